Background: an optimization exercise with open tools, aiming at small area and a short achievable clock period. Do not read the settings as production practice. Where RTL was checked, it was by simulation tests only, not by an equivalence proof against the original. The runs stand in the order in which they began. Some may have run side by side, so a run need not build on the results above it, and the first need not be the original design. The series may have gaps, and a smaller design here may also do less where the tests do not look. The RTL of runs 5 to 14, 17 and 32 was laid out without a check of its function. Power and IR drop assume default switching activity.

==> flow/design.v <==
`timescale 1ns / 1ps
module alu (
    input clk,
    input [2:0] s,
    input [7:0] A,
    input [7:0] B,
    input cin,
    output reg [15:0] C
);
    wire [15:0] dadda_result;
    wire [7:0] sum_out;
    wire sum_cout;
    dadda_8 dadda_multiplier (.A(A), .B(B), .y(dadda_result));
    kb kb_adder (
        .a(A),
        .b(B),
        .cin(cin),
        .sum(sum_out),
        .cout(sum_cout)
    );
    always @(posedge clk) begin
        case (s)
            3'b000: C <= {8'b0, sum_cout, sum_out};
            3'b001: C <= dadda_result;
            3'b010: C <= {8'b0, A & B};
            3'b011: C <= {8'b0, A | B};
            3'b100: C <= {8'b0, ~A};
            3'b101: C <= {8'b0, ~B};
            default: C <= C;
        endcase
    end
endmodule
module re (
    input clk,
    input [1:0] cui,
    input [7:0] in1,
    input [7:0] filter,
    input [2:0] o,
    output reg [15:0] pe
);
    reg [7:0] alu_A, alu_B;
    wire [15:0] alu_result;
    always @(posedge clk) begin
        if (cui == 2'b00) begin
            alu_A <= in1;
            alu_B <= filter;
        end else if (cui == 2'b01) begin
            pe <= alu_result;
        end
    end
    alu alu_1 (
        .clk(clk),
        .s(o),
        .A(alu_A),
        .B(alu_B),
        .cin(1'b0),
        .C(alu_result)
    );
endmodule
module pe (
    input clk,
    input [2:0] a,
    input [1:0] r,
    input [7:0] in1,
    input [7:0] filter,
    output [15:0] pe_out
);
    wire [15:0] pe;
    re re_1 (
        .clk(clk),
        .cui(r),
        .in1(in1),
        .filter(filter),
        .o(a),
        .pe(pe)
    );
    assign pe_out = pe;
endmodule
module NoC (
    input clk,
    input [31:0] data_in,
    input [7:0] control,
    input [11:0] control2,
    input [31:0] filter,
    output [63:0] data_out
);
    genvar i;
    generate
        for (i = 0; i < 4; i = i + 1) begin : PE_INST
            pe pe_inst (
                .clk(clk),
                .a(control2[3*i +: 3]),
                .r(control[2*i +: 2]),
                .in1(data_in[8*i +: 8]),
                .filter(filter[8*i +: 8]),
                .pe_out(data_out[16*i +: 16])
            );
        end
    endgenerate
endmodule
module TopModule (
    input clk,
    input [31:0] global_data,
    input [7:0] global_control,
    input [11:0] global_control2,
    input [31:0] global_filter,
    output [63:0] global_output
);
    NoC noc_inst (
        .clk(clk),
        .data_in(global_data),
        .control(global_control),
        .control2(global_control2),
        .filter(global_filter),
        .data_out(global_output)
    );
endmodule
module dadda_8(A,B,y);
    input [7:0] A;
    input [7:0] B;
    output wire [15:0] y;
    wire  gen_pp [0:7][7:0];
    wire [0:5]s1,c1;
    wire [0:13]s2,c2;  
    wire [0:9]s3,c3;
    wire [0:11]s4,c4;
    wire [0:13]s5,c5;
genvar i;
genvar j;
for(i = 0; i<8; i=i+1)begin
   for(j = 0; j<8;j = j+1)begin
      assign gen_pp[i][j] = A[j]*B[i];
end
end
    HA h1(.a(gen_pp[6][0]),.b(gen_pp[5][1]),.Sum(s1[0]),.Cout(c1[0]));
    HA h2(.a(gen_pp[4][3]),.b(gen_pp[3][4]),.Sum(s1[2]),.Cout(c1[2]));
    HA h3(.a(gen_pp[4][4]),.b(gen_pp[3][5]),.Sum(s1[4]),.Cout(c1[4]));
    csa_dadda c11(.A(gen_pp[7][0]),.B(gen_pp[6][1]),.Cin(gen_pp[5][2]),.Y(s1[1]),.Cout(c1[1]));
    csa_dadda c12(.A(gen_pp[7][1]),.B(gen_pp[6][2]),.Cin(gen_pp[5][3]),.Y(s1[3]),.Cout(c1[3]));    
    csa_dadda c13(.A(gen_pp[7][2]),.B(gen_pp[6][3]),.Cin(gen_pp[5][4]),.Y(s1[5]),.Cout(c1[5]));
    HA h4(.a(gen_pp[4][0]),.b(gen_pp[3][1]),.Sum(s2[0]),.Cout(c2[0]));
    HA h5(.a(gen_pp[2][3]),.b(gen_pp[1][4]),.Sum(s2[2]),.Cout(c2[2]));
    csa_dadda c21(.A(gen_pp[5][0]),.B(gen_pp[4][1]),.Cin(gen_pp[3][2]),.Y(s2[1]),.Cout(c2[1]));
    csa_dadda c22(.A(s1[0]),.B(gen_pp[4][2]),.Cin(gen_pp[3][3]),.Y(s2[3]),.Cout(c2[3]));
    csa_dadda c23(.A(gen_pp[2][4]),.B(gen_pp[1][5]),.Cin(gen_pp[0][6]),.Y(s2[4]),.Cout(c2[4]));
    csa_dadda c24(.A(s1[1]),.B(s1[2]),.Cin(c1[0]),.Y(s2[5]),.Cout(c2[5]));
    csa_dadda c25(.A(gen_pp[2][5]),.B(gen_pp[1][6]),.Cin(gen_pp[0][7]),.Y(s2[6]),.Cout(c2[6]));
    csa_dadda c26(.A(s1[3]),.B(s1[4]),.Cin(c1[1]),.Y(s2[7]),.Cout(c2[7]));
    csa_dadda c27(.A(c1[2]),.B(gen_pp[2][6]),.Cin(gen_pp[1][7]),.Y(s2[8]),.Cout(c2[8]));
    csa_dadda c28(.A(s1[5]),.B(c1[3]),.Cin(c1[4]),.Y(s2[9]),.Cout(c2[9]));
    csa_dadda c29(.A(gen_pp[4][5]),.B(gen_pp[3][6]),.Cin(gen_pp[2][7]),.Y(s2[10]),.Cout(c2[10]));
    csa_dadda c210(.A(gen_pp[7][3]),.B(c1[5]),.Cin(gen_pp[6][4]),.Y(s2[11]),.Cout(c2[11]));
    csa_dadda c211(.A(gen_pp[5][5]),.B(gen_pp[4][6]),.Cin(gen_pp[3][7]),.Y(s2[12]),.Cout(c2[12]));
    csa_dadda c212(.A(gen_pp[7][4]),.B(gen_pp[6][5]),.Cin(gen_pp[5][6]),.Y(s2[13]),.Cout(c2[13]));
    HA h6(.a(gen_pp[3][0]),.b(gen_pp[2][1]),.Sum(s3[0]),.Cout(c3[0]));
    csa_dadda c31(.A(s2[0]),.B(gen_pp[2][2]),.Cin(gen_pp[1][3]),.Y(s3[1]),.Cout(c3[1]));
    csa_dadda c32(.A(s2[1]),.B(s2[2]),.Cin(c2[0]),.Y(s3[2]),.Cout(c3[2]));
    csa_dadda c33(.A(c2[1]),.B(c2[2]),.Cin(s2[3]),.Y(s3[3]),.Cout(c3[3]));
    csa_dadda c34(.A(c2[3]),.B(c2[4]),.Cin(s2[5]),.Y(s3[4]),.Cout(c3[4]));
    csa_dadda c35(.A(c2[5]),.B(c2[6]),.Cin(s2[7]),.Y(s3[5]),.Cout(c3[5]));
    csa_dadda c36(.A(c2[7]),.B(c2[8]),.Cin(s2[9]),.Y(s3[6]),.Cout(c3[6]));
    csa_dadda c37(.A(c2[9]),.B(c2[10]),.Cin(s2[11]),.Y(s3[7]),.Cout(c3[7]));
    csa_dadda c38(.A(c2[11]),.B(c2[12]),.Cin(s2[13]),.Y(s3[8]),.Cout(c3[8]));
    csa_dadda c39(.A(gen_pp[7][5]),.B(gen_pp[6][6]),.Cin(gen_pp[5][7]),.Y(s3[9]),.Cout(c3[9]));
    HA h7(.a(gen_pp[2][0]),.b(gen_pp[1][1]),.Sum(s4[0]),.Cout(c4[0]));
    csa_dadda c41(.A(s3[0]),.B(gen_pp[1][2]),.Cin(gen_pp[0][3]),.Y(s4[1]),.Cout(c4[1]));
    csa_dadda c42(.A(c3[0]),.B(s3[1]),.Cin(gen_pp[0][4]),.Y(s4[2]),.Cout(c4[2]));
    csa_dadda c43(.A(c3[1]),.B(s3[2]),.Cin(gen_pp[0][5]),.Y(s4[3]),.Cout(c4[3]));
    csa_dadda c44(.A(c3[2]),.B(s3[3]),.Cin(s2[4]),.Y(s4[4]),.Cout(c4[4]));
    csa_dadda c45(.A(c3[3]),.B(s3[4]),.Cin(s2[6]),.Y(s4[5]),.Cout(c4[5]));
    csa_dadda c46(.A(c3[4]),.B(s3[5]),.Cin(s2[8]),.Y(s4[6]),.Cout(c4[6]));
    csa_dadda c47(.A(c3[5]),.B(s3[6]),.Cin(s2[10]),.Y(s4[7]),.Cout(c4[7]));
    csa_dadda c48(.A(c3[6]),.B(s3[7]),.Cin(s2[12]),.Y(s4[8]),.Cout(c4[8]));
    csa_dadda c49(.A(c3[7]),.B(s3[8]),.Cin(gen_pp[4][7]),.Y(s4[9]),.Cout(c4[9]));
    csa_dadda c410(.A(c3[8]),.B(s3[9]),.Cin(c2[13]),.Y(s4[10]),.Cout(c4[10]));
    csa_dadda c411(.A(c3[9]),.B(gen_pp[7][6]),.Cin(gen_pp[6][7]),.Y(s4[11]),.Cout(c4[11]));
    HA h8(.a(gen_pp[1][0]),.b(gen_pp[0][1]),.Sum(y[1]),.Cout(c5[0]));
    csa_dadda c51(.A(s4[0]),.B(gen_pp[0][2]),.Cin(c5[0]),.Y(y[2]),.Cout(c5[1]));
    csa_dadda c52(.A(c4[0]),.B(s4[1]),.Cin(c5[1]),.Y(y[3]),.Cout(c5[2]));
    csa_dadda c54(.A(c4[1]),.B(s4[2]),.Cin(c5[2]),.Y(y[4]),.Cout(c5[3]));
    csa_dadda c55(.A(c4[2]),.B(s4[3]),.Cin(c5[3]),.Y(y[5]),.Cout(c5[4]));
    csa_dadda c56(.A(c4[3]),.B(s4[4]),.Cin(c5[4]),.Y(y[6]),.Cout(c5[5]));
    csa_dadda c57(.A(c4[4]),.B(s4[5]),.Cin(c5[5]),.Y(y[7]),.Cout(c5[6]));
    csa_dadda c58(.A(c4[5]),.B(s4[6]),.Cin(c5[6]),.Y(y[8]),.Cout(c5[7]));
    csa_dadda c59(.A(c4[6]),.B(s4[7]),.Cin(c5[7]),.Y(y[9]),.Cout(c5[8]));
    csa_dadda c510(.A(c4[7]),.B(s4[8]),.Cin(c5[8]),.Y(y[10]),.Cout(c5[9]));
    csa_dadda c511(.A(c4[8]),.B(s4[9]),.Cin(c5[9]),.Y(y[11]),.Cout(c5[10]));
    csa_dadda c512(.A(c4[9]),.B(s4[10]),.Cin(c5[10]),.Y(y[12]),.Cout(c5[11]));
    csa_dadda c513(.A(c4[10]),.B(s4[11]),.Cin(c5[11]),.Y(y[13]),.Cout(c5[12]));
    csa_dadda c514(.A(c4[11]),.B(gen_pp[7][7]),.Cin(c5[12]),.Y(y[14]),.Cout(c5[13]));
    assign y[0] =  gen_pp[0][0];
    assign y[15] = c5[13];
endmodule
module csa_dadda(A,B,Cin,Y,Cout);
input A,B,Cin;
output Y,Cout;
assign Y = A^B^Cin;
assign Cout = (A&B)|(A&Cin)|(B&Cin);
endmodule
module HA(a, b, Sum, Cout);
input a, b;  
output Sum, Cout;  
assign Sum = a ^ b;
assign Cout = a & b;
endmodule
module kb(
    input [7:0] a,
    input [7:0] b,
    input cin,
    output [7:0] sum,
    output cout
);
    wire [7:0] p, g, c;
    assign p = a ^ b;
    assign g = a & b;
    assign c[0] = cin;
    assign c[1] = g[0] | (p[0] & c[0]);
    assign c[2] = g[1] | (p[1] & c[1]);
    assign c[3] = g[2] | (p[2] & c[2]);
    assign c[4] = g[3] | (p[3] & c[3]);
    assign c[5] = g[4] | (p[4] & c[4]);
    assign c[6] = g[5] | (p[5] & c[5]);
    assign c[7] = g[6] | (p[6] & c[6]);
    assign cout = g[7] | (p[7] & c[7]);  
    assign sum = p ^ c;
endmodule
==> flow/run.sh <==
#!/bin/bash
# synth_recipe.tcl (not shown) runs the flow's synth.tcl, then flattens the netlist and writes it again
# the make line also repeats each setting of config.mk as NAME=value (left out here)
make -C /OpenROAD-flow-scripts/flow DESIGN_CONFIG=/design/flow/config.mk WORK_HOME=/design/flow/orfs CLKGATE_MAP_FILE= SYNTH_SCRIPT=/design/flow/synth_recipe.tcl finish
==> flow/config.mk <==
export PLATFORM = sky130hd
export DESIGN_NAME = TopModule
export DESIGN_NICKNAME = TopModule
export VERILOG_FILES = /design/flow/design.v
export SDC_FILE = /design/flow/constraint.sdc
export NUM_CORES = 4
export LEC_CHECK = 0
export CAP_MARGIN = 20
export CORE_MARGIN = 2
export CORE_UTILIZATION = 40
export SLEW_MARGIN = 20
==> flow/constraint.sdc <==
create_clock -name core_clock -period 7.0 [get_ports {clk}]
set_input_delay 1.4000 -clock core_clock [delete_from_list [all_inputs] [get_ports {clk}]]
set_output_delay 1.4000 -clock core_clock [all_outputs]
set_load 0.01 [all_outputs]
==> impl_metrics.json, run 1 <==
{
  "die-area_um2": 40520,
  "r2r_slack_ns": 0.31,
  "ys_top_cells_by_count": "inv_1 (273), nor2_1 (222), fa_1 (220)",
  "avgSynthCellArea_um2": 11.39,
  "drt_first_pass_iters": 5,
  "drive_gt1_share_pct": 4.622,
  "critPathCaptureType": "flip-flop",
  "worstSetupEndpoint": "noc_inst.PE_INST[0].pe_inst.re_1.alu_1.C[14]$_DFFE_PP_",
  "slew_headroom_pct": 40.37,
  "grt_max_degree": 38,
  "p_sw_mw": 1.409,
  "rsz0062_at_grt": "false",
  "clkTransAtPathRegs_ns": 0.07,
  "gr-total-overflow": 0,
  "synth_xor_area_share_pct": 0.05625,
  "drc": 0,
  "layout-area-overhead-vs-synth_pct": 17.27,
  "die_w_um": 201.3,
  "drtAntennaViolNets": 0,
  "post-route-min-period_ns": 6.691,
  "grtUsageTotal_pct": 18.09,
  "critPathKind": "flip-flop to flip-flop",
  "min_period_over_period_pct": 95.59,
  "synth_top_cell_by_area": "edfxtp_1",
  "path_max_fanout": 7,
  "skew_ns": 0.01613,
  "gp_congestion": 0.8900,
  "grt_pass1_wl_um": 57060,
  "cp.arrival_ns": 7.01,
  "hpwl_um": 27640,
  "fin_util_pct": 47.36,
  "synth_cells": 1367,
  "tightest_slew_ns": 0.8916,
  "grt_pass1_vias": 10680,
  "pre_cts_slack_ns": 0.3672,
  "synth_compound_gate_area_share_pct": 5.143,
  "cts_hold_buf": 0,
  "start_util_pct": 40.38,
  "holdCritPathClass": "flip-flop to flip-flop",
  "layout.nets": 1927,
  "portBuffers": 148,
  "postSynthNetCount": 1768,
  "numClockSinks": 192,
  "power_density_nw_per_um2": 227.2,
  "finalPower_mw": 4.148,
  "cts_buffers": 17,
  "row_count": 72,
  "routedWlPerCell_um": 16.75,
  "synth_top_family_by_area": "adder cells",
  "wl_um": 34400,
  "clk_path_buf_depth": 2,
  "syn-cell-area_um2": 15570,
  "antennaDiodeCount": 0,
  "num_vias": 9889,
  "viasPerCell": 4.815,
  "worstReg2RegStart": "noc_inst.PE_INST[0].pe_inst.re_1.alu_B[3]$_DFFE_PN_",
  "synth_seq_cells": 192,
  "synth_top_area_share_pct": 37.03,
  "r2r_cells": 18,
  "cts_resized": 0,
  "r2r-end": "noc_inst.PE_INST[0].pe_inst.re_1.alu_1.C[14]$_DFFE_PP_",
  "maxCapViolCount": 0,
  "run_status": "timing/DRC/antenna clean",
  "maxSlewViolCount": 0,
  "h-tree-depth": 4,
  "synth-simple-area-share_pct": 9.916,
  "clkPwrFrac_pct": 23.8,
  "synth-main-ff-cell": "edfxtp_1",
  "postSynth.asyncResetShare_pct": 0,
  "ys_top_cells_by_area": "edfxtp_1 (37%), fa_1 (28%), ha_1 (7.7%)",
  "cts_tree": "built",
  "fin_tns_setup_ns": 0,
  "p_seq_share_pct": 36.3,
  "setup_viol": 0,
  "first_iter_violations": 555,
  "irDropWorstVdd_mv": 0.1340,
  "cp_data_required_time_ns": 7.32,
  "swShare_pct": 33.96,
  "synth_adder_area_share_pct": 36.00,
  "synth_mux_area_share_pct": 3.592,
  "synth_cell_types": 53,
  "postCtsSetupRepairBufs": 0,
  "clk_latency_ns": 0.47,
  "num_io_pins": 149,
  "clockRootBuffer": "clkbuf_16",
  "synth_most_common_cell": "inv_1",
  "cellInternalPower_mw": 2.739,
  "yosysSeqAreaShare_pct": 37.03,
  "fmax_mhz": 149.4,
  "ys_warn_count": 3,
  "die_y_um": 201.3,
  "combPwrFrac_pct": 40.0,
  "synth_enable_flop_cells": 192,
  "setup_ws_ns": 0.3086,
  "p_leak_nw": 7.841,
  "cp-start-kind": "flip-flop",
  "startpoint": "noc_inst.PE_INST[0].pe_inst.re_1.alu_B[3]$_DFFE_PN_",
  "antenna_found_initial": 0,
  "timing.final.hold_violations": 0,
  "core-area_um2": 38560
}
layout by cell type, fill, tap and decap left out, types with 17 or more instances in the layout:
cell and instances:
ha_1 96, a21oi_1 31, o21ai_0 27, fa_1 220, clkinv_1 18, edfxtp_1 192
mux2i_1 27, buf_4 22, nor2_1 222, clkbuf_16 17, inv_1 273, clkdlybuf4s50_1 148
nand2_1 84
metal layers:
layer	up-vias	wire length, µm	GRT usage [%]
li1	4657	-	-
met1	4970	15060	23.66
met2	228	17490	31.17
met3	34	1399	3.142
met4	0	454	4.911
met5	-	0	0
area by class of cell:
cell class | count | area [µm²]
Fill cell | 3616 | 20300
Tap cell | 518 | 648.1
Sequential cell | 192 | 5766
Clock inverter | 11 | 140.1
Inverter | 292 | 1096
Multi-Input combinational cell | 852 | 8518
Clock buffer | 18 | 429.2
Timing Repair Buffer | 171 | 1662
kinds of logic after synthesis:
group,count (synthesis)
flip-flops,192
AND/OR/NAND/NOR,371
multiplexers,42
XOR/XNOR,1
buffers and inverters,323
AO/OA/AOI/OAI,122
adder cells (fa/ha/maj),316
state kept, by name, summed over array words and instances, names as in the netlist:
signal	count
noc_inst.PE_INST.pe_inst.re_1.pe	64
noc_inst.PE_INST.pe_inst.re_1.alu_A	32
noc_inst.PE_INST.pe_inst.re_1.alu_B	32
noc_inst.PE_INST.pe_inst.re_1.alu_1.C	64
worst min path at each step:
stage                                                                start  cells past startpoint                                           endpoint
floorplan            noc_inst.PE_INST[0].pe_inst.re_1.alu_1.C[0]$_DFFE_PP_                      0   noc_inst.PE_INST[0].pe_inst.re_1.pe[0]$_DFFE_PP_
global placement     noc_inst.PE_INST[3].pe_inst.re_1.alu_1.C[8]$_DFFE_PP_                      0   noc_inst.PE_INST[3].pe_inst.re_1.pe[8]$_DFFE_PP_
detailed placement  noc_inst.PE_INST[0].pe_inst.re_1.alu_1.C[10]$_DFFE_PP_                      0  noc_inst.PE_INST[0].pe_inst.re_1.pe[10]$_DFFE_PP_
CTS                  noc_inst.PE_INST[0].pe_inst.re_1.alu_1.C[9]$_DFFE_PP_                      0   noc_inst.PE_INST[0].pe_inst.re_1.pe[9]$_DFFE_PP_
global route        noc_inst.PE_INST[0].pe_inst.re_1.alu_1.C[13]$_DFFE_PP_                      0  noc_inst.PE_INST[0].pe_inst.re_1.pe[13]$_DFFE_PP_
finish               noc_inst.PE_INST[0].pe_inst.re_1.alu_1.C[6]$_DFFE_PP_                      0   noc_inst.PE_INST[0].pe_inst.re_1.pe[6]$_DFFE_PP_
per-stage QoR:
step | cell area, µm² | instances | hold slack (ns)
after floorplan | 15570 | 1367 | 0.4003
after global placement | 17670 | 2024 | 0.4003
after detailed placement | 17670 | 2024 | 0.4045
after CTS | 18240 | 2053 | 0.4202
after global routing | 18260 | 2054 | 0.4250
final | 18260 | 2054 | 0.4163
critical path, stage by stage (launching register included):
cell and delay, ns:
edfxtp_1 0.47, inv_1 0.23, nor2_1 0.07, ha_1 0.31
fa_1 0.57, fa_1 0.45, fa_1 0.43, fa_1 0.40
fa_1 0.39, fa_1 0.44, fa_1 0.43, fa_1 0.43
fa_1 0.40, fa_1 0.40, fa_1 0.38, inv_1 0.08
fa_1 0.18, fa_1 0.40, nor2_1 0.10
power groups by stage:
stage	logic (mW)	clock network, mW	registers (mW)
after floorplan	1.10	0	1.52
final	1.66	0.986	1.50
after detailed placement	1.67	0	1.53
after CTS	1.68	1.02	1.51
after global routing	1.95	1.05	1.52
after global placement	1.63	0	1.53
==> inputs of run 2 (changes only) <==
==> flow/design.v (replaced) <==
`timescale 1ns / 1ps
module mul_csa (
    input  [7:0] A,
    input  [7:0] B,
    output [15:0] s,
    output [14:0] t
);
    wire pp [0:7][0:7];
    genvar i, j;
    for (i = 0; i < 8; i = i + 1) begin : g_i
        for (j = 0; j < 8; j = j + 1) begin : g_j
            assign pp[i][j] = A[j] & B[i];
        end
    end
    wire hs0 = pp[0][2] ^ pp[1][1];
    wire hc0 = pp[0][2] & pp[1][1];
    wire fs0 = pp[0][3] ^ pp[1][2] ^ pp[2][1];
    wire fc0 = (pp[0][3] & pp[1][2]) | (pp[0][3] & pp[2][1]) | (pp[1][2] & pp[2][1]);
    wire hs1 = pp[3][0] ^ hc0;
    wire hc1 = pp[3][0] & hc0;
    wire fs1 = pp[0][4] ^ pp[1][3] ^ pp[2][2];
    wire fc1 = (pp[0][4] & pp[1][3]) | (pp[0][4] & pp[2][2]) | (pp[1][3] & pp[2][2]);
    wire fs2 = pp[3][1] ^ pp[4][0] ^ fc0;
    wire fc2 = (pp[3][1] & pp[4][0]) | (pp[3][1] & fc0) | (pp[4][0] & fc0);
    wire hs2 = hc1 ^ fs1;
    wire hc2 = hc1 & fs1;
    wire fs3 = pp[0][5] ^ pp[1][4] ^ pp[2][3];
    wire fc3 = (pp[0][5] & pp[1][4]) | (pp[0][5] & pp[2][3]) | (pp[1][4] & pp[2][3]);
    wire fs4 = pp[3][2] ^ pp[4][1] ^ pp[5][0];
    wire fc4 = (pp[3][2] & pp[4][1]) | (pp[3][2] & pp[5][0]) | (pp[4][1] & pp[5][0]);
    wire fs5 = fc1 ^ fs3 ^ fs4;
    wire fc5 = (fc1 & fs3) | (fc1 & fs4) | (fs3 & fs4);
    wire hs3 = hc2 ^ fc2;
    wire hc3 = hc2 & fc2;
    wire fs6 = pp[0][6] ^ pp[1][5] ^ pp[2][4];
    wire fc6 = (pp[0][6] & pp[1][5]) | (pp[0][6] & pp[2][4]) | (pp[1][5] & pp[2][4]);
    wire fs7 = pp[3][3] ^ pp[4][2] ^ pp[5][1];
    wire fc7 = (pp[3][3] & pp[4][2]) | (pp[3][3] & pp[5][1]) | (pp[4][2] & pp[5][1]);
    wire fs8 = pp[6][0] ^ fc3 ^ fc4;
    wire fc8 = (pp[6][0] & fc3) | (pp[6][0] & fc4) | (fc3 & fc4);
    wire fs9 = fs6 ^ fs7 ^ fc5;
    wire fc9 = (fs6 & fs7) | (fs6 & fc5) | (fs7 & fc5);
    wire hs4 = fs8 ^ hc3;
    wire hc4 = fs8 & hc3;
    wire fs10 = pp[0][7] ^ pp[1][6] ^ pp[2][5];
    wire fc10 = (pp[0][7] & pp[1][6]) | (pp[0][7] & pp[2][5]) | (pp[1][6] & pp[2][5]);
    wire fs11 = pp[3][4] ^ pp[4][3] ^ pp[5][2];
    wire fc11 = (pp[3][4] & pp[4][3]) | (pp[3][4] & pp[5][2]) | (pp[4][3] & pp[5][2]);
    wire fs12 = pp[6][1] ^ pp[7][0] ^ fc6;
    wire fc12 = (pp[6][1] & pp[7][0]) | (pp[6][1] & fc6) | (pp[7][0] & fc6);
    wire fs13 = fc7 ^ fs10 ^ fs11;
    wire fc13 = (fc7 & fs10) | (fc7 & fs11) | (fs10 & fs11);
    wire fs14 = fc8 ^ fs12 ^ fs13;
    wire fc14 = (fc8 & fs12) | (fc8 & fs13) | (fs12 & fs13);
    wire hs5 = hc4 ^ fc9;
    wire hc5 = hc4 & fc9;
    wire fs15 = pp[1][7] ^ pp[2][6] ^ pp[3][5];
    wire fc15 = (pp[1][7] & pp[2][6]) | (pp[1][7] & pp[3][5]) | (pp[2][6] & pp[3][5]);
    wire fs16 = pp[4][4] ^ pp[5][3] ^ pp[6][2];
    wire fc16 = (pp[4][4] & pp[5][3]) | (pp[4][4] & pp[6][2]) | (pp[5][3] & pp[6][2]);
    wire fs17 = pp[7][1] ^ fc10 ^ fc11;
    wire fc17 = (pp[7][1] & fc10) | (pp[7][1] & fc11) | (fc10 & fc11);
    wire fs18 = fs15 ^ fs16 ^ fc12;
    wire fc18 = (fs15 & fs16) | (fs15 & fc12) | (fs16 & fc12);
    wire fs19 = fc13 ^ fs17 ^ fs18;
    wire fc19 = (fc13 & fs17) | (fc13 & fs18) | (fs17 & fs18);
    wire hs6 = fc14 ^ hc5;
    wire hc6 = fc14 & hc5;
    wire fs20 = pp[2][7] ^ pp[3][6] ^ pp[4][5];
    wire fc20 = (pp[2][7] & pp[3][6]) | (pp[2][7] & pp[4][5]) | (pp[3][6] & pp[4][5]);
    wire fs21 = pp[5][4] ^ pp[6][3] ^ pp[7][2];
    wire fc21 = (pp[5][4] & pp[6][3]) | (pp[5][4] & pp[7][2]) | (pp[6][3] & pp[7][2]);
    wire fs22 = fc15 ^ fc16 ^ fs20;
    wire fc22 = (fc15 & fc16) | (fc15 & fs20) | (fc16 & fs20);
    wire fs23 = fs21 ^ fc17 ^ fs22;
    wire fc23 = (fs21 & fc17) | (fs21 & fs22) | (fc17 & fs22);
    wire fs24 = fc18 ^ fs23 ^ hc6;
    wire fc24 = (fc18 & fs23) | (fc18 & hc6) | (fs23 & hc6);
    wire fs25 = pp[3][7] ^ pp[4][6] ^ pp[5][5];
    wire fc25 = (pp[3][7] & pp[4][6]) | (pp[3][7] & pp[5][5]) | (pp[4][6] & pp[5][5]);
    wire fs26 = pp[6][4] ^ pp[7][3] ^ fc20;
    wire fc26 = (pp[6][4] & pp[7][3]) | (pp[6][4] & fc20) | (pp[7][3] & fc20);
    wire fs27 = fc21 ^ fs25 ^ fc22;
    wire fc27 = (fc21 & fs25) | (fc21 & fc22) | (fs25 & fc22);
    wire fs28 = fs26 ^ fc23 ^ fs27;
    wire fc28 = (fs26 & fc23) | (fs26 & fs27) | (fc23 & fs27);
    wire fs29 = pp[4][7] ^ pp[5][6] ^ pp[6][5];
    wire fc29 = (pp[4][7] & pp[5][6]) | (pp[4][7] & pp[6][5]) | (pp[5][6] & pp[6][5]);
    wire fs30 = pp[7][4] ^ fc25 ^ fs29;
    wire fc30 = (pp[7][4] & fc25) | (pp[7][4] & fs29) | (fc25 & fs29);
    wire fs31 = fc26 ^ fs30 ^ fc27;
    wire fc31 = (fc26 & fs30) | (fc26 & fc27) | (fs30 & fc27);
    wire fs32 = pp[5][7] ^ pp[6][6] ^ pp[7][5];
    wire fc32 = (pp[5][7] & pp[6][6]) | (pp[5][7] & pp[7][5]) | (pp[6][6] & pp[7][5]);
    wire fs33 = fc29 ^ fs32 ^ fc30;
    wire fc33 = (fc29 & fs32) | (fc29 & fc30) | (fs32 & fc30);
    wire fs34 = pp[6][7] ^ pp[7][6] ^ fc32;
    wire fc34 = (pp[6][7] & pp[7][6]) | (pp[6][7] & fc32) | (pp[7][6] & fc32);
    assign s[0] = pp[0][0];
    assign s[1] = pp[0][1];
    assign s[2] = pp[2][0];
    assign s[3] = fs0;
    assign s[4] = hs2;
    assign s[5] = fs5;
    assign s[6] = hs4;
    assign s[7] = fs14;
    assign s[8] = fs19;
    assign s[9] = fc19;
    assign s[10] = fs28;
    assign s[11] = fc28;
    assign s[12] = fs33;
    assign s[13] = fs34;
    assign s[14] = pp[7][7];
    assign s[15] = 1'b0;
    assign t[0] = 1'b0;
    assign t[1] = pp[1][0];
    assign t[2] = hs0;
    assign t[3] = hs1;
    assign t[4] = fs2;
    assign t[5] = hs3;
    assign t[6] = fs9;
    assign t[7] = hs5;
    assign t[8] = hs6;
    assign t[9] = fs24;
    assign t[10] = fc24;
    assign t[11] = fs31;
    assign t[12] = fc31;
    assign t[13] = fc33;
    assign t[14] = fc34;
endmodule
module pe (
    input clk,
    input [2:0] a,
    input [1:0] r,
    input [7:0] in1,
    input [7:0] filter,
    output reg [15:0] pe_out
);
    reg [7:0] A, B;
    reg [15:0] cs;
    reg [14:0] ct;
    wire [15:0] ms;
    wire [14:0] mt;
    mul_csa mul (.A(A), .B(B), .s(ms), .t(mt));
    always @(posedge clk) begin
        if (r == 2'b00) begin
            A <= in1;
            B <= filter;
        end
        if (r == 2'b01)
            pe_out <= cs + ct;
        case (a)
            3'b000: begin cs <= {8'b0, A};  ct <= {{(15-8){1'b0}}, B}; end
            3'b001: begin cs <= ms;         ct <= mt; end
            3'b010: begin cs <= {8'b0, A & B}; ct <= 0; end
            3'b011: begin cs <= {8'b0, A | B}; ct <= 0; end
            3'b100: begin cs <= {8'b0, ~A}; ct <= 0; end
            3'b101: begin cs <= {8'b0, ~B}; ct <= 0; end
            default: ;
        endcase
    end
endmodule
module TopModule (
    input clk,
    input [31:0] global_data,
    input [7:0] global_control,
    input [11:0] global_control2,
    input [31:0] global_filter,
    output [63:0] global_output
);
    genvar i;
    generate
        for (i = 0; i < 4; i = i + 1) begin : PE_INST
            pe pe_inst (
                .clk(clk),
                .a(global_control2[3*i +: 3]),
                .r(global_control[2*i +: 2]),
                .in1(global_data[8*i +: 8]),
                .filter(global_filter[8*i +: 8]),
                .pe_out(global_output[16*i +: 16])
            );
        end
    endgenerate
endmodule
==> run 2 against run 1 <==
Effect of this change:
- still clean
- die area grew 13%
- first-iteration DRC count is 51% higher
- final cell count grew 14%
- clock-buffer cell count up 16
- register-to-register slack better by 3.2 ns
- synthesized cell count up 20%
- via count increased by 21%
- sequential share of layout area increased by 4.8 points
- combinational power shrank 27%
- power up 11%
- non-clock buffer count is 17 lower
- hold slack improved by 0.12 ns
==> impl_metrics.json, run 2 <==
{
  "run_status": "timing/DRC/antenna clean",
  "synth_top_cell_by_area": "edfxtp_1",
  "power_density_nw_per_um2": 225.6,
  "synth_top_area_share_pct": 42.28,
  "layout_common_cells": "edfxtp_1 (248), inv_1 (169), nand2_1 (157), and2_1 (148), clkdlybuf4s50_1 (148)",
  "die_w_um": 213.8,
  "cts_buffers": 30,
  "clkPwrFrac_pct": 31.2,
  "clk_latency_ns": 0.56,
  "grtUsageMet1_pct": 22.35,
  "cellInternalPower_mw": 3.226,
  "antenna_found_initial": 0,
  "synth_cell_types": 56,
  "numClockSinks": 248,
  "clk_path_buf_depth": 3,
  "swShare_pct": 30.08,
  "regArea_um2": 7447,
  "skew_ns": 0.02008,
  "fmax_mhz": 287.8,
  "irDropWorstVdd_mv": 0.1931,
  "largest_reg_flops": 64,
  "cts_tree": "built",
  "drtAntennaViolNets": 0,
  "timing.final.hold_violations": 0,
  "maxSlewViolCount": 0,
  "fin_tns_setup_ns": 0,
  "p_seq_share_pct": 42.4,
  "layout-area-overhead-vs-synth_pct": 16.15,
  "start_util_pct": 40.71,
  "portBuffers": 148,
  "nFillCells": 4020,
  "num_vias": 12000,
  "antennaDiodeCount": 0,
  "rsz0062_at_grt": "false",
  "row_count": 76,
  "grt_pass1_vias": 12170,
  "p_sw_mw": 1.388,
  "viasPerCell": 5.111,
  "drc": 0,
  "syn-cell-area_um2": 17610,
  "ys_warn_count": 2,
  "gr-usage-met3_pct": 2.871,
  "first_iter_violations": 838,
  "multi_input_area_um2": 9181,
  "clkTransAtPathRegs_ns": 0.06,
  "postPlaceCellArea_um2": 19520,
  "cts_hold_buf": 0,
  "h-tree-depth": 1,
  "num_io_pins": 149,
  "postSynth.asyncResetShare_pct": 0,
  "synth_seq_cells": 248,
  "yosysSeqAreaShare_pct": 42.28,
  "clockRootBuffer": "clkbuf_16",
  "ys_top_cells_by_area": "edfxtp_1 (42%), fa_1 (16%), ha_1 (6.3%)",
  "synth_cells": 1646,
  "grt_pass1_wl_um": 62710,
  "hpwl_um": 28280,
  "slew_headroom_pct": 31.41,
  "p_leak_nw": 8.331,
  "setup_viol": 0,
  "wl_um": 38110,
  "gp_congestion": 0.8612,
  "synth_most_common_cell": "edfxtp_1",
  "postSynthNetCount": 1963,
  "ys_top_cells_by_count": "edfxtp_1 (248), inv_1 (169), nand2_1 (157)",
  "critPathCaptureType": "flip-flop",
  "gr-total-overflow": 0,
  "layout.nets": 2056,
  "postCtsSetupRepairBufs": 0,
  "core-area_um2": 43270,
  "synth_enable_flop_cells": 248,
  "die-area_um2": 45730,
  "cp.arrival_ns": 3.78,
  "tightest_slew_ns": 1.026,
  "holdCritPathClass": "flip-flop to flip-flop",
  "met2_usage_pct": 29.58,
  "grtUsageTotal_pct": 17.05,
  "grt_max_degree": 29,
  "drive_gt1_share_pct": 3.916,
  "die_y_um": 213.8,
  "design_area_um2": 20460,
  "drt_first_pass_iters": 5,
  "path_max_fanout": 10,
  "avgSynthCellArea_um2": 10.70,
  "synth-main-ff-cell": "edfxtp_1",
  "cp_data_required_time_ns": 7.30,
  "cp-start-kind": "flip-flop",
  "layout_commonest_cell": "edfxtp_1",
  "cts_resized": 0,
  "min_period_over_period_pct": 49.64,
  "combPwrFrac_pct": 26.4,
  "routedWlPerCell_um": 16.24,
  "top_register": "PE_INST.pe_inst.pe_out",
  "maxCapViolCount": 0,
  "reg.largest.list": "PE_INST.pe_inst.pe_out: 64 flops, PE_INST.pe_inst.cs: 60 flops, PE_INST.pe_inst.ct: 60 flops",
  "post-route-min-period_ns": 3.475,
  "grt.busiest_layer": "met2",
  "critPathKind": "flip-flop to flip-flop"
}
## run 2: cell types whose count changed after synthesis, sizes merged, moves of 29 or more
cell / delta
inv: -108
fa: -76
nor2: -93
edfxtp: +56
o21ai: +29
and2: +142
clkbuf: +81
xnor2: +33
nand2: +73
a21oi: +45
## run 2: critical path, cell delays in order (launching register included)
cell and delay (ns):
edfxtp_1 0.58, and2_1 0.27, fa_1 0.53, inv_1 0.05, fa_1 0.49, fa_1 0.43, inv_1 0.06, ha_1 0.14
inv_1 0.06, fa_1 0.54, nor2_1 0.05
## run 2: through the flow
stage / hold slack (ns) / cells / total power [mW] / setup WS, ns / utilization, %
floorplan: 0.5128 / 1646 / 2.795 / 3.721 / -
global placement: 0.5232 / 2292 / 3.186 / 3.184 / 45.12
detailed placement: 0.5298 / 2292 / 3.204 / 3.077 / 45.12
CTS: 0.5429 / 2347 / 4.673 / 3.519 / 47.28
global route: 0.5686 / 2347 / 4.915 / 3.380 / 47.28
finish: 0.5359 / 2347 / 4.614 / 3.525 / 47.28
## run 2: area by class of cell
cell class | instances | area share [%]
multi-input cells | 1135 | 44.88
clock buffers | 34 | 3.743
well taps | 585 | 3.578
repair buffers | 154 | 7.462
flip-flops and latches | 248 | 36.40
inverters | 170 | 3.119
clock inverters | 21 | 0.8135
## run 2: routing by layer
metal  vias up  wire length (µm)
li1       5818                 -
met1      5832             16790
met2       294             18700
met3        52              1896
met4         0               714
met5         -                 0
## run 2: final timing paths
path / start / endpoint / slack [ns] / depth (start not counted)
worst max register to register: PE_INST[0].pe_inst.B[2]$_DFFE_PN_ / PE_INST[0].pe_inst.ct[9]$_DFFE_PP_ / 3.53 / 10
worst min-delay path: PE_INST[0].pe_inst.cs[0]$_DFFE_PP_ / PE_INST[0].pe_inst.pe_out[0]$_DFFE_PN_ / 0.54 / 1
worst max-delay path: PE_INST[0].pe_inst.B[2]$_DFFE_PN_ / PE_INST[0].pe_inst.ct[9]$_DFFE_PP_ / 3.53 / 10
worst min register to register: PE_INST[0].pe_inst.cs[0]$_DFFE_PP_ / PE_INST[0].pe_inst.pe_out[0]$_DFFE_PN_ / 0.54 / 1
## run 2: kinds of logic (layout without fill, tap and decap cells)
logic type | count (synthesis) | count (layout) | synth area share, %
buffers and inverters | 263 | 379 | 5.619
AOI/OAI and AO/OA | 304 | 304 | 11.30
adders and majority gates | 232 | 232 | 22.62
muxes | 16 | 16 | 0.9591
and+or+nand+nor | 533 | 533 | 14.74
xor gates and xnor gates | 50 | 50 | 2.486
DFF | 248 | 248 | 42.28
## run 2: power groups by stage
| stage | Clock [mW] | Sequential, mW | Combinational, mW |
|---|---|---|---|
| global placement | 0 | 1.99 | 1.20 |
| finish | 1.44 | 1.96 | 1.22 |
| global route | 1.55 | 1.98 | 1.39 |
| detailed placement | 0 | 1.99 | 1.21 |
| floorplan | 0 | 1.92 | 0.873 |
| CTS | 1.49 | 1.96 | 1.22 |
==> inputs of run 3 (changes only) <==
--- a/flow/config.mk
+++ b/flow/config.mk
@@ -5,7 +5,9 @@
 export SDC_FILE = /design/flow/constraint.sdc
 export NUM_CORES = 4
 export LEC_CHECK = 0
+export ABC_CLOCK_PERIOD_IN_PS = 2500
 export CAP_MARGIN = 20
 export CORE_MARGIN = 2
 export CORE_UTILIZATION = 40
+export SETUP_SLACK_MARGIN = 4.5
 export SLEW_MARGIN = 20
==> run 3 against run 2 <==
Effect of this change:
- hold slack worse by 0.0066 ns
- sequential share of layout area shrank 3.5 points
- largest power group unchanged
- cell area rose by 11%
- power is 6.2% higher
- final cell count increased by 8.2%
- register-to-register slack better by 0.36 ns
- largest cell class unchanged
==> impl_metrics.json, run 3 <==
{
  "reg.largest.list": "PE_INST.pe_inst.pe_out: 64 flops, PE_INST.pe_inst.cs: 60 flops, PE_INST.pe_inst.ct: 60 flops",
  "ys_warn_count": 2,
  "p_sw_mw": 1.461,
  "critPathSlowestCell": "edfxtp_1",
  "grt_max_degree": 29,
  "cp-start-kind": "flip-flop",
  "min_period_over_period_pct": 44.50,
  "yosysSeqAreaShare_pct": 42.28,
  "synth_top_cell_by_area": "edfxtp_1",
  "fin_tns_setup_ns": 0,
  "synth_seq_cells": 248,
  "worstHoldStart": "PE_INST[2].pe_inst.cs[0]$_DFFE_PP_",
  "slew_headroom_pct": 47.51,
  "timing.final.hold_violations": 0,
  "die_w_um": 213.8,
  "setup_viol": 0,
  "run_status": "timing/DRC/antenna clean",
  "cts_tree": "built",
  "min_to": "PE_INST[2].pe_inst.pe_out[0]$_DFFE_PN_",
  "syn-cell-area_um2": 17610,
  "first_iter_violations": 729,
  "cp_top_family": "adder cells",
  "irDropWorstVdd_mv": 0.1755,
  "wl_um": 40420,
  "worstReg2RegStart": "PE_INST[2].pe_inst.B[2]$_DFFE_PN_",
  "r2r-end": "PE_INST[2].pe_inst.ct[9]$_DFFE_PP_",
  "cp.arrival_ns": 3.41,
  "finalPower_mw": 4.902,
  "start_util_pct": 40.71,
  "holdPathStages": 1,
  "r2r_cells": 10,
  "combPwrFrac_pct": 29.8,
  "drt_first_pass_iters": 6,
  "ys_top_cells_by_count": "edfxtp_1 (248), inv_1 (169), nand2_1 (157)",
  "crit_path_cell_trace": "and2_4 > fa_1 > inv_2 > fa_1 > fa_2 > inv_2 > ha_4 > inv_2 > fa_1 > nor2_1",
  "tightest_slew_ns": 0.7837,
  "cp_data_required_time_ns": 7.30,
  "routedWlPerCell_um": 15.92,
  "drtAntennaViolNets": 0,
  "cts_buffers": 30,
  "antennaDiodeCount": 0,
  "postSynth.asyncResetShare_pct": 0,
  "num_io_pins": 149,
  "swShare_pct": 29.80,
  "maxSlewViolCount": 0,
  "core-area_um2": 43270,
  "drc": 0,
  "layout.nets": 2248,
  "slowest_delay_ns": 0.52,
  "avgSynthCellArea_um2": 10.70,
  "gp_congestion": 0.8615,
  "layout_commonest_cell": "edfxtp_1",
  "clkTransAtPathRegs_ns": 0.06,
  "grtUsageTotal_pct": 17.74,
  "layout-area-overhead-vs-synth_pct": 28.58,
  "fmax_mhz": 321.0,
  "maxCapViolCount": 0,
  "numClockSinks": 248,
  "postPlaceCellArea_um2": 19840,
  "num_vias": 12820,
  "synth_enable_flop_cells": 248,
  "clk_path_buf_depth": 3,
  "clk_latency_ns": 0.56,
  "path_max_fanout": 6,
  "synth_most_common_cell": "edfxtp_1",
  "holdCritPathClass": "flip-flop to flip-flop",
  "synth-main-ff-cell": "edfxtp_1",
  "grt_pass1_wl_um": 65020,
  "ys_top_cells_by_area": "edfxtp_1 (42%), fa_1 (16%), ha_1 (6.3%)",
  "design_area_um2": 22650,
  "die-area_um2": 45730,
  "top_register": "PE_INST.pe_inst.pe_out",
  "p_seq_share_pct": 39.0,
  "cp_num_buf_inv": 3,
  "grt_pass1_vias": 13140,
  "clkPwrFrac_pct": 31.2,
  "power_density_nw_per_um2": 216.5,
  "skew_ns": 0.01493,
  "viasPerCell": 5.047,
  "antenna_found_initial": 0,
  "drive_gt1_share_pct": 30.14,
  "h-tree-depth": 1,
  "hpwl_um": 27980,
  "clockRootBuffer": "clkbuf_16",
  "layout_common_cells": "edfxtp_1 (248), buf_4 (149), nand2_1 (127), inv_1 (122), nor2_1 (121)",
  "postSynthNetCount": 1963,
  "critPathKind": "flip-flop to flip-flop",
  "portBuffers": 148,
  "p_leak_nw": 9.443,
  "r2r_slack_ns": 3.89,
  "rsz0062_at_grt": "true",
  "synth_cell_types": 56,
  "largest_reg_flops": 64,
  "die_y_um": 213.8,
  "row_count": 76,
  "synth_top_area_share_pct": 42.28,
  "gr-total-overflow": 0,
  "synth_cells": 1646,
  "post-route-min-period_ns": 3.115,
  "cellInternalPower_mw": 3.442,
  "critPathCaptureType": "flip-flop"
}
==> run 3: cell counts after synthesis <==
No cell type changed its count.
==> run 3: stage by stage <==
stage / hold WS [ns] / instances / setup WS, ns / utilization (%)
2_1_floorplan: 0.5128 / 1646 / 4.003 / -
6_report: 0.5293 / 2539 / 3.885 / 52.34
3_5_place_dp: 0.5261 / 2289 / 3.220 / 45.86
4_1_cts: 0.5333 / 2503 / 3.932 / 50.87
5_1_grt: 0.5561 / 2539 / 3.798 / 52.34
3_3_place_gp: 0.5338 / 2288 / 3.275 / 45.84
==> run 3: kinds of logic after synthesis <==
family,share of synthesized area (%)
buffers and inverters,5.619
adder cells (fa/ha/maj),22.62
flip-flops,42.28
XOR/XNOR,2.486
AND/OR/NAND/NOR,14.74
AO/OA/AOI/OAI,11.30
multiplexers,0.9591
==> run 3: worst register-to-register path, cell delays in order (launching register included) <==
cell,delay (ns)
edfxtp_1,0.52
and2_4,0.22
fa_1,0.49
inv_2,0.04
fa_1,0.47
fa_2,0.36
inv_2,0.08
ha_4,0.13
inv_2,0.03
fa_1,0.47
nor2_1,0.04
==> run 3: per-layer routing <==
metal | GRT usage (%) | share of wire, %
met1 | 22.19 | 43
met2 | 31.53 | 50
met3 | 2.973 | 4.3
met4 | 5.196 | 2.4
met5 | 0 | 0
==> run 3: worst max-delay path by stage <==
stage                                            startpoint                                 end  slack [ns]  depth (start not counted)
after floorplan           PE_INST[0].pe_inst.A[6]$_DFFE_PN_  PE_INST[0].pe_inst.ct[9]$_DFFE_PP_        4.00                         11
after global placement                   global_control2[9]  PE_INST[3].pe_inst.cs[5]$_DFFE_PP_        3.28                          6
after detailed placement                 global_control2[9]  PE_INST[3].pe_inst.cs[5]$_DFFE_PP_        3.22                          6
after CTS                 PE_INST[2].pe_inst.B[2]$_DFFE_PN_  PE_INST[2].pe_inst.ct[9]$_DFFE_PP_        3.93                         10
after global routing      PE_INST[3].pe_inst.A[3]$_DFFE_PN_  PE_INST[3].pe_inst.ct[9]$_DFFE_PP_        3.80                          9
final                     PE_INST[2].pe_inst.B[2]$_DFFE_PN_  PE_INST[2].pe_inst.ct[9]$_DFFE_PP_        3.89                         10
==> run 3: cell type report <==
cell class                 count  area (µm²)
clock buffer                  32       779.5
clock inverter                23       206.4
fill                        3837       20620
inverter                     170       654.4
multi-input combinational   1135        9967
sequential                   248        7447
tap                          585       732.0
timing repair buffer         346        2860
==> run 3: power by group through the flow <==
stage	clock [mW]	sequential, mW	combinational [mW]
after floorplan	0	1.92	0.942
after global placement	0	1.99	1.22
after detailed placement	0	1.99	1.25
after CTS	1.57	1.92	1.38
after global routing	1.63	1.93	1.65
final	1.53	1.91	1.46
==> run 3: repair_timing <==
item,in CTS,in global routing
pin swaps,60,60
buffers inserted,159,36
endpoints found under the setup margin,316,185
hold buffers,0,0
gates resized for setup,392,126
==> inputs of run 4 (changes only) <==
--- a/flow/config.mk
+++ b/flow/config.mk
@@ -5,7 +5,6 @@
 export SDC_FILE = /design/flow/constraint.sdc
 export NUM_CORES = 4
 export LEC_CHECK = 0
-export ABC_CLOCK_PERIOD_IN_PS = 2500
 export CAP_MARGIN = 20
 export CORE_MARGIN = 2
 export CORE_UTILIZATION = 40
==> run 4 against run 3 <==
Effect of this change:
- clock power hardly changed
- still clean
- largest power group unchanged
- final cell count is the same
- utilization is the same
- maximum frequency stayed put
- via count stayed put
==> impl_metrics.json, run 4 <==
{
  "run_status": "timing/DRC/antenna clean",
  "grt_pass1_wl_um": 65020,
  "power_density_nw_per_um2": 216.5,
  "combPwrFrac_pct": 29.8,
  "final_cells": 2539,
  "post-route-min-period_ns": 3.115,
  "ys_top_cells_by_area": "edfxtp_1 (42%), fa_1 (16%), ha_1 (6.3%)",
  "largest_reg_flops": 64,
  "skew_ns": 0.01493,
  "cp_data_required_time_ns": 7.30,
  "maxCapViolCount": 0,
  "viasPerCell": 5.047,
  "placed_cells": 2289,
  "tightest_slew_ns": 0.7837,
  "synth_cells": 1646,
  "numClockSinks": 248,
  "synth_mux_area_share_pct": 0.9590,
  "path_max_fanout": 6,
  "synth_top_family_by_area": "adder cells",
  "core-area_um2": 43270,
  "layout_commonest_cell": "edfxtp_1",
  "p_sw_mw": 1.461,
  "ys_top_cells_by_count": "edfxtp_1 (248), inv_1 (169), nand2_1 (157)",
  "setup_viol": 0,
  "start_util_pct": 40.71,
  "gp_congestion": 0.8615,
  "maxSlewViolCount": 0,
  "clk_latency_ns": 0.56,
  "layout.nets": 2248,
  "critPathKind": "flip-flop to flip-flop",
  "num_io_pins": 149,
  "die-area_um2": 45730,
  "min_period_over_period_pct": 44.50,
  "postPlaceCellArea_um2": 19840,
  "design_area_um2": 22650,
  "synth-simple-area-share_pct": 14.74,
  "cp.arrival_ns": 3.41,
  "holdCritPathClass": "flip-flop to flip-flop",
  "drive_gt1_share_pct": 30.14,
  "drtAntennaViolNets": 0,
  "cellInternalPower_mw": 3.442,
  "num_vias": 12820,
  "grtUsageTotal_pct": 17.74,
  "gr-total-overflow": 0,
  "clockRootBuffer": "clkbuf_16",
  "synth_enable_flop_cells": 248,
  "synth_xor_area_share_pct": 2.486,
  "fin_tns_setup_ns": 0,
  "swShare_pct": 29.80,
  "die_y_um": 213.8,
  "h-tree-depth": 1,
  "postSynth.asyncResetShare_pct": 0,
  "grt_pass1_vias": 13140,
  "synth_compound_gate_area_share_pct": 11.30,
  "routedWlPerCell_um": 15.92,
  "row_count": 76,
  "drc": 0,
  "die_w_um": 213.8,
  "nFillCells": 3837,
  "hpwl_um": 27980,
  "clkTransAtPathRegs_ns": 0.06,
  "slew_headroom_pct": 47.51,
  "postSynthNetCount": 1963,
  "finalPower_mw": 4.902,
  "synth_most_common_cell": "edfxtp_1",
  "synth_adder_area_share_pct": 22.62,
  "rsz0062_at_grt": "true",
  "synth_seq_cells": 248,
  "finalHoldWorstSlack_ns": 0.5293,
  "critPathCaptureType": "flip-flop",
  "irDropWorstVdd_mv": 0.1755,
  "synth-main-ff-cell": "edfxtp_1",
  "layout_common_cells": "edfxtp_1 (248), buf_4 (149), nand2_1 (127), inv_1 (122), nor2_1 (121)",
  "fmax_mhz": 321.0,
  "top_register": "PE_INST.pe_inst.pe_out",
  "reg.largest.list": "PE_INST.pe_inst.pe_out: 64 flops, PE_INST.pe_inst.cs: 60 flops, PE_INST.pe_inst.ct: 60 flops",
  "wl_um": 40420,
  "p_leak_nw": 9.443,
  "antenna_found_initial": 0,
  "portBuffers": 148,
  "yosysSeqAreaShare_pct": 42.28,
  "ys_warn_count": 2,
  "clk_path_buf_depth": 3,
  "synth_top_area_share_pct": 42.28,
  "drt_first_pass_iters": 6,
  "cp-start-kind": "flip-flop",
  "clkPwrFrac_pct": 31.2,
  "timing.final.hold_violations": 0,
  "layout-area-overhead-vs-synth_pct": 28.58,
  "synth_top_cell_by_area": "edfxtp_1",
  "avgSynthCellArea_um2": 10.70,
  "first_iter_violations": 729,
  "syn-cell-area_um2": 17610,
  "grt_max_degree": 29,
  "cts_tree": "built",
  "p_seq_share_pct": 39.0,
  "antennaDiodeCount": 0,
  "synth_cell_types": 56,
  "cts_buffers": 30
}
==> run 4: kinds of logic (layout without fill, tap and decap cells) <==
group           count (synthesis)  after routing
simple gates                  533            533
compound gates                304            304
buf+inv                       263            571
flops                         248            248
fa+ha+maj                     232            232
xor+xnor                       50             50
mux                            16             16
==> run 4: per-layer routing <==
metal / wire [µm] / up-vias / GRT usage (%)
met5: 0 / - / 0
met4: 953 / 0 / 5.196
met3: 1755 / 67 / 2.973
met2: 20320 / 299 / 31.53
met1: 17390 / 6239 / 22.19
li1: - / 6210 / -
==> run 4: worst max-delay path, cell delays in order (launching register included) <==
cell and delay (ns):
edfxtp_1 0.52, and2_4 0.22, fa_1 0.49, inv_2 0.04, fa_1 0.47, fa_2 0.36, inv_2 0.08, ha_4 0.13
inv_2 0.03, fa_1 0.47, nor2_1 0.04
==> run 4: worst paths after layout <==
| path | startpoint | slack [ns] | depth (start not counted) | endpoint |
|---|---|---|---|---|
| worst max-delay path | PE_INST[2].pe_inst.B[2]$_DFFE_PN_ | 3.89 | 10 | PE_INST[2].pe_inst.ct[9]$_DFFE_PP_ |
| worst min-delay path | PE_INST[2].pe_inst.cs[0]$_DFFE_PP_ | 0.53 | 1 | PE_INST[2].pe_inst.pe_out[0]$_DFFE_PN_ |
| worst max register to register | PE_INST[2].pe_inst.B[2]$_DFFE_PN_ | 3.89 | 10 | PE_INST[2].pe_inst.ct[9]$_DFFE_PP_ |
| worst min register to register | PE_INST[2].pe_inst.cs[0]$_DFFE_PP_ | 0.53 | 1 | PE_INST[2].pe_inst.pe_out[0]$_DFFE_PN_ |
==> run 4: timing repair <==
action | in CTS | in global routing
hold buffers | 0 | 0
resized for setup | 392 | 126
buffers inserted | 159 | 36
pin swaps | 60 | 60
setup endpoints to repair | 316 | 185
==> run 4: power groups by stage <==
stage / Sequential, mW / Clock [mW] / Combinational, mW
2_1_floorplan: 1.92 / 0 / 0.942
3_3_place_gp: 1.99 / 0 / 1.22
3_5_place_dp: 1.99 / 0 / 1.25
4_1_cts: 1.92 / 1.57 / 1.38
5_1_grt: 1.93 / 1.63 / 1.65
6_report: 1.91 / 1.53 / 1.46
==> run 4: layout make-up <==
type / count / area [µm²] / share of cell area (%)
Sequential cell: 248 / 7447 / 32.88
Clock buffer: 32 / 779.5 / 3.442
Inverter: 170 / 654.4 / 2.890
Multi-Input combinational cell: 1135 / 9967 / 44.01
Timing Repair Buffer: 346 / 2860 / 12.63
Clock inverter: 23 / 206.4 / 0.9116
Tap cell: 585 / 732.0 / 3.232
==> run 4: metrics by stage <==
step | util, % | setup slack (ns)
after floorplan | - | 4.003
after global placement | 45.84 | 3.275
after detailed placement | 45.86 | 3.220
after CTS | 50.87 | 3.932
after global routing | 52.34 | 3.798
final | 52.34 | 3.885
==> inputs of run 5 (changes only) <==
==> flow/design.v (replaced) <==
`timescale 1ns / 1ps
module mul_csa (
    input  [7:0] A,
    input  [3:0] b1,
    input  [3:0] b2,
    input  [3:0] bn,
    output [15:0] s,
    output [15:0] t
);
    wire [9:0] r0, r1, r2, r3;
    wire [7:0] r4;
    wire [9:0] ax = {1'b0, A, 1'b0};
    genvar k0;
    for (k0 = 0; k0 < 10; k0 = k0 + 1) begin : g_r0
        wire lo = (k0 < 9) ? ax[k0 + 1] : 1'b0;
        assign r0[k0] = bn[0] ^ ((b1[0] & lo) | (b2[0] & ax[k0]));
    end
    genvar k1;
    for (k1 = 0; k1 < 10; k1 = k1 + 1) begin : g_r1
        wire lo = (k1 < 9) ? ax[k1 + 1] : 1'b0;
        assign r1[k1] = bn[1] ^ ((b1[1] & lo) | (b2[1] & ax[k1]));
    end
    genvar k2;
    for (k2 = 0; k2 < 10; k2 = k2 + 1) begin : g_r2
        wire lo = (k2 < 9) ? ax[k2 + 1] : 1'b0;
        assign r2[k2] = bn[2] ^ ((b1[2] & lo) | (b2[2] & ax[k2]));
    end
    genvar k3;
    for (k3 = 0; k3 < 10; k3 = k3 + 1) begin : g_r3
        wire lo = (k3 < 9) ? ax[k3 + 1] : 1'b0;
        assign r3[k3] = bn[3] ^ ((b1[3] & lo) | (b2[3] & ax[k3]));
    end
    assign r4 = A & {8{bn[3]}};
    wire hs0 = bn[1] ^ r0[2];
    wire hc0 = bn[1] & r0[2];
    wire hs1 = r0[3] ^ r1[1];
    wire hc1 = r0[3] & r1[1];
    wire fs0 = bn[2] ^ r0[4] ^ r1[2];
    wire fc0 = (bn[2] & r0[4]) | (bn[2] & r1[2]) | (r0[4] & r1[2]);
    wire hs2 = r2[0] ^ hc1;
    wire hc2 = r2[0] & hc1;
    wire fs1 = r0[5] ^ r1[3] ^ r2[1];
    wire fc1 = (r0[5] & r1[3]) | (r0[5] & r2[1]) | (r1[3] & r2[1]);
    wire hs3 = hc2 ^ fc0;
    wire hc3 = hc2 & fc0;
    wire fs2 = bn[3] ^ r0[6] ^ r1[4];
    wire fc2 = (bn[3] & r0[6]) | (bn[3] & r1[4]) | (r0[6] & r1[4]);
    wire fs3 = r2[2] ^ r3[0] ^ fc1;
    wire fc3 = (r2[2] & r3[0]) | (r2[2] & fc1) | (r3[0] & fc1);
    wire hs4 = fs2 ^ hc3;
    wire hc4 = fs2 & hc3;
    wire fs4 = r0[7] ^ r1[5] ^ r2[3];
    wire fc4 = (r0[7] & r1[5]) | (r0[7] & r2[3]) | (r1[5] & r2[3]);
    wire fs5 = r3[1] ^ fc2 ^ fs4;
    wire fc5 = (r3[1] & fc2) | (r3[1] & fs4) | (fc2 & fs4);
    wire hs5 = hc4 ^ fc3;
    wire hc5 = hc4 & fc3;
    wire fs6 = r4[0] ^ r0[8] ^ r1[6];
    wire fc6 = (r4[0] & r0[8]) | (r4[0] & r1[6]) | (r0[8] & r1[6]);
    wire fs7 = r2[4] ^ r3[2] ^ fc4;
    wire fc7 = (r2[4] & r3[2]) | (r2[4] & fc4) | (r3[2] & fc4);
    wire fs8 = fs6 ^ fc5 ^ fs7;
    wire fc8 = (fs6 & fc5) | (fs6 & fs7) | (fc5 & fs7);
    wire fs9 = 1'b1 ^ r4[1] ^ r1[7];
    wire fc9 = (1'b1 & r4[1]) | (1'b1 & r1[7]) | (r4[1] & r1[7]);
    wire fs10 = r2[5] ^ r3[3] ^ ~r0[9];
    wire fc10 = (r2[5] & r3[3]) | (r2[5] & ~r0[9]) | (r3[3] & ~r0[9]);
    wire fs11 = fc6 ^ fs10 ^ fs9;
    wire fc11 = (fc6 & fs10) | (fc6 & fs9) | (fs10 & fs9);
    wire hs6 = fc7 ^ fs11;
    wire hc6 = fc7 & fs11;
    wire fs12 = 1'b1 ^ r4[2] ^ r1[8];
    wire fc12 = (1'b1 & r4[2]) | (1'b1 & r1[8]) | (r4[2] & r1[8]);
    wire fs13 = r2[6] ^ r3[4] ^ fc10;
    wire fc13 = (r2[6] & r3[4]) | (r2[6] & fc10) | (r3[4] & fc10);
    wire fs14 = fc9 ^ fs12 ^ fc11;
    wire fc14 = (fc9 & fs12) | (fc9 & fc11) | (fs12 & fc11);
    wire hs7 = fs13 ^ hc6;
    wire hc7 = fs13 & hc6;
    wire fs15 = r4[3] ^ r2[7] ^ r3[5];
    wire fc15 = (r4[3] & r2[7]) | (r4[3] & r3[5]) | (r2[7] & r3[5]);
    wire fs16 = ~r1[9] ^ fc12 ^ fs15;
    wire fc16 = (~r1[9] & fc12) | (~r1[9] & fs15) | (fc12 & fs15);
    wire fs17 = fc13 ^ fs16 ^ fc14;
    wire fc17 = (fc13 & fs16) | (fc13 & fc14) | (fs16 & fc14);
    wire fs18 = 1'b1 ^ r4[4] ^ r2[8];
    wire fc18 = (1'b1 & r4[4]) | (1'b1 & r2[8]) | (r4[4] & r2[8]);
    wire fs19 = r3[6] ^ fc15 ^ fs18;
    wire fc19 = (r3[6] & fc15) | (r3[6] & fs18) | (fc15 & fs18);
    wire hs8 = fc16 ^ fs19;
    wire hc8 = fc16 & fs19;
    wire fs20 = r4[5] ^ r3[7] ^ ~r2[9];
    wire fc20 = (r4[5] & r3[7]) | (r4[5] & ~r2[9]) | (r3[7] & ~r2[9]);
    wire fs21 = fc18 ^ fs20 ^ fc19;
    wire fc21 = (fc18 & fs20) | (fc18 & fc19) | (fs20 & fc19);
    wire fs22 = 1'b1 ^ r4[6] ^ r3[8];
    wire fc22 = (1'b1 & r4[6]) | (1'b1 & r3[8]) | (r4[6] & r3[8]);
    wire hs9 = fc20 ^ fs22;
    wire hc9 = fc20 & fs22;
    wire fs23 = r4[7] ^ ~r3[9] ^ fc22;
    wire fc23 = (r4[7] & ~r3[9]) | (r4[7] & fc22) | (~r3[9] & fc22);
    assign s[0] = bn[0];
    assign s[1] = r0[1];
    assign s[2] = r1[0];
    assign s[3] = hc0;
    assign s[4] = hs2;
    assign s[5] = fs1;
    assign s[6] = hs4;
    assign s[7] = fs5;
    assign s[8] = hc5;
    assign s[9] = hs6;
    assign s[10] = fs14;
    assign s[11] = hc7;
    assign s[12] = hs8;
    assign s[13] = hc8;
    assign s[14] = hs9;
    assign s[15] = hc9;
    assign t[0] = r0[0];
    assign t[1] = 1'b0;
    assign t[2] = hs0;
    assign t[3] = hs1;
    assign t[4] = fs0;
    assign t[5] = hs3;
    assign t[6] = fs3;
    assign t[7] = hs5;
    assign t[8] = fs8;
    assign t[9] = fc8;
    assign t[10] = hs7;
    assign t[11] = fs17;
    assign t[12] = fc17;
    assign t[13] = fs21;
    assign t[14] = fc21;
    assign t[15] = fs23;
endmodule
module pe (
    input clk,
    input [2:0] a,
    input [1:0] r,
    input [7:0] in1,
    input [7:0] filter,
    output reg [15:0] pe_out
);
    reg [7:0] A;
    reg [3:0] b1, b2, bn;
    reg [15:0] cs, ct;
    wire [15:0] ms, mt;
    wire [8:0] fx = {filter, 1'b0};
    wire [3:0] f1, f2, fn;
    genvar i;
    for (i = 0; i < 4; i = i + 1) begin : g_enc
        assign fn[i] = fx[2*i+2];
        assign f1[i] = fx[2*i+1] ^ fx[2*i];
        assign f2[i] = (fx[2*i+2] & ~fx[2*i+1] & ~fx[2*i]) |
                       (~fx[2*i+2] & fx[2*i+1] & fx[2*i]);
    end
    wire [7:0] B = {bn[3], b1[3] ^ bn[2], bn[2], b1[2] ^ bn[1],
                    bn[1], b1[1] ^ bn[0], bn[0], b1[0]};
    mul_csa mul (.A(A), .b1(b1), .b2(b2), .bn(bn), .s(ms), .t(mt));
    always @(posedge clk) begin
        if (r == 2'b00) begin
            A <= in1;
            b1 <= f1;
            b2 <= f2;
            bn <= fn;
        end
        if (r == 2'b01)
            pe_out <= cs + ct;
        case (a)
            3'b000: begin cs <= {8'b0, A};  ct <= {8'b0, B}; end
            3'b001: begin cs <= ms;         ct <= mt; end
            3'b010: begin cs <= {8'b0, A & B}; ct <= 16'b0; end
            3'b011: begin cs <= {8'b0, A | B}; ct <= 16'b0; end
            3'b100: begin cs <= {8'b0, ~A}; ct <= 16'b0; end
            3'b101: begin cs <= {8'b0, ~B}; ct <= 16'b0; end
            default: ;
        endcase
    end
endmodule
module TopModule (
    input clk,
    input [31:0] global_data,
    input [7:0] global_control,
    input [11:0] global_control2,
    input [31:0] global_filter,
    output [63:0] global_output
);
    genvar i;
    generate
        for (i = 0; i < 4; i = i + 1) begin : PE_INST
            pe pe_inst (
                .clk(clk),
                .a(global_control2[3*i +: 3]),
                .r(global_control[2*i +: 2]),
                .in1(global_data[8*i +: 8]),
                .filter(global_filter[8*i +: 8]),
                .pe_out(global_output[16*i +: 16])
            );
        end
    endgenerate
endmodule
==> run 5 against run 4 <==
Effect of this change:
- hold slack gained 0.013 ns
- sequential share of layout area grew 0.23 points
- sequential power grew 12%
- flip-flop and latch count grew 24
- wire length grew 12%
- worst setup slack gained 0.17 ns
- critical endpoint is now PE_INST[1].pe_inst.ct[11]$_DFFE_PP_
- largest power group unchanged
==> impl_metrics.json, run 5 <==
{
  "synth_top_cell_by_area": "edfxtp_1",
  "reg.largest.list": "PE_INST.pe_inst.cs: 64 flops, PE_INST.pe_inst.ct: 64 flops, PE_INST.pe_inst.pe_out: 64 flops",
  "maxSlewViolCount": 0,
  "synth_adder_area_share_pct": 15.46,
  "skew_ns": 0.01077,
  "pre_cts_slack_ns": 3.280,
  "grt_pass1_vias": 14000,
  "critPathCaptureType": "flip-flop",
  "die-area_um2": 50160,
  "gp_congestion": 0.8572,
  "maxCapViolCount": 0,
  "row_count": 80,
  "drive_gt1_share_pct": 28.56,
  "cp-start-kind": "flip-flop",
  "grt_max_degree": 35,
  "r2r_cells": 8,
  "cts_hold_buf": 0,
  "antenna_found_initial": 0,
  "hpwl_um": 29480,
  "die_w_um": 224.0,
  "grt_pass1_wl_um": 71970,
  "drt_first_pass_iters": 5,
  "clk_latency_ns": 0.53,
  "tightest_slew_ns": 0.9421,
  "ys_top_cells_by_count": "edfxtp_1 (272), xnor2_1 (171), nor2_1 (121)",
  "nFillCells": 4166,
  "die_y_um": 224.0,
  "rsz0062_at_grt": "true",
  "ys_warn_count": 1,
  "post-route-min-period_ns": 2.941,
  "run_status": "timing/DRC/antenna clean",
  "synth_mux_area_share_pct": 0.6465,
  "drtAntennaViolNets": 0,
  "antennaDiodeCount": 0,
  "irDropWorstVdd_mv": 0.1946,
  "clkTransAtPathRegs_ns": 0.06,
  "holdCritPathClass": "flip-flop to flip-flop",
  "start_util_pct": 40.54,
  "setup_viol": 0,
  "timing.final.hold_violations": 0,
  "critPathKind": "flip-flop to flip-flop",
  "cts_buffers": 34,
  "path_max_fanout": 4,
  "synth_compound_gate_area_share_pct": 16.15,
  "layout-area-overhead-vs-synth_pct": 27.45,
  "min_period_over_period_pct": 42.01,
  "synth_cells": 1839,
  "fmax_mhz": 340.0,
  "synth_top_area_share_pct": 42.20,
  "viasPerCell": 5.313,
  "gr-total-overflow": 0,
  "slew_headroom_pct": 37.13,
  "ys_top_cells_by_area": "edfxtp_1 (42%), fa_1 (7.9%), xnor2_1 (7.7%)",
  "synth_most_common_cell": "edfxtp_1",
  "num_vias": 14360,
  "first_iter_violations": 989,
  "cts_tree": "built",
  "layout.nets": 2339,
  "synth-main-ff-cell": "edfxtp_1",
  "num_io_pins": 149,
  "synth_cell_types": 68,
  "wl_um": 45170,
  "postPlaceCellArea_um2": 21430,
  "postSynth.asyncResetShare_pct": 0,
  "setup_ws_ns": 4.059,
  "clk_path_buf_depth": 3,
  "fin_tns_setup_ns": 0,
  "synth_xor_area_share_pct": 10.09,
  "layout_commonest_cell": "edfxtp_1",
  "drc": 0,
  "numClockSinks": 272,
  "routedWlPerCell_um": 16.72,
  "synth-simple-area-share_pct": 10.93,
  "postSynthNetCount": 2116,
  "layout_common_cells": "edfxtp_1 (272), xnor2_1 (148), buf_4 (118), nand2_1 (110), a21oi_1 (108)",
  "cp_data_required_time_ns": 7.28,
  "yosysSeqAreaShare_pct": 42.20,
  "r2r-end": "PE_INST[1].pe_inst.ct[11]$_DFFE_PP_",
  "synth_top_family_by_area": "compound AO/OA/AOI/OAI gates",
  "r2r_slack_ns": 4.06,
  "portBuffers": 148,
  "p_leak_nw": 9.680,
  "power_density_nw_per_um2": 247.5,
  "synth_enable_flop_cells": 272,
  "worstReg2RegStart": "PE_INST[1].pe_inst.A[5]$_DFFE_PN_",
  "syn-cell-area_um2": 19350,
  "design_area_um2": 24670,
  "startpoint": "PE_INST[1].pe_inst.A[5]$_DFFE_PN_",
  "cp.arrival_ns": 3.22,
  "worstSetupEndpoint": "PE_INST[1].pe_inst.ct[11]$_DFFE_PP_",
  "synth_seq_cells": 272,
  "grtUsageTotal_pct": 17.56,
  "h-tree-depth": 2,
  "core-area_um2": 47750,
  "clockRootBuffer": "clkbuf_16",
  "avgSynthCellArea_um2": 10.52
}
==> run 5: cell count changes after synthesis, moves of 39 or more <==
cell	delta
nand2_1	-39
a21oi_1	+40
and2_1	-95
inv_1	-77
a22oi_1	+98
xnor2_1	+137
fa_1	-68
==> run 5: cell type report <==
cell class,count,area (µm²),area share (%)
Tap cell,615,769.5,3.119
Clock buffer,38,929.6,3.769
Clock inverter,23,254.0,1.030
Sequential cell,272,8168,33.11
Inverter,102,402.9,1.633
Multi-Input combinational cell,1336,11480,46.56
Timing Repair Buffer,316,2659,10.78
==> run 5: kinds of logic (layout without fill, tap and decap cells) <==
group / after synthesis / after routing
compound gates: 470 / 470
simple gates: 437 / 437
flops: 272 / 272
buf+inv: 231 / 479
xor+xnor: 223 / 223
fa+ha+maj: 194 / 194
mux: 12 / 12
==> run 5: what timing repair did <==
item                       4_1_cts  5_1_grt
buffers inserted               134       32
setup endpoints to repair      314      178
resized for setup              422      151
pin swaps                       73      104
cloned                           0        1
==> run 5: where the power goes <==
part           internal (mW)  leakage, nW  switching, mW
clock network           1.15        0.586          0.685
registers               2.04         2.73          0.102
logic                   1.02         6.36           1.11
==> run 5: worst min path at each step <==
stage | startpoint | slack (ns) | depth (start not counted) | to
6_report | PE_INST[1].pe_inst.cs[0]$_DFFE_PP_ | 0.54 | 1 | PE_INST[1].pe_inst.pe_out[0]$_DFFE_PN_
3_3_place_gp | PE_INST[3].pe_inst.cs[0]$_DFFE_PP_ | 0.53 | 1 | PE_INST[3].pe_inst.pe_out[0]$_DFFE_PN_
2_1_floorplan | PE_INST[0].pe_inst.cs[0]$_DFFE_PP_ | 0.51 | 1 | PE_INST[0].pe_inst.pe_out[0]$_DFFE_PN_
4_1_cts | PE_INST[1].pe_inst.cs[0]$_DFFE_PP_ | 0.54 | 1 | PE_INST[1].pe_inst.pe_out[0]$_DFFE_PN_
3_5_place_dp | PE_INST[1].pe_inst.cs[0]$_DFFE_PP_ | 0.53 | 1 | PE_INST[1].pe_inst.pe_out[0]$_DFFE_PN_
5_1_grt | PE_INST[0].pe_inst.cs[0]$_DFFE_PP_ | 0.56 | 1 | PE_INST[0].pe_inst.pe_out[0]$_DFFE_PN_
==> run 5: worst max-delay path: stages, from the launching register on <==
cell	delay [ns]
edfxtp_1	0.50
a22oi_2	0.27
xnor2_2	0.10
fa_1	0.51
fa_2	0.37
fa_2	0.35
inv_2	0.07
fa_2	0.40
and2_1	0.14
==> run 5: per-stage QoR <==
stage	total power, mW	utilization [%]	std cells	hold WS, ns
CTS	5.985	49.83	2669	0.5431
floorplan	3.507	-	1839	0.5128
finish	6.104	51.66	2702	0.5426
global placement	3.981	44.88	2474	0.5265
global route	6.489	51.66	2702	0.5638
detailed placement	4.004	44.88	2474	0.5294
==> run 5: metal layers <==
metal	vias up	GRT usage, %	routed length [µm]
li1	7000	-	-
met1	6781	21.77	18710
met2	459	29.91	22370
met3	117	3.174	2375
met4	0	7.763	1717
met5	-	0	0
==> inputs of run 6 (changes only) <==
--- a/flow/config.mk
+++ b/flow/config.mk
@@ -8,5 +8,4 @@
 export CAP_MARGIN = 20
 export CORE_MARGIN = 2
 export CORE_UTILIZATION = 40
-export SETUP_SLACK_MARGIN = 4.5
 export SLEW_MARGIN = 20
==> run 6 against run 5 <==
Effect of this change:
- still clean on timing, DRC and antenna
- critical path depth is the same
- global-route usage shrank 1.0 points
- power shrank 7.7%
- largest power group unchanged
- highest routed layer unchanged
==> impl_metrics.json, run 6 <==
{
  "syn-cell-area_um2": 19350,
  "postSynthNetCount": 2116,
  "fin_tns_setup_ns": 0,
  "layout_commonest_cell": "edfxtp_1",
  "synth_cells": 1839,
  "synth_enable_flop_cells": 272,
  "ys_top_cells_by_area": "edfxtp_1 (42%), fa_1 (7.9%), xnor2_1 (7.7%)",
  "postSynth.asyncResetShare_pct": 0,
  "slew_headroom_pct": 31.40,
  "yosysSeqAreaShare_pct": 42.20,
  "h-tree-depth": 2,
  "ys_top_cells_by_count": "edfxtp_1 (272), xnor2_1 (171), nor2_1 (121)",
  "maxCapViolCount": 0,
  "avgSynthCellArea_um2": 10.52,
  "cts_hold_buf": 0,
  "tightest_slew_ns": 1.026,
  "cts_buffers": 34,
  "antenna_found_initial": 0,
  "cp_data_required_time_ns": 7.30,
  "row_count": 80,
  "skew_ns": 0.01109,
  "p_leak_nw": 8.592,
  "cts_tree": "built",
  "grtUsageTotal_pct": 16.53,
  "hpwl_um": 30170,
  "num_io_pins": 149,
  "synth_most_common_cell": "edfxtp_1",
  "clkTransAtPathRegs_ns": 0.06,
  "clockRootBuffer": "clkbuf_16",
  "run_status": "timing/DRC/antenna clean",
  "post-route-min-period_ns": 3.543,
  "critPathCaptureType": "flip-flop",
  "clk_latency_ns": 0.54,
  "timing.final.hold_violations": 0,
  "m1WireLength_um": 18520,
  "core-area_um2": 47750,
  "grt_pass1_wl_um": 68270,
  "setup_viol": 0,
  "ys_warn_count": 1,
  "gp_congestion": 0.8543,
  "drc": 0,
  "dr_wl_met3_um": 1950,
  "nFillCells": 4377,
  "setup_ws_ns": 3.457,
  "synth_top_area_share_pct": 42.20,
  "routedWlPerCell_um": 16.32,
  "fin_util_pct": 46.70,
  "min_period_over_period_pct": 50.62,
  "fmax_mhz": 282.2,
  "path_max_fanout": 12,
  "num_vias": 13610,
  "irDropWorstVdd_mv": 0.1925,
  "layout_common_cells": "edfxtp_1 (272), xnor2_1 (171), clkdlybuf4s50_1 (147), nand2_1 (118), nor2_1 (118)",
  "power_density_nw_per_um2": 252.6,
  "pre_cts_slack_ns": 3.010,
  "antennaDiodeCount": 0,
  "postPlaceCellArea_um2": 21170,
  "wl_um": 41470,
  "synth_top_cell_by_area": "edfxtp_1",
  "design_area_um2": 22300,
  "first_iter_violations": 833,
  "reg.largest.list": "PE_INST.pe_inst.cs: 64 flops, PE_INST.pe_inst.ct: 64 flops, PE_INST.pe_inst.pe_out: 64 flops",
  "start_util_pct": 40.54,
  "drt_first_pass_iters": 5,
  "maxSlewViolCount": 0,
  "drtAntennaViolNets": 0,
  "viasPerCell": 5.355,
  "synth_seq_cells": 272,
  "rsz0062_at_grt": "false",
  "synth-main-ff-cell": "edfxtp_1",
  "gr-total-overflow": 0,
  "die_w_um": 224.0,
  "drive_gt1_share_pct": 5.088,
  "grt_pass1_vias": 13430,
  "critPathKind": "flip-flop to flip-flop",
  "numClockSinks": 272,
  "wl_met2_um": 20170,
  "top_layer_used": "met4",
  "layout.nets": 2177,
  "cp.arrival_ns": 3.84,
  "clk_path_buf_depth": 3,
  "cts_resized": 0,
  "holdCritPathClass": "flip-flop to flip-flop",
  "die-area_um2": 50160,
  "die_y_um": 224.0,
  "postCtsSetupRepairBufs": 0,
  "cp-start-kind": "flip-flop",
  "layout-area-overhead-vs-synth_pct": 15.20,
  "portBuffers": 148,
  "synth_cell_types": 68,
  "grt_max_degree": 35
}
[run 6: cell counts after synthesis]
No cell type changed its count.
[run 6: critical path: stages, from the launching register on]
cell and delay, ns:
edfxtp_1 0.76, clkinv_1 0.43, xnor2_1 0.25, fa_1 0.44
fa_1 0.40, fa_1 0.42, inv_1 0.09, fa_1 0.37
and2_1 0.14
[run 6: path summary, 6_finish.rpt]
check	end	start	slack, ns	cells after the start
min reg2reg	PE_INST[0].pe_inst.pe_out[0]$_DFFE_PN_	PE_INST[0].pe_inst.cs[0]$_DFFE_PP_	0.54	1
max reg2reg	PE_INST[0].pe_inst.ct[11]$_DFFE_PP_	PE_INST[0].pe_inst.bn[1]$_DFFE_PN_	3.46	8
max	PE_INST[0].pe_inst.ct[11]$_DFFE_PP_	PE_INST[0].pe_inst.bn[1]$_DFFE_PN_	3.46	8
min	PE_INST[0].pe_inst.pe_out[0]$_DFFE_PN_	PE_INST[0].pe_inst.cs[0]$_DFFE_PP_	0.54	1
[run 6: logic make-up after synthesis]
kind of cell | share of synthesized area, %
buf+inv | 4.519
simple gates | 10.93
xor+xnor | 10.09
compound gates | 16.16
fa+ha+maj | 15.46
flops | 42.20
mux | 0.6465
[run 6: layout make-up]
type                            count  area (µm²)  share of cell area [%]
Timing Repair Buffer              154        1521                   6.823
Tap cell                          615       769.5                   3.451
Clock buffer                       42       944.7                   4.237
Multi-Input combinational cell   1336       10330                   46.35
Inverter                          102       382.9                   1.717
Sequential cell                   272        8168                   36.63
Clock inverter                     20       176.4                  0.7912
[run 6: per-layer routing]
metal	vias to the layer above	track usage [%]
met5	-	0
met4	0	5.204
met3	59	2.623
met2	346	28.49
met1	6531	21.29
li1	6672	-
[run 6: power by group]
group	leakage, nW	switching (mW)	internal, mW	total, mW
Clock	0.539	0.683	1.07	1.75
Combinational	5.32	0.875	0.796	1.67
Sequential	2.73	0.169	2.04	2.21
[run 6: through the flow]
stage	total power [mW]	hold slack [ns]	std cells
final	5.632	0.5438	2541
after detailed placement	3.907	0.5339	2479
after global routing	6.005	0.5585	2541
after global placement	3.872	0.5360	2479
after CTS	5.688	0.5478	2541
after floorplan	3.404	0.5128	1839
==> inputs of run 7 (changes only) <==
==> flow/design.v (replaced) <==
`timescale 1ns / 1ps
module mul_csa (
    input  [7:0] A,
    input  [7:0] B,
    output [15:0] s,
    output [14:0] t
);
    wire pp [0:7][0:7];
    genvar i, j;
    for (i = 0; i < 8; i = i + 1) begin : g_i
        for (j = 0; j < 8; j = j + 1) begin : g_j
            assign pp[i][j] = A[j] & B[i];
        end
    end
    wire hs0 = pp[0][2] ^ pp[1][1];
    wire hc0 = pp[0][2] & pp[1][1];
    wire fs0 = pp[0][3] ^ pp[1][2] ^ pp[2][1];
    wire fc0 = (pp[0][3] & pp[1][2]) | (pp[0][3] & pp[2][1]) | (pp[1][2] & pp[2][1]);
    wire hs1 = pp[3][0] ^ hc0;
    wire hc1 = pp[3][0] & hc0;
    wire fs1 = pp[0][4] ^ pp[1][3] ^ pp[2][2];
    wire fc1 = (pp[0][4] & pp[1][3]) | (pp[0][4] & pp[2][2]) | (pp[1][3] & pp[2][2]);
    wire fs2 = pp[3][1] ^ pp[4][0] ^ fc0;
    wire fc2 = (pp[3][1] & pp[4][0]) | (pp[3][1] & fc0) | (pp[4][0] & fc0);
    wire hs2 = hc1 ^ fs1;
    wire hc2 = hc1 & fs1;
    wire fs3 = pp[0][5] ^ pp[1][4] ^ pp[2][3];
    wire fc3 = (pp[0][5] & pp[1][4]) | (pp[0][5] & pp[2][3]) | (pp[1][4] & pp[2][3]);
    wire fs4 = pp[3][2] ^ pp[4][1] ^ pp[5][0];
    wire fc4 = (pp[3][2] & pp[4][1]) | (pp[3][2] & pp[5][0]) | (pp[4][1] & pp[5][0]);
    wire fs5 = fc1 ^ fs3 ^ fs4;
    wire fc5 = (fc1 & fs3) | (fc1 & fs4) | (fs3 & fs4);
    wire hs3 = hc2 ^ fc2;
    wire hc3 = hc2 & fc2;
    wire fs6 = pp[0][6] ^ pp[1][5] ^ pp[2][4];
    wire fc6 = (pp[0][6] & pp[1][5]) | (pp[0][6] & pp[2][4]) | (pp[1][5] & pp[2][4]);
    wire fs7 = pp[3][3] ^ pp[4][2] ^ pp[5][1];
    wire fc7 = (pp[3][3] & pp[4][2]) | (pp[3][3] & pp[5][1]) | (pp[4][2] & pp[5][1]);
    wire fs8 = pp[6][0] ^ fc3 ^ fc4;
    wire fc8 = (pp[6][0] & fc3) | (pp[6][0] & fc4) | (fc3 & fc4);
    wire fs9 = fs6 ^ fs7 ^ fc5;
    wire fc9 = (fs6 & fs7) | (fs6 & fc5) | (fs7 & fc5);
    wire hs4 = fs8 ^ hc3;
    wire hc4 = fs8 & hc3;
    wire fs10 = pp[0][7] ^ pp[1][6] ^ pp[2][5];
    wire fc10 = (pp[0][7] & pp[1][6]) | (pp[0][7] & pp[2][5]) | (pp[1][6] & pp[2][5]);
    wire fs11 = pp[3][4] ^ pp[4][3] ^ pp[5][2];
    wire fc11 = (pp[3][4] & pp[4][3]) | (pp[3][4] & pp[5][2]) | (pp[4][3] & pp[5][2]);
    wire fs12 = pp[6][1] ^ pp[7][0] ^ fc6;
    wire fc12 = (pp[6][1] & pp[7][0]) | (pp[6][1] & fc6) | (pp[7][0] & fc6);
    wire fs13 = fc7 ^ fs10 ^ fs11;
    wire fc13 = (fc7 & fs10) | (fc7 & fs11) | (fs10 & fs11);
    wire fs14 = fc8 ^ fs12 ^ fs13;
    wire fc14 = (fc8 & fs12) | (fc8 & fs13) | (fs12 & fs13);
    wire hs5 = hc4 ^ fc9;
    wire hc5 = hc4 & fc9;
    wire fs15 = pp[1][7] ^ pp[2][6] ^ pp[3][5];
    wire fc15 = (pp[1][7] & pp[2][6]) | (pp[1][7] & pp[3][5]) | (pp[2][6] & pp[3][5]);
    wire fs16 = pp[4][4] ^ pp[5][3] ^ pp[6][2];
    wire fc16 = (pp[4][4] & pp[5][3]) | (pp[4][4] & pp[6][2]) | (pp[5][3] & pp[6][2]);
    wire fs17 = pp[7][1] ^ fc10 ^ fc11;
    wire fc17 = (pp[7][1] & fc10) | (pp[7][1] & fc11) | (fc10 & fc11);
    wire fs18 = fs15 ^ fs16 ^ fc12;
    wire fc18 = (fs15 & fs16) | (fs15 & fc12) | (fs16 & fc12);
    wire fs19 = fc13 ^ fs17 ^ fs18;
    wire fc19 = (fc13 & fs17) | (fc13 & fs18) | (fs17 & fs18);
    wire hs6 = fc14 ^ hc5;
    wire hc6 = fc14 & hc5;
    wire fs20 = pp[2][7] ^ pp[3][6] ^ pp[4][5];
    wire fc20 = (pp[2][7] & pp[3][6]) | (pp[2][7] & pp[4][5]) | (pp[3][6] & pp[4][5]);
    wire fs21 = pp[5][4] ^ pp[6][3] ^ pp[7][2];
    wire fc21 = (pp[5][4] & pp[6][3]) | (pp[5][4] & pp[7][2]) | (pp[6][3] & pp[7][2]);
    wire fs22 = fc15 ^ fc16 ^ fs20;
    wire fc22 = (fc15 & fc16) | (fc15 & fs20) | (fc16 & fs20);
    wire fs23 = fs21 ^ fc17 ^ fs22;
    wire fc23 = (fs21 & fc17) | (fs21 & fs22) | (fc17 & fs22);
    wire fs24 = fc18 ^ fs23 ^ hc6;
    wire fc24 = (fc18 & fs23) | (fc18 & hc6) | (fs23 & hc6);
    wire fs25 = pp[3][7] ^ pp[4][6] ^ pp[5][5];
    wire fc25 = (pp[3][7] & pp[4][6]) | (pp[3][7] & pp[5][5]) | (pp[4][6] & pp[5][5]);
    wire fs26 = pp[6][4] ^ pp[7][3] ^ fc20;
    wire fc26 = (pp[6][4] & pp[7][3]) | (pp[6][4] & fc20) | (pp[7][3] & fc20);
    wire fs27 = fc21 ^ fs25 ^ fc22;
    wire fc27 = (fc21 & fs25) | (fc21 & fc22) | (fs25 & fc22);
    wire fs28 = fs26 ^ fc23 ^ fs27;
    wire fc28 = (fs26 & fc23) | (fs26 & fs27) | (fc23 & fs27);
    wire fs29 = pp[4][7] ^ pp[5][6] ^ pp[6][5];
    wire fc29 = (pp[4][7] & pp[5][6]) | (pp[4][7] & pp[6][5]) | (pp[5][6] & pp[6][5]);
    wire fs30 = pp[7][4] ^ fc25 ^ fs29;
    wire fc30 = (pp[7][4] & fc25) | (pp[7][4] & fs29) | (fc25 & fs29);
    wire fs31 = fc26 ^ fs30 ^ fc27;
    wire fc31 = (fc26 & fs30) | (fc26 & fc27) | (fs30 & fc27);
    wire fs32 = pp[5][7] ^ pp[6][6] ^ pp[7][5];
    wire fc32 = (pp[5][7] & pp[6][6]) | (pp[5][7] & pp[7][5]) | (pp[6][6] & pp[7][5]);
    wire fs33 = fc29 ^ fs32 ^ fc30;
    wire fc33 = (fc29 & fs32) | (fc29 & fc30) | (fs32 & fc30);
    wire fs34 = pp[6][7] ^ pp[7][6] ^ fc32;
    wire fc34 = (pp[6][7] & pp[7][6]) | (pp[6][7] & fc32) | (pp[7][6] & fc32);
    assign s[0] = pp[0][0];
    assign s[1] = pp[0][1];
    assign s[2] = pp[2][0];
    assign s[3] = fs0;
    assign s[4] = hs2;
    assign s[5] = fs5;
    assign s[6] = hs4;
    assign s[7] = fs14;
    assign s[8] = fs19;
    assign s[9] = fc19;
    assign s[10] = fs28;
    assign s[11] = fc28;
    assign s[12] = fs33;
    assign s[13] = fs34;
    assign s[14] = pp[7][7];
    assign s[15] = 1'b0;
    assign t[0] = 1'b0;
    assign t[1] = pp[1][0];
    assign t[2] = hs0;
    assign t[3] = hs1;
    assign t[4] = fs2;
    assign t[5] = hs3;
    assign t[6] = fs9;
    assign t[7] = hs5;
    assign t[8] = hs6;
    assign t[9] = fs24;
    assign t[10] = fc24;
    assign t[11] = fs31;
    assign t[12] = fc31;
    assign t[13] = fc33;
    assign t[14] = fc34;
endmodule
module pe (
    input clk,
    input [2:0] a,
    input [1:0] r,
    input [7:0] in1,
    input [7:0] filter,
    output reg [15:0] pe_out
);
    reg [7:0] A, B;
    reg [15:0] cs;
    reg [14:0] ct;
    wire [15:0] ms;
    wire [14:0] mt;
    mul_csa mul (.A(A), .B(B), .s(ms), .t(mt));
    wire ld = (r == 2'b00);      
    wire up = (r == 2'b01);      
    wire en = ~(a[2] & a[1]);    
    reg [15:0] cs_n;
    reg [14:0] ct_n;
    always @(*) begin
        case (a)
            3'b000: begin cs_n = {8'b0, A};  ct_n = {{(15-8){1'b0}}, B}; end
            3'b001: begin cs_n = ms;         ct_n = mt; end
            3'b010: begin cs_n = {8'b0, A & B}; ct_n = 0; end
            3'b011: begin cs_n = {8'b0, A | B}; ct_n = 0; end
            3'b100: begin cs_n = {8'b0, ~A}; ct_n = 0; end
            3'b101: begin cs_n = {8'b0, ~B}; ct_n = 0; end
            default: begin cs_n = 16'b0; ct_n = 0; end
        endcase
    end
    always @(posedge clk) begin
        A <= (in1 & {8{ld}}) | (A & {8{~ld}});
        B <= (filter & {8{ld}}) | (B & {8{~ld}});
        pe_out <= ((cs + ct) & {16{up}}) | (pe_out & {16{~up}});
        cs <= (cs_n & {16{en}}) | (cs & {16{~en}});
        ct <= (ct_n & {15{en}}) | (ct & {15{~en}});
    end
endmodule
module TopModule (
    input clk,
    input [31:0] global_data,
    input [7:0] global_control,
    input [11:0] global_control2,
    input [31:0] global_filter,
    output [63:0] global_output
);
    genvar i;
    generate
        for (i = 0; i < 4; i = i + 1) begin : PE_INST
            pe pe_inst (
                .clk(clk),
                .a(global_control2[3*i +: 3]),
                .r(global_control[2*i +: 2]),
                .in1(global_data[8*i +: 8]),
                .filter(global_filter[8*i +: 8]),
                .pe_out(global_output[16*i +: 16])
            );
        end
    endgenerate
endmodule
--- a/flow/config.mk
+++ b/flow/config.mk
@@ -8,4 +8,5 @@
 export CAP_MARGIN = 20
 export CORE_MARGIN = 2
 export CORE_UTILIZATION = 40
+export SETUP_SLACK_MARGIN = 4.5
 export SLEW_MARGIN = 20
==> run 7 against run 6 <==
Effect of this change:
- power is 15% lower
- clock-buffer cell count fell by 4
- critical path depth up 3
- flip-flop and latch count down 20
==> impl_metrics.json, run 7 <==
{
  "run_status": "timing/DRC/antenna clean",
  "portBuffers": 148,
  "synth_compound_gate_area_share_pct": 10.44,
  "final_cells": 2508,
  "ys_top_cells_by_count": "edfxtp_1 (248), nand2_1 (163), inv_1 (158)",
  "setup_ws_ns": 3.953,
  "fmax_mhz": 328.2,
  "grt_pass1_wl_um": 62180,
  "cts_hold_buf": 0,
  "cts_buffers": 29,
  "grt_max_degree": 37,
  "die_w_um": 214.3,
  "drt_first_pass_iters": 6,
  "die_y_um": 214.3,
  "tightest_slew_ns": 0.8477,
  "syn-cell-area_um2": 17690,
  "critPathCaptureType": "flip-flop",
  "synth-main-ff-cell": "edfxtp_1",
  "timing.final.hold_violations": 0,
  "power_density_nw_per_um2": 214.0,
  "pre_cts_slack_ns": 3.552,
  "drive_gt1_share_pct": 29.28,
  "cp_data_required_time_ns": 7.30,
  "antenna_found_initial": 1,
  "drc": 0,
  "layout.nets": 2210,
  "slew_headroom_pct": 43.23,
  "synth_mux_area_share_pct": 2.602,
  "synth_most_common_cell": "edfxtp_1",
  "num_io_pins": 149,
  "layout-area-overhead-vs-synth_pct": 26.55,
  "synth_adder_area_share_pct": 22.69,
  "gp_congestion": 0.8407,
  "grtUsageTotal_pct": 16.28,
  "r2r_slack_ns": 3.95,
  "routedWlPerCell_um": 14.87,
  "clkTransAtPathRegs_ns": 0.06,
  "r2r_cells": 11,
  "maxSlewViolCount": 0,
  "min_period_over_period_pct": 43.53,
  "synth_xor_area_share_pct": 2.228,
  "h-tree-depth": 1,
  "ys_top_cells_by_area": "edfxtp_1 (42%), fa_1 (16%), ha_1 (6.2%)",
  "core-area_um2": 43930,
  "setup_viol": 0,
  "holdCritPathClass": "flip-flop to flip-flop",
  "path_max_fanout": 6,
  "maxCapViolCount": 0,
  "layout_commonest_cell": "edfxtp_1",
  "cp-start-kind": "flip-flop",
  "cp.arrival_ns": 3.35,
  "synth-simple-area-share_pct": 13.61,
  "p_leak_nw": 9.265,
  "postSynth.asyncResetShare_pct": 0,
  "antennaDiodeCount": 0,
  "hpwl_um": 26100,
  "post-route-min-period_ns": 3.047,
  "start_util_pct": 40.27,
  "gr-total-overflow": 0,
  "layout_common_cells": "edfxtp_1 (248), nor2_1 (135), buf_4 (133), nand2_1 (125), inv_1 (116)",
  "finalPower_mw": 4.792,
  "synth_top_family_by_area": "adder cells",
  "ys_warn_count": 2,
  "fin_tns_setup_ns": 0,
  "postSynthNetCount": 1965,
  "synth_cell_types": 68,
  "row_count": 77,
  "placed_cells": 2282,
  "avgSynthCellArea_um2": 10.74,
  "numClockSinks": 252,
  "critPathKind": "flip-flop to flip-flop",
  "cts_tree": "built",
  "num_vias": 12310,
  "synth_cells": 1648,
  "die-area_um2": 45930,
  "viasPerCell": 4.906,
  "drtAntennaViolNets": 0,
  "clockRootBuffer": "clkbuf_16",
  "synth_enable_flop_cells": 248,
  "wl_um": 37290,
  "clk_latency_ns": 0.56,
  "fin_util_pct": 50.97,
  "rsz0062_at_grt": "true",
  "grt_pass1_vias": 12530,
  "synth_seq_cells": 252,
  "synth_top_area_share_pct": 42.09,
  "synth_top_cell_by_area": "edfxtp_1",
  "clk_path_buf_depth": 3,
  "first_iter_violations": 855,
  "yosysSeqAreaShare_pct": 42.54,
  "irDropWorstVdd_mv": 0.1907,
  "skew_ns": 0.01742
}
## run 7: cell count changes in the layout (fill, tap and decap cells not counted), sizes merged, moves of 31 or more
cell / before / now
a22oi: 108 / 4
xor2: 52 / 16
fa: 76 / 144
nand2b: 39 / 8
a21oi: 117 / 84
buf: 7 / 243
clkdlybuf4s50: 147 / 77
xnor2: 171 / 29
nand2: 118 / 164
inv: 100 / 159
and2: 53 / 114
## run 7: timing repair
action / in CTS / in global routing
resized for setup: 406 / 96
buffers inserted: 153 / 19
endpoints found under the setup margin: 261 / 151
pin swaps: 111 / 48
## run 7: metal layers
layer / wire [µm] / GRT usage [%] / vias to the layer above
met1: 16310 / 20.66 / 5912
li1: - / - / 6092
met5: 0 / 0 / -
met3: 1531 / 2.681 / 57
met4: 840 / 3.889 / 0
met2: 18620 / 29.06 / 244
## run 7: layout make-up
class                           count  area (µm²)
Inverter                          158       593.1
Fill cell                        3908       21540
Clock buffer                       38       779.5
Clock inverter                     16       185.2
Sequential cell                   252        7527
Multi-Input combinational cell   1125        9862
Tap cell                          592       740.7
Timing Repair Buffer              327        2704
## run 7: power breakdown
| group | switching [mW] | internal [mW] | leakage, nW |
|---|---|---|---|
| combinational | 0.721 | 0.655 | 6.25 |
| clock | 0.582 | 0.926 | 0.461 |
| sequential | 0.0729 | 1.83 | 2.56 |
| total | 1.38 | 3.42 | 9.27 |
## run 7: how the worst min path moves through the flow
stage	from	to	slack [ns]	cells past startpoint
6_report	PE_INST[3].pe_inst.cs[15]$_DFF_P_	PE_INST[3].pe_inst.cs[15]$_DFF_P_	0.52	1
5_1_grt	flip-flop	flip-flop	0.53	1
4_1_cts	PE_INST[3].pe_inst.cs[15]$_DFF_P_	PE_INST[3].pe_inst.cs[15]$_DFF_P_	0.52	1
3_5_place_dp	PE_INST[3].pe_inst.cs[15]$_DFF_P_	PE_INST[3].pe_inst.cs[15]$_DFF_P_	0.50	1
3_3_place_gp	PE_INST[3].pe_inst.cs[15]$_DFF_P_	PE_INST[3].pe_inst.cs[15]$_DFF_P_	0.51	1
2_1_floorplan	PE_INST[1].pe_inst.cs[15]$_DFF_P_	PE_INST[1].pe_inst.cs[15]$_DFF_P_	0.48	1
## run 7: worst max-delay path, stage by stage (launching register included)
cell	delay, ns
edfxtp_1	0.51
and2_4	0.20
fa_1	0.39
inv_1	0.10
fa_1	0.43
inv_1	0.07
ha_2	0.18
ha_4	0.14
ha_4	0.13
inv_2	0.04
fa_2	0.54
nor2_1	0.04
## run 7: logic make-up (layout without fill, tap and decap cells)
family	after synthesis	in the layout
compound gates	294	294
xor+xnor	45	45
fa+ha+maj	235	235
buf+inv	271	539
flops	252	252
mux	44	44
simple gates	507	507
## run 7: through the flow
step / area (µm²) / hold slack [ns]
floorplan: 18360 / 0.4845
global placement: 19800 / 0.5070
detailed placement: 19810 / 0.5039
CTS: 21960 / 0.5170
global route: 22390 / 0.5340
finish: 22390 / 0.5160
==> inputs of run 8 (changes only) <==
--- a/flow/config.mk
+++ b/flow/config.mk
@@ -8,5 +8,4 @@
 export CAP_MARGIN = 20
 export CORE_MARGIN = 2
 export CORE_UTILIZATION = 40
-export SETUP_SLACK_MARGIN = 4.5
 export SLEW_MARGIN = 20
==> run 8 against run 7 <==
Effect of this change:
- maximum frequency decreased by 9.6%
- non-clock buffer count is 167 lower
- critical path depth shrank 2
- register-to-register slack worse by 0.32 ns
- hold slack improved by 0.011 ns
- sequential share of layout area is 2.8 points higher
- area after synthesis stayed put
- die area is the same
- clock skew down 0.0089 ns
- clock-buffer cell count shrank 1
- utilization is 3.9 points lower
- via count is 5.1% lower
- critical path type unchanged
- highest routed layer unchanged
==> impl_metrics.json, run 8 <==
{
  "run_status": "timing/DRC/antenna clean",
  "synth_most_common_cell": "edfxtp_1",
  "portBuffers": 148,
  "num_io_pins": 149,
  "routedWlPerCell_um": 15.14,
  "die-area_um2": 45930,
  "layout.nets": 2045,
  "design_area_um2": 20680,
  "holdCritPathClass": "flip-flop to flip-flop",
  "viasPerCell": 4.981,
  "setup_viol": 0,
  "ys_warn_count": 2,
  "tightest_slew_ns": 0.8375,
  "pre_cts_slack_ns": 3.143,
  "drc": 0,
  "setup_ws_ns": 3.631,
  "final_cells": 2345,
  "fin_tns_setup_ns": 0,
  "postPlaceCellArea_um2": 19560,
  "start_util_pct": 40.27,
  "cts_buffers": 31,
  "power_density_nw_per_um2": 230.5,
  "irDropWorstVdd_mv": 0.2105,
  "finalHoldWorstSlack_ns": 0.5272,
  "h-tree-depth": 1,
  "post-route-min-period_ns": 3.369,
  "grt_max_degree": 37,
  "cts_resized": 0,
  "cp_data_required_time_ns": 7.41,
  "clockRootBuffer": "clkbuf_16",
  "fmax_mhz": 296.8,
  "clkTransAtPathRegs_ns": 0.06,
  "postCtsSetupRepairBufs": 0,
  "synth_top_area_share_pct": 42.09,
  "slew_headroom_pct": 43.99,
  "synth-main-ff-cell": "edfxtp_1",
  "synth_cells": 1648,
  "numClockSinks": 252,
  "grtUsageTotal_pct": 15.54,
  "antennaDiodeCount": 0,
  "synth_top_cell_by_area": "edfxtp_1",
  "cp.arrival_ns": 3.77,
  "die_y_um": 214.3,
  "hpwl_um": 26380,
  "yosysSeqAreaShare_pct": 42.54,
  "core-area_um2": 43930,
  "layout_common_cells": "edfxtp_1 (248), nand2_1 (159), inv_1 (158), clkdlybuf4s50_1 (148), nor2_1 (146)",
  "finalPower_mw": 4.766,
  "drt_first_pass_iters": 5,
  "row_count": 77,
  "cts_hold_buf": 0,
  "drtAntennaViolNets": 0,
  "min_period_over_period_pct": 48.13,
  "num_vias": 11680,
  "antenna_found_initial": 0,
  "cts_tree": "built",
  "skew_ns": 0.008540,
  "layout-area-overhead-vs-synth_pct": 16.88,
  "syn-cell-area_um2": 17690,
  "fin_util_pct": 47.07,
  "placed_cells": 2287,
  "first_iter_violations": 732,
  "postSynthNetCount": 1965,
  "critPathCaptureType": "flip-flop",
  "synth_enable_flop_cells": 248,
  "synth_cell_types": 68,
  "nFillCells": 4066,
  "critPathKind": "flip-flop to flip-flop",
  "wl_um": 35510,
  "maxCapViolCount": 0,
  "ys_top_cells_by_count": "edfxtp_1 (248), nand2_1 (163), inv_1 (158)",
  "multi_input_area_um2": 9138,
  "die_w_um": 214.3,
  "p_leak_nw": 8.469,
  "rsz0062_at_grt": "false",
  "drive_gt1_share_pct": 5.705,
  "r2r_slack_ns": 3.63,
  "layout_commonest_cell": "edfxtp_1",
  "timing.final.hold_violations": 0,
  "avgSynthCellArea_um2": 10.74,
  "gp_congestion": 0.8594,
  "synth_seq_cells": 252,
  "postSynth.asyncResetShare_pct": 0,
  "grt_pass1_vias": 11890,
  "grt_pass1_wl_um": 59610,
  "clk_path_buf_depth": 3,
  "cp-start-kind": "flip-flop",
  "clk_latency_ns": 0.56,
  "ys_top_cells_by_area": "edfxtp_1 (42%), fa_1 (16%), ha_1 (6.2%)",
  "regArea_um2": 7527,
  "gr-total-overflow": 0,
  "maxSlewViolCount": 0,
  "path_max_fanout": 11
}
run 8: cell counts after synthesis:
No cell type changed its count.
run 8: final timing paths:
path	start	to	depth (start not counted)
setup / recovery	flip-flop	flip-flop	9
hold / removal	PE_INST[3].pe_inst.cs[15]$_DFF_P_	PE_INST[3].pe_inst.cs[15]$_DFF_P_	1
setup reg to reg	flip-flop	flip-flop	9
hold reg to reg	PE_INST[3].pe_inst.cs[15]$_DFF_P_	PE_INST[3].pe_inst.cs[15]$_DFF_P_	1
run 8: metal layers:
metal | vias to the layer above | wire, µm | global-route usage [%]
met5 | - | 0 | 0
met4 | 0 | 827 | 4.028
met3 | 57 | 1194 | 2.241
met2 | 205 | 17260 | 26.81
met1 | 5659 | 16220 | 20.58
li1 | 5759 | - | -
run 8: power breakdown:
| group | leakage, nW | switching (mW) | internal, mW | total, mW |
|---|---|---|---|---|
| sequential | 2.56 | 0.109 | 1.84 | 1.94 |
| clock | 0.544 | 0.611 | 1.07 | 1.68 |
| combinational | 5.37 | 0.612 | 0.531 | 1.14 |
| total | 8.47 | 1.33 | 3.43 | 4.77 |
run 8: logic make-up after synthesis:
group,count (synthesis),share of synthesized area [%]
buf+inv,271,5.884
compound gates,294,10.44
xor+xnor,45,2.228
fa+ha+maj,235,22.69
flops,252,42.54
mux,44,2.602
simple gates,507,13.61
run 8: layout make-up:
type,count,area share (%)
tap,592,3.582
inverter,158,2.868
clock buffer,37,4.005
sequential,252,36.40
multi-input combinational,1125,44.19
clock inverter,21,1.361
timing repair buffer,160,7.599
run 8: worst max-delay path: stages, from the launching register on:
cell,delay (ns)
edfxtp_1,0.56
and2_1,0.24
fa_1,0.50
fa_1,0.49
fa_1,0.44
ha_1,0.21
ha_1,0.19
inv_1,0.08
fa_1,0.39
nor2_1,0.11
==> inputs of run 9 (changes only) <==
==> flow/design.v (replaced) <==
`timescale 1ns / 1ps
module mul_csa (
    input  [7:0] A,
    input  [7:0] B,
    output [14:0] s,
    output [14:0] t
);
    wire pp [0:7][0:7];
    genvar i, j;
    for (i = 0; i < 8; i = i + 1) begin : g_i
        for (j = 0; j < 8; j = j + 1) begin : g_j
            assign pp[i][j] = A[j] & B[i];
        end
    end
    wire hs0 = pp[0][6] ^ pp[1][5];
    wire hc0 = pp[0][6] & pp[1][5];
    wire fs0 = pp[0][7] ^ pp[1][6] ^ pp[2][5];
    wire fc0 = (pp[0][7] & pp[1][6]) | (pp[0][7] & pp[2][5]) | (pp[1][6] & pp[2][5]);
    wire hs1 = pp[3][4] ^ pp[4][3];
    wire hc1 = pp[3][4] & pp[4][3];
    wire fs1 = pp[1][7] ^ pp[2][6] ^ pp[3][5];
    wire fc1 = (pp[1][7] & pp[2][6]) | (pp[1][7] & pp[3][5]) | (pp[2][6] & pp[3][5]);
    wire hs2 = pp[4][4] ^ pp[5][3];
    wire hc2 = pp[4][4] & pp[5][3];
    wire fs2 = pp[2][7] ^ pp[3][6] ^ pp[4][5];
    wire fc2 = (pp[2][7] & pp[3][6]) | (pp[2][7] & pp[4][5]) | (pp[3][6] & pp[4][5]);
    wire hs3 = pp[0][4] ^ pp[1][3];
    wire hc3 = pp[0][4] & pp[1][3];
    wire fs3 = pp[0][5] ^ pp[1][4] ^ pp[2][3];
    wire fc3 = (pp[0][5] & pp[1][4]) | (pp[0][5] & pp[2][3]) | (pp[1][4] & pp[2][3]);
    wire hs4 = pp[3][2] ^ pp[4][1];
    wire hc4 = pp[3][2] & pp[4][1];
    wire fs4 = pp[2][4] ^ pp[3][3] ^ pp[4][2];
    wire fc4 = (pp[2][4] & pp[3][3]) | (pp[2][4] & pp[4][2]) | (pp[3][3] & pp[4][2]);
    wire fs5 = pp[5][1] ^ pp[6][0] ^ hs0;
    wire fc5 = (pp[5][1] & pp[6][0]) | (pp[5][1] & hs0) | (pp[6][0] & hs0);
    wire fs6 = pp[5][2] ^ pp[6][1] ^ pp[7][0];
    wire fc6 = (pp[5][2] & pp[6][1]) | (pp[5][2] & pp[7][0]) | (pp[6][1] & pp[7][0]);
    wire fs7 = hc0 ^ hs1 ^ fs0;
    wire fc7 = (hc0 & hs1) | (hc0 & fs0) | (hs1 & fs0);
    wire fs8 = pp[6][2] ^ pp[7][1] ^ hc1;
    wire fc8 = (pp[6][2] & pp[7][1]) | (pp[6][2] & hc1) | (pp[7][1] & hc1);
    wire fs9 = hs2 ^ fc0 ^ fs1;
    wire fc9 = (hs2 & fc0) | (hs2 & fs1) | (fc0 & fs1);
    wire fs10 = pp[5][4] ^ pp[6][3] ^ pp[7][2];
    wire fc10 = (pp[5][4] & pp[6][3]) | (pp[5][4] & pp[7][2]) | (pp[6][3] & pp[7][2]);
    wire fs11 = hc2 ^ fc1 ^ fs2;
    wire fc11 = (hc2 & fc1) | (hc2 & fs2) | (fc1 & fs2);
    wire fs12 = pp[3][7] ^ pp[4][6] ^ pp[5][5];
    wire fc12 = (pp[3][7] & pp[4][6]) | (pp[3][7] & pp[5][5]) | (pp[4][6] & pp[5][5]);
    wire fs13 = pp[6][4] ^ pp[7][3] ^ fc2;
    wire fc13 = (pp[6][4] & pp[7][3]) | (pp[6][4] & fc2) | (pp[7][3] & fc2);
    wire fs14 = pp[4][7] ^ pp[5][6] ^ pp[6][5];
    wire fc14 = (pp[4][7] & pp[5][6]) | (pp[4][7] & pp[6][5]) | (pp[5][6] & pp[6][5]);
    wire hs5 = pp[0][3] ^ pp[1][2];
    wire hc5 = pp[0][3] & pp[1][2];
    wire fs15 = pp[2][2] ^ pp[3][1] ^ pp[4][0];
    wire fc15 = (pp[2][2] & pp[3][1]) | (pp[2][2] & pp[4][0]) | (pp[3][1] & pp[4][0]);
    wire fs16 = pp[5][0] ^ hc3 ^ hs4;
    wire fc16 = (pp[5][0] & hc3) | (pp[5][0] & hs4) | (hc3 & hs4);
    wire fs17 = hc4 ^ fc3 ^ fs4;
    wire fc17 = (hc4 & fc3) | (hc4 & fs4) | (fc3 & fs4);
    wire fs18 = fc4 ^ fs6 ^ fc5;
    wire fc18 = (fc4 & fs6) | (fc4 & fc5) | (fs6 & fc5);
    wire fs19 = fc6 ^ fs8 ^ fc7;
    wire fc19 = (fc6 & fs8) | (fc6 & fc7) | (fs8 & fc7);
    wire fs20 = fs10 ^ fc8 ^ fc9;
    wire fc20 = (fs10 & fc8) | (fs10 & fc9) | (fc8 & fc9);
    wire fs21 = fc10 ^ fs12 ^ fc11;
    wire fc21 = (fc10 & fs12) | (fc10 & fc11) | (fs12 & fc11);
    wire fs22 = pp[7][4] ^ fc12 ^ fs14;
    wire fc22 = (pp[7][4] & fc12) | (pp[7][4] & fs14) | (fc12 & fs14);
    wire fs23 = pp[5][7] ^ pp[6][6] ^ pp[7][5];
    wire fc23 = (pp[5][7] & pp[6][6]) | (pp[5][7] & pp[7][5]) | (pp[6][6] & pp[7][5]);
    wire hs6 = pp[0][2] ^ pp[1][1];
    wire hc6 = pp[0][2] & pp[1][1];
    wire fs24 = pp[2][1] ^ pp[3][0] ^ hs5;
    wire fc24 = (pp[2][1] & pp[3][0]) | (pp[2][1] & hs5) | (pp[3][0] & hs5);
    wire fs25 = hc5 ^ hs3 ^ fs15;
    wire fc25 = (hc5 & hs3) | (hc5 & fs15) | (hs3 & fs15);
    wire fs26 = fc15 ^ fs3 ^ fs16;
    wire fc26 = (fc15 & fs3) | (fc15 & fs16) | (fs3 & fs16);
    wire fs27 = fc16 ^ fs5 ^ fs17;
    wire fc27 = (fc16 & fs5) | (fc16 & fs17) | (fs5 & fs17);
    wire fs28 = fc17 ^ fs7 ^ fs18;
    wire fc28 = (fc17 & fs7) | (fc17 & fs18) | (fs7 & fs18);
    wire fs29 = fs9 ^ fc18 ^ fs19;
    wire fc29 = (fs9 & fc18) | (fs9 & fs19) | (fc18 & fs19);
    wire fs30 = fs11 ^ fc19 ^ fs20;
    wire fc30 = (fs11 & fc19) | (fs11 & fs20) | (fc19 & fs20);
    wire fs31 = fs13 ^ fc20 ^ fs21;
    wire fc31 = (fs13 & fc20) | (fs13 & fs21) | (fc20 & fs21);
    wire fs32 = fc13 ^ fs22 ^ fc21;
    wire fc32 = (fc13 & fs22) | (fc13 & fc21) | (fs22 & fc21);
    wire fs33 = fc14 ^ fs23 ^ fc22;
    wire fc33 = (fc14 & fs23) | (fc14 & fc22) | (fs23 & fc22);
    wire fs34 = pp[6][7] ^ pp[7][6] ^ fc23;
    wire fc34 = (pp[6][7] & pp[7][6]) | (pp[6][7] & fc23) | (pp[7][6] & fc23);
    assign s[0] = pp[0][0];
    assign s[1] = pp[0][1];
    assign s[2] = pp[2][0];
    assign s[3] = hc6;
    assign s[4] = fc24;
    assign s[5] = fc25;
    assign s[6] = fc26;
    assign s[7] = fc27;
    assign s[8] = fc28;
    assign s[9] = fc29;
    assign s[10] = fc30;
    assign s[11] = fs32;
    assign s[12] = fs33;
    assign s[13] = fs34;
    assign s[14] = pp[7][7];
    assign t[0] = 1'b0;
    assign t[1] = pp[1][0];
    assign t[2] = hs6;
    assign t[3] = fs24;
    assign t[4] = fs25;
    assign t[5] = fs26;
    assign t[6] = fs27;
    assign t[7] = fs28;
    assign t[8] = fs29;
    assign t[9] = fs30;
    assign t[10] = fs31;
    assign t[11] = fc31;
    assign t[12] = fc32;
    assign t[13] = fc33;
    assign t[14] = fc34;
endmodule
module pe (
    input clk,
    input [2:0] a,
    input [1:0] r,
    input [7:0] in1,
    input [7:0] filter,
    output reg [15:0] pe_out
);
    reg [7:0] A, B;
    reg [14:0] cs;
    reg [14:0] ct;
    wire [14:0] ms;
    wire [14:0] mt;
    mul_csa mul (.A(A), .B(B), .s(ms), .t(mt));
    always @(posedge clk) begin
        if (r == 2'b00) begin
            A <= in1;
            B <= filter;
        end
        if (r == 2'b01)
            pe_out <= {{(16-15){1'b0}}, cs} + {{(16-15){1'b0}}, ct};
        case (a)
            3'b000: begin cs <= {{(15-8){1'b0}}, A};  ct <= {{(15-8){1'b0}}, B}; end
            3'b001: begin cs <= ms;         ct <= mt; end
            3'b010: begin cs <= {{(15-8){1'b0}}, A & B}; ct <= 0; end
            3'b011: begin cs <= {{(15-8){1'b0}}, A | B}; ct <= 0; end
            3'b100: begin cs <= {{(15-8){1'b0}}, ~A}; ct <= 0; end
            3'b101: begin cs <= {{(15-8){1'b0}}, ~B}; ct <= 0; end
            default: ;
        endcase
    end
endmodule
module TopModule (
    input clk,
    input [31:0] global_data,
    input [7:0] global_control,
    input [11:0] global_control2,
    input [31:0] global_filter,
    output [63:0] global_output
);
    genvar i;
    generate
        for (i = 0; i < 4; i = i + 1) begin : PE_INST
            pe pe_inst (
                .clk(clk),
                .a(global_control2[3*i +: 3]),
                .r(global_control[2*i +: 2]),
                .in1(global_data[8*i +: 8]),
                .filter(global_filter[8*i +: 8]),
                .pe_out(global_output[16*i +: 16])
            );
        end
    endgenerate
endmodule
--- a/flow/config.mk
+++ b/flow/config.mk
@@ -8,4 +8,5 @@
 export CAP_MARGIN = 20
 export CORE_MARGIN = 2
 export CORE_UTILIZATION = 40
+export SETUP_SLACK_MARGIN = 4.2
 export SLEW_MARGIN = 20
==> run 9 against run 8 <==
Effect of this change:
- sequential power about the same
- wire length up 10%
- highest routed layer unchanged
- global-route usage rose by 1.3 points
==> impl_metrics.json, run 9 <==
{
  "design_area_um2": 21780,
  "reg.largest.list": "PE_INST.pe_inst.pe_out: 64 flops, PE_INST.pe_inst.cs: 60 flops, PE_INST.pe_inst.ct: 60 flops",
  "fmax_mhz": 341.6,
  "synth_seq_cells": 248,
  "clkTransAtPathRegs_ns": 0.06,
  "layout.nets": 2190,
  "num_vias": 12440,
  "worstHoldStart": "PE_INST[0].pe_inst.cs[0]$_DFFE_PP_",
  "critPathSlowestCell": "edfxtp_1",
  "grtUsageTotal_pct": 16.86,
  "setup_viol": 0,
  "nFillCells": 4018,
  "combPwrFrac_pct": 27.1,
  "portBuffers": 148,
  "power_density_nw_per_um2": 227.5,
  "p_sw_mw": 1.430,
  "fin_util_pct": 49.48,
  "slowest_delay_ns": 0.53,
  "drc": 0,
  "top_register": "PE_INST.pe_inst.pe_out",
  "num_io_pins": 149,
  "finalHoldWorstSlack_ns": 0.5486,
  "holdPathStages": 1,
  "slew_headroom_pct": 46.59,
  "synth_enable_flop_cells": 248,
  "ys_warn_count": 2,
  "ys_top_cells_by_count": "edfxtp_1 (248), inv_1 (169), and2_1 (155)",
  "maxCapViolCount": 0,
  "clockRootBuffer": "clkbuf_16",
  "antenna_found_initial": 1,
  "synth_cell_types": 58,
  "layout_commonest_cell": "edfxtp_1",
  "wl_um": 39160,
  "largest_reg_flops": 64,
  "worstReg2RegStart": "PE_INST[0].pe_inst.B[3]$_DFFE_PN_",
  "maxSlewViolCount": 0,
  "clkPwrFrac_pct": 34.2,
  "die_w_um": 214.7,
  "swShare_pct": 28.85,
  "synth_top_area_share_pct": 41.96,
  "drive_gt1_share_pct": 14.65,
  "numClockSinks": 248,
  "fin_tns_setup_ns": 0,
  "skew_ns": 0.007414,
  "synth_most_common_cell": "edfxtp_1",
  "syn-cell-area_um2": 17750,
  "crit_path_cell_trace": "and2_4 > fa_1 > fa_2 > fa_1 > inv_1 > fa_1 > nor2_1",
  "p_seq_share_pct": 38.8,
  "drtAntennaViolNets": 0,
  "grt_pass1_wl_um": 64120,
  "startpoint": "PE_INST[0].pe_inst.B[3]$_DFFE_PN_",
  "post-route-min-period_ns": 2.927,
  "critPathKind": "flip-flop to flip-flop",
  "p_leak_nw": 9.082,
  "cts_tree": "built",
  "critPathCaptureType": "flip-flop",
  "cp-start-kind": "flip-flop",
  "cp_data_required_time_ns": 7.30,
  "layout-area-overhead-vs-synth_pct": 22.73,
  "timing.final.hold_violations": 0,
  "synth-main-ff-cell": "edfxtp_1",
  "postPlaceCellArea_um2": 19700,
  "cts_hold_buf": 0,
  "cp.arrival_ns": 3.23,
  "synth_top_cell_by_area": "edfxtp_1",
  "routedWlPerCell_um": 15.72,
  "cellInternalPower_mw": 3.526,
  "core-area_um2": 44030,
  "yosysSeqAreaShare_pct": 41.96,
  "gr-total-overflow": 0,
  "cts_buffers": 30,
  "postSynth.asyncResetShare_pct": 0,
  "row_count": 77,
  "drt_first_pass_iters": 8,
  "path_max_fanout": 8,
  "die-area_um2": 46070,
  "gp_congestion": 0.8426,
  "ys_top_cells_by_area": "edfxtp_1 (42%), fa_1 (16%), ha_1 (6.2%)",
  "path_common_cell": "fa_1",
  "irDropWorstVdd_mv": 0.1860,
  "hpwl_um": 27850,
  "r2r_cells": 7,
  "holdCritPathClass": "flip-flop to flip-flop",
  "die_y_um": 214.7,
  "final_cells": 2490,
  "first_iter_violations": 737,
  "rsz0062_at_grt": "true",
  "placed_cells": 2308,
  "h-tree-depth": 1,
  "tightest_slew_ns": 0.8012,
  "min_period_over_period_pct": 41.82,
  "layout_common_cells": "edfxtp_1 (248), inv_1 (154), nand2_1 (141), and2_1 (136), buf_4 (126)",
  "grt_max_degree": 29,
  "postSynthNetCount": 1973,
  "clk_path_buf_depth": 3,
  "grt_pass1_vias": 12720,
  "avgSynthCellArea_um2": 10.72,
  "run_status": "timing/DRC/antenna clean",
  "start_util_pct": 40.31,
  "viasPerCell": 4.996,
  "synth_cells": 1656,
  "clk_latency_ns": 0.56
}
==> run 9: cell count changes after synthesis, moves of 13 or more <==
cell / change
nand2_1: -17
o21ai_1: +22
a22o_1: +13
nor2_1: -37
mux2i_1: -24
nor2b_1: +17
and2_1: +41
mux2_2: -13
o21ai_0: -45
==> run 9: through the flow <==
| step | setup WS (ns) | total power [mW] |
|---|---|---|
| CTS | 4.092 | 4.984 |
| detailed placement | 3.065 | 3.236 |
| floorplan | 4.176 | 2.844 |
| finish | 4.073 | 4.956 |
| global placement | 3.202 | 3.216 |
| global route | 4.011 | 5.261 |
==> run 9: repair_timing <==
action,CTS,global route
pin swaps,34,37
setup buffers,89,36
gates resized for setup,102,46
endpoints found under the setup margin,213,89
==> run 9: cell families after synthesis <==
group           synth area share, %
mux                          0.9869
flops                         41.96
xor+xnor                      2.418
compound gates                11.86
simple gates                  14.46
fa+ha+maj                     22.44
buf+inv                       5.879
==> run 9: cell type report <==
cell class	instances	area, µm²	area share (%)
Clock buffer	34	787.0	3.613
Sequential cell	248	7447	34.19
Inverter	180	675.6	3.102
Clock inverter	22	297.8	1.367
Tap cell	592	740.7	3.400
Antenna cell	1	2.502	0.01149
Multi-Input combinational cell	1132	9437	43.32
Timing Repair Buffer	281	2396	11.00
==> run 9: worst max-delay path, delay by kind of cell, from the launching register on <==
kind          cells  cell delay [ns]
fa+ha+maj         4             1.82
flops             1             0.53
simple gates      2             0.26
buf+inv           1             0.05
==> run 9: power groups by stage <==
| stage | logic [mW] | clock network [mW] | registers (mW) |
|---|---|---|---|
| floorplan | 0.913 | 0 | 1.93 |
| global placement | 1.22 | 0 | 1.99 |
| detailed placement | 1.25 | 0 | 1.99 |
| CTS | 1.31 | 1.74 | 1.93 |
| global route | 1.52 | 1.80 | 1.94 |
| finish | 1.34 | 1.69 | 1.92 |
==> run 9: path summary, 6_finish.rpt <==
check,endpoint,slack (ns)
max,PE_INST[0].pe_inst.ct[9]$_DFFE_PP_,4.07
max reg2reg,PE_INST[0].pe_inst.ct[9]$_DFFE_PP_,4.07
min,PE_INST[0].pe_inst.pe_out[0]$_DFFE_PN_,0.55
min reg2reg,PE_INST[0].pe_inst.pe_out[0]$_DFFE_PN_,0.55
==> run 9: routing by layer <==
layer,vias to the layer above,global-route usage [%],part of all wire [%]
met5,-,0,0
met4,0,5.231,2.9
met3,73,2.837,4.2
met2,252,29.63,49
met1,6027,21.25,44
li1,6087,-,-
==> inputs of run 10 (changes only) <==
--- a/flow/config.mk
+++ b/flow/config.mk
@@ -8,5 +8,5 @@
 export CAP_MARGIN = 20
 export CORE_MARGIN = 2
 export CORE_UTILIZATION = 40
-export SETUP_SLACK_MARGIN = 4.2
+export SETUP_SLACK_MARGIN = 4.5
 export SLEW_MARGIN = 20
==> run 10 against run 9 <==
Effect of this change:
- clock power about the same
- combinational power increased by 9%
- register-to-register slack about the same
- clock skew increased by 0.0059 ns
- worst setup slack improved by 0.0050 ns
- power increased by 1.7%
- highest routed layer unchanged
==> impl_metrics.json, run 10 <==
{
  "synth_cell_types": 58,
  "timing.final.hold_violations": 0,
  "layout-area-overhead-vs-synth_pct": 26.31,
  "nFillCells": 3917,
  "grtUsageTotal_pct": 18.10,
  "maxSlewViolCount": 0,
  "antenna_found_initial": 0,
  "postSynthNetCount": 1973,
  "grt_pass1_vias": 13030,
  "path_max_fanout": 5,
  "top_register": "PE_INST.pe_inst.pe_out",
  "synth_seq_cells": 248,
  "cp-start-kind": "flip-flop",
  "slew_headroom_pct": 41.95,
  "critPathCaptureType": "flip-flop",
  "viasPerCell": 5.025,
  "drc": 0,
  "p_leak_nw": 9.269,
  "maxCapViolCount": 0,
  "num_io_pins": 149,
  "cp_num_buf_inv": 1,
  "holdCritPathClass": "flip-flop to flip-flop",
  "critPathSlowestCell": "fa_2",
  "irDropWorstVdd_mv": 0.1941,
  "design_area_um2": 22420,
  "portBuffers": 148,
  "clk_latency_ns": 0.57,
  "fmax_mhz": 342.2,
  "reg.largest.list": "PE_INST.pe_inst.pe_out: 64 flops, PE_INST.pe_inst.cs: 60 flops, PE_INST.pe_inst.ct: 60 flops",
  "synth_most_common_cell": "edfxtp_1",
  "multi_input_area_um2": 9910,
  "synth_enable_flop_cells": 248,
  "layout_common_cells": "edfxtp_1 (248), inv_1 (131), buf_4 (130), nand2_1 (120), and2_1 (109)",
  "drive_gt1_share_pct": 27.46,
  "pre_cts_slack_ns": 3.359,
  "fin_tns_setup_ns": 0,
  "post-route-min-period_ns": 2.922,
  "layout_commonest_cell": "edfxtp_1",
  "ys_warn_count": 2,
  "grt_pass1_wl_um": 68270,
  "die-area_um2": 46070,
  "critPathKind": "flip-flop to flip-flop",
  "grt_max_degree": 29,
  "regArea_um2": 7447,
  "cts_buffers": 30,
  "slowest_delay_ns": 0.53,
  "drt_first_pass_iters": 8,
  "min_period_over_period_pct": 41.74,
  "tightest_slew_ns": 0.8668,
  "drtAntennaViolNets": 0,
  "postPlaceCellArea_um2": 19860,
  "synth_cells": 1656,
  "postSynth.asyncResetShare_pct": 0,
  "run_status": "timing/DRC/antenna clean",
  "row_count": 77,
  "wl_um": 41830,
  "synth_top_cell_by_area": "edfxtp_1",
  "clkTransAtPathRegs_ns": 0.07,
  "yosysSeqAreaShare_pct": 41.96,
  "core-area_um2": 44030,
  "routedWlPerCell_um": 16.56,
  "setup_viol": 0,
  "avgSynthCellArea_um2": 10.72,
  "clk_path_buf_depth": 3,
  "layout.nets": 2227,
  "antennaDiodeCount": 0,
  "hpwl_um": 28520,
  "num_vias": 12690,
  "syn-cell-area_um2": 17750,
  "die_y_um": 214.7,
  "cp_data_required_time_ns": 7.30,
  "synth_top_area_share_pct": 41.96,
  "crit_path_cell_trace": "and2_4 > fa_1 > fa_2 > fa_1 > inv_1 > fa_2 > nor2_1",
  "synth-main-ff-cell": "edfxtp_1",
  "ys_top_cells_by_count": "edfxtp_1 (248), inv_1 (169), and2_1 (155)",
  "first_iter_violations": 793,
  "cp_top_family": "adder cells",
  "cts_tree": "built",
  "gr-total-overflow": 0,
  "h-tree-depth": 1,
  "start_util_pct": 40.31,
  "cp.arrival_ns": 3.22,
  "rsz0062_at_grt": "true",
  "clockRootBuffer": "clkbuf_16",
  "placed_cells": 2303,
  "largest_reg_flops": 64,
  "ys_top_cells_by_area": "edfxtp_1 (42%), fa_1 (16%), ha_1 (6.2%)",
  "power_density_nw_per_um2": 224.9,
  "skew_ns": 0.01327,
  "gp_congestion": 0.8466,
  "die_w_um": 214.7,
  "final_cells": 2526,
  "numClockSinks": 248,
  "setup_ws_ns": 4.078
}
## run 10: cell counts after synthesis
Identical to the previous run, type by type.
## run 10: final cells by class
cell class	count	area share (%)
Tap cell	592	3.304
Sequential cell	248	33.22
Timing Repair Buffer	318	11.52
Inverter	180	3.014
Multi-Input combinational cell	1132	44.20
Clock inverter	21	1.211
Clock buffer	35	3.527
## run 10: per-layer routing
layer	up-vias	share of wire [%]	GRT usage, %
met4	0	2.8	5.833
li1	6164	-	-
met5	-	0	0
met2	323	49	31.15
met3	85	4.8	2.936
met1	6121	43	23.34
## run 10: final timing paths
| check | start | endpoint | slack [ns] | depth (start not counted) |
|---|---|---|---|---|
| setup / recovery | PE_INST[2].pe_inst.B[3]$_DFFE_PN_ | PE_INST[2].pe_inst.ct[9]$_DFFE_PP_ | 4.08 | 7 |
| setup reg to reg | PE_INST[2].pe_inst.B[3]$_DFFE_PN_ | PE_INST[2].pe_inst.ct[9]$_DFFE_PP_ | 4.08 | 7 |
| hold / removal | PE_INST[1].pe_inst.cs[0]$_DFFE_PP_ | PE_INST[1].pe_inst.pe_out[0]$_DFFE_PN_ | 0.54 | 1 |
| hold reg to reg | PE_INST[1].pe_inst.cs[0]$_DFFE_PP_ | PE_INST[1].pe_inst.pe_out[0]$_DFFE_PN_ | 0.54 | 1 |
## run 10: cells by family after synthesis
group | after synthesis | synth area share [%]
DFF | 248 | 41.96
buffers and inverters | 276 | 5.879
AOI/OAI and AO/OA | 321 | 11.86
adders and majority gates | 232 | 22.44
xor gates and xnor gates | 49 | 2.418
muxes | 16 | 0.9869
and+or+nand+nor | 514 | 14.46
## run 10: report_power, final
part / internal [mW] / leakage, nW / switching [mW] / total (mW)
Sequential: 1.84 / 2.51 / 0.0869 / 1.92
Combinational: 0.688 / 6.24 / 0.768 / 1.46
Clock: 1.03 / 0.519 / 0.633 / 1.66
## run 10: stage by stage
stage	power [mW]	hold slack [ns]	utilization, %
finish	5.042	0.5396	50.92
global route	5.363	0.5553	50.92
CTS	5.027	0.5519	49.59
detailed placement	3.278	0.5334	45.10
global placement	3.254	0.5272	45.10
floorplan	2.879	0.5128	-
## run 10: repair_timing
| action | 4_1_cts | 5_1_grt |
|---|---|---|
| buffers inserted | 123 | 44 |
| hold buffers | 0 | 0 |
| pin swaps | 67 | 73 |
| endpoints found under the setup margin | 321 | 241 |
| gates resized for setup | 379 | 94 |
==> inputs of run 11 (changes only) <==
==> flow/design.v (replaced) <==
`timescale 1ns / 1ps
module mul_csa (
    input  [7:0] A,
    input  [9:0] A3,
    input  [7:0] B,
    output [15:0] s,
    output [14:0] t
);
    wire [9:0] a1 = {2'b0, A};
    wire [9:0] a2 = {1'b0, A, 1'b0};
    wire [9:0] p0, p1, p2, p3;
    wire [1:0] d0 = B[1:0];
    assign p0 = ({10{d0 == 2'd1}} & a1) | ({10{d0 == 2'd2}} & a2) |
                ({10{d0 == 2'd3}} & A3);
    wire [1:0] d1 = B[3:2];
    assign p1 = ({10{d1 == 2'd1}} & a1) | ({10{d1 == 2'd2}} & a2) |
                ({10{d1 == 2'd3}} & A3);
    wire [1:0] d2 = B[5:4];
    assign p2 = ({10{d2 == 2'd1}} & a1) | ({10{d2 == 2'd2}} & a2) |
                ({10{d2 == 2'd3}} & A3);
    wire [1:0] d3 = B[7:6];
    assign p3 = ({10{d3 == 2'd1}} & a1) | ({10{d3 == 2'd2}} & a2) |
                ({10{d3 == 2'd3}} & A3);
    wire hs0 = p0[6] ^ p1[4];
    wire hc0 = p0[6] & p1[4];
    wire fs0 = p0[7] ^ p1[5] ^ p2[3];
    wire fc0 = (p0[7] & p1[5]) | (p0[7] & p2[3]) | (p1[5] & p2[3]);
    wire fs1 = p0[8] ^ p1[6] ^ p2[4];
    wire fc1 = (p0[8] & p1[6]) | (p0[8] & p2[4]) | (p1[6] & p2[4]);
    wire fs2 = p0[9] ^ p1[7] ^ p2[5];
    wire fc2 = (p0[9] & p1[7]) | (p0[9] & p2[5]) | (p1[7] & p2[5]);
    wire hs1 = p1[8] ^ p2[6];
    wire hc1 = p1[8] & p2[6];
    wire hs2 = p1[9] ^ p2[7];
    wire hc2 = p1[9] & p2[7];
    wire hs3 = p0[4] ^ p1[2];
    wire hc3 = p0[4] & p1[2];
    wire fs3 = p0[5] ^ p1[3] ^ p2[1];
    wire fc3 = (p0[5] & p1[3]) | (p0[5] & p2[1]) | (p1[3] & p2[1]);
    wire fs4 = p2[2] ^ p3[0] ^ hs0;
    wire fc4 = (p2[2] & p3[0]) | (p2[2] & hs0) | (p3[0] & hs0);
    wire fs5 = p3[1] ^ hc0 ^ fs0;
    wire fc5 = (p3[1] & hc0) | (p3[1] & fs0) | (hc0 & fs0);
    wire fs6 = p3[2] ^ fc0 ^ fs1;
    wire fc6 = (p3[2] & fc0) | (p3[2] & fs1) | (fc0 & fs1);
    wire fs7 = p3[3] ^ fc1 ^ fs2;
    wire fc7 = (p3[3] & fc1) | (p3[3] & fs2) | (fc1 & fs2);
    wire fs8 = p3[4] ^ hs1 ^ fc2;
    wire fc8 = (p3[4] & hs1) | (p3[4] & fc2) | (hs1 & fc2);
    wire fs9 = p3[5] ^ hc1 ^ hs2;
    wire fc9 = (p3[5] & hc1) | (p3[5] & hs2) | (hc1 & hs2);
    wire fs10 = p2[8] ^ p3[6] ^ hc2;
    wire fc10 = (p2[8] & p3[6]) | (p2[8] & hc2) | (p3[6] & hc2);
    wire hs4 = p2[9] ^ p3[7];
    wire hc4 = p2[9] & p3[7];
    assign s[0] = p0[0];
    assign s[1] = p0[1];
    assign s[2] = p0[2];
    assign s[3] = p0[3];
    assign s[4] = p2[0];
    assign s[5] = hc3;
    assign s[6] = fc3;
    assign s[7] = fc4;
    assign s[8] = fc5;
    assign s[9] = fc6;
    assign s[10] = fc7;
    assign s[11] = fs9;
    assign s[12] = fs10;
    assign s[13] = hs4;
    assign s[14] = p3[8];
    assign s[15] = p3[9];
    assign t[0] = 1'b0;
    assign t[1] = 1'b0;
    assign t[2] = p1[0];
    assign t[3] = p1[1];
    assign t[4] = hs3;
    assign t[5] = fs3;
    assign t[6] = fs4;
    assign t[7] = fs5;
    assign t[8] = fs6;
    assign t[9] = fs7;
    assign t[10] = fs8;
    assign t[11] = fc8;
    assign t[12] = fc9;
    assign t[13] = fc10;
    assign t[14] = hc4;
endmodule
module pe (
    input clk,
    input [2:0] a,
    input [1:0] r,
    input [7:0] in1,
    input [7:0] filter,
    output reg [15:0] pe_out
);
    reg [7:0] A, B;
    reg [9:0] A3;
    reg [15:0] cs;
    reg [14:0] ct;
    wire [15:0] ms;
    wire [14:0] mt;
    mul_csa mul (.A(A), .A3(A3), .B(B), .s(ms), .t(mt));
    always @(posedge clk) begin
        if (r == 2'b00) begin
            A <= in1;
            A3 <= {2'b0, in1} + {1'b0, in1, 1'b0};
            B <= filter;
        end
        if (r == 2'b01)
            pe_out <= {{(16-16){1'b0}}, cs} + {{(16-15){1'b0}}, ct};
        case (a)
            3'b000: begin cs <= {{(16-8){1'b0}}, A};  ct <= {{(15-8){1'b0}}, B}; end
            3'b001: begin cs <= ms;         ct <= mt; end
            3'b010: begin cs <= {{(16-8){1'b0}}, A & B}; ct <= 0; end
            3'b011: begin cs <= {{(16-8){1'b0}}, A | B}; ct <= 0; end
            3'b100: begin cs <= {{(16-8){1'b0}}, ~A}; ct <= 0; end
            3'b101: begin cs <= {{(16-8){1'b0}}, ~B}; ct <= 0; end
            default: ;
        endcase
    end
endmodule
module TopModule (
    input clk,
    input [31:0] global_data,
    input [7:0] global_control,
    input [11:0] global_control2,
    input [31:0] global_filter,
    output [63:0] global_output
);
    genvar i;
    generate
        for (i = 0; i < 4; i = i + 1) begin : PE_INST
            pe pe_inst (
                .clk(clk),
                .a(global_control2[3*i +: 3]),
                .r(global_control[2*i +: 2]),
                .in1(global_data[8*i +: 8]),
                .filter(global_filter[8*i +: 8]),
                .pe_out(global_output[16*i +: 16])
            );
        end
    endgenerate
endmodule
==> run 11 against run 10 <==
Effect of this change:
- register-to-register slack better by 0.36 ns
- wire length grew 13%
- die area is 8.8% higher
- sequential share of layout area is 3.5 points higher
- hold slack improved by 0.0057 ns
- area after synthesis is 9.0% higher
- clock power grew 5%
- cell area increased by 5.2%
- utilization is 1.5 points lower
- sequential power rose by 16%
- largest cell class unchanged
- largest power group unchanged
==> impl_metrics.json, run 11 <==
{
  "num_io_pins": 149,
  "holdPathStages": 1,
  "layout.nets": 2264,
  "fmax_mhz": 384.5,
  "postSynth.asyncResetShare_pct": 0,
  "layout_commonest_cell": "edfxtp_1",
  "die-area_um2": 50140,
  "avgSynthCellArea_um2": 10.68,
  "drt_first_pass_iters": 6,
  "maxCapViolCount": 0,
  "p_sw_mw": 1.526,
  "multi_input_area_um2": 10480,
  "cp_num_cells": 1,
  "clkTransAtPathRegs_ns": 0.06,
  "min_period_over_period_pct": 37.15,
  "synth_top_area_share_pct": 44.70,
  "synth_cell_types": 67,
  "reg.largest.list": "PE_INST.pe_inst.cs: 64 flops, PE_INST.pe_inst.pe_out: 64 flops, PE_INST.pe_inst.ct: 60 flops",
  "yosysSeqAreaShare_pct": 44.70,
  "run_status": "timing/DRC/antenna clean",
  "wl_um": 47240,
  "critPathCaptureType": "output port",
  "gp_congestion": 0.8675,
  "fin_util_pct": 49.38,
  "slew_headroom_pct": 46.26,
  "synth_most_common_cell": "edfxtp_1",
  "cp_data_required_time_ns": 5.60,
  "post-route-min-period_ns": 2.601,
  "rsz0062_at_grt": "true",
  "drive_gt1_share_pct": 23.61,
  "numClockSinks": 288,
  "skew_ns": 0.01192,
  "irDropWorstVdd_mv": 0.1516,
  "layout_common_cells": "edfxtp_1 (288), nor2_1 (147), buf_4 (118), nand2_1 (111), a21oi_1 (107)",
  "cellInternalPower_mw": 3.762,
  "grt_max_degree": 30,
  "fin_tns_setup_ns": 0,
  "h-tree-depth": 2,
  "synth_cells": 1812,
  "postSynthNetCount": 2065,
  "cp.arrival_ns": 1.20,
  "portBuffers": 148,
  "viasPerCell": 5.518,
  "holdCritPathClass": "flip-flop to flip-flop",
  "power_density_nw_per_um2": 224.3,
  "start_util_pct": 40.52,
  "row_count": 80,
  "r2r_cells": 7,
  "timing.final.hold_violations": 0,
  "critPathKind": "flip-flop to output port",
  "p_seq_share_pct": 42.3,
  "num_vias": 14640,
  "slowest_delay_ns": 0.49,
  "cts_hold_buf": 0,
  "grt_pass1_wl_um": 75500,
  "layout-area-overhead-vs-synth_pct": 21.86,
  "syn-cell-area_um2": 19350,
  "synth-main-ff-cell": "edfxtp_1",
  "synth_seq_cells": 288,
  "core-area_um2": 47750,
  "hpwl_um": 32430,
  "ys_top_cells_by_area": "edfxtp_1 (45%), ha_1 (7.5%), fa_1 (5.4%)",
  "cp_top_family": "flip-flops",
  "p_leak_nw": 9.596,
  "crit_path_cell_trace": "buf_6",
  "tightest_slew_ns": 0.8025,
  "regArea_um2": 8648,
  "drtAntennaViolNets": 0,
  "maxSlewViolCount": 0,
  "clkPwrFrac_pct": 33.1,
  "ys_top_cells_by_count": "edfxtp_1 (288), nor2_1 (161), ha_1 (116), nand2_1 (116), a21oi_1 (114)",
  "clk_path_buf_depth": 3,
  "synth_enable_flop_cells": 288,
  "cp_num_buf_inv": 1,
  "ys_warn_count": 1,
  "synth_top_cell_by_area": "edfxtp_1",
  "nFillCells": 4303,
  "clk_latency_ns": 0.54,
  "gr-total-overflow": 0,
  "cp-start-kind": "flip-flop",
  "combPwrFrac_pct": 24.7,
  "grt_pass1_vias": 14400,
  "grtUsageTotal_pct": 18.56,
  "first_iter_violations": 1117,
  "drc": 0,
  "swShare_pct": 28.85,
  "path_max_fanout": 1,
  "cts_tree": "built",
  "critPathSlowestCell": "edfxtp_1",
  "cts_buffers": 36,
  "setup_viol": 0,
  "clockRootBuffer": "clkbuf_16",
  "antenna_found_initial": 4,
  "die_y_um": 223.9,
  "routedWlPerCell_um": 17.80,
  "die_w_um": 223.9
}
## run 11: logic make-up (layout without fill, tap and decap cells)
group	Yosys count	after routing	share of synthesized area [%]
mux	143	143	7.994
xor+xnor	66	66	2.988
compound gates	496	496	16.93
other cells	0	1	0
buf+inv	224	449	4.378
fa+ha+maj	168	168	12.88
flops	288	288	44.70
simple gates	427	427	10.13
## run 11: path summary, 6_finish.rpt
check,from,end,slack (ns)
hold reg to reg,PE_INST[0].pe_inst.cs[0]$_DFFE_PP_,PE_INST[0].pe_inst.pe_out[0]$_DFFE_PN_,0.55
setup / recovery,PE_INST[2].pe_inst.pe_out[10]$_DFFE_PN_,global_output[42],4.40
setup reg to reg,PE_INST[0].pe_inst.B[5]$_DFFE_PN_,PE_INST[0].pe_inst.ct[7]$_DFFE_PP_,4.44
hold / removal,PE_INST[0].pe_inst.cs[0]$_DFFE_PP_,PE_INST[0].pe_inst.pe_out[0]$_DFFE_PN_,0.55
## run 11: power groups by stage
stage                     sequential (mW)  clock, mW  combinational [mW]
after floorplan                      2.22          0               0.878
after global placement               2.32          0                1.15
after detailed placement             2.32          0                1.17
after CTS                            2.24       1.81                1.25
after global routing                 2.25       1.86                1.45
final                                2.23       1.75                1.31
## run 11: timing repair
action                                  4_1_cts  5_1_grt
pin swaps                                    10       59
setup buffers                                87       36
gates cloned                                  0        0
endpoints found under the setup margin      373      130
gates resized for setup                     407      118
## run 11: layout make-up
type | count | share of cell area [%]
multi-input cells | 1300 | 44.45
clock inverters | 22 | 0.6899
flip-flops and latches | 288 | 36.68
well taps | 615 | 3.264
inverters | 112 | 1.921
repair buffers | 273 | 8.969
clock buffers | 42 | 4.007
diodes | 1 | 0.01061
## run 11: routing by layer
metal	GRT usage [%]	share of wire, %	wire length [µm]
met2	31.27	48	22780
met3	3.292	5.1	2411
met5	0	0.036	17
met1	23.56	44	20630
met4	7.699	2.9	1391
## run 11: through the flow
stage	setup slack, ns	cells	hold WS, ns	instance area (µm²)	total power, mW
after global placement	3.234	2465	0.5265	21450	3.467
after CTS	4.365	2616	0.5348	23120	5.292
final	4.399	2653	0.5453	23580	5.288
after detailed placement	3.165	2465	0.5251	21460	3.481
after floorplan	4.259	1812	0.5128	19710	3.101
after global routing	4.357	2652	0.5663	23570	5.570
==> inputs of run 12 (changes only) <==
--- a/flow/config.mk
+++ b/flow/config.mk
@@ -8,5 +8,5 @@
 export CAP_MARGIN = 20
 export CORE_MARGIN = 2
 export CORE_UTILIZATION = 40
-export SETUP_SLACK_MARGIN = 4.5
+export SETUP_SLACK_MARGIN = 4.2
 export SLEW_MARGIN = 20
==> run 12 against run 11 <==
Effect of this change:
- still clean
- clock-buffer cell count stayed put
- clock power hardly changed
- cell area is 2.5% lower
- register-to-register slack worse by 0.13 ns
- final cell count is 1.6% lower
- sequential share of layout area is 0.96 points higher
- first-iteration DRC count is 5.2% lower
- global-route usage is 1.2 points lower
- maximum frequency is 5.5% lower
- synthesized cell count stayed put
- wire length is 6.8% lower
- sequential power hardly changed
- highest routed layer is now met4
==> impl_metrics.json, run 12 <==
{
  "run_status": "timing/DRC/antenna clean",
  "fin_tns_setup_ns": 0,
  "grt_max_degree": 30,
  "p_seq_share_pct": 43.0,
  "crit_path_cell_trace": "dlygate4sd2_1 > ha_2 > buf_4 > a21o_1 > a21oi_2 > o21ai_1 > nor4_1 > nor3_1 > xor2_1",
  "design_area_um2": 22970,
  "gp_congestion": 0.8906,
  "viasPerCell": 5.454,
  "gr-total-overflow": 0,
  "holdCritPathClass": "flip-flop to flip-flop",
  "clkPwrFrac_pct": 33.9,
  "r2r_cells": 7,
  "combPwrFrac_pct": 23.0,
  "timing.final.hold_violations": 0,
  "clockRootBuffer": "clkbuf_16",
  "path_max_fanout": 4,
  "final_cells": 2611,
  "swShare_pct": 28.20,
  "die_y_um": 223.9,
  "slew_headroom_pct": 53.81,
  "maxSlewViolCount": 0,
  "synth_cell_types": 67,
  "row_count": 80,
  "drt_first_pass_iters": 5,
  "min_to": "PE_INST[3].pe_inst.pe_out[0]$_DFFE_PN_",
  "wl_um": 44030,
  "clk_latency_ns": 0.54,
  "min_period_over_period_pct": 39.32,
  "maxCapViolCount": 0,
  "antenna_found_initial": 1,
  "postSynth.asyncResetShare_pct": 0,
  "irDropWorstVdd_mv": 0.1376,
  "synth_enable_flop_cells": 288,
  "critPathSlowestCell": "dlygate4sd2_1",
  "die_w_um": 223.9,
  "postPlaceCellArea_um2": 21280,
  "num_vias": 14240,
  "drc": 0,
  "cp_data_required_time_ns": 7.27,
  "tightest_slew_ns": 0.6912,
  "cp.arrival_ns": 3.03,
  "nFillCells": 4323,
  "ys_top_cells_by_count": "edfxtp_1 (288), nor2_1 (161), ha_1 (116), nand2_1 (116), a21oi_1 (114)",
  "synth-main-ff-cell": "edfxtp_1",
  "synth_most_common_cell": "edfxtp_1",
  "ys_warn_count": 1,
  "power_density_nw_per_um2": 227.6,
  "r2r_slack_ns": 4.31,
  "setup_viol": 0,
  "worstReg2RegStart": "PE_INST[0].pe_inst.B[3]$_DFFE_PN_",
  "ys_top_cells_by_area": "edfxtp_1 (45%), ha_1 (7.5%), fa_1 (5.4%)",
  "start_util_pct": 40.52,
  "synth_top_area_share_pct": 44.70,
  "clk_path_buf_depth": 3,
  "portBuffers": 148,
  "slowest_delay_ns": 0.27,
  "num_io_pins": 149,
  "rsz0062_at_grt": "false",
  "finalPower_mw": 5.228,
  "synth_seq_cells": 288,
  "grtUsageTotal_pct": 17.39,
  "first_iter_violations": 1059,
  "routedWlPerCell_um": 16.86,
  "synth_cells": 1812,
  "setup_ws_ns": 4.247,
  "die-area_um2": 50140,
  "grt_pass1_wl_um": 71740,
  "layout.nets": 2223,
  "numClockSinks": 288,
  "cts_buffers": 35,
  "drive_gt1_share_pct": 14.54,
  "skew_ns": 0.01104,
  "pre_cts_slack_ns": 2.802,
  "reg.largest.list": "PE_INST.pe_inst.cs: 64 flops, PE_INST.pe_inst.pe_out: 64 flops, PE_INST.pe_inst.ct: 60 flops",
  "cts_hold_buf": 0,
  "layout_commonest_cell": "edfxtp_1",
  "cellInternalPower_mw": 3.754,
  "avgSynthCellArea_um2": 10.68,
  "synth_top_cell_by_area": "edfxtp_1",
  "post-route-min-period_ns": 2.753,
  "syn-cell-area_um2": 19350,
  "clkTransAtPathRegs_ns": 0.06,
  "cts_tree": "built",
  "worstHoldStart": "PE_INST[3].pe_inst.cs[0]$_DFFE_PP_",
  "p_leak_nw": 9.342,
  "layout-area-overhead-vs-synth_pct": 18.76,
  "drtAntennaViolNets": 0,
  "core-area_um2": 47750,
  "postSynthNetCount": 2065,
  "cp-start-kind": "input port",
  "critPathKind": "input port to flip-flop",
  "r2r-end": "PE_INST[0].pe_inst.ct[7]$_DFFE_PP_",
  "grt_pass1_vias": 13800,
  "holdPathStages": 1,
  "fmax_mhz": 363.3,
  "yosysSeqAreaShare_pct": 44.70,
  "hpwl_um": 31170,
  "h-tree-depth": 2,
  "placed_cells": 2470,
  "layout_common_cells": "edfxtp_1 (288), nor2_1 (154), nand2_1 (113), a21oi_1 (110), ha_1 (109)",
  "critPathCaptureType": "flip-flop",
  "p_sw_mw": 1.474
}
==> run 12: repair_timing <==
| action | 4_1_cts | 5_1_grt |
|---|---|---|
| gates cloned | 0 | 0 |
| setup endpoints to repair | 307 | 120 |
| setup buffers | 22 | 56 |
| hold endpoints to repair | 0 | 0 |
| pin swaps | 6 | 4 |
| gates resized for setup | 114 | 31 |
==> run 12: layout make-up <==
type,instances,area (µm²),area share [%]
clock inverters,20,180.2,0.7842
inverters,112,439.2,1.912
clock buffers,42,944.7,4.112
diodes,1,2.502,0.01089
repair buffers,233,2009,8.746
flip-flops and latches,288,8648,37.64
well taps,615,769.5,3.349
multi-input cells,1300,9981,43.44
==> run 12: layer usage <==
layer  routed length [µm]  part of all wire (%)  vias to the layer above  global-route usage, %
li1                     -                     -                     7001                      -
met1                19310                    44                     6758                  22.26
met2                21390                    49                      407                  29.92
met3                 2218                   5.0                       75                  2.623
met4                 1116                   2.5                        0                  6.237
met5                    0                     0                        -                      0
==> run 12: critical path: cells and delay by family <==
family	cells	cell delay, ns
simple gates	2	0.39
fa+ha+maj	1	0.21
xor+xnor	1	0.16
compound gates	3	0.46
buf+inv	2	0.40
==> run 12: how the worst max path moves through the flow <==
| stage | endpoint | slack (ns) | cells after the start | start |
|---|---|---|---|---|
| after floorplan | PE_INST[0].pe_inst.A3[9]$_DFFE_PN_ | 4.20 | 9 | global_data[0] |
| after global placement | PE_INST[1].pe_inst.ct[7]$_DFFE_PP_ | 2.91 | 5 | global_control2[3] |
| after detailed placement | PE_INST[1].pe_inst.ct[7]$_DFFE_PP_ | 2.80 | 5 | global_control2[3] |
| after CTS | PE_INST[1].pe_inst.ct[7]$_DFFE_PP_ | 4.15 | 6 | PE_INST[1].pe_inst.B[1]$_DFFE_PN_ |
| after global routing | PE_INST[1].pe_inst.A3[7]$_DFFE_PN_ | 4.20 | 10 | global_data[9] |
| final | PE_INST[1].pe_inst.A3[8]$_DFFE_PN_ | 4.25 | 9 | global_data[9] |
==> run 12: kinds of logic after synthesis <==
family | count (synthesis) | share of synthesized area (%)
xor+xnor | 66 | 2.988
simple gates | 427 | 10.13
flops | 288 | 44.70
fa+ha+maj | 168 | 12.88
compound gates | 496 | 16.93
mux | 143 | 7.994
buf+inv | 224 | 4.378
==> run 12: through the flow <==
stage / hold slack (ns) / utilization, %
finish: 0.5380 / 48.12
global route: 0.5589 / 48.12
CTS: 0.5429 / 47.20
detailed placement: 0.5294 / 44.58
global placement: 0.5315 / 44.57
floorplan: 0.5128 / -
==> run 12: power groups by stage <==
| stage | Clock [mW] | Sequential [mW] | Combinational (mW) |
|---|---|---|---|
| global route | 1.90 | 2.27 | 1.35 |
| finish | 1.77 | 2.25 | 1.20 |
| global placement | 0 | 2.31 | 1.13 |
| detailed placement | 0 | 2.31 | 1.15 |
| CTS | 1.83 | 2.26 | 1.16 |
| floorplan | 0 | 2.22 | 0.862 |
==> inputs of run 13 (changes only) <==
--- a/flow/config.mk
+++ b/flow/config.mk
@@ -8,5 +8,7 @@
 export CAP_MARGIN = 20
 export CORE_MARGIN = 2
 export CORE_UTILIZATION = 40
-export SETUP_SLACK_MARGIN = 4.2
+export CTS_BUF_LIST = sky130_fd_sc_hd__clkbuf_8
+export CTS_CLUSTER_SIZE = 30
+export SETUP_SLACK_MARGIN = 4.5
 export SLEW_MARGIN = 20
==> run 13 against run 12 <==
Effect of this change:
- still clean on timing, DRC and antenna
- wire length up 7.5%
- die area unchanged
- synthesized cell count unchanged
- non-clock buffer count up 38
- clock power is 14% lower
- critical path depth decreased by 8
- sequential share of layout area down 0.60 points
- cell area increased by 1.6%
- critical endpoint is now global_output[42]
- largest power group unchanged
==> impl_metrics.json, run 13 <==
{
  "maxCapViolCount": 0,
  "design_area_um2": 23350,
  "clk_path_buf_depth": 3,
  "crit_path_cell_trace": "buf_6",
  "die_y_um": 223.9,
  "synth_cell_types": 67,
  "drt_first_pass_iters": 6,
  "first_iter_violations": 1058,
  "syn-cell-area_um2": 19350,
  "drive_gt1_share_pct": 23.90,
  "holdCritPathClass": "flip-flop to flip-flop",
  "synth_compound_gate_area_share_pct": 16.93,
  "clk_latency_ns": 0.62,
  "wl_um": 47350,
  "met2_usage_pct": 31.21,
  "row_count": 80,
  "synth_enable_flop_cells": 288,
  "layout_common_cells": "edfxtp_1 (288), nor2_1 (150), buf_4 (115), nand2_1 (111), a21oi_1 (105)",
  "layout_commonest_cell": "edfxtp_1",
  "path_max_fanout": 1,
  "p_sw_mw": 1.511,
  "clockRootBuffer": "clkbuf_8",
  "power_density_nw_per_um2": 216.6,
  "maxSlewViolCount": 0,
  "critPathSlowestCell": "edfxtp_1",
  "swShare_pct": 29.88,
  "layout.nets": 2277,
  "ys_top_cells_by_count": "edfxtp_1 (288), nor2_1 (161), ha_1 (116), nand2_1 (116), a21oi_1 (114)",
  "slew_headroom_pct": 43.23,
  "h-tree-depth": 2,
  "ys_top_cells_by_area": "edfxtp_1 (45%), ha_1 (7.5%), fa_1 (5.4%)",
  "slowest_delay_ns": 0.49,
  "core-area_um2": 47750,
  "numClockSinks": 288,
  "rsz0062_at_grt": "true",
  "finalPower_mw": 5.056,
  "pre_cts_slack_ns": 3.165,
  "cp_data_required_time_ns": 5.60,
  "synth_cells": 1812,
  "cts_hold_buf": 0,
  "grt_pass1_wl_um": 75230,
  "critPathCaptureType": "output port",
  "grtUsageTotal_pct": 18.48,
  "num_io_pins": 149,
  "grt.busiest_layer": "met2",
  "die-area_um2": 50140,
  "layout-area-overhead-vs-synth_pct": 20.69,
  "synth_top_family_by_area": "compound AO/OA/AOI/OAI gates",
  "multi_input_area_um2": 10440,
  "gr-usage-met3_pct": 3.437,
  "die_w_um": 223.9,
  "cts_tree": "built",
  "skew_ns": 0.02284,
  "combPwrFrac_pct": 25.7,
  "grt_pass1_vias": 14390,
  "critPathKind": "flip-flop to output port",
  "avgSynthCellArea_um2": 10.68,
  "cp_num_buf_inv": 1,
  "cts_buffers": 51,
  "cp-start-kind": "flip-flop",
  "synth_mux_area_share_pct": 7.994,
  "nFillCells": 4353,
  "reg.largest.list": "PE_INST.pe_inst.cs: 64 flops, PE_INST.pe_inst.pe_out: 64 flops, PE_INST.pe_inst.ct: 60 flops",
  "synth-simple-area-share_pct": 10.13,
  "fin_tns_setup_ns": 0,
  "finalHoldWorstSlack_ns": 0.5512,
  "cp.arrival_ns": 1.29,
  "synth_xor_area_share_pct": 2.988,
  "clkPwrFrac_pct": 30.1,
  "drtAntennaViolNets": 0,
  "p_leak_nw": 9.548,
  "clkTransAtPathRegs_ns": 0.06,
  "run_status": "timing/DRC/antenna clean",
  "start_util_pct": 40.52,
  "yosysSeqAreaShare_pct": 44.70,
  "grt_max_degree": 30,
  "viasPerCell": 5.478,
  "cellInternalPower_mw": 3.545,
  "postSynthNetCount": 2065,
  "timing.final.hold_violations": 0,
  "ys_warn_count": 1,
  "p_seq_share_pct": 44.2,
  "postSynth.asyncResetShare_pct": 0,
  "hpwl_um": 32430,
  "regArea_um2": 8648,
  "synth_seq_cells": 288,
  "synth_most_common_cell": "edfxtp_1",
  "num_vias": 14650,
  "portBuffers": 148,
  "antenna_found_initial": 5,
  "synth_top_cell_by_area": "edfxtp_1",
  "synth_top_area_share_pct": 44.70,
  "synth-main-ff-cell": "edfxtp_1",
  "post-route-min-period_ns": 2.694,
  "setup_viol": 0,
  "synth_adder_area_share_pct": 12.88,
  "grtUsageMet1_pct": 23.35,
  "cp_top_family": "flip-flops",
  "gr-total-overflow": 0,
  "routedWlPerCell_um": 17.70,
  "irDropWorstVdd_mv": 0.1223,
  "min_period_over_period_pct": 38.49,
  "postPlaceCellArea_um2": 21460,
  "tightest_slew_ns": 0.8477,
  "fmax_mhz": 371.2,
  "drc": 0,
  "gp_congestion": 0.8675,
  "setup_ws_ns": 4.306
}
==> run 13: cells by family (layout without fill, tap and decap cells) <==
| kind of cell | count (synthesis) | count (layout) |
|---|---|---|
| AOI/OAI and AO/OA | 496 | 496 |
| DFF | 288 | 288 |
| other | 0 | 1 |
| adders and majority gates | 168 | 168 |
| and+or+nand+nor | 427 | 427 |
| muxes | 143 | 143 |
| buffers and inverters | 224 | 471 |
| xor gates and xnor gates | 66 | 66 |
==> run 13: layout make-up <==
type / instances / area share (%)
flip-flops and latches: 288 / 37.04
diodes: 1 / 0.01072
well taps: 615 / 3.296
multi-input cells: 1300 / 44.71
clock buffers: 51 / 3.006
clock inverters: 37 / 1.163
inverters: 112 / 1.908
repair buffers: 271 / 8.863
==> run 13: power groups by stage <==
stage / Sequential (mW) / Combinational, mW / Clock, mW
after floorplan: 2.22 / 0.878 / 0
after global placement: 2.32 / 1.15 / 0
after detailed placement: 2.32 / 1.17 / 0
after CTS: 2.24 / 1.24 / 1.58
after global routing: 2.25 / 1.45 / 1.65
final: 2.23 / 1.30 / 1.52
==> run 13: layer usage <==
layer,vias to the layer above,part of all wire (%)
met5,-,0.065
met3,110,5.7
li1,7116,-
met2,471,48
met1,6951,43
met4,6,3.1
==> run 13: worst paths after layout <==
| kind | startpoint | end | slack, ns | depth (start not counted) |
|---|---|---|---|---|
| worst max-delay path | PE_INST[2].pe_inst.pe_out[10]$_DFFE_PN_ | global_output[42] | 4.31 | 1 |
| worst min-delay path | PE_INST[0].pe_inst.cs[0]$_DFFE_PP_ | PE_INST[0].pe_inst.pe_out[0]$_DFFE_PN_ | 0.55 | 1 |
| worst max register to register | PE_INST[2].pe_inst.B[2]$_DFFE_PN_ | PE_INST[2].pe_inst.ct[9]$_DFFE_PP_ | 4.45 | 7 |
| worst min register to register | PE_INST[0].pe_inst.cs[0]$_DFFE_PP_ | PE_INST[0].pe_inst.pe_out[0]$_DFFE_PN_ | 0.55 | 1 |
==> run 13: metrics by stage <==
stage	std cells	utilization (%)
6_report	2675	48.90
4_1_cts	2629	47.81
5_1_grt	2675	48.90
2_1_floorplan	1812	-
3_3_place_gp	2465	44.93
3_5_place_dp	2465	44.94
==> run 13: timing repair <==
item / CTS / global route
setup buffers: 76 / 44
endpoints found under the setup margin: 310 / 175
pin swaps: 2 / 45
gates resized for setup: 361 / 110
cloned: 0 / 1
==> inputs of run 14 (changes only) <==
--- a/flow/config.mk
+++ b/flow/config.mk
@@ -7,8 +7,6 @@
 export LEC_CHECK = 0
 export CAP_MARGIN = 20
 export CORE_MARGIN = 2
-export CORE_UTILIZATION = 40
-export CTS_BUF_LIST = sky130_fd_sc_hd__clkbuf_8
-export CTS_CLUSTER_SIZE = 30
+export CORE_UTILIZATION = 60
 export SETUP_SLACK_MARGIN = 4.5
 export SLEW_MARGIN = 20
==> run 14 against run 13 <==
Effect of this change:
- critical endpoint is now PE_INST[1].pe_inst.ct[7]$_DFFE_PP_
- still clean
- non-clock buffer count down 8
- highest routed layer is now met4
- sequential power about the same
- largest cell class unchanged
- clock-buffer cell count down 12
- first-iteration DRC count grew 15%
==> impl_metrics.json, run 14 <==
{
  "timing.final.hold_violations": 0,
  "synth_most_common_cell": "edfxtp_1",
  "synth_seq_cells": 288,
  "finalPower_mw": 5.395,
  "combPwrFrac_pct": 24.1,
  "synth-simple-area-share_pct": 10.13,
  "critPathSlowestCell": "fa_1",
  "synth_cells": 1812,
  "holdCritPathClass": "flip-flop to flip-flop",
  "p_seq_share_pct": 41.5,
  "reg.largest.list": "PE_INST.pe_inst.cs: 64 flops, PE_INST.pe_inst.pe_out: 64 flops, PE_INST.pe_inst.ct: 60 flops",
  "num_vias": 14780,
  "synth_top_cell_by_area": "edfxtp_1",
  "design_area_um2": 23300,
  "clockRootBuffer": "clkbuf_16",
  "finalHoldWorstSlack_ns": 0.5470,
  "synth_top_family_by_area": "compound AO/OA/AOI/OAI gates",
  "synth_cell_types": 67,
  "path_common_cell": "fa_1",
  "viasPerCell": 6.092,
  "min_period_over_period_pct": 36.24,
  "slowest_delay_ns": 0.46,
  "layout_commonest_cell": "edfxtp_1",
  "p_sw_mw": 1.500,
  "row_count": 65,
  "layout.nets": 2252,
  "antenna_found_initial": 1,
  "crit_path_cell_trace": "buf_6 > mux2_2 > a22oi_2 > fa_1 > inv_2 > fa_1 > a32o_1",
  "cp_num_buf_inv": 2,
  "synth_adder_area_share_pct": 12.88,
  "ys_top_cells_by_area": "edfxtp_1 (45%), ha_1 (7.5%), fa_1 (5.4%)",
  "clkPwrFrac_pct": 34.4,
  "grt_pass1_vias": 14500,
  "placed_cells": 2253,
  "maxSlewViolCount": 0,
  "maxCapViolCount": 0,
  "path_max_fanout": 3,
  "drc": 0,
  "postSynthNetCount": 2065,
  "grt_pass1_wl_um": 72390,
  "numClockSinks": 288,
  "portBuffers": 148,
  "hpwl_um": 30440,
  "pre_cts_slack_ns": 3.192,
  "start_util_pct": 61.15,
  "core-area_um2": 31640,
  "irDropWorstVdd_mv": 0.1870,
  "cts_tree": "built",
  "cp_data_required_time_ns": 7.25,
  "ys_top_cells_by_count": "edfxtp_1 (288), nor2_1 (161), ha_1 (116), nand2_1 (116), a21oi_1 (114)",
  "cp_top_family": "adder cells",
  "h-tree-depth": 2,
  "drive_gt1_share_pct": 23.73,
  "synth_top_area_share_pct": 44.70,
  "clk_path_buf_depth": 3,
  "swShare_pct": 27.80,
  "synth_mux_area_share_pct": 7.994,
  "synth_xor_area_share_pct": 2.988,
  "run_status": "timing/DRC/antenna clean",
  "gr-total-overflow": 0,
  "final_cells": 2426,
  "drt_first_pass_iters": 7,
  "drtAntennaViolNets": 0,
  "cp-start-kind": "flip-flop",
  "die_w_um": 183.6,
  "syn-cell-area_um2": 19350,
  "fmax_mhz": 394.2,
  "setup_viol": 0,
  "postPlaceCellArea_um2": 21200,
  "rsz0062_at_grt": "true",
  "skew_ns": 0.01034,
  "clk_latency_ns": 0.51,
  "gp_congestion": 0.9133,
  "p_leak_nw": 9.624,
  "critPathCaptureType": "flip-flop",
  "post-route-min-period_ns": 2.537,
  "die_y_um": 183.6,
  "synth_enable_flop_cells": 288,
  "first_iter_violations": 1221,
  "setup_ws_ns": 4.463,
  "postSynth.asyncResetShare_pct": 0,
  "layout-area-overhead-vs-synth_pct": 20.44,
  "die-area_um2": 33700,
  "avgSynthCellArea_um2": 10.68,
  "slew_headroom_pct": 50.42,
  "routedWlPerCell_um": 18.78,
  "synth-main-ff-cell": "edfxtp_1",
  "wl_um": 45550,
  "clkTransAtPathRegs_ns": 0.06,
  "layout_common_cells": "edfxtp_1 (288), nor2_1 (148), nand2_1 (109), a21oi_1 (104), buf_4 (104)",
  "tightest_slew_ns": 0.7403,
  "fin_util_pct": 73.65,
  "ys_warn_count": 1,
  "yosysSeqAreaShare_pct": 44.70,
  "num_io_pins": 149,
  "grtUsageTotal_pct": 26.42,
  "critPathKind": "flip-flop to flip-flop",
  "power_density_nw_per_um2": 231.5,
  "fin_tns_setup_ns": 0,
  "grt_max_degree": 30,
  "cellInternalPower_mw": 3.895,
  "synth_compound_gate_area_share_pct": 16.93,
  "cts_buffers": 34,
  "cp.arrival_ns": 2.79
}
==> run 14: layout make-up <==
class                           count  area (µm²)
Multi-Input combinational cell   1300       10500
Sequential cell                   288        8648
Fill cell                        2206        8335
Timing Repair Buffer              263        2006
Clock buffer                       39       933.4
Tap cell                          402       503.0
Inverter                          112       451.7
Clock inverter                     21       257.7
Antenna cell                        1       2.502
==> run 14: power groups by stage <==
stage                     logic [mW]  clock network (mW)  registers, mW
final                           1.30                1.86           2.24
after global routing            1.45                1.95           2.25
after CTS                       1.23                1.89           2.24
after detailed placement        1.15                   0           2.31
after global placement          1.13                   0           2.31
after floorplan                0.878                   0           2.22
==> run 14: worst paths after layout <==
kind | from | cells after the start | endpoint | slack [ns]
worst min-delay path | PE_INST[0].pe_inst.cs[0]$_DFFE_PP_ | 1 | PE_INST[0].pe_inst.pe_out[0]$_DFFE_PN_ | 0.55
worst max-delay path | PE_INST[1].pe_inst.B[1]$_DFFE_PN_ | 7 | PE_INST[1].pe_inst.ct[7]$_DFFE_PP_ | 4.46
worst max register to register | PE_INST[1].pe_inst.B[1]$_DFFE_PN_ | 7 | PE_INST[1].pe_inst.ct[7]$_DFFE_PP_ | 4.46
worst min register to register | PE_INST[0].pe_inst.cs[0]$_DFFE_PP_ | 1 | PE_INST[0].pe_inst.pe_out[0]$_DFFE_PN_ | 0.55
==> run 14: what timing repair did <==
action,4_1_cts,5_1_grt
hold buffers,0,0
setup endpoints to repair,377,118
pin swaps,25,47
gates resized for setup,416,114
endpoints found under the hold margin,0,0
setup buffers,79,33
==> run 14: cell families (layout without fill, tap and decap cells) <==
| group | Yosys count | count (layout) |
|---|---|---|
| buffers and inverters | 224 | 435 |
| xor gates and xnor gates | 66 | 66 |
| AOI/OAI and AO/OA | 496 | 496 |
| DFF | 288 | 288 |
| and+or+nand+nor | 427 | 427 |
| other | 0 | 1 |
| muxes | 143 | 143 |
| adders and majority gates | 168 | 168 |
==> run 14: layer usage <==
layer  vias to the layer above  global-route usage [%]  part of all wire, %  routed length, µm
met2                       646                   46.54                   50              22580
met3                       118                   4.338                  7.1               3226
met1                      6963                   32.09                   40              18080
li1                       7052                       -                    -                  -
met5                         -                       0                    0                  0
met4                         0                   11.46                  3.7               1664
==> inputs of run 15 (changes only) <==
--- a/flow/design.v
+++ b/flow/design.v
@@ -1,7 +1,7 @@
 `timescale 1ns / 1ps
 module mul_csa (
     input  [7:0] A,
-    input  [9:0] A3,
+    input  [9:1] A3,
     input  [7:0] B,
     output [15:0] s,
     output [14:0] t
@@ -11,16 +11,16 @@
     wire [9:0] p0, p1, p2, p3;
     wire [1:0] d0 = B[1:0];
     assign p0 = ({10{d0 == 2'd1}} & a1) | ({10{d0 == 2'd2}} & a2) |
-                ({10{d0 == 2'd3}} & A3);
+                ({10{d0 == 2'd3}} & {A3, A[0]});
     wire [1:0] d1 = B[3:2];
     assign p1 = ({10{d1 == 2'd1}} & a1) | ({10{d1 == 2'd2}} & a2) |
-                ({10{d1 == 2'd3}} & A3);
+                ({10{d1 == 2'd3}} & {A3, A[0]});
     wire [1:0] d2 = B[5:4];
     assign p2 = ({10{d2 == 2'd1}} & a1) | ({10{d2 == 2'd2}} & a2) |
-                ({10{d2 == 2'd3}} & A3);
+                ({10{d2 == 2'd3}} & {A3, A[0]});
     wire [1:0] d3 = B[7:6];
     assign p3 = ({10{d3 == 2'd1}} & a1) | ({10{d3 == 2'd2}} & a2) |
-                ({10{d3 == 2'd3}} & A3);
+                ({10{d3 == 2'd3}} & {A3, A[0]});
     wire hs0 = p0[6] ^ p1[4];
     wire hc0 = p0[6] & p1[4];
     wire fs0 = p0[7] ^ p1[5] ^ p2[3];
@@ -94,7 +94,7 @@
     output reg [15:0] pe_out
 );
     reg [7:0] A, B;
-    reg [9:0] A3;
+    reg [9:1] A3;      
     reg [15:0] cs;
     reg [14:0] ct;
     wire [15:0] ms;
@@ -103,7 +103,7 @@
     always @(posedge clk) begin
         if (r == 2'b00) begin
             A <= in1;
-            A3 <= {2'b0, in1} + {1'b0, in1, 1'b0};
+            A3 <= in1[7:1] + in1;
             B <= filter;
         end
         if (r == 2'b01)
==> run 15 against run 14 <==
Effect of this change:
- maximum frequency shrank 1.7%
- global-route usage decreased by 0.22 points
- critical path depth fell by 6
- sequential power hardly changed
- power fell by 4.6%
- clock skew up 0.0083 ns
- clock-buffer cell count is the same
- largest cell class unchanged
==> impl_metrics.json, run 15 <==
{
  "synth_top_area_share_pct": 45.05,
  "layout-area-overhead-vs-synth_pct": 18.89,
  "maxCapViolCount": 0,
  "slew_headroom_pct": 47.55,
  "h-tree-depth": 1,
  "grt_pass1_wl_um": 71650,
  "cp_top_family": "flip-flops",
  "synth_most_common_cell": "edfxtp_1",
  "holdPathStages": 1,
  "cts_tree": "built",
  "r2r-end": "PE_INST[3].pe_inst.ct[7]$_DFFE_PP_",
  "cp_num_cells": 1,
  "rsz0062_at_grt": "true",
  "die_y_um": 182.9,
  "start_util_pct": 60.84,
  "clk_path_buf_depth": 3,
  "grt_pass1_vias": 14310,
  "ys_warn_count": 1,
  "fin_tns_setup_ns": 0,
  "cp_num_buf_inv": 1,
  "die_w_um": 182.9,
  "slowest_delay_ns": 0.47,
  "syn-cell-area_um2": 19200,
  "nFillCells": 2326,
  "r2r_cells": 6,
  "cp-start-kind": "flip-flop",
  "tightest_slew_ns": 0.7832,
  "postSynth.asyncResetShare_pct": 0,
  "num_vias": 14480,
  "power_density_nw_per_um2": 225.5,
  "r2r_slack_ns": 4.46,
  "p_leak_nw": 9.265,
  "antenna_found_initial": 0,
  "num_io_pins": 149,
  "setup_viol": 0,
  "cts_buffers": 31,
  "grtUsageTotal_pct": 26.21,
  "irDropWorstVdd_mv": 0.2418,
  "critPathKind": "flip-flop to output port",
  "fmax_mhz": 387.4,
  "gr-total-overflow": 0,
  "portBuffers": 148,
  "drive_gt1_share_pct": 22.56,
  "clk_latency_ns": 0.57,
  "numClockSinks": 288,
  "wl_um": 44140,
  "holdCritPathClass": "flip-flop to flip-flop",
  "timing.final.hold_violations": 0,
  "layout_common_cells": "edfxtp_1 (288), nor2_1 (142), a21oi_1 (110), nand2_1 (102), ha_1 (98)",
  "synth_cells": 1785,
  "synth_cell_types": 64,
  "ys_top_cells_by_area": "edfxtp_1 (45%), ha_1 (7.6%), fa_1 (5.4%)",
  "critPathCaptureType": "output port",
  "hpwl_um": 30380,
  "clkTransAtPathRegs_ns": 0.06,
  "yosysSeqAreaShare_pct": 45.05,
  "crit_path_cell_trace": "buf_6",
  "cp.arrival_ns": 1.18,
  "drc": 0,
  "ys_top_cells_by_count": "edfxtp_1 (288), nor2_1 (157), a21oi_1 (119)",
  "postSynthNetCount": 2038,
  "viasPerCell": 6.084,
  "worstReg2RegStart": "PE_INST[3].pe_inst.B[3]$_DFFE_PN_",
  "synth_enable_flop_cells": 288,
  "routedWlPerCell_um": 18.55,
  "synth_top_cell_by_area": "edfxtp_1",
  "cp_data_required_time_ns": 5.60,
  "gp_congestion": 0.9005,
  "min_to": "PE_INST[2].pe_inst.pe_out[0]$_DFFE_PN_",
  "core-area_um2": 31560,
  "fin_util_pct": 72.33,
  "skew_ns": 0.01865,
  "row_count": 65,
  "drtAntennaViolNets": 0,
  "maxSlewViolCount": 0,
  "run_status": "timing/DRC/antenna clean",
  "finalPower_mw": 5.147,
  "drt_first_pass_iters": 5,
  "path_max_fanout": 1,
  "worstHoldStart": "PE_INST[2].pe_inst.cs[0]$_DFFE_PP_",
  "layout.nets": 2205,
  "first_iter_violations": 1235,
  "clockRootBuffer": "clkbuf_16",
  "avgSynthCellArea_um2": 10.75,
  "grt_max_degree": 29,
  "critPathSlowestCell": "edfxtp_1",
  "reg.largest.list": "PE_INST.pe_inst.cs: 64 flops, PE_INST.pe_inst.pe_out: 64 flops, PE_INST.pe_inst.ct: 60 flops",
  "layout_commonest_cell": "edfxtp_1",
  "synth-main-ff-cell": "edfxtp_1",
  "synth_seq_cells": 288,
  "min_period_over_period_pct": 36.87,
  "die-area_um2": 33440,
  "post-route-min-period_ns": 2.581
}
-- run 15: where the power goes --
part / internal, mW / switching (mW) / leakage, nW / total, mW
clock network: 0.964 / 0.667 / 0.490 / 1.63
registers: 2.12 / 0.120 / 2.89 / 2.24
logic: 0.586 / 0.694 / 5.88 / 1.28
-- run 15: area by class of cell --
class | instances | area (µm²) | area share [%]
Clock inverter | 19 | 214.0 | 0.9374
Antenna cell | 1 | 2.502 | 0.01096
Sequential cell | 288 | 8648 | 37.89
Timing Repair Buffer | 245 | 1936 | 8.480
Inverter | 101 | 415.4 | 1.820
Multi-Input combinational cell | 1285 | 10300 | 45.13
Clock buffer | 39 | 805.8 | 3.530
Tap cell | 402 | 503.0 | 2.204
-- run 15: worst max path at each step --
stage                                                 from                                  to
global placement                        global_control2[0]  PE_INST[0].pe_inst.cs[3]$_DFFE_PP_
CTS                 PE_INST[1].pe_inst.pe_out[1]$_DFFE_PN_                   global_output[17]
finish              PE_INST[1].pe_inst.pe_out[1]$_DFFE_PN_                   global_output[17]
global route        PE_INST[1].pe_inst.pe_out[1]$_DFFE_PN_                   global_output[17]
detailed placement                      global_control2[0]  PE_INST[0].pe_inst.cs[3]$_DFFE_PP_
floorplan                                  global_data[24]  PE_INST[3].pe_inst.A3[9]$_DFFE_PN_
-- run 15: per-stage QoR --
step / instance area [µm²] / hold slack, ns / instances / setup WS [ns]
after floorplan: 19480 / 0.5128 / 1785 / 4.259
after global placement: 20990 / 0.5227 / 2226 / 3.091
after detailed placement: 20990 / 0.5255 / 2226 / 3.028
after CTS: 22470 / 0.5457 / 2355 / 4.391
after global routing: 22820 / 0.5600 / 2379 / 4.389
final: 22820 / 0.5398 / 2380 / 4.419
-- run 15: what timing repair did --
action | 4_1_cts | 5_1_grt
gates cloned | 1 | 0
resized for setup | 428 | 82
setup endpoints to repair | 407 | 164
buffers inserted | 70 | 24
hold buffers | 0 | 0
pin swaps | 16 | 41
hold endpoints to repair | 0 | 0
-- run 15: layer usage --
layer / part of all wire [%] / vias to the layer above / routed length (µm) / GRT usage, %
met1: 40 / 6906 / 17820 / 32.75
li1: - / 6923 / - / -
met4: 3.3 / 0 / 1440 / 8.768
met5: 0 / - / 0 / 0
met2: 50 / 551 / 22160 / 46.90
met3: 6.2 / 99 / 2723 / 3.773
-- run 15: logic make-up after synthesis --
| kind of cell | share of synthesized area, % |
|---|---|
| AOI/OAI and AO/OA | 16.94 |
| xor gates and xnor gates | 3.330 |
| adders and majority gates | 12.98 |
| buffers and inverters | 4.236 |
| DFF | 45.05 |
| muxes | 7.893 |
| and+or+nand+nor | 9.568 |
==> inputs of run 16 (changes only) <==
--- a/flow/config.mk
+++ b/flow/config.mk
@@ -8,5 +8,7 @@
 export CAP_MARGIN = 20
 export CORE_MARGIN = 2
 export CORE_UTILIZATION = 60
+export CTS_CLUSTER_DIAMETER = 150
+export CTS_CLUSTER_SIZE = 28
 export SETUP_SLACK_MARGIN = 4.5
 export SLEW_MARGIN = 20
==> run 16 against run 15 <==
Effect of this change:
- clock power shrank 44%
- synthesized cell count is the same
- non-clock buffer count grew 20
==> impl_metrics.json, run 16 <==
{
  "run_status": "timing/DRC/antenna clean",
  "synth-main-ff-cell": "edfxtp_1",
  "postSynth.asyncResetShare_pct": 0,
  "core-area_um2": 31560,
  "cellInternalPower_mw": 3.099,
  "grt_max_degree": 29,
  "timing.final.hold_violations": 0,
  "antenna_found_initial": 0,
  "critPathKind": "flip-flop to output port",
  "final_cells": 2357,
  "maxSlewViolCount": 0,
  "finalHoldWorstSlack_ns": 0.5529,
  "path_max_fanout": 1,
  "gr-total-overflow": 0,
  "p_leak_nw": 9.067,
  "wl_um": 43840,
  "synth-simple-area-share_pct": 9.568,
  "synth_xor_area_share_pct": 3.331,
  "numClockSinks": 288,
  "skew_ns": 0.02550,
  "synth_top_cell_by_area": "edfxtp_1",
  "clk_latency_ns": 0.50,
  "nFillCells": 2392,
  "combPwrFrac_pct": 29.1,
  "hpwl_um": 30380,
  "layout_common_cells": "edfxtp_1 (288), nor2_1 (143), buf_4 (110), a21oi_1 (109), nand2_1 (102)",
  "critPathCaptureType": "output port",
  "num_io_pins": 149,
  "cp_data_required_time_ns": 5.60,
  "p_sw_mw": 1.338,
  "synth_seq_cells": 288,
  "drc": 0,
  "placed_cells": 2226,
  "synth_cell_types": 64,
  "cp.arrival_ns": 1.14,
  "swShare_pct": 30.15,
  "die-area_um2": 33440,
  "layout_commonest_cell": "edfxtp_1",
  "synth_compound_gate_area_share_pct": 16.94,
  "critPathSlowestCell": "edfxtp_1",
  "die_w_um": 182.9,
  "syn-cell-area_um2": 19200,
  "synth_adder_area_share_pct": 12.98,
  "clk_path_buf_depth": 3,
  "crit_path_cell_trace": "buf_6",
  "drtAntennaViolNets": 0,
  "cts_hold_buf": 0,
  "clkTransAtPathRegs_ns": 0.10,
  "ys_warn_count": 1,
  "slew_headroom_pct": 51.07,
  "holdCritPathClass": "flip-flop to flip-flop",
  "avgSynthCellArea_um2": 10.75,
  "cts_buffers": 14,
  "irDropWorstVdd_mv": 0.1777,
  "grt_pass1_vias": 14180,
  "start_util_pct": 60.84,
  "slowest_delay_ns": 0.48,
  "drt_first_pass_iters": 5,
  "layout.nets": 2208,
  "layout-area-overhead-vs-synth_pct": 16.31,
  "routedWlPerCell_um": 18.60,
  "cts_tree": "built",
  "synth_enable_flop_cells": 288,
  "fin_util_pct": 70.76,
  "min_period_over_period_pct": 36.27,
  "gp_congestion": 0.9005,
  "portBuffers": 148,
  "clockRootBuffer": "clkbuf_16",
  "fmax_mhz": 393.9,
  "p_seq_share_pct": 50.2,
  "synth_top_area_share_pct": 45.05,
  "first_iter_violations": 1173,
  "synth_most_common_cell": "edfxtp_1",
  "reg.largest.list": "PE_INST.pe_inst.cs: 64 flops, PE_INST.pe_inst.pe_out: 64 flops, PE_INST.pe_inst.ct: 60 flops",
  "rsz0062_at_grt": "true",
  "ys_top_cells_by_count": "edfxtp_1 (288), nor2_1 (157), a21oi_1 (119)",
  "antennaDiodeCount": 0,
  "viasPerCell": 6.149,
  "post-route-min-period_ns": 2.539,
  "tightest_slew_ns": 0.7307,
  "cp-start-kind": "flip-flop",
  "drive_gt1_share_pct": 22.35,
  "synth_top_family_by_area": "compound AO/OA/AOI/OAI gates",
  "synth_cells": 1785,
  "yosysSeqAreaShare_pct": 45.05,
  "cp_num_buf_inv": 1,
  "die_y_um": 182.9,
  "power_density_nw_per_um2": 198.7,
  "grtUsageTotal_pct": 25.97,
  "num_vias": 14490,
  "fin_tns_setup_ns": 0,
  "finalPower_mw": 4.437,
  "ys_top_cells_by_area": "edfxtp_1 (45%), ha_1 (7.6%), fa_1 (5.4%)",
  "clkPwrFrac_pct": 20.7,
  "setup_viol": 0,
  "grt_pass1_wl_um": 70830,
  "row_count": 65,
  "cp_top_family": "flip-flops",
  "synth_mux_area_share_pct": 7.893,
  "postSynthNetCount": 2038,
  "maxCapViolCount": 0,
  "h-tree-depth": 1
}
run 16: changes by cell type in the layout (fill, tap and decap cells not counted), moves of 2 or more:
cell,change
clkinvlp_4,-3
clkdlybuf4s50_1,-4
clkinv_1,-3
buf_4,+22
buf_2,+5
dlygate4sd2_1,+3
bufinv_16,-4
clkdlybuf4s15_2,-3
clkdlybuf4s18_2,-2
buf_6,-3
clkinv_4,-3
clkbuf_1,-8
clkinv_2,-5
clkbuf_16,-16
run 16: layout make-up:
class                      instances  area, µm²  share of cell area [%]
multi-input combinational       1285      10310                   46.20
sequential                       288       8648                   38.73
timing repair buffer             265       2054                   9.201
tap                              402      503.0                   2.253
inverter                         101      412.9                   1.849
clock buffer                      15      375.4                   1.681
clock inverter                     1      20.02                 0.08966
run 16: cells by family after synthesis:
kind of cell / count (synthesis)
multiplexers: 142
adder cells (fa/ha/maj): 168
flip-flops: 288
AND/OR/NAND/NOR: 408
AO/OA/AOI/OAI: 494
XOR/XNOR: 73
buffers and inverters: 212
run 16: what timing repair did:
item | in CTS | in global routing
setup buffers | 83 | 31
gates resized for setup | 442 | 91
cloned | 1 | 0
endpoints found under the setup margin | 413 | 142
pin swaps | 27 | 41
run 16: path summary, 6_finish.rpt:
| check | slack, ns | start | to | cells after the start |
|---|---|---|---|---|
| worst max register to register | 4.47 | PE_INST[1].pe_inst.B[5]$_DFFE_PN_ | PE_INST[1].pe_inst.ct[7]$_DFFE_PP_ | 7 |
| worst min register to register | 0.55 | PE_INST[2].pe_inst.cs[0]$_DFFE_PP_ | PE_INST[2].pe_inst.pe_out[0]$_DFFE_PN_ | 1 |
| worst min-delay path | 0.55 | PE_INST[2].pe_inst.cs[0]$_DFFE_PP_ | PE_INST[2].pe_inst.pe_out[0]$_DFFE_PN_ | 1 |
| worst max-delay path | 4.46 | PE_INST[1].pe_inst.pe_out[1]$_DFFE_PN_ | global_output[17] | 1 |
run 16: per-layer routing:
| metal | vias up | global-route usage [%] | routed length, µm |
|---|---|---|---|
| met1 | 6916 | 32.45 | 17980 |
| li1 | 6897 | - | - |
| met4 | 0 | 9.312 | 1494 |
| met3 | 113 | 3.078 | 2460 |
| met5 | - | 0 | 0 |
| met2 | 568 | 46.69 | 21910 |
run 16: worst reg2reg max path: cells and delay by family, from the launching register on:
| family | cells | cell delay [ns] |
|---|---|---|
| adders and majority gates | 2 | 1.05 |
| DFF | 1 | 0.50 |
| AOI/OAI and AO/OA | 2 | 0.28 |
| buffers and inverters | 2 | 0.25 |
| muxes | 1 | 0.23 |
run 16: power by group through the flow:
| stage | Sequential, mW | Clock [mW] | Combinational [mW] |
|---|---|---|---|
| 2_1_floorplan | 2.22 | 0 | 0.869 |
| 3_3_place_gp | 2.30 | 0 | 1.12 |
| 3_5_place_dp | 2.31 | 0 | 1.16 |
| 4_1_cts | 2.23 | 0.936 | 1.23 |
| 5_1_grt | 2.25 | 0.993 | 1.43 |
| 6_report | 2.23 | 0.916 | 1.29 |
run 16: stage by stage:
stage                     area (µm²)  setup slack (ns)
after floorplan                19480             4.259
after global placement         20990             3.091
after detailed placement       20990             3.028
after CTS                      21930             4.368
after global routing           22330             4.398
final                          22330             4.461
==> inputs of run 17 (changes only) <==
--- a/flow/design.v
+++ b/flow/design.v
@@ -2,25 +2,20 @@
 module mul_csa (
     input  [7:0] A,
     input  [9:1] A3,
-    input  [7:0] B,
+    input  [3:0] s1,
+    input  [3:0] s2,
+    input  [3:0] s3,
     output [15:0] s,
     output [14:0] t
 );
     wire [9:0] a1 = {2'b0, A};
     wire [9:0] a2 = {1'b0, A, 1'b0};
+    wire [9:0] a3 = {A3, A[0]};
     wire [9:0] p0, p1, p2, p3;
-    wire [1:0] d0 = B[1:0];
-    assign p0 = ({10{d0 == 2'd1}} & a1) | ({10{d0 == 2'd2}} & a2) |
-                ({10{d0 == 2'd3}} & {A3, A[0]});
-    wire [1:0] d1 = B[3:2];
-    assign p1 = ({10{d1 == 2'd1}} & a1) | ({10{d1 == 2'd2}} & a2) |
-                ({10{d1 == 2'd3}} & {A3, A[0]});
-    wire [1:0] d2 = B[5:4];
-    assign p2 = ({10{d2 == 2'd1}} & a1) | ({10{d2 == 2'd2}} & a2) |
-                ({10{d2 == 2'd3}} & {A3, A[0]});
-    wire [1:0] d3 = B[7:6];
-    assign p3 = ({10{d3 == 2'd1}} & a1) | ({10{d3 == 2'd2}} & a2) |
-                ({10{d3 == 2'd3}} & {A3, A[0]});
+    assign p0 = ({10{s1[0]}} & a1) | ({10{s2[0]}} & a2) | ({10{s3[0]}} & a3);
+    assign p1 = ({10{s1[1]}} & a1) | ({10{s2[1]}} & a2) | ({10{s3[1]}} & a3);
+    assign p2 = ({10{s1[2]}} & a1) | ({10{s2[2]}} & a2) | ({10{s3[2]}} & a3);
+    assign p3 = ({10{s1[3]}} & a1) | ({10{s2[3]}} & a2) | ({10{s3[3]}} & a3);
     wire hs0 = p0[6] ^ p1[4];
     wire hc0 = p0[6] & p1[4];
     wire fs0 = p0[7] ^ p1[5] ^ p2[3];
@@ -93,18 +88,25 @@
     input [7:0] filter,
     output reg [15:0] pe_out
 );
-    reg [7:0] A, B;
-    reg [9:1] A3;      
+    reg [7:0] A;
+    reg [9:1] A3;              
+    reg [3:0] s1, s2, s3;      
     reg [15:0] cs;
     reg [14:0] ct;
     wire [15:0] ms;
     wire [14:0] mt;
-    mul_csa mul (.A(A), .A3(A3), .B(B), .s(ms), .t(mt));
+    mul_csa mul (.A(A), .A3(A3), .s1(s1), .s2(s2), .s3(s3), .s(ms), .t(mt));
+    wire [7:0] B = {s2[3] | s3[3], s1[3] | s3[3], s2[2] | s3[2], s1[2] | s3[2],
+                    s2[1] | s3[1], s1[1] | s3[1], s2[0] | s3[0], s1[0] | s3[0]};
+    wire [3:0] f_lo = {filter[6], filter[4], filter[2], filter[0]};
+    wire [3:0] f_hi = {filter[7], filter[5], filter[3], filter[1]};
     always @(posedge clk) begin
         if (r == 2'b00) begin
             A <= in1;
             A3 <= in1[7:1] + in1;
-            B <= filter;
+            s1 <= f_lo & ~f_hi;
+            s2 <= ~f_lo & f_hi;
+            s3 <= f_lo & f_hi;
         end
         if (r == 2'b01)
             pe_out <= {{(16-16){1'b0}}, cs} + {{(16-15){1'b0}}, ct};
--- a/flow/config.mk
+++ b/flow/config.mk
@@ -7,7 +7,7 @@
 export LEC_CHECK = 0
 export CAP_MARGIN = 20
 export CORE_MARGIN = 2
-export CORE_UTILIZATION = 60
+export CORE_UTILIZATION = 50
 export CTS_CLUSTER_DIAMETER = 150
 export CTS_CLUSTER_SIZE = 28
 export SETUP_SLACK_MARGIN = 4.5
==> run 17 against run 16 <==
Effect of this change:
- clock-buffer cell count stayed put
- flip-flop and latch count is 16 higher
- critical path depth is 6 higher
- hold slack better by 0.0053 ns
- power is 6.9% higher
==> impl_metrics.json, run 17 <==
{
  "fin_tns_setup_ns": 0,
  "drt_first_pass_iters": 11,
  "grt_pass1_wl_um": 73470,
  "postPlaceCellArea_um2": 21370,
  "rsz0062_at_grt": "true",
  "synth_top_area_share_pct": 46.92,
  "fmax_mhz": 394.5,
  "drive_gt1_share_pct": 18.66,
  "irDropWorstVdd_mv": 0.1672,
  "yosysSeqAreaShare_pct": 46.92,
  "post-route-min-period_ns": 2.535,
  "design_area_um2": 22990,
  "hpwl_um": 32070,
  "wl_um": 46000,
  "gp_congestion": 0.8774,
  "worstSetupEndpoint": "PE_INST[3].pe_inst.ct[7]$_DFFE_PP_",
  "layout_commonest_cell": "edfxtp_1",
  "r2r_slack_ns": 4.47,
  "postSynth.asyncResetShare_pct": 0,
  "r2r-end": "PE_INST[3].pe_inst.ct[7]$_DFFE_PP_",
  "viasPerCell": 6.009,
  "h-tree-depth": 1,
  "postSynthNetCount": 2071,
  "skew_ns": 0.01948,
  "antenna_found_initial": 1,
  "ys_top_cells_by_area": "edfxtp_1 (47%), ha_1 (7.5%), fa_1 (5.4%)",
  "synth_enable_flop_cells": 304,
  "clkTransAtPathRegs_ns": 0.10,
  "antennaDiodeCount": 0,
  "min_period_over_period_pct": 36.21,
  "drc": 0,
  "cts_hold_buf": 0,
  "clockRootBuffer": "clkbuf_16",
  "num_io_pins": 149,
  "clk_latency_ns": 0.51,
  "die_y_um": 201.3,
  "grt_max_degree": 39,
  "r2r_cells": 7,
  "clk_path_buf_depth": 3,
  "startpoint": "PE_INST[3].pe_inst.s1[0]$_DFFE_PN_",
  "portBuffers": 148,
  "cp.arrival_ns": 2.79,
  "synth-main-ff-cell": "edfxtp_1",
  "critPathCaptureType": "flip-flop",
  "ys_top_cells_by_count": "edfxtp_1 (304), nor2_1 (175), a21oi_1 (128)",
  "maxCapViolCount": 0,
  "p_leak_nw": 8.867,
  "critPathKind": "flip-flop to flip-flop",
  "layout.nets": 2263,
  "synth_cells": 1818,
  "tightest_slew_ns": 0.8585,
  "reg.largest.list": "PE_INST.pe_inst.cs: 64 flops, PE_INST.pe_inst.pe_out: 64 flops, PE_INST.pe_inst.ct: 60 flops",
  "maxSlewViolCount": 0,
  "layout-area-overhead-vs-synth_pct": 18.17,
  "die_w_um": 201.3,
  "cts_tree": "built",
  "num_vias": 15190,
  "cts_buffers": 14,
  "run_status": "timing/DRC/antenna clean",
  "routedWlPerCell_um": 18.20,
  "avgSynthCellArea_um2": 10.70,
  "holdCritPathClass": "flip-flop to flip-flop",
  "numClockSinks": 304,
  "syn-cell-area_um2": 19460,
  "first_iter_violations": 1882,
  "drtAntennaViolNets": 0,
  "path_max_fanout": 2,
  "die-area_um2": 40510,
  "slew_headroom_pct": 42.63,
  "power_density_nw_per_um2": 206.3,
  "ys_warn_count": 1,
  "setup_viol": 0,
  "synth_seq_cells": 304,
  "start_util_pct": 50.46,
  "core-area_um2": 38560,
  "cp-start-kind": "flip-flop",
  "timing.final.hold_violations": 0,
  "gr-total-overflow": 0,
  "grt_pass1_vias": 14160,
  "synth_cell_types": 74,
  "worstReg2RegStart": "PE_INST[3].pe_inst.s1[0]$_DFFE_PN_",
  "layout_common_cells": "edfxtp_1 (304), nor2_1 (161), buf_4 (143), a21oi_1 (117), inv_1 (116)",
  "synth_top_cell_by_area": "edfxtp_1",
  "cp_data_required_time_ns": 7.26,
  "synth_most_common_cell": "edfxtp_1",
  "row_count": 72,
  "grtUsageTotal_pct": 21.86
}
## run 17: repair_timing
action	CTS	global route
buffers inserted	64	89
pin swaps	39	92
setup endpoints to repair	335	151
resized for setup	384	95
cloned	0	1
## run 17: final cells by class
class                   count  area (µm²)
clock inverters             1       30.03
fillers                  3263       15560
inverters                 127       493.0
multi-input cells        1259        9932
repair buffers            304        2386
well taps                 518       648.1
clock buffers              15       375.4
flip-flops and latches    304        9129
## run 17: cell families after synthesis
group	after synthesis	synth area share, %
buf+inv	256	5.016
compound gates	560	20.85
simple gates	456	11.02
flops	304	46.92
xor+xnor	67	3.016
mux	7	0.3730
fa+ha+maj	168	12.81
## run 17: power breakdown
group / internal, mW / switching [mW]
sequential: 2.24 / 0.141
clock: 0.425 / 0.537
combinational: 0.637 / 0.760
total: 3.31 / 1.44
## run 17: routing by layer
metal | part of all wire (%) | GRT usage (%) | vias up
met4 | 3.2 | 7.064 | 2
met5 | 0.028 | 0 | -
met1 | 41 | 28.02 | 7132
met2 | 49 | 38.42 | 641
li1 | - | - | 7287
met3 | 6.3 | 2.915 | 128
## run 17: worst max-delay path, stage by stage (launching register included)
cell       delay, ns
edfxtp_1        0.48
a222oi_1        0.37
inv_1           0.11
fa_1            0.55
inv_1           0.06
fa_1            0.53
a21oi_1         0.07
o2bb2ai_1       0.14
## run 17: per-stage QoR
| stage | power, mW | worst slack, ns | hold WS (ns) | util (%) | instances |
|---|---|---|---|---|---|
| finish | 4.743 | 4.465 | 0.5582 | 59.63 | 2528 |
| global route | 5.019 | 4.339 | 0.5785 | 59.63 | 2528 |
| CTS | 4.677 | 4.430 | 0.5521 | 57.23 | 2438 |
| detailed placement | 3.709 | 3.267 | 0.5280 | 55.41 | 2358 |
| global placement | 3.696 | 3.373 | 0.5223 | 55.41 | 2358 |
| floorplan | 3.299 | 4.168 | 0.5128 | - | 1818 |
## run 17: worst min-delay path by stage
stage	start	endpoint	slack [ns]	cells past startpoint
2_1_floorplan	PE_INST[0].pe_inst.cs[0]$_DFFE_PP_	PE_INST[0].pe_inst.pe_out[0]$_DFFE_PN_	0.51	1
3_3_place_gp	PE_INST[3].pe_inst.cs[0]$_DFFE_PP_	PE_INST[3].pe_inst.pe_out[0]$_DFFE_PN_	0.52	1
3_5_place_dp	PE_INST[3].pe_inst.cs[0]$_DFFE_PP_	PE_INST[3].pe_inst.pe_out[0]$_DFFE_PN_	0.53	1
4_1_cts	PE_INST[3].pe_inst.cs[0]$_DFFE_PP_	PE_INST[3].pe_inst.pe_out[0]$_DFFE_PN_	0.55	1
5_1_grt	PE_INST[2].pe_inst.cs[0]$_DFFE_PP_	PE_INST[2].pe_inst.pe_out[0]$_DFFE_PN_	0.58	1
6_report	PE_INST[2].pe_inst.cs[0]$_DFFE_PP_	PE_INST[2].pe_inst.pe_out[0]$_DFFE_PN_	0.56	1
==> inputs of run 18 (changes only) <==
--- a/flow/design.v
+++ b/flow/design.v
@@ -2,20 +2,25 @@
 module mul_csa (
     input  [7:0] A,
     input  [9:1] A3,
-    input  [3:0] s1,
-    input  [3:0] s2,
-    input  [3:0] s3,
+    input  [7:0] B,
     output [15:0] s,
     output [14:0] t
 );
     wire [9:0] a1 = {2'b0, A};
     wire [9:0] a2 = {1'b0, A, 1'b0};
-    wire [9:0] a3 = {A3, A[0]};
     wire [9:0] p0, p1, p2, p3;
-    assign p0 = ({10{s1[0]}} & a1) | ({10{s2[0]}} & a2) | ({10{s3[0]}} & a3);
-    assign p1 = ({10{s1[1]}} & a1) | ({10{s2[1]}} & a2) | ({10{s3[1]}} & a3);
-    assign p2 = ({10{s1[2]}} & a1) | ({10{s2[2]}} & a2) | ({10{s3[2]}} & a3);
-    assign p3 = ({10{s1[3]}} & a1) | ({10{s2[3]}} & a2) | ({10{s3[3]}} & a3);
+    wire [1:0] d0 = B[1:0];
+    assign p0 = ({10{d0 == 2'd1}} & a1) | ({10{d0 == 2'd2}} & a2) |
+                ({10{d0 == 2'd3}} & {A3, A[0]});
+    wire [1:0] d1 = B[3:2];
+    assign p1 = ({10{d1 == 2'd1}} & a1) | ({10{d1 == 2'd2}} & a2) |
+                ({10{d1 == 2'd3}} & {A3, A[0]});
+    wire [1:0] d2 = B[5:4];
+    assign p2 = ({10{d2 == 2'd1}} & a1) | ({10{d2 == 2'd2}} & a2) |
+                ({10{d2 == 2'd3}} & {A3, A[0]});
+    wire [1:0] d3 = B[7:6];
+    assign p3 = ({10{d3 == 2'd1}} & a1) | ({10{d3 == 2'd2}} & a2) |
+                ({10{d3 == 2'd3}} & {A3, A[0]});
     wire hs0 = p0[6] ^ p1[4];
     wire hc0 = p0[6] & p1[4];
     wire fs0 = p0[7] ^ p1[5] ^ p2[3];
@@ -88,25 +93,18 @@
     input [7:0] filter,
     output reg [15:0] pe_out
 );
-    reg [7:0] A;
-    reg [9:1] A3;              
-    reg [3:0] s1, s2, s3;      
+    reg [7:0] A, B;
+    reg [9:1] A3;      
     reg [15:0] cs;
     reg [14:0] ct;
     wire [15:0] ms;
     wire [14:0] mt;
-    mul_csa mul (.A(A), .A3(A3), .s1(s1), .s2(s2), .s3(s3), .s(ms), .t(mt));
-    wire [7:0] B = {s2[3] | s3[3], s1[3] | s3[3], s2[2] | s3[2], s1[2] | s3[2],
-                    s2[1] | s3[1], s1[1] | s3[1], s2[0] | s3[0], s1[0] | s3[0]};
-    wire [3:0] f_lo = {filter[6], filter[4], filter[2], filter[0]};
-    wire [3:0] f_hi = {filter[7], filter[5], filter[3], filter[1]};
+    mul_csa mul (.A(A), .A3(A3), .B(B), .s(ms), .t(mt));
     always @(posedge clk) begin
         if (r == 2'b00) begin
             A <= in1;
             A3 <= in1[7:1] + in1;
-            s1 <= f_lo & ~f_hi;
-            s2 <= ~f_lo & f_hi;
-            s3 <= f_lo & f_hi;
+            B <= filter;
         end
         if (r == 2'b01)
             pe_out <= {{(16-16){1'b0}}, cs} + {{(16-15){1'b0}}, ct};
--- a/flow/config.mk
+++ b/flow/config.mk
@@ -7,8 +7,8 @@
 export LEC_CHECK = 0
 export CAP_MARGIN = 20
 export CORE_MARGIN = 2
-export CORE_UTILIZATION = 50
+export CORE_UTILIZATION = 60
 export CTS_CLUSTER_DIAMETER = 150
 export CTS_CLUSTER_SIZE = 28
-export SETUP_SLACK_MARGIN = 4.5
+export SETUP_SLACK_MARGIN = 4.7
 export SLEW_MARGIN = 20
==> run 18 against run 17 <==
Effect of this change:
- still clean on timing, DRC and antenna
- worst setup slack better by 0.0086 ns
- clock power fell by 4.1%
- hold slack gained 0.012 ns
- sequential share of layout area fell by 3.1 points
- non-clock buffer count rose by 18
- register-to-register slack hardly changed
- area after synthesis down 1.3%
- largest cell class unchanged
==> impl_metrics.json, run 18 <==
{
  "num_vias": 14820,
  "ys_top_cells_by_area": "edfxtp_1 (45%), ha_1 (7.6%), fa_1 (5.4%)",
  "top_layer_used": "met4",
  "clkTransAtPathRegs_ns": 0.11,
  "slowest_delay_ns": 0.45,
  "setup_viol": 0,
  "fmax_mhz": 395.9,
  "antenna_found_initial": 2,
  "layout_commonest_cell": "edfxtp_1",
  "gr-total-overflow": 0,
  "viasPerCell": 6.124,
  "min_period_over_period_pct": 36.09,
  "numClockSinks": 288,
  "cts_tree": "built",
  "ys_warn_count": 1,
  "final_cells": 2420,
  "slew_headroom_pct": 61.15,
  "synth_xor_area_share_pct": 3.331,
  "cp_num_cells": 1,
  "postSynthNetCount": 2038,
  "synth_most_common_cell": "edfxtp_1",
  "clockRootBuffer": "clkbuf_16",
  "timing.final.hold_violations": 0,
  "layout.nets": 2269,
  "cp.arrival_ns": 1.13,
  "core-area_um2": 31560,
  "synth_top_family_by_area": "compound AO/OA/AOI/OAI gates",
  "hpwl_um": 30070,
  "p_leak_nw": 9.567,
  "critPathSlowestCell": "edfxtp_1",
  "tightest_slew_ns": 0.5827,
  "cp_num_buf_inv": 1,
  "portBuffers": 148,
  "synth_compound_gate_area_share_pct": 16.94,
  "gp_congestion": 0.8952,
  "drtAntennaViolNets": 0,
  "synth_cell_types": 64,
  "synth-simple-area-share_pct": 9.568,
  "row_count": 65,
  "wl_met2_um": 23280,
  "synth_seq_cells": 288,
  "clk_path_buf_depth": 3,
  "critPathKind": "flip-flop to output port",
  "placed_cells": 2228,
  "num_io_pins": 149,
  "dr_wl_met3_um": 2951,
  "grtUsageTotal_pct": 26.92,
  "synth_top_cell_by_area": "edfxtp_1",
  "drc": 0,
  "grt_pass1_wl_um": 72970,
  "path_max_fanout": 1,
  "drt_first_pass_iters": 6,
  "fin_tns_setup_ns": 0,
  "synth-main-ff-cell": "edfxtp_1",
  "skew_ns": 0.02912,
  "clk_latency_ns": 0.51,
  "post-route-min-period_ns": 2.526,
  "m1WireLength_um": 18080,
  "cts_buffers": 14,
  "die_y_um": 182.9,
  "maxSlewViolCount": 0,
  "cp_data_required_time_ns": 5.60,
  "layout_common_cells": "edfxtp_1 (288), buf_4 (143), nor2_1 (132), a21oi_1 (101), nand2_1 (98)",
  "maxCapViolCount": 0,
  "synth_top_area_share_pct": 45.05,
  "syn-cell-area_um2": 19200,
  "cts_hold_buf": 0,
  "die_w_um": 182.9,
  "start_util_pct": 60.84,
  "first_iter_violations": 1216,
  "rsz0062_at_grt": "true",
  "finalPower_mw": 4.564,
  "holdPathStages": 1,
  "crit_path_cell_trace": "buf_2",
  "h-tree-depth": 1,
  "holdCritPathClass": "flip-flop to flip-flop",
  "postSynth.asyncResetShare_pct": 0,
  "r2r_cells": 6,
  "die-area_um2": 33440,
  "critPathCaptureType": "output port",
  "cp-start-kind": "flip-flop",
  "synth_cells": 1785,
  "routedWlPerCell_um": 19.04,
  "layout-area-overhead-vs-synth_pct": 23.22,
  "cp_top_family": "flip-flops",
  "wl_um": 46090,
  "power_density_nw_per_um2": 192.9,
  "reg.largest.list": "PE_INST.pe_inst.cs: 64 flops, PE_INST.pe_inst.pe_out: 64 flops, PE_INST.pe_inst.ct: 60 flops",
  "grt_pass1_vias": 14320,
  "avgSynthCellArea_um2": 10.75,
  "yosysSeqAreaShare_pct": 45.05,
  "drive_gt1_share_pct": 29.27,
  "run_status": "timing/DRC/antenna clean",
  "synth_mux_area_share_pct": 7.893,
  "grt_max_degree": 29,
  "ys_top_cells_by_count": "edfxtp_1 (288), nor2_1 (157), a21oi_1 (119)",
  "irDropWorstVdd_mv": 0.2375,
  "synth_adder_area_share_pct": 12.98,
  "synth_enable_flop_cells": 288
}
==> run 18: changes by cell type in the layout (fill, tap and decap cells not counted), moves of 16 or more <==
cell	change
inv_1	-50
mux2_2	+58
a222oi_1	-100
nor2b_1	-22
a21oi_1	-16
mux2i_1	+59
a21o_1	+18
nor2_1	-29
and2_1	-24
a22o_1	+28
a31oi_1	+23
edfxtp_1	-16
o21ai_1	+23
==> run 18: logic make-up (layout without fill, tap and decap cells) <==
| logic type | after synthesis | after routing |
|---|---|---|
| compound gates | 494 | 494 |
| xor+xnor | 73 | 73 |
| fa+ha+maj | 168 | 168 |
| buf+inv | 212 | 439 |
| flops | 288 | 288 |
| mux | 142 | 142 |
| other cells | 0 | 2 |
| simple gates | 408 | 412 |
==> run 18: layout make-up <==
| cell class | instances | area (µm²) |
|---|---|---|
| clock inverter | 1 | 20.02 |
| fill | 2153 | 7901 |
| sequential | 288 | 8648 |
| clock buffer | 15 | 375.4 |
| inverter | 101 | 452.9 |
| timing repair buffer | 322 | 2836 |
| multi-input combinational | 1289 | 10810 |
| antenna | 2 | 5.005 |
| tap | 402 | 503.0 |
==> run 18: through the flow <==
| step | cell area, µm² | hold slack [ns] | setup slack [ns] | util, % |
|---|---|---|---|---|
| after floorplan | 20100 | 0.5128 | 4.259 | - |
| after global routing | 23650 | 0.5984 | 4.435 | 74.96 |
| final | 23650 | 0.5706 | 4.474 | 74.96 |
| after detailed placement | 21290 | 0.5283 | 2.764 | 67.47 |
| after global placement | 21290 | 0.5318 | 2.875 | 67.47 |
| after CTS | 22970 | 0.5606 | 4.429 | 72.78 |
==> run 18: power breakdown <==
part / internal [mW] / total, mW / switching [mW]
Clock: 0.394 / 0.922 / 0.528
Combinational: 0.670 / 1.42 / 0.750
Sequential: 2.11 / 2.22 / 0.111
==> run 18: routing by layer <==
metal	global-route usage, %	up-vias
li1	-	7041
met1	33.58	7000
met2	48.44	641
met4	9.632	0
met5	0	-
met3	3.197	138
==> run 18: worst paths after layout <==
check | start | slack (ns) | to
min reg2reg | PE_INST[1].pe_inst.cs[15]$_DFFE_PP_ | 0.57 | PE_INST[1].pe_inst.pe_out[15]$_DFFE_PN_
max reg2reg | PE_INST[3].pe_inst.B[1]$_DFFE_PN_ | 4.48 | PE_INST[3].pe_inst.ct[7]$_DFFE_PP_
min | PE_INST[1].pe_inst.cs[15]$_DFFE_PP_ | 0.57 | PE_INST[1].pe_inst.pe_out[15]$_DFFE_PN_
max | PE_INST[3].pe_inst.pe_out[4]$_DFFE_PN_ | 4.47 | global_output[52]
==> run 18: timing repair <==
item                                   4_1_cts  5_1_grt
pin swaps                                   64       70
cloned                                       9        1
setup endpoints to repair                  488      230
gates resized for setup                    532      112
buffers inserted                           118       46
endpoints found under the hold margin        0        0
==> inputs of run 19 (changes only) <==
--- a/flow/config.mk
+++ b/flow/config.mk
@@ -5,10 +5,11 @@
 export SDC_FILE = /design/flow/constraint.sdc
 export NUM_CORES = 4
 export LEC_CHECK = 0
+export ABC_AREA = 1
 export CAP_MARGIN = 20
 export CORE_MARGIN = 2
 export CORE_UTILIZATION = 60
 export CTS_CLUSTER_DIAMETER = 150
 export CTS_CLUSTER_SIZE = 28
-export SETUP_SLACK_MARGIN = 4.7
+export SETUP_SLACK_MARGIN = 4.5
 export SLEW_MARGIN = 20
==> run 19 against run 18 <==
Effect of this change:
- area after synthesis fell by 0.57%
- sequential share of layout area rose by 2.2 points
- combinational power fell by 13%
- register-to-register slack improved by 0.02 ns
- critical path depth did not move
- cell area fell by 5.7%
- largest cell class unchanged
==> impl_metrics.json, run 19 <==
{
  "routedWlPerCell_um": 16.76,
  "postSynthNetCount": 2469,
  "cp_top_family": "flip-flops",
  "fin_tns_setup_ns": 0,
  "avgSynthCellArea_um2": 8.614,
  "postSynth.asyncResetShare_pct": 0,
  "slowest_delay_ns": 0.50,
  "die-area_um2": 33260,
  "synth_top_cell_by_area": "edfxtp_1",
  "layout.nets": 2676,
  "post-route-min-period_ns": 2.574,
  "grt_pass1_wl_um": 74230,
  "ys_top_cells_by_count": "nand2_1 (596), inv_1 (400), edfxtp_1 (288)",
  "r2r_slack_ns": 4.50,
  "die_y_um": 182.4,
  "cts_hold_buf": 0,
  "synth_cells": 2216,
  "startpoint": "PE_INST[3].pe_inst.pe_out[0]$_DFFE_PN_",
  "r2r_cells": 8,
  "rsz0062_at_grt": "true",
  "run_status": "timing/DRC/antenna clean",
  "r2r-end": "PE_INST[3].pe_inst.ct[9]$_DFFE_PP_",
  "nFillCells": 2424,
  "portBuffers": 148,
  "ys_warn_count": 1,
  "cp_num_buf_inv": 1,
  "cp_num_cells": 1,
  "cts_buffers": 14,
  "numClockSinks": 288,
  "layout_common_cells": "nand2_1 (562), inv_1 (376), edfxtp_1 (288), nor2_1 (176), ha_1 (96)",
  "holdCritPathClass": "flip-flop to flip-flop",
  "gr-total-overflow": 0,
  "reg.largest.list": "PE_INST.pe_inst.cs: 64 flops, PE_INST.pe_inst.pe_out: 64 flops, PE_INST.pe_inst.ct: 60 flops",
  "grt_pass1_vias": 15260,
  "synth_cell_types": 36,
  "cp_data_required_time_ns": 5.60,
  "synth_top_area_share_pct": 45.31,
  "h-tree-depth": 1,
  "drt_first_pass_iters": 7,
  "num_vias": 16210,
  "syn-cell-area_um2": 19090,
  "ys_top_cells_by_area": "edfxtp_1 (45%), nand2_1 (12%), inv_1 (7.9%)",
  "finalPower_mw": 4.354,
  "clockRootBuffer": "clkbuf_16",
  "start_util_pct": 60.65,
  "synth_most_common_cell": "nand2_1",
  "hpwl_um": 35730,
  "grt_max_degree": 29,
  "cp-start-kind": "flip-flop",
  "viasPerCell": 5.736,
  "drive_gt1_share_pct": 12.88,
  "grtUsageTotal_pct": 27.44,
  "clk_path_buf_depth": 3,
  "slew_headroom_pct": 50.51,
  "skew_ns": 0.01738,
  "p_leak_nw": 10.35,
  "cts_tree": "built",
  "yosysSeqAreaShare_pct": 45.31,
  "drc": 0,
  "gp_congestion": 0.9827,
  "clkTransAtPathRegs_ns": 0.11,
  "drtAntennaViolNets": 0,
  "worstReg2RegStart": "PE_INST[3].pe_inst.B[3]$_DFFE_PN_",
  "critPathCaptureType": "output port",
  "layout-area-overhead-vs-synth_pct": 16.86,
  "crit_path_cell_trace": "clkbuf_2",
  "clk_latency_ns": 0.50,
  "worstSetupEndpoint": "global_output[48]",
  "synth-main-ff-cell": "edfxtp_1",
  "tightest_slew_ns": 0.7416,
  "power_density_nw_per_um2": 195.2,
  "path_max_fanout": 1,
  "maxSlewViolCount": 0,
  "row_count": 65,
  "antenna_found_initial": 1,
  "die_w_um": 182.4,
  "synth_enable_flop_cells": 288,
  "critPathKind": "flip-flop to output port",
  "fmax_mhz": 388.6,
  "setup_viol": 0,
  "critPathSlowestCell": "edfxtp_1",
  "num_io_pins": 149,
  "cp.arrival_ns": 1.17,
  "timing.final.hold_violations": 0,
  "irDropWorstVdd_mv": 0.2231,
  "core-area_um2": 31470,
  "synth_seq_cells": 288,
  "maxCapViolCount": 0,
  "first_iter_violations": 1381,
  "min_period_over_period_pct": 36.77,
  "wl_um": 47350,
  "layout_commonest_cell": "nand2_1"
}
==> run 19: worst reg2reg max path, cell delays in order, from the launching register on <==
cell      delay (ns)
edfxtp_1        0.52
nand2_2         0.25
inv_1           0.10
nand2_1         0.07
o221ai_1        0.14
fa_1            0.57
inv_1           0.07
fa_1            0.53
nor2_1          0.04
==> run 19: layout make-up <==
class / instances / area, µm² / area share, %
flip-flops and latches: 288 / 8648 / 38.77
multi-input cells: 1499 / 9614 / 43.10
repair buffers: 213 / 1608 / 7.208
diodes: 1 / 2.502 / 0.01122
inverters: 407 / 1535 / 6.882
well taps: 402 / 503.0 / 2.255
clock buffers: 15 / 375.4 / 1.683
clock inverters: 1 / 20.02 / 0.08975
==> run 19: logic make-up after synthesis <==
| family | synth area share (%) |
|---|---|
| XOR/XNOR | 2.019 |
| flip-flops | 45.31 |
| buffers and inverters | 8.626 |
| adder cells (fa/ha/maj) | 13.06 |
| AND/OR/NAND/NOR | 19.90 |
| AO/OA/AOI/OAI | 11.09 |
==> run 19: where the power goes <==
group	internal, mW	total (mW)	switching [mW]
registers	2.11	2.21	0.0977
logic	0.473	1.23	0.761
clock network	0.394	0.913	0.519
total	2.98	4.35	1.38
==> run 19: timing repair <==
action | CTS | global route
gates cloned | 1 | 0
setup endpoints to repair | 277 | 129
gates resized for setup | 361 | 96
pin swaps | 4 | 10
buffers inserted | 22 | 41
==> run 19: worst min-delay path by stage <==
stage | from | to | cells past startpoint | slack (ns)
2_1_floorplan | PE_INST[0].pe_inst.cs[0]$_DFFE_PP_ | PE_INST[0].pe_inst.pe_out[0]$_DFFE_PN_ | 1 | 0.51
3_3_place_gp | PE_INST[0].pe_inst.cs[0]$_DFFE_PP_ | PE_INST[0].pe_inst.pe_out[0]$_DFFE_PN_ | 1 | 0.53
3_5_place_dp | PE_INST[2].pe_inst.ct[0]$_DFFE_PP_ | PE_INST[2].pe_inst.pe_out[0]$_DFFE_PN_ | 1 | 0.54
4_1_cts | PE_INST[3].pe_inst.cs[0]$_DFFE_PP_ | PE_INST[3].pe_inst.pe_out[0]$_DFFE_PN_ | 1 | 0.57
5_1_grt | PE_INST[3].pe_inst.cs[0]$_DFFE_PP_ | PE_INST[3].pe_inst.pe_out[0]$_DFFE_PN_ | 1 | 0.59
6_report | PE_INST[3].pe_inst.cs[0]$_DFFE_PP_ | PE_INST[3].pe_inst.pe_out[0]$_DFFE_PN_ | 1 | 0.55
==> run 19: metrics by stage <==
step | util (%) | instance area, µm² | setup WS [ns] | hold slack, ns | instances
2_1_floorplan | - | 19270 | 4.502 | 0.5128 | 2216
3_3_place_gp | 67.20 | 21150 | 3.678 | 0.5254 | 2745
3_5_place_dp | 67.20 | 21150 | 3.597 | 0.5403 | 2745
4_1_cts | 69.06 | 21740 | 4.337 | 0.5665 | 2784
5_1_grt | 70.87 | 22310 | 4.420 | 0.5924 | 2826
6_report | 70.87 | 22310 | 4.426 | 0.5488 | 2826
==> run 19: per-layer routing <==
layer / wire [µm] / track usage, % / share of wire, % / up-vias
li1: - / - / - / 7799
met1: 18510 / 33.24 / 39 / 7481
met2: 23800 / 50.29 / 50 / 780
met3: 3172 / 2.894 / 6.7 / 151
met4: 1866 / 10.81 / 3.9 / 0
met5: 0 / 0 / 0 / -
==> inputs of run 20 (changes only) <==
--- a/flow/design.v
+++ b/flow/design.v
@@ -96,10 +96,27 @@
     reg [7:0] A, B;
     reg [9:1] A3;      
     reg [15:0] cs;
-    reg [14:0] ct;
+    reg [14:4] ct;
+    reg cc;
     wire [15:0] ms;
     wire [14:0] mt;
     mul_csa mul (.A(A), .A3(A3), .B(B), .s(ms), .t(mt));
+    reg [15:0] xs;
+    reg [14:0] xt;
+    always @(*) begin
+        case (a)
+            3'b000: begin xs = {{(16-8){1'b0}}, A};  xt = {{(15-8){1'b0}}, B}; end
+            3'b001: begin xs = ms;                     xt = mt; end
+            3'b010: begin xs = {{(16-8){1'b0}}, A & B}; xt = 0; end
+            3'b011: begin xs = {{(16-8){1'b0}}, A | B}; xt = 0; end
+            3'b100: begin xs = {{(16-8){1'b0}}, ~A}; xt = 0; end
+            default: begin xs = {{(16-8){1'b0}}, ~B}; xt = 0; end
+        endcase
+    end
+    wire [4:0] lo_mul = ms[3:0] + mt[3:0];
+    wire [4:0] lo_add = A[3:0] + B[3:0];
+    wire [4:0] lo = (a == 3'b001) ? lo_mul : (a == 3'b000) ? lo_add : {1'b0, xs[3:0]};
+    wire [15:4] hi = cs[15:4] + ct + cc;
     always @(posedge clk) begin
         if (r == 2'b00) begin
             A <= in1;
@@ -107,16 +124,12 @@
             B <= filter;
         end
         if (r == 2'b01)
-            pe_out <= {{(16-16){1'b0}}, cs} + {{(16-15){1'b0}}, ct};
-        case (a)
-            3'b000: begin cs <= {{(16-8){1'b0}}, A};  ct <= {{(15-8){1'b0}}, B}; end
-            3'b001: begin cs <= ms;         ct <= mt; end
-            3'b010: begin cs <= {{(16-8){1'b0}}, A & B}; ct <= 0; end
-            3'b011: begin cs <= {{(16-8){1'b0}}, A | B}; ct <= 0; end
-            3'b100: begin cs <= {{(16-8){1'b0}}, ~A}; ct <= 0; end
-            3'b101: begin cs <= {{(16-8){1'b0}}, ~B}; ct <= 0; end
-            default: ;
-        endcase
+            pe_out <= {hi, cs[3:0]};
+        if (~(a[2] & a[1])) begin
+            cs <= {xs[15:4], lo[3:0]};
+            ct <= xt[14:4];
+            cc <= lo[4];
+        end
     end
 endmodule
 module TopModule (
--- a/flow/config.mk
+++ b/flow/config.mk
@@ -5,7 +5,6 @@
 export SDC_FILE = /design/flow/constraint.sdc
 export NUM_CORES = 4
 export LEC_CHECK = 0
-export ABC_AREA = 1
 export CAP_MARGIN = 20
 export CORE_MARGIN = 2
 export CORE_UTILIZATION = 60
==> run 20 against run 19 <==
Effect of this change:
- wire length is 11% lower
- clock-buffer cell count decreased by 2
- sequential share of layout area fell by 0.62 points
- combinational power shrank 7%
- hold slack lost 0.12 ns
- clock skew down 0.0077 ns
- sequential power fell by 4%
- non-clock buffer count grew 26
- largest cell class unchanged
- largest power group unchanged
- highest routed layer unchanged
==> impl_metrics.json, run 20 <==
{
  "viasPerCell": 5.944,
  "die_y_um": 180.4,
  "cp.arrival_ns": 1.13,
  "clkTransAtPathRegs_ns": 0.11,
  "portBuffers": 148,
  "layout-area-overhead-vs-synth_pct": 16.43,
  "die-area_um2": 32530,
  "maxCapViolCount": 0,
  "fin_tns_setup_ns": 0,
  "setup_viol": 0,
  "reg.largest.list": "PE_INST.pe_inst.cs: 64 flops, PE_INST.pe_inst.pe_out: 64 flops, PE_INST.pe_inst.ct: 44 flops",
  "critPathCaptureType": "output port",
  "layout_common_cells": "edfxtp_1 (276), nand2_1 (177), nor2_1 (136), inv_1 (117)",
  "cts_hold_buf": 0,
  "tightest_slew_ns": 0.7879,
  "cp-start-kind": "flip-flop",
  "worstReg2RegStart": "PE_INST[2].pe_inst.B[1]$_DFFE_PN_",
  "drt_first_pass_iters": 6,
  "postSynth.asyncResetShare_pct": 0,
  "combPwrFrac_pct": 27.7,
  "core-area_um2": 30590,
  "ys_top_cells_by_count": "edfxtp_1 (276), nand2_1 (184), nor2_1 (156)",
  "grtUsageTotal_pct": 25.44,
  "cts_buffers": 13,
  "p_sw_mw": 1.220,
  "layout_commonest_cell": "edfxtp_1",
  "holdPathStages": 0,
  "die_w_um": 180.4,
  "rsz0062_at_grt": "true",
  "drc": 0,
  "regArea_um2": 8288,
  "critPathKind": "flip-flop to output port",
  "nFillCells": 2246,
  "p_leak_nw": 8.989,
  "swShare_pct": 29.60,
  "slowest_delay_ns": 0.46,
  "post-route-min-period_ns": 2.531,
  "ys_top_cells_by_area": "edfxtp_1 (44%), ha_1 (9.1%), fa_1 (6.9%)",
  "critPathSlowestCell": "edfxtp_1",
  "synth_most_common_cell": "edfxtp_1",
  "grt_max_degree": 34,
  "syn-cell-area_um2": 18660,
  "cellInternalPower_mw": 2.902,
  "routedWlPerCell_um": 18.10,
  "gr-total-overflow": 0,
  "power_density_nw_per_um2": 189.7,
  "path_max_fanout": 1,
  "num_io_pins": 149,
  "startpoint": "PE_INST[3].pe_inst.pe_out[4]$_DFFE_PN_",
  "hpwl_um": 29920,
  "synth_cell_types": 55,
  "maxSlewViolCount": 0,
  "design_area_um2": 21730,
  "start_util_pct": 61.00,
  "numClockSinks": 276,
  "cts_tree": "built",
  "multi_input_area_um2": 10150,
  "h-tree-depth": 1,
  "p_seq_share_pct": 51.4,
  "grt_pass1_wl_um": 68500,
  "min_period_over_period_pct": 36.15,
  "holdCritPathClass": "flip-flop to flip-flop",
  "first_iter_violations": 1041,
  "cp_num_cells": 1,
  "cp_top_family": "flip-flops",
  "antenna_found_initial": 1,
  "slew_headroom_pct": 47.23,
  "r2r_slack_ns": 4.52,
  "drive_gt1_share_pct": 19.22,
  "synth-main-ff-cell": "edfxtp_1",
  "clk_path_buf_depth": 3,
  "clkPwrFrac_pct": 20.9,
  "synth_enable_flop_cells": 276,
  "clk_latency_ns": 0.49,
  "grt_pass1_vias": 13560,
  "irDropWorstVdd_mv": 0.1299,
  "avgSynthCellArea_um2": 10.48,
  "clockRootBuffer": "clkbuf_16",
  "yosysSeqAreaShare_pct": 44.41,
  "row_count": 64,
  "synth_seq_cells": 276,
  "synth_top_area_share_pct": 44.41,
  "worstSetupEndpoint": "global_output[52]",
  "synth_top_cell_by_area": "edfxtp_1",
  "crit_path_cell_trace": "buf_2",
  "timing.final.hold_violations": 0,
  "gp_congestion": 0.9260,
  "postPlaceCellArea_um2": 20650,
  "run_status": "timing/DRC/antenna clean",
  "wl_um": 42210,
  "r2r-end": "PE_INST[2].pe_inst.cs[3]$_DFFE_PN_",
  "cp_num_buf_inv": 1,
  "r2r_cells": 7,
  "cp_data_required_time_ns": 5.60,
  "drtAntennaViolNets": 0,
  "fmax_mhz": 395.1,
  "layout.nets": 2221,
  "skew_ns": 0.009655,
  "postSynthNetCount": 2066,
  "num_vias": 13860,
  "synth_cells": 1781,
  "ys_warn_count": 1
}
-- run 20: worst min path at each step --
stage,start,endpoint,slack [ns]
after floorplan,PE_INST[0].pe_inst.cs[0]$_DFFE_PN_,PE_INST[0].pe_inst.pe_out[0]$_DFFE_PN_,0.40
after global placement,PE_INST[3].pe_inst.cs[2]$_DFFE_PN_,PE_INST[3].pe_inst.pe_out[2]$_DFFE_PN_,0.40
after detailed placement,PE_INST[3].pe_inst.cs[2]$_DFFE_PN_,PE_INST[3].pe_inst.pe_out[2]$_DFFE_PN_,0.41
after CTS,PE_INST[3].pe_inst.cs[2]$_DFFE_PN_,PE_INST[3].pe_inst.pe_out[2]$_DFFE_PN_,0.43
after global routing,PE_INST[3].pe_inst.cs[2]$_DFFE_PN_,PE_INST[3].pe_inst.pe_out[2]$_DFFE_PN_,0.44
final,PE_INST[3].pe_inst.cs[2]$_DFFE_PN_,PE_INST[3].pe_inst.pe_out[2]$_DFFE_PN_,0.43
-- run 20: per-layer routing --
metal / GRT usage, % / vias up / wire, µm
li1: - / 6675 / -
met1: 32.87 / 6603 / 17540
met2: 44.93 / 499 / 21040
met3: 2.809 / 85 / 2182
met4: 8.290 / 0 / 1449
met5: 0 / - / 0
-- run 20: metrics by stage --
stage | power [mW] | utilization (%) | setup slack, ns | std cells | hold slack [ns]
6_report | 4.122 | 71.02 | 4.469 | 2332 | 0.4307
3_3_place_gp | 3.181 | 67.49 | 3.248 | 2230 | 0.4011
5_1_grt | 4.343 | 71.02 | 4.417 | 2332 | 0.4394
3_5_place_dp | 3.212 | 67.49 | 3.182 | 2230 | 0.4054
2_1_floorplan | 2.871 | - | 4.269 | 1781 | 0.4003
4_1_cts | 4.075 | 69.77 | 4.455 | 2297 | 0.4310
-- run 20: cells by family (layout without fill, tap and decap cells) --
kind of cell,after synthesis,in the layout,share of synthesized area [%]
AO/OA/AOI/OAI,420,420,14.23
XOR/XNOR,60,60,2.816
adder cells (fa/ha/maj),204,204,16.20
flip-flops,276,276,44.41
AND/OR/NAND/NOR,468,468,10.88
other,0,1,0
multiplexers,117,117,6.537
buffers and inverters,236,390,4.915
-- run 20: timing repair --
action,CTS,global route
gates resized for setup,427,111
buffers inserted,51,34
endpoints found under the setup margin,362,97
pin swaps,26,55
gates cloned,2,0
-- run 20: power groups by stage --
stage / Clock [mW] / Sequential (mW) / Combinational, mW
detailed placement: 0 / 2.19 / 1.03
global route: 0.934 / 2.13 / 1.27
global placement: 0 / 2.18 / 0.999
CTS: 0.874 / 2.12 / 1.08
floorplan: 0 / 2.11 / 0.764
finish: 0.862 / 2.12 / 1.14
-- run 20: worst reg2reg max path, stage by stage, from the launching register on --
cell and delay [ns]:
edfxtp_1 0.52, nor2_4 0.20, buf_4 0.17, nand2_1 0.06, o21ai_1 0.17, fa_1 0.47, mux4_2 0.46, o21a_1 0.19
-- run 20: area by class of cell --
type | instances | area share, %
Multi-Input combinational cell | 1269 | 46.73
Sequential cell | 276 | 38.15
Timing Repair Buffer | 239 | 8.760
Inverter | 137 | 2.436
Tap cell | 396 | 2.281
Clock buffer | 13 | 1.497
Clock inverter | 1 | 0.1382
Antenna cell | 1 | 0.01152
==> inputs of run 21 (changes only) <==
==> flow/flow/run.sh (new file) <==
#!/bin/bash
# Standard synthesis, then the standard layout steps with the slow delay
# buffers kept out of port buffering and timing repair.
set -euo pipefail
bash standard.sh synth > synth_make.log 2>&1
export DONT_USE_CELLS="sky130_fd_sc_hd__clkdlybuf4s15_1 sky130_fd_sc_hd__clkdlybuf4s15_2 sky130_fd_sc_hd__clkdlybuf4s18_1 sky130_fd_sc_hd__clkdlybuf4s18_2 sky130_fd_sc_hd__clkdlybuf4s25_1 sky130_fd_sc_hd__clkdlybuf4s25_2 sky130_fd_sc_hd__clkdlybuf4s50_1 sky130_fd_sc_hd__clkdlybuf4s50_2 sky130_fd_sc_hd__dlygate4sd1_1 sky130_fd_sc_hd__dlygate4sd2_1 sky130_fd_sc_hd__dlygate4sd3_1 sky130_fd_sc_hd__dlymetal6s2s_1 sky130_fd_sc_hd__dlymetal6s4s_1 sky130_fd_sc_hd__dlymetal6s6s_1"
bash standard.sh finish > finish_make.log 2>&1
==> flow/standard.sh (new file) <==
#!/bin/bash
# synth_recipe.tcl (not shown) runs the flow's synth.tcl, then flattens the netlist and writes it again
# the make line also repeats each setting of config.mk as NAME=value (left out here)
make -C /OpenROAD-flow-scripts/flow DESIGN_CONFIG=/design/flow/config.mk WORK_HOME=/design/flow/orfs CLKGATE_MAP_FILE= SYNTH_SCRIPT=/design/flow/synth_recipe.tcl "${@:-finish}"
removed: flow/run.sh
==> run 21 against run 20 <==
Effect of this change:
- critical endpoint unchanged
- die area unchanged
- clock-buffer cell count unchanged
- cell area unchanged
- hold slack unchanged
- global-route usage unchanged
- register-to-register slack about the same
- critical path depth unchanged
==> impl_metrics.json, run 21 <==
{
  "min_period_over_period_pct": 36.15,
  "layout-area-overhead-vs-synth_pct": 16.43,
  "p_leak_nw": 8.989,
  "critPathKind": "flip-flop to output port",
  "synth-main-ff-cell": "edfxtp_1",
  "drtAntennaViolNets": 0,
  "clockRootBuffer": "clkbuf_16",
  "clk_latency_ns": 0.49,
  "finalHoldWorstSlack_ns": 0.4307,
  "wl_um": 42210,
  "crit_path_cell_trace": "buf_2",
  "slew_headroom_pct": 47.23,
  "yosysSeqAreaShare_pct": 44.41,
  "cp.arrival_ns": 1.13,
  "slowest_delay_ns": 0.46,
  "gp_congestion": 0.9260,
  "clkTransAtPathRegs_ns": 0.11,
  "holdCritPathClass": "flip-flop to flip-flop",
  "grt_max_degree": 34,
  "postSynthNetCount": 2066,
  "cp_data_required_time_ns": 5.60,
  "start_util_pct": 61.00,
  "layout.nets": 2221,
  "synth_cell_types": 55,
  "die-area_um2": 32530,
  "setup_viol": 0,
  "avgSynthCellArea_um2": 10.48,
  "cp_num_buf_inv": 1,
  "cts_tree": "built",
  "met2_usage_pct": 44.93,
  "post-route-min-period_ns": 2.531,
  "num_io_pins": 149,
  "critPathCaptureType": "output port",
  "grtUsageTotal_pct": 25.44,
  "postSynth.asyncResetShare_pct": 0,
  "setup_ws_ns": 4.469,
  "core-area_um2": 30590,
  "gr-total-overflow": 0,
  "synth_cells": 1781,
  "first_iter_violations": 1041,
  "hpwl_um": 29920,
  "pre_cts_slack_ns": 3.182,
  "cp_top_family": "flip-flops",
  "synth_most_common_cell": "edfxtp_1",
  "postPlaceCellArea_um2": 20650,
  "synth_top_area_share_pct": 44.41,
  "cts_hold_buf": 0,
  "nFillCells": 2246,
  "gr-usage-met3_pct": 2.809,
  "layout_common_cells": "edfxtp_1 (276), nand2_1 (177), nor2_1 (136), inv_1 (117)",
  "cts_buffers": 13,
  "ys_warn_count": 1,
  "drt_first_pass_iters": 6,
  "row_count": 64,
  "ys_top_cells_by_area": "edfxtp_1 (44%), ha_1 (9.1%), fa_1 (6.9%)",
  "grt_pass1_vias": 13560,
  "synth_enable_flop_cells": 276,
  "portBuffers": 148,
  "fmax_mhz": 395.1,
  "viasPerCell": 5.944,
  "design_area_um2": 21730,
  "skew_ns": 0.009655,
  "irDropWorstVdd_mv": 0.1299,
  "die_w_um": 180.4,
  "synth_top_cell_by_area": "edfxtp_1",
  "die_y_um": 180.4,
  "num_vias": 13860,
  "syn-cell-area_um2": 18660,
  "grtUsageMet1_pct": 32.87,
  "drc": 0,
  "clk_path_buf_depth": 3,
  "antenna_found_initial": 1,
  "grt_pass1_wl_um": 68500,
  "drive_gt1_share_pct": 19.22,
  "timing.final.hold_violations": 0,
  "maxSlewViolCount": 0,
  "numClockSinks": 276,
  "placed_cells": 2230,
  "maxCapViolCount": 0,
  "reg.largest.list": "PE_INST.pe_inst.cs: 64 flops, PE_INST.pe_inst.pe_out: 64 flops, PE_INST.pe_inst.ct: 44 flops",
  "tightest_slew_ns": 0.7879,
  "fin_tns_setup_ns": 0,
  "grt.busiest_layer": "met2",
  "path_max_fanout": 1,
  "fin_util_pct": 71.02,
  "final_cells": 2332,
  "rsz0062_at_grt": "true",
  "run_status": "timing/DRC/antenna clean",
  "power_density_nw_per_um2": 189.7,
  "routedWlPerCell_um": 18.10,
  "ys_top_cells_by_count": "edfxtp_1 (276), nand2_1 (184), nor2_1 (156)",
  "synth_seq_cells": 276,
  "h-tree-depth": 1,
  "critPathSlowestCell": "edfxtp_1",
  "finalPower_mw": 4.122,
  "cp-start-kind": "flip-flop",
  "layout_commonest_cell": "edfxtp_1"
}
-- run 21: cell counts after synthesis --
No cell type changed its count.
-- run 21: final timing paths --
| check | end | slack [ns] | cells past startpoint | from |
|---|---|---|---|---|
| max | global_output[52] | 4.47 | 1 | PE_INST[3].pe_inst.pe_out[4]$_DFFE_PN_ |
| min | PE_INST[3].pe_inst.pe_out[2]$_DFFE_PN_ | 0.43 | 0 | PE_INST[3].pe_inst.cs[2]$_DFFE_PN_ |
| max reg2reg | PE_INST[2].pe_inst.cs[3]$_DFFE_PN_ | 4.52 | 7 | PE_INST[2].pe_inst.B[1]$_DFFE_PN_ |
| min reg2reg | PE_INST[3].pe_inst.pe_out[2]$_DFFE_PN_ | 0.43 | 0 | PE_INST[3].pe_inst.cs[2]$_DFFE_PN_ |
-- run 21: kinds of logic (layout without fill, tap and decap cells) --
family                     Yosys count  count (layout)  synth area share, %
and+or+nand+nor                    468             468                10.88
AOI/OAI and AO/OA                  420             420                14.23
DFF                                276             276                44.41
buffers and inverters              236             390                4.915
adders and majority gates          204             204                16.20
muxes                              117             117                6.537
xor gates and xnor gates            60              60                2.816
other                                0               1                    0
-- run 21: metal layers --
layer  share of wire, %  wire, µm  up-vias
li1                   -         -     6675
met1                 42     17540     6603
met2                 50     21040      499
met3                5.2      2182       85
met4                3.4      1449        0
met5                  0         0        -
-- run 21: final cells by class --
cell class                 instances  area [µm²]  share of cell area (%)
inverter                         137       529.3                   2.436
tap                              396       495.5                   2.281
sequential                       276        8288                   38.15
clock buffer                      13       325.3                   1.497
multi-input combinational       1269       10150                   46.73
antenna                            1       2.502                 0.01152
timing repair buffer             239        1903                   8.760
clock inverter                     1       30.03                  0.1382
-- run 21: repair_timing --
item | in CTS | in global routing
pin swaps | 26 | 55
resized for setup | 427 | 111
cloned | 2 | 0
endpoints found under the setup margin | 362 | 97
buffers inserted | 51 | 34
-- run 21: report_power, final --
part / total, mW / internal, mW / switching, mW
Sequential: 2.12 / 2.00 / 0.113
Clock: 0.862 / 0.375 / 0.487
Combinational: 1.14 / 0.522 / 0.620
Total: 4.12 / 2.90 / 1.22
==> inputs of run 22 (changes only) <==
==> flow/flow/run.sh (replaced) <==
#!/bin/bash
# Standard synthesis, then the standard layout steps, with the port buffers
# started as sky130_fd_sc_hd__buf_2 (timing repair resizes them as needed).
set -euo pipefail
bash standard.sh synth > synth_make.log 2>&1
export BUFFER_PORTS_ARGS="-buffer_cell sky130_fd_sc_hd__buf_2"
bash standard.sh finish > finish_make.log 2>&1
==> run 22 against run 21 <==
Effect of this change:
- critical endpoint is now PE_INST[2].pe_inst.ct[9]$_DFFE_PN_
- sequential power about the same
- clock skew up 0.0040 ns
- clock-buffer cell count unchanged
- largest cell class unchanged
- global-route usage down 0.95 points
- utilization down 1.6 points
- wire length down 2.5%
- cell area down 2.3%
- hold slack worse by 0.0060 ns
- still clean on timing, DRC and antenna
- first-iteration DRC count up 2.4%
- combinational power down 4%
- power down 1.1%
- worst setup slack worse by 0.020 ns
==> impl_metrics.json, run 22 <==
{
  "setup_ws_ns": 4.449,
  "first_iter_violations": 1066,
  "num_io_pins": 149,
  "r2r_cells": 7,
  "core-area_um2": 30590,
  "run_status": "timing/DRC/antenna clean",
  "syn-cell-area_um2": 18660,
  "slew_headroom_pct": 39.12,
  "drive_gt1_share_pct": 20.62,
  "antennaDiodeCount": 0,
  "fmax_mhz": 392.0,
  "p_leak_nw": 8.932,
  "ys_warn_count": 1,
  "reg.largest.list": "PE_INST.pe_inst.cs: 64 flops, PE_INST.pe_inst.pe_out: 64 flops, PE_INST.pe_inst.ct: 44 flops",
  "met2_usage_pct": 43.24,
  "startpoint": "PE_INST[2].pe_inst.B[4]$_DFFE_PN_",
  "critPathCaptureType": "flip-flop",
  "cp.arrival_ns": 2.79,
  "drc": 0,
  "die_y_um": 180.4,
  "maxCapViolCount": 0,
  "multi_input_area_um2": 10030,
  "cts_tree": "built",
  "irDropWorstVdd_mv": 0.2073,
  "finalPower_mw": 4.078,
  "gr-usage-met3_pct": 3.153,
  "clkPwrFrac_pct": 21.0,
  "cp-start-kind": "flip-flop",
  "synth_cells": 1781,
  "grt.busiest_layer": "met2",
  "synth-main-ff-cell": "edfxtp_1",
  "p_seq_share_pct": 52.0,
  "combPwrFrac_pct": 27.1,
  "numClockSinks": 276,
  "layout.nets": 2226,
  "skew_ns": 0.01369,
  "row_count": 64,
  "tightest_slew_ns": 0.9090,
  "swShare_pct": 29.51,
  "p_sw_mw": 1.204,
  "path_common_cell": "fa_1",
  "cts_buffers": 13,
  "grt_pass1_vias": 13200,
  "drt_first_pass_iters": 6,
  "crit_path_cell_trace": "buf_4 > buf_6 > mux2_2 > a22oi_1 > fa_1 > fa_1 > nor2_1",
  "cp_data_required_time_ns": 7.24,
  "layout_common_cells": "edfxtp_1 (276), nand2_1 (179), nor2_1 (141), buf_2 (139), inv_1 (123)",
  "ys_top_cells_by_area": "edfxtp_1 (44%), ha_1 (9.1%), fa_1 (6.9%)",
  "clkTransAtPathRegs_ns": 0.11,
  "yosysSeqAreaShare_pct": 44.41,
  "layout-area-overhead-vs-synth_pct": 13.80,
  "die_w_um": 180.4,
  "holdCritPathClass": "flip-flop to flip-flop",
  "worstReg2RegStart": "PE_INST[2].pe_inst.B[4]$_DFFE_PN_",
  "h-tree-depth": 1,
  "worstHoldStart": "PE_INST[3].pe_inst.cs[3]$_DFFE_PN_",
  "clockRootBuffer": "clkbuf_16",
  "fin_tns_setup_ns": 0,
  "synth_enable_flop_cells": 276,
  "gp_congestion": 0.9488,
  "die-area_um2": 32530,
  "synth_most_common_cell": "edfxtp_1",
  "grtUsageTotal_pct": 24.49,
  "grt_pass1_wl_um": 66120,
  "drtAntennaViolNets": 0,
  "synth_seq_cells": 276,
  "wl_um": 41160,
  "antenna_found_initial": 0,
  "pre_cts_slack_ns": 3.877,
  "min_period_over_period_pct": 36.44,
  "cp_top_family": "adder cells",
  "timing.final.hold_violations": 0,
  "avgSynthCellArea_um2": 10.48,
  "postSynthNetCount": 2066,
  "path_max_fanout": 5,
  "layout_commonest_cell": "edfxtp_1",
  "cp_num_buf_inv": 2,
  "critPathKind": "flip-flop to flip-flop",
  "slowest_delay_ns": 0.54,
  "num_vias": 13740,
  "postSynth.asyncResetShare_pct": 0,
  "post-route-min-period_ns": 2.551,
  "grt_max_degree": 34,
  "cellInternalPower_mw": 2.875,
  "rsz0062_at_grt": "true",
  "power_density_nw_per_um2": 192.0,
  "ys_top_cells_by_count": "edfxtp_1 (276), nand2_1 (184), nor2_1 (156)",
  "cp_num_cells": 7,
  "nFillCells": 2300,
  "grtUsageMet1_pct": 31.75,
  "synth_top_cell_by_area": "edfxtp_1",
  "start_util_pct": 61.00,
  "setup_viol": 0,
  "viasPerCell": 5.883,
  "gr-total-overflow": 0,
  "clk_latency_ns": 0.50,
  "portBuffers": 148,
  "clk_path_buf_depth": 3,
  "holdPathStages": 0,
  "critPathSlowestCell": "fa_1",
  "cts_hold_buf": 0,
  "regArea_um2": 8288,
  "maxSlewViolCount": 0,
  "synth_cell_types": 55,
  "synth_top_area_share_pct": 44.41,
  "routedWlPerCell_um": 17.62,
  "hpwl_um": 29660
}
[run 22: cell counts after synthesis]
No cell type changed its count.
[run 22: final cells by class]
type | count | area share [%]
clock buffers | 13 | 1.532
multi-input cells | 1269 | 47.24
well taps | 396 | 2.333
clock inverters | 1 | 0.1414
inverters | 137 | 2.486
repair buffers | 244 | 7.235
flip-flops and latches | 276 | 39.03
[run 22: final timing paths]
| check | to | slack (ns) |
|---|---|---|
| max | PE_INST[2].pe_inst.ct[9]$_DFFE_PN_ | 4.45 |
| min | PE_INST[3].pe_inst.pe_out[3]$_DFFE_PN_ | 0.42 |
| max reg2reg | PE_INST[2].pe_inst.ct[9]$_DFFE_PN_ | 4.45 |
| min reg2reg | PE_INST[3].pe_inst.pe_out[3]$_DFFE_PN_ | 0.42 |
[run 22: power groups by stage]
stage          combinational (mW)  sequential (mW)  clock, mW
3_5_place_dp                0.970             2.19          0
2_1_floorplan               0.764             2.11          0
4_1_cts                      1.04             2.12      0.876
3_3_place_gp                0.945             2.19          0
5_1_grt                      1.23             2.14      0.927
6_report                     1.10             2.12      0.855
[run 22: kinds of logic after synthesis]
logic type,after synthesis,synth area share [%]
flip-flops,276,44.41
XOR/XNOR,60,2.816
AND/OR/NAND/NOR,468,10.88
adder cells (fa/ha/maj),204,16.20
AO/OA/AOI/OAI,420,14.23
buffers and inverters,236,4.915
multiplexers,117,6.537
[run 22: per-layer routing]
layer  up-vias  part of all wire (%)  routed length (µm)
met1      6465                    41               16960
li1       6677                     -                   -
met4         0                   3.1                1274
met2       522                    50               20380
met3        79                   6.2                2543
met5         -                     0                   0
[run 22: through the flow]
stage,hold WS (ns),std cells,utilization [%],instance area [µm²]
2_1_floorplan,0.4003,1781,-,19110
3_3_place_gp,0.4025,2228,65.02,19890
3_5_place_dp,0.4061,2229,65.06,19900
4_1_cts,0.4301,2290,67.57,20670
5_1_grt,0.4381,2336,69.42,21240
6_report,0.4247,2336,69.42,21240
[run 22: timing repair]
action | CTS | global route
setup endpoints to repair | 70 | 60
gates resized for setup | 22 | 65
pin swaps | 6 | 42
setup buffers | 47 | 45
gates cloned | 0 | 1
endpoints found under the hold margin | 0 | 0
==> inputs of run 23 (changes only) <==
==> flow/flow/run.sh (replaced) <==
#!/bin/bash
# Standard synthesis, then the standard layout steps, with the port buffers
# started as sky130_fd_sc_hd__buf_1 (timing repair resizes them as needed).
set -euo pipefail
bash standard.sh synth > synth_make.log 2>&1
export BUFFER_PORTS_ARGS="-buffer_cell sky130_fd_sc_hd__buf_1"
bash standard.sh finish > finish_make.log 2>&1
==> run 23 against run 22 <==
Effect of this change:
- still clean
- via count down 0.37%
- hold slack improved by 0.0051 ns
- wire length increased by 0.56%
- largest cell class unchanged
==> impl_metrics.json, run 23 <==
{
  "drive_gt1_share_pct": 15.23,
  "ys_top_cells_by_count": "edfxtp_1 (276), nand2_1 (184), nor2_1 (156)",
  "postPlaceCellArea_um2": 19740,
  "layout.nets": 2223,
  "row_count": 64,
  "maxSlewViolCount": 0,
  "synth_top_area_share_pct": 44.41,
  "p_leak_nw": 8.612,
  "cp-start-kind": "flip-flop",
  "viasPerCell": 5.866,
  "nFillCells": 2375,
  "multi_input_area_um2": 10060,
  "fin_tns_setup_ns": 0,
  "synth_cells": 1781,
  "layout_common_cells": "edfxtp_1 (276), nand2_1 (179), nor2_1 (138), inv_1 (122), o21ai_0 (115)",
  "cellInternalPower_mw": 2.866,
  "portBuffers": 148,
  "power_density_nw_per_um2": 192.5,
  "drtAntennaViolNets": 0,
  "fin_util_pct": 69.15,
  "fmax_mhz": 394.6,
  "holdCritPathClass": "flip-flop to flip-flop",
  "path_common_cell": "fa_1",
  "cts_tree": "built",
  "skew_ns": 0.009567,
  "grtUsageTotal_pct": 24.77,
  "swShare_pct": 29.62,
  "rsz0062_at_grt": "true",
  "critPathCaptureType": "flip-flop",
  "layout-area-overhead-vs-synth_pct": 13.35,
  "start_util_pct": 61.00,
  "synth_top_cell_by_area": "edfxtp_1",
  "irDropWorstVdd_mv": 0.1938,
  "wl_um": 41390,
  "crit_path_cell_trace": "buf_6 > mux2_2 > a22o_1 > fa_1 > inv_2 > fa_1 > nor2_1",
  "clkTransAtPathRegs_ns": 0.10,
  "path_max_fanout": 3,
  "regArea_um2": 8288,
  "p_seq_share_pct": 52.0,
  "clk_path_buf_depth": 3,
  "slew_headroom_pct": 36.92,
  "avgSynthCellArea_um2": 10.48,
  "slowest_delay_ns": 0.52,
  "clkPwrFrac_pct": 21.0,
  "critPathSlowestCell": "fa_1",
  "gp_congestion": 0.9339,
  "core-area_um2": 30590,
  "syn-cell-area_um2": 18660,
  "synth_most_common_cell": "edfxtp_1",
  "ys_top_cells_by_area": "edfxtp_1 (44%), ha_1 (9.1%), fa_1 (6.9%)",
  "maxCapViolCount": 0,
  "routedWlPerCell_um": 17.73,
  "run_status": "timing/DRC/antenna clean",
  "cts_buffers": 13,
  "grt_pass1_vias": 13350,
  "num_io_pins": 149,
  "antenna_found_initial": 3,
  "cp_top_family": "adder cells",
  "hpwl_um": 29880,
  "numClockSinks": 276,
  "p_sw_mw": 1.206,
  "yosysSeqAreaShare_pct": 44.41,
  "cp_num_buf_inv": 2,
  "critPathKind": "flip-flop to flip-flop",
  "timing.final.hold_violations": 0,
  "synth-main-ff-cell": "edfxtp_1",
  "die_y_um": 180.4,
  "postSynthNetCount": 2066,
  "cp.arrival_ns": 2.78,
  "h-tree-depth": 1,
  "layout_commonest_cell": "edfxtp_1",
  "num_vias": 13690,
  "pre_cts_slack_ns": 3.693,
  "post-route-min-period_ns": 2.534,
  "setup_ws_ns": 4.466,
  "combPwrFrac_pct": 27.0,
  "synth_seq_cells": 276,
  "setup_viol": 0,
  "cp_data_required_time_ns": 7.25,
  "synth_cell_types": 55,
  "drc": 0,
  "drt_first_pass_iters": 5,
  "ys_warn_count": 1,
  "tightest_slew_ns": 0.9419,
  "finalHoldWorstSlack_ns": 0.4298,
  "clockRootBuffer": "clkbuf_16",
  "grt_pass1_wl_um": 66670,
  "die_w_um": 180.4,
  "gr-total-overflow": 0,
  "min_period_over_period_pct": 36.21,
  "grt_max_degree": 34,
  "die-area_um2": 32530,
  "design_area_um2": 21150,
  "synth_enable_flop_cells": 276,
  "postSynth.asyncResetShare_pct": 0,
  "first_iter_violations": 999,
  "reg.largest.list": "PE_INST.pe_inst.cs: 64 flops, PE_INST.pe_inst.pe_out: 64 flops, PE_INST.pe_inst.ct: 44 flops",
  "clk_latency_ns": 0.50
}
==> run 23: power by group through the flow <==
stage / Clock [mW] / Sequential (mW) / Combinational (mW)
finish: 0.855 / 2.12 / 1.10
global route: 0.924 / 2.14 / 1.23
global placement: 0 / 2.19 / 0.932
CTS: 0.878 / 2.13 / 1.02
detailed placement: 0 / 2.19 / 0.958
floorplan: 0 / 2.11 / 0.764
==> run 23: what timing repair did <==
item,CTS,global route
pin swaps,9,33
gates cloned,0,0
setup buffers,37,50
hold buffers,0,0
gates resized for setup,57,93
endpoints found under the setup margin,103,57
==> run 23: path summary, 6_finish.rpt <==
| kind | to | start | slack [ns] | depth (start not counted) |
|---|---|---|---|---|
| max reg2reg | PE_INST[0].pe_inst.ct[9]$_DFFE_PN_ | PE_INST[0].pe_inst.B[5]$_DFFE_PN_ | 4.47 | 7 |
| min | PE_INST[1].pe_inst.pe_out[0]$_DFFE_PN_ | PE_INST[1].pe_inst.cs[0]$_DFFE_PN_ | 0.43 | 0 |
| max | PE_INST[0].pe_inst.ct[9]$_DFFE_PN_ | PE_INST[0].pe_inst.B[5]$_DFFE_PN_ | 4.47 | 7 |
| min reg2reg | PE_INST[1].pe_inst.pe_out[0]$_DFFE_PN_ | PE_INST[1].pe_inst.cs[0]$_DFFE_PN_ | 0.43 | 0 |
==> run 23: metal layers <==
layer  vias up  global-route usage [%]  wire, µm
li1       6687                       -         -
met1      6460                   31.28     17170
met2       464                   43.54     20390
met3        77                   3.193      2310
met4         4                   9.516      1496
met5         -                       0        27
==> run 23: final cells by class <==
cell class / count / area share, %
Inverter: 137 / 2.532
Timing Repair Buffer: 241 / 6.708
Clock buffer: 13 / 1.538
Multi-Input combinational cell: 1269 / 47.54
Clock inverter: 1 / 0.1420
Sequential cell: 276 / 39.18
Tap cell: 396 / 2.343
Antenna cell: 1 / 0.01183
==> run 23: per-stage QoR <==
step / power [mW] / instances
5_1_grt: 4.291 / 2334
6_report: 4.072 / 2334
3_3_place_gp: 3.119 / 2232
3_5_place_dp: 3.147 / 2232
2_1_floorplan: 2.871 / 1781
4_1_cts: 4.029 / 2283
==> run 23: worst register-to-register path, delay by kind of cell, from the launching register on <==
| kind | cells | cell delay, ns |
|---|---|---|
| muxes | 1 | 0.33 |
| AOI/OAI and AO/OA | 1 | 0.22 |
| and+or+nand+nor | 1 | 0.04 |
| buffers and inverters | 2 | 0.19 |
| DFF | 1 | 0.50 |
| adders and majority gates | 2 | 1.01 |
==> run 23: logic make-up after synthesis <==
family / after synthesis / share of synthesized area (%)
and+or+nand+nor: 468 / 10.88
xor gates and xnor gates: 60 / 2.816
AOI/OAI and AO/OA: 420 / 14.23
muxes: 117 / 6.537
adders and majority gates: 204 / 16.20
DFF: 276 / 44.41
buffers and inverters: 236 / 4.915
==> inputs of run 24 (changes only) <==
--- a/flow/config.mk
+++ b/flow/config.mk
@@ -10,5 +10,5 @@
 export CORE_UTILIZATION = 60
 export CTS_CLUSTER_DIAMETER = 150
 export CTS_CLUSTER_SIZE = 28
-export SETUP_SLACK_MARGIN = 4.5
+export SETUP_SLACK_MARGIN = 4.6
 export SLEW_MARGIN = 20
==> run 24 against run 23 <==
Effect of this change:
- final cell count is 1.2% higher
- still clean on timing, DRC and antenna
- sequential power about the same
- via count rose by 1.7%
- first-iteration DRC count is 18% higher
- highest routed layer unchanged
- clock skew up 0.0067 ns
- critical path type is now flip-flop to output port
- clock-buffer cell count unchanged
==> impl_metrics.json, run 24 <==
{
  "num_io_pins": 149,
  "grt_pass1_vias": 13470,
  "h-tree-depth": 1,
  "swShare_pct": 29.84,
  "worstReg2RegStart": "PE_INST[0].pe_inst.B[5]$_DFFE_PN_",
  "fin_util_pct": 70.89,
  "maxCapViolCount": 0,
  "finalPower_mw": 4.139,
  "maxSlewViolCount": 0,
  "syn-cell-area_um2": 18660,
  "cp_top_family": "flip-flops",
  "slowest_delay_ns": 0.46,
  "critPathCaptureType": "output port",
  "die_w_um": 180.4,
  "clkTransAtPathRegs_ns": 0.11,
  "fin_tns_setup_ns": 0,
  "synth_most_common_cell": "edfxtp_1",
  "p_sw_mw": 1.235,
  "layout_common_cells": "edfxtp_1 (276), nand2_1 (175), nor2_1 (134), inv_1 (118), ha_1 (109)",
  "gp_congestion": 0.8890,
  "hpwl_um": 29540,
  "cp-start-kind": "flip-flop",
  "grt_pass1_wl_um": 67210,
  "clk_path_buf_depth": 3,
  "numClockSinks": 276,
  "antenna_found_initial": 1,
  "layout-area-overhead-vs-synth_pct": 16.20,
  "cts_buffers": 13,
  "final_cells": 2362,
  "cp_num_buf_inv": 1,
  "tightest_slew_ns": 0.8972,
  "drt_first_pass_iters": 5,
  "first_iter_violations": 1174,
  "power_density_nw_per_um2": 190.9,
  "synth_enable_flop_cells": 276,
  "fmax_mhz": 397.9,
  "ys_warn_count": 1,
  "postSynth.asyncResetShare_pct": 0,
  "holdCritPathClass": "flip-flop to flip-flop",
  "cts_tree": "built",
  "start_util_pct": 61.00,
  "slew_headroom_pct": 39.91,
  "crit_path_cell_trace": "clkbuf_2",
  "synth_seq_cells": 276,
  "routedWlPerCell_um": 17.77,
  "cp_data_required_time_ns": 5.60,
  "ys_top_cells_by_area": "edfxtp_1 (44%), ha_1 (9.1%), fa_1 (6.9%)",
  "clockRootBuffer": "clkbuf_16",
  "core-area_um2": 30590,
  "cp.arrival_ns": 1.11,
  "ys_top_cells_by_count": "edfxtp_1 (276), nand2_1 (184), nor2_1 (156)",
  "num_vias": 13920,
  "cts_hold_buf": 0,
  "min_period_over_period_pct": 35.90,
  "wl_um": 41970,
  "combPwrFrac_pct": 28.0,
  "viasPerCell": 5.894,
  "critPathKind": "flip-flop to output port",
  "die-area_um2": 32530,
  "skew_ns": 0.01629,
  "timing.final.hold_violations": 0,
  "synth_cell_types": 55,
  "grtUsageTotal_pct": 24.94,
  "drc": 0,
  "r2r_slack_ns": 4.49,
  "path_max_fanout": 1,
  "die_y_um": 180.4,
  "antennaDiodeCount": 0,
  "row_count": 64,
  "clk_latency_ns": 0.50,
  "yosysSeqAreaShare_pct": 44.41,
  "p_leak_nw": 8.965,
  "layout_commonest_cell": "edfxtp_1",
  "startpoint": "PE_INST[2].pe_inst.pe_out[0]$_DFFE_PN_",
  "synth_top_area_share_pct": 44.41,
  "p_seq_share_pct": 51.1,
  "rsz0062_at_grt": "true",
  "critPathSlowestCell": "edfxtp_1",
  "layout.nets": 2252,
  "reg.largest.list": "PE_INST.pe_inst.cs: 64 flops, PE_INST.pe_inst.pe_out: 64 flops, PE_INST.pe_inst.ct: 44 flops",
  "worstHoldStart": "PE_INST[1].pe_inst.cs[3]$_DFFE_PN_",
  "drtAntennaViolNets": 0,
  "gr-total-overflow": 0,
  "avgSynthCellArea_um2": 10.48,
  "irDropWorstVdd_mv": 0.1878,
  "synth_cells": 1781,
  "grt_max_degree": 34,
  "synth-main-ff-cell": "edfxtp_1",
  "drive_gt1_share_pct": 20.70,
  "setup_viol": 0,
  "clkPwrFrac_pct": 20.9,
  "post-route-min-period_ns": 2.513,
  "run_status": "timing/DRC/antenna clean",
  "placed_cells": 2230,
  "cellInternalPower_mw": 2.904,
  "portBuffers": 148,
  "postSynthNetCount": 2066,
  "synth_top_cell_by_area": "edfxtp_1"
}
-- run 24: cell counts after synthesis --
No cell type changed its count.
-- run 24: cell families after synthesis --
kind of cell             share of synthesized area [%]
multiplexers                                     6.537
buffers and inverters                            4.915
adder cells (fa/ha/maj)                          16.20
AO/OA/AOI/OAI                                    14.23
AND/OR/NAND/NOR                                  10.88
flip-flops                                       44.41
XOR/XNOR                                         2.816
-- run 24: through the flow --
step / setup WS (ns) / hold slack (ns) / area, µm²
after floorplan: 4.296 / 0.4003 / 19210
final: 4.487 / 0.4290 / 21680
after CTS: 4.446 / 0.4303 / 21050
after global routing: 4.440 / 0.4373 / 21680
after detailed placement: 3.650 / 0.4045 / 19760
after global placement: 3.728 / 0.4030 / 19760
-- run 24: worst paths after layout --
check | endpoint | depth (start not counted)
worst max-delay path | global_output[32] | 1
worst min-delay path | PE_INST[1].pe_inst.pe_out[3]$_DFFE_PN_ | 0
worst max register to register | PE_INST[0].pe_inst.ct[9]$_DFFE_PN_ | 7
worst min register to register | PE_INST[1].pe_inst.pe_out[3]$_DFFE_PN_ | 0
-- run 24: timing repair --
action	4_1_cts	5_1_grt
gates resized for setup	125	144
pin swaps	47	56
setup endpoints to repair	208	132
setup buffers	78	40
-- run 24: per-layer routing --
metal	part of all wire [%]	wire (µm)	track usage, %
met3	5.4	2262	2.991
met1	42	17690	32.45
met5	0.021	9	0
met2	50	21160	44.27
met4	2.0	851	6.742
-- run 24: area by class of cell --
| class | instances | area, µm² |
|---|---|---|
| Multi-Input combinational cell | 1269 | 10240 |
| Fill cell | 2280 | 8906 |
| Sequential cell | 276 | 8288 |
| Timing Repair Buffer | 270 | 1770 |
| Inverter | 137 | 535.5 |
| Tap cell | 396 | 495.5 |
| Clock buffer | 13 | 325.3 |
| Clock inverter | 1 | 30.03 |
-- run 24: power groups by stage --
stage / sequential, mW / combinational (mW) / clock (mW)
2_1_floorplan: 2.11 / 0.770 / 0
3_3_place_gp: 2.19 / 0.931 / 0
3_5_place_dp: 2.19 / 0.959 / 0
4_1_cts: 2.12 / 1.07 / 0.888
5_1_grt: 2.13 / 1.29 / 0.941
6_report: 2.11 / 1.16 / 0.867
==> inputs of run 25 (changes only) <==
--- a/flow/config.mk
+++ b/flow/config.mk
@@ -10,5 +10,6 @@
 export CORE_UTILIZATION = 60
 export CTS_CLUSTER_DIAMETER = 150
 export CTS_CLUSTER_SIZE = 28
-export SETUP_SLACK_MARGIN = 4.6
+export GPL_TIMING_DRIVEN = 0
+export SETUP_SLACK_MARGIN = 4.4
 export SLEW_MARGIN = 20
==> run 25 against run 24 <==
Effect of this change:
- still clean
- hold slack lost 0.013 ns
- final cell count is 0.76% higher
- clock power down 0.6%
- critical endpoint is now PE_INST[3].pe_inst.cs[3]$_DFFE_PN_
- largest power group unchanged
==> impl_metrics.json, run 25 <==
{
  "cts_buffers": 13,
  "slew_headroom_pct": 39.73,
  "holdCritPathClass": "flip-flop to flip-flop",
  "cp.arrival_ns": 2.77,
  "grtUsageTotal_pct": 25.10,
  "synth_enable_flop_cells": 276,
  "ys_warn_count": 1,
  "drive_gt1_share_pct": 12.91,
  "postPlaceCellArea_um2": 20090,
  "synth_cell_types": 55,
  "die_y_um": 180.4,
  "timing.final.hold_violations": 0,
  "clk_path_buf_depth": 3,
  "yosysSeqAreaShare_pct": 44.41,
  "cp_data_required_time_ns": 7.23,
  "first_iter_violations": 876,
  "layout.nets": 2269,
  "postSynthNetCount": 2066,
  "portBuffers": 145,
  "layout_common_cells": "edfxtp_1 (276), nand2_1 (179), nor2_1 (144), buf_1 (133), inv_1 (124)",
  "synth-main-ff-cell": "edfxtp_1",
  "core-area_um2": 30590,
  "grt_pass1_vias": 13620,
  "clkTransAtPathRegs_ns": 0.12,
  "gp_congestion": 0.9347,
  "clockRootBuffer": "clkbuf_16",
  "setup_viol": 0,
  "skew_ns": 0.03737,
  "ys_top_cells_by_count": "edfxtp_1 (276), nand2_1 (184), nor2_1 (156)",
  "reg.largest.list": "PE_INST.pe_inst.cs: 64 flops, PE_INST.pe_inst.pe_out: 64 flops, PE_INST.pe_inst.ct: 44 flops",
  "num_vias": 13850,
  "numClockSinks": 276,
  "cp-start-kind": "input port",
  "die-area_um2": 32530,
  "cts_hold_buf": 0,
  "synth_seq_cells": 276,
  "row_count": 64,
  "clk_latency_ns": 0.51,
  "drtAntennaViolNets": 0,
  "synth_most_common_cell": "edfxtp_1",
  "die_w_um": 180.4,
  "synth_cells": 1781,
  "synth_top_cell_by_area": "edfxtp_1",
  "wl_um": 41640,
  "maxCapViolCount": 0,
  "ys_top_cells_by_area": "edfxtp_1 (44%), ha_1 (9.1%), fa_1 (6.9%)",
  "fin_util_pct": 68.91,
  "grt_max_degree": 29,
  "hpwl_um": 31690,
  "layout_commonest_cell": "edfxtp_1",
  "critPathKind": "input port to flip-flop",
  "layout-area-overhead-vs-synth_pct": 12.95,
  "viasPerCell": 5.820,
  "p_leak_nw": 8.564,
  "grt_pass1_wl_um": 67510,
  "finalPower_mw": 4.061,
  "postSynth.asyncResetShare_pct": 0,
  "routedWlPerCell_um": 17.50,
  "fmax_mhz": 393.4,
  "fin_tns_setup_ns": 0,
  "num_io_pins": 149,
  "tightest_slew_ns": 0.9000,
  "synth_top_area_share_pct": 44.41,
  "h-tree-depth": 1,
  "critPathCaptureType": "flip-flop",
  "maxSlewViolCount": 0,
  "cts_tree": "built",
  "path_max_fanout": 10,
  "power_density_nw_per_um2": 192.7,
  "drc": 0,
  "drt_first_pass_iters": 5,
  "start_util_pct": 61.00,
  "rsz0062_at_grt": "true",
  "avgSynthCellArea_um2": 10.48,
  "run_status": "timing/DRC/antenna clean",
  "syn-cell-area_um2": 18660,
  "gr-total-overflow": 0,
  "min_period_over_period_pct": 36.32,
  "design_area_um2": 21080,
  "antenna_found_initial": 1,
  "irDropWorstVdd_mv": 0.1980,
  "post-route-min-period_ns": 2.542
}
[run 25: cell count changes in the layout (fill, tap and decap cells not counted), moves of 7 or more]
cell / before / now
ha_1: 109 / 116
o21ai_0: 105 / 116
buf_2: 18 / 26
buf_6: 26 / 11
o21ai_1: 22 / 12
clkbuf_1: 0 / 38
clkbuf_2: 63 / 23
nor2_1: 134 / 144
buf_1: 57 / 133
buf_4: 99 / 49
[run 25: routing by layer]
metal	global-route usage (%)	vias to the layer above	routed length (µm)
met3	2.324	90	1898
li1	-	6764	-
met1	32.09	6579	17700
met2	44.92	419	20390
met4	8.452	0	1651
met5	0	-	0
[run 25: worst max-delay path, stage by stage]
cell      delay, ns
buf_1          0.18
buf_2          0.27
clkbuf_1       0.49
nor2_1         0.11
o22ai_1        0.19
o21ai_0        0.13
[run 25: final timing paths]
path | startpoint | depth (start not counted) | slack, ns | end
setup / recovery | global_control2[10] | 6 | 4.46 | PE_INST[3].pe_inst.cs[3]$_DFFE_PN_
setup reg to reg | PE_INST[1].pe_inst.B[4]$_DFFE_PN_ | 8 | 4.49 | PE_INST[1].pe_inst.ct[7]$_DFFE_PN_
hold reg to reg | PE_INST[2].pe_inst.cs[3]$_DFFE_PN_ | 0 | 0.42 | PE_INST[2].pe_inst.pe_out[3]$_DFFE_PN_
hold / removal | PE_INST[2].pe_inst.cs[3]$_DFFE_PN_ | 0 | 0.42 | PE_INST[2].pe_inst.pe_out[3]$_DFFE_PN_
[run 25: area by class of cell]
class	instances	area, µm²
diodes	1	2.502
plain buffers	99	533.0
clock buffers	13	325.3
clock inverters	1	30.03
fillers	2382	9512
inverters	137	529.3
multi-input cells	1269	9945
flip-flops and latches	276	8288
well taps	396	495.5
repair buffers	188	929.6
[run 25: what timing repair did]
item,4_1_cts,5_1_grt
pin swaps,3,25
setup endpoints to repair,30,131
setup buffers,6,34
gates resized for setup,46,124
gates cloned,0,1
[run 25: power breakdown]
group | switching [mW] | internal, mW
sequential | 0.0790 | 2.00
combinational | 0.642 | 0.474
clock | 0.487 | 0.375
[run 25: cell families (layout without fill, tap and decap cells)]
kind of cell               count (synthesis)  count (layout)  share of synthesized area [%]
AOI/OAI and AO/OA                        420             420                          14.23
xor gates and xnor gates                  60              60                          2.816
adders and majority gates                204             204                          16.20
buffers and inverters                    236             438                          4.915
DFF                                      276             276                          44.41
muxes                                    117             117                          6.537
other                                      0               1                              0
and+or+nand+nor                          468             468                          10.88
[run 25: metrics by stage]
stage | hold WS (ns) | setup WS (ns) | instances
CTS | 0.4231 | 4.343 | 2344
floorplan | 0.4003 | 4.269 | 1781
global placement | 0.4038 | 3.798 | 2322
detailed placement | 0.4056 | 3.716 | 2324
finish | 0.4159 | 4.458 | 2380
global route | 0.4391 | 4.302 | 2380
==> inputs of run 26 (changes only) <==
--- a/flow/config.mk
+++ b/flow/config.mk
@@ -10,6 +10,6 @@
 export CORE_UTILIZATION = 60
 export CTS_CLUSTER_DIAMETER = 150
 export CTS_CLUSTER_SIZE = 28
-export GPL_TIMING_DRIVEN = 0
 export SETUP_SLACK_MARGIN = 4.4
 export SLEW_MARGIN = 20
+export TNS_END_PERCENT = 20
==> run 26 against run 25 <==
Effect of this change:
- die area unchanged
- critical endpoint is now PE_INST[2].pe_inst.cs[3]$_DFFE_PN_
- maximum frequency decreased by 3.4%
- utilization decreased by 2.6 points
- via count decreased by 2.9%
- register-to-register slack got worse by 0.12 ns
- combinational power decreased by 9.8%
- clock skew decreased by 0.020 ns
- worst setup slack got worse by 0.090 ns
- largest cell class unchanged
- still clean on timing, DRC and antenna
- first-iteration DRC count increased by 12%
- final cell count decreased by 3.7%
- critical path type is now flip-flop to flip-flop
==> impl_metrics.json, run 26 <==
{
  "grt_max_degree": 34,
  "critPathKind": "flip-flop to flip-flop",
  "layout_common_cells": "edfxtp_1 (276), nand2_1 (180), nor2_1 (142), buf_1 (140), ha_1 (130)",
  "p_leak_nw": 8.237,
  "placed_cells": 2237,
  "syn-cell-area_um2": 18660,
  "min_period_over_period_pct": 37.60,
  "row_count": 64,
  "first_iter_violations": 978,
  "post-route-min-period_ns": 2.632,
  "synth_cell_types": 55,
  "worstReg2RegStart": "PE_INST[2].pe_inst.B[1]$_DFFE_PN_",
  "synth_seq_cells": 276,
  "synth_top_area_share_pct": 44.41,
  "start_util_pct": 61.00,
  "layout.nets": 2181,
  "hpwl_um": 29450,
  "regArea_um2": 8288,
  "maxCapViolCount": 0,
  "run_status": "timing/DRC/antenna clean",
  "viasPerCell": 5.871,
  "cts_hold_buf": 0,
  "postSynthNetCount": 2066,
  "fmax_mhz": 379.9,
  "cts_buffers": 13,
  "critPathSlowestCell": "edfxtp_1",
  "synth-main-ff-cell": "edfxtp_1",
  "num_io_pins": 149,
  "worstHoldStart": "PE_INST[3].pe_inst.cs[2]$_DFFE_PN_",
  "numClockSinks": 276,
  "yosysSeqAreaShare_pct": 44.41,
  "antennaDiodeCount": 0,
  "critPathCaptureType": "flip-flop",
  "reg.largest.list": "PE_INST.pe_inst.cs: 64 flops, PE_INST.pe_inst.pe_out: 64 flops, PE_INST.pe_inst.ct: 44 flops",
  "tightest_slew_ns": 0.8660,
  "synth_top_cell_by_area": "edfxtp_1",
  "routedWlPerCell_um": 17.32,
  "clk_path_buf_depth": 3,
  "rsz0062_at_grt": "true",
  "drtAntennaViolNets": 0,
  "antenna_found_initial": 0,
  "synth_most_common_cell": "edfxtp_1",
  "setup_viol": 0,
  "postSynth.asyncResetShare_pct": 0,
  "synth_enable_flop_cells": 276,
  "grtUsageTotal_pct": 23.59,
  "startpoint": "PE_INST[2].pe_inst.B[1]$_DFFE_PN_",
  "die_y_um": 180.4,
  "slowest_delay_ns": 0.52,
  "slew_headroom_pct": 42.27,
  "final_cells": 2291,
  "grt_pass1_vias": 12960,
  "holdCritPathClass": "flip-flop to flip-flop",
  "min_to": "PE_INST[3].pe_inst.pe_out[2]$_DFFE_PN_",
  "path_max_fanout": 7,
  "timing.final.hold_violations": 0,
  "r2r_cells": 7,
  "ys_top_cells_by_count": "edfxtp_1 (276), nand2_1 (184), nor2_1 (156)",
  "fin_tns_setup_ns": 0,
  "cp_data_required_time_ns": 7.25,
  "design_area_um2": 20270,
  "portBuffers": 148,
  "cts_tree": "built",
  "ys_warn_count": 1,
  "die-area_um2": 32530,
  "power_density_nw_per_um2": 196.8,
  "num_vias": 13450,
  "synth_cells": 1781,
  "setup_ws_ns": 4.368,
  "pre_cts_slack_ns": 3.537,
  "layout-area-overhead-vs-synth_pct": 8.649,
  "skew_ns": 0.01772,
  "multi_input_area_um2": 9653,
  "wl_um": 39670,
  "clkTransAtPathRegs_ns": 0.11,
  "r2r-end": "PE_INST[2].pe_inst.cs[3]$_DFFE_PN_",
  "h-tree-depth": 1,
  "clk_latency_ns": 0.50,
  "drive_gt1_share_pct": 8.549,
  "layout_commonest_cell": "edfxtp_1",
  "ys_top_cells_by_area": "edfxtp_1 (44%), ha_1 (9.1%), fa_1 (6.9%)",
  "die_w_um": 180.4,
  "drc": 0,
  "avgSynthCellArea_um2": 10.48,
  "drt_first_pass_iters": 5,
  "clockRootBuffer": "clkbuf_16",
  "r2r_slack_ns": 4.37,
  "holdPathStages": 0,
  "gp_congestion": 0.9095,
  "gr-total-overflow": 0,
  "maxSlewViolCount": 0,
  "nFillCells": 2475,
  "grt_pass1_wl_um": 63600,
  "postPlaceCellArea_um2": 19510,
  "irDropWorstVdd_mv": 0.1522,
  "cp.arrival_ns": 2.88,
  "crit_path_cell_trace": "nor2_2 > nand2_1 > o21ai_0 > ha_1 > fa_1 > mux4_2 > o21a_1",
  "core-area_um2": 30590,
  "cp-start-kind": "flip-flop"
}
## run 26: cells by family after synthesis
group / count (synthesis) / synth area share [%]
and+or+nand+nor: 468 / 10.88
AOI/OAI and AO/OA: 420 / 14.23
DFF: 276 / 44.41
buffers and inverters: 236 / 4.915
adders and majority gates: 204 / 16.20
muxes: 117 / 6.537
xor gates and xnor gates: 60 / 2.816
## run 26: worst max path at each step
stage,end,slack (ns),cells after the start
2_1_floorplan,PE_INST[1].pe_inst.A3[1]$_DFFE_PN_,4.12,1
3_3_place_gp,PE_INST[0].pe_inst.cs[14]$_DFFE_PN_,3.62,2
3_5_place_dp,PE_INST[0].pe_inst.ct[13]$_DFFE_PN_,3.54,2
4_1_cts,PE_INST[0].pe_inst.A3[7]$_DFFE_PN_,4.25,9
5_1_grt,PE_INST[1].pe_inst.cs[1]$_DFFE_PN_,4.23,5
6_report,PE_INST[2].pe_inst.cs[3]$_DFFE_PN_,4.37,7
## run 26: what timing repair did
action                                  4_1_cts  5_1_grt
buffers inserted                             23       17
cloned                                        0        0
endpoints found under the setup margin       76      133
pin swaps                                     0       10
gates resized for setup                       8       38
## run 26: critical path: cells and delay by family (launching register included)
kind,cells,cell delay (ns)
AO/OA/AOI/OAI,2,0.36
AND/OR/NAND/NOR,2,0.40
multiplexers,1,0.46
adder cells (fa/ha/maj),2,0.65
flip-flops,1,0.52
## run 26: layer usage
layer / GRT usage [%] / vias to the layer above / wire, µm
met4: 6.484 / 0 / 1011
li1: - / 6592 / -
met5: 0 / - / 0
met3: 2.668 / 53 / 1897
met1: 30.73 / 6431 / 17190
met2: 41.91 / 375 / 19580
## run 26: power breakdown
group | switching, mW | leakage [nW] | internal, mW | total [mW]
registers | 0.117 | 2.76 | 2.00 | 2.12
clock network | 0.484 | 0.174 | 0.375 | 0.859
logic | 0.576 | 5.30 | 0.433 | 1.01
total | 1.18 | 8.24 | 2.81 | 3.99
## run 26: layout make-up
| cell class | instances | area share [%] |
|---|---|---|
| clock buffers | 13 | 1.605 |
| multi-input cells | 1269 | 47.61 |
| well taps | 396 | 2.444 |
| inverters | 137 | 2.573 |
| flip-flops and latches | 276 | 40.88 |
| clock inverters | 1 | 0.1481 |
| repair buffers | 199 | 4.740 |
## run 26: stage by stage
step                      hold slack (ns)  util [%]  total power [mW]
after floorplan                    0.4003         -             2.852
after global placement             0.4010     63.79             3.095
after detailed placement           0.4059     63.79             3.124
after CTS                          0.4308     65.57             3.988
after global routing               0.4390     66.28             4.206
final                              0.4171     66.28             3.990
==> inputs of run 27 (changes only) <==
--- a/flow/config.mk
+++ b/flow/config.mk
@@ -12,4 +12,3 @@
 export CTS_CLUSTER_SIZE = 28
 export SETUP_SLACK_MARGIN = 4.4
 export SLEW_MARGIN = 20
-export TNS_END_PERCENT = 20
==> run 27 against run 26 <==
Effect of this change:
- still clean on timing, DRC and antenna
- synthesized cell count unchanged
- first-iteration DRC count increased by 17%
- clock power decreased by 1%
- global-route usage increased by 0.56 points
- die area unchanged
- power increased by 0.58%
- hold slack improved by 0.0092 ns
- wire length increased by 0.63%
- final cell count increased by 0.79%
- critical endpoint is now PE_INST[1].pe_inst.ct[7]$_DFFE_PN_
==> impl_metrics.json, run 27 <==
{
  "synth_enable_flop_cells": 276,
  "viasPerCell": 5.848,
  "min_period_over_period_pct": 36.59,
  "design_area_um2": 20670,
  "combPwrFrac_pct": 26.0,
  "die_w_um": 180.4,
  "layout-area-overhead-vs-synth_pct": 10.76,
  "drt_first_pass_iters": 8,
  "p_leak_nw": 8.377,
  "cts_buffers": 13,
  "fmax_mhz": 390.5,
  "synth_seq_cells": 276,
  "path_common_cell": "fa_1",
  "antennaDiodeCount": 0,
  "grt_max_degree": 34,
  "postPlaceCellArea_um2": 19710,
  "fin_util_pct": 67.57,
  "clockRootBuffer": "clkbuf_16",
  "synth_top_family_by_area": "adder cells",
  "timing.final.hold_violations": 0,
  "postSynth.asyncResetShare_pct": 0,
  "core-area_um2": 30590,
  "start_util_pct": 61.00,
  "synth_mux_area_share_pct": 6.537,
  "clkTransAtPathRegs_ns": 0.10,
  "nFillCells": 2371,
  "cts_hold_buf": 0,
  "path_max_fanout": 13,
  "row_count": 64,
  "portBuffers": 148,
  "p_seq_share_pct": 52.8,
  "layout_commonest_cell": "edfxtp_1",
  "num_io_pins": 149,
  "synth_cell_types": 55,
  "post-route-min-period_ns": 2.561,
  "cts_tree": "built",
  "synth-main-ff-cell": "edfxtp_1",
  "clk_latency_ns": 0.49,
  "synth_cells": 1781,
  "ys_warn_count": 1,
  "die_y_um": 180.4,
  "gr-total-overflow": 0,
  "first_iter_violations": 1149,
  "p_sw_mw": 1.180,
  "synth-simple-area-share_pct": 10.88,
  "ys_top_cells_by_count": "edfxtp_1 (276), nand2_1 (184), nor2_1 (156)",
  "holdCritPathClass": "flip-flop to flip-flop",
  "synth_adder_area_share_pct": 16.20,
  "cp_data_required_time_ns": 7.26,
  "drive_gt1_share_pct": 11.66,
  "regArea_um2": 8288,
  "rsz0062_at_grt": "false",
  "numClockSinks": 276,
  "wl_um": 39920,
  "reg.largest.list": "PE_INST.pe_inst.cs: 64 flops, PE_INST.pe_inst.pe_out: 64 flops, PE_INST.pe_inst.ct: 44 flops",
  "swShare_pct": 29.40,
  "setup_ws_ns": 4.439,
  "setup_viol": 0,
  "routedWlPerCell_um": 17.29,
  "cp-start-kind": "flip-flop",
  "antenna_found_initial": 0,
  "cp_top_family": "adder cells",
  "fin_tns_setup_ns": 0,
  "drtAntennaViolNets": 0,
  "maxCapViolCount": 0,
  "maxSlewViolCount": 0,
  "power_density_nw_per_um2": 194.1,
  "critPathCaptureType": "flip-flop",
  "cp.arrival_ns": 2.82,
  "synth_most_common_cell": "edfxtp_1",
  "layout_common_cells": "edfxtp_1 (276), nand2_1 (180), nor2_1 (140), buf_1 (128), inv_1 (127)",
  "clk_path_buf_depth": 3,
  "layout.nets": 2199,
  "synth_top_cell_by_area": "edfxtp_1",
  "critPathKind": "flip-flop to flip-flop",
  "h-tree-depth": 1,
  "run_status": "timing/DRC/antenna clean",
  "slew_headroom_pct": 34.94,
  "multi_input_area_um2": 9897,
  "ys_top_cells_by_area": "edfxtp_1 (44%), ha_1 (9.1%), fa_1 (6.9%)",
  "cellInternalPower_mw": 2.833,
  "crit_path_cell_trace": "buf_4 > nand2_1 > o21ai_0 > a22o_1 > fa_1 > fa_1 > mux2i_1 > nor2_1",
  "grtUsageTotal_pct": 24.15,
  "die-area_um2": 32530,
  "syn-cell-area_um2": 18660,
  "synth_top_area_share_pct": 44.41,
  "synth_xor_area_share_pct": 2.816,
  "grt_pass1_vias": 13040,
  "finalHoldWorstSlack_ns": 0.4263,
  "critPathSlowestCell": "fa_1",
  "gp_congestion": 0.9134,
  "avgSynthCellArea_um2": 10.48,
  "yosysSeqAreaShare_pct": 44.41,
  "irDropWorstVdd_mv": 0.1573,
  "grt_pass1_wl_um": 65320,
  "postSynthNetCount": 2066,
  "skew_ns": 0.006247,
  "tightest_slew_ns": 0.9715,
  "cp_num_buf_inv": 1,
  "drc": 0,
  "pre_cts_slack_ns": 3.692,
  "synth_compound_gate_area_share_pct": 14.23,
  "hpwl_um": 29510,
  "num_vias": 13500,
  "slowest_delay_ns": 0.52,
  "clkPwrFrac_pct": 21.2
}
==> run 27: cell counts after synthesis <==
Identical to the previous run, type by type.
==> run 27: cell families (layout without fill, tap and decap cells) <==
logic type,after synthesis,after routing
XOR/XNOR,60,60
AND/OR/NAND/NOR,468,468
adder cells (fa/ha/maj),204,204
AO/OA/AOI/OAI,420,420
flip-flops,276,276
buffers and inverters,236,368
multiplexers,117,117
==> run 27: timing repair <==
action                     in CTS  in global routing
resized for setup              14                 47
setup endpoints to repair      52                 88
pin swaps                       0                 10
buffers inserted               29                 32
==> run 27: area by class of cell <==
| type | count | share of cell area, % |
|---|---|---|
| multi-input combinational | 1269 | 47.88 |
| sequential | 276 | 40.10 |
| timing repair buffer | 217 | 5.357 |
| inverter | 137 | 2.543 |
| tap | 396 | 2.397 |
| clock buffer | 13 | 1.574 |
| clock inverter | 1 | 0.1453 |
==> run 27: power groups by stage <==
stage	sequential [mW]	combinational, mW	clock [mW]
5_1_grt	2.14	1.18	0.933
2_1_floorplan	2.11	0.758	0
3_3_place_gp	2.18	0.937	0
6_report	2.12	1.04	0.849
4_1_cts	2.12	1.01	0.878
3_5_place_dp	2.19	0.954	0
==> run 27: path summary, 6_finish.rpt <==
check	start	endpoint	slack (ns)	cells past startpoint
hold reg to reg	PE_INST[0].pe_inst.cs[2]$_DFFE_PN_	PE_INST[0].pe_inst.pe_out[2]$_DFFE_PN_	0.43	0
setup reg to reg	PE_INST[1].pe_inst.B[4]$_DFFE_PN_	PE_INST[1].pe_inst.ct[7]$_DFFE_PN_	4.44	8
setup / recovery	PE_INST[1].pe_inst.B[4]$_DFFE_PN_	PE_INST[1].pe_inst.ct[7]$_DFFE_PN_	4.44	8
hold / removal	PE_INST[0].pe_inst.cs[2]$_DFFE_PN_	PE_INST[0].pe_inst.pe_out[2]$_DFFE_PN_	0.43	0
==> run 27: through the flow <==
stage	std cells	total power, mW
global placement	2234	3.122
CTS	2277	4.008
finish	2309	4.013
global route	2309	4.245
detailed placement	2234	3.142
floorplan	1781	2.865
==> run 27: metal layers <==
layer | global-route usage (%) | wire [µm] | part of all wire [%] | vias up
li1 | - | - | - | 6632
met2 | 41.50 | 19470 | 49 | 448
met4 | 7.710 | 1156 | 2.9 | 0
met5 | 0 | 0 | 0 | -
met1 | 32.28 | 17290 | 43 | 6354
met3 | 2.708 | 2008 | 5.0 | 68
==> inputs of run 28 (changes only) <==
--- a/flow/config.mk
+++ b/flow/config.mk
@@ -10,5 +10,6 @@
 export CORE_UTILIZATION = 60
 export CTS_CLUSTER_DIAMETER = 150
 export CTS_CLUSTER_SIZE = 28
-export SETUP_SLACK_MARGIN = 4.4
+export SETUP_SLACK_MARGIN = 4.6
 export SLEW_MARGIN = 20
+export TNS_END_PERCENT = 30
==> run 28 against run 27 <==
Effect of this change:
- still clean
- sequential power about the same
- via count up 3.0%
- wire length up 3.6%
- area after synthesis unchanged
- sequential share of layout area down 1.7 points
- combinational power up 9.6%
- hold slack worse by 0.010 ns
- clock-buffer cell count unchanged
- largest power group unchanged
==> impl_metrics.json, run 28 <==
{
  "clkTransAtPathRegs_ns": 0.11,
  "run_status": "timing/DRC/antenna clean",
  "cts_tree": "built",
  "synth_compound_gate_area_share_pct": 14.23,
  "postSynthNetCount": 2066,
  "drive_gt1_share_pct": 18.13,
  "setup_viol": 0,
  "min_to": "PE_INST[3].pe_inst.pe_out[3]$_DFFE_PN_",
  "clockRootBuffer": "clkbuf_16",
  "start_util_pct": 61.00,
  "drt_first_pass_iters": 6,
  "design_area_um2": 21560,
  "min_period_over_period_pct": 35.98,
  "clk_path_buf_depth": 3,
  "combPwrFrac_pct": 27.7,
  "holdPathStages": 0,
  "die_y_um": 180.4,
  "clkPwrFrac_pct": 20.9,
  "synth_cells": 1781,
  "syn-cell-area_um2": 18660,
  "synth_top_cell_by_area": "edfxtp_1",
  "synth_enable_flop_cells": 276,
  "die-area_um2": 32530,
  "rsz0062_at_grt": "true",
  "irDropWorstVdd_mv": 0.2144,
  "fmax_mhz": 397.1,
  "synth_top_family_by_area": "adder cells",
  "worstHoldStart": "PE_INST[3].pe_inst.cs[3]$_DFFE_PN_",
  "h-tree-depth": 1,
  "cp_data_required_time_ns": 7.25,
  "ys_top_cells_by_count": "edfxtp_1 (276), nand2_1 (184), nor2_1 (156)",
  "p_seq_share_pct": 51.4,
  "die_w_um": 180.4,
  "clk_latency_ns": 0.50,
  "gp_congestion": 0.9261,
  "slowest_delay_ns": 0.56,
  "postPlaceCellArea_um2": 19720,
  "final_cells": 2372,
  "layout-area-overhead-vs-synth_pct": 15.53,
  "cellInternalPower_mw": 2.894,
  "cp-start-kind": "flip-flop",
  "power_density_nw_per_um2": 190.8,
  "antenna_found_initial": 1,
  "critPathCaptureType": "flip-flop",
  "worstReg2RegStart": "PE_INST[1].pe_inst.B[4]$_DFFE_PN_",
  "ys_top_cells_by_area": "edfxtp_1 (44%), ha_1 (9.1%), fa_1 (6.9%)",
  "yosysSeqAreaShare_pct": 44.41,
  "holdCritPathClass": "flip-flop to flip-flop",
  "maxCapViolCount": 0,
  "synth_cell_types": 55,
  "numClockSinks": 276,
  "row_count": 64,
  "cp.arrival_ns": 2.77,
  "r2r-end": "PE_INST[1].pe_inst.ct[7]$_DFFE_PN_",
  "postSynth.asyncResetShare_pct": 0,
  "r2r_slack_ns": 4.48,
  "placed_cells": 2235,
  "setup_ws_ns": 4.481,
  "reg.largest.list": "PE_INST.pe_inst.cs: 64 flops, PE_INST.pe_inst.pe_out: 64 flops, PE_INST.pe_inst.ct: 44 flops",
  "synth_top_area_share_pct": 44.41,
  "num_io_pins": 149,
  "crit_path_cell_trace": "buf_6 > buf_12 > nand2_1 > o21ai_2 > a22o_1 > fa_1 > fa_2 > mux2i_1 > nor2_1",
  "hpwl_um": 29050,
  "wl_um": 41360,
  "skew_ns": 0.02235,
  "first_iter_violations": 1084,
  "synth_most_common_cell": "edfxtp_1",
  "routedWlPerCell_um": 17.44,
  "pre_cts_slack_ns": 3.690,
  "layout_commonest_cell": "edfxtp_1",
  "num_vias": 13910,
  "p_sw_mw": 1.220,
  "grt_pass1_wl_um": 67420,
  "fin_tns_setup_ns": 0,
  "synth_seq_cells": 276,
  "layout.nets": 2261,
  "tightest_slew_ns": 0.7089,
  "r2r_cells": 9,
  "critPathSlowestCell": "fa_1",
  "portBuffers": 148,
  "drtAntennaViolNets": 0,
  "swShare_pct": 29.65,
  "critPathKind": "flip-flop to flip-flop",
  "cts_buffers": 13,
  "core-area_um2": 30590,
  "finalHoldWorstSlack_ns": 0.4162,
  "ys_warn_count": 1,
  "maxSlewViolCount": 0,
  "cts_hold_buf": 0,
  "synth-main-ff-cell": "edfxtp_1",
  "grtUsageTotal_pct": 24.90,
  "slew_headroom_pct": 52.63,
  "gr-total-overflow": 0,
  "drc": 0,
  "path_max_fanout": 5,
  "layout_common_cells": "edfxtp_1 (276), nand2_1 (174), nor2_1 (137), inv_1 (117), buf_4 (116)",
  "synth_mux_area_share_pct": 6.537,
  "synth_adder_area_share_pct": 16.20,
  "post-route-min-period_ns": 2.519,
  "grt_pass1_vias": 13510,
  "timing.final.hold_violations": 0,
  "synth_xor_area_share_pct": 2.816,
  "grt_max_degree": 34,
  "synth-simple-area-share_pct": 10.88,
  "avgSynthCellArea_um2": 10.48,
  "p_leak_nw": 8.852,
  "viasPerCell": 5.863
}
## run 28: logic make-up after synthesis
logic type | Yosys count
AND/OR/NAND/NOR | 468
AO/OA/AOI/OAI | 420
flip-flops | 276
buffers and inverters | 236
adder cells (fa/ha/maj) | 204
multiplexers | 117
XOR/XNOR | 60
## run 28: layer usage
| metal | vias to the layer above | part of all wire (%) | track usage (%) |
|---|---|---|---|
| li1 | 6744 | - | - |
| met1 | 6545 | 41 | 32.61 |
| met2 | 515 | 48 | 42.05 |
| met3 | 102 | 7.0 | 3.901 |
| met4 | 0 | 3.7 | 9.323 |
| met5 | - | 0 | 0 |
## run 28: metrics by stage
step,utilization (%),total power [mW]
after floorplan,-,2.865
after global placement,64.47,3.117
after detailed placement,64.47,3.143
after CTS,68.67,4.065
after global routing,70.47,4.346
final,70.48,4.114
## run 28: area by class of cell
cell class	count	area [µm²]
antenna	1	2.502
clock buffer	13	325.3
multi-input combinational	1269	10110
timing repair buffer	279	1782
tap	396	495.5
inverter	137	521.8
fill	2252	9031
sequential	276	8288
clock inverter	1	30.03
## run 28: timing repair
item | in CTS | in global routing
pin swaps | 51 | 51
setup endpoints to repair | 198 | 160
hold endpoints to repair | 0 | 0
setup buffers | 82 | 40
cloned | 0 | 0
gates resized for setup | 117 | 91
## run 28: worst max-delay path by stage
stage                                                 from                                 end  slack (ns)
floorplan                                   global_data[0]  PE_INST[0].pe_inst.A3[7]$_DFFE_PN_        4.30
global placement                        global_control2[5]  PE_INST[1].pe_inst.cs[1]$_DFFE_PN_        3.83
detailed placement                      global_control2[5]  PE_INST[1].pe_inst.cs[1]$_DFFE_PN_        3.69
CTS                 PE_INST[2].pe_inst.pe_out[0]$_DFFE_PN_                   global_output[32]        4.47
global route             PE_INST[1].pe_inst.B[4]$_DFFE_PN_  PE_INST[1].pe_inst.ct[7]$_DFFE_PN_        4.39
finish                   PE_INST[1].pe_inst.B[4]$_DFFE_PN_  PE_INST[1].pe_inst.ct[7]$_DFFE_PN_        4.48
## run 28: worst max-delay path: cells and delay by family (launching register included)
kind | cells | cell delay, ns
AND/OR/NAND/NOR | 2 | 0.13
flip-flops | 1 | 0.45
AO/OA/AOI/OAI | 2 | 0.28
adder cells (fa/ha/maj) | 2 | 0.99
buffers and inverters | 2 | 0.28
multiplexers | 1 | 0.15
## run 28: power groups by stage
stage	sequential, mW	combinational (mW)	clock [mW]
detailed placement	2.19	0.955	0
finish	2.11	1.14	0.860
global route	2.13	1.28	0.941
floorplan	2.11	0.758	0
CTS	2.12	1.07	0.878
global placement	2.19	0.931	0
==> inputs of run 29 (changes only) <==
--- a/flow/config.mk
+++ b/flow/config.mk
@@ -8,8 +8,7 @@
 export CAP_MARGIN = 20
 export CORE_MARGIN = 2
 export CORE_UTILIZATION = 60
-export CTS_CLUSTER_DIAMETER = 150
-export CTS_CLUSTER_SIZE = 28
-export SETUP_SLACK_MARGIN = 4.6
+export CTS_CLUSTER_DIAMETER = 120
+export CTS_CLUSTER_SIZE = 34
+export SETUP_SLACK_MARGIN = 4.4
 export SLEW_MARGIN = 20
-export TNS_END_PERCENT = 30
==> run 29 against run 28 <==
Effect of this change:
- area after synthesis unchanged
- clock-buffer cell count unchanged
- sequential power about the same
- sequential share of layout area up 1.6 points
- critical path type unchanged
- critical path depth down 2
- clock power down 3.6%
- maximum frequency down 1.3%
==> impl_metrics.json, run 29 <==
{
  "synth-main-ff-cell": "edfxtp_1",
  "core-area_um2": 30590,
  "synth_cell_types": 55,
  "synth_top_cell_by_area": "edfxtp_1",
  "cts_tree": "built",
  "nFillCells": 2372,
  "timing.final.hold_violations": 0,
  "cp-start-kind": "flip-flop",
  "fmax_mhz": 391.8,
  "cp_data_required_time_ns": 7.27,
  "synth_top_area_share_pct": 44.41,
  "drtAntennaViolNets": 0,
  "synth_cells": 1781,
  "layout.nets": 2199,
  "clockRootBuffer": "clkbuf_16",
  "antenna_found_initial": 0,
  "grtUsageTotal_pct": 24.11,
  "grt_pass1_wl_um": 65250,
  "drc": 0,
  "postPlaceCellArea_um2": 19710,
  "rsz0062_at_grt": "true",
  "pre_cts_slack_ns": 3.692,
  "first_iter_violations": 1109,
  "maxCapViolCount": 0,
  "hpwl_um": 29510,
  "irDropWorstVdd_mv": 0.1606,
  "cp.arrival_ns": 2.82,
  "synth_enable_flop_cells": 276,
  "finalPower_mw": 4.000,
  "antennaDiodeCount": 0,
  "grt_max_degree": 35,
  "num_vias": 13550,
  "setup_viol": 0,
  "slew_headroom_pct": 36.28,
  "syn-cell-area_um2": 18660,
  "h-tree-depth": 1,
  "postSynth.asyncResetShare_pct": 0,
  "holdPathStages": 0,
  "die_w_um": 180.4,
  "p_leak_nw": 8.384,
  "layout-area-overhead-vs-synth_pct": 10.94,
  "num_io_pins": 149,
  "portBuffers": 148,
  "critPathCaptureType": "flip-flop",
  "drt_first_pass_iters": 5,
  "synth_seq_cells": 276,
  "ys_top_cells_by_area": "edfxtp_1 (44%), ha_1 (9.1%), fa_1 (6.9%)",
  "layout_common_cells": "edfxtp_1 (276), nand2_1 (180), nor2_1 (140), buf_1 (128), inv_1 (127)",
  "wl_um": 39960,
  "cts_buffers": 12,
  "routedWlPerCell_um": 17.30,
  "tightest_slew_ns": 0.9515,
  "yosysSeqAreaShare_pct": 44.41,
  "cts_hold_buf": 0,
  "gp_congestion": 0.9134,
  "maxSlewViolCount": 0,
  "power_density_nw_per_um2": 193.2,
  "setup_ws_ns": 4.448,
  "r2r_cells": 7,
  "placed_cells": 2234,
  "row_count": 64,
  "die-area_um2": 32530,
  "final_cells": 2310,
  "ys_warn_count": 1,
  "clkTransAtPathRegs_ns": 0.12,
  "reg.largest.list": "PE_INST.pe_inst.cs: 64 flops, PE_INST.pe_inst.pe_out: 64 flops, PE_INST.pe_inst.ct: 44 flops",
  "grt_pass1_vias": 13080,
  "avgSynthCellArea_um2": 10.48,
  "crit_path_cell_trace": "buf_4 > mux2i_1 > o21ai_1 > fa_1 > fa_1 > mux2i_1 > nor2_1",
  "drive_gt1_share_pct": 11.86,
  "post-route-min-period_ns": 2.552,
  "min_period_over_period_pct": 36.46,
  "layout_commonest_cell": "edfxtp_1",
  "ys_top_cells_by_count": "edfxtp_1 (276), nand2_1 (184), nor2_1 (156)",
  "die_y_um": 180.4,
  "clk_path_buf_depth": 3,
  "viasPerCell": 5.865,
  "numClockSinks": 276,
  "skew_ns": 0.04684,
  "run_status": "timing/DRC/antenna clean",
  "fin_tns_setup_ns": 0,
  "critPathKind": "flip-flop to flip-flop",
  "critPathSlowestCell": "fa_1",
  "path_max_fanout": 11,
  "holdCritPathClass": "flip-flop to flip-flop",
  "gr-total-overflow": 0,
  "synth_most_common_cell": "edfxtp_1",
  "start_util_pct": 61.00,
  "clk_latency_ns": 0.50,
  "postSynthNetCount": 2066,
  "design_area_um2": 20700,
  "slowest_delay_ns": 0.51
}
[run 29: timing repair]
| action | CTS | global route |
|---|---|---|
| resized for setup | 13 | 53 |
| buffers inserted | 28 | 34 |
| pin swaps | 0 | 11 |
| endpoints found under the setup margin | 52 | 88 |
| endpoints found under the hold margin | 0 | 0 |
[run 29: routing by layer]
| layer | part of all wire [%] | track usage (%) | routed length [µm] |
|---|---|---|---|
| met4 | 3.0 | 7.903 | 1218 |
| met5 | 0 | 0 | 0 |
| met2 | 49 | 41.40 | 19460 |
| met1 | 43 | 32.32 | 17190 |
| met3 | 5.2 | 2.445 | 2088 |
[run 29: cell type report]
type	instances	area [µm²]	area share, %
Clock buffer	13	325.3	1.571
Clock inverter	1	30.03	0.1451
Inverter	137	525.5	2.539
Multi-Input combinational cell	1269	9922	47.93
Sequential cell	276	8288	40.04
Tap cell	396	495.5	2.393
Timing Repair Buffer	218	1115	5.385
[run 29: where the power goes]
part | leakage, nW | internal [mW] | switching, mW
Combinational | 5.45 | 0.456 | 0.593
Clock | 0.172 | 0.345 | 0.484
Sequential | 2.76 | 2.00 | 0.116
Total | 8.38 | 2.81 | 1.19
[run 29: per-stage QoR]
step	hold WS, ns	util [%]
2_1_floorplan	0.4003	-
3_3_place_gp	0.4027	64.44
3_5_place_dp	0.4052	64.44
4_1_cts	0.4338	66.36
5_1_grt	0.4397	67.67
6_report	0.4317	67.67
[run 29: path summary, 6_finish.rpt]
kind,from,endpoint,slack [ns]
worst min-delay path,PE_INST[0].pe_inst.cs[2]$_DFFE_PN_,PE_INST[0].pe_inst.pe_out[2]$_DFFE_PN_,0.43
worst max-delay path,PE_INST[1].pe_inst.B[2]$_DFFE_PN_,PE_INST[1].pe_inst.ct[7]$_DFFE_PN_,4.45
worst min register to register,PE_INST[0].pe_inst.cs[2]$_DFFE_PN_,PE_INST[0].pe_inst.pe_out[2]$_DFFE_PN_,0.43
worst max register to register,PE_INST[1].pe_inst.B[2]$_DFFE_PN_,PE_INST[1].pe_inst.ct[7]$_DFFE_PN_,4.45
[run 29: logic make-up (layout without fill, tap and decap cells)]
kind of cell,after synthesis,after routing,synth area share (%)
xor+xnor,60,60,2.816
mux,117,117,6.537
buf+inv,236,369,4.915
fa+ha+maj,204,204,16.20
compound gates,420,420,14.23
simple gates,468,468,10.88
flops,276,276,44.41
[run 29: critical path: cells and delay by family, from the launching register on]
kind	cells	cell delay, ns
AND/OR/NAND/NOR	1	0.06
flip-flops	1	0.46
multiplexers	2	0.42
AO/OA/AOI/OAI	1	0.12
adder cells (fa/ha/maj)	2	1.00
buffers and inverters	1	0.26
==> inputs of run 30 (changes only) <==
--- a/flow/design.v
+++ b/flow/design.v
@@ -1,7 +1,7 @@
 `timescale 1ns / 1ps
 module mul_csa (
     input  [7:0] A,
-    input  [9:1] A3,
+    input  [9:2] A3,
     input  [7:0] B,
     output [15:0] s,
     output [14:0] t
@@ -11,16 +11,16 @@
     wire [9:0] p0, p1, p2, p3;
     wire [1:0] d0 = B[1:0];
     assign p0 = ({10{d0 == 2'd1}} & a1) | ({10{d0 == 2'd2}} & a2) |
-                ({10{d0 == 2'd3}} & {A3, A[0]});
+                ({10{d0 == 2'd3}} & {A3, A[1] ^ A[0], A[0]});
     wire [1:0] d1 = B[3:2];
     assign p1 = ({10{d1 == 2'd1}} & a1) | ({10{d1 == 2'd2}} & a2) |
-                ({10{d1 == 2'd3}} & {A3, A[0]});
+                ({10{d1 == 2'd3}} & {A3, A[1] ^ A[0], A[0]});
     wire [1:0] d2 = B[5:4];
     assign p2 = ({10{d2 == 2'd1}} & a1) | ({10{d2 == 2'd2}} & a2) |
-                ({10{d2 == 2'd3}} & {A3, A[0]});
+                ({10{d2 == 2'd3}} & {A3, A[1] ^ A[0], A[0]});
     wire [1:0] d3 = B[7:6];
     assign p3 = ({10{d3 == 2'd1}} & a1) | ({10{d3 == 2'd2}} & a2) |
-                ({10{d3 == 2'd3}} & {A3, A[0]});
+                ({10{d3 == 2'd3}} & {A3, A[1] ^ A[0], A[0]});
     wire hs0 = p0[6] ^ p1[4];
     wire hc0 = p0[6] & p1[4];
     wire fs0 = p0[7] ^ p1[5] ^ p2[3];
@@ -94,13 +94,14 @@
     output reg [15:0] pe_out
 );
     reg [7:0] A, B;
-    reg [9:1] A3;      
+    reg [9:2] A3;      
     reg [15:0] cs;
     reg [14:4] ct;
     reg cc;
     wire [15:0] ms;
     wire [14:0] mt;
     mul_csa mul (.A(A), .A3(A3), .B(B), .s(ms), .t(mt));
+    wire [8:0] in3 = in1[7:1] + in1;    
     reg [15:0] xs;
     reg [14:0] xt;
     always @(*) begin
@@ -120,7 +121,7 @@
     always @(posedge clk) begin
         if (r == 2'b00) begin
             A <= in1;
-            A3 <= in1[7:1] + in1;
+            A3 <= in3[8:1];
             B <= filter;
         end
         if (r == 2'b01)
--- a/flow/config.mk
+++ b/flow/config.mk
@@ -8,7 +8,7 @@
 export CAP_MARGIN = 20
 export CORE_MARGIN = 2
 export CORE_UTILIZATION = 60
-export CTS_CLUSTER_DIAMETER = 120
-export CTS_CLUSTER_SIZE = 34
+export CTS_CLUSTER_DIAMETER = 150
+export CTS_CLUSTER_SIZE = 28
 export SETUP_SLACK_MARGIN = 4.4
 export SLEW_MARGIN = 20
==> run 30 against run 29 <==
Effect of this change:
- still clean
- hold slack lost 0.014 ns
- area after synthesis down 0.40%
- final cell count decreased by 0.56%
==> impl_metrics.json, run 30 <==
{
  "skew_ns": 0.01193,
  "nFillCells": 2424,
  "drtAntennaViolNets": 0,
  "die-area_um2": 32400,
  "cp_top_family": "flip-flops",
  "grt_max_degree": 39,
  "drive_gt1_share_pct": 10.68,
  "critPathKind": "flip-flop to output port",
  "gp_congestion": 0.9289,
  "synth_enable_flop_cells": 272,
  "path_max_fanout": 1,
  "die_y_um": 180,
  "slowest_delay_ns": 0.48,
  "drt_first_pass_iters": 5,
  "synth_xor_area_share_pct": 3.346,
  "postPlaceCellArea_um2": 19550,
  "grtUsageTotal_pct": 24.21,
  "critPathSlowestCell": "edfxtp_1",
  "clk_path_buf_depth": 3,
  "irDropWorstVdd_mv": 0.1435,
  "design_area_um2": 20460,
  "clkTransAtPathRegs_ns": 0.10,
  "grt_pass1_wl_um": 65400,
  "ys_top_cells_by_area": "edfxtp_1 (44%), ha_1 (8.7%), fa_1 (6.9%)",
  "m1WireLength_um": 17180,
  "tightest_slew_ns": 0.7841,
  "cp_num_buf_inv": 1,
  "min_period_over_period_pct": 36.33,
  "num_io_pins": 149,
  "hpwl_um": 29140,
  "start_util_pct": 60.92,
  "holdCritPathClass": "flip-flop to flip-flop",
  "cp-start-kind": "flip-flop",
  "power_density_nw_per_um2": 192.9,
  "worstReg2RegStart": "PE_INST[3].pe_inst.B[5]$_DFFE_PN_",
  "postSynthNetCount": 2055,
  "synth_compound_gate_area_share_pct": 15.08,
  "synth_top_cell_by_area": "edfxtp_1",
  "layout_commonest_cell": "edfxtp_1",
  "setup_ws_ns": 4.457,
  "dr_wl_met3_um": 2006,
  "slew_headroom_pct": 47.73,
  "h-tree-depth": 1,
  "synth-simple-area-share_pct": 11.16,
  "antennaDiodeCount": 0,
  "first_iter_violations": 893,
  "synth_mux_area_share_pct": 5.992,
  "layout.nets": 2180,
  "top_layer_used": "met4",
  "clk_latency_ns": 0.49,
  "portBuffers": 148,
  "fmax_mhz": 393.3,
  "numClockSinks": 272,
  "fin_tns_setup_ns": 0,
  "setup_viol": 0,
  "syn-cell-area_um2": 18590,
  "yosysSeqAreaShare_pct": 43.95,
  "wl_um": 39720,
  "p_leak_nw": 8.287,
  "synth_adder_area_share_pct": 15.63,
  "critPathCaptureType": "output port",
  "wl_met2_um": 19930,
  "rsz0062_at_grt": "false",
  "drc": 0,
  "avgSynthCellArea_um2": 10.46,
  "reg.largest.list": "PE_INST.pe_inst.cs: 64 flops, PE_INST.pe_inst.pe_out: 64 flops, PE_INST.pe_inst.ct: 44 flops",
  "pre_cts_slack_ns": 3.703,
  "layout-area-overhead-vs-synth_pct": 10.11,
  "maxSlewViolCount": 0,
  "ys_top_cells_by_count": "edfxtp_1 (272), nand2_1 (190), nor2_1 (149)",
  "synth_most_common_cell": "edfxtp_1",
  "layout_common_cells": "edfxtp_1 (272), nand2_1 (185), nor2_1 (135), buf_1 (131), ha_1 (121)",
  "crit_path_cell_trace": "buf_1",
  "startpoint": "PE_INST[2].pe_inst.pe_out[0]$_DFFE_PN_",
  "gr-total-overflow": 0,
  "routedWlPerCell_um": 17.29,
  "cts_buffers": 13,
  "grt_pass1_vias": 12830,
  "synth-main-ff-cell": "edfxtp_1",
  "ys_warn_count": 1,
  "maxCapViolCount": 0,
  "synth_seq_cells": 272,
  "row_count": 64,
  "antenna_found_initial": 0,
  "core-area_um2": 30510,
  "clockRootBuffer": "clkbuf_16",
  "synth_cell_types": 62,
  "synth_top_area_share_pct": 43.95,
  "timing.final.hold_violations": 0,
  "postSynth.asyncResetShare_pct": 0,
  "worstHoldStart": "PE_INST[1].pe_inst.cs[2]$_DFFE_PN_",
  "post-route-min-period_ns": 2.543,
  "cts_tree": "built",
  "cp_data_required_time_ns": 5.60,
  "viasPerCell": 5.879,
  "run_status": "timing/DRC/antenna clean",
  "synth_cells": 1777,
  "synth_top_family_by_area": "adder cells",
  "cp.arrival_ns": 1.14,
  "die_w_um": 180,
  "num_vias": 13500
}
[run 30: routing by layer]
metal  vias up  track usage [%]
met4         0            4.748
met5         -                0
li1       6610                -
met2       358            42.59
met1      6500            32.61
met3        36            2.857
[run 30: logic make-up (layout without fill, tap and decap cells)]
kind of cell,count (synthesis),after routing
compound gates,426,426
xor+xnor,71,71
fa+ha+maj,194,194
buf+inv,231,355
flops,272,272
mux,108,108
simple gates,475,475
[run 30: repair_timing]
item,4_1_cts,5_1_grt
setup endpoints to repair,71,75
gates cloned,0,0
hold buffers,0,0
buffers inserted,23,33
gates resized for setup,10,47
pin swaps,0,7
[run 30: cell type report]
| class | instances | area (µm²) | area share (%) |
|---|---|---|---|
| well taps | 396 | 495.5 | 2.421 |
| inverters | 127 | 491.7 | 2.403 |
| flip-flops and latches | 272 | 8168 | 39.91 |
| repair buffers | 214 | 1101 | 5.381 |
| clock inverters | 1 | 8.758 | 0.04280 |
| multi-input cells | 1274 | 9873 | 48.25 |
| clock buffers | 13 | 325.3 | 1.590 |
[run 30: path summary, 6_finish.rpt]
kind                                                 end  slack, ns  depth (start not counted)
hold reg to reg   PE_INST[1].pe_inst.pe_out[2]$_DFFE_PN_       0.42                          0
hold / removal    PE_INST[1].pe_inst.pe_out[2]$_DFFE_PN_       0.42                          0
setup / recovery                       global_output[32]       4.46                          1
setup reg to reg      PE_INST[3].pe_inst.ct[7]$_DFFE_PN_       4.48                          8
[run 30: through the flow]
stage	hold WS (ns)	util (%)	power [mW]	instances
CTS	0.4198	65.83	3.942	2263
global route	0.4391	67.07	4.182	2297
floorplan	0.4003	-	2.848	1777
finish	0.4173	67.07	3.948	2297
global placement	0.4010	64.08	3.089	2226
detailed placement	0.4045	64.08	3.119	2226
[run 30: where the power goes]
| part | total (mW) | leakage (nW) | internal (mW) | switching [mW] |
|---|---|---|---|---|
| Combinational | 1.04 | 5.40 | 0.452 | 0.591 |
| Clock | 0.812 | 0.165 | 0.340 | 0.472 |
| Sequential | 2.09 | 2.73 | 1.98 | 0.118 |
==> inputs of run 31 (changes only) <==
--- a/flow/config.mk
+++ b/flow/config.mk
@@ -10,5 +10,5 @@
 export CORE_UTILIZATION = 60
 export CTS_CLUSTER_DIAMETER = 150
 export CTS_CLUSTER_SIZE = 28
-export SETUP_SLACK_MARGIN = 4.4
+export SETUP_SLACK_MARGIN = 4.5
 export SLEW_MARGIN = 20
==> run 31 against run 30 <==
Effect of this change:
- non-clock buffer count up 19
- die area stayed put
- combinational power increased by 4%
- critical path type unchanged
- largest power group unchanged
- highest routed layer unchanged
==> impl_metrics.json, run 31 <==
{
  "power_density_nw_per_um2": 191.8,
  "post-route-min-period_ns": 2.522,
  "maxCapViolCount": 0,
  "critPathKind": "flip-flop to output port",
  "skew_ns": 0.008503,
  "portBuffers": 148,
  "tightest_slew_ns": 0.8711,
  "placed_cells": 2222,
  "nFillCells": 2414,
  "row_count": 64,
  "layout-area-overhead-vs-synth_pct": 12.00,
  "rsz0062_at_grt": "true",
  "gp_congestion": 0.9198,
  "cp.arrival_ns": 1.12,
  "hpwl_um": 28900,
  "grt_pass1_wl_um": 65270,
  "reg.largest.list": "PE_INST.pe_inst.cs: 64 flops, PE_INST.pe_inst.pe_out: 64 flops, PE_INST.pe_inst.ct: 44 flops",
  "synth_cell_types": 62,
  "drc": 0,
  "postPlaceCellArea_um2": 19550,
  "r2r_slack_ns": 4.48,
  "final_cells": 2318,
  "grtUsageTotal_pct": 24.23,
  "slowest_delay_ns": 0.47,
  "synth_top_cell_by_area": "edfxtp_1",
  "antenna_found_initial": 2,
  "start_util_pct": 60.92,
  "synth_top_area_share_pct": 43.95,
  "layout_commonest_cell": "edfxtp_1",
  "cp_top_family": "flip-flops",
  "synth_seq_cells": 272,
  "ys_warn_count": 1,
  "cts_hold_buf": 0,
  "irDropWorstVdd_mv": 0.1731,
  "critPathCaptureType": "output port",
  "synth_most_common_cell": "edfxtp_1",
  "cts_buffers": 13,
  "gr-total-overflow": 0,
  "num_vias": 13630,
  "cts_tree": "built",
  "die_w_um": 180,
  "synth_cells": 1777,
  "clockRootBuffer": "clkbuf_16",
  "min_period_over_period_pct": 36.03,
  "drtAntennaViolNets": 0,
  "clkTransAtPathRegs_ns": 0.10,
  "die_y_um": 180,
  "synth_enable_flop_cells": 272,
  "drive_gt1_share_pct": 14.48,
  "design_area_um2": 20820,
  "avgSynthCellArea_um2": 10.46,
  "ys_top_cells_by_area": "edfxtp_1 (44%), ha_1 (8.7%), fa_1 (6.9%)",
  "p_leak_nw": 8.481,
  "ys_top_cells_by_count": "edfxtp_1 (272), nand2_1 (190), nor2_1 (149)",
  "die-area_um2": 32400,
  "wl_um": 40350,
  "slew_headroom_pct": 41.66,
  "routedWlPerCell_um": 17.41,
  "clk_latency_ns": 0.49,
  "synth-main-ff-cell": "edfxtp_1",
  "timing.final.hold_violations": 0,
  "clk_path_buf_depth": 3,
  "critPathSlowestCell": "edfxtp_1",
  "h-tree-depth": 1,
  "setup_viol": 0,
  "core-area_um2": 30510,
  "holdCritPathClass": "flip-flop to flip-flop",
  "layout_common_cells": "edfxtp_1 (272), nand2_1 (184), nor2_1 (133), ha_1 (118), inv_1 (112)",
  "viasPerCell": 5.881,
  "crit_path_cell_trace": "buf_1",
  "fin_tns_setup_ns": 0,
  "num_io_pins": 149,
  "cp-start-kind": "flip-flop",
  "maxSlewViolCount": 0,
  "cp_data_required_time_ns": 5.60,
  "fmax_mhz": 396.5,
  "yosysSeqAreaShare_pct": 43.95,
  "layout.nets": 2199,
  "grt_pass1_vias": 13200,
  "postSynth.asyncResetShare_pct": 0,
  "cp_num_buf_inv": 1,
  "numClockSinks": 272,
  "postSynthNetCount": 2055,
  "finalHoldWorstSlack_ns": 0.4236,
  "syn-cell-area_um2": 18590,
  "grt_max_degree": 39,
  "drt_first_pass_iters": 5,
  "run_status": "timing/DRC/antenna clean",
  "first_iter_violations": 921,
  "path_max_fanout": 1
}
[run 31: cell counts after synthesis]
Identical to the previous run, type by type.
[run 31: where the power goes]
group,switching [mW],internal [mW]
logic,0.607,0.476
registers,0.117,1.98
clock network,0.476,0.340
[run 31: layout make-up]
cell class                 count  area [µm²]  area share, %
inverter                     127       495.5          2.380
multi-input combinational   1274       10020          48.12
timing repair buffer         233        1301          6.251
tap                          396       495.5          2.380
antenna                        2       5.005        0.02404
clock buffer                  13       325.3          1.563
sequential                   272        8168          39.24
clock inverter                 1       8.758        0.04207
[run 31: logic make-up after synthesis]
kind of cell	count (synthesis)	synth area share, %
AND/OR/NAND/NOR	475	11.16
AO/OA/AOI/OAI	426	15.08
flip-flops	272	43.95
buffers and inverters	231	4.840
adder cells (fa/ha/maj)	194	15.63
multiplexers	108	5.992
XOR/XNOR	71	3.346
[run 31: path summary, 6_finish.rpt]
kind	start	end	cells past startpoint
worst max register to register	PE_INST[2].pe_inst.B[5]$_DFFE_PN_	PE_INST[2].pe_inst.ct[8]$_DFFE_PN_	7
worst min register to register	PE_INST[1].pe_inst.cs[2]$_DFFE_PN_	PE_INST[1].pe_inst.pe_out[2]$_DFFE_PN_	0
worst min-delay path	PE_INST[1].pe_inst.cs[2]$_DFFE_PN_	PE_INST[1].pe_inst.pe_out[2]$_DFFE_PN_	0
worst max-delay path	PE_INST[1].pe_inst.pe_out[1]$_DFFE_PN_	global_output[17]	1
[run 31: stage by stage]
stage	power (mW)	utilization (%)	setup slack, ns
final	3.992	68.23	4.478
after CTS	3.950	66.34	4.390
after floorplan	2.850	-	4.266
after global placement	3.091	64.05	3.797
after detailed placement	3.118	64.06	3.710
after global routing	4.217	68.23	4.354
[run 31: layer usage]
layer	track usage, %	routed length (µm)	vias to the layer above
met4	9.366	1240	0
met1	31.55	17140	6508
met2	41.90	19980	399
met3	2.573	1992	67
li1	-	-	6658
met5	0	0	-
[run 31: what timing repair did]
item | 4_1_cts | 5_1_grt
pin swaps | 2 | 24
cloned | 0 | 0
buffers inserted | 39 | 41
setup endpoints to repair | 84 | 46
gates resized for setup | 26 | 102
==> inputs of run 32 (changes only) <==
--- a/flow/design.v
+++ b/flow/design.v
@@ -1,7 +1,7 @@
 `timescale 1ns / 1ps
 module mul_csa (
     input  [7:0] A,
-    input  [9:2] A3,
+    input  [9:3] A3,
     input  [7:0] B,
     output [15:0] s,
     output [14:0] t
@@ -11,16 +11,16 @@
     wire [9:0] p0, p1, p2, p3;
     wire [1:0] d0 = B[1:0];
     assign p0 = ({10{d0 == 2'd1}} & a1) | ({10{d0 == 2'd2}} & a2) |
-                ({10{d0 == 2'd3}} & {A3, A[1] ^ A[0], A[0]});
+                ({10{d0 == 2'd3}} & {A3, A[2] ^ (A[1] & ~A[0]), A[1] ^ A[0], A[0]});
     wire [1:0] d1 = B[3:2];
     assign p1 = ({10{d1 == 2'd1}} & a1) | ({10{d1 == 2'd2}} & a2) |
-                ({10{d1 == 2'd3}} & {A3, A[1] ^ A[0], A[0]});
+                ({10{d1 == 2'd3}} & {A3, A[2] ^ (A[1] & ~A[0]), A[1] ^ A[0], A[0]});
     wire [1:0] d2 = B[5:4];
     assign p2 = ({10{d2 == 2'd1}} & a1) | ({10{d2 == 2'd2}} & a2) |
-                ({10{d2 == 2'd3}} & {A3, A[1] ^ A[0], A[0]});
+                ({10{d2 == 2'd3}} & {A3, A[2] ^ (A[1] & ~A[0]), A[1] ^ A[0], A[0]});
     wire [1:0] d3 = B[7:6];
     assign p3 = ({10{d3 == 2'd1}} & a1) | ({10{d3 == 2'd2}} & a2) |
-                ({10{d3 == 2'd3}} & {A3, A[1] ^ A[0], A[0]});
+                ({10{d3 == 2'd3}} & {A3, A[2] ^ (A[1] & ~A[0]), A[1] ^ A[0], A[0]});
     wire hs0 = p0[6] ^ p1[4];
     wire hc0 = p0[6] & p1[4];
     wire fs0 = p0[7] ^ p1[5] ^ p2[3];
@@ -33,12 +33,12 @@
     wire hc1 = p1[8] & p2[6];
     wire hs2 = p1[9] ^ p2[7];
     wire hc2 = p1[9] & p2[7];
-    wire hs3 = p0[4] ^ p1[2];
-    wire hc3 = p0[4] & p1[2];
+    wire hs3 = p0[4] ^ p2[0];
+    wire hc3 = p0[4] & p2[0];
     wire fs3 = p0[5] ^ p1[3] ^ p2[1];
     wire fc3 = (p0[5] & p1[3]) | (p0[5] & p2[1]) | (p1[3] & p2[1]);
-    wire fs4 = p2[2] ^ p3[0] ^ hs0;
-    wire fc4 = (p2[2] & p3[0]) | (p2[2] & hs0) | (p3[0] & hs0);
+    wire fs4 = p3[0] ^ hs0 ^ p2[2];
+    wire fc4 = (p3[0] & hs0) | (p3[0] & p2[2]) | (hs0 & p2[2]);
     wire fs5 = p3[1] ^ hc0 ^ fs0;
     wire fc5 = (p3[1] & hc0) | (p3[1] & fs0) | (hc0 & fs0);
     wire fs6 = p3[2] ^ fc0 ^ fs1;
@@ -55,9 +55,9 @@
     wire hc4 = p2[9] & p3[7];
     assign s[0] = p0[0];
     assign s[1] = p0[1];
-    assign s[2] = p0[2];
+    assign s[2] = p1[0];
     assign s[3] = p0[3];
-    assign s[4] = p2[0];
+    assign s[4] = hs3;
     assign s[5] = hc3;
     assign s[6] = fc3;
     assign s[7] = fc4;
@@ -71,9 +71,9 @@
     assign s[15] = p3[9];
     assign t[0] = 1'b0;
     assign t[1] = 1'b0;
-    assign t[2] = p1[0];
+    assign t[2] = p0[2];
     assign t[3] = p1[1];
-    assign t[4] = hs3;
+    assign t[4] = p1[2];
     assign t[5] = fs3;
     assign t[6] = fs4;
     assign t[7] = fs5;
@@ -94,7 +94,7 @@
     output reg [15:0] pe_out
 );
     reg [7:0] A, B;
-    reg [9:2] A3;      
+    reg [9:3] A3;      
     reg [15:0] cs;
     reg [14:4] ct;
     reg cc;
@@ -121,7 +121,7 @@
     always @(posedge clk) begin
         if (r == 2'b00) begin
             A <= in1;
-            A3 <= in3[8:1];
+            A3 <= in3[8:2];
             B <= filter;
         end
         if (r == 2'b01)
--- a/flow/config.mk
+++ b/flow/config.mk
@@ -10,5 +10,5 @@
 export CORE_UTILIZATION = 60
 export CTS_CLUSTER_DIAMETER = 150
 export CTS_CLUSTER_SIZE = 28
-export SETUP_SLACK_MARGIN = 4.5
+export SETUP_SLACK_MARGIN = 4.4
 export SLEW_MARGIN = 20
==> run 32 against run 31 <==
Effect of this change:
- sequential power is essentially flat
- still clean
- sequential share of layout area grew 0.41 points
- power shrank 1.4%
- maximum frequency shrank 1.8%
- first-iteration DRC count grew 22%
- wire length shrank 3.4%
- largest power group unchanged
- clock power grew 0.5%
- area after synthesis shrank 1.4%
==> impl_metrics.json, run 32 <==
{
  "maxCapViolCount": 0,
  "clockRootBuffer": "clkbuf_16",
  "synth_top_area_share_pct": 43.93,
  "gr-total-overflow": 0,
  "antenna_found_initial": 1,
  "skew_ns": 0.02006,
  "h-tree-depth": 1,
  "synth_cells": 1733,
  "first_iter_violations": 1125,
  "num_vias": 13390,
  "slowest_delay_ns": 0.59,
  "drc": 0,
  "cp_data_required_time_ns": 7.26,
  "cts_buffers": 13,
  "postSynthNetCount": 2013,
  "cp.arrival_ns": 2.83,
  "die_w_um": 178.7,
  "postSynth.asyncResetShare_pct": 0,
  "layout_common_cells": "edfxtp_1 (268), nand2_1 (151), nor2_1 (151), buf_1 (140), ha_1 (129)",
  "cts_hold_buf": 0,
  "cp-start-kind": "flip-flop",
  "layout_commonest_cell": "edfxtp_1",
  "cts_tree": "built",
  "final_cells": 2268,
  "critPathKind": "flip-flop to flip-flop",
  "drtAntennaViolNets": 0,
  "ys_warn_count": 1,
  "fmax_mhz": 389.2,
  "grt_pass1_wl_um": 62910,
  "min_period_over_period_pct": 36.71,
  "syn-cell-area_um2": 18320,
  "synth-main-ff-cell": "edfxtp_1",
  "grt_max_degree": 36,
  "path_common_cell": "fa_1",
  "portBuffers": 148,
  "routedWlPerCell_um": 17.19,
  "ys_top_cells_by_count": "edfxtp_1 (268), nor2_1 (164), nand2_1 (155)",
  "finalPower_mw": 3.938,
  "slew_headroom_pct": 30.53,
  "synth_top_cell_by_area": "edfxtp_1",
  "layout-area-overhead-vs-synth_pct": 10.81,
  "cp_num_buf_inv": 1,
  "setup_viol": 0,
  "core-area_um2": 29870,
  "fin_util_pct": 67.94,
  "drive_gt1_share_pct": 11.29,
  "cp_top_family": "adder cells",
  "hpwl_um": 28040,
  "gp_congestion": 0.9355,
  "timing.final.hold_violations": 0,
  "layout.nets": 2158,
  "start_util_pct": 61.32,
  "irDropWorstVdd_mv": 0.1391,
  "numClockSinks": 268,
  "critPathSlowestCell": "edfxtp_1",
  "grtUsageTotal_pct": 24.36,
  "synth_most_common_cell": "edfxtp_1",
  "yosysSeqAreaShare_pct": 43.93,
  "drt_first_pass_iters": 6,
  "tightest_slew_ns": 1.041,
  "wl_um": 38990,
  "path_max_fanout": 9,
  "holdCritPathClass": "flip-flop to flip-flop",
  "reg.largest.list": "PE_INST.pe_inst.cs: 64 flops, PE_INST.pe_inst.pe_out: 64 flops, PE_INST.pe_inst.ct: 44 flops",
  "maxSlewViolCount": 0,
  "placed_cells": 2171,
  "crit_path_cell_trace": "nor2_2 > a21oi_1 > fa_1 > inv_1 > fa_1 > mux2i_1 > nor2_1",
  "die-area_um2": 31940,
  "clkTransAtPathRegs_ns": 0.11,
  "nFillCells": 2370,
  "grt_pass1_vias": 12560,
  "finalHoldWorstSlack_ns": 0.4278,
  "fin_tns_setup_ns": 0,
  "multi_input_area_um2": 9716,
  "power_density_nw_per_um2": 194.0,
  "clk_path_buf_depth": 3,
  "p_leak_nw": 8.167,
  "avgSynthCellArea_um2": 10.57,
  "ys_top_cells_by_area": "edfxtp_1 (44%), ha_1 (9.2%), fa_1 (6.6%)",
  "num_io_pins": 149,
  "regArea_um2": 8048,
  "synth_cell_types": 61,
  "die_y_um": 178.7,
  "viasPerCell": 5.905,
  "critPathCaptureType": "flip-flop",
  "clk_latency_ns": 0.50,
  "synth_seq_cells": 268,
  "run_status": "timing/DRC/antenna clean",
  "synth_enable_flop_cells": 268,
  "rsz0062_at_grt": "true",
  "post-route-min-period_ns": 2.570,
  "row_count": 63
}
## run 32: changes by cell type after synthesis, sizes merged, moves of 14 or more
cell    change
nand2      -35
buf        -16
mux2       +14
o21ai      -21
a21oi      -19
inv        -17
mux2i      -18
clkbuf     +21
nor2       +14
## run 32: final timing paths
check,start,end,slack (ns),cells past startpoint
min,PE_INST[3].pe_inst.cs[2]$_DFFE_PN_,PE_INST[3].pe_inst.pe_out[2]$_DFFE_PN_,0.43,0
min reg2reg,PE_INST[3].pe_inst.cs[2]$_DFFE_PN_,PE_INST[3].pe_inst.pe_out[2]$_DFFE_PN_,0.43,0
max,PE_INST[0].pe_inst.B[0]$_DFFE_PN_,PE_INST[0].pe_inst.ct[7]$_DFFE_PN_,4.43,7
max reg2reg,PE_INST[0].pe_inst.B[0]$_DFFE_PN_,PE_INST[0].pe_inst.ct[7]$_DFFE_PN_,4.43,7
## run 32: cells by family (layout without fill, tap and decap cells)
kind of cell             after synthesis  after routing  synth area share (%)
AND/OR/NAND/NOR                      458            458                 10.97
AO/OA/AOI/OAI                        415            415                 15.07
flip-flops                           268            268                 43.93
buffers and inverters                214            358                 4.446
adder cells (fa/ha/maj)              205            205                 16.32
multiplexers                         104            104                 5.956
XOR/XNOR                              69             69                 3.299
other                                  0              1                     0
## run 32: final cells by class
cell class	instances	area share, %
clock buffers	13	1.603
clock inverters	1	0.08013
well taps	390	2.404
repair buffers	239	6.411
diodes	1	0.01233
multi-input cells	1251	47.86
flip-flops and latches	268	39.65
inverters	105	1.979
## run 32: repair_timing
action | CTS | global route
gates resized for setup | 24 | 18
gates cloned | 0 | 0
pin swaps | 0 | 4
buffers inserted | 32 | 49
setup endpoints to repair | 55 | 29
## run 32: worst reg2reg max path, stage by stage, from the launching register on
cell	delay (ns)
edfxtp_1	0.59
nor2_2	0.39
a21oi_1	0.14
fa_1	0.50
inv_1	0.06
fa_1	0.47
mux2i_1	0.15
nor2_1	0.05
## run 32: layer usage
| metal | part of all wire (%) | track usage, % | up-vias |
|---|---|---|---|
| li1 | - | - | 6563 |
| met2 | 49 | 42.15 | 430 |
| met5 | 0 | 0 | - |
| met3 | 5.6 | 2.269 | 64 |
| met1 | 43 | 33.02 | 6336 |
| met4 | 2.4 | 6.640 | 0 |
## run 32: report_power, final
group	leakage, nW	internal, mW	switching (mW)
registers	2.69	1.95	0.111
clock network	0.167	0.341	0.478
logic	5.31	0.466	0.594
total	8.17	2.76	1.18
## run 32: stage by stage
step | cell area [µm²] | setup slack (ns)
after floorplan | 18490 | 4.351
after global placement | 19180 | 3.664
after detailed placement | 19180 | 3.589
after CTS | 19850 | 4.301
after global routing | 20300 | 4.298
final | 20300 | 4.430
==> inputs of run 33 (changes only) <==
==> flow/design.v: back to that of run 30 <==
--- a/flow/config.mk
+++ b/flow/config.mk
@@ -7,7 +7,7 @@
 export LEC_CHECK = 0
 export CAP_MARGIN = 20
 export CORE_MARGIN = 2
-export CORE_UTILIZATION = 60
+export CORE_UTILIZATION = 65
 export CTS_CLUSTER_DIAMETER = 150
 export CTS_CLUSTER_SIZE = 28
 export SETUP_SLACK_MARGIN = 4.4
==> run 33 against run 32 <==
Effect of this change:
- still clean
- synthesized cell count up 2.5%
- maximum frequency down 0.70%
- clock-buffer cell count unchanged
- die area down 6.2%
- hold slack worse by 0.0023 ns
- via count up 1.6%
- power up 0.13%
- non-clock buffer count down 24
- utilization up 5.2 points
- flip-flop and latch count up 4
- register-to-register slack worse by 0.02 ns
- critical endpoint unchanged
- largest power group unchanged
- highest routed layer unchanged
==> impl_metrics.json, run 33 <==
{
  "timing.final.hold_violations": 0,
  "grt_pass1_wl_um": 63890,
  "die_y_um": 173.1,
  "path_max_fanout": 6,
  "irDropWorstVdd_mv": 0.1772,
  "h-tree-depth": 1,
  "layout_commonest_cell": "edfxtp_1",
  "cp_data_required_time_ns": 7.24,
  "slew_headroom_pct": 49.14,
  "synth_top_cell_by_area": "edfxtp_1",
  "p_leak_nw": 8.290,
  "r2r_cells": 8,
  "power_density_nw_per_um2": 193.0,
  "rsz0062_at_grt": "true",
  "fin_util_pct": 73.12,
  "holdPathStages": 0,
  "clockRootBuffer": "clkbuf_16",
  "viasPerCell": 5.970,
  "ys_top_cells_by_area": "edfxtp_1 (44%), ha_1 (8.7%), fa_1 (6.9%)",
  "first_iter_violations": 1016,
  "fin_tns_setup_ns": 0,
  "syn-cell-area_um2": 18590,
  "clkPwrFrac_pct": 20.5,
  "maxSlewViolCount": 0,
  "fmax_mhz": 386.4,
  "grt_max_degree": 39,
  "die-area_um2": 29960,
  "ys_warn_count": 1,
  "r2r-end": "PE_INST[0].pe_inst.ct[7]$_DFFE_PN_",
  "run_status": "timing/DRC/antenna clean",
  "cp.arrival_ns": 2.83,
  "cts_tree": "built",
  "synth_enable_flop_cells": 272,
  "cellInternalPower_mw": 2.767,
  "synth_cell_types": 62,
  "layout.nets": 2181,
  "hpwl_um": 28530,
  "layout-area-overhead-vs-synth_pct": 9.896,
  "slowest_delay_ns": 0.53,
  "synth_seq_cells": 272,
  "tightest_slew_ns": 0.7628,
  "grtUsageTotal_pct": 25.66,
  "ys_top_cells_by_count": "edfxtp_1 (272), nand2_1 (190), nor2_1 (149)",
  "synth_top_area_share_pct": 43.95,
  "min_period_over_period_pct": 36.97,
  "critPathKind": "flip-flop to flip-flop",
  "critPathSlowestCell": "fa_1",
  "num_vias": 13610,
  "drtAntennaViolNets": 0,
  "row_count": 61,
  "p_sw_mw": 1.176,
  "synth_cells": 1777,
  "multi_input_area_um2": 9864,
  "finalPower_mw": 3.943,
  "core-area_um2": 27930,
  "holdCritPathClass": "flip-flop to flip-flop",
  "clk_latency_ns": 0.48,
  "combPwrFrac_pct": 26.4,
  "numClockSinks": 272,
  "synth_most_common_cell": "edfxtp_1",
  "avgSynthCellArea_um2": 10.46,
  "gp_congestion": 0.9315,
  "p_seq_share_pct": 53.1,
  "portBuffers": 148,
  "drt_first_pass_iters": 6,
  "gr-total-overflow": 0,
  "swShare_pct": 29.83,
  "grt_pass1_vias": 12880,
  "regArea_um2": 8168,
  "yosysSeqAreaShare_pct": 43.95,
  "wl_um": 38920,
  "reg.largest.list": "PE_INST.pe_inst.cs: 64 flops, PE_INST.pe_inst.pe_out: 64 flops, PE_INST.pe_inst.ct: 44 flops",
  "clkTransAtPathRegs_ns": 0.10,
  "die_w_um": 173.1,
  "antennaDiodeCount": 0,
  "drive_gt1_share_pct": 10.78,
  "worstHoldStart": "PE_INST[1].pe_inst.cs[2]$_DFFE_PN_",
  "post-route-min-period_ns": 2.588,
  "r2r_slack_ns": 4.41,
  "postSynth.asyncResetShare_pct": 0,
  "cts_buffers": 13,
  "postSynthNetCount": 2055,
  "routedWlPerCell_um": 17.07,
  "maxCapViolCount": 0,
  "worstReg2RegStart": "PE_INST[0].pe_inst.B[3]$_DFFE_PN_",
  "skew_ns": 0.008758,
  "cp-start-kind": "flip-flop",
  "critPathCaptureType": "flip-flop",
  "finalHoldWorstSlack_ns": 0.4255,
  "layout_common_cells": "edfxtp_1 (272), nand2_1 (185), nor2_1 (135), buf_1 (130), ha_1 (121)",
  "nFillCells": 2032,
  "crit_path_cell_trace": "inv_1 > nor2_1 > a21oi_1 > fa_1 > inv_1 > fa_1 > mux2i_1 > nor2_1",
  "cts_hold_buf": 0,
  "start_util_pct": 66.53,
  "antenna_found_initial": 0,
  "setup_viol": 0,
  "synth-main-ff-cell": "edfxtp_1",
  "num_io_pins": 149,
  "min_to": "PE_INST[1].pe_inst.pe_out[2]$_DFFE_PN_",
  "clk_path_buf_depth": 3,
  "drc": 0
}
## run 33: worst max path at each step
stage	from	endpoint	slack, ns	cells past startpoint
floorplan	global_data[5]	PE_INST[0].pe_inst.A3[8]$_DFFE_PN_	4.27	6
global placement	global_control2[4]	PE_INST[1].pe_inst.cs[3]$_DFFE_PN_	3.79	4
detailed placement	global_control2[4]	PE_INST[1].pe_inst.cs[3]$_DFFE_PN_	3.74	4
CTS	PE_INST[0].pe_inst.B[4]$_DFFE_PN_	PE_INST[0].pe_inst.ct[7]$_DFFE_PN_	4.33	7
global route	PE_INST[0].pe_inst.B[2]$_DFFE_PN_	PE_INST[0].pe_inst.ct[7]$_DFFE_PN_	4.27	8
finish	PE_INST[0].pe_inst.B[3]$_DFFE_PN_	PE_INST[0].pe_inst.ct[7]$_DFFE_PN_	4.41	8
## run 33: area by class of cell
cell class                 instances  area share [%]
multi-input combinational       1274           48.30
inverter                         127           2.389
sequential                       272           39.99
timing repair buffer             215           5.372
tap                              378           2.316
clock buffer                      13           1.593
clock inverter                     1         0.04288
## run 33: what timing repair did
item,CTS,global route
setup buffers,27,31
resized for setup,13,36
hold endpoints to repair,0,0
pin swaps,0,8
endpoints found under the setup margin,75,35
## run 33: critical path: cells and delay by family (launching register included)
kind                     cells  cell delay [ns]
AO/OA/AOI/OAI                1             0.17
adder cells (fa/ha/maj)      2             0.99
buffers and inverters        2             0.20
flip-flops                   1             0.44
multiplexers                 1             0.14
AND/OR/NAND/NOR              2             0.40
## run 33: layer usage
metal | track usage (%) | part of all wire, % | vias up
met5 | 0 | 0 | -
met1 | 34.42 | 42 | 6428
met2 | 44.57 | 50 | 497
met4 | 7.380 | 2.5 | 0
met3 | 2.661 | 6.2 | 58
li1 | - | - | 6628
## run 33: logic make-up after synthesis
logic type                 count (synthesis)  share of synthesized area, %
AOI/OAI and AO/OA                        426                         15.08
xor gates and xnor gates                  71                         3.346
adders and majority gates                194                         15.63
buffers and inverters                    231                         4.840
DFF                                      272                         43.95
muxes                                    108                         5.992
and+or+nand+nor                          475                         11.16
## run 33: through the flow
step / setup slack [ns] / instances / instance area (µm²)
2_1_floorplan: 4.266 / 1777 / 18900
6_report: 4.412 / 2280 / 20420
4_1_cts: 4.331 / 2249 / 20100
5_1_grt: 4.273 / 2280 / 20420
3_3_place_gp: 3.786 / 2208 / 19530
3_5_place_dp: 3.736 / 2208 / 19530
## run 33: power by group through the flow
stage	combinational (mW)	clock (mW)	sequential, mW
floorplan	0.773	0	2.07
global route	1.17	0.881	2.11
global placement	0.929	0	2.15
finish	1.04	0.808	2.09
detailed placement	0.956	0	2.16
CTS	1.00	0.822	2.10
==> inputs of run 34 (changes only) <==
--- a/flow/config.mk
+++ b/flow/config.mk
@@ -7,8 +7,8 @@
 export LEC_CHECK = 0
 export CAP_MARGIN = 20
 export CORE_MARGIN = 2
-export CORE_UTILIZATION = 65
+export CORE_UTILIZATION = 60
 export CTS_CLUSTER_DIAMETER = 150
 export CTS_CLUSTER_SIZE = 28
-export SETUP_SLACK_MARGIN = 4.4
+export SETUP_SLACK_MARGIN = 4.3
 export SLEW_MARGIN = 20
==> run 34 against run 33 <==
Effect of this change:
- register-to-register slack worse by 0.12 ns
- global-route usage down 1.7 points
- power down 0.46%
- sequential power about the same
- maximum frequency down 4.6%
- via count down 1.5%
- wire length up 0.62%
- critical path depth down 3
- combinational power about the same
- cell area down 1.3%
- hold slack worse by 0.0069 ns
- sequential share of layout area up 0.53 points
==> impl_metrics.json, run 34 <==
{
  "min_period_over_period_pct": 38.75,
  "antenna_found_initial": 0,
  "drtAntennaViolNets": 0,
  "cp_num_buf_inv": 0,
  "nFillCells": 2463,
  "cp-start-kind": "flip-flop",
  "synth_most_common_cell": "edfxtp_1",
  "syn-cell-area_um2": 18590,
  "holdCritPathClass": "flip-flop to flip-flop",
  "first_iter_violations": 1043,
  "clk_path_buf_depth": 3,
  "h-tree-depth": 1,
  "worstReg2RegStart": "PE_INST[3].pe_inst.B[0]$_DFFE_PN_",
  "layout-area-overhead-vs-synth_pct": 8.469,
  "rsz0062_at_grt": "true",
  "grt_pass1_vias": 12830,
  "cts_buffers": 13,
  "slowest_delay_ns": 0.62,
  "die_w_um": 180,
  "synth_top_cell_by_area": "edfxtp_1",
  "cp_num_cells": 5,
  "avgSynthCellArea_um2": 10.46,
  "critPathCaptureType": "flip-flop",
  "crit_path_cell_trace": "nor2_1 > a21oi_1 > fa_1 > fa_1 > a211oi_1",
  "gr-total-overflow": 0,
  "reg.largest.list": "PE_INST.pe_inst.cs: 64 flops, PE_INST.pe_inst.pe_out: 64 flops, PE_INST.pe_inst.ct: 44 flops",
  "irDropWorstVdd_mv": 0.2084,
  "row_count": 64,
  "die_y_um": 180,
  "cp_top_family": "adder cells",
  "drc": 0,
  "path_common_cell": "fa_1",
  "grtUsageTotal_pct": 23.92,
  "num_vias": 13410,
  "finalPower_mw": 3.925,
  "worstSetupEndpoint": "PE_INST[3].pe_inst.ct[7]$_DFFE_PN_",
  "post-route-min-period_ns": 2.713,
  "synth_enable_flop_cells": 272,
  "r2r_cells": 5,
  "timing.final.hold_violations": 0,
  "cts_tree": "built",
  "run_status": "timing/DRC/antenna clean",
  "grt_max_degree": 39,
  "hpwl_um": 28910,
  "fin_tns_setup_ns": 0,
  "synth_cells": 1777,
  "maxSlewViolCount": 0,
  "r2r_slack_ns": 4.29,
  "skew_ns": 0.03127,
  "layout.nets": 2157,
  "finalHoldWorstSlack_ns": 0.4186,
  "viasPerCell": 5.898,
  "postSynth.asyncResetShare_pct": 0,
  "layout_commonest_cell": "edfxtp_1",
  "synth_cell_types": 62,
  "synth_seq_cells": 272,
  "start_util_pct": 60.92,
  "fmax_mhz": 368.6,
  "slew_headroom_pct": 44.09,
  "postSynthNetCount": 2055,
  "numClockSinks": 272,
  "core-area_um2": 30510,
  "grt_pass1_wl_um": 64410,
  "path_max_fanout": 10,
  "power_density_nw_per_um2": 194.7,
  "drt_first_pass_iters": 5,
  "setup_viol": 0,
  "regArea_um2": 8168,
  "tightest_slew_ns": 0.8387,
  "portBuffers": 148,
  "design_area_um2": 20160,
  "layout_common_cells": "edfxtp_1 (272), nand2_1 (186), nor2_1 (140), buf_1 (138), ha_1 (122)",
  "ys_warn_count": 1,
  "cp_data_required_time_ns": 7.30,
  "wl_um": 39160,
  "synth_top_area_share_pct": 43.95,
  "routedWlPerCell_um": 17.22,
  "antennaDiodeCount": 0,
  "p_leak_nw": 8.130,
  "num_io_pins": 149,
  "ys_top_cells_by_count": "edfxtp_1 (272), nand2_1 (190), nor2_1 (149)",
  "r2r-end": "PE_INST[3].pe_inst.ct[7]$_DFFE_PN_",
  "synth-main-ff-cell": "edfxtp_1",
  "startpoint": "PE_INST[3].pe_inst.B[0]$_DFFE_PN_",
  "multi_input_area_um2": 9779,
  "gp_congestion": 0.9351,
  "critPathSlowestCell": "edfxtp_1",
  "yosysSeqAreaShare_pct": 43.95,
  "clkTransAtPathRegs_ns": 0.11,
  "drive_gt1_share_pct": 8.253,
  "cts_hold_buf": 0,
  "clk_latency_ns": 0.50,
  "clockRootBuffer": "clkbuf_16",
  "postPlaceCellArea_um2": 19520,
  "maxCapViolCount": 0,
  "critPathKind": "flip-flop to flip-flop",
  "ys_top_cells_by_area": "edfxtp_1 (44%), ha_1 (8.7%), fa_1 (6.9%)",
  "die-area_um2": 32400,
  "cp.arrival_ns": 3.01
}
==> run 34: logic make-up after synthesis <==
logic type                 count (synthesis)  synth area share (%)
DFF                                      272                 43.95
adders and majority gates                194                 15.63
and+or+nand+nor                          475                 11.16
muxes                                    108                 5.992
buffers and inverters                    231                 4.840
xor gates and xnor gates                  71                 3.346
AOI/OAI and AO/OA                        426                 15.08
==> run 34: how the worst min path moves through the flow <==
stage                                                   to                                from  cells past startpoint
global route        PE_INST[2].pe_inst.pe_out[2]$_DFFE_PN_  PE_INST[2].pe_inst.cs[2]$_DFFE_PN_                      0
detailed placement  PE_INST[3].pe_inst.pe_out[1]$_DFFE_PN_  PE_INST[3].pe_inst.cs[1]$_DFFE_PN_                      0
CTS                 PE_INST[2].pe_inst.pe_out[1]$_DFFE_PN_  PE_INST[2].pe_inst.cs[1]$_DFFE_PN_                      0
finish              PE_INST[1].pe_inst.pe_out[3]$_DFFE_PN_  PE_INST[1].pe_inst.cs[3]$_DFFE_PN_                      0
floorplan           PE_INST[0].pe_inst.pe_out[0]$_DFFE_PN_  PE_INST[0].pe_inst.cs[0]$_DFFE_PN_                      0
global placement    PE_INST[3].pe_inst.pe_out[2]$_DFFE_PN_  PE_INST[3].pe_inst.cs[2]$_DFFE_PN_                      0
==> run 34: report_power, final <==
group / leakage, nW / internal, mW / switching [mW]
clock network: 0.165 / 0.340 / 0.472
registers: 2.73 / 1.98 / 0.122
logic: 5.24 / 0.435 / 0.580
==> run 34: layout make-up <==
type / instances / area share [%]
multi-input cells: 1274 / 48.51
flip-flops and latches: 272 / 40.52
repair buffers: 191 / 4.419
well taps: 396 / 2.458
inverters: 127 / 2.439
clock buffers: 13 / 1.614
clock inverters: 1 / 0.04345
==> run 34: routing by layer <==
| layer | share of wire (%) | global-route usage [%] |
|---|---|---|
| met1 | 43 | 32.14 |
| met2 | 48 | 40.87 |
| met3 | 5.5 | 2.715 |
| met4 | 2.9 | 7.577 |
| met5 | 0 | 0 |
==> run 34: worst reg2reg max path, cell delays in order, from the launching register on <==
cell and delay, ns:
edfxtp_1 0.62, nor2_1 0.47, a21oi_1 0.16, fa_1 0.48, fa_1 0.48, a211oi_1 0.30
==> run 34: stage by stage <==
step | utilization (%) | setup slack (ns) | cells
after floorplan | - | 4.266 | 1777
after global placement | 63.97 | 3.809 | 2227
after detailed placement | 63.97 | 3.782 | 2227
after CTS | 65.58 | 4.292 | 2261
after global routing | 66.08 | 4.198 | 2274
final | 66.08 | 4.287 | 2274
==> run 34: timing repair <==
item                                    CTS  global route
endpoints found under the hold margin     0             0
endpoints found under the setup margin   27           129
setup buffers                            20            13
pin swaps                                 0             2
gates resized for setup                   3            25
==> inputs of run 35 (changes only) <==
--- a/flow/config.mk
+++ b/flow/config.mk
@@ -10,5 +10,6 @@
 export CORE_UTILIZATION = 60
 export CTS_CLUSTER_DIAMETER = 150
 export CTS_CLUSTER_SIZE = 28
-export SETUP_SLACK_MARGIN = 4.3
+export GPL_ROUTABILITY_DRIVEN = 0
+export SETUP_SLACK_MARGIN = 4.4
 export SLEW_MARGIN = 20
==> run 35 against run 34 <==
Effect of this change:
- still clean
- clock power decreased by 1%
- utilization grew 0.91 points
- die area unchanged
- flip-flop and latch count is the same
- maximum frequency increased by 5.6%
- clock-buffer cell count unchanged
- first-iteration DRC count grew 0.77%
==> impl_metrics.json, run 35 <==
{
  "cp-start-kind": "input port",
  "die-area_um2": 32400,
  "grt_pass1_wl_um": 63940,
  "min_to": "PE_INST[1].pe_inst.pe_out[3]$_DFFE_PN_",
  "first_iter_violations": 1051,
  "synth_most_common_cell": "edfxtp_1",
  "synth_top_cell_by_area": "edfxtp_1",
  "clk_latency_ns": 0.49,
  "avgSynthCellArea_um2": 10.46,
  "rsz0062_at_grt": "true",
  "fmax_mhz": 389.2,
  "maxCapViolCount": 0,
  "die_y_um": 180,
  "power_density_nw_per_um2": 192.5,
  "maxSlewViolCount": 0,
  "holdPathStages": 0,
  "layout_common_cells": "edfxtp_1 (272), nand2_1 (186), nor2_1 (134), buf_1 (131), ha_1 (121)",
  "finalPower_mw": 3.934,
  "synth_enable_flop_cells": 272,
  "viasPerCell": 5.860,
  "start_util_pct": 60.92,
  "r2r_slack_ns": 4.49,
  "die_w_um": 180,
  "antennaDiodeCount": 0,
  "ys_warn_count": 1,
  "cts_buffers": 13,
  "fin_tns_setup_ns": 0,
  "multi_input_area_um2": 9862,
  "setup_viol": 0,
  "fin_util_pct": 66.98,
  "holdCritPathClass": "flip-flop to flip-flop",
  "worstHoldStart": "PE_INST[1].pe_inst.cs[3]$_DFFE_PN_",
  "reg.largest.list": "PE_INST.pe_inst.cs: 64 flops, PE_INST.pe_inst.pe_out: 64 flops, PE_INST.pe_inst.ct: 44 flops",
  "nFillCells": 2471,
  "wl_um": 39270,
  "clk_path_buf_depth": 3,
  "slew_headroom_pct": 28.35,
  "post-route-min-period_ns": 2.569,
  "core-area_um2": 30510,
  "postSynth.asyncResetShare_pct": 0,
  "layout_commonest_cell": "edfxtp_1",
  "irDropWorstVdd_mv": 0.1899,
  "drt_first_pass_iters": 5,
  "r2r-end": "PE_INST[0].pe_inst.ct[7]$_DFFE_PN_",
  "num_io_pins": 149,
  "drive_gt1_share_pct": 10.58,
  "num_vias": 13450,
  "run_status": "timing/DRC/antenna clean",
  "critPathCaptureType": "flip-flop",
  "path_max_fanout": 5,
  "grtUsageTotal_pct": 23.71,
  "cts_tree": "built",
  "clkTransAtPathRegs_ns": 0.10,
  "synth_seq_cells": 272,
  "r2r_cells": 7,
  "portBuffers": 148,
  "regArea_um2": 8168,
  "worstReg2RegStart": "PE_INST[0].pe_inst.B[5]$_DFFE_PN_",
  "ys_top_cells_by_count": "edfxtp_1 (272), nand2_1 (190), nor2_1 (149)",
  "skew_ns": 0.01777,
  "clockRootBuffer": "clkbuf_16",
  "row_count": 64,
  "numClockSinks": 272,
  "min_period_over_period_pct": 36.70,
  "cp_data_required_time_ns": 7.30,
  "drc": 0,
  "critPathKind": "input port to flip-flop",
  "routedWlPerCell_um": 17.10,
  "h-tree-depth": 1,
  "antenna_found_initial": 0,
  "synth_cells": 1777,
  "p_leak_nw": 8.276,
  "timing.final.hold_violations": 0,
  "ys_top_cells_by_area": "edfxtp_1 (44%), ha_1 (8.7%), fa_1 (6.9%)",
  "gr-total-overflow": 0,
  "yosysSeqAreaShare_pct": 43.95,
  "cts_hold_buf": 0,
  "grt_max_degree": 39,
  "cp.arrival_ns": 2.86,
  "synth-main-ff-cell": "edfxtp_1",
  "synth_top_area_share_pct": 43.95,
  "tightest_slew_ns": 1.074,
  "syn-cell-area_um2": 18590,
  "postSynthNetCount": 2055,
  "layout.nets": 2179,
  "grt_pass1_vias": 12950,
  "layout-area-overhead-vs-synth_pct": 9.957,
  "drtAntennaViolNets": 0,
  "synth_cell_types": 62,
  "hpwl_um": 29090
}
==> run 35: logic make-up after synthesis <==
kind of cell,after synthesis,synth area share (%)
AO/OA/AOI/OAI,426,15.08
buffers and inverters,231,4.840
multiplexers,108,5.992
adder cells (fa/ha/maj),194,15.63
XOR/XNOR,71,3.346
AND/OR/NAND/NOR,475,11.16
flip-flops,272,43.95
==> run 35: layout make-up <==
class                           instances  share of cell area (%)
Tap cell                              396                   2.425
Clock inverter                          1                 0.04286
Clock buffer                           13                   1.592
Multi-Input combinational cell       1274                   48.26
Sequential cell                       272                   39.97
Timing Repair Buffer                  213                   5.308
Inverter                              127                   2.406
==> run 35: how the worst max path moves through the flow <==
| stage | cells after the start | startpoint | to | slack [ns] |
|---|---|---|---|---|
| floorplan | 6 | global_data[5] | PE_INST[0].pe_inst.A3[8]$_DFFE_PN_ | 4.27 |
| global route | 8 | global_data[1] | PE_INST[0].pe_inst.A3[7]$_DFFE_PN_ | 4.29 |
| CTS | 7 | PE_INST[0].pe_inst.B[0]$_DFFE_PN_ | PE_INST[0].pe_inst.ct[7]$_DFFE_PN_ | 4.32 |
| detailed placement | 4 | global_control2[4] | PE_INST[1].pe_inst.cs[3]$_DFFE_PN_ | 3.75 |
| global placement | 4 | global_control2[4] | PE_INST[1].pe_inst.cs[3]$_DFFE_PN_ | 3.79 |
| finish | 8 | global_data[1] | PE_INST[0].pe_inst.A3[7]$_DFFE_PN_ | 4.43 |
==> run 35: worst max-delay path, stage by stage <==
cell      delay, ns
clkbuf_2       0.13
inv_1          0.08
fa_2           0.41
nor2b_2        0.14
o21ai_2        0.09
a21boi_2       0.22
nor4_1         0.09
a311oi_1       0.30
==> run 35: through the flow <==
| step | instances | hold slack [ns] | area, µm² | setup WS [ns] |
|---|---|---|---|---|
| detailed placement | 2226 | 0.4045 | 19550 | 3.747 |
| finish | 2296 | 0.4183 | 20440 | 4.431 |
| CTS | 2266 | 0.4287 | 20110 | 4.315 |
| global placement | 2226 | 0.4022 | 19550 | 3.792 |
| global route | 2296 | 0.4464 | 20440 | 4.286 |
| floorplan | 1777 | 0.4003 | 18900 | 4.266 |
==> run 35: what timing repair did <==
item / 4_1_cts / 5_1_grt
pin swaps: 0 / 4
endpoints found under the setup margin: 58 / 81
setup buffers: 26 / 30
gates resized for setup: 11 / 39
==> run 35: routing by layer <==
layer,GRT usage (%),up-vias,part of all wire (%)
met1,30.80,6398,42
met5,0,-,0
li1,-,6605,-
met3,2.715,58,5.1
met4,6.341,0,2.5
met2,42.24,393,50
==> run 35: power by group <==
group	switching, mW	internal (mW)	leakage, nW
sequential	0.119	1.98	2.73
clock	0.463	0.339	0.165
combinational	0.587	0.449	5.39
total	1.17	2.76	8.28
==> inputs of run 36 (changes only) <==
--- a/flow/config.mk
+++ b/flow/config.mk
@@ -6,10 +6,11 @@
 export NUM_CORES = 4
 export LEC_CHECK = 0
 export CAP_MARGIN = 20
+export CELL_PAD_IN_SITES_DETAIL_PLACEMENT = 0
+export CELL_PAD_IN_SITES_GLOBAL_PLACEMENT = 0
 export CORE_MARGIN = 2
 export CORE_UTILIZATION = 60
 export CTS_CLUSTER_DIAMETER = 150
 export CTS_CLUSTER_SIZE = 28
-export GPL_ROUTABILITY_DRIVEN = 0
 export SETUP_SLACK_MARGIN = 4.4
 export SLEW_MARGIN = 20
==> run 36 against run 35 <==
Effect of this change:
- hold slack got worse by 0.00092 ns
- power grew 0.37%
- non-clock buffer count is 1 higher
- still clean
- clock power is 1% higher
- combinational power barely moved
- clock skew fell by 0.0058 ns
- critical path depth shrank 7
- area after synthesis is the same
- largest power group unchanged
- utilization rose by 0.090 points
- flip-flop and latch count unchanged
- wire length is 1.1% higher
==> impl_metrics.json, run 36 <==
{
  "critPathCaptureType": "output port",
  "antennaDiodeCount": 0,
  "p_seq_share_pct": 53.0,
  "worstHoldStart": "PE_INST[1].pe_inst.cs[2]$_DFFE_PN_",
  "start_util_pct": 60.92,
  "maxCapViolCount": 0,
  "pre_cts_slack_ns": 3.703,
  "layout.nets": 2180,
  "synth_xor_area_share_pct": 3.346,
  "irDropWorstVdd_mv": 0.1435,
  "holdCritPathClass": "flip-flop to flip-flop",
  "die_y_um": 180,
  "grtUsageTotal_pct": 24.21,
  "combPwrFrac_pct": 26.4,
  "first_iter_violations": 893,
  "viasPerCell": 5.879,
  "synth_top_cell_by_area": "edfxtp_1",
  "cp-start-kind": "flip-flop",
  "drtAntennaViolNets": 0,
  "synth_most_common_cell": "edfxtp_1",
  "num_io_pins": 149,
  "synth_adder_area_share_pct": 15.63,
  "synth_enable_flop_cells": 272,
  "slew_headroom_pct": 47.73,
  "cts_hold_buf": 0,
  "run_status": "timing/DRC/antenna clean",
  "crit_path_cell_trace": "buf_1",
  "regArea_um2": 8168,
  "clkPwrFrac_pct": 20.6,
  "holdPathStages": 0,
  "p_sw_mw": 1.181,
  "ys_top_cells_by_area": "edfxtp_1 (44%), ha_1 (8.7%), fa_1 (6.9%)",
  "syn-cell-area_um2": 18590,
  "wl_um": 39720,
  "min_period_over_period_pct": 36.33,
  "hpwl_um": 29140,
  "p_leak_nw": 8.287,
  "design_area_um2": 20460,
  "cellInternalPower_mw": 2.768,
  "synth_top_area_share_pct": 43.95,
  "finalHoldWorstSlack_ns": 0.4173,
  "routedWlPerCell_um": 17.29,
  "layout_common_cells": "edfxtp_1 (272), nand2_1 (185), nor2_1 (135), buf_1 (131), ha_1 (121)",
  "gr-total-overflow": 0,
  "placed_cells": 2226,
  "postPlaceCellArea_um2": 19550,
  "drt_first_pass_iters": 5,
  "postSynth.asyncResetShare_pct": 0,
  "yosysSeqAreaShare_pct": 43.95,
  "finalPower_mw": 3.948,
  "cts_tree": "built",
  "cp_data_required_time_ns": 5.60,
  "worstReg2RegStart": "PE_INST[3].pe_inst.B[5]$_DFFE_PN_",
  "slowest_delay_ns": 0.48,
  "setup_viol": 0,
  "fin_util_pct": 67.07,
  "numClockSinks": 272,
  "portBuffers": 148,
  "cp_num_cells": 1,
  "fin_tns_setup_ns": 0,
  "gp_congestion": 0.9289,
  "clockRootBuffer": "clkbuf_16",
  "num_vias": 13500,
  "post-route-min-period_ns": 2.543,
  "drive_gt1_share_pct": 10.68,
  "r2r_slack_ns": 4.48,
  "path_max_fanout": 1,
  "drc": 0,
  "tightest_slew_ns": 0.7841,
  "grt_pass1_wl_um": 65400,
  "synth_cell_types": 62,
  "reg.largest.list": "PE_INST.pe_inst.cs: 64 flops, PE_INST.pe_inst.pe_out: 64 flops, PE_INST.pe_inst.ct: 44 flops",
  "h-tree-depth": 1,
  "maxSlewViolCount": 0,
  "synth_top_family_by_area": "adder cells",
  "critPathSlowestCell": "edfxtp_1",
  "die_w_um": 180,
  "timing.final.hold_violations": 0,
  "multi_input_area_um2": 9873,
  "cp_top_family": "flip-flops",
  "core-area_um2": 30510,
  "synth-simple-area-share_pct": 11.16,
  "synth_mux_area_share_pct": 5.992,
  "postSynthNetCount": 2055,
  "synth_cells": 1777,
  "fmax_mhz": 393.3,
  "cp.arrival_ns": 1.14,
  "synth_seq_cells": 272,
  "die-area_um2": 32400,
  "avgSynthCellArea_um2": 10.46,
  "min_to": "PE_INST[1].pe_inst.pe_out[2]$_DFFE_PN_",
  "ys_warn_count": 1,
  "r2r-end": "PE_INST[3].pe_inst.ct[7]$_DFFE_PN_",
  "grt_pass1_vias": 12830,
  "ys_top_cells_by_count": "edfxtp_1 (272), nand2_1 (190), nor2_1 (149)",
  "layout-area-overhead-vs-synth_pct": 10.11,
  "row_count": 64,
  "cp_num_buf_inv": 1,
  "r2r_cells": 8,
  "cts_buffers": 13,
  "synth_compound_gate_area_share_pct": 15.08,
  "skew_ns": 0.01193,
  "setup_ws_ns": 4.457,
  "clk_latency_ns": 0.49,
  "layout_commonest_cell": "edfxtp_1",
  "synth-main-ff-cell": "edfxtp_1",
  "nFillCells": 2424,
  "grt_max_degree": 39,
  "clk_path_buf_depth": 3,
  "rsz0062_at_grt": "false",
  "critPathKind": "flip-flop to output port",
  "clkTransAtPathRegs_ns": 0.10,
  "antenna_found_initial": 0,
  "final_cells": 2297,
  "power_density_nw_per_um2": 192.9,
  "swShare_pct": 29.90
}
run 36: cell counts after synthesis:
No cell type changed its count.
run 36: final cells by class:
type / instances / share of cell area (%)
Inverter: 127 / 2.403
Sequential cell: 272 / 39.91
Clock buffer: 13 / 1.590
Multi-Input combinational cell: 1274 / 48.25
Clock inverter: 1 / 0.04280
Timing Repair Buffer: 214 / 5.381
Tap cell: 396 / 2.421
run 36: worst max path at each step:
| stage | start | to |
|---|---|---|
| 3_3_place_gp | global_control2[4] | PE_INST[1].pe_inst.cs[3]$_DFFE_PN_ |
| 3_5_place_dp | global_control2[4] | PE_INST[1].pe_inst.cs[3]$_DFFE_PN_ |
| 2_1_floorplan | global_data[5] | PE_INST[0].pe_inst.A3[8]$_DFFE_PN_ |
| 6_report | PE_INST[2].pe_inst.pe_out[0]$_DFFE_PN_ | global_output[32] |
| 4_1_cts | PE_INST[0].pe_inst.B[4]$_DFFE_PN_ | PE_INST[0].pe_inst.ct[7]$_DFFE_PN_ |
| 5_1_grt | PE_INST[3].pe_inst.B[5]$_DFFE_PN_ | PE_INST[3].pe_inst.ct[7]$_DFFE_PN_ |
run 36: cells by family after synthesis:
kind of cell | after synthesis
buf+inv | 231
simple gates | 475
fa+ha+maj | 194
mux | 108
xor+xnor | 71
flops | 272
compound gates | 426
run 36: power groups by stage:
stage | logic, mW | clock network [mW] | registers [mW]
floorplan | 0.773 | 0 | 2.07
global placement | 0.933 | 0 | 2.16
detailed placement | 0.958 | 0 | 2.16
CTS | 1.00 | 0.839 | 2.10
global route | 1.17 | 0.898 | 2.11
finish | 1.04 | 0.812 | 2.09
run 36: repair_timing:
item | 4_1_cts | 5_1_grt
buffers inserted | 23 | 33
setup endpoints to repair | 71 | 75
gates resized for setup | 10 | 47
pin swaps | 0 | 7
run 36: metal layers:
metal,vias up,wire (µm),track usage [%]
met5,-,0,0
met4,0,603,4.748
met3,36,2006,2.857
met2,358,19930,42.59
met1,6500,17180,32.61
li1,6610,-,-
==> inputs of run 37 (changes only) <==
--- a/flow/config.mk
+++ b/flow/config.mk
@@ -6,11 +6,10 @@
 export NUM_CORES = 4
 export LEC_CHECK = 0
 export CAP_MARGIN = 20
-export CELL_PAD_IN_SITES_DETAIL_PLACEMENT = 0
-export CELL_PAD_IN_SITES_GLOBAL_PLACEMENT = 0
 export CORE_MARGIN = 2
 export CORE_UTILIZATION = 60
 export CTS_CLUSTER_DIAMETER = 150
 export CTS_CLUSTER_SIZE = 28
 export SETUP_SLACK_MARGIN = 4.4
 export SLEW_MARGIN = 20
+export TNS_END_PERCENT = 50
==> run 37 against run 36 <==
Effect of this change:
- highest routed layer unchanged
- non-clock buffer count shrank 4
- flip-flop and latch count is the same
- largest cell class unchanged
- power shrank 0.38%
- synthesized cell count is the same
- clock-buffer cell count is the same
- still clean on timing, DRC and antenna
- clock skew grew 0.0060 ns
- sequential share of layout area grew 0.57 points
- area after synthesis is the same
- critical endpoint is now PE_INST[0].pe_inst.A3[7]$_DFFE_PN_
- maximum frequency shrank 2.6%
- global-route usage grew 0.29 points
==> impl_metrics.json, run 37 <==
{
  "clk_latency_ns": 0.49,
  "cp-start-kind": "input port",
  "viasPerCell": 5.954,
  "cts_buffers": 13,
  "power_density_nw_per_um2": 194.9,
  "p_leak_nw": 8.232,
  "regArea_um2": 8168,
  "yosysSeqAreaShare_pct": 43.95,
  "layout.nets": 2176,
  "synth_top_cell_by_area": "edfxtp_1",
  "nFillCells": 2432,
  "holdCritPathClass": "flip-flop to flip-flop",
  "synth_top_family_by_area": "adder cells",
  "min_period_over_period_pct": 37.29,
  "synth_enable_flop_cells": 272,
  "design_area_um2": 20180,
  "setup_viol": 0,
  "die_y_um": 180,
  "drtAntennaViolNets": 0,
  "multi_input_area_um2": 9661,
  "clockRootBuffer": "clkbuf_16",
  "synth_adder_area_share_pct": 15.63,
  "cp_data_required_time_ns": 7.32,
  "timing.final.hold_violations": 0,
  "reg.largest.list": "PE_INST.pe_inst.cs: 64 flops, PE_INST.pe_inst.pe_out: 64 flops, PE_INST.pe_inst.ct: 44 flops",
  "die-area_um2": 32400,
  "drc": 0,
  "syn-cell-area_um2": 18590,
  "num_io_pins": 149,
  "antennaDiodeCount": 0,
  "synth_mux_area_share_pct": 5.992,
  "tightest_slew_ns": 0.7582,
  "h-tree-depth": 1,
  "avgSynthCellArea_um2": 10.46,
  "core-area_um2": 30510,
  "portBuffers": 148,
  "layout-area-overhead-vs-synth_pct": 8.564,
  "synth_xor_area_share_pct": 3.346,
  "start_util_pct": 60.92,
  "cts_tree": "built",
  "r2r_slack_ns": 4.44,
  "maxSlewViolCount": 0,
  "synth_cell_types": 62,
  "synth-simple-area-share_pct": 11.16,
  "num_vias": 13650,
  "synth-main-ff-cell": "edfxtp_1",
  "grt_pass1_wl_um": 66120,
  "ys_top_cells_by_area": "edfxtp_1 (44%), ha_1 (8.7%), fa_1 (6.9%)",
  "post-route-min-period_ns": 2.610,
  "postSynthNetCount": 2055,
  "fin_tns_setup_ns": 0,
  "numClockSinks": 272,
  "antenna_found_initial": 0,
  "drt_first_pass_iters": 5,
  "slew_headroom_pct": 49.45,
  "rsz0062_at_grt": "true",
  "irDropWorstVdd_mv": 0.1925,
  "fmax_mhz": 383.1,
  "clk_path_buf_depth": 3,
  "ys_top_cells_by_count": "edfxtp_1 (272), nand2_1 (190), nor2_1 (149)",
  "row_count": 64,
  "clkTransAtPathRegs_ns": 0.10,
  "routedWlPerCell_um": 17.73,
  "synth_compound_gate_area_share_pct": 15.08,
  "synth_top_area_share_pct": 43.95,
  "gr-total-overflow": 0,
  "critPathKind": "input port to flip-flop",
  "layout_common_cells": "edfxtp_1 (272), nand2_1 (186), buf_1 (141), nor2_1 (134), ha_1 (129)",
  "synth_most_common_cell": "edfxtp_1",
  "synth_cells": 1777,
  "path_max_fanout": 5,
  "skew_ns": 0.01791,
  "ys_warn_count": 1,
  "run_status": "timing/DRC/antenna clean",
  "grt_pass1_vias": 13080,
  "first_iter_violations": 1007,
  "grtUsageTotal_pct": 24.50,
  "cp.arrival_ns": 2.93,
  "postPlaceCellArea_um2": 19330,
  "wl_um": 40670,
  "grt_max_degree": 39,
  "maxCapViolCount": 0,
  "hpwl_um": 29650,
  "critPathCaptureType": "flip-flop",
  "postSynth.asyncResetShare_pct": 0,
  "synth_seq_cells": 272,
  "drive_gt1_share_pct": 8.645,
  "gp_congestion": 0.8774,
  "layout_commonest_cell": "edfxtp_1",
  "die_w_um": 180
}
run 37: cell count changes in the layout (fill, tap and decap cells not counted), sizes merged:
cell           change
buf                +1
clkbuf             -3
clkdlybuf4s15      -2
clkinv             +1
clkinvlp           -1
run 37: layer usage:
metal  track usage [%]  wire (µm)  up-vias
li1                  -          -     6616
met1             33.21      17640     6549
met2             42.27      20100      415
met3             2.411       1862       72
met4             6.829       1055        0
met5                 0          0        -
run 37: cell type report:
type / instances / area share, %
multi-input cells: 1274 / 47.88
repair buffers: 210 / 5.104
well taps: 396 / 2.456
clock inverters: 1 / 0.04341
flip-flops and latches: 272 / 40.48
clock buffers: 13 / 1.612
inverters: 127 / 2.425
run 37: kinds of logic (layout without fill, tap and decap cells):
| logic type | Yosys count | in the layout |
|---|---|---|
| buffers and inverters | 231 | 351 |
| muxes | 108 | 108 |
| DFF | 272 | 272 |
| xor gates and xnor gates | 71 | 71 |
| and+or+nand+nor | 475 | 475 |
| AOI/OAI and AO/OA | 426 | 426 |
| adders and majority gates | 194 | 194 |
run 37: worst paths after layout:
| path | from | to | cells past startpoint |
|---|---|---|---|
| worst max register to register | PE_INST[3].pe_inst.B[2]$_DFFE_PN_ | PE_INST[3].pe_inst.ct[8]$_DFFE_PN_ | 5 |
| worst max-delay path | global_data[1] | PE_INST[0].pe_inst.A3[7]$_DFFE_PN_ | 8 |
| worst min-delay path | PE_INST[0].pe_inst.cs[1]$_DFFE_PN_ | PE_INST[0].pe_inst.pe_out[1]$_DFFE_PN_ | 0 |
| worst min register to register | PE_INST[0].pe_inst.cs[1]$_DFFE_PN_ | PE_INST[0].pe_inst.pe_out[1]$_DFFE_PN_ | 0 |
run 37: through the flow:
| stage | hold slack, ns | util (%) | setup slack [ns] | cells | total power [mW] |
|---|---|---|---|---|---|
| global placement | 0.4010 | 63.36 | 3.833 | 2228 | 3.081 |
| finish | 0.4289 | 66.13 | 4.390 | 2293 | 3.933 |
| detailed placement | 0.4054 | 63.36 | 3.746 | 2228 | 3.103 |
| CTS | 0.4305 | 65.42 | 4.321 | 2275 | 3.945 |
| global route | 0.4364 | 66.13 | 4.258 | 2293 | 4.155 |
| floorplan | 0.4003 | - | 4.160 | 1777 | 2.825 |
run 37: worst max-delay path, cell delays in order:
cell	delay (ns)
buf_1	0.18
inv_1	0.09
fa_1	0.46
nor2b_1	0.15
o21ai_1	0.11
a21boi_2	0.22
nor4_1	0.07
a311oi_1	0.24
run 37: report_power, final:
| part | total (mW) | internal, mW | switching [mW] |
|---|---|---|---|
| sequential | 2.10 | 1.98 | 0.124 |
| combinational | 1.02 | 0.434 | 0.585 |
| clock | 0.815 | 0.340 | 0.475 |
run 37: repair_timing:
item,CTS,global route
cloned,0,0
endpoints found under the hold margin,0,0
hold buffers,0,0
pin swaps,0,2
setup endpoints to repair,83,108
buffers inserted,33,18
gates resized for setup,15,33
==> inputs of run 38 (changes only) <==
--- a/flow/config.mk
+++ b/flow/config.mk
@@ -8,8 +8,7 @@
 export CAP_MARGIN = 20
 export CORE_MARGIN = 2
 export CORE_UTILIZATION = 60
-export CTS_CLUSTER_DIAMETER = 150
-export CTS_CLUSTER_SIZE = 28
+export CTS_CLUSTER_DIAMETER = 120
+export CTS_CLUSTER_SIZE = 22
 export SETUP_SLACK_MARGIN = 4.4
 export SLEW_MARGIN = 20
-export TNS_END_PERCENT = 50
==> run 38 against run 37 <==
Effect of this change:
- still clean on timing, DRC and antenna
- synthesized cell count unchanged
- combinational power about the same
- maximum frequency up 2.2%
- via count down 1.4%
- critical path type is now flip-flop to output port
==> impl_metrics.json, run 38 <==
{
  "run_status": "timing/DRC/antenna clean",
  "slew_headroom_pct": 48.84,
  "fmax_mhz": 391.3,
  "synth_compound_gate_area_share_pct": 15.08,
  "cp-start-kind": "flip-flop",
  "row_count": 64,
  "h-tree-depth": 1,
  "min_period_over_period_pct": 36.51,
  "avgSynthCellArea_um2": 10.46,
  "synth_mux_area_share_pct": 5.992,
  "synth_enable_flop_cells": 272,
  "layout_commonest_cell": "edfxtp_1",
  "routedWlPerCell_um": 17.28,
  "rsz0062_at_grt": "true",
  "nFillCells": 2409,
  "syn-cell-area_um2": 18590,
  "synth-main-ff-cell": "edfxtp_1",
  "finalHoldWorstSlack_ns": 0.4286,
  "r2r-end": "PE_INST[0].pe_inst.ct[7]$_DFFE_PN_",
  "clk_path_buf_depth": 3,
  "dr_wl_met3_um": 1989,
  "grt_pass1_wl_um": 65510,
  "r2r_cells": 7,
  "start_util_pct": 60.92,
  "startpoint": "PE_INST[2].pe_inst.pe_out[0]$_DFFE_PN_",
  "cts_hold_buf": 0,
  "wl_um": 39570,
  "regArea_um2": 8168,
  "holdCritPathClass": "flip-flop to flip-flop",
  "numClockSinks": 272,
  "synth_most_common_cell": "edfxtp_1",
  "antenna_found_initial": 0,
  "num_vias": 13460,
  "viasPerCell": 5.879,
  "die_y_um": 180,
  "postSynthNetCount": 2055,
  "cp.arrival_ns": 1.16,
  "p_leak_nw": 8.278,
  "slowest_delay_ns": 0.48,
  "hpwl_um": 29140,
  "top_layer_used": "met4",
  "timing.final.hold_violations": 0,
  "synth_xor_area_share_pct": 3.346,
  "r2r_slack_ns": 4.45,
  "ys_top_cells_by_count": "edfxtp_1 (272), nand2_1 (190), nor2_1 (149)",
  "antennaDiodeCount": 0,
  "worstReg2RegStart": "PE_INST[0].pe_inst.B[0]$_DFFE_PN_",
  "grtUsageTotal_pct": 24.25,
  "critPathSlowestCell": "edfxtp_1",
  "fin_tns_setup_ns": 0,
  "gp_congestion": 0.9289,
  "critPathCaptureType": "output port",
  "clkTransAtPathRegs_ns": 0.08,
  "tightest_slew_ns": 0.7673,
  "holdPathStages": 0,
  "ys_top_cells_by_area": "edfxtp_1 (44%), ha_1 (8.7%), fa_1 (6.9%)",
  "postSynth.asyncResetShare_pct": 0,
  "clk_latency_ns": 0.50,
  "drt_first_pass_iters": 6,
  "skew_ns": 0.01964,
  "ys_warn_count": 1,
  "die-area_um2": 32400,
  "first_iter_violations": 932,
  "layout.nets": 2172,
  "synth-simple-area-share_pct": 11.16,
  "post-route-min-period_ns": 2.555,
  "drive_gt1_share_pct": 10.30,
  "worstSetupEndpoint": "global_output[32]",
  "synth_top_area_share_pct": 43.95,
  "fin_util_pct": 67.05,
  "cts_tree": "built",
  "cp_num_buf_inv": 1,
  "drc": 0,
  "synth_top_family_by_area": "adder cells",
  "cp_top_family": "flip-flops",
  "maxSlewViolCount": 0,
  "core-area_um2": 30510,
  "synth_cells": 1777,
  "synth_top_cell_by_area": "edfxtp_1",
  "die_w_um": 180,
  "reg.largest.list": "PE_INST.pe_inst.cs: 64 flops, PE_INST.pe_inst.pe_out: 64 flops, PE_INST.pe_inst.ct: 44 flops",
  "cp_data_required_time_ns": 5.60,
  "gr-total-overflow": 0,
  "synth_cell_types": 62,
  "layout-area-overhead-vs-synth_pct": 10.07,
  "portBuffers": 148,
  "multi_input_area_um2": 9862,
  "synth_seq_cells": 272,
  "drtAntennaViolNets": 0,
  "grt_pass1_vias": 12880,
  "num_io_pins": 149,
  "crit_path_cell_trace": "buf_1",
  "synth_adder_area_share_pct": 15.63,
  "wl_met2_um": 19630,
  "setup_viol": 0,
  "maxCapViolCount": 0,
  "critPathKind": "flip-flop to output port",
  "irDropWorstVdd_mv": 0.2387,
  "cp_num_cells": 1,
  "cts_buffers": 16,
  "grt_max_degree": 39,
  "clockRootBuffer": "clkbuf_16",
  "layout_common_cells": "edfxtp_1 (272), nand2_1 (185), nor2_1 (135), buf_1 (131), ha_1 (121)",
  "m1WireLength_um": 17140,
  "path_max_fanout": 1,
  "power_density_nw_per_um2": 198.6,
  "yosysSeqAreaShare_pct": 43.95
}
## run 38: layout make-up
| type | instances | area share (%) |
|---|---|---|
| Clock buffer | 17 | 2.080 |
| Sequential cell | 272 | 39.93 |
| Tap cell | 396 | 2.422 |
| Clock inverter | 1 | 0.07951 |
| Inverter | 127 | 2.404 |
| Multi-Input combinational cell | 1274 | 48.21 |
| Timing Repair Buffer | 203 | 4.881 |
## run 38: power by group
| group | total [mW] | internal [mW] | switching, mW |
|---|---|---|---|
| sequential | 2.10 | 1.98 | 0.120 |
| clock | 0.935 | 0.439 | 0.496 |
| combinational | 1.03 | 0.446 | 0.587 |
| total | 4.06 | 2.86 | 1.20 |
## run 38: metrics by stage
step | area [µm²] | instances | setup slack [ns] | total power, mW
6_report | 20460 | 2290 | 4.445 | 4.063
5_1_grt | 20460 | 2290 | 4.310 | 4.299
4_1_cts | 20200 | 2269 | 4.309 | 4.066
3_5_place_dp | 19550 | 2226 | 3.703 | 3.119
3_3_place_gp | 19550 | 2226 | 3.747 | 3.089
2_1_floorplan | 18900 | 1777 | 4.266 | 2.848
## run 38: kinds of logic after synthesis
logic type / count (synthesis)
compound gates: 426
xor+xnor: 71
fa+ha+maj: 194
buf+inv: 231
flops: 272
mux: 108
simple gates: 475
## run 38: worst min path at each step
stage,start,endpoint
after floorplan,PE_INST[0].pe_inst.cs[0]$_DFFE_PN_,PE_INST[0].pe_inst.pe_out[0]$_DFFE_PN_
after global placement,PE_INST[1].pe_inst.cs[0]$_DFFE_PN_,PE_INST[1].pe_inst.pe_out[0]$_DFFE_PN_
after detailed placement,PE_INST[1].pe_inst.cs[2]$_DFFE_PN_,PE_INST[1].pe_inst.pe_out[2]$_DFFE_PN_
after CTS,PE_INST[2].pe_inst.cs[2]$_DFFE_PN_,PE_INST[2].pe_inst.pe_out[2]$_DFFE_PN_
after global routing,PE_INST[2].pe_inst.cs[2]$_DFFE_PN_,PE_INST[2].pe_inst.pe_out[2]$_DFFE_PN_
final,PE_INST[3].pe_inst.cs[0]$_DFFE_PN_,PE_INST[3].pe_inst.pe_out[0]$_DFFE_PN_
## run 38: routing by layer
| layer | GRT usage, % | vias to the layer above |
|---|---|---|
| met5 | 0 | - |
| met4 | 5.593 | 0 |
| met3 | 2.958 | 50 |
| met2 | 42.31 | 366 |
| met1 | 32.56 | 6443 |
| li1 | - | 6605 |
## run 38: repair_timing
| item | 4_1_cts | 5_1_grt |
|---|---|---|
| buffers inserted | 25 | 21 |
| endpoints found under the setup margin | 69 | 88 |
| pin swaps | 0 | 6 |
| resized for setup | 7 | 41 |
## run 38: worst reg2reg max path, stage by stage, from the launching register on
cell and delay (ns):
edfxtp_1 0.59, nor2_2 0.35, a21oi_1 0.14, fa_1 0.51, inv_1 0.06, fa_1 0.46
mux2i_1 0.15, nor2_1 0.05

[static timing again, ports no longer ideal]
How much do the figures lean on ideal ports? The routed layouts below were timed once more, with nothing changed but the port constraints.
Step 1 sets driving cells, clkbuf_16 on the clock port and buf_2 on the other inputs (assumed; they add their load-dependent delay and slew).
Step 2 also shifts input and output timing later by t, the mid clock arrival at the registers, as if the neighbouring blocks saw the same clock.
a / b / c = no drivers / after step 1 / after step 2; a / b = the first two.
run	t (ns)	setup WS [ns]	pins driven straight from the clock port
run 1	0.515	0.309 / 0.309 / 0.309	1
run 2	0.613	3.525 / 3.525 / 3.033	1
run 3	0.605	3.885 / 3.885 / 3.885	1
run 4	0.605	3.885 / 3.885 / 3.885	1
run 5	0.575	4.059 / 4.059 / 3.970	1
run 6	0.581	3.457 / 3.457 / 2.981	1
run 7	0.604	3.953 / 3.953 / 3.953	1
run 8	0.603	3.631 / 3.631 / 3.454	1
run 9	0.610	4.073 / 4.073 / 3.682	1
run 10	0.617	4.078 / 4.078 / 3.932	1
run 11	0.582	4.399 / 4.349 / 3.941	1
run 12	0.591	4.247 / 4.249 / 3.658	1
run 13	0.664	4.306 / 4.257 / 3.871	1
run 14	0.553	4.463 / 4.419 / 3.934	1
run 15	0.613	4.419 / 4.366 / 3.867	1
run 16	0.541	4.461 / 4.410 / 3.981	1
run 17	0.557	4.465 / 4.413 / 3.961	1
run 18	0.552	4.474 / 4.420 / 3.961	1
run 19	0.546	4.426 / 4.375 / 4.000	1
run 20	0.540	4.469 / 4.416 / 4.002	1
run 21	0.540	4.469 / 4.416 / 4.002	1
run 22	0.544	4.449 / 4.415 / 3.945	1
run 23	0.542	4.466 / 4.420 / 3.915	1
run 24	0.544	4.487 / 4.436 / 3.970	1
run 25	0.540	4.458 / 4.425 / 3.948	1
run 26	0.544	4.368 / 4.368 / 3.848	1
run 27	0.540	4.439 / 4.434 / 3.944	1
run 28	0.539	4.481 / 4.440 / 4.012	1
run 29	0.532	4.448 / 4.410 / 3.938	1
run 30	0.536	4.457 / 4.405 / 3.973	1
run 31	0.542	4.478 / 4.423 / 4.016	1
run 32	0.544	4.430 / 4.430 / 3.981	1
run 33	0.528	4.412 / 4.412 / 3.975	1
run 34	0.536	4.287 / 4.287 / 3.864	1
run 35	0.529	4.431 / 4.427 / 3.900	1
run 36	0.536	4.457 / 4.405 / 3.973	1
run 37	0.539	4.390 / 4.377 / 3.838	1
run 38	0.547	4.445 / 4.391 / 3.964	1
After both steps every run listed still meets setup and hold. For run 12, which loses most, drivers alone change the setup slack by +0.002 ns; drivers and shift together by -0.589 ns.
